Background: an optimization exercise with open tools, aiming at small area, a short achievable clock period and few clock cycles per item. Do not read the settings as production practice.
RTL that was checked went through simulation tests only; none was proved equivalent to the original.
Order is by start time. A run may have started before the one above it ended, and the first run may already hold edits.
The series may have gaps, and a smaller design here may also do less where the tests do not look.
No functional check of the RTL was part of runs 2 to 12, 17, 18, 30, 31 and 38 to 40.
Power and IR drop assume default switching activity.

File: flow/run.sh
#!/bin/bash
# synth_recipe.tcl (not shown) runs the flow's synth.tcl, then flattens the netlist and writes it again
# the make line also repeats each setting of config.mk as NAME=value (left out here)
make -C /OpenROAD-flow-scripts/flow DESIGN_CONFIG=/design/flow/config.mk WORK_HOME=/design/flow/orfs CLKGATE_MAP_FILE= SYNTH_SCRIPT=/design/flow/synth_recipe.tcl finish
File: flow/config.mk
export PLATFORM = sky130hd
export DESIGN_NAME = booth_multiplier
export DESIGN_NICKNAME = booth_multiplier
export VERILOG_FILES = /design/flow/design.v
export SDC_FILE = /design/flow/constraint.sdc
export NUM_CORES = 4
export LEC_CHECK = 0
export CAP_MARGIN = 20
export CORE_MARGIN = 2
export CORE_UTILIZATION = 40
export SLEW_MARGIN = 20
File: flow/constraint.sdc
create_clock -name core_clock -period 6.0 [get_ports {clk}]
set_input_delay 1.2000 -clock core_clock [delete_from_list [all_inputs] [get_ports {clk}]]
set_output_delay 1.2000 -clock core_clock [all_outputs]
set_load 0.01 [all_outputs]
File: flow/design.v
module register_2bits(clk, reset_n, d, q);
	input clk, reset_n;
	input [1:0] d;
	output reg [1:0] q;
	always @(posedge clk or negedge reset_n)
	begin
		if(reset_n == 0)
			q <= 2'b0;
		else
			q <= d;
	end
endmodule
module register_5bits(clk, reset_n, en, d, q);
	input clk, reset_n, en;
	input [4:0] d;
	output reg [4:0] q;
	always @(posedge clk or negedge reset_n)
	begin
		if(reset_n == 0)
			q <= 4'b0;
		else if (en == 1)
			q <= d;
		else
			q <= q;
	end
endmodule
module register_64bits(clk, reset_n, en, d, q);
	input clk, reset_n, en;
	input [63:0] d;
	output reg [63:0] q;
	always @(posedge clk or negedge reset_n)
	begin
		if(reset_n == 0)
			q <= 64'b0;
		else if (en == 1)
			q <= d;
		else
			q <= q;
	end
endmodule
module register_65bits(clk, reset_n, en, d, q);
	input clk, reset_n, en;
	input [64:0] d;
	output reg [64:0] q;
	always @(posedge clk or negedge reset_n)
	begin
		if(reset_n == 0)
			q <= 65'b0;
		else if (en == 1)
			q <= d;
		else
			q <= q;
	end
endmodule
module register_128bits(clk, reset_n, en, d, q);
	input clk, reset_n, en;
	input [127:0] d;
	output reg [127:0] q;
	always @(posedge clk or negedge reset_n)
	begin
		if(reset_n == 0)
			q <= 128'b0;
		else if (en == 1)
			q <= d;
		else
			q <= q;
	end
endmodule
module state_count_output_controler(op_start, count, q, d, nextCount, countEnabler, op_done);
	input op_start;
	input [4:0] count;
	input [1:0] q;
	output [1:0] d;
	output [4:0]nextCount;
	output countEnabler, op_done;
	parameter IDLE = 2'b00;
	parameter CALCULATING = 2'b01;
	parameter DONE = 2'b10;
	wire finish;
	reg [1:0] d;
	assign finish = count[0] & count[1] & count[2] & count[3] & count[4];
	always @(q, op_start, finish)
	casex({q, op_start, finish})
		4'b0000 : d <= IDLE;
		4'b0010 : d <= CALCULATING;
		4'b00x1 : d <= DONE;	 
		4'b01X0 : d <= CALCULATING;
		4'b01X1 : d <= DONE;
		4'b10XX : d <= DONE;
		default : d <= 2'bxx;	 
	endcase
	assign op_done = q[1];
	assign nextCount = count + 1;
	assign countEnabler = ~q[1] & q[0];
endmodule 
module multiplier_multiplicand_controler(op, shiftedMultiplicand,
		multiplierStart, multiplierIn, multiplierEnabler, multiplierOut,
		multiplicandStart, multiplicandIn, multiplicandEnabler, multiplicandOut);
	input [1:0] op;
	output reg [127:0] shiftedMultiplicand;
	input [63:0] multiplierStart;
	input [64:0] multiplierIn;
	output [64:0] multiplierOut;
	output multiplierEnabler;
	input [63:0] multiplicandStart;
	input [63:0] multiplicandIn;
	output [63:0] multiplicandOut;
	output multiplicandEnabler;
	wire [64:0] multiplicandMinus;	 
	parameter IDLE = 2'b00;
	parameter CALCULATING = 2'b01;
	parameter DONE = 2'b10;
	assign multiplicandMinus = -{multiplicandIn[63],multiplicandIn};
	always @(*)
	case (multiplierIn[2:0])
		3'b000 : shiftedMultiplicand <= 128'b0;
		3'b001 : shiftedMultiplicand <= {multiplicandIn[63],multiplicandIn[63],multiplicandIn,62'b0};
		3'b010 : shiftedMultiplicand <= {multiplicandIn[63],multiplicandIn[63],multiplicandIn,62'b0};
		3'b011 : shiftedMultiplicand <= {multiplicandIn[63],multiplicandIn,63'b0};		
		3'b100 : shiftedMultiplicand <= {multiplicandMinus,63'b0};		
		3'b101 : shiftedMultiplicand <= {multiplicandMinus[64],multiplicandMinus,62'b0};		
		3'b110 : shiftedMultiplicand <= {multiplicandMinus[64],multiplicandMinus,62'b0};	
		3'b111 : shiftedMultiplicand <= 128'b0;
	endcase
	assign multiplierOut = op == IDLE ? { multiplierStart, 1'b0 } :
								  op == CALCULATING ? { multiplierIn[64],multiplierIn[64],multiplierIn[64:2] } :	 
								  multiplierIn;
	assign multiplierEnabler = ~op[1];	 
	assign multiplicandOut = op == IDLE ? multiplicandStart : multiplicandIn;
	assign multiplicandEnabler = ~(op[1] | op[0]);	 
endmodule 
module result_controler(op, shiftedNumber, resultIn, resultOut, resultEnabler);
	input [1:0] op;
	input [127:0] shiftedNumber, resultIn;
	output [127:0] resultOut;
	output resultEnabler;
	parameter IDLE = 2'b00;
	parameter CALCULATING = 2'b01;
	parameter DONE = 2'b10;
	assign resultEnabler = ~op[1] & op[0];
	assign resultOut = shiftedNumber + { resultIn[127],resultIn[127],resultIn[127:2] };	 
endmodule 
module booth_multiplier(clk, reset_n, multiplier, multiplicand, op_start, op_clear, result, op_done);
	input clk, reset_n, op_start, op_clear;
	input [63:0] multiplier, multiplicand;
	output op_done;
	output [127:0] result;
	wire compounded_reset_n, en_cntr, en_mltr, en_mltd, en_res;
	wire [1:0] op, nextOp;
	wire [4:0] counter, nextCounter;
	wire [63:0] mltd, nextMltd;
	wire [64:0] mltr, nextMltr;
	wire [127:0] shiftedNumber, nextResult;
	assign compounded_reset_n = ~op_clear & reset_n;
	register_2bits R0_state (.clk(clk), .reset_n(compounded_reset_n), .d(nextOp), .q(op));
	register_5bits R1_count (.clk(clk), .reset_n(compounded_reset_n), .en(en_cntr), .d(nextCounter), .q(counter));
	register_64bits R2_multiplicand (.clk(clk), .reset_n(compounded_reset_n), .en(en_mltd), .d(nextMltd), .q(mltd));
	register_65bits R3_multiplier (.clk(clk), .reset_n(compounded_reset_n), .en(en_mltr), .d(nextMltr), .q(mltr));
	register_128bits R4_result(.clk(clk), .reset_n(compounded_reset_n), .en(en_res), .d(nextResult), .q(result));
	state_count_output_controler U0_state_count_output_controler(.op_start(op_start), .count(counter), .q(op), .d(nextOp), .nextCount(nextCounter), .countEnabler(en_cntr), .op_done(op_done));
	multiplier_multiplicand_controler U1_multiplier_multiplicand_controler (.op(op), .shiftedMultiplicand(shiftedNumber),
		.multiplierStart(multiplier), .multiplierIn(mltr), .multiplierEnabler(en_mltr), .multiplierOut(nextMltr),
		.multiplicandStart(multiplicand), .multiplicandIn(mltd), .multiplicandEnabler(en_mltd), .multiplicandOut(nextMltd));
	result_controler U2_result_controler(.op(op), .shiftedNumber(shiftedNumber), .resultIn(result), .resultOut(nextResult), .resultEnabler(en_res));
endmodule 
==> results of run 1 <==
==> cell families after synthesis <==
family / count (synthesis)
AOI/OAI and AO/OA: 628
xor gates and xnor gates: 115
adders and majority gates: 71
buffers and inverters: 229
DFF: 264
muxes: 134
and+or+nand+nor: 761
==> metrics by stage <==
stage	setup TNS (ps)	utilization (%)
3_3_place_gp	0	46.5
2_1_floorplan	-141550	-
5_1_grt	-3.08	49.2
6_report	0	49.2
4_1_cts	0	49.1
3_5_place_dp	0	46.5
==> cell usage in the layout (no fill, tap or decap), types with 10 or more instances in the layout <==
| master | netlist | final |
|---|---|---|
| o22ai_1 | 16 | 16 |
| clkbuf_16 | 0 | 34 |
| xnor2_1 | 60 | 60 |
| nor2_1 | 138 | 135 |
| xor2_1 | 54 | 54 |
| a22oi_1 | 15 | 15 |
| a31oi_1 | 13 | 13 |
| o21a_1 | 15 | 15 |
| o21ai_0 | 260 | 259 |
| a21o_1 | 44 | 44 |
| inv_1 | 16 | 16 |
| nor3_1 | 35 | 33 |
| a211oi_1 | 10 | 10 |
| clkdlybuf4s50_1 | 0 | 260 |
| o21bai_1 | 14 | 14 |
| mux2_2 | 62 | 62 |
| dfrtp_1 | 264 | 261 |
| a221oi_1 | 15 | 15 |
| nor2b_1 | 12 | 10 |
| nand3_1 | 33 | 33 |
| mux2i_1 | 72 | 72 |
| nand4_1 | 16 | 16 |
| and3_1 | 12 | 12 |
| nand2_1 | 437 | 437 |
| ha_1 | 68 | 68 |
| buf_4 | 62 | 50 |
| o211ai_1 | 12 | 12 |
| a21oi_1 | 145 | 145 |
==> registers in the layout (all words and copies together), names as in the netlist <==
signal,cells
R4_result.q,128
R0_state.q,2
R1_count.q,5
R2_multiplicand.q,64
R3_multiplier.q,65
==> repair_timing <==
action,4_1_cts,5_1_grt
hold buffers,0,0
gates resized for setup,0,10
hold endpoints to repair,0,0
endpoints found under the setup margin,0,15
==> layer usage <==
metal | vias to the layer above | part of all wire, % | track usage [%]
li1 | 7982 | - | -
met1 | 7876 | 41 | 30.4
met2 | 578 | 48 | 41.9
met3 | 107 | 7.3 | 5.76
met4 | 2 | 3.7 | 9.70
met5 | - | 0.022 | 0
==> worst min path at each step <==
stage / from / to / cells after the start
after floorplan: R3_multiplier.q[10]$_DFFE_PN0P_ / R3_multiplier.q[10]$_DFFE_PN0P_ / 2
after global placement: R4_result.q[1]$_DFFE_PN0P_ / R4_result.q[1]$_DFFE_PN0P_ / 2
after detailed placement: R4_result.q[0]$_DFFE_PN0P_ / R4_result.q[0]$_DFFE_PN0P_ / 2
after CTS: R4_result.q[7]$_DFFE_PN0P_ / R4_result.q[5]$_DFFE_PN0P_ / 2
after global routing: R3_multiplier.q[25]$_DFFE_PN0P_ / R3_multiplier.q[25]$_DFFE_PN0P_ / 2
final: R4_result.q[7]$_DFFE_PN0P_ / R4_result.q[5]$_DFFE_PN0P_ / 2
==> worst reg2reg max path: stages (launching register included) <==
cell       delay [ps]
dfrtp_1           500
nor4_4            320
nand2b_2          150
or4_1             680
or3_1             420
or3_1             370
xnor2_1           140
o21ai_0           160
o211ai_1          110
a21oi_1           230
ha_1              360
a21o_1            210
a21o_1            160
a21oi_1           220
nor2_1             60
a2111oi_0         370
o31a_1            310
o21a_1            260
o21ai_0           140
xnor2_1           160
o21ai_0           100
==> area by class of cell <==
cell class / count / area, um2 / share of cell area [%]
sequential: 264 / 6620 / 29.8
clock buffer: 45 / 962 / 4.33
antenna: 1 / 2.50 / 0.0113
timing repair buffer: 313 / 3040 / 13.7
inverter: 19 / 71.3 / 0.321
tap: 600 / 751 / 3.38
multi-input combinational: 1709 / 10600 / 47.6
clock inverter: 15 / 205 / 0.923
==> results_dict.tcl, run 1 <==
set metrics [dict create \
    outcome "timing/DRC/antenna clean" \
    cp_slowest_stage_delay_ps 680 \
    htree_levels 2 \
    cp-start-kind "register" \
    grt_usage_pct 24.8 \
    grt_pass1_vias 16300 \
    fp.dieH_um 218 \
    fmax_mhz 180 \
    path_cells "nor4_4, nand2b_2, or4_1, or3_1, or3_1, xnor2_1, o21ai_0, o211ai_1, a21oi_1, ha_1, a21o_1, a21o_1, a21oi_1, nor2_1, a2111oi_0, o31a_1, o21a_1, o21ai_0, xnor2_1, o21ai_0" \
    clk_latency_ps 560 \
    ys_top_cells_by_count "nand2_1 (437), dfrtp_1 (264), o21ai_0 (260)" \
    cts_tree "done" \
    crit_fanout 9 \
    drt_pass1_iterations 6 \
    drc 0 \
    synth.area.top_cells "dfrtp_1 (36%), nand2_1 (9.0%), o21ai_0 (7.1%), ha_1 (4.7%), a21oi_1 (4.0%)" \
    dp_hpwl_mm 43.1 \
    antenna_found_initial 1 \
    design_area_um2 22200 \
    seq_area_frac_synth_pct 36.2 \
    cts_buffer_depth 3 \
    slew_headroom_pct 27.1 \
    post-route-period-util_pct 92.8 \
    critPathCaptureType "register" \
    wl_per_cell_um 19.7 \
    finalNonFillerCells 2966 \
    crit_required_ps 6400 \
    synth_edf_count 0 \
    netlist_area_um2 18200 \
    r2r_start "R2_multiplicand.q[8]$_DFFE_PN0P_" \
    core-area_um2 45200 \
    critPathCapture "R4_result.q[122]$_DFFE_PN0P_" \
    avgViaCountPerCell 5.58 \
    r2r_end "R4_result.q[122]$_DFFE_PN0P_" \
    holdWs_ps 477 \
    place_ws_ps 201 \
    worst-r2r-cell-count 20 \
    via_count 16500 \
    dpl.cell_count 2905 \
    setup_viol 0 \
    ff2ff_setup_slack_ps 430 \
    cts.reportedPaths.clkPinSlew_ps 60 \
    worst_pin_slew_ps 1090 \
    overflow 0 \
    start_util_pct 40.4 \
    startpoint "R2_multiplicand.q[8]$_DFFE_PN0P_" \
    fin_ws_ps 434 \
    nNetsFinal 2542 \
    finalHoldViolations 0 \
    cp.arrival_ps 5970 \
    numClockSinks 264 \
    syn2layout_area_growth_pct 21.9 \
    gp_congestion 0.923 \
    synth_top_family_by_area "compound AO/OA/AOI/OAI gates" \
    synthXorXnorAreaFrac_pct 5.56 \
    portBuffers 260 \
    layout-drive-gt1-share_pct 9.43 \
    avgSynthCellArea_um2 8.29 \
    synth_compound_area_share_pct 20.7 \
    syn_inst 2202 \
    n_fill_cell 4367 \
    grt_max_degree 141 \
    numCtsBuffers 34 \
    wl_mm 58.4 \
    die-area_um2 47300 \
    detail-route-antenna-nets 0 \
    fin_crit_ps 5570 \
    drv_cap 0 \
    ys_seq_elements 264 \
    hp-class "reg -> reg" \
    synth_mux_area_share_pct 7.78 \
    pin_count 261 \
    synth_cell_types 81 \
    finClkSkew_ps 29.2 \
    rows 78 \
    dpl_cell_area_um2 21000 \
    synth.most_common_cell "nand2_1" \
    yosysTopAreaCell "dfrtp_1" \
    post_cts_buffers 0 \
    synth_warnings 7 \
    async_flop_share_pct 100 \
    synthSimpleGateAreaFrac_pct 18.7 \
    synth_fa_ha_area_share_pct 4.88 \
    drv_slew 0 \
    yosysTopAreaCellShare_pct 36.2 \
    crit_cells 20 \
    crit_family "compound AO/OA/AOI/OAI gates" \
    cp.buffers_inverters 0 \
    die_width_um 218 \
    critPathKind "reg -> reg" \
    drt-initial-drc-count 1339 \
    ys.flop_type "dfrtp_1" \
    clockRootBuffer "clkbuf_16" \
    cp_slowest_cell "or4_1" \
    grt_pass1_wl_mm 92.9 \
    critPathMostFrequentCell "o21ai_0" \
]
Testbench counts, summed over its fixed seeds: cycles 16,800, items 480.
Power of run 1 is not shown: default switching activity piles up to over one toggle a cycle in this logic, so the estimate is an artifact.
==> run 2, diff against run 1 <==
==> flow/design.v (replaced) <==
module booth_multiplier(clk, reset_n, multiplier, multiplicand, op_start, op_clear, result, op_done);
	input clk, reset_n, op_start, op_clear;
	input [63:0] multiplier, multiplicand;
	output op_done;
	output [127:0] result;
	reg busy, fin, done;
	reg [2:0] cnt;
	wire idle = ~(busy | fin | done);
	wire last = (cnt == 3'd7);
	always @(posedge clk or negedge reset_n)
		if (!reset_n) begin
			busy <= 1'b0; fin <= 1'b0; done <= 1'b0;
		end else if (op_clear) begin
			busy <= 1'b0; fin <= 1'b0; done <= 1'b0;
		end else begin
			busy <= idle ? op_start : (busy & ~last);
			fin <= busy & last;
			done <= fin | done;
		end
	always @(posedge clk)
		cnt <= busy ? cnt + 1'b1 : 3'd0;
	reg [63:0] B;       
	reg [63:0] lo;      
	reg [63:0] S;       
	reg [62:0] C;       
	reg [7:0] DS, DC;  
	reg cf;             
	reg [3:0] e_one, e_two, e_neg;  
	wire [8:0] eb = idle ? {multiplier[7:0], 1'b0} : lo[15:7];
	wire [3:0] n_one, n_two, n_neg;
	genvar g;
	generate for (g = 0; g < 4; g = g + 1) begin : enc
		assign n_one[g] = eb[2*g+1] ^ eb[2*g];
		assign n_two[g] = (eb[2*g+2] & ~eb[2*g+1] & ~eb[2*g]) | (~eb[2*g+2] & eb[2*g+1] & eb[2*g]);
		assign n_neg[g] = eb[2*g+2];
	end endgenerate
	always @(posedge clk) begin
		e_one <= n_one; e_two <= n_two; e_neg <= n_neg;
	end
	wire [64:0] bx = {B[63], B};
	wire [65:0] bx2 = {B[63], B, 1'b0};
	wire [64:0] pp0 = {1'b1, 64'b0} ^ ({65{e_neg[0]}} ^ (({65{e_one[0]}} & bx) | ({65{e_two[0]}} & bx2[64:0])));
	wire [64:0] pp1 = {1'b1, 64'b0} ^ ({65{e_neg[1]}} ^ (({65{e_one[1]}} & bx) | ({65{e_two[1]}} & bx2[64:0])));
	wire [64:0] pp2 = {1'b1, 64'b0} ^ ({65{e_neg[2]}} ^ (({65{e_one[2]}} & bx) | ({65{e_two[2]}} & bx2[64:0])));
	wire [64:0] pp3 = {1'b1, 64'b0} ^ ({65{e_neg[3]}} ^ (({65{e_one[3]}} & bx) | ({65{e_two[3]}} & bx2[64:0])));
	wire s1;
	wire k2;
	wire s3;
	wire k4;
	wire s5;
	wire k6;
	wire s7;
	wire k8;
	wire s9;
	wire k10;
	wire s11;
	wire k12;
	wire s13;
	wire k14;
	wire s15;
	wire k16;
	wire s17;
	wire k18;
	wire s19;
	wire k20;
	wire s21;
	wire k22;
	wire s23;
	wire k24;
	wire s25;
	wire k26;
	wire s27;
	wire k28;
	wire s29;
	wire k30;
	wire s31;
	wire k32;
	wire s33;
	wire k34;
	wire s35;
	wire k36;
	wire s37;
	wire k38;
	wire s39;
	wire k40;
	wire s41;
	wire k42;
	wire s43;
	wire k44;
	wire s45;
	wire k46;
	wire s47;
	wire k48;
	wire s49;
	wire k50;
	wire s51;
	wire k52;
	wire s53;
	wire k54;
	wire s55;
	wire k56;
	wire s57;
	wire k58;
	wire s59;
	wire k60;
	wire s61;
	wire k62;
	wire s63;
	wire k64;
	wire s65;
	wire k66;
	wire s67;
	wire k68;
	wire s69;
	wire k70;
	wire s71;
	wire k72;
	wire s73;
	wire k74;
	wire s75;
	wire k76;
	wire s77;
	wire k78;
	wire s79;
	wire k80;
	wire s81;
	wire k82;
	wire s83;
	wire k84;
	wire s85;
	wire k86;
	wire s87;
	wire k88;
	wire s89;
	wire k90;
	wire s91;
	wire k92;
	wire s93;
	wire k94;
	wire s95;
	wire k96;
	wire s97;
	wire k98;
	wire s99;
	wire k100;
	wire s101;
	wire k102;
	wire s103;
	wire k104;
	wire s105;
	wire k106;
	wire s107;
	wire k108;
	wire s109;
	wire k110;
	wire s111;
	wire k112;
	wire s113;
	wire k114;
	wire s115;
	wire k116;
	wire s117;
	wire k118;
	wire s119;
	wire k120;
	wire s121;
	wire k122;
	wire s123;
	wire k124;
	wire s125;
	wire k126;
	wire s127;
	wire k128;
	wire s129;
	wire k130;
	wire s131;
	wire k132;
	wire s133;
	wire k134;
	wire s135;
	wire k136;
	wire s137;
	wire k138;
	wire s139;
	wire k140;
	wire s141;
	wire k142;
	wire s143;
	wire k144;
	wire s145;
	wire k146;
	wire s147;
	wire k148;
	wire s149;
	wire k150;
	wire s151;
	wire k152;
	wire s153;
	wire k154;
	wire s155;
	wire k156;
	wire s157;
	wire k158;
	wire s159;
	wire k160;
	wire s161;
	wire k162;
	wire s163;
	wire k164;
	wire s165;
	wire k166;
	wire s167;
	wire k168;
	wire s169;
	wire k170;
	wire s171;
	wire k172;
	wire s173;
	wire k174;
	wire s175;
	wire k176;
	wire s177;
	wire k178;
	wire s179;
	wire k180;
	wire s181;
	wire k182;
	wire s183;
	wire k184;
	wire s185;
	wire k186;
	wire s187;
	wire k188;
	wire s189;
	wire k190;
	wire s191;
	wire k192;
	wire s193;
	wire k194;
	wire s195;
	wire k196;
	wire s197;
	wire k198;
	wire s199;
	wire k200;
	wire s201;
	wire k202;
	wire s203;
	wire k204;
	wire s205;
	wire k206;
	wire s207;
	wire k208;
	wire s209;
	wire k210;
	wire s211;
	wire k212;
	wire s213;
	wire k214;
	wire s215;
	wire k216;
	wire s217;
	wire k218;
	wire s219;
	wire k220;
	wire s221;
	wire k222;
	wire s223;
	wire k224;
	wire s225;
	wire k226;
	wire s227;
	wire k228;
	wire s229;
	wire k230;
	wire s231;
	wire k232;
	wire s233;
	wire k234;
	wire s235;
	wire k236;
	wire s237;
	wire k238;
	wire s239;
	wire k240;
	wire s241;
	wire k242;
	wire s243;
	wire k244;
	wire s245;
	wire k246;
	wire s247;
	wire k248;
	wire s249;
	wire k250;
	wire s251;
	wire k252;
	wire s253;
	wire k254;
	wire s255;
	wire k256;
	wire s257;
	wire k258;
	wire s259;
	wire k260;
	wire s261;
	wire k262;
	wire s263;
	wire k264;
	wire s265;
	wire k266;
	wire s267;
	wire k268;
	wire s269;
	wire k270;
	wire s271;
	wire k272;
	wire s273;
	wire k274;
	wire s275;
	wire k276;
	wire s277;
	wire k278;
	wire s279;
	wire k280;
	wire s281;
	wire k282;
	wire s283;
	wire k284;
	wire s285;
	wire k286;
	wire s287;
	wire k288;
	wire s289;
	wire k290;
	wire s291;
	wire k292;
	wire s293;
	wire k294;
	wire s295;
	wire k296;
	wire s297;
	wire k298;
	wire s299;
	wire k300;
	wire s301;
	wire k302;
	wire s303;
	wire k304;
	wire s305;
	wire k306;
	wire s307;
	wire k308;
	wire s309;
	wire k310;
	wire s311;
	wire k312;
	wire s313;
	wire k314;
	wire s315;
	wire k316;
	wire s317;
	wire k318;
	wire s319;
	wire k320;
	wire s321;
	wire k322;
	wire s323;
	wire k324;
	wire s325;
	wire k326;
	wire s327;
	wire k328;
	wire s329;
	wire k330;
	wire s331;
	wire k332;
	wire s333;
	wire k334;
	wire s335;
	wire k336;
	wire s337;
	wire k338;
	wire s339;
	wire k340;
	wire s341;
	wire k342;
	wire s343;
	wire k344;
	wire s345;
	wire k346;
	wire s347;
	wire k348;
	wire s349;
	wire k350;
	wire s351;
	wire k352;
	wire s353;
	wire k354;
	wire s355;
	wire k356;
	wire s357;
	wire k358;
	wire s359;
	wire k360;
	wire s361;
	wire k362;
	wire s363;
	wire k364;
	wire s365;
	wire k366;
	wire s367;
	wire k368;
	wire s369;
	wire k370;
	wire s371;
	wire k372;
	wire s373;
	wire k374;
	wire s375;
	wire k376;
	wire s377;
	wire k378;
	wire s379;
	wire k380;
	wire s381;
	wire k382;
	wire s383;
	wire k384;
	wire s385;
	wire k386;
	wire s387;
	wire k388;
	wire s389;
	wire k390;
	wire s391;
	wire k392;
	wire s393;
	wire k394;
	wire s395;
	wire k396;
	wire s397;
	wire k398;
	wire s399;
	wire k400;
	wire s401;
	wire k402;
	wire s403;
	wire k404;
	wire s405;
	wire k406;
	wire s407;
	wire k408;
	wire s409;
	wire k410;
	wire s411;
	wire k412;
	wire s413;
	wire k414;
	wire s415;
	wire k416;
	wire s417;
	wire k418;
	wire s419;
	wire k420;
	wire s421;
	wire k422;
	wire s423;
	wire k424;
	wire s425;
	wire k426;
	wire s427;
	wire k428;
	wire s429;
	wire k430;
	wire s431;
	wire k432;
	wire s433;
	wire k434;
	wire s435;
	wire k436;
	wire s437;
	wire k438;
	wire s439;
	wire k440;
	wire s441;
	wire k442;
	wire s443;
	wire k444;
	wire s445;
	wire k446;
	wire s447;
	wire k448;
	wire s449;
	wire k450;
	wire s451;
	wire k452;
	wire s453;
	wire k454;
	wire s455;
	wire k456;
	wire s457;
	wire k458;
	wire s459;
	wire k460;
	wire s461;
	wire k462;
	wire s463;
	wire k464;
	wire s465;
	wire k466;
	wire s467;
	wire k468;
	wire s469;
	wire k470;
	wire s471;
	wire k472;
	wire s473;
	wire k474;
	wire s475;
	wire k476;
	wire s477;
	wire k478;
	wire s479;
	wire k480;
	wire s481;
	wire k482;
	wire s483;
	wire k484;
	wire s485;
	wire k486;
	wire s487;
	wire k488;
	wire s489;
	wire k490;
	wire s491;
	wire k492;
	wire s493;
	wire k494;
	wire s495;
	wire k496;
	wire s497;
	wire k498;
	wire s499;
	wire k500;
	wire s501;
	wire k502;
	wire s503;
	wire k504;
	wire s505;
	wire k506;
	wire s507;
	wire k508;
	wire s509;
	wire k510;
	wire s511;
	wire k512;
	assign s1 = S[0] ^ C[0] ^ e_neg[0];
	assign k2 = (S[0] & C[0]) | (S[0] & e_neg[0]) | (C[0] & e_neg[0]);
	assign s3 = S[1] ^ C[1] ^ k2;
	assign k4 = (S[1] & C[1]) | (S[1] & k2) | (C[1] & k2);
	assign s5 = S[2] ^ C[2] ^ e_neg[1];
	assign k6 = (S[2] & C[2]) | (S[2] & e_neg[1]) | (C[2] & e_neg[1]);
	assign s7 = s5 ^ pp0[2] ^ pp1[0];
	assign k8 = (s5 & pp0[2]) | (s5 & pp1[0]) | (pp0[2] & pp1[0]);
	assign s9 = S[3] ^ C[3] ^ k6;
	assign k10 = (S[3] & C[3]) | (S[3] & k6) | (C[3] & k6);
	assign s11 = pp0[3] ^ pp1[1] ^ s9;
	assign k12 = (pp0[3] & pp1[1]) | (pp0[3] & s9) | (pp1[1] & s9);
	assign s13 = S[4] ^ C[4] ^ e_neg[2];
	assign k14 = (S[4] & C[4]) | (S[4] & e_neg[2]) | (C[4] & e_neg[2]);
	assign s15 = s13 ^ pp0[4] ^ pp1[2];
	assign k16 = (s13 & pp0[4]) | (s13 & pp1[2]) | (pp0[4] & pp1[2]);
	assign s17 = pp2[0] ^ k10 ^ s15;
	assign k18 = (pp2[0] & k10) | (pp2[0] & s15) | (k10 & s15);
	assign s19 = S[5] ^ C[5] ^ k14;
	assign k20 = (S[5] & C[5]) | (S[5] & k14) | (C[5] & k14);
	assign s21 = pp0[5] ^ pp1[3] ^ pp2[1];
	assign k22 = (pp0[5] & pp1[3]) | (pp0[5] & pp2[1]) | (pp1[3] & pp2[1]);
	assign s23 = s19 ^ k16 ^ s21;
	assign k24 = (s19 & k16) | (s19 & s21) | (k16 & s21);
	assign s25 = S[6] ^ C[6] ^ e_neg[3];
	assign k26 = (S[6] & C[6]) | (S[6] & e_neg[3]) | (C[6] & e_neg[3]);
	assign s27 = s25 ^ pp0[6] ^ pp1[4];
	assign k28 = (s25 & pp0[6]) | (s25 & pp1[4]) | (pp0[6] & pp1[4]);
	assign s29 = pp2[2] ^ pp3[0] ^ k20;
	assign k30 = (pp2[2] & pp3[0]) | (pp2[2] & k20) | (pp3[0] & k20);
	assign s31 = k22 ^ s27 ^ s29;
	assign k32 = (k22 & s27) | (k22 & s29) | (s27 & s29);
	assign s33 = S[7] ^ C[7] ^ k26;
	assign k34 = (S[7] & C[7]) | (S[7] & k26) | (C[7] & k26);
	assign s35 = pp0[7] ^ pp1[5] ^ pp2[3];
	assign k36 = (pp0[7] & pp1[5]) | (pp0[7] & pp2[3]) | (pp1[5] & pp2[3]);
	assign s37 = pp3[1] ^ s33 ^ k28;
	assign k38 = (pp3[1] & s33) | (pp3[1] & k28) | (s33 & k28);
	assign s39 = s35 ^ k30 ^ s37;
	assign k40 = (s35 & k30) | (s35 & s37) | (k30 & s37);
	assign s41 = S[8] ^ C[8] ^ pp0[8];
	assign k42 = (S[8] & C[8]) | (S[8] & pp0[8]) | (C[8] & pp0[8]);
	assign s43 = pp1[6] ^ pp2[4] ^ pp3[2];
	assign k44 = (pp1[6] & pp2[4]) | (pp1[6] & pp3[2]) | (pp2[4] & pp3[2]);
	assign s45 = k34 ^ k36 ^ s41;
	assign k46 = (k34 & k36) | (k34 & s41) | (k36 & s41);
	assign s47 = s43 ^ k38 ^ s45;
	assign k48 = (s43 & k38) | (s43 & s45) | (k38 & s45);
	assign s49 = S[9] ^ C[9] ^ pp0[9];
	assign k50 = (S[9] & C[9]) | (S[9] & pp0[9]) | (C[9] & pp0[9]);
	assign s51 = pp1[7] ^ pp2[5] ^ pp3[3];
	assign k52 = (pp1[7] & pp2[5]) | (pp1[7] & pp3[3]) | (pp2[5] & pp3[3]);
	assign s53 = k42 ^ k44 ^ s49;
	assign k54 = (k42 & k44) | (k42 & s49) | (k44 & s49);
	assign s55 = s51 ^ k46 ^ s53;
	assign k56 = (s51 & k46) | (s51 & s53) | (k46 & s53);
	assign s57 = S[10] ^ C[10] ^ pp0[10];
	assign k58 = (S[10] & C[10]) | (S[10] & pp0[10]) | (C[10] & pp0[10]);
	assign s59 = pp1[8] ^ pp2[6] ^ pp3[4];
	assign k60 = (pp1[8] & pp2[6]) | (pp1[8] & pp3[4]) | (pp2[6] & pp3[4]);
	assign s61 = k50 ^ k52 ^ s57;
	assign k62 = (k50 & k52) | (k50 & s57) | (k52 & s57);
	assign s63 = s59 ^ k54 ^ s61;
	assign k64 = (s59 & k54) | (s59 & s61) | (k54 & s61);
	assign s65 = S[11] ^ C[11] ^ pp0[11];
	assign k66 = (S[11] & C[11]) | (S[11] & pp0[11]) | (C[11] & pp0[11]);
	assign s67 = pp1[9] ^ pp2[7] ^ pp3[5];
	assign k68 = (pp1[9] & pp2[7]) | (pp1[9] & pp3[5]) | (pp2[7] & pp3[5]);
	assign s69 = k58 ^ k60 ^ s65;
	assign k70 = (k58 & k60) | (k58 & s65) | (k60 & s65);
	assign s71 = s67 ^ k62 ^ s69;
	assign k72 = (s67 & k62) | (s67 & s69) | (k62 & s69);
	assign s73 = S[12] ^ C[12] ^ pp0[12];
	assign k74 = (S[12] & C[12]) | (S[12] & pp0[12]) | (C[12] & pp0[12]);
	assign s75 = pp1[10] ^ pp2[8] ^ pp3[6];
	assign k76 = (pp1[10] & pp2[8]) | (pp1[10] & pp3[6]) | (pp2[8] & pp3[6]);
	assign s77 = k66 ^ k68 ^ s73;
	assign k78 = (k66 & k68) | (k66 & s73) | (k68 & s73);
	assign s79 = s75 ^ k70 ^ s77;
	assign k80 = (s75 & k70) | (s75 & s77) | (k70 & s77);
	assign s81 = S[13] ^ C[13] ^ pp0[13];
	assign k82 = (S[13] & C[13]) | (S[13] & pp0[13]) | (C[13] & pp0[13]);
	assign s83 = pp1[11] ^ pp2[9] ^ pp3[7];
	assign k84 = (pp1[11] & pp2[9]) | (pp1[11] & pp3[7]) | (pp2[9] & pp3[7]);
	assign s85 = k74 ^ k76 ^ s81;
	assign k86 = (k74 & k76) | (k74 & s81) | (k76 & s81);
	assign s87 = s83 ^ k78 ^ s85;
	assign k88 = (s83 & k78) | (s83 & s85) | (k78 & s85);
	assign s89 = S[14] ^ C[14] ^ pp0[14];
	assign k90 = (S[14] & C[14]) | (S[14] & pp0[14]) | (C[14] & pp0[14]);
	assign s91 = pp1[12] ^ pp2[10] ^ pp3[8];
	assign k92 = (pp1[12] & pp2[10]) | (pp1[12] & pp3[8]) | (pp2[10] & pp3[8]);
	assign s93 = k82 ^ k84 ^ s89;
	assign k94 = (k82 & k84) | (k82 & s89) | (k84 & s89);
	assign s95 = s91 ^ k86 ^ s93;
	assign k96 = (s91 & k86) | (s91 & s93) | (k86 & s93);
	assign s97 = S[15] ^ C[15] ^ pp0[15];
	assign k98 = (S[15] & C[15]) | (S[15] & pp0[15]) | (C[15] & pp0[15]);
	assign s99 = pp1[13] ^ pp2[11] ^ pp3[9];
	assign k100 = (pp1[13] & pp2[11]) | (pp1[13] & pp3[9]) | (pp2[11] & pp3[9]);
	assign s101 = k90 ^ k92 ^ s97;
	assign k102 = (k90 & k92) | (k90 & s97) | (k92 & s97);
	assign s103 = s99 ^ k94 ^ s101;
	assign k104 = (s99 & k94) | (s99 & s101) | (k94 & s101);
	assign s105 = S[16] ^ C[16] ^ pp0[16];
	assign k106 = (S[16] & C[16]) | (S[16] & pp0[16]) | (C[16] & pp0[16]);
	assign s107 = pp1[14] ^ pp2[12] ^ pp3[10];
	assign k108 = (pp1[14] & pp2[12]) | (pp1[14] & pp3[10]) | (pp2[12] & pp3[10]);
	assign s109 = k98 ^ k100 ^ s105;
	assign k110 = (k98 & k100) | (k98 & s105) | (k100 & s105);
	assign s111 = s107 ^ k102 ^ s109;
	assign k112 = (s107 & k102) | (s107 & s109) | (k102 & s109);
	assign s113 = S[17] ^ C[17] ^ pp0[17];
	assign k114 = (S[17] & C[17]) | (S[17] & pp0[17]) | (C[17] & pp0[17]);
	assign s115 = pp1[15] ^ pp2[13] ^ pp3[11];
	assign k116 = (pp1[15] & pp2[13]) | (pp1[15] & pp3[11]) | (pp2[13] & pp3[11]);
	assign s117 = k106 ^ k108 ^ s113;
	assign k118 = (k106 & k108) | (k106 & s113) | (k108 & s113);
	assign s119 = s115 ^ k110 ^ s117;
	assign k120 = (s115 & k110) | (s115 & s117) | (k110 & s117);
	assign s121 = S[18] ^ C[18] ^ pp0[18];
	assign k122 = (S[18] & C[18]) | (S[18] & pp0[18]) | (C[18] & pp0[18]);
	assign s123 = pp1[16] ^ pp2[14] ^ pp3[12];
	assign k124 = (pp1[16] & pp2[14]) | (pp1[16] & pp3[12]) | (pp2[14] & pp3[12]);
	assign s125 = k114 ^ k116 ^ s121;
	assign k126 = (k114 & k116) | (k114 & s121) | (k116 & s121);
	assign s127 = s123 ^ k118 ^ s125;
	assign k128 = (s123 & k118) | (s123 & s125) | (k118 & s125);
	assign s129 = S[19] ^ C[19] ^ pp0[19];
	assign k130 = (S[19] & C[19]) | (S[19] & pp0[19]) | (C[19] & pp0[19]);
	assign s131 = pp1[17] ^ pp2[15] ^ pp3[13];
	assign k132 = (pp1[17] & pp2[15]) | (pp1[17] & pp3[13]) | (pp2[15] & pp3[13]);
	assign s133 = k122 ^ k124 ^ s129;
	assign k134 = (k122 & k124) | (k122 & s129) | (k124 & s129);
	assign s135 = s131 ^ k126 ^ s133;
	assign k136 = (s131 & k126) | (s131 & s133) | (k126 & s133);
	assign s137 = S[20] ^ C[20] ^ pp0[20];
	assign k138 = (S[20] & C[20]) | (S[20] & pp0[20]) | (C[20] & pp0[20]);
	assign s139 = pp1[18] ^ pp2[16] ^ pp3[14];
	assign k140 = (pp1[18] & pp2[16]) | (pp1[18] & pp3[14]) | (pp2[16] & pp3[14]);
	assign s141 = k130 ^ k132 ^ s137;
	assign k142 = (k130 & k132) | (k130 & s137) | (k132 & s137);
	assign s143 = s139 ^ k134 ^ s141;
	assign k144 = (s139 & k134) | (s139 & s141) | (k134 & s141);
	assign s145 = S[21] ^ C[21] ^ pp0[21];
	assign k146 = (S[21] & C[21]) | (S[21] & pp0[21]) | (C[21] & pp0[21]);
	assign s147 = pp1[19] ^ pp2[17] ^ pp3[15];
	assign k148 = (pp1[19] & pp2[17]) | (pp1[19] & pp3[15]) | (pp2[17] & pp3[15]);
	assign s149 = k138 ^ k140 ^ s145;
	assign k150 = (k138 & k140) | (k138 & s145) | (k140 & s145);
	assign s151 = s147 ^ k142 ^ s149;
	assign k152 = (s147 & k142) | (s147 & s149) | (k142 & s149);
	assign s153 = S[22] ^ C[22] ^ pp0[22];
	assign k154 = (S[22] & C[22]) | (S[22] & pp0[22]) | (C[22] & pp0[22]);
	assign s155 = pp1[20] ^ pp2[18] ^ pp3[16];
	assign k156 = (pp1[20] & pp2[18]) | (pp1[20] & pp3[16]) | (pp2[18] & pp3[16]);
	assign s157 = k146 ^ k148 ^ s153;
	assign k158 = (k146 & k148) | (k146 & s153) | (k148 & s153);
	assign s159 = s155 ^ k150 ^ s157;
	assign k160 = (s155 & k150) | (s155 & s157) | (k150 & s157);
	assign s161 = S[23] ^ C[23] ^ pp0[23];
	assign k162 = (S[23] & C[23]) | (S[23] & pp0[23]) | (C[23] & pp0[23]);
	assign s163 = pp1[21] ^ pp2[19] ^ pp3[17];
	assign k164 = (pp1[21] & pp2[19]) | (pp1[21] & pp3[17]) | (pp2[19] & pp3[17]);
	assign s165 = k154 ^ k156 ^ s161;
	assign k166 = (k154 & k156) | (k154 & s161) | (k156 & s161);
	assign s167 = s163 ^ k158 ^ s165;
	assign k168 = (s163 & k158) | (s163 & s165) | (k158 & s165);
	assign s169 = S[24] ^ C[24] ^ pp0[24];
	assign k170 = (S[24] & C[24]) | (S[24] & pp0[24]) | (C[24] & pp0[24]);
	assign s171 = pp1[22] ^ pp2[20] ^ pp3[18];
	assign k172 = (pp1[22] & pp2[20]) | (pp1[22] & pp3[18]) | (pp2[20] & pp3[18]);
	assign s173 = k162 ^ k164 ^ s169;
	assign k174 = (k162 & k164) | (k162 & s169) | (k164 & s169);
	assign s175 = s171 ^ k166 ^ s173;
	assign k176 = (s171 & k166) | (s171 & s173) | (k166 & s173);
	assign s177 = S[25] ^ C[25] ^ pp0[25];
	assign k178 = (S[25] & C[25]) | (S[25] & pp0[25]) | (C[25] & pp0[25]);
	assign s179 = pp1[23] ^ pp2[21] ^ pp3[19];
	assign k180 = (pp1[23] & pp2[21]) | (pp1[23] & pp3[19]) | (pp2[21] & pp3[19]);
	assign s181 = k170 ^ k172 ^ s177;
	assign k182 = (k170 & k172) | (k170 & s177) | (k172 & s177);
	assign s183 = s179 ^ k174 ^ s181;
	assign k184 = (s179 & k174) | (s179 & s181) | (k174 & s181);
	assign s185 = S[26] ^ C[26] ^ pp0[26];
	assign k186 = (S[26] & C[26]) | (S[26] & pp0[26]) | (C[26] & pp0[26]);
	assign s187 = pp1[24] ^ pp2[22] ^ pp3[20];
	assign k188 = (pp1[24] & pp2[22]) | (pp1[24] & pp3[20]) | (pp2[22] & pp3[20]);
	assign s189 = k178 ^ k180 ^ s185;
	assign k190 = (k178 & k180) | (k178 & s185) | (k180 & s185);
	assign s191 = s187 ^ k182 ^ s189;
	assign k192 = (s187 & k182) | (s187 & s189) | (k182 & s189);
	assign s193 = S[27] ^ C[27] ^ pp0[27];
	assign k194 = (S[27] & C[27]) | (S[27] & pp0[27]) | (C[27] & pp0[27]);
	assign s195 = pp1[25] ^ pp2[23] ^ pp3[21];
	assign k196 = (pp1[25] & pp2[23]) | (pp1[25] & pp3[21]) | (pp2[23] & pp3[21]);
	assign s197 = k186 ^ k188 ^ s193;
	assign k198 = (k186 & k188) | (k186 & s193) | (k188 & s193);
	assign s199 = s195 ^ k190 ^ s197;
	assign k200 = (s195 & k190) | (s195 & s197) | (k190 & s197);
	assign s201 = S[28] ^ C[28] ^ pp0[28];
	assign k202 = (S[28] & C[28]) | (S[28] & pp0[28]) | (C[28] & pp0[28]);
	assign s203 = pp1[26] ^ pp2[24] ^ pp3[22];
	assign k204 = (pp1[26] & pp2[24]) | (pp1[26] & pp3[22]) | (pp2[24] & pp3[22]);
	assign s205 = k194 ^ k196 ^ s201;
	assign k206 = (k194 & k196) | (k194 & s201) | (k196 & s201);
	assign s207 = s203 ^ k198 ^ s205;
	assign k208 = (s203 & k198) | (s203 & s205) | (k198 & s205);
	assign s209 = S[29] ^ C[29] ^ pp0[29];
	assign k210 = (S[29] & C[29]) | (S[29] & pp0[29]) | (C[29] & pp0[29]);
	assign s211 = pp1[27] ^ pp2[25] ^ pp3[23];
	assign k212 = (pp1[27] & pp2[25]) | (pp1[27] & pp3[23]) | (pp2[25] & pp3[23]);
	assign s213 = k202 ^ k204 ^ s209;
	assign k214 = (k202 & k204) | (k202 & s209) | (k204 & s209);
	assign s215 = s211 ^ k206 ^ s213;
	assign k216 = (s211 & k206) | (s211 & s213) | (k206 & s213);
	assign s217 = S[30] ^ C[30] ^ pp0[30];
	assign k218 = (S[30] & C[30]) | (S[30] & pp0[30]) | (C[30] & pp0[30]);
	assign s219 = pp1[28] ^ pp2[26] ^ pp3[24];
	assign k220 = (pp1[28] & pp2[26]) | (pp1[28] & pp3[24]) | (pp2[26] & pp3[24]);
	assign s221 = k210 ^ k212 ^ s217;
	assign k222 = (k210 & k212) | (k210 & s217) | (k212 & s217);
	assign s223 = s219 ^ k214 ^ s221;
	assign k224 = (s219 & k214) | (s219 & s221) | (k214 & s221);
	assign s225 = S[31] ^ C[31] ^ pp0[31];
	assign k226 = (S[31] & C[31]) | (S[31] & pp0[31]) | (C[31] & pp0[31]);
	assign s227 = pp1[29] ^ pp2[27] ^ pp3[25];
	assign k228 = (pp1[29] & pp2[27]) | (pp1[29] & pp3[25]) | (pp2[27] & pp3[25]);
	assign s229 = k218 ^ k220 ^ s225;
	assign k230 = (k218 & k220) | (k218 & s225) | (k220 & s225);
	assign s231 = s227 ^ k222 ^ s229;
	assign k232 = (s227 & k222) | (s227 & s229) | (k222 & s229);
	assign s233 = S[32] ^ C[32] ^ pp0[32];
	assign k234 = (S[32] & C[32]) | (S[32] & pp0[32]) | (C[32] & pp0[32]);
	assign s235 = pp1[30] ^ pp2[28] ^ pp3[26];
	assign k236 = (pp1[30] & pp2[28]) | (pp1[30] & pp3[26]) | (pp2[28] & pp3[26]);
	assign s237 = k226 ^ k228 ^ s233;
	assign k238 = (k226 & k228) | (k226 & s233) | (k228 & s233);
	assign s239 = s235 ^ k230 ^ s237;
	assign k240 = (s235 & k230) | (s235 & s237) | (k230 & s237);
	assign s241 = S[33] ^ C[33] ^ pp0[33];
	assign k242 = (S[33] & C[33]) | (S[33] & pp0[33]) | (C[33] & pp0[33]);
	assign s243 = pp1[31] ^ pp2[29] ^ pp3[27];
	assign k244 = (pp1[31] & pp2[29]) | (pp1[31] & pp3[27]) | (pp2[29] & pp3[27]);
	assign s245 = k234 ^ k236 ^ s241;
	assign k246 = (k234 & k236) | (k234 & s241) | (k236 & s241);
	assign s247 = s243 ^ k238 ^ s245;
	assign k248 = (s243 & k238) | (s243 & s245) | (k238 & s245);
	assign s249 = S[34] ^ C[34] ^ pp0[34];
	assign k250 = (S[34] & C[34]) | (S[34] & pp0[34]) | (C[34] & pp0[34]);
	assign s251 = pp1[32] ^ pp2[30] ^ pp3[28];
	assign k252 = (pp1[32] & pp2[30]) | (pp1[32] & pp3[28]) | (pp2[30] & pp3[28]);
	assign s253 = k242 ^ k244 ^ s249;
	assign k254 = (k242 & k244) | (k242 & s249) | (k244 & s249);
	assign s255 = s251 ^ k246 ^ s253;
	assign k256 = (s251 & k246) | (s251 & s253) | (k246 & s253);
	assign s257 = S[35] ^ C[35] ^ pp0[35];
	assign k258 = (S[35] & C[35]) | (S[35] & pp0[35]) | (C[35] & pp0[35]);
	assign s259 = pp1[33] ^ pp2[31] ^ pp3[29];
	assign k260 = (pp1[33] & pp2[31]) | (pp1[33] & pp3[29]) | (pp2[31] & pp3[29]);
	assign s261 = k250 ^ k252 ^ s257;
	assign k262 = (k250 & k252) | (k250 & s257) | (k252 & s257);
	assign s263 = s259 ^ k254 ^ s261;
	assign k264 = (s259 & k254) | (s259 & s261) | (k254 & s261);
	assign s265 = S[36] ^ C[36] ^ pp0[36];
	assign k266 = (S[36] & C[36]) | (S[36] & pp0[36]) | (C[36] & pp0[36]);
	assign s267 = pp1[34] ^ pp2[32] ^ pp3[30];
	assign k268 = (pp1[34] & pp2[32]) | (pp1[34] & pp3[30]) | (pp2[32] & pp3[30]);
	assign s269 = k258 ^ k260 ^ s265;
	assign k270 = (k258 & k260) | (k258 & s265) | (k260 & s265);
	assign s271 = s267 ^ k262 ^ s269;
	assign k272 = (s267 & k262) | (s267 & s269) | (k262 & s269);
	assign s273 = S[37] ^ C[37] ^ pp0[37];
	assign k274 = (S[37] & C[37]) | (S[37] & pp0[37]) | (C[37] & pp0[37]);
	assign s275 = pp1[35] ^ pp2[33] ^ pp3[31];
	assign k276 = (pp1[35] & pp2[33]) | (pp1[35] & pp3[31]) | (pp2[33] & pp3[31]);
	assign s277 = k266 ^ k268 ^ s273;
	assign k278 = (k266 & k268) | (k266 & s273) | (k268 & s273);
	assign s279 = s275 ^ k270 ^ s277;
	assign k280 = (s275 & k270) | (s275 & s277) | (k270 & s277);
	assign s281 = S[38] ^ C[38] ^ pp0[38];
	assign k282 = (S[38] & C[38]) | (S[38] & pp0[38]) | (C[38] & pp0[38]);
	assign s283 = pp1[36] ^ pp2[34] ^ pp3[32];
	assign k284 = (pp1[36] & pp2[34]) | (pp1[36] & pp3[32]) | (pp2[34] & pp3[32]);
	assign s285 = k274 ^ k276 ^ s281;
	assign k286 = (k274 & k276) | (k274 & s281) | (k276 & s281);
	assign s287 = s283 ^ k278 ^ s285;
	assign k288 = (s283 & k278) | (s283 & s285) | (k278 & s285);
	assign s289 = S[39] ^ C[39] ^ pp0[39];
	assign k290 = (S[39] & C[39]) | (S[39] & pp0[39]) | (C[39] & pp0[39]);
	assign s291 = pp1[37] ^ pp2[35] ^ pp3[33];
	assign k292 = (pp1[37] & pp2[35]) | (pp1[37] & pp3[33]) | (pp2[35] & pp3[33]);
	assign s293 = k282 ^ k284 ^ s289;
	assign k294 = (k282 & k284) | (k282 & s289) | (k284 & s289);
	assign s295 = s291 ^ k286 ^ s293;
	assign k296 = (s291 & k286) | (s291 & s293) | (k286 & s293);
	assign s297 = S[40] ^ C[40] ^ pp0[40];
	assign k298 = (S[40] & C[40]) | (S[40] & pp0[40]) | (C[40] & pp0[40]);
	assign s299 = pp1[38] ^ pp2[36] ^ pp3[34];
	assign k300 = (pp1[38] & pp2[36]) | (pp1[38] & pp3[34]) | (pp2[36] & pp3[34]);
	assign s301 = k290 ^ k292 ^ s297;
	assign k302 = (k290 & k292) | (k290 & s297) | (k292 & s297);
	assign s303 = s299 ^ k294 ^ s301;
	assign k304 = (s299 & k294) | (s299 & s301) | (k294 & s301);
	assign s305 = S[41] ^ C[41] ^ pp0[41];
	assign k306 = (S[41] & C[41]) | (S[41] & pp0[41]) | (C[41] & pp0[41]);
	assign s307 = pp1[39] ^ pp2[37] ^ pp3[35];
	assign k308 = (pp1[39] & pp2[37]) | (pp1[39] & pp3[35]) | (pp2[37] & pp3[35]);
	assign s309 = k298 ^ k300 ^ s305;
	assign k310 = (k298 & k300) | (k298 & s305) | (k300 & s305);
	assign s311 = s307 ^ k302 ^ s309;
	assign k312 = (s307 & k302) | (s307 & s309) | (k302 & s309);
	assign s313 = S[42] ^ C[42] ^ pp0[42];
	assign k314 = (S[42] & C[42]) | (S[42] & pp0[42]) | (C[42] & pp0[42]);
	assign s315 = pp1[40] ^ pp2[38] ^ pp3[36];
	assign k316 = (pp1[40] & pp2[38]) | (pp1[40] & pp3[36]) | (pp2[38] & pp3[36]);
	assign s317 = k306 ^ k308 ^ s313;
	assign k318 = (k306 & k308) | (k306 & s313) | (k308 & s313);
	assign s319 = s315 ^ k310 ^ s317;
	assign k320 = (s315 & k310) | (s315 & s317) | (k310 & s317);
	assign s321 = S[43] ^ C[43] ^ pp0[43];
	assign k322 = (S[43] & C[43]) | (S[43] & pp0[43]) | (C[43] & pp0[43]);
	assign s323 = pp1[41] ^ pp2[39] ^ pp3[37];
	assign k324 = (pp1[41] & pp2[39]) | (pp1[41] & pp3[37]) | (pp2[39] & pp3[37]);
	assign s325 = k314 ^ k316 ^ s321;
	assign k326 = (k314 & k316) | (k314 & s321) | (k316 & s321);
	assign s327 = s323 ^ k318 ^ s325;
	assign k328 = (s323 & k318) | (s323 & s325) | (k318 & s325);
	assign s329 = S[44] ^ C[44] ^ pp0[44];
	assign k330 = (S[44] & C[44]) | (S[44] & pp0[44]) | (C[44] & pp0[44]);
	assign s331 = pp1[42] ^ pp2[40] ^ pp3[38];
	assign k332 = (pp1[42] & pp2[40]) | (pp1[42] & pp3[38]) | (pp2[40] & pp3[38]);
	assign s333 = k322 ^ k324 ^ s329;
	assign k334 = (k322 & k324) | (k322 & s329) | (k324 & s329);
	assign s335 = s331 ^ k326 ^ s333;
	assign k336 = (s331 & k326) | (s331 & s333) | (k326 & s333);
	assign s337 = S[45] ^ C[45] ^ pp0[45];
	assign k338 = (S[45] & C[45]) | (S[45] & pp0[45]) | (C[45] & pp0[45]);
	assign s339 = pp1[43] ^ pp2[41] ^ pp3[39];
	assign k340 = (pp1[43] & pp2[41]) | (pp1[43] & pp3[39]) | (pp2[41] & pp3[39]);
	assign s341 = k330 ^ k332 ^ s337;
	assign k342 = (k330 & k332) | (k330 & s337) | (k332 & s337);
	assign s343 = s339 ^ k334 ^ s341;
	assign k344 = (s339 & k334) | (s339 & s341) | (k334 & s341);
	assign s345 = S[46] ^ C[46] ^ pp0[46];
	assign k346 = (S[46] & C[46]) | (S[46] & pp0[46]) | (C[46] & pp0[46]);
	assign s347 = pp1[44] ^ pp2[42] ^ pp3[40];
	assign k348 = (pp1[44] & pp2[42]) | (pp1[44] & pp3[40]) | (pp2[42] & pp3[40]);
	assign s349 = k338 ^ k340 ^ s345;
	assign k350 = (k338 & k340) | (k338 & s345) | (k340 & s345);
	assign s351 = s347 ^ k342 ^ s349;
	assign k352 = (s347 & k342) | (s347 & s349) | (k342 & s349);
	assign s353 = S[47] ^ C[47] ^ pp0[47];
	assign k354 = (S[47] & C[47]) | (S[47] & pp0[47]) | (C[47] & pp0[47]);
	assign s355 = pp1[45] ^ pp2[43] ^ pp3[41];
	assign k356 = (pp1[45] & pp2[43]) | (pp1[45] & pp3[41]) | (pp2[43] & pp3[41]);
	assign s357 = k346 ^ k348 ^ s353;
	assign k358 = (k346 & k348) | (k346 & s353) | (k348 & s353);
	assign s359 = s355 ^ k350 ^ s357;
	assign k360 = (s355 & k350) | (s355 & s357) | (k350 & s357);
	assign s361 = S[48] ^ C[48] ^ pp0[48];
	assign k362 = (S[48] & C[48]) | (S[48] & pp0[48]) | (C[48] & pp0[48]);
	assign s363 = pp1[46] ^ pp2[44] ^ pp3[42];
	assign k364 = (pp1[46] & pp2[44]) | (pp1[46] & pp3[42]) | (pp2[44] & pp3[42]);
	assign s365 = k354 ^ k356 ^ s361;
	assign k366 = (k354 & k356) | (k354 & s361) | (k356 & s361);
	assign s367 = s363 ^ k358 ^ s365;
	assign k368 = (s363 & k358) | (s363 & s365) | (k358 & s365);
	assign s369 = S[49] ^ C[49] ^ pp0[49];
	assign k370 = (S[49] & C[49]) | (S[49] & pp0[49]) | (C[49] & pp0[49]);
	assign s371 = pp1[47] ^ pp2[45] ^ pp3[43];
	assign k372 = (pp1[47] & pp2[45]) | (pp1[47] & pp3[43]) | (pp2[45] & pp3[43]);
	assign s373 = k362 ^ k364 ^ s369;
	assign k374 = (k362 & k364) | (k362 & s369) | (k364 & s369);
	assign s375 = s371 ^ k366 ^ s373;
	assign k376 = (s371 & k366) | (s371 & s373) | (k366 & s373);
	assign s377 = S[50] ^ C[50] ^ pp0[50];
	assign k378 = (S[50] & C[50]) | (S[50] & pp0[50]) | (C[50] & pp0[50]);
	assign s379 = pp1[48] ^ pp2[46] ^ pp3[44];
	assign k380 = (pp1[48] & pp2[46]) | (pp1[48] & pp3[44]) | (pp2[46] & pp3[44]);
	assign s381 = k370 ^ k372 ^ s377;
	assign k382 = (k370 & k372) | (k370 & s377) | (k372 & s377);
	assign s383 = s379 ^ k374 ^ s381;
	assign k384 = (s379 & k374) | (s379 & s381) | (k374 & s381);
	assign s385 = S[51] ^ C[51] ^ pp0[51];
	assign k386 = (S[51] & C[51]) | (S[51] & pp0[51]) | (C[51] & pp0[51]);
	assign s387 = pp1[49] ^ pp2[47] ^ pp3[45];
	assign k388 = (pp1[49] & pp2[47]) | (pp1[49] & pp3[45]) | (pp2[47] & pp3[45]);
	assign s389 = k378 ^ k380 ^ s385;
	assign k390 = (k378 & k380) | (k378 & s385) | (k380 & s385);
	assign s391 = s387 ^ k382 ^ s389;
	assign k392 = (s387 & k382) | (s387 & s389) | (k382 & s389);
	assign s393 = S[52] ^ C[52] ^ pp0[52];
	assign k394 = (S[52] & C[52]) | (S[52] & pp0[52]) | (C[52] & pp0[52]);
	assign s395 = pp1[50] ^ pp2[48] ^ pp3[46];
	assign k396 = (pp1[50] & pp2[48]) | (pp1[50] & pp3[46]) | (pp2[48] & pp3[46]);
	assign s397 = k386 ^ k388 ^ s393;
	assign k398 = (k386 & k388) | (k386 & s393) | (k388 & s393);
	assign s399 = s395 ^ k390 ^ s397;
	assign k400 = (s395 & k390) | (s395 & s397) | (k390 & s397);
	assign s401 = S[53] ^ C[53] ^ pp0[53];
	assign k402 = (S[53] & C[53]) | (S[53] & pp0[53]) | (C[53] & pp0[53]);
	assign s403 = pp1[51] ^ pp2[49] ^ pp3[47];
	assign k404 = (pp1[51] & pp2[49]) | (pp1[51] & pp3[47]) | (pp2[49] & pp3[47]);
	assign s405 = k394 ^ k396 ^ s401;
	assign k406 = (k394 & k396) | (k394 & s401) | (k396 & s401);
	assign s407 = s403 ^ k398 ^ s405;
	assign k408 = (s403 & k398) | (s403 & s405) | (k398 & s405);
	assign s409 = S[54] ^ C[54] ^ pp0[54];
	assign k410 = (S[54] & C[54]) | (S[54] & pp0[54]) | (C[54] & pp0[54]);
	assign s411 = pp1[52] ^ pp2[50] ^ pp3[48];
	assign k412 = (pp1[52] & pp2[50]) | (pp1[52] & pp3[48]) | (pp2[50] & pp3[48]);
	assign s413 = k402 ^ k404 ^ s409;
	assign k414 = (k402 & k404) | (k402 & s409) | (k404 & s409);
	assign s415 = s411 ^ k406 ^ s413;
	assign k416 = (s411 & k406) | (s411 & s413) | (k406 & s413);
	assign s417 = S[55] ^ C[55] ^ pp0[55];
	assign k418 = (S[55] & C[55]) | (S[55] & pp0[55]) | (C[55] & pp0[55]);
	assign s419 = pp1[53] ^ pp2[51] ^ pp3[49];
	assign k420 = (pp1[53] & pp2[51]) | (pp1[53] & pp3[49]) | (pp2[51] & pp3[49]);
	assign s421 = k410 ^ k412 ^ s417;
	assign k422 = (k410 & k412) | (k410 & s417) | (k412 & s417);
	assign s423 = s419 ^ k414 ^ s421;
	assign k424 = (s419 & k414) | (s419 & s421) | (k414 & s421);
	assign s425 = S[56] ^ C[56] ^ pp0[56];
	assign k426 = (S[56] & C[56]) | (S[56] & pp0[56]) | (C[56] & pp0[56]);
	assign s427 = pp1[54] ^ pp2[52] ^ pp3[50];
	assign k428 = (pp1[54] & pp2[52]) | (pp1[54] & pp3[50]) | (pp2[52] & pp3[50]);
	assign s429 = k418 ^ k420 ^ s425;
	assign k430 = (k418 & k420) | (k418 & s425) | (k420 & s425);
	assign s431 = s427 ^ k422 ^ s429;
	assign k432 = (s427 & k422) | (s427 & s429) | (k422 & s429);
	assign s433 = S[57] ^ C[57] ^ pp0[57];
	assign k434 = (S[57] & C[57]) | (S[57] & pp0[57]) | (C[57] & pp0[57]);
	assign s435 = pp1[55] ^ pp2[53] ^ pp3[51];
	assign k436 = (pp1[55] & pp2[53]) | (pp1[55] & pp3[51]) | (pp2[53] & pp3[51]);
	assign s437 = k426 ^ k428 ^ s433;
	assign k438 = (k426 & k428) | (k426 & s433) | (k428 & s433);
	assign s439 = s435 ^ k430 ^ s437;
	assign k440 = (s435 & k430) | (s435 & s437) | (k430 & s437);
	assign s441 = S[58] ^ C[58] ^ pp0[58];
	assign k442 = (S[58] & C[58]) | (S[58] & pp0[58]) | (C[58] & pp0[58]);
	assign s443 = pp1[56] ^ pp2[54] ^ pp3[52];
	assign k444 = (pp1[56] & pp2[54]) | (pp1[56] & pp3[52]) | (pp2[54] & pp3[52]);
	assign s445 = k434 ^ k436 ^ s441;
	assign k446 = (k434 & k436) | (k434 & s441) | (k436 & s441);
	assign s447 = s443 ^ k438 ^ s445;
	assign k448 = (s443 & k438) | (s443 & s445) | (k438 & s445);
	assign s449 = S[59] ^ C[59] ^ pp0[59];
	assign k450 = (S[59] & C[59]) | (S[59] & pp0[59]) | (C[59] & pp0[59]);
	assign s451 = pp1[57] ^ pp2[55] ^ pp3[53];
	assign k452 = (pp1[57] & pp2[55]) | (pp1[57] & pp3[53]) | (pp2[55] & pp3[53]);
	assign s453 = k442 ^ k444 ^ s449;
	assign k454 = (k442 & k444) | (k442 & s449) | (k444 & s449);
	assign s455 = s451 ^ k446 ^ s453;
	assign k456 = (s451 & k446) | (s451 & s453) | (k446 & s453);
	assign s457 = S[60] ^ C[60] ^ pp0[60];
	assign k458 = (S[60] & C[60]) | (S[60] & pp0[60]) | (C[60] & pp0[60]);
	assign s459 = pp1[58] ^ pp2[56] ^ pp3[54];
	assign k460 = (pp1[58] & pp2[56]) | (pp1[58] & pp3[54]) | (pp2[56] & pp3[54]);
	assign s461 = k450 ^ k452 ^ s457;
	assign k462 = (k450 & k452) | (k450 & s457) | (k452 & s457);
	assign s463 = s459 ^ k454 ^ s461;
	assign k464 = (s459 & k454) | (s459 & s461) | (k454 & s461);
	assign s465 = S[61] ^ C[61] ^ pp0[61];
	assign k466 = (S[61] & C[61]) | (S[61] & pp0[61]) | (C[61] & pp0[61]);
	assign s467 = pp1[59] ^ pp2[57] ^ pp3[55];
	assign k468 = (pp1[59] & pp2[57]) | (pp1[59] & pp3[55]) | (pp2[57] & pp3[55]);
	assign s469 = k458 ^ k460 ^ s465;
	assign k470 = (k458 & k460) | (k458 & s465) | (k460 & s465);
	assign s471 = s467 ^ k462 ^ s469;
	assign k472 = (s467 & k462) | (s467 & s469) | (k462 & s469);
	assign s473 = S[62] ^ C[62] ^ pp0[62];
	assign k474 = (S[62] & C[62]) | (S[62] & pp0[62]) | (C[62] & pp0[62]);
	assign s475 = pp1[60] ^ pp2[58] ^ pp3[56];
	assign k476 = (pp1[60] & pp2[58]) | (pp1[60] & pp3[56]) | (pp2[58] & pp3[56]);
	assign s477 = k466 ^ k468 ^ s473;
	assign k478 = (k466 & k468) | (k466 & s473) | (k468 & s473);
	assign s479 = s475 ^ k470 ^ s477;
	assign k480 = (s475 & k470) | (s475 & s477) | (k470 & s477);
	assign s481 = ~(S[63] ^ pp0[63]);
	assign k482 = S[63] | pp0[63];
	assign s483 = pp1[61] ^ pp2[59] ^ pp3[57];
	assign k484 = (pp1[61] & pp2[59]) | (pp1[61] & pp3[57]) | (pp2[59] & pp3[57]);
	assign s485 = k474 ^ k476 ^ s481;
	assign k486 = (k474 & k476) | (k474 & s481) | (k476 & s481);
	assign s487 = s483 ^ k478 ^ s485;
	assign k488 = (s483 & k478) | (s483 & s485) | (k478 & s485);
	assign s489 = pp0[64] ^ pp1[62] ^ pp2[60];
	assign k490 = (pp0[64] & pp1[62]) | (pp0[64] & pp2[60]) | (pp1[62] & pp2[60]);
	assign s491 = pp3[58] ^ k482 ^ k484;
	assign k492 = (pp3[58] & k482) | (pp3[58] & k484) | (k482 & k484);
	assign s493 = s489 ^ k486 ^ s491;
	assign k494 = (s489 & k486) | (s489 & s491) | (k486 & s491);
	assign s495 = ~(pp1[63] ^ pp2[61]);
	assign k496 = pp1[63] | pp2[61];
	assign s497 = pp3[59] ^ k490 ^ s495;
	assign k498 = (pp3[59] & k490) | (pp3[59] & s495) | (k490 & s495);
	assign s499 = k492 ^ s497 ^ k494;
	assign k500 = (k492 & s497) | (k492 & k494) | (s497 & k494);
	assign s501 = pp1[64] ^ pp2[62] ^ pp3[60];
	assign k502 = (pp1[64] & pp2[62]) | (pp1[64] & pp3[60]) | (pp2[62] & pp3[60]);
	assign s503 = k496 ^ s501 ^ k498;
	assign k504 = (k496 & s501) | (k496 & k498) | (s501 & k498);
	assign s505 = ~(pp2[63] ^ pp3[61]);
	assign k506 = pp2[63] | pp3[61];
	assign s507 = k502 ^ s505 ^ k504;
	assign k508 = (k502 & s505) | (k502 & k504) | (s505 & k504);
	assign s509 = pp2[64] ^ pp3[62] ^ k506;
	assign k510 = (pp2[64] & pp3[62]) | (pp2[64] & k506) | (pp3[62] & k506);
	assign s511 = ~(pp3[63] ^ k510);
	assign k512 = pp3[63] | k510;
	wire [71:0] sp = {1'b0, pp3[64], s511, s509, s507, s503, s499, k488, k480, k472, k464, k456, k448, k440, k432, k424, k416, k408, k400, k392, k384, k376, k368, k360, k352, k344, k336, k328, k320, k312, k304, k296, k288, k280, k272, k264, k256, k248, k240, k232, k224, k216, k208, k200, k192, k184, k176, k168, k160, k152, k144, k136, k128, k120, k112, k104, k96, k88, k80, k72, k64, k56, k48, k40, k32, k24, k18, k12, k8, k4, pp0[1], s1};
	wire [71:0] cp = {1'b0, k512, 1'b0, k508, 1'b0, k500, 1'b0, s493, s487, s479, s471, s463, s455, s447, s439, s431, s423, s415, s407, s399, s391, s383, s375, s367, s359, s351, s343, s335, s327, s319, s311, s303, s295, s287, s279, s271, s263, s255, s247, s239, s231, s223, s215, s207, s199, s191, s183, s175, s167, s159, s151, s143, s135, s127, s119, s111, s103, s95, s87, s79, s71, s63, s55, s47, s39, s31, s23, s17, s11, s7, s3, pp0[0]};
	wire [63:0] s_next = {sp[71] | cp[71], sp[70:8]};
	wire [62:0] c_next = cp[70:8];
	wire [8:0] low = DS + DC + cf;
	wire [63:0] hi = S + {1'b0, C} + low[8];
	wire first = busy & (cnt == 3'd0);
	always @(posedge clk) begin
		DS <= sp[7:0];
		DC <= cp[7:0];
		cf <= low[8] & ~first;
		B <= idle ? multiplicand : B;
		lo <= (busy | fin) ? {low[7:0], lo[63:8]} : (done ? lo : multiplier);
		S <= busy ? s_next : (fin ? {~hi[63], hi[62:0]} : (done ? S : {1'b1, 63'b0}));
		C <= busy ? c_next : 63'b0;
	end
	assign result = {S, lo};
	assign op_done = done;
endmodule
==> results_dict.tcl, run 2 <==
set metrics [dict create \
    min_path_cells 1 \
    gp_congestion 0.920 \
    slew_headroom_pct 33.9 \
    fin_crit_ps 5290 \
    hold_buffers 0 \
    final_common_cell "xnor2_1" \
    numCtsBuffers 38 \
    critPathMostFrequentCell "fa_1" \
    core-area_um2 58700 \
    critPathKind "reg -> reg" \
    avgSynthCellArea_um2 11.2 \
    ys_top_cells_by_count "xnor2_1 (284), fa_1 (253), a22oi_1 (252)" \
    yosysTopAreaCellShare_pct 24.3 \
    setup-tns-final_ps 0 \
    grt_pass1_vias 18300 \
    regArea_um2 7700 \
    multi_input_area_um2 14900 \
    synthXorXnorAreaFrac_pct 12.2 \
    power.density_nw_per_um2 481 \
    syn2layout_area_growth_pct 18.2 \
    avgViaCountPerCell 5.69 \
    drc 0 \
    crit_required_ps 6280 \
    antenna_found_initial 5 \
    via_count 17300 \
    wl_mm 71.6 \
    synth.most_common_cell "xnor2_1" \
    start_util_pct 40.2 \
    synth_mux_area_share_pct 3.03 \
    design_area_um2 27900 \
    reg.largest.list "B (64), S (64), lo (64)" \
    post_cts_buffers 0 \
    worst-r2r-cell-count 24 \
    cts.reportedPaths.clkPinSlew_ps 60 \
    clockRootBuffer "clkbuf_16" \
    dpl.cell_count 2972 \
    drt-initial-drc-count 1307 \
    ys.flop_type "edfxtp_1" \
    cp_slowest_stage_delay_ps 420 \
    cp.buffers_inverters 3 \
    finalNonFillerCells 3045 \
    drv_slew 0 \
    grt_pass1_wl_mm 111 \
    fin_util_pct 47.5 \
    fmax_mhz 189 \
    portBuffers 260 \
    vdd.ir_drop.worst_uv 237 \
    post-route-period-util_pct 88.2 \
    rsz0062_at_grt "no" \
    layout-drive-gt1-share_pct 7.32 \
    yosysTopAreaCell "edfxtp_1" \
    startpoint "DS[0]$_DFF_P_" \
    nNetsFinal 2700 \
    synth.area.top_cells "edfxtp_1 (24%), fa_1 (21%), xnor2_1 (11%), a22oi_1 (8.0%), dfxtp_1 (7.9%)" \
    finClkSkew_ps 38.8 \
    clk_latency_ps 590 \
    dp_hpwl_mm 54.1 \
    outcome "timing/DRC/antenna clean" \
    cts_buffer_depth 3 \
    die-area_um2 60900 \
    detail-route-antenna-nets 0 \
    rows 89 \
    ctsResizeCount 0 \
    synth_cell_types 74 \
    worst_pin_slew_ps 991 \
    crit_fanout 4 \
    worstHoldStart "cnt[0]$_SDFF_PN0_" \
    hp-class "reg -> reg" \
    die_width_um 247 \
    drv_cap 0 \
    path_cells "inv_1, fa_1, inv_1, fa_1, nand2_1, nand2_1, a21oi_1, o21bai_1, a21oi_1, o21bai_1, a21oi_1, fa_1, inv_1, fa_1, a211o_1, a211o_1, a41oi_2, a211oi_1, o31a_1, o21ai_2, o21ai_2, a311oi_2, xor2_1, o21ai_1" \
    netlist_area_um2 23600 \
    cts_tree "done" \
    syn_inst 2112 \
    leakage_nw 10.5 \
    synth_warnings 1 \
    n_fill_cell 5340 \
    fp.dieH_um 247 \
    crit_cells 24 \
    layout_common_cells "xnor2_1 (284), clkdlybuf4s50_1 (260), fa_1 (253)" \
    wl_per_cell_um 23.5 \
    synth_edf_count 191 \
    finalHoldViolations 0 \
    async_flop_share_pct 1.05 \
    cp_slowest_cell "fa_1" \
    grt_usage_pct 23.7 \
    synth_top_family_by_area "adder cells" \
    crit_family "compound AO/OA/AOI/OAI gates" \
    pin_count 261 \
    ys_seq_elements 287 \
    setup_viol 0 \
    critPathCaptureType "register" \
    cp.arrival_ps 5570 \
    grt_max_degree 86 \
    seq_area_frac_synth_pct 32.5 \
    dpl_cell_area_um2 26500 \
    overflow 0 \
    cp-start-kind "register" \
    drt_pass1_iterations 5 \
    numClockSinks 287 \
    holdWs_ps 443 \
    synth_fa_ha_area_share_pct 25.5 \
    htree_levels 2 \
    synth_compound_area_share_pct 16.0 \
    synthSimpleGateAreaFrac_pct 6.24 \
    r2r_start "DS[0]$_DFF_P_" \
    ff2ff_setup_slack_ps 710 \
]
run 2: changes by cell type after synthesis, sizes merged, moves of 69 or more:
cell,delta
dfxtp,+93
edfxtp,+191
o21ai,-159
dfrtp,-261
nand2,-317
a21oi,-69
nor2,-89
a22oi,+237
fa,+252
xnor2,+223
run 2: metrics by stage:
stage	total power, W	setup slack (ps)
6_report	0.0134	706
5_1_grt	0.0147	310
4_1_cts	0.0136	707
3_5_place_dp	0.0111	773
3_3_place_gp	0.0110	792
2_1_floorplan	0.00843	1310
run 2: power by group:
| group | switching (W) | internal (W) | total [W] | leakage (nW) |
|---|---|---|---|---|
| logic | 0.00391 | 0.00364 | 0.00756 | 6.95 |
| registers | 0.000773 | 0.00268 | 0.00345 | 2.90 |
| clock network | 0.000970 | 0.00144 | 0.00241 | 0.646 |
run 2: final timing paths:
check,end
setup / recovery,S[50]$_DFFE_PP_
hold / removal,cnt[0]$_SDFF_PN0_
setup reg to reg,S[50]$_DFFE_PP_
hold reg to reg,cnt[0]$_SDFF_PN0_
max in group asynchronous,fin$_DFF_PN0_
min in group asynchronous,busy$_DFF_PN0_
run 2: cell type report:
type	instances	area share (%)
well taps	773	3.47
repair buffers	279	9.86
clock buffers	57	4.00
inverters	65	0.875
clock inverters	13	0.750
flip-flops and latches	287	27.6
multi-input cells	1568	53.4
diodes	3	0.0269
run 2: metal layers:
| metal | global-route usage, % | wire (um) |
|---|---|---|
| met5 | 0 | 13 |
| met4 | 7.76 | 2180 |
| met3 | 4.37 | 4600 |
| met2 | 38.4 | 33900 |
| met1 | 32.1 | 30900 |
run 2: kinds of logic (layout without fill, tap and decap cells):
kind of cell             count (synthesis)  in the layout
XOR/XNOR                               328            328
adder cells (fa/ha/maj)                329            329
buffers and inverters                  257            414
AO/OA/AOI/OAI                          544            544
other                                    0              3
AND/OR/NAND/NOR                        303            303
flip-flops                             287            287
multiplexers                            64             64
==> run 3, diff against run 2 <==
--- a/flow/design.v
+++ b/flow/design.v
@@ -1071,8 +1071,10 @@
 	wire [71:0] cp = {1'b0, k512, 1'b0, k508, 1'b0, k500, 1'b0, s493, s487, s479, s471, s463, s455, s447, s439, s431, s423, s415, s407, s399, s391, s383, s375, s367, s359, s351, s343, s335, s327, s319, s311, s303, s295, s287, s279, s271, s263, s255, s247, s239, s231, s223, s215, s207, s199, s191, s183, s175, s167, s159, s151, s143, s135, s127, s119, s111, s103, s95, s87, s79, s71, s63, s55, s47, s39, s31, s23, s17, s11, s7, s3, pp0[0]};
 	wire [63:0] s_next = {sp[71] | cp[71], sp[70:8]};
 	wire [62:0] c_next = cp[70:8];
-	wire [8:0] low = DS + DC + cf;
-	wire [63:0] hi = S + {1'b0, C} + low[8];
+	wire [9:0] low0 = {1'b0, DS, cf} + {1'b0, DC, cf};
+	wire [8:0] low = low0[9:1];
+	wire [72:0] sum = {S, DS, cf} + {1'b0, C, DC, cf};
+	wire [63:0] hi = sum[72:9];
 	wire first = busy & (cnt == 3'd0);
 	always @(posedge clk) begin
 		DS <= sp[7:0];
--- a/flow/config.mk
+++ b/flow/config.mk
@@ -5,7 +5,9 @@
 export SDC_FILE = /design/flow/constraint.sdc
 export NUM_CORES = 4
 export LEC_CHECK = 0
+export ABC_CLOCK_PERIOD_IN_PS = 2700
 export CAP_MARGIN = 20
 export CORE_MARGIN = 2
 export CORE_UTILIZATION = 40
+export SETUP_SLACK_MARGIN = 3.3
 export SLEW_MARGIN = 20
==> results_dict.tcl, run 3 <==
set metrics [dict create \
    outcome "timing/DRC/antenna clean" \
    critPathKind "reg -> reg" \
    path_cells "ha_4, o21ai_0, o211ai_1, nand2_1, a211o_1, and2_4, o31a_1, o41ai_4, a211oi_2, a31oi_1, o21ai_1" \
    antenna_found_initial 5 \
    numCtsBuffers 38 \
    synth.area.top_cells "edfxtp_1 (23%), fa_1 (20%), a22oi_1 (7.7%), dfxtp_1 (7.6%), xnor2_1 (6.3%)" \
    cts_buffer_depth 3 \
    crit_fanout 4 \
    wl_mm 90.6 \
    cp-start-kind "register" \
    setup_viol 0 \
    fmax_mhz 298 \
    syn_inst 2349 \
    slew_headroom_pct 39.3 \
    cp.arrival_ps 3670 \
    rows 90 \
    numClockSinks 287 \
    leakage_nw 13.7 \
    rsz0062_at_grt "yes" \
    layout_common_cells "edfxtp_1 (191), a22oi_1 (171), inv_1 (162)" \
    drt_pass1_iterations 6 \
    cp_slowest_cell "edfxtp_1" \
    critPathCaptureType "register" \
    avgSynthCellArea_um2 10.5 \
    drv_cap 0 \
    finClkSkew_ps 16.2 \
    avgViaCountPerCell 5.85 \
    layout-drive-gt1-share_pct 32.0 \
    htree_levels 2 \
    grt_usage_pct 28.0 \
    finalNonFillerCells 3525 \
    clockRootBuffer "clkbuf_16" \
    final_common_cell "edfxtp_1" \
    holdWs_ps 436 \
    start_util_pct 40.6 \
    async_flop_share_pct 1.05 \
    cts_tree "done" \
    via_count 20600 \
    ys_top_cells_by_count "a22oi_1 (252), fa_1 (250), edfxtp_1 (191)" \
    pin_count 261 \
    diodes 0 \
    worst_pin_slew_ps 904 \
    place_ws_ps 1820 \
    vdd.ir_drop.worst_uv 248 \
    die-area_um2 63400 \
    die_width_um 252 \
    grt_pass1_wl_mm 135 \
    fp.dieH_um 252 \
    post-route-period-util_pct 56.0 \
    ys.flop_type "edfxtp_1" \
    syn2layout_area_growth_pct 38.3 \
    seq_area_frac_synth_pct 31.2 \
    synth.most_common_cell "a22oi_1" \
    finalHoldViolations 0 \
    overflow 0 \
    hold_buffers 0 \
    yosysTopAreaCell "edfxtp_1" \
    core-area_um2 60600 \
    grt_max_degree 81 \
    fin_crit_ps 3360 \
    drv_slew 0 \
    cp_slowest_stage_delay_ps 440 \
    yosysTopAreaCellShare_pct 23.3 \
    fin_ws_ps 2640 \
    detail-route-antenna-nets 0 \
    fin_util_pct 56.1 \
    setup-tns-final_ps 0 \
    synth_edf_count 191 \
    drt-initial-drc-count 2096 \
    dp_hpwl_mm 57.1 \
    clk_latency_ps 570 \
    gp_congestion 1.01 \
    reg.largest.list "B (64), S (64), lo (64)" \
    drc 0 \
    ys_seq_elements 287 \
    dpl.cell_count 3202 \
    cp.buffers_inverters 0 \
    netlist_area_um2 24600 \
    crit_family "compound AO/OA/AOI/OAI gates" \
    power.density_nw_per_um2 466 \
    crit_required_ps 6310 \
    cts.reportedPaths.clkPinSlew_ps 70 \
    portBuffers 260 \
    nNetsFinal 3173 \
    grt_pass1_vias 21600 \
    synth_cell_types 77 \
    synth_warnings 1 \
    wl_per_cell_um 25.7 \
    hp-class "reg -> reg" \
]
-- run 3: changes by cell type after synthesis, moves of 23 or more --
cell,previous run,this run
clkbuf_1,83,108
inv_1,63,170
nand2_1,121,147
o21ai_0,76,99
xnor2_1,284,178
xor2_1,44,152
-- run 3: stage by stage --
step	total power [W]	cell area, um2
6_report	0.0159	34000
5_1_grt	0.0170	34000
4_1_cts	0.0154	33200
3_5_place_dp	0.0115	27800
3_3_place_gp	0.0113	27800
2_1_floorplan	0.00876	25200
-- run 3: logic make-up (layout without fill, tap and decap cells) --
group,after synthesis,after routing,synth area share [%]
buf+inv,379,772,6.15
compound gates,581,581,16.1
xor+xnor,330,330,11.8
mux,64,64,2.90
simple gates,380,381,7.58
flops,287,287,31.2
fa+ha+maj,328,328,24.3
-- run 3: repair_timing --
action                                  4_1_cts  5_1_grt
pin swaps                                   253      182
setup buffers                               206       33
resized for setup                           607      152
endpoints found under the setup margin      376      196
cloned                                       13        1
-- run 3: power by group --
part | leakage (nW) | switching (W) | internal, W
Combinational | 10.1 | 0.00535 | 0.00486
Sequential | 2.90 | 0.000571 | 0.00268
Clock | 0.641 | 0.000972 | 0.00142
-- run 3: path summary, 6_finish.rpt --
check,start,to,slack [ps],depth (start not counted)
worst min register to register,cnt[0]$_SDFF_PN0_,cnt[0]$_SDFF_PN0_,440,1
worst min-delay path,cnt[0]$_SDFF_PN0_,cnt[0]$_SDFF_PN0_,440,1
max in group asynchronous,reset_n,busy$_DFF_PN0_,5020,1
worst max-delay path,S[1]$_DFFE_PP_,S[49]$_DFFE_PP_,2640,11
min in group asynchronous,reset_n,busy$_DFF_PN0_,810,1
worst max register to register,S[1]$_DFFE_PP_,S[49]$_DFFE_PP_,2640,11
-- run 3: metal layers --
| layer | up-vias | wire length, um | GRT usage (%) |
|---|---|---|---|
| li1 | 8896 | - | - |
| met1 | 10400 | 36200 | 36.7 |
| met2 | 1061 | 43400 | 46.4 |
| met3 | 236 | 7030 | 4.67 |
| met4 | 2 | 3980 | 11.0 |
| met5 | - | 11 | 0 |
-- run 3: cell type report --
class                   instances  area (um2)
multi-input cells            1684       17800
inverters                     173         663
well taps                     782         978
flip-flops and latches        287        7730
clock buffers                  54        1140
fillers                      5042       26600
clock inverters                16         165
repair buffers                528        5500
repair inverters                1        16.3
-- run 3: worst register-to-register path, delay by kind of cell, from the launching register on --
family	cells	cell delay [ps]
AO/OA/AOI/OAI	8	2000
adder cells (fa/ha/maj)	1	330
flip-flops	1	440
AND/OR/NAND/NOR	2	330
==> run 4, diff against run 3 <==
--- a/flow/config.mk
+++ b/flow/config.mk
@@ -5,9 +5,7 @@
 export SDC_FILE = /design/flow/constraint.sdc
 export NUM_CORES = 4
 export LEC_CHECK = 0
-export ABC_CLOCK_PERIOD_IN_PS = 2700
 export CAP_MARGIN = 20
 export CORE_MARGIN = 2
 export CORE_UTILIZATION = 40
-export SETUP_SLACK_MARGIN = 3.3
 export SLEW_MARGIN = 20
==> results_dict.tcl, run 4 <==
set metrics [dict create \
    post_cts_buffers 0 \
    ctsResizeCount 0 \
    fmax_mhz 240 \
    cp_slowest_cell "clkinv_2" \
    crit_required_ps 6270 \
    wl_mm 79.3 \
    ys_top_cells_by_count "a22oi_1 (252), fa_1 (250), edfxtp_1 (191)" \
    cp.buffers_inverters 3 \
    synth_warnings 1 \
    synth.area.top_cells "edfxtp_1 (23%), fa_1 (20%), a22oi_1 (7.7%), dfxtp_1 (7.6%), xnor2_1 (6.3%)" \
    worst-r2r-cell-count 10 \
    design_area_um2 28800 \
    yosysTopAreaCell "edfxtp_1" \
    numClockSinks 287 \
    critPathKind "reg -> reg" \
    hp-class "reg -> reg" \
    seq_area_frac_synth_pct 31.2 \
    vdd.ir_drop.worst_uv 232 \
    regArea_um2 7700 \
    worst_pin_slew_ps 1040 \
    drv_slew 0 \
    critPathCaptureType "register" \
    cts_buffer_depth 3 \
    crit_family "buffers and inverters" \
    yosysTopAreaCellShare_pct 23.3 \
    ys.flop_type "edfxtp_1" \
    syn_inst 2349 \
    finClkSkew_ps 28.4 \
    power.density_nw_per_um2 476 \
    gp_congestion 0.935 \
    setup_viol 0 \
    routed-wl-met3_mm 6.25 \
    pin_count 261 \
    finalHoldViolations 0 \
    final_common_cell "clkdlybuf4s50_1" \
    post-route-period-util_pct 69.5 \
    core-area_um2 60600 \
    avgSynthCellArea_um2 10.5 \
    cts.reportedPaths.clkPinSlew_ps 60 \
    crit_cells 10 \
    nNetsFinal 2923 \
    finalNonFillerCells 3277 \
    dpl_cell_area_um2 27500 \
    syn2layout_area_growth_pct 17.1 \
    fin_crit_ps 4170 \
    crit_fanout 35 \
    die_width_um 252 \
    overflow 0 \
    drv_cap 0 \
    outcome "timing/DRC/antenna clean" \
    start_util_pct 40.6 \
    cp.arrival_ps 4430 \
    drt_pass1_iterations 6 \
    via_count 18900 \
    numCtsBuffers 38 \
    async_flop_share_pct 1.05 \
    wl_met2_mm 37.4 \
    hold_buffers 0 \
    cp-start-kind "register" \
    setup-tns-final_ps 0 \
    rows 90 \
    grt_usage_pct 24.8 \
    slew_headroom_pct 30.4 \
    dp_hpwl_mm 58.9 \
    synth_cell_types 77 \
    grt_pass1_wl_mm 120 \
    leakage_nw 11.3 \
    path_cells "clkinv_2, buf_4, xnor2_1, fa_1, fa_1, inv_1, fa_1, fa_1, nand2_1, o21ai_0" \
    min_path_cells 1 \
    dr.max_layer_used "met4" \
    detail-route-antenna-nets 0 \
    drt-initial-drc-count 1769 \
    ys_seq_elements 287 \
    antenna_found_initial 3 \
    grt_max_degree 72 \
    layout-drive-gt1-share_pct 6.94 \
    die-area_um2 63400 \
    netlist_area_um2 24600 \
    multi_input_area_um2 15400 \
    grt_pass1_vias 19300 \
    drc 0 \
    synth.most_common_cell "a22oi_1" \
    clk_latency_ps 560 \
    avgViaCountPerCell 5.77 \
    dpl.cell_count 3205 \
    critPathMostFrequentCell "fa_1" \
    clockRootBuffer "clkbuf_16" \
    rsz0062_at_grt "no" \
    layout_common_cells "clkdlybuf4s50_1 (260), a22oi_1 (252), fa_1 (250)" \
    n_fill_cell 5615 \
    cts_tree "done" \
    reg.largest.list "B (64), S (64), lo (64)" \
    wl_per_cell_um 24.2 \
    cp_slowest_stage_delay_ps 770 \
    fp.dieH_um 252 \
    htree_levels 2 \
    portBuffers 260 \
    wl_met1_mm 33.2 \
    synth_edf_count 191 \
]
==> run 4: cell types whose count changed in the layout (fill, tap and decap cells not counted), sizes merged, moves of 3 or more <==
cell	previous run	this run
dlygate4sd2	105	0
inv	175	172
buf	271	20
clkbuf	56	51
dlymetal6s2s	5	0
clkdlybuf4s50	143	260
==> run 4: cell type report <==
type	count	area share, %
multi-input cells	1683	53.6
flip-flops and latches	287	26.7
repair buffers	280	9.56
clock buffers	51	3.69
well taps	782	3.40
inverters	173	2.26
clock inverters	19	0.748
diodes	2	0.0174
==> run 4: where the power goes <==
part,internal (W),leakage [nW],switching (W)
clock,0.00142,0.623,0.000942
sequential,0.00268,2.90,0.000738
combinational,0.00359,7.79,0.00433
total,0.00769,11.3,0.00601
==> run 4: metal layers <==
metal	track usage, %	vias up
li1	-	8355
met1	33.4	9542
met2	40.3	868
met3	4.90	158
met4	8.18	0
met5	0	-
==> run 4: worst reg2reg max path, cell delays in order (launching register included) <==
cell,delay [ps]
dfxtp_1,510
clkinv_2,770
buf_4,610
xnor2_1,260
fa_1,440
fa_1,420
inv_1,110
fa_1,210
fa_1,400
nand2_1,70
o21ai_0,80
==> run 4: cells by family after synthesis <==
kind of cell / count (synthesis) / synth area share [%]
AND/OR/NAND/NOR: 380 / 7.58
multiplexers: 64 / 2.90
AO/OA/AOI/OAI: 581 / 16.1
XOR/XNOR: 330 / 11.8
buffers and inverters: 379 / 6.15
flip-flops: 287 / 31.2
adder cells (fa/ha/maj): 328 / 24.3
==> run 4: final timing paths <==
path / start / end / slack (ps)
max: e_neg[1]$_DFF_P_ / S[59]$_DFFE_PP_ / 1830
min: cnt[0]$_SDFF_PN0_ / cnt[0]$_SDFF_PN0_ / 440
max reg2reg: e_neg[1]$_DFF_P_ / S[59]$_DFFE_PP_ / 1830
min reg2reg: cnt[0]$_SDFF_PN0_ / cnt[0]$_SDFF_PN0_ / 440
max in group asynchronous: reset_n / busy$_DFF_PN0_ / 4990
min in group asynchronous: reset_n / fin$_DFF_PN0_ / 840
==> run 4: per-stage QoR <==
| stage | hold WS, ps | worst slack [ps] | util (%) | total power, W |
|---|---|---|---|---|
| 2_1_floorplan | 402 | 1640 | - | 0.00858 |
| 3_3_place_gp | 411 | 1850 | 45.4 | 0.0112 |
| 3_5_place_dp | 436 | 1840 | 45.4 | 0.0113 |
| 4_1_cts | 452 | 1830 | 47.5 | 0.0138 |
| 5_1_grt | 493 | 1700 | 47.5 | 0.0149 |
| 6_report | 440 | 1830 | 47.5 | 0.0137 |
--- run 5: outline of the changes from run 4 ---
flow/design.v: 1090 -> 1616 lines; modules unchanged: 0
  booth_multiplier: edited, 1090 -> 1616 lines, shown in part
==> module booth_multiplier as of run 5, first 49 of 1616 lines <==
module booth_multiplier(clk, reset_n, multiplier, multiplicand, op_start, op_clear, result, op_done);
	input clk, reset_n, op_start, op_clear;
	input [63:0] multiplier, multiplicand;
	output op_done;
	output [127:0] result;
	reg busy, fin, done;
	reg [2:0] cnt;
	wire idle = ~(busy | fin | done);
	wire last = (cnt == 3'd7);
	always @(posedge clk or negedge reset_n)
		if (!reset_n) begin
			busy <= 1'b0; fin <= 1'b0; done <= 1'b0;
		end else if (op_clear) begin
			busy <= 1'b0; fin <= 1'b0; done <= 1'b0;
		end else begin
			busy <= idle ? op_start : (busy & ~last);
			fin <= busy & last;
			done <= fin | done;
		end
	always @(posedge clk)
		cnt <= busy ? cnt + 1'b1 : 3'd0;
	reg [63:0] B;       
	reg [63:0] lo;      
	reg [63:0] S;       
	reg [62:0] C;       
	reg [7:0] DS, DC;  
	reg cf;             
	wire [8:0] eb = idle ? {multiplier[7:0], 1'b0} : lo[15:7];
	wire [3:0] n_one, n_two, n_neg;
	genvar g;
	generate for (g = 0; g < 4; g = g + 1) begin : enc
		assign n_one[g] = eb[2*g+1] ^ eb[2*g];
		assign n_two[g] = (eb[2*g+2] & ~eb[2*g+1] & ~eb[2*g]) | (~eb[2*g+2] & eb[2*g+1] & eb[2*g]);
		assign n_neg[g] = eb[2*g+2];
	end endgenerate
	reg [3:0] e_one, e_two, e_neg;
	always @(posedge clk) begin
		e_one <= n_one; e_two <= n_two; e_neg <= n_neg;
	end
	wire [3:0] negb = e_neg;
	wire [64:0] bx = {B[63], B};
	wire [65:0] bx2 = {B[63], B, 1'b0};
	wire [64:0] pp0;
	assign pp0 = {1'b1, 64'b0} ^ ({65{e_neg[0]}} ^ (({65{e_one[0]}} & bx) | ({65{e_two[0]}} & bx2[64:0])));
	wire [64:0] pp1;
	assign pp1 = {1'b1, 64'b0} ^ ({65{e_neg[1]}} ^ (({65{e_one[1]}} & bx) | ({65{e_two[1]}} & bx2[64:0])));
	wire [64:0] pp2;
	assign pp2 = {1'b1, 64'b0} ^ ({65{e_neg[2]}} ^ (({65{e_one[2]}} & bx) | ({65{e_two[2]}} & bx2[64:0])));
	wire [64:0] pp3;
--- a/flow/config.mk
+++ b/flow/config.mk
@@ -5,7 +5,9 @@
 export SDC_FILE = /design/flow/constraint.sdc
 export NUM_CORES = 4
 export LEC_CHECK = 0
+export ABC_CLOCK_PERIOD_IN_PS = 2700
 export CAP_MARGIN = 20
 export CORE_MARGIN = 2
 export CORE_UTILIZATION = 40
+export SETUP_SLACK_MARGIN = 3.3
 export SLEW_MARGIN = 20
==> results_dict.tcl, run 5 <==
set metrics [dict create \
    r2r_end "S[12]$_DFFE_PP_" \
    cts.reportedPaths.clkPinSlew_ps 60 \
    synth_warnings 1 \
    p_int_w 0.00872 \
    outcome "timing/DRC/antenna clean" \
    avgViaCountPerCell 5.72 \
    met3_usage_pct 5.65 \
    leakage_nw 13.0 \
    nNetsFinal 3016 \
    pin_count 261 \
    setup-tns-final_ps 0 \
    critPathCapture "S[12]$_DFFE_PP_" \
    p_seq_share_pct 21.3 \
    grt_usage_pct 28.2 \
    drv_slew 0 \
    drt_pass1_iterations 5 \
    grt_pass1_vias 20000 \
    start_util_pct 40.3 \
    met2_usage_pct 46.6 \
    hp-class "reg -> reg" \
    overflow 0 \
    syn2layout_area_growth_pct 40.4 \
    worst-r2r-cell-count 16 \
    via_count 19100 \
    vdd.ir_drop.worst_uv 252 \
    slew_headroom_pct 36.2 \
    switching_share_pct 42.0 \
    syn_inst 2139 \
    die_width_um 244 \
    gp_congestion 0.896 \
    rsz0062_at_grt "yes" \
    fmax_mhz 299 \
    detail-route-antenna-nets 0 \
    synth.area.top_cells "edfxtp_1 (25%), fa_1 (22%), xnor2_1 (10%), dfxtp_1 (8.2%), a22oi_1 (8.2%)" \
    wl_mm 85.2 \
    crit_required_ps 6300 \
    grt_max_degree 80 \
    drv_cap 0 \
    async_flop_share_pct 1.04 \
    seq_area_frac_synth_pct 33.4 \
    place_ws_ps 1990 \
    crit_fanout 2 \
    drt-initial-drc-count 1858 \
    finClkSkew_ps 52.0 \
    yosysTopAreaCell "edfxtp_1" \
    synth_cell_types 68 \
    fp.dieH_um 244 \
    critPathCaptureType "register" \
    finalHoldViolations 0 \
    netlist_area_um2 23100 \
    portBuffers 260 \
    fin_crit_ps 3340 \
    grt_pass1_wl_mm 127 \
    numClockSinks 289 \
    cp-start-kind "register" \
    wl_per_cell_um 25.5 \
    layout-drive-gt1-share_pct 29.6 \
    dp_hpwl_mm 51.8 \
    final_common_cell "nand2_1" \
    post-route-period-util_pct 55.7 \
    reg.largest.list "B (64), S (64), lo (64)" \
    ys.flop_type "edfxtp_1" \
    diodes 0 \
    combPwrFrac_pct 62.9 \
    antenna_found_initial 1 \
    numCtsBuffers 38 \
    grt.busiest_layer "met2" \
    p_clk_share_pct 15.8 \
    n_fill_cell 4683 \
    synth.most_common_cell "nand2_1" \
    fin_ws_ps 2660 \
    setup_viol 0 \
    clk_latency_ps 600 \
    layout_common_cells "nand2_1 (271), xnor2_1 (221), edfxtp_1 (191)" \
    die-area_um2 59700 \
    cp.arrival_ps 3640 \
    drc 0 \
    core-area_um2 57400 \
    min_path_cells 1 \
    cts_tree "done" \
    ys_seq_elements 289 \
    power.density_nw_per_um2 463 \
    worst_pin_slew_ps 956 \
    ys_top_cells_by_count "nand2_1 (278), xnor2_1 (272), fa_1 (256)" \
    critPathKind "reg -> reg" \
    clockRootBuffer "clkbuf_16" \
    use_met1_pct 36.3 \
    ff2ff_setup_slack_ps 2660 \
    rows 88 \
    cts_buffer_depth 3 \
    htree_levels 2 \
    avgSynthCellArea_um2 10.8 \
    switchingPower_w 0.00630 \
    synth_edf_count 191 \
    startpoint "cf$_DFF_P_" \
    r2r_start "cf$_DFF_P_" \
    hold_buffers 0 \
    yosysTopAreaCellShare_pct 24.8 \
]
-- run 5: critical path, cell delays in order, from the launching register on --
cell      delay (ps)
dfxtp_2          320
inv_2             40
fa_2             400
nor2b_2          130
o211ai_1         110
and3_1           190
or3b_4           410
buf_6            130
buf_6            110
a211oi_4         320
buf_4            170
o21a_1           160
buf_4            130
buf_6             90
nor2_2            30
xnor2_1          130
a22o_1           190
-- run 5: routing by layer --
layer	share of wire [%]	routed length (um)	up-vias
li1	-	-	8254
met1	39	33400	9642
met2	48	40800	978
met3	8.2	7020	251
met4	4.7	3970	2
met5	0.015	13	-
-- run 5: worst min-delay path by stage --
stage | from | endpoint | slack [ps]
CTS | cnt[0]$_SDFF_PN0_ | cnt[0]$_SDFF_PN0_ | 450
finish | cnt[0]$_SDFF_PN0_ | cnt[0]$_SDFF_PN0_ | 440
global route | cnt[0]$_SDFF_PN0_ | cnt[0]$_SDFF_PN0_ | 460
global placement | cnt[0]$_SDFF_PN0_ | cnt[0]$_SDFF_PN0_ | 410
floorplan | cnt[0]$_SDFF_PN0_ | cnt[0]$_SDFF_PN0_ | 400
detailed placement | cnt[0]$_SDFF_PN0_ | cnt[0]$_SDFF_PN0_ | 430
-- run 5: cells by family (layout without fill, tap and decap cells) --
kind of cell	Yosys count	count (layout)	share of synthesized area, %
muxes	9	9	0.401
AOI/OAI and AO/OA	469	469	14.6
buffers and inverters	279	718	4.84
and+or+nand+nor	466	467	9.25
DFF	289	289	33.4
adders and majority gates	335	335	26.5
xor gates and xnor gates	292	292	11.1
-- run 5: power groups by stage --
stage	sequential [W]	combinational [W]	clock, W
2_1_floorplan	0.00313	0.00537	0
3_3_place_gp	0.00349	0.00760	0
3_5_place_dp	0.00350	0.00766	0
4_1_cts	0.00319	0.00898	0.00242
5_1_grt	0.00325	0.0104	0.00250
6_report	0.00319	0.00946	0.00237
-- run 5: what timing repair did --
item	CTS	global route
endpoints found under the hold margin	0	0
cloned	17	2
buffers inserted	216	42
setup endpoints to repair	454	200
resized for setup	428	170
pin swaps	256	154
-- run 5: final cells by class --
type / instances / area [um2] / share of cell area [%]
multi-input cells: 1572 / 16200 / 49.9
flip-flops and latches: 289 / 7770 / 23.9
repair buffers: 553 / 5850 / 18.0
clock buffers: 47 / 1000 / 3.10
well taps: 765 / 957 / 2.95
inverters: 95 / 364 / 1.12
clock inverters: 23 / 299 / 0.922
-- run 5: through the flow --
step                power [W]  util [%]  hold WS (ps)  instances  cell area (um2)
floorplan             0.00850         -           402       2139            23800
finish                 0.0150      56.6           442       3344            32400
global route           0.0162      56.6           458       3344            32400
global placement       0.0111      46.3           411       2997            26600
CTS                    0.0146      54.7           450       3300            31400
detailed placement     0.0112      46.3           433       2997            26600
==> run 6, diff against run 5 <==
--- a/flow/design.v
+++ b/flow/design.v
@@ -34,20 +34,26 @@
 		assign n_neg[g] = eb[2*g+2];
 	end endgenerate
 	reg [3:0] e_one, e_two, e_neg;
+	reg [3:0] f_one, f_two, f_neg;  
 	always @(posedge clk) begin
 		e_one <= n_one; e_two <= n_two; e_neg <= n_neg;
+		f_one <= ~n_one; f_two <= ~n_two; f_neg <= ~n_neg;
 	end
 	wire [3:0] negb = e_neg;
 	wire [64:0] bx = {B[63], B};
 	wire [65:0] bx2 = {B[63], B, 1'b0};
 	wire [64:0] pp0;
-	assign pp0 = {1'b1, 64'b0} ^ ({65{e_neg[0]}} ^ (({65{e_one[0]}} & bx) | ({65{e_two[0]}} & bx2[64:0])));
+	assign pp0[32:0] = {33{e_neg[0]}} ^ (({33{e_one[0]}} & bx[32:0]) | ({33{e_two[0]}} & bx2[32:0]));
+	assign pp0[64:33] = {1'b1, 31'b0} ^ ({32{f_neg[0]}} ^ (({32{f_one[0]}} | ~bx[64:33]) & ({32{f_two[0]}} | ~bx2[64:33])));
 	wire [64:0] pp1;
-	assign pp1 = {1'b1, 64'b0} ^ ({65{e_neg[1]}} ^ (({65{e_one[1]}} & bx) | ({65{e_two[1]}} & bx2[64:0])));
+	assign pp1[32:0] = {33{e_neg[1]}} ^ (({33{e_one[1]}} & bx[32:0]) | ({33{e_two[1]}} & bx2[32:0]));
+	assign pp1[64:33] = {1'b1, 31'b0} ^ ({32{f_neg[1]}} ^ (({32{f_one[1]}} | ~bx[64:33]) & ({32{f_two[1]}} | ~bx2[64:33])));
 	wire [64:0] pp2;
-	assign pp2 = {1'b1, 64'b0} ^ ({65{e_neg[2]}} ^ (({65{e_one[2]}} & bx) | ({65{e_two[2]}} & bx2[64:0])));
+	assign pp2[32:0] = {33{e_neg[2]}} ^ (({33{e_one[2]}} & bx[32:0]) | ({33{e_two[2]}} & bx2[32:0]));
+	assign pp2[64:33] = {1'b1, 31'b0} ^ ({32{f_neg[2]}} ^ (({32{f_one[2]}} | ~bx[64:33]) & ({32{f_two[2]}} | ~bx2[64:33])));
 	wire [64:0] pp3;
-	assign pp3 = {1'b1, 64'b0} ^ ({65{e_neg[3]}} ^ (({65{e_one[3]}} & bx) | ({65{e_two[3]}} & bx2[64:0])));
+	assign pp3[32:0] = {33{e_neg[3]}} ^ (({33{e_one[3]}} & bx[32:0]) | ({33{e_two[3]}} & bx2[32:0]));
+	assign pp3[64:33] = {1'b1, 31'b0} ^ ({32{f_neg[3]}} ^ (({32{f_one[3]}} | ~bx[64:33]) & ({32{f_two[3]}} | ~bx2[64:33])));
 	wire fs1 = S[0] ^ C[0] ^ negb[0];
 	wire fc1 = (S[0] & C[0]) | (S[0] & negb[0]) | (C[0] & negb[0]);
 	wire fs2 = S[1] ^ C[1] ^ fc1;
==> results_dict.tcl, run 6 <==
set metrics [dict create \
    outcome "timing/DRC/antenna clean" \
    wl_met1_mm 31.0 \
    post-route-period-util_pct 55.1 \
    holdPathEnd "cnt[0]$_SDFF_PN0_" \
    avgViaCountPerCell 5.62 \
    async_flop_share_pct 0.997 \
    switching_share_pct 41.2 \
    vdd.ir_drop.worst_uv 299 \
    crit_required_ps 6320 \
    finClkSkew_ps 35.8 \
    layout_common_cells "xnor2_1 (212), edfxtp_1 (191), buf_4 (190)" \
    critPathCaptureType "register" \
    pin_count 261 \
    clockRootBuffer "clkbuf_16" \
    drv_slew 0 \
    gp_congestion 0.896 \
    ff2ff_setup_slack_ps 2700 \
    nNetsFinal 2891 \
    synth.most_common_cell "xnor2_1" \
    numClockSinks 301 \
    cts_buffer_depth 3 \
    p_clk_share_pct 15.8 \
    avgSynthCellArea_um2 11.5 \
    htree_levels 2 \
    critPathKind "reg -> reg" \
    switchingPower_w 0.00624 \
    routed-wl-met3_mm 5.52 \
    clk_latency_ps 590 \
    ys_seq_elements 301 \
    dp_hpwl_mm 49.7 \
    min_path_cells 1 \
    reg.largest.list "B (64), S (64), lo (64)" \
    r2r_start "DS[0]$_DFF_P_" \
    final_common_cell "xnor2_1" \
    leakage_nw 12.8 \
    worst_pin_slew_ps 760 \
    finalHoldViolations 0 \
    path_cells "inv_2, fa_2, nand2b_4, a21oi_4, o211ai_4, a2111oi_4, nor4_4, buf_6, o31a_4, buf_12, buf_6, o21ai_4, a21oi_2, xor2_1, o21ai_1" \
    via_count 18000 \
    dr.max_layer_used "met4" \
    grt_usage_pct 25.6 \
    synth.area.top_cells "edfxtp_1 (25%), fa_1 (22%), xnor2_1 (10%), dfxtp_1 (9.3%), ha_1 (4.3%)" \
    r2r_end "S[45]$_DFFE_PP_" \
    slew_headroom_pct 49.3 \
    combPwrFrac_pct 62.6 \
    cts_tree "done" \
    wl_mm 78.2 \
    critPathMostFrequentCell "buf_6" \
    power.density_nw_per_um2 468 \
    n_fill_cell 4637 \
    netlist_area_um2 22900 \
    drc 0 \
    synth_cell_types 69 \
    drv_cap 0 \
    synth_warnings 1 \
    cp_slowest_cell "a2111oi_4" \
    p_int_w 0.00891 \
    grt_max_degree 73 \
    portBuffers 260 \
    setup_viol 0 \
    crit_fanout 4 \
    cp_slowest_stage_delay_ps 530 \
    drt_pass1_iterations 6 \
    ys.flop_type "edfxtp_1" \
    syn_inst 1988 \
    rsz0062_at_grt "yes" \
    p_seq_share_pct 21.6 \
    start_util_pct 40.5 \
    hold_buffers 0 \
    die_width_um 244 \
    antenna_found_initial 3 \
    fmax_mhz 303 \
    synth_edf_count 191 \
    cts.reportedPaths.clkPinSlew_ps 60 \
    cp-start-kind "register" \
    fin_crit_ps 3300 \
    seq_area_frac_synth_pct 34.7 \
    hp-class "reg -> reg" \
    drt-initial-drc-count 1717 \
    grt_pass1_wl_mm 116 \
    cp.arrival_ps 3630 \
    setup-tns-final_ps 0 \
    rows 87 \
    fp.dieH_um 244 \
    worst-r2r-cell-count 15 \
    wl_per_cell_um 24.4 \
    grt_pass1_vias 18800 \
    detail-route-antenna-nets 0 \
    ys_top_cells_by_count "xnor2_1 (274), fa_1 (256), edfxtp_1 (191)" \
    wl_met2_mm 38.5 \
    cp.buffers_inverters 4 \
    worstHoldStart "cnt[0]$_SDFF_PN0_" \
    syn2layout_area_growth_pct 41.0 \
    numCtsBuffers 38 \
    yosysTopAreaCell "edfxtp_1" \
    overflow 0 \
    core-area_um2 56600 \
    die-area_um2 59300 \
    power_w 0.0152 \
    crit_family "compound AO/OA/AOI/OAI gates" \
    layout-drive-gt1-share_pct 34.6 \
    yosysTopAreaCellShare_pct 25.0 \
]
[run 6: changes by cell type after synthesis, moves of 8 or more]
cell	change
a22oi_1	-124
buf_1	-15
clkbuf_2	-28
dfxtp_1	+12
inv_1	+18
mux2_2	+56
nand2_1	-170
nor2_1	-11
o21ai_0	+10
o21ai_1	+8
o22ai_1	+120
o31ai_1	-13
xor2_1	+24
[run 6: area by class of cell]
class                           instances  area (um2)  area share [%]
Inverter                              113         464            1.43
Timing Repair Buffer                  542        5320            16.4
Sequential cell                       301        8020            24.8
Clock buffer                           53        1090            3.37
Clock inverter                         17         191           0.591
Antenna cell                            1        2.50         0.00773
Multi-Input combinational cell       1428       16300            50.5
Tap cell                              756         946            2.92
[run 6: through the flow]
stage	utilization [%]	std cells	hold WS [ps]	setup WS (ps)	instance area [um2]
detailed placement	46.9	2884	438	2410	26500
finish	57.2	3211	445	2700	32400
CTS	54.1	3126	451	2730	30600
floorplan	-	1988	420	2870	23500
global route	57.2	3211	475	2590	32400
global placement	46.9	2884	436	2440	26500
[run 6: kinds of logic (layout without fill, tap and decap cells)]
group,count (synthesis),after routing,share of synthesized area (%)
AO/OA/AOI/OAI,450,450,13.4
adder cells (fa/ha/maj),335,335,26.6
XOR/XNOR,318,318,12.1
flip-flops,301,301,34.7
buffers and inverters,260,725,4.41
AND/OR/NAND/NOR,258,259,5.56
multiplexers,66,66,3.19
other,0,1,0
[run 6: how the worst max path moves through the flow]
stage | start | to | slack, ps | cells after the start
final | DS[0]$_DFF_P_ | S[45]$_DFFE_PP_ | 2700 | 15
after global routing | S[20]$_DFFE_PP_ | S[53]$_DFFE_PP_ | 2590 | 15
after CTS | S[48]$_DFFE_PP_ | S[62]$_DFFE_PP_ | 2730 | 11
after detailed placement | S[34]$_DFFE_PP_ | S[62]$_DFFE_PP_ | 2410 | 11
after global placement | S[34]$_DFFE_PP_ | S[62]$_DFFE_PP_ | 2440 | 11
after floorplan | S[50]$_DFFE_PP_ | S[62]$_DFFE_PP_ | 2870 | 11
[run 6: timing repair]
action	in CTS	in global routing
pin swaps	257	213
setup endpoints to repair	435	192
gates resized for setup	452	224
setup buffers	162	83
gates cloned	10	1
[run 6: power by group through the flow]
stage	sequential, W	clock, W	combinational [W]
after CTS	0.00326	0.00244	0.00889
final	0.00327	0.00240	0.00948
after global placement	0.00343	0	0.00775
after global routing	0.00332	0.00252	0.0104
after floorplan	0.00325	0	0.00531
after detailed placement	0.00344	0	0.00790
[run 6: metal layers]
metal	up-vias	GRT usage, %
li1	7852	-
met1	9138	32.9
met2	864	43.2
met3	194	4.44
met4	0	9.94
met5	-	0
==> run 7, diff against run 6 <==
--- a/flow/config.mk
+++ b/flow/config.mk
@@ -5,9 +5,9 @@
 export SDC_FILE = /design/flow/constraint.sdc
 export NUM_CORES = 4
 export LEC_CHECK = 0
-export ABC_CLOCK_PERIOD_IN_PS = 2700
+export ABC_CLOCK_PERIOD_IN_PS = 2000
 export CAP_MARGIN = 20
 export CORE_MARGIN = 2
 export CORE_UTILIZATION = 40
-export SETUP_SLACK_MARGIN = 3.3
+export SETUP_SLACK_MARGIN = 3.5
 export SLEW_MARGIN = 20
==> results_dict.tcl, run 7 <==
set metrics [dict create \
    vdd.ir_drop.worst_uv 261 \
    rows 87 \
    hp-class "reg -> reg" \
    grt_max_degree 94 \
    gp_congestion 0.895 \
    p_clk_share_pct 15.4 \
    nNetsFinal 2989 \
    ys.flop_type "edfxtp_1" \
    slew_headroom_pct 47.0 \
    core-area_um2 56600 \
    worst_pin_slew_ps 795 \
    start_util_pct 40.5 \
    final_common_cell "xnor2_1" \
    grt_pass1_vias 19300 \
    cts.reportedPaths.clkPinSlew_ps 60 \
    syn_inst 1988 \
    switchingPower_w 0.00632 \
    antenna_found_initial 2 \
    die_width_um 244 \
    portBuffers 260 \
    post-route-period-util_pct 54.5 \
    leakage_nw 13.3 \
    async_flop_share_pct 0.997 \
    fp.dieH_um 244 \
    synth.most_common_cell "xnor2_1" \
    synth.area.top_cells "edfxtp_1 (25%), fa_1 (22%), xnor2_1 (10%), dfxtp_1 (9.3%), ha_1 (4.3%)" \
    rsz0062_at_grt "yes" \
    crit_fanout 4 \
    drt-initial-drc-count 1458 \
    critPathCaptureType "register" \
    ys_seq_elements 301 \
    setup_viol 0 \
    holdWs_ps 460 \
    ys_top_cells_by_count "xnor2_1 (274), fa_1 (256), edfxtp_1 (191)" \
    synth_edf_count 191 \
    numCtsBuffers 38 \
    finalHoldViolations 0 \
    avgSynthCellArea_um2 11.5 \
    layout-drive-gt1-share_pct 40.6 \
    htree_levels 2 \
    netlist_area_um2 22900 \
    outcome "timing/DRC/antenna clean" \
    clockRootBuffer "clkbuf_16" \
    reg.largest.list "B (64), S (64), lo (64)" \
    numClockSinks 301 \
    finClkSkew_ps 23.6 \
    power.density_nw_per_um2 464 \
    synth_warnings 1 \
    cp-start-kind "register" \
    fmax_mhz 306 \
    pin_count 261 \
    drc 0 \
    cts_buffer_depth 3 \
    dp_hpwl_mm 49.4 \
    ff2ff_setup_slack_ps 2730 \
    finalNonFillerCells 3309 \
    setup-tns-final_ps 0 \
    dpl.cell_count 2878 \
    synth_cell_types 69 \
    drv_cap 0 \
    overflow 0 \
    fin_util_pct 59.8 \
    seq_area_frac_synth_pct 34.7 \
    yosysTopAreaCell "edfxtp_1" \
    p_seq_share_pct 20.8 \
    detail-route-antenna-nets 0 \
    grt_usage_pct 26.6 \
    grt_pass1_wl_mm 120 \
    hold_buffers 0 \
    die-area_um2 59300 \
    wl_per_cell_um 24.8 \
    layout_common_cells "xnor2_1 (211), buf_4 (202), edfxtp_1 (191)" \
    wl_mm 82.0 \
    combPwrFrac_pct 63.8 \
    critPathKind "reg -> reg" \
    yosysTopAreaCellShare_pct 25.0 \
    cp.arrival_ps 3590 \
    crit_required_ps 6320 \
    syn2layout_area_growth_pct 47.4 \
    drv_slew 0 \
    fin_crit_ps 3270 \
    drt_pass1_iterations 6 \
    p_int_w 0.00938 \
    clk_latency_ps 570 \
    via_count 18600 \
    avgViaCountPerCell 5.61 \
    switching_share_pct 40.3 \
    cts_tree "done" \
]
## run 7: cell counts after synthesis
No cell type changed its count.
## run 7: cell type report
| type | count | area [um2] |
|---|---|---|
| clock inverter | 11 | 154 |
| tap | 756 | 946 |
| sequential | 301 | 8040 |
| timing repair buffer | 639 | 6700 |
| clock buffer | 59 | 1160 |
| fill | 4471 | 22800 |
| antenna | 1 | 2.50 |
| multi-input combinational | 1429 | 16400 |
| inverter | 113 | 462 |
## run 7: final timing paths
path                            cells past startpoint                end              start
max in group asynchronous                           1     busy$_DFF_PN0_            reset_n
min in group asynchronous                           1      fin$_DFF_PN0_            reset_n
worst max-delay path                               11    S[62]$_DFFE_PP_    S[45]$_DFFE_PP_
worst min-delay path                                1  cnt[0]$_SDFF_PN0_  cnt[0]$_SDFF_PN0_
worst min register to register                      1  cnt[0]$_SDFF_PN0_  cnt[0]$_SDFF_PN0_
worst max register to register                     11    S[62]$_DFFE_PP_    S[45]$_DFFE_PP_
## run 7: cells by family after synthesis
kind of cell	Yosys count	share of synthesized area [%]
buf+inv	260	4.41
xor+xnor	318	12.1
flops	301	34.7
fa+ha+maj	335	26.6
simple gates	258	5.56
mux	66	3.19
compound gates	450	13.4
## run 7: through the flow
stage	power (W)	setup slack [ps]	area, um2
after global routing	0.0168	2630	33800
after global placement	0.0112	2340	26800
after floorplan	0.00868	2870	24000
after detailed placement	0.0113	2340	26800
after CTS	0.0151	2750	32400
final	0.0157	2730	33800
## run 7: routing by layer
metal	share of wire, %	track usage (%)
met1	39	33.5
met2	49	45.1
met3	7.8	5.08
met4	4.8	10.3
met5	0.016	0
## run 7: critical path, stage by stage (launching register included)
cell and delay, ps:
edfxtp_1 400, ha_1 360, and3_1 220, and2_1 200, a221oi_4 340, o32ai_2 130
a311oi_2 220, o21ai_2 130, a41o_4 330, a211oi_4 280, nor4_1 70, a311o_1 320
## run 7: what timing repair did
| item | in CTS | in global routing |
|---|---|---|
| cloned | 10 | 4 |
| gates resized for setup | 777 | 191 |
| setup endpoints to repair | 400 | 288 |
| endpoints found under the hold margin | 0 | 0 |
| buffers inserted | 271 | 75 |
| pin swaps | 233 | 161 |
## run 7: power by group through the flow
stage               registers [W]  logic [W]  clock network [W]
finish                    0.00326     0.0100            0.00242
global route              0.00331     0.0110            0.00255
CTS                       0.00324    0.00941            0.00246
detailed placement        0.00351    0.00783                  0
global placement          0.00350    0.00772                  0
floorplan                 0.00324    0.00544                  0
==> run 8, diff against run 7 <==
--- a/flow/config.mk
+++ b/flow/config.mk
@@ -5,9 +5,9 @@
 export SDC_FILE = /design/flow/constraint.sdc
 export NUM_CORES = 4
 export LEC_CHECK = 0
-export ABC_CLOCK_PERIOD_IN_PS = 2000
+export ABC_CLOCK_PERIOD_IN_PS = 1500
 export CAP_MARGIN = 20
 export CORE_MARGIN = 2
 export CORE_UTILIZATION = 40
-export SETUP_SLACK_MARGIN = 3.5
+export SETUP_SLACK_MARGIN = 3.3
 export SLEW_MARGIN = 20
==> results_dict.tcl, run 8 <==
set metrics [dict create \
    finClkSkew_ps 35.8 \
    fin_crit_ps 3300 \
    cts_buffer_depth 3 \
    dp_hpwl_mm 49.7 \
    worst_pin_slew_ps 760 \
    critPathCaptureType "register" \
    detail-route-antenna-nets 0 \
    synth_fa_ha_area_share_pct 26.6 \
    drv_slew 0 \
    start_util_pct 40.5 \
    drt-initial-drc-count 1717 \
    ys_top_cells_by_count "xnor2_1 (274), fa_1 (256), edfxtp_1 (191)" \
    worstHoldStart "cnt[0]$_SDFF_PN0_" \
    avgSynthCellArea_um2 11.5 \
    yosysTopAreaCell "edfxtp_1" \
    synth_cell_types 69 \
    layout-drive-gt1-share_pct 34.6 \
    numClockSinks 301 \
    cts.reportedPaths.clkPinSlew_ps 60 \
    htree_levels 2 \
    synth_top_family_by_area "adder cells" \
    setup_viol 0 \
    r2r_start "DS[0]$_DFF_P_" \
    crit_family "compound AO/OA/AOI/OAI gates" \
    cp-start-kind "register" \
    synth_edf_count 191 \
    hold_buffers 0 \
    fmax_mhz 303 \
    pin_count 261 \
    synthSimpleGateAreaFrac_pct 5.56 \
    drt_pass1_iterations 6 \
    ys_seq_elements 301 \
    outcome "timing/DRC/antenna clean" \
    nNetsFinal 2891 \
    crit_required_ps 6320 \
    antenna_found_initial 3 \
    cp.buffers_inverters 4 \
    syn_inst 1988 \
    ys.flop_type "edfxtp_1" \
    critPathMostFrequentCell "buf_6" \
    drv_cap 0 \
    cp_slowest_cell "a2111oi_4" \
    fp.dieH_um 244 \
    hp-class "reg -> reg" \
    setup-tns-final_ps 0 \
    startpoint "DS[0]$_DFF_P_" \
    switching_share_pct 41.2 \
    synth_warnings 1 \
    slew_headroom_pct 49.3 \
    cp_slowest_stage_delay_ps 530 \
    clockRootBuffer "clkbuf_16" \
    synthXorXnorAreaFrac_pct 12.1 \
    reg.largest.list "B (64), S (64), lo (64)" \
    clk_latency_ps 590 \
    grt_max_degree 73 \
    numCtsBuffers 38 \
    p_clk_share_pct 15.8 \
    yosysTopAreaCellShare_pct 25.0 \
    grt_pass1_wl_mm 116 \
    die_width_um 244 \
    grt_usage_pct 25.6 \
    synth_compound_area_share_pct 13.4 \
    critPathKind "reg -> reg" \
    netlist_area_um2 22900 \
    p_int_w 0.00891 \
    avgViaCountPerCell 5.62 \
    drc 0 \
    path_cells "inv_2, fa_2, nand2b_4, a21oi_4, o211ai_4, a2111oi_4, nor4_4, buf_6, o31a_4, buf_12, buf_6, o21ai_4, a21oi_2, xor2_1, o21ai_1" \
    rows 87 \
    syn2layout_area_growth_pct 41.0 \
    layout_common_cells "xnor2_1 (212), edfxtp_1 (191), buf_4 (190)" \
    crit_fanout 4 \
    finalHoldViolations 0 \
    synth_mux_area_share_pct 3.19 \
    grt_pass1_vias 18800 \
    die-area_um2 59300 \
    portBuffers 260 \
    combPwrFrac_pct 62.6 \
    p_seq_share_pct 21.6 \
    seq_area_frac_synth_pct 34.7 \
    power.density_nw_per_um2 468 \
    n_fill_cell 4637 \
    power_w 0.0152 \
    synth.area.top_cells "edfxtp_1 (25%), fa_1 (22%), xnor2_1 (10%), dfxtp_1 (9.3%), ha_1 (4.3%)" \
    core-area_um2 56600 \
    synth.most_common_cell "xnor2_1" \
    rsz0062_at_grt "yes" \
    switchingPower_w 0.00624 \
    overflow 0 \
    wl_mm 78.2 \
    final_common_cell "xnor2_1" \
    wl_per_cell_um 24.4 \
    gp_congestion 0.896 \
    cts_tree "done" \
    leakage_nw 12.8 \
    post-route-period-util_pct 55.1 \
    cp.arrival_ps 3630 \
    fin_util_pct 57.2 \
    vdd.ir_drop.worst_uv 299 \
    via_count 18000 \
    async_flop_share_pct 0.997 \
]
## run 8: cell counts after synthesis
No cell type changed its count.
## run 8: power by group through the flow
stage | logic (W) | registers [W] | clock network, W
floorplan | 0.00531 | 0.00325 | 0
global placement | 0.00775 | 0.00343 | 0
detailed placement | 0.00790 | 0.00344 | 0
CTS | 0.00889 | 0.00326 | 0.00244
global route | 0.0104 | 0.00332 | 0.00252
finish | 0.00948 | 0.00327 | 0.00240
## run 8: timing repair
action / 4_1_cts / 5_1_grt
hold endpoints to repair: 0 / 0
buffers inserted: 162 / 83
gates resized for setup: 452 / 224
endpoints found under the setup margin: 435 / 192
gates cloned: 10 / 1
pin swaps: 257 / 213
## run 8: final timing paths
kind / end / slack (ps) / depth (start not counted)
setup / recovery: S[45]$_DFFE_PP_ / 2700 / 15
hold / removal: cnt[0]$_SDFF_PN0_ / 450 / 1
setup reg to reg: S[45]$_DFFE_PP_ / 2700 / 15
hold reg to reg: cnt[0]$_SDFF_PN0_ / 450 / 1
max in group asynchronous: busy$_DFF_PN0_ / 5010 / 1
min in group asynchronous: done$_DFF_PN0_ / 820 / 1
## run 8: worst register-to-register path: cells and delay by family (launching register included)
family | cells | cell delay, ps
xor gates and xnor gates | 1 | 190
DFF | 1 | 320
adders and majority gates | 1 | 390
and+or+nand+nor | 2 | 230
buffers and inverters | 4 | 450
AOI/OAI and AO/OA | 7 | 1490
## run 8: cell families (layout without fill, tap and decap cells)
logic type / count (synthesis) / count (layout)
AOI/OAI and AO/OA: 450 / 450
xor gates and xnor gates: 318 / 318
adders and majority gates: 335 / 335
buffers and inverters: 260 / 725
DFF: 301 / 301
muxes: 66 / 66
other: 0 / 1
and+or+nand+nor: 258 / 259
## run 8: layout make-up
| type | count | area [um2] | area share (%) |
|---|---|---|---|
| Timing Repair Buffer | 542 | 5320 | 16.4 |
| Antenna cell | 1 | 2.50 | 0.00773 |
| Clock inverter | 17 | 191 | 0.591 |
| Sequential cell | 301 | 8020 | 24.8 |
| Tap cell | 756 | 946 | 2.92 |
| Inverter | 113 | 464 | 1.43 |
| Clock buffer | 53 | 1090 | 3.37 |
| Multi-Input combinational cell | 1428 | 16300 | 50.5 |
## run 8: metrics by stage
step / cell area (um2) / hold slack [ps] / std cells / setup slack [ps]
after floorplan: 23500 / 420 / 1988 / 2870
after global routing: 32400 / 475 / 3211 / 2590
after CTS: 30600 / 451 / 3126 / 2730
after detailed placement: 26500 / 438 / 2884 / 2410
after global placement: 26500 / 436 / 2884 / 2440
final: 32400 / 445 / 3211 / 2700
## run 8: per-layer routing
metal / vias up / track usage [%] / wire [um]
li1: 7852 / - / -
met1: 9138 / 32.9 / 31000
met2: 864 / 43.2 / 38500
met3: 194 / 4.44 / 5520
met4: 0 / 9.94 / 3260
met5: - / 0 / 0
==> run 9, diff against run 8 <==
--- a/flow/design.v
+++ b/flow/design.v
@@ -33,27 +33,44 @@
 		assign n_two[g] = (eb[2*g+2] & ~eb[2*g+1] & ~eb[2*g]) | (~eb[2*g+2] & eb[2*g+1] & eb[2*g]);
 		assign n_neg[g] = eb[2*g+2];
 	end endgenerate
-	reg [3:0] e_one, e_two, e_neg;
-	reg [3:0] f_one, f_two, f_neg;  
+	reg [3:0] e_one, e_two, e_neg;     
+	wire [3:0] n_nz = n_one | n_two;
+	reg [3:0] f_one, f_two, f_neg;     
+	reg [3:0] g_nz, g_two, g_neg;      
+	reg [3:0] h_nz, h_two, h_neg;      
 	always @(posedge clk) begin
 		e_one <= n_one; e_two <= n_two; e_neg <= n_neg;
 		f_one <= ~n_one; f_two <= ~n_two; f_neg <= ~n_neg;
+		g_nz <= n_nz; g_two <= n_two; g_neg <= n_neg;
+		h_nz <= ~n_nz; h_two <= ~n_two; h_neg <= ~n_neg;
 	end
 	wire [3:0] negb = e_neg;
 	wire [64:0] bx = {B[63], B};
-	wire [65:0] bx2 = {B[63], B, 1'b0};
-	wire [64:0] pp0;
-	assign pp0[32:0] = {33{e_neg[0]}} ^ (({33{e_one[0]}} & bx[32:0]) | ({33{e_two[0]}} & bx2[32:0]));
-	assign pp0[64:33] = {1'b1, 31'b0} ^ ({32{f_neg[0]}} ^ (({32{f_one[0]}} | ~bx[64:33]) & ({32{f_two[0]}} | ~bx2[64:33])));
-	wire [64:0] pp1;
-	assign pp1[32:0] = {33{e_neg[1]}} ^ (({33{e_one[1]}} & bx[32:0]) | ({33{e_two[1]}} & bx2[32:0]));
-	assign pp1[64:33] = {1'b1, 31'b0} ^ ({32{f_neg[1]}} ^ (({32{f_one[1]}} | ~bx[64:33]) & ({32{f_two[1]}} | ~bx2[64:33])));
-	wire [64:0] pp2;
-	assign pp2[32:0] = {33{e_neg[2]}} ^ (({33{e_one[2]}} & bx[32:0]) | ({33{e_two[2]}} & bx2[32:0]));
-	assign pp2[64:33] = {1'b1, 31'b0} ^ ({32{f_neg[2]}} ^ (({32{f_one[2]}} | ~bx[64:33]) & ({32{f_two[2]}} | ~bx2[64:33])));
-	wire [64:0] pp3;
-	assign pp3[32:0] = {33{e_neg[3]}} ^ (({33{e_one[3]}} & bx[32:0]) | ({33{e_two[3]}} & bx2[32:0]));
-	assign pp3[64:33] = {1'b1, 31'b0} ^ ({32{f_neg[3]}} ^ (({32{f_one[3]}} | ~bx[64:33]) & ({32{f_two[3]}} | ~bx2[64:33])));
+	wire [64:0] bx2 = {B, 1'b0};
+	wire [64:0] pp0, px0;
+	assign px0[15:0] = {16{e_neg[0]}} ^ (({16{e_one[0]}} & bx[15:0]) | ({16{e_two[0]}} & bx2[15:0]));
+	assign px0[31:16] = {16{f_neg[0]}} ^ (({16{f_one[0]}} | ~bx[31:16]) & ({16{f_two[0]}} | ~bx2[31:16]));
+	assign px0[48:32] = {17{g_neg[0]}} ^ ({17{g_nz[0]}} & (g_two[0] ? bx2[48:32] : bx[48:32]));
+	assign px0[64:49] = ~{16{h_neg[0]}} ^ (~{16{h_nz[0]}} & (h_two[0] ? bx[64:49] : bx2[64:49]));
+	assign pp0 = {~px0[64], px0[63:0]};
+	wire [64:0] pp1, px1;
+	assign px1[15:0] = {16{e_neg[1]}} ^ (({16{e_one[1]}} & bx[15:0]) | ({16{e_two[1]}} & bx2[15:0]));
+	assign px1[31:16] = {16{f_neg[1]}} ^ (({16{f_one[1]}} | ~bx[31:16]) & ({16{f_two[1]}} | ~bx2[31:16]));
+	assign px1[48:32] = {17{g_neg[1]}} ^ ({17{g_nz[1]}} & (g_two[1] ? bx2[48:32] : bx[48:32]));
+	assign px1[64:49] = ~{16{h_neg[1]}} ^ (~{16{h_nz[1]}} & (h_two[1] ? bx[64:49] : bx2[64:49]));
+	assign pp1 = {~px1[64], px1[63:0]};
+	wire [64:0] pp2, px2;
+	assign px2[15:0] = {16{e_neg[2]}} ^ (({16{e_one[2]}} & bx[15:0]) | ({16{e_two[2]}} & bx2[15:0]));
+	assign px2[31:16] = {16{f_neg[2]}} ^ (({16{f_one[2]}} | ~bx[31:16]) & ({16{f_two[2]}} | ~bx2[31:16]));
+	assign px2[48:32] = {17{g_neg[2]}} ^ ({17{g_nz[2]}} & (g_two[2] ? bx2[48:32] : bx[48:32]));
+	assign px2[64:49] = ~{16{h_neg[2]}} ^ (~{16{h_nz[2]}} & (h_two[2] ? bx[64:49] : bx2[64:49]));
+	assign pp2 = {~px2[64], px2[63:0]};
+	wire [64:0] pp3, px3;
+	assign px3[15:0] = {16{e_neg[3]}} ^ (({16{e_one[3]}} & bx[15:0]) | ({16{e_two[3]}} & bx2[15:0]));
+	assign px3[31:16] = {16{f_neg[3]}} ^ (({16{f_one[3]}} | ~bx[31:16]) & ({16{f_two[3]}} | ~bx2[31:16]));
+	assign px3[48:32] = {17{g_neg[3]}} ^ ({17{g_nz[3]}} & (g_two[3] ? bx2[48:32] : bx[48:32]));
+	assign px3[64:49] = ~{16{h_neg[3]}} ^ (~{16{h_nz[3]}} & (h_two[3] ? bx[64:49] : bx2[64:49]));
+	assign pp3 = {~px3[64], px3[63:0]};
 	wire fs1 = S[0] ^ C[0] ^ negb[0];
 	wire fc1 = (S[0] & C[0]) | (S[0] & negb[0]) | (C[0] & negb[0]);
 	wire fs2 = S[1] ^ C[1] ^ fc1;
@@ -568,7 +585,7 @@
 	wire fc256 = pp3[63] | fc255;
 	wire [71:0] sp = {1'b0, pp3[64], fs256, fc254, fs254, fc250, fs250, fc244, fc240, fc236, fc232, fc228, fc224, fc220, fc216, fc212, fc208, fc204, fc200, fc196, fc192, fc188, fc184, fc180, fc176, fc172, fc168, fc164, fc160, fc156, fc152, fc148, fc144, fc140, fc136, fc132, fc128, fc124, fc120, fc116, fc112, fc108, fc104, fc100, fc96, fc92, fc88, fc84, fc80, fc76, fc72, fc68, fc64, fc60, fc56, fc52, fc48, fc44, fc40, fc36, fc32, fc28, fc24, fc20, fc16, fc12, fc9, fc6, fs5, fc2, pp0[1], pp0[0]};
 	wire [71:0] cp = {1'b0, fc256, 1'b0, fs255, fc252, fs252, fc247, fs247, fs244, fs240, fs236, fs232, fs228, fs224, fs220, fs216, fs212, fs208, fs204, fs200, fs196, fs192, fs188, fs184, fs180, fs176, fs172, fs168, fs164, fs160, fs156, fs152, fs148, fs144, fs140, fs136, fs132, fs128, fs124, fs120, fs116, fs112, fs108, fs104, fs100, fs96, fs92, fs88, fs84, fs80, fs76, fs72, fs68, fs64, fs60, fs56, fs52, fs48, fs44, fs40, fs36, fs32, fs28, fs24, fs20, fs16, fs12, fs9, fs6, fs4, fs2, fs1};
-	wire [63:0] s_next = {sp[71] | cp[71], sp[70:8]};
+	wire [63:0] s_next = {(sp[71] | cp[71]) ^ last, sp[70:8]};
 	wire [62:0] c_next = cp[70:8];
 	wire [71:0] aa = {S, DS};
 	wire [71:0] ab = {1'b0, C, DC};
@@ -1609,12 +1626,12 @@
 	wire [63:0] hi = asum[71:8];
 	wire first = busy & (cnt == 3'd0);
 	always @(posedge clk) begin
-		DS <= sp[7:0];
-		DC <= cp[7:0];
-		cf <= acarry & ~first;
+		DS <= busy ? sp[7:0] : 8'b0;
+		DC <= busy ? cp[7:0] : 8'b0;
+		cf <= busy & ~first & acarry;
 		B <= idle ? multiplicand : B;
 		lo <= (busy | fin) ? {asum[7:0], lo[63:8]} : (done ? lo : multiplier);
-		S <= busy ? s_next : (fin ? {~hi[63], hi[62:0]} : (done ? S : {1'b1, 63'b0}));
+		S <= busy ? s_next : (idle ? {1'b1, 63'b0} : hi);
 		C <= busy ? c_next : 63'b0;
 	end
 	assign result = {S, lo};
--- a/flow/config.mk
+++ b/flow/config.mk
@@ -5,7 +5,6 @@
 export SDC_FILE = /design/flow/constraint.sdc
 export NUM_CORES = 4
 export LEC_CHECK = 0
-export ABC_CLOCK_PERIOD_IN_PS = 1500
 export CAP_MARGIN = 20
 export CORE_MARGIN = 2
 export CORE_UTILIZATION = 40
==> results_dict.tcl, run 9 <==
set metrics [dict create \
    vdd.ir_drop.worst_uv 276 \
    setup-tns-final_ps 0 \
    drt-initial-drc-count 1196 \
    syn_inst 2441 \
    drt_pass1_iterations 7 \
    layout-drive-gt1-share_pct 26.9 \
    nNetsFinal 3212 \
    path_cells "mux2_4, nand2_4, xnor2_2, fa_1, fa_1, inv_2, fa_2, a32o_1, or3_1" \
    ys_top_cells_by_count "nand2_1 (321), inv_1 (258), fa_1 (256)" \
    worst-r2r-cell-count 9 \
    hold_buffers 0 \
    p_int_w 0.00850 \
    r2r_start "e_two[0]$_DFF_P_" \
    grt_usage_pct 24.3 \
    critPathCaptureType "register" \
    cp_slowest_cell "fa_1" \
    power.density_nw_per_um2 451 \
    cp-start-kind "register" \
    die_width_um 251 \
    worst_pin_slew_ps 921 \
    layout_common_cells "nand2_1 (293), xnor2_1 (214), inv_1 (208)" \
    clk_latency_ps 590 \
    gp_congestion 0.886 \
    synth_cell_types 71 \
    drv_slew 0 \
    async_flop_share_pct 0.971 \
    finalHoldViolations 0 \
    start_util_pct 40.4 \
    setup_viol 0 \
    fin_ws_ps 2960 \
    ys.flop_type "dfxtp_1" \
    drc 0 \
    dp_hpwl_mm 53.4 \
    ys_seq_elements 309 \
    yosysTopAreaCellShare_pct 21.1 \
    die-area_um2 62800 \
    cp_slowest_stage_delay_ps 510 \
    synth_warnings 1 \
    detail-route-antenna-nets 0 \
    clockRootBuffer "clkbuf_16" \
    hp-class "reg -> reg" \
    final_common_cell "nand2_1" \
    netlist_area_um2 24300 \
    switchingPower_w 0.00617 \
    slew_headroom_pct 38.6 \
    cts.reportedPaths.clkPinSlew_ps 60 \
    pin_count 261 \
    synth.most_common_cell "nand2_1" \
    antenna_found_initial 2 \
    numClockSinks 309 \
    drv_cap 0 \
    synth.area.top_cells "fa_1 (21%), edfxtp_1 (16%), dfxtp_1 (15%), xnor2_1 (8.9%), nand2_1 (5.0%)" \
    multi_input_area_um2 17200 \
    avgViaCountPerCell 5.30 \
    critPathMostFrequentCell "fa_1" \
    cts_tree "done" \
    core-area_um2 60200 \
    combPwrFrac_pct 59.4 \
    wl_per_cell_um 21.8 \
    regArea_um2 7630 \
    rsz0062_at_grt "yes" \
    grt_max_degree 69 \
    crit_required_ps 6450 \
    seq_area_frac_synth_pct 30.7 \
    place_ws_ps 2270 \
    ff2ff_setup_slack_ps 2960 \
    p_clk_share_pct 17.4 \
    holdPathEnd "cnt[0]$_SDFF_PN0_" \
    avgSynthCellArea_um2 9.97 \
    wl_mm 77.6 \
    syn2layout_area_growth_pct 33.8 \
    via_count 18900 \
    portBuffers 260 \
    switching_share_pct 42.0 \
    grt_pass1_wl_mm 117 \
    grt_pass1_vias 19400 \
    crit_fanout 8 \
    p_seq_share_pct 23.2 \
    n_fill_cell 5237 \
    yosysTopAreaCell "fa_1" \
    reg.largest.list "B (64), S (64), lo (64)" \
    critPathKind "reg -> reg" \
    rows 90 \
    r2r_end "S[26]$_DFF_P_" \
    fmax_mhz 329 \
    outcome "timing/DRC/antenna clean" \
    power_w 0.0147 \
    post-route-period-util_pct 50.6 \
    overflow 0 \
    worstHoldStart "cnt[0]$_SDFF_PN0_" \
    finClkSkew_ps 23.5 \
    leakage_nw 13.8 \
    fin_crit_ps 3040 \
    fp.dieH_um 251 \
    numCtsBuffers 39 \
    min_path_cells 1 \
    cp.arrival_ps 3490 \
    cts_buffer_depth 3 \
    synth_edf_count 128 \
    htree_levels 2 \
]
## run 9: timing repair
action                                  4_1_cts  5_1_grt
resized for setup                           484      193
endpoints found under the setup margin      360      183
setup buffers                                97       38
pin swaps                                   217      173
cloned                                        7        1
## run 9: layout make-up
type,count,area share (%)
Multi-Input combinational cell,1717,52.9
Sequential cell,309,23.5
Timing Repair Buffer,419,13.2
Clock buffer,57,3.47
Inverter,259,3.16
Tap cell,782,3.01
Clock inverter,15,0.749
Antenna cell,1,0.00769
## run 9: per-stage QoR
step / area (um2) / cells / utilization [%] / hold slack, ps
3_3_place_gp: 27800 / 3343 / 46.1 / 414
4_1_cts: 31400 / 3519 / 52.1 / 443
2_1_floorplan: 24900 / 2441 / - / 402
3_5_place_dp: 27800 / 3343 / 46.1 / 428
5_1_grt: 32600 / 3558 / 54.0 / 471
6_report: 32600 / 3559 / 54.0 / 440
## run 9: power by group through the flow
stage | Combinational, W | Sequential, W | Clock (W)
floorplan | 0.00545 | 0.00310 | 0
global placement | 0.00750 | 0.00346 | 0
detailed placement | 0.00760 | 0.00346 | 0
CTS | 0.00829 | 0.00339 | 0.00260
global route | 0.00985 | 0.00346 | 0.00268
finish | 0.00872 | 0.00340 | 0.00255
## run 9: worst max path at each step
stage                                 from             to  slack (ps)  cells after the start
after floorplan           e_two[0]$_DFF_P_  S[26]$_DFF_P_        3010                     10
after global routing            cf$_DFF_P_  S[62]$_DFF_P_        2880                     11
after global placement    e_neg[0]$_DFF_P_  S[26]$_DFF_P_        2300                      8
after detailed placement  e_neg[0]$_DFF_P_  S[26]$_DFF_P_        2270                      8
after CTS                       cf$_DFF_P_  S[62]$_DFF_P_        2950                     11
final                     e_two[0]$_DFF_P_  S[26]$_DFF_P_        2960                      9
## run 9: cells by family after synthesis
| logic type | Yosys count | share of synthesized area [%] |
|---|---|---|
| fa+ha+maj | 335 | 25.1 |
| flops | 309 | 30.7 |
| xor+xnor | 297 | 10.7 |
| compound gates | 345 | 9.77 |
| buf+inv | 416 | 6.47 |
| simple gates | 602 | 11.2 |
| mux | 137 | 5.98 |
## run 9: metal layers
layer,part of all wire (%),vias up,GRT usage (%)
li1,-,8644,-
met1,42,9432,31.5
met2,49,645,41.6
met3,5.7,148,3.78
met4,3.2,2,7.48
met5,0.013,-,0
## run 9: worst max-delay path: cells and delay by family, from the launching register on
family / cells / cell delay (ps)
buffers and inverters: 1 / 40
adders and majority gates: 3 / 1340
AOI/OAI and AO/OA: 1 / 200
xor gates and xnor gates: 1 / 130
muxes: 1 / 340
and+or+nand+nor: 2 / 380
DFF: 1 / 460
==> run 10, diff against run 9 <==
--- a/flow/config.mk
+++ b/flow/config.mk
@@ -7,6 +7,7 @@
 export LEC_CHECK = 0
 export CAP_MARGIN = 20
 export CORE_MARGIN = 2
-export CORE_UTILIZATION = 40
+export CORE_UTILIZATION = 65
+export PLACE_DENSITY = 0.85
 export SETUP_SLACK_MARGIN = 3.3
 export SLEW_MARGIN = 20
==> results_dict.tcl, run 10 <==
set metrics [dict create \
    pin_count 261 \
    fin_util_pct 87.6 \
    synth.most_common_cell "nand2_1" \
    synth_top_family_by_area "adder cells" \
    grt_max_degree 81 \
    synthXorXnorAreaFrac_pct 10.7 \
    clockRootBuffer "clkbuf_16" \
    cts_tree "done" \
    rows 70 \
    gp_congestion 0.948 \
    start_util_pct 66.2 \
    wl_mm 94.1 \
    finClkSkew_ps 30.1 \
    yosysTopAreaCell "fa_1" \
    clk_latency_ps 590 \
    fin_ws_ps 2770 \
    antenna_found_initial 5 \
    critPathCapture "S[26]$_DFF_P_" \
    reg.largest.list "B (64), S (64), lo (64)" \
    final_common_cell "nand2_1" \
    setup_viol 0 \
    cp-start-kind "register" \
    syn2layout_area_growth_pct 32.4 \
    leakage_nw 13.9 \
    synth_mux_area_share_pct 5.98 \
    die_width_um 198 \
    via_count 21900 \
    portBuffers 260 \
    startpoint "DS[1]$_SDFF_PN0_" \
    post-route-period-util_pct 53.8 \
    drt-initial-drc-count 3021 \
    numCtsBuffers 36 \
    r2r_start "DS[1]$_SDFF_PN0_" \
    synth_edf_count 128 \
    dp_hpwl_mm 51.6 \
    avgSynthCellArea_um2 9.97 \
    slew_headroom_pct 17.0 \
    synth.area.top_cells "fa_1 (21%), edfxtp_1 (16%), dfxtp_1 (15%), xnor2_1 (8.9%), nand2_1 (5.0%)" \
    critPathKind "reg -> reg" \
    fp.dieH_um 198 \
    crit_fanout 4 \
    worst-r2r-cell-count 11 \
    yosysTopAreaCellShare_pct 21.1 \
    critPathCaptureType "register" \
    ys_top_cells_by_count "nand2_1 (321), inv_1 (258), fa_1 (256)" \
    power.density_nw_per_um2 484 \
    place_ws_ps 2320 \
    grt_pass1_wl_mm 130 \
    htree_levels 2 \
    synth_cell_types 71 \
    cts.reportedPaths.clkPinSlew_ps 80 \
    netlist_area_um2 24300 \
    seq_area_frac_synth_pct 30.7 \
    drv_slew 0 \
    drc 0 \
    ff2ff_setup_slack_ps 2770 \
    cp.arrival_ps 3740 \
    overflow 0 \
    drv_cap 0 \
    layout-drive-gt1-share_pct 27.8 \
    die-area_um2 39000 \
    crit_required_ps 6520 \
    fin_crit_ps 3230 \
    core-area_um2 36800 \
    synth_fa_ha_area_share_pct 25.1 \
    outcome "timing/DRC/antenna clean" \
    drt_pass1_iterations 8 \
    hp-class "reg -> reg" \
    synth_compound_area_share_pct 9.77 \
    synthSimpleGateAreaFrac_pct 11.2 \
    vdd.ir_drop.worst_uv 356 \
    worst_pin_slew_ps 1240 \
    layout_common_cells "nand2_1 (296), xnor2_1 (213), inv_1 (203)" \
    ys_seq_elements 309 \
    grt_pass1_vias 22200 \
    nNetsFinal 3217 \
    avgViaCountPerCell 6.74 \
    detail-route-antenna-nets 0 \
    ys.flop_type "dfxtp_1" \
    hold_buffers 0 \
    n_fill_cell 1525 \
    setup-tns-final_ps 0 \
    r2r_end "S[26]$_DFF_P_" \
    async_flop_share_pct 0.971 \
    finalHoldViolations 0 \
    fmax_mhz 310 \
    wl_per_cell_um 29.0 \
    syn_inst 2441 \
    cts_buffer_depth 3 \
    grt_usage_pct 44.5 \
    rsz0062_at_grt "yes" \
    numClockSinks 309 \
    synth_warnings 1 \
]
run 10: kinds of logic after synthesis:
family	after synthesis
DFF	309
xor gates and xnor gates	297
and+or+nand+nor	602
muxes	137
buffers and inverters	416
adders and majority gates	335
AOI/OAI and AO/OA	345
run 10: metrics by stage:
stage / hold slack, ps / total power [W] / area (um2) / std cells
final: 464 / 0.0156 / 32200 / 3249
after global routing: 508 / 0.0164 / 32200 / 3247
after CTS: 457 / 0.0143 / 31000 / 3198
after detailed placement: 438 / 0.0112 / 27400 / 3031
after global placement: 413 / 0.0109 / 27400 / 3030
after floorplan: 402 / 0.00856 / 24900 / 2441
run 10: power by group:
part / total [W] / internal (W) / leakage [nW] / switching (W)
logic: 0.00984 / 0.00456 / 10.5 / 0.00528
registers: 0.00341 / 0.00272 / 2.88 / 0.000695
clock network: 0.00235 / 0.00132 / 0.594 / 0.00104
total: 0.0156 / 0.00859 / 13.9 / 0.00702
run 10: layer usage:
metal / vias to the layer above / track usage, % / wire [um]
li1: 8660 / - / -
met4: 4 / 27.3 / 8500
met5: - / 0 / 33
met1: 10500 / 53.3 / 30600
met3: 708 / 11.8 / 12600
met2: 2066 / 72.0 / 42400
run 10: timing repair:
item | 4_1_cts | 5_1_grt
cloned | 11 | 1
gates resized for setup | 513 | 200
buffers inserted | 90 | 47
endpoints found under the setup margin | 247 | 156
pin swaps | 201 | 152
run 10: cell type report:
cell class	count	area (um2)	share of cell area (%)
diodes	3	7.51	0.0233
clock buffers	48	1030	3.19
clock inverters	18	185	0.575
inverters	259	990	3.07
multi-input cells	1717	17200	53.5
flip-flops and latches	309	7640	23.7
well taps	468	586	1.82
repair buffers	427	4550	14.1
run 10: worst min-delay path by stage:
stage	startpoint	endpoint	slack [ps]	cells past startpoint
global route	cnt[2]$_SDFF_PN0_	cf$_DFF_P_	510	2
floorplan	cnt[0]$_SDFF_PN0_	cnt[0]$_SDFF_PN0_	400	1
CTS	cnt[2]$_SDFF_PN0_	cf$_DFF_P_	460	2
global placement	cnt[0]$_SDFF_PN0_	cnt[0]$_SDFF_PN0_	410	1
finish	cnt[2]$_SDFF_PN0_	cf$_DFF_P_	460	2
detailed placement	cnt[0]$_SDFF_PN0_	cnt[0]$_SDFF_PN0_	440	1
run 10: worst max-delay path, cell delays in order (launching register included):
cell and delay (ps):
dfxtp_1 360, ha_1 230, nor2_1 390, a211oi_4 140, o21a_1 250, o21a_4 280, buf_6 140, o21ai_4 230
o21ai_2 110, a31o_2 310, a2111oi_0 520, or3_1 180
==> run 11: too many edits to list; what changed since run 10 <==
flow/design.v: 1639 -> 1642 lines; modules unchanged: 0
  booth_multiplier: edited, 1639 -> 1642 lines, shown in part
==> module booth_multiplier, changes in run 11, first 36 of 642 lines <==
@@ -71,488 +71,492 @@
 	assign px3[48:32] = {17{g_neg[3]}} ^ ({17{g_nz[3]}} & (g_two[3] ? bx2[48:32] : bx[48:32]));
 	assign px3[64:49] = ~{16{h_neg[3]}} ^ (~{16{h_nz[3]}} & (h_two[3] ? bx[64:49] : bx2[64:49]));
 	assign pp3 = {~px3[64], px3[63:0]};
-	wire fs1 = S[0] ^ C[0] ^ negb[0];
-	wire fc1 = (S[0] & C[0]) | (S[0] & negb[0]) | (C[0] & negb[0]);
-	wire fs2 = S[1] ^ C[1] ^ fc1;
-	wire fc2 = (S[1] & C[1]) | (S[1] & fc1) | (C[1] & fc1);
-	wire fs3 = S[2] ^ C[2] ^ negb[1];
-	wire fc3 = (S[2] & C[2]) | (S[2] & negb[1]) | (C[2] & negb[1]);
+	reg first;
+	always @(posedge clk) first <= idle & op_start;
+	wire [63:0] Sx = first ? {1'b1, 63'b0} : S;
+	wire [62:0] Cx = first ? 63'b0 : C;
+	wire fs1 = Sx[0] ^ Cx[0] ^ negb[0];
+	wire fc1 = (Sx[0] & Cx[0]) | (Sx[0] & negb[0]) | (Cx[0] & negb[0]);
+	wire fs2 = Sx[1] ^ Cx[1] ^ fc1;
+	wire fc2 = (Sx[1] & Cx[1]) | (Sx[1] & fc1) | (Cx[1] & fc1);
+	wire fs3 = Sx[2] ^ Cx[2] ^ negb[1];
+	wire fc3 = (Sx[2] & Cx[2]) | (Sx[2] & negb[1]) | (Cx[2] & negb[1]);
 	wire fs4 = pp0[2] ^ pp1[0] ^ fs3;
 	wire fc4 = (pp0[2] & pp1[0]) | (pp0[2] & fs3) | (pp1[0] & fs3);
-	wire fs5 = S[3] ^ C[3] ^ fc3;
-	wire fc5 = (S[3] & C[3]) | (S[3] & fc3) | (C[3] & fc3);
+	wire fs5 = Sx[3] ^ Cx[3] ^ fc3;
+	wire fc5 = (Sx[3] & Cx[3]) | (Sx[3] & fc3) | (Cx[3] & fc3);
 	wire fs6 = pp0[3] ^ pp1[1] ^ fc4;
 	wire fc6 = (pp0[3] & pp1[1]) | (pp0[3] & fc4) | (pp1[1] & fc4);
-	wire fs7 = S[4] ^ C[4] ^ negb[2];
-	wire fc7 = (S[4] & C[4]) | (S[4] & negb[2]) | (C[4] & negb[2]);
+	wire fs7 = Sx[4] ^ Cx[4] ^ negb[2];
+	wire fc7 = (Sx[4] & Cx[4]) | (Sx[4] & negb[2]) | (Cx[4] & negb[2]);
 	wire fs8 = pp0[4] ^ pp1[2] ^ pp2[0];
 	wire fc8 = (pp0[4] & pp1[2]) | (pp0[4] & pp2[0]) | (pp1[2] & pp2[0]);
 	wire fs9 = fs7 ^ fc5 ^ fs8;
 	wire fc9 = (fs7 & fc5) | (fs7 & fs8) | (fc5 & fs8);
--- a/flow/config.mk
+++ b/flow/config.mk
@@ -7,7 +7,6 @@
 export LEC_CHECK = 0
 export CAP_MARGIN = 20
 export CORE_MARGIN = 2
-export CORE_UTILIZATION = 65
-export PLACE_DENSITY = 0.85
+export CORE_UTILIZATION = 40
 export SETUP_SLACK_MARGIN = 3.3
 export SLEW_MARGIN = 20
==> results_dict.tcl, run 11 <==
set metrics [dict create \
    syn_inst 2397 \
    start_util_pct 40.3 \
    synth_top_family_by_area "adder cells" \
    post-route-period-util_pct 56.8 \
    htree_levels 2 \
    ys_seq_elements 310 \
    drv_cap 0 \
    die-area_um2 64000 \
    seq_area_frac_synth_pct 32.9 \
    grt_pass1_vias 20000 \
    grt_usage_pct 24.8 \
    ff2ff_setup_slack_ps 2590 \
    nNetsFinal 3277 \
    grt_max_degree 76 \
    numClockSinks 310 \
    wl_per_cell_um 22.3 \
    synth_mux_area_share_pct 6.05 \
    final_common_cell "nand2_1" \
    place_ws_ps 1950 \
    synth.area.top_cells "edfxtp_1 (23%), fa_1 (21%), dfxtp_1 (9.3%), xnor2_1 (5.8%), xor2_1 (5.2%)" \
    netlist_area_um2 24800 \
    fin_crit_ps 3410 \
    detail-route-antenna-nets 0 \
    regArea_um2 8240 \
    yosysTopAreaCellShare_pct 23.3 \
    rows 91 \
    cp-start-kind "register" \
    reg.largest.list "B (64), S (64), lo (64)" \
    min_path_cells 1 \
    holdPathEnd "cnt[0]$_SDFF_PN0_" \
    portBuffers 260 \
    numCtsBuffers 40 \
    layout-drive-gt1-share_pct 28.0 \
    synth.most_common_cell "nand2_1" \
    avgSynthCellArea_um2 10.3 \
    design_area_um2 33900 \
    async_flop_share_pct 0.968 \
    slew_headroom_pct 30.9 \
    power_w 0.0198 \
    wl_mm 81.2 \
    layout_common_cells "nand2_1 (311), edfxtp_1 (192), fa_1 (165)" \
    syn2layout_area_growth_pct 36.8 \
    gp_congestion 0.907 \
    synth_fa_ha_area_share_pct 24.6 \
    crit_fanout 3 \
    worstHoldStart "cnt[0]$_SDFF_PN0_" \
    vdd.ir_drop.worst_uv 318 \
    fin_ws_ps 2590 \
    cts.reportedPaths.clkPinSlew_ps 60 \
    clk_latency_ps 590 \
    overflow 0 \
    dpl_cell_area_um2 28200 \
    grt_pass1_wl_mm 121 \
    antenna_found_initial 5 \
    cp.arrival_ps 3730 \
    critPathKind "reg -> reg" \
    synth_cell_types 67 \
    synth_edf_count 192 \
    worst_pin_slew_ps 1040 \
    pin_count 261 \
    ys_top_cells_by_count "nand2_1 (335), fa_1 (256), edfxtp_1 (192)" \
    drc 0 \
    avgViaCountPerCell 5.36 \
    n_fill_cell 5223 \
    crit_required_ps 6320 \
    drt-initial-drc-count 1395 \
    finClkSkew_ps 24.8 \
    dp_hpwl_mm 53.7 \
    r2r_start "S[0]$_DFFE_PN_" \
    die_width_um 253 \
    power.density_nw_per_um2 584 \
    r2r_end "S[55]$_DFFE_PN_" \
    synthXorXnorAreaFrac_pct 11.0 \
    critPathCaptureType "register" \
    setup-tns-final_ps 0 \
    hp-class "reg -> reg" \
    leakage_nw 14.6 \
    worst-r2r-cell-count 11 \
    core-area_um2 61500 \
    yosysTopAreaCell "edfxtp_1" \
    drt_pass1_iterations 5 \
    rsz0062_at_grt "yes" \
    fmax_mhz 293 \
    finalHoldViolations 0 \
    cts_tree "done" \
    fp.dieH_um 253 \
    via_count 19500 \
    drv_slew 0 \
    outcome "timing/DRC/antenna clean" \
    synthSimpleGateAreaFrac_pct 11.7 \
    multi_input_area_um2 17100 \
    setup_viol 0 \
    ys.flop_type "edfxtp_1" \
    synth_warnings 1 \
    clockRootBuffer "clkbuf_16" \
    cts_buffer_depth 3 \
    synth_compound_area_share_pct 8.46 \
]
==> run 11: layer usage <==
layer / vias to the layer above / track usage, % / part of all wire (%)
li1: 8748 / - / -
met1: 9888 / 32.7 / 42
met2: 669 / 42.1 / 49
met3: 163 / 3.92 / 5.7
met4: 4 / 7.20 / 3.1
met5: - / 0 / 0.026
==> run 11: kinds of logic after synthesis <==
group | count (synthesis)
xor gates and xnor gates | 310
adders and majority gates | 334
buffers and inverters | 352
muxes | 141
DFF | 310
and+or+nand+nor | 635
AOI/OAI and AO/OA | 315
==> run 11: worst max-delay path by stage <==
stage / startpoint / to / slack [ps] / depth (start not counted)
final: S[0]$_DFFE_PN_ / S[55]$_DFFE_PN_ / 2590 / 11
after detailed placement: busy$_DFF_PN0_ / h_nz[1]$_DFF_P_ / 1950 / 11
after CTS: S[13]$_DFFE_PN_ / S[55]$_DFFE_PN_ / 2620 / 11
after floorplan: f_two[0]$_DFF_P_ / S[54]$_DFFE_PN_ / 2890 / 10
after global placement: busy$_DFF_PN0_ / h_nz[1]$_DFF_P_ / 2000 / 11
after global routing: S[0]$_DFFE_PN_ / S[21]$_DFFE_PN_ / 2490 / 16
==> run 11: cell type report <==
type	instances	share of cell area, %
antenna	1	0.00738
timing repair buffer	531	16.0
clock inverter	21	0.764
sequential	310	24.3
inverter	193	2.21
clock buffer	53	3.29
tap	790	2.92
multi-input combinational	1735	50.6
==> run 11: stage by stage <==
stage	util [%]	hold WS (ps)	instances
after floorplan	-	398	2397
after global placement	45.9	412	3308
after detailed placement	45.9	419	3308
after CTS	52.6	428	3564
after global routing	55.1	464	3634
final	55.1	427	3634
==> run 11: report_power, final <==
part           switching [W]  leakage (nW)  internal, W
clock network        0.00103         0.681      0.00153
registers           0.000764          2.96      0.00335
logic                0.00671          10.9      0.00641
==> run 11: worst max-delay path, stage by stage (launching register included) <==
cell,delay (ps)
edfxtp_1,430
ha_4,300
nand4_1,210
a211oi_4,320
o21ai_4,110
a21oi_4,270
o21ai_4,170
a2111oi_4,480
nor2_4,40
nand2_2,100
fa_2,420
mux2_2,260
==> run 11: timing repair <==
item / in CTS / in global routing
pin swaps: 173 / 190
setup endpoints to repair: 425 / 145
hold buffers: 0 / 0
buffers inserted: 172 / 66
cloned: 10 / 3
gates resized for setup: 464 / 240
==> run 12, diff against run 11 <==
--- a/flow/config.mk
+++ b/flow/config.mk
@@ -8,5 +8,5 @@
 export CAP_MARGIN = 20
 export CORE_MARGIN = 2
 export CORE_UTILIZATION = 40
-export SETUP_SLACK_MARGIN = 3.3
+export SETUP_SLACK_MARGIN = 3.0
 export SLEW_MARGIN = 20
==> results_dict.tcl, run 12 <==
set metrics [dict create \
    outcome "timing/DRC/antenna clean" \
    critPathCapture "S[55]$_DFFE_PN_" \
    worst-r2r-cell-count 11 \
    via_count 18600 \
    die_width_um 253 \
    pin_count 261 \
    post-route-period-util_pct 56.3 \
    overflow 0 \
    r2r_start "S[17]$_DFFE_PN_" \
    combPwrFrac_pct 64.9 \
    crit_family "compound AO/OA/AOI/OAI gates" \
    synth_warnings 1 \
    startpoint "S[17]$_DFFE_PN_" \
    synth_edf_count 192 \
    hold_buffers 0 \
    r2r_end "S[55]$_DFFE_PN_" \
    cp_slowest_cell "or3_4" \
    synth.most_common_cell "nand2_1" \
    reg.largest.list "B (64), S (64), lo (64)" \
    synth_cell_types 67 \
    crit_cells 11 \
    ys_top_cells_by_count "nand2_1 (335), fa_1 (256), edfxtp_1 (192)" \
    worst_pin_slew_ps 1150 \
    ys_seq_elements 310 \
    fp.dieH_um 253 \
    grt_max_degree 90 \
    p_int_w 0.0113 \
    netlist_area_um2 24800 \
    wl_mm 77.9 \
    cp-start-kind "register" \
    htree_levels 2 \
    synth.area.top_cells "edfxtp_1 (23%), fa_1 (21%), dfxtp_1 (9.3%), xnor2_1 (5.8%), xor2_1 (5.2%)" \
    drv_cap 0 \
    p_seq_share_pct 21.3 \
    layout-drive-gt1-share_pct 18.5 \
    syn2layout_area_growth_pct 29.1 \
    fin_crit_ps 3380 \
    detail-route-antenna-nets 0 \
    clk_latency_ps 600 \
    setup-tns-final_ps 0 \
    yosysTopAreaCell "edfxtp_1" \
    finClkSkew_ps 47.6 \
    critPathKind "reg -> reg" \
    numClockSinks 310 \
    crit_fanout 4 \
    cp.buffers_inverters 0 \
    wl_per_cell_um 22.2 \
    final_common_cell "nand2_1" \
    cp_slowest_stage_delay_ps 460 \
    ys.flop_type "edfxtp_1" \
    yosysTopAreaCellShare_pct 23.3 \
    grt_pass1_vias 19500 \
    rows 91 \
    drc 0 \
    critPathCaptureType "register" \
    avgSynthCellArea_um2 10.3 \
    switching_share_pct 43.0 \
    antenna_found_initial 2 \
    portBuffers 260 \
    finalHoldViolations 0 \
    cts_tree "done" \
    start_util_pct 40.3 \
    ff2ff_setup_slack_ps 2620 \
    nNetsFinal 3146 \
    hp-class "reg -> reg" \
    rsz0062_at_grt "yes" \
    numCtsBuffers 40 \
    fin_ws_ps 2620 \
    grt_pass1_wl_mm 118 \
    setup_viol 0 \
    holdWs_ps 437 \
    place_ws_ps 2150 \
    die-area_um2 64000 \
    fmax_mhz 296 \
    syn_inst 2397 \
    async_flop_share_pct 0.968 \
    path_cells "ha_4, nand2_1, o21ai_2, o21ba_1, o21a_1, or3_4, a2111oi_4, nor2_2, nand2_2, fa_2, mux2_2" \
    core-area_um2 61500 \
    seq_area_frac_synth_pct 32.9 \
    drt-initial-drc-count 1376 \
    crit_required_ps 6330 \
    cp.arrival_ps 3710 \
    cts_buffer_depth 3 \
    layout_common_cells "nand2_1 (321), clkdlybuf4s50_1 (260), fa_1 (220)" \
    power.density_nw_per_um2 617 \
    dp_hpwl_mm 55.7 \
    switchingPower_w 0.00848 \
    grt_usage_pct 24.2 \
    drt_pass1_iterations 5 \
    leakage_nw 13.4 \
    clockRootBuffer "clkbuf_16" \
    drv_slew 0 \
    gp_congestion 0.912 \
    cts.reportedPaths.clkPinSlew_ps 60 \
    slew_headroom_pct 23.2 \
    p_clk_share_pct 13.8 \
    vdd.ir_drop.worst_uv 358 \
    avgViaCountPerCell 5.31 \
]
==> run 12: kinds of logic (layout without fill, tap and decap cells) <==
family / Yosys count / in the layout / share of synthesized area (%)
AO/OA/AOI/OAI: 315 / 315 / 8.46
XOR/XNOR: 310 / 310 / 11.0
adder cells (fa/ha/maj): 334 / 334 / 24.6
buffers and inverters: 352 / 667 / 5.41
flip-flops: 310 / 310 / 32.9
multiplexers: 141 / 141 / 6.05
other: 0 / 1 / 0
AND/OR/NAND/NOR: 635 / 635 / 11.7
==> run 12: layout make-up <==
cell class	count	area, um2
clock buffers	48	1130
diodes	1	2.50
flip-flops and latches	310	8220
multi-input cells	1735	16500
well taps	790	988
clock inverters	26	373
fillers	5360	29500
repair buffers	400	4040
inverters	193	734
==> run 12: stage by stage <==
step / util, % / area (um2) / instances / power (W)
after floorplan: - / 24900 / 2397 / 0.0114
after global placement: 45.6 / 28000 / 3311 / 0.0148
after detailed placement: 45.6 / 28000 / 3311 / 0.0150
after CTS: 50.5 / 31100 / 3467 / 0.0190
after global routing: 52.0 / 32000 / 3503 / 0.0214
final: 52.0 / 32000 / 3503 / 0.0197
==> run 12: worst min-delay path by stage <==
stage	start	endpoint	slack (ps)	cells past startpoint
after floorplan	cnt[0]$_SDFF_PN0_	cnt[0]$_SDFF_PN0_	400	1
final	cnt[0]$_SDFF_PN0_	cnt[0]$_SDFF_PN0_	440	1
after global routing	cnt[0]$_SDFF_PN0_	cnt[0]$_SDFF_PN0_	470	1
after CTS	cnt[0]$_SDFF_PN0_	cnt[0]$_SDFF_PN0_	440	1
after global placement	cnt[0]$_SDFF_PN0_	cnt[0]$_SDFF_PN0_	410	1
after detailed placement	cnt[0]$_SDFF_PN0_	cnt[0]$_SDFF_PN0_	430	1
==> run 12: per-layer routing <==
metal	global-route usage, %	part of all wire (%)	wire length [um]
met5	0	0	0
met4	6.02	2.5	1970
met3	3.30	5.4	4170
met2	42.7	51	39700
met1	31.2	41	32000
==> run 12: power by group through the flow <==
stage	registers, W	logic, W	clock network (W)
2_1_floorplan	0.00384	0.00755	0
3_3_place_gp	0.00426	0.0106	0
3_5_place_dp	0.00426	0.0107	0
4_1_cts	0.00418	0.0120	0.00277
5_1_grt	0.00428	0.0143	0.00285
6_report	0.00420	0.0128	0.00272
==> run 12: timing repair <==
action / in CTS / in global routing
buffers inserted: 81 / 34
pin swaps: 117 / 115
gates cloned: 1 / 1
gates resized for setup: 205 / 136
endpoints found under the setup margin: 134 / 66
==> run 13: too many edits to list; what changed since run 12 <==
flow/design.v: 1642 -> 1627 lines; modules unchanged: 0
  booth_multiplier: edited, 1642 -> 1627 lines, shown in part
==> module booth_multiplier, changes in run 13, first 29 of 685 lines <==
@@ -36,527 +36,511 @@
 	reg [3:0] e_one, e_two, e_neg;     
 	wire [3:0] n_nz = n_one | n_two;
 	reg [3:0] f_one, f_two, f_neg;     
-	reg [3:0] g_nz, g_two, g_neg;      
-	reg [3:0] h_nz, h_two, h_neg;      
 	always @(posedge clk) begin
 		e_one <= n_one; e_two <= n_two; e_neg <= n_neg;
 		f_one <= ~n_one; f_two <= ~n_two; f_neg <= ~n_neg;
-		g_nz <= n_nz; g_two <= n_two; g_neg <= n_neg;
-		h_nz <= ~n_nz; h_two <= ~n_two; h_neg <= ~n_neg;
 	end
 	wire [3:0] negb = e_neg;
 	wire [64:0] bx = {B[63], B};
 	wire [64:0] bx2 = {B, 1'b0};
 	wire [64:0] pp0, px0;
-	assign px0[15:0] = {16{e_neg[0]}} ^ (({16{e_one[0]}} & bx[15:0]) | ({16{e_two[0]}} & bx2[15:0]));
-	assign px0[31:16] = {16{f_neg[0]}} ^ (({16{f_one[0]}} | ~bx[31:16]) & ({16{f_two[0]}} | ~bx2[31:16]));
-	assign px0[48:32] = {17{g_neg[0]}} ^ ({17{g_nz[0]}} & (g_two[0] ? bx2[48:32] : bx[48:32]));
-	assign px0[64:49] = ~{16{h_neg[0]}} ^ (~{16{h_nz[0]}} & (h_two[0] ? bx[64:49] : bx2[64:49]));
+	assign px0[31:0] = {32{e_neg[0]}} ^ (({32{e_one[0]}} & bx[31:0]) | ({32{e_two[0]}} & bx2[31:0]));
+	assign px0[64:32] = {33{f_neg[0]}} ^ (({33{f_one[0]}} | ~bx[64:32]) & ({33{f_two[0]}} | ~bx2[64:32]));
 	assign pp0 = {~px0[64], px0[63:0]};
 	wire [64:0] pp1, px1;
-	assign px1[15:0] = {16{e_neg[1]}} ^ (({16{e_one[1]}} & bx[15:0]) | ({16{e_two[1]}} & bx2[15:0]));
-	assign px1[31:16] = {16{f_neg[1]}} ^ (({16{f_one[1]}} | ~bx[31:16]) & ({16{f_two[1]}} | ~bx2[31:16]));
-	assign px1[48:32] = {17{g_neg[1]}} ^ ({17{g_nz[1]}} & (g_two[1] ? bx2[48:32] : bx[48:32]));
-	assign px1[64:49] = ~{16{h_neg[1]}} ^ (~{16{h_nz[1]}} & (h_two[1] ? bx[64:49] : bx2[64:49]));
+	assign px1[31:0] = {32{e_neg[1]}} ^ (({32{e_one[1]}} & bx[31:0]) | ({32{e_two[1]}} & bx2[31:0]));
--- a/flow/config.mk
+++ b/flow/config.mk
@@ -8,5 +8,5 @@
 export CAP_MARGIN = 20
 export CORE_MARGIN = 2
 export CORE_UTILIZATION = 40
-export SETUP_SLACK_MARGIN = 3.0
+export SETUP_SLACK_MARGIN = 3.3
 export SLEW_MARGIN = 20
==> results_dict.tcl, run 13 <==
set metrics [dict create \
    rsz0062_at_grt "yes" \
    setup-tns-final_ps 0 \
    reg.largest.list "B (64), S (64), lo (64)" \
    diodes 0 \
    die-area_um2 59500 \
    n_fill_cell 4788 \
    hp-class "reg -> reg" \
    power_w 0.0141 \
    finClkSkew_ps 17.3 \
    wl_per_cell_um 22.8 \
    grt_usage_pct 25.8 \
    critPathKind "reg -> reg" \
    multi_input_area_um2 16300 \
    grt_max_degree 70 \
    seq_area_frac_synth_pct 31.8 \
    cp-start-kind "register" \
    design_area_um2 32100 \
    r2r_start "S[36]$_DFF_P_" \
    worst_pin_slew_ps 843 \
    clockRootBuffer "clkbuf_16" \
    final_common_cell "nand2_1" \
    dp_hpwl_mm 50.5 \
    start_util_pct 40.6 \
    synth_cell_types 81 \
    drt-initial-drc-count 1303 \
    fp.dieH_um 244 \
    place_ws_ps 2300 \
    numClockSinks 301 \
    synth.most_common_cell "xnor2_1" \
    core-area_um2 56700 \
    slew_headroom_pct 43.8 \
    nNetsFinal 3111 \
    die_width_um 244 \
    async_flop_share_pct 0.997 \
    worst-r2r-cell-count 12 \
    regArea_um2 7460 \
    finalHoldViolations 0 \
    drt_pass1_iterations 6 \
    outcome "timing/DRC/antenna clean" \
    fin_ws_ps 2930 \
    cts_tree "done" \
    avgViaCountPerCell 5.55 \
    drc 0 \
    syn2layout_area_growth_pct 39.2 \
    critPathCapture "S[63]$_DFF_P_" \
    synth_warnings 1 \
    overflow 0 \
    setup_viol 0 \
    ff2ff_setup_slack_ps 2930 \
    power.density_nw_per_um2 438 \
    wl_mm 78.2 \
    post-route-period-util_pct 51.2 \
    cp.arrival_ps 3480 \
    detail-route-antenna-nets 0 \
    worstHoldStart "cnt[0]$_SDFF_PN0_" \
    crit_required_ps 6410 \
    grt_pass1_vias 19500 \
    holdWs_ps 439 \
    drv_cap 0 \
    critPathCaptureType "register" \
    clk_latency_ps 580 \
    dpl_cell_area_um2 26400 \
    netlist_area_um2 23000 \
    layout_common_cells "nand2_1 (247), xnor2_1 (207), fa_1 (156)" \
    ys.flop_type "dfxtp_1" \
    grt_pass1_wl_mm 118 \
    cts.reportedPaths.clkPinSlew_ps 60 \
    ys_top_cells_by_count "xnor2_1 (266), nand2_1 (261), fa_1 (256)" \
    ys_seq_elements 301 \
    yosysTopAreaCell "fa_1" \
    fmax_mhz 325 \
    avgSynthCellArea_um2 10.2 \
    pin_count 261 \
    gp_congestion 0.929 \
    drv_slew 0 \
    numCtsBuffers 37 \
    syn_inst 2257 \
    leakage_nw 13.2 \
    synth_edf_count 128 \
    portBuffers 260 \
    layout-drive-gt1-share_pct 29.7 \
    htree_levels 2 \
    antenna_found_initial 1 \
    yosysTopAreaCellShare_pct 22.2 \
    rows 87 \
    vdd.ir_drop.worst_uv 306 \
    startpoint "S[36]$_DFF_P_" \
    via_count 19000 \
    cts_buffer_depth 3 \
    r2r_end "S[63]$_DFF_P_" \
    crit_fanout 5 \
    fin_crit_ps 3070 \
    synth.area.top_cells "fa_1 (22%), edfxtp_1 (17%), dfxtp_1 (15%), xnor2_1 (10%), ha_1 (4.3%)" \
]
==> run 13: changes by cell type after synthesis, sizes merged, moves of 11 or more <==
cell    previous run  this run
mux2              70         2
a22oi             62       128
mux2i             71         9
inv              191       210
nor2             103        51
nor2b            123         2
a211oi             3        14
dfxtp            115       170
xor2             146        35
edfxtp           192       128
o22ai             65       130
and2               4        76
nand2            335       261
xnor2            164       266
==> run 13: logic make-up after synthesis <==
family | count (synthesis) | share of synthesized area, %
mux | 11 | 0.489
fa+ha+maj | 335 | 26.5
flops | 301 | 31.8
simple gates | 470 | 9.51
xor+xnor | 301 | 11.4
compound gates | 469 | 14.1
buf+inv | 370 | 6.14
==> run 13: report_power, final <==
part           switching [W]  internal (W)
Clock               0.000959       0.00136
Sequential          0.000466       0.00262
Combinational        0.00444       0.00422
Total                0.00586       0.00819
==> run 13: how the worst min path moves through the flow <==
stage                        end  slack (ps)  depth (start not counted)
2_1_floorplan  cnt[0]$_SDFF_PN0_         400                          1
3_3_place_gp   cnt[0]$_SDFF_PN0_         410                          1
3_5_place_dp   cnt[0]$_SDFF_PN0_         430                          1
4_1_cts        cnt[0]$_SDFF_PN0_         440                          1
5_1_grt        cnt[0]$_SDFF_PN0_         470                          1
6_report       cnt[0]$_SDFF_PN0_         440                          1
==> run 13: cell type report <==
class / instances / area share, %
Inverter: 211 / 2.63
Clock buffer: 51 / 3.25
Timing Repair Buffer: 507 / 16.4
Clock inverter: 17 / 0.585
Multi-Input combinational cell: 1586 / 50.9
Tap cell: 756 / 2.95
Sequential cell: 301 / 23.3
==> run 13: layer usage <==
layer	wire length, um	up-vias	GRT usage [%]
met4	3130	0	9.49
met5	0	-	0
li1	-	8420	-
met1	31600	9600	33.7
met3	5150	177	3.96
met2	38200	820	43.2
==> run 13: worst max-delay path, stage by stage (launching register included) <==
cell and delay [ps]:
dfxtp_2 340, ha_4 290, nand4_1 150, or4_4 640, nand3b_4 190, a21oi_4 230, nor3_4 70, buf_12 160
buf_12 130, o311ai_4 270, a41oi_2 180, xnor2_1 160, a22oi_1 80
==> run 13: timing repair <==
item | 4_1_cts | 5_1_grt
gates resized for setup | 503 | 242
cloned | 12 | 0
buffers inserted | 134 | 80
pin swaps | 261 | 198
setup endpoints to repair | 399 | 138
hold buffers | 0 | 0
==> run 13: stage by stage <==
stage / util, % / cells
2_1_floorplan: - / 2257
3_3_place_gp: 46.6 / 3134
3_5_place_dp: 46.6 / 3135
4_1_cts: 53.8 / 3349
5_1_grt: 56.6 / 3429
6_report: 56.6 / 3429
Testbench counts for the RTL of run 13, summed over its fixed seeds: cycles 5,760, items 480.
==> run 14, diff against run 13 <==
==> flow/flow/run.sh (new file) <==
#!/bin/bash
# Standard layout, except that the port buffers are plain buffers (buf_2)
# instead of the delay buffers buffer_ports picks by default.
bash standard.sh "BUFFER_PORTS_ARGS=-buffer_cell sky130_fd_sc_hd__buf_2" finish > standard.log 2>&1
==> flow/standard.sh (new file) <==
#!/bin/bash
# synth_recipe.tcl (not shown) runs the flow's synth.tcl, then flattens the netlist and writes it again
# the make line also repeats each setting of config.mk as NAME=value (left out here)
make -C /OpenROAD-flow-scripts/flow DESIGN_CONFIG=/design/flow/config.mk WORK_HOME=/design/flow/orfs CLKGATE_MAP_FILE= SYNTH_SCRIPT=/design/flow/synth_recipe.tcl "${@:-finish}"
removed: flow/run.sh
==> results_dict.tcl, run 14 <==
set metrics [dict create \
    cp.buffers_inverters 2 \
    setup_viol 0 \
    gp_congestion 0.949 \
    switching_share_pct 42.0 \
    syn_inst 2257 \
    detail-route-antenna-nets 0 \
    ys_top_cells_by_count "xnor2_1 (266), nand2_1 (261), fa_1 (256)" \
    critPathCapture "S[63]$_DFF_P_" \
    design_area_um2 31200 \
    layout-drive-gt1-share_pct 38.9 \
    cp_slowest_stage_delay_ps 640 \
    wl_mm 78.3 \
    leakage_nw 13.0 \
    rows 87 \
    avgViaCountPerCell 5.54 \
    fin_crit_ps 3120 \
    crit_family "simple AND/OR/NAND/NOR gates" \
    path_cells "ha_4, nand4_1, or4_4, nand3b_4, a21oi_4, nor3_4, buf_12, buf_8, o311ai_4, a41oi_2, xnor2_1, a22oi_1" \
    yosysTopAreaCell "fa_1" \
    outcome "timing/DRC/antenna clean" \
    r2r_start "S[29]$_DFF_P_" \
    cp-start-kind "register" \
    dpl_cell_area_um2 25100 \
    grt_pass1_vias 19600 \
    r2r_end "S[63]$_DFF_P_" \
    avgSynthCellArea_um2 10.2 \
    fp.dieH_um 244 \
    ys.flop_type "dfxtp_1" \
    synth.most_common_cell "xnor2_1" \
    combPwrFrac_pct 60.5 \
    drv_slew 0 \
    numClockSinks 301 \
    pin_count 261 \
    crit_cells 12 \
    switchingPower_w 0.00600 \
    vdd.ir_drop.worst_uv 272 \
    hp-class "in -> async" \
    async_flop_share_pct 0.997 \
    antenna_found_initial 0 \
    p_clk_share_pct 17.8 \
    finClkSkew_ps 23.1 \
    yosysTopAreaCellShare_pct 22.2 \
    fmax_mhz 321 \
    netlist_area_um2 23000 \
    layout_common_cells "buf_2 (260), nand2_1 (254), xnor2_1 (215)" \
    overflow 0 \
    cp.arrival_ps 3550 \
    drv_cap 0 \
    nNetsFinal 3118 \
    synth.area.top_cells "fa_1 (22%), edfxtp_1 (17%), dfxtp_1 (15%), xnor2_1 (10%), ha_1 (4.3%)" \
    startpoint "S[29]$_DFF_P_" \
    grt_usage_pct 25.4 \
    rsz0062_at_grt "yes" \
    power.density_nw_per_um2 458 \
    cts_tree "done" \
    ys_seq_elements 301 \
    final_common_cell "buf_2" \
    dp_hpwl_mm 49.8 \
    worst_pin_slew_ps 847 \
    grt_max_degree 80 \
    synth_cell_types 81 \
    htree_levels 2 \
    grt_pass1_wl_mm 117 \
    die-area_um2 59500 \
    syn2layout_area_growth_pct 35.3 \
    start_util_pct 40.6 \
    reg.largest.list "B (64), S (64), lo (64)" \
    ff2ff_setup_slack_ps 2880 \
    p_seq_share_pct 21.7 \
    finalHoldViolations 0 \
    critPathKind "reg -> reg" \
    portBuffers 260 \
    p_int_w 0.00828 \
    via_count 19000 \
    crit_fanout 5 \
    drt-initial-drc-count 1698 \
    cts.reportedPaths.clkPinSlew_ps 60 \
    clockRootBuffer "clkbuf_16" \
    critPathCaptureType "register" \
    crit_required_ps 6440 \
    die_width_um 244 \
    cts_buffer_depth 3 \
    drc 0 \
    synth_warnings 1 \
    post-route-period-util_pct 51.9 \
    seq_area_frac_synth_pct 31.8 \
    hold_buffers 0 \
    core-area_um2 56700 \
    wl_per_cell_um 22.8 \
    slew_headroom_pct 43.5 \
    setup-tns-final_ps 0 \
    cp_slowest_cell "or4_4" \
    worst-r2r-cell-count 12 \
    synth_edf_count 128 \
    numCtsBuffers 39 \
    drt_pass1_iterations 7 \
    diodes 0 \
    clk_latency_ps 600 \
]
-- run 14: worst register-to-register path, cell delays in order, from the launching register on --
cell      delay (ps)
dfxtp_4          360
ha_4             270
nand4_1          160
or4_4            640
nand3b_4         190
a21oi_4          250
nor3_4            90
buf_12           160
buf_8            140
o311ai_4         290
a41oi_2          170
xnor2_1          180
a22oi_1           70
-- run 14: power groups by stage --
stage          logic [W]  clock network, W  registers [W]
2_1_floorplan    0.00499                 0        0.00298
3_3_place_gp     0.00697                 0        0.00318
3_5_place_dp     0.00707                 0        0.00320
4_1_cts          0.00790           0.00258        0.00311
5_1_grt          0.00958           0.00266        0.00315
6_report         0.00864           0.00254        0.00310
-- run 14: cell families (layout without fill, tap and decap cells) --
| family | count (synthesis) | in the layout | synth area share, % |
|---|---|---|---|
| multiplexers | 11 | 11 | 0.489 |
| AO/OA/AOI/OAI | 469 | 469 | 14.1 |
| buffers and inverters | 370 | 793 | 6.14 |
| XOR/XNOR | 301 | 301 | 11.4 |
| adder cells (fa/ha/maj) | 335 | 335 | 26.5 |
| AND/OR/NAND/NOR | 470 | 472 | 9.51 |
| flip-flops | 301 | 301 | 31.8 |
-- run 14: metrics by stage --
stage | hold slack [ps] | util [%] | total power [W] | cells | setup WS, ps
6_report | 390 | 55.0 | 0.0143 | 3438 | 2880
5_1_grt | 379 | 55.0 | 0.0154 | 3438 | 2830
3_5_place_dp | 434 | 44.3 | 0.0103 | 3134 | 2280
2_1_floorplan | 402 | - | 0.00797 | 2257 | 3080
3_3_place_gp | 415 | 44.3 | 0.0102 | 3134 | 2350
4_1_cts | 361 | 51.9 | 0.0136 | 3353 | 2940
-- run 14: per-layer routing --
layer | track usage, % | vias up | routed length (um)
met5 | 0 | - | 0
met4 | 9.27 | 0 | 3020
met3 | 4.40 | 198 | 5810
met1 | 33.1 | 9483 | 31200
met2 | 42.4 | 924 | 38200
li1 | - | 8433 | -
-- run 14: worst min path at each step --
stage	slack [ps]	startpoint	cells past startpoint	to
3_3_place_gp	410	cnt[0]$_SDFF_PN0_	1	cnt[0]$_SDFF_PN0_
3_5_place_dp	430	cnt[0]$_SDFF_PN0_	1	cnt[0]$_SDFF_PN0_
6_report	390	reset_n	1	done$_DFF_PN0_
4_1_cts	360	reset_n	1	done$_DFF_PN0_
2_1_floorplan	400	cnt[0]$_SDFF_PN0_	1	cnt[0]$_SDFF_PN0_
5_1_grt	380	reset_n	1	done$_DFF_PN0_
-- run 14: cell type report --
class	instances	area, um2
clock buffers	52	1140
clock inverters	20	258
fillers	4771	25500
inverters	211	838
multi-input cells	1588	16400
flip-flops and latches	301	7460
well taps	756	946
repair buffers	510	4160
-- run 14: repair_timing --
| item | 4_1_cts | 5_1_grt |
|---|---|---|
| hold endpoints to repair | 0 | 0 |
| cloned | 11 | 2 |
| setup buffers | 136 | 83 |
| resized for setup | 363 | 227 |
| endpoints found under the setup margin | 220 | 133 |
| pin swaps | 253 | 197 |
==> run 15, diff against run 14 <==
==> flow/flow/run.sh (replaced) <==
#!/bin/bash
# Standard layout with two changes: the port buffers are plain buffers (buf_2)
# instead of delay buffers, and synthesis leaves adders to abc (no full-adder
# cells). Registers are untouched by either change.
bash standard.sh ADDER_MAP_FILE= "BUFFER_PORTS_ARGS=-buffer_cell sky130_fd_sc_hd__buf_2" finish > standard.log 2>&1
==> results_dict.tcl, run 15 <==
set metrics [dict create \
    outcome "timing/DRC/antenna clean" \
    synthSimpleGateAreaFrac_pct 6.22 \
    startpoint "cf$_DFF_P_" \
    numCtsBuffers 38 \
    clockRootBuffer "clkbuf_16" \
    finClkSkew_ps 32.2 \
    seq_area_frac_synth_pct 31.1 \
    path_cells "maj3_2, maj3_2, maj3_2, a21bo_4, maj3_2, maj3_2, maj3_2, maj3_2, maj3_2, maj3_2, a21o_1, a211oi_2, o21ai_1" \
    drv_cap 0 \
    async_flop_share_pct 0.997 \
    ys.flop_type "dfxtp_1" \
    finalNonFillerCells 3589 \
    pin_count 261 \
    grt_pass1_vias 19300 \
    numClockSinks 301 \
    drt_pass1_iterations 6 \
    drc 0 \
    critPathMostFrequentCell "maj3_2" \
    nNetsFinal 2923 \
    vdd.ir_drop.worst_uv 338 \
    synth_edf_count 128 \
    power_w 0.0158 \
    hp-class "in -> async" \
    cp_slowest_stage_delay_ps 330 \
    synth_compound_area_share_pct 13.1 \
    netlist_area_um2 23600 \
    ys_top_cells_by_count "xnor2_1 (518), xor2_1 (317), maj3_1 (258)" \
    synth_cell_types 60 \
    power.density_nw_per_um2 560 \
    portBuffers 260 \
    ys_seq_elements 301 \
    grt_usage_pct 23.4 \
    worst_pin_slew_ps 891 \
    rsz0062_at_grt "yes" \
    critPathCaptureType "register" \
    fin_util_pct 48.5 \
    final_common_cell "xnor2_1" \
    worst-r2r-cell-count 13 \
    grt_pass1_wl_mm 111 \
    yosysTopAreaCellShare_pct 19.2 \
    clk_latency_ps 580 \
    cp-start-kind "register" \
    synth.area.top_cells "xnor2_1 (19%), edfxtp_1 (16%), dfxtp_1 (14%), xor2_1 (12%), maj3_1 (11%)" \
    setup-tns-final_ps 0 \
    synth.most_common_cell "xnor2_1" \
    cts_tree "done" \
    reg.largest.list "B (64), S (64), lo (64)" \
    gp_congestion 0.952 \
    synth_fa_ha_area_share_pct 11.4 \
    crit_required_ps 6420 \
    crit_family "adder cells" \
    synthXorXnorAreaFrac_pct 31.0 \
    finalHoldViolations 0 \
    cp_slowest_cell "dfxtp_2" \
    avgViaCountPerCell 5.48 \
    htree_levels 2 \
    fin_crit_ps 3990 \
    yosysTopAreaCell "xnor2_1" \
    synth_warnings 1 \
    dpl.cell_count 3446 \
    cts.reportedPaths.clkPinSlew_ps 60 \
    cts_buffer_depth 3 \
    layout-drive-gt1-share_pct 22.7 \
    cp.buffers_inverters 0 \
    start_util_pct 40.6 \
    synth_mux_area_share_pct 3.16 \
    core-area_um2 58000 \
    crit_fanout 2 \
    setup_viol 0 \
    cp.arrival_ps 4410 \
    post-route-period-util_pct 66.5 \
    dp_hpwl_mm 51.7 \
    wl_mm 73.2 \
    detail-route-antenna-nets 0 \
    slew_headroom_pct 40.4 \
    grt_max_degree 72 \
    syn_inst 2551 \
    wl_per_cell_um 20.4 \
    fmax_mhz 251 \
    overflow 0 \
    r2r_end "S[6]$_DFF_P_" \
    layout_common_cells "xnor2_1 (490), xor2_1 (303), buf_2 (260)" \
    fp.dieH_um 247 \
    syn2layout_area_growth_pct 19.4 \
    die_width_um 247 \
    antenna_found_initial 4 \
    ff2ff_setup_slack_ps 2010 \
    die-area_um2 60900 \
    leakage_nw 10.7 \
    critPathKind "reg -> reg" \
    drv_slew 0 \
    r2r_start "cf$_DFF_P_" \
    via_count 19700 \
    rows 88 \
    synth_top_family_by_area "XOR/XNOR gates" \
    drt-initial-drc-count 1418 \
    avgSynthCellArea_um2 9.24 \
]
-- run 15: changes by cell type in the layout (fill, tap and decap cells not counted), sizes merged, moves of 13 or more --
| cell | change |
|---|---|
| fa | -256 |
| nand2 | -125 |
| o22ai | +13 |
| mux2 | +57 |
| maj3 | +267 |
| o21ai | +53 |
| xnor2 | +252 |
| ha | -79 |
| buf | -154 |
| inv | -103 |
| and2 | -69 |
| xor2 | +282 |
| a21o | -13 |
| nor2 | +90 |
-- run 15: layout make-up --
cell class	instances	area (um2)
inverters	99	374
clock buffers	50	1040
diodes	3	7.51
well taps	765	957
flip-flops and latches	301	7400
fillers	5374	29900
repair buffers	354	2100
clock inverters	20	294
multi-input cells	1997	16000
-- run 15: kinds of logic after synthesis --
| kind of cell | after synthesis |
|---|---|
| DFF | 301 |
| xor gates and xnor gates | 835 |
| and+or+nand+nor | 346 |
| muxes | 67 |
| adders and majority gates | 267 |
| buffers and inverters | 253 |
| AOI/OAI and AO/OA | 482 |
-- run 15: metrics by stage --
step | setup WS [ps] | hold slack (ps) | instance area, um2
after floorplan | 2020 | 448 | 23700
after global placement | 1660 | 463 | 25500
after detailed placement | 1700 | 476 | 25500
after CTS | 1980 | 398 | 27700
after global routing | 1890 | 405 | 28200
final | 2010 | 429 | 28200
-- run 15: power breakdown --
group	internal (W)	leakage [nW]	switching [W]
registers	0.00262	2.79	0.000708
logic	0.00465	7.31	0.00531
clock network	0.00150	0.645	0.000991
-- run 15: what timing repair did --
item	in CTS	in global routing
setup endpoints to repair	114	74
resized for setup	136	61
endpoints found under the hold margin	0	0
pin swaps	70	70
cloned	0	0
buffers inserted	49	21
hold buffers	0	0
-- run 15: metal layers --
metal | wire length [um] | share of wire [%] | GRT usage [%]
met1 | 31000 | 42 | 29.7
met5 | 0 | 0 | 0
met2 | 36200 | 49 | 41.0
met4 | 2520 | 3.4 | 8.42
met3 | 3520 | 4.8 | 2.38
-- run 15: worst max path at each step --
stage                          to  slack, ps  depth (start not counted)
floorplan            S[6]$_DFF_P_       2020                         13
global placement    S[45]$_DFF_P_       1660                         13
detailed placement  S[45]$_DFF_P_       1700                         13
CTS                  S[6]$_DFF_P_       1980                         13
global route         S[6]$_DFF_P_       1890                         13
finish               S[6]$_DFF_P_       2010                         13
==> run 16, diff against run 15 <==
==> flow/flow/run.sh (replaced) <==
#!/bin/bash
# Standard layout with two changes: the port buffers are plain buffers (buf_2)
# instead of delay buffers, and the resizer may swap a cell for one of
# another footprint.
bash standard.sh MATCH_CELL_FOOTPRINT=0 "BUFFER_PORTS_ARGS=-buffer_cell sky130_fd_sc_hd__buf_2" finish > standard.log 2>&1
==> results_dict.tcl, run 16 <==
set metrics [dict create \
    outcome "timing/DRC/antenna clean" \
    power.density_nw_per_um2 453 \
    die-area_um2 59500 \
    setup-tns-final_ps 0 \
    grt_pass1_vias 19200 \
    finClkSkew_ps 43.5 \
    design_area_um2 31400 \
    synth_edf_count 128 \
    worst_pin_slew_ps 897 \
    clk_latency_ps 590 \
    leakage_nw 13.1 \
    cts.reportedPaths.clkPinSlew_ps 60 \
    drt-initial-drc-count 1289 \
    power_w 0.0142 \
    synth.area.top_cells "fa_1 (22%), edfxtp_1 (17%), dfxtp_1 (15%), xnor2_1 (10%), ha_1 (4.3%)" \
    crit_required_ps 6400 \
    wl_per_cell_um 22.2 \
    r2r_end "S[63]$_DFF_P_" \
    synth_warnings 1 \
    async_flop_share_pct 0.997 \
    syn_inst 2257 \
    drt_pass1_iterations 5 \
    seq_area_frac_synth_pct 31.8 \
    portBuffers 260 \
    dp_hpwl_mm 49.8 \
    netlist_area_um2 23000 \
    cp.arrival_ps 3480 \
    cts_tree "done" \
    synth_cell_types 81 \
    layout-drive-gt1-share_pct 40.2 \
    gp_congestion 0.934 \
    core-area_um2 56700 \
    via_count 19000 \
    worst-r2r-cell-count 11 \
    ys.flop_type "dfxtp_1" \
    yosysTopAreaCell "fa_1" \
    fmax_mhz 325 \
    yosysTopAreaCellShare_pct 22.2 \
    hp-class "in -> async" \
    post-route-period-util_pct 51.3 \
    fp.dieH_um 244 \
    fin_crit_ps 3080 \
    ys_seq_elements 301 \
    grt_max_degree 82 \
    dpl_cell_area_um2 25100 \
    htree_levels 2 \
    start_util_pct 40.6 \
    hold_buffers 0 \
    wl_mm 77.1 \
    avgSynthCellArea_um2 10.2 \
    detail-route-antenna-nets 0 \
    slew_headroom_pct 40.2 \
    drv_slew 0 \
    grt_usage_pct 24.7 \
    numCtsBuffers 38 \
    nNetsFinal 3150 \
    r2r_start "C[28]$_SDFF_PN0_" \
    cts_buffer_depth 3 \
    vdd.ir_drop.worst_uv 287 \
    critPathKind "reg -> reg" \
    final_common_cell "buf_2" \
    pin_count 261 \
    crit_fanout 5 \
    ff2ff_setup_slack_ps 2920 \
    clockRootBuffer "clkbuf_16" \
    ys_top_cells_by_count "xnor2_1 (266), nand2_1 (261), fa_1 (256)" \
    layout_common_cells "buf_2 (260), nand2_1 (258), xnor2_1 (214)" \
    reg.largest.list "B (64), S (64), lo (64)" \
    holdWs_ps 417 \
    setup_viol 0 \
    avgViaCountPerCell 5.47 \
    syn2layout_area_growth_pct 36.3 \
    numClockSinks 301 \
    drv_cap 0 \
    finalHoldViolations 0 \
    antenna_found_initial 1 \
    rows 87 \
    critPathCaptureType "register" \
    rsz0062_at_grt "yes" \
    cp-start-kind "register" \
    die_width_um 244 \
    synth.most_common_cell "xnor2_1" \
    overflow 0 \
    grt_pass1_wl_mm 114 \
    drc 0 \
]
==> run 16: changes by cell type after synthesis, moves of 79 or more <==
| cell | delta |
|---|---|
| nor2_1 | -92 |
| ha_1 | +79 |
| maj3_1 | -258 |
| fa_1 | +256 |
| xnor2_1 | -252 |
| xor2_1 | -282 |
| nand2_1 | +125 |
| inv_1 | +112 |
==> run 16: repair_timing <==
item                                    CTS  global route
pin swaps                               245           229
gates cloned                              6             5
buffers inserted                        151           102
gates resized for setup                 353           281
endpoints found under the setup margin  151           124
==> run 16: cells by family after synthesis <==
| logic type | after synthesis | synth area share [%] |
|---|---|---|
| AOI/OAI and AO/OA | 469 | 14.1 |
| xor gates and xnor gates | 301 | 11.4 |
| adders and majority gates | 335 | 26.5 |
| buffers and inverters | 370 | 6.14 |
| DFF | 301 | 31.8 |
| muxes | 11 | 0.489 |
| and+or+nand+nor | 470 | 9.51 |
==> run 16: worst max-delay path by stage <==
| stage | cells after the start | to | slack, ps | start |
|---|---|---|---|---|
| after global placement | 7 | S[18]$_DFF_P_ | 2340 | e_neg[0]$_DFF_P_ |
| after CTS | 10 | S[55]$_DFF_P_ | 2900 | DS[4]$_SDFF_PN0_ |
| after floorplan | 9 | S[50]$_DFF_P_ | 3080 | f_two[1]$_DFF_P_ |
| after global routing | 11 | S[55]$_DFF_P_ | 2840 | S[37]$_DFF_P_ |
| final | 11 | S[63]$_DFF_P_ | 2920 | C[28]$_SDFF_PN0_ |
| after detailed placement | 7 | S[50]$_DFF_P_ | 2270 | f_two[3]$_DFF_P_ |
==> run 16: cell type report <==
class                   count  area, um2
fillers                  4733      25300
multi-input cells        1586      16500
flip-flops and latches    301       7460
repair buffers            545       4300
clock buffers              55       1150
well taps                 756        946
inverters                 211        843
clock inverters            14        223
diodes                      1       2.50
==> run 16: layer usage <==
metal  wire length, um  global-route usage, %  vias up
li1                  -                      -     8493
met3              4410                   3.98      174
met5                 0                      0        -
met2             37900                   41.1      701
met1             31800                   32.5     9619
met4              2930                   8.66        0
==> run 16: worst max-delay path, cell delays in order (launching register included) <==
cell and delay (ps):
dfxtp_2 340, ha_4 280, nand4_1 140, or4_4 630
nand3b_4 190, a21oi_4 260, nor3_4 150, buf_6 170
o311ai_4 280, a41oi_2 170, xnor2_1 170, a22oi_1 90
==> run 16: metrics by stage <==
| step | std cells | util [%] | setup slack, ps |
|---|---|---|---|
| after detailed placement | 3135 | 44.3 | 2270 |
| after floorplan | 2257 | - | 3080 |
| after CTS | 3361 | 51.8 | 2900 |
| final | 3469 | 55.4 | 2920 |
| after global placement | 3134 | 44.2 | 2340 |
| after global routing | 3469 | 55.4 | 2840 |
==> run 16: report_power, final <==
| part | switching [W] | internal [W] | total, W |
|---|---|---|---|
| combinational | 0.00444 | 0.00413 | 0.00857 |
| clock | 0.000987 | 0.00156 | 0.00254 |
| sequential | 0.000492 | 0.00262 | 0.00311 |
==> run 17, diff against run 16 <==
--- a/flow/design.v
+++ b/flow/design.v
@@ -575,6 +575,30 @@
 	wire [71:0] cp = {1'b0, fc256, 1'b0, fs255, fc252, fs252, fc247, fs247, fs244, fs240, fs236, fs232, fs228, fs224, fs220, fs216, fs212, fs208, fs204, fs200, fs196, fs192, fs188, fs184, fs180, fs176, fs172, fs168, fs164, fs160, fs156, fs152, fs148, fs144, fs140, fs136, fs132, fs128, fs124, fs120, fs116, fs112, fs108, fs104, fs100, fs96, fs92, fs88, fs84, fs80, fs76, fs72, fs68, fs64, fs60, fs56, fs52, fs48, fs44, fs40, fs36, fs32, fs28, fs24, fs20, fs16, fs12, fs9, fs6, fs4, fs2, fs1};
 	wire [63:0] s_next = {(sp[71] | cp[71]) ^ last, sp[70:8]};
 	wire [62:0] c_next = cp[70:8];
+	wire [71:0] asum;
+	wire acarry;
+	booth_final_adder u_add(.S(S), .C(C), .DS(DS), .DC(DC), .cf(cf), .asum(asum), .acarry(acarry));
+	wire [63:0] hi = asum[71:8];
+	wire first = busy & (cnt == 3'd0);
+	always @(posedge clk) begin
+		DS <= busy ? sp[7:0] : 8'b0;
+		DC <= busy ? cp[7:0] : 8'b0;
+		cf <= busy & ~first & acarry;
+		B <= idle ? multiplicand : B;
+		lo <= (busy | fin) ? {asum[7:0], lo[63:8]} : (done ? lo : multiplier);
+		S <= busy ? s_next : (idle ? {1'b1, 63'b0} : hi);
+		C <= busy ? c_next : 63'b0;
+	end
+	assign result = {S, lo};
+	assign op_done = done;
+endmodule
+module booth_final_adder(S, C, DS, DC, cf, asum, acarry);
+	input [63:0] S;
+	input [62:0] C;
+	input [7:0] DS, DC;
+	input cf;
+	output [71:0] asum;
+	output acarry;
 	wire [71:0] aa = {S, DS};
 	wire [71:0] ab = {1'b0, C, DC};
 	wire [71:0] ap = aa ^ ab;
@@ -1609,19 +1633,6 @@
 	assign ap7[71] = ap6[71] & ap6[63];
 	assign ag7[72] = ag6[72] | (ap6[72] & ag6[63]);
 	assign ap7[72] = ap6[72] & ap6[63];
-	wire [71:0] asum = ap ^ ag7[71:0];
-	wire acarry = ag7[8];   
-	wire [63:0] hi = asum[71:8];
-	wire first = busy & (cnt == 3'd0);
-	always @(posedge clk) begin
-		DS <= busy ? sp[7:0] : 8'b0;
-		DC <= busy ? cp[7:0] : 8'b0;
-		cf <= busy & ~first & acarry;
-		B <= idle ? multiplicand : B;
-		lo <= (busy | fin) ? {asum[7:0], lo[63:8]} : (done ? lo : multiplier);
-		S <= busy ? s_next : (idle ? {1'b1, 63'b0} : hi);
-		C <= busy ? c_next : 63'b0;
-	end
-	assign result = {S, lo};
-	assign op_done = done;
+	assign asum = ap ^ ag7[71:0];
+	assign acarry = ag7[8];   
 endmodule
==> flow/run.sh (new file) <==
#!/bin/bash
# synth_recipe.tcl (not shown) runs the flow's synth.tcl, then flattens the netlist and writes it again
# the make line also repeats each setting of config.mk as NAME=value (left out here)
make -C /OpenROAD-flow-scripts/flow DESIGN_CONFIG=/design/flow/config.mk WORK_HOME=/design/flow/orfs CLKGATE_MAP_FILE= SYNTH_SCRIPT=/design/flow/synth_recipe.tcl finish
--- a/flow/config.mk
+++ b/flow/config.mk
@@ -10,3 +10,4 @@
 export CORE_UTILIZATION = 40
 export SETUP_SLACK_MARGIN = 3.3
 export SLEW_MARGIN = 20
+export SYNTH_HIERARCHICAL = 1
removed: flow/flow/run.sh
removed: flow/standard.sh
==> results_dict.tcl, run 17 <==
set metrics [dict create \
    outcome "timing/DRC/antenna clean" \
    hold_buffers 0 \
    drc 0 \
    final_common_cell "xnor2_1" \
    cts_tree "done" \
    worst_pin_slew_ps 978 \
    numClockSinks 301 \
    yosysTopAreaCell "fa_1" \
    layout-drive-gt1-share_pct 36.1 \
    reg.largest.list "B (64), S (64), lo (64)" \
    start_util_pct 40.3 \
    ys_top_cells_by_count "xnor2_1 (282), fa_1 (256), dfxtp_1 (170)" \
    post-route-period-util_pct 51.6 \
    dpl_cell_area_um2 26000 \
    die_width_um 242 \
    cts.reportedPaths.clkPinSlew_ps 50 \
    r2r_start "S[20]$_DFF_P_" \
    drt-initial-drc-count 1264 \
    clk_latency_ps 590 \
    layout_common_cells "xnor2_1 (229), buf_4 (160), fa_1 (155)" \
    numCtsBuffers 39 \
    die-area_um2 58500 \
    finClkSkew_ps 25.9 \
    critPathCapture "S[50]$_DFF_P_" \
    setup-tns-final_ps 0 \
    setup_viol 0 \
    wl_mm 74.9 \
    core-area_um2 56200 \
    grt.busiest_layer "met2" \
    worst-r2r-cell-count 14 \
    synth.most_common_cell "xnor2_1" \
    dp_hpwl_mm 48.1 \
    grt_pass1_vias 18400 \
    ys.flop_type "dfxtp_1" \
    wl_per_cell_um 23.7 \
    drv_cap 0 \
    seq_area_frac_synth_pct 32.4 \
    drv_slew 0 \
    overflow 0 \
    startpoint "S[20]$_DFF_P_" \
    slew_headroom_pct 34.8 \
    nNetsFinal 2845 \
    portBuffers 260 \
    synth.area.top_cells "fa_1 (23%), edfxtp_1 (17%), dfxtp_1 (15%), xnor2_1 (11%), ha_1 (4.4%)" \
    leakage_nw 12.7 \
    ys_seq_elements 301 \
    avgSynthCellArea_um2 11.5 \
    met3_usage_pct 5.05 \
    critPathCaptureType "register" \
    detail-route-antenna-nets 0 \
    crit_required_ps 6470 \
    ff2ff_setup_slack_ps 2910 \
    netlist_area_um2 22600 \
    power_w 0.0148 \
    cp.arrival_ps 3560 \
    design_area_um2 31900 \
    drt_pass1_iterations 5 \
    met2_usage_pct 41.6 \
    finalHoldViolations 0 \
    htree_levels 2 \
    fp.dieH_um 242 \
    r2r_end "S[50]$_DFF_P_" \
    cp-start-kind "register" \
    yosysTopAreaCellShare_pct 22.6 \
    gp_congestion 0.870 \
    syn2layout_area_growth_pct 40.9 \
    grt_pass1_wl_mm 111 \
    async_flop_share_pct 0.997 \
    fmax_mhz 323 \
    power.density_nw_per_um2 466 \
    avgViaCountPerCell 5.54 \
    antenna_found_initial 2 \
    synth_cell_types 69 \
    pin_count 261 \
    fin_crit_ps 3090 \
    clockRootBuffer "clkbuf_16" \
    synth_edf_count 128 \
    fin_util_pct 56.8 \
    holdWs_ps 466 \
    hp-class "reg -> reg" \
    synth_warnings 7 \
    critPathKind "reg -> reg" \
    vdd.ir_drop.worst_uv 255 \
    syn_inst 1972 \
    via_count 17500 \
    grt_usage_pct 24.7 \
    cts_buffer_depth 3 \
    rows 87 \
    use_met1_pct 31.1 \
    crit_fanout 4 \
    grt_max_degree 90 \
    rsz0062_at_grt "yes" \
]
run 17: changes by cell type after synthesis, moves of 36 or more:
cell,delta
a22o_1,+60
buf_2,+36
clkbuf_1,-44
inv_1,-110
mux2_2,+65
nand2_1,-214
run 17: final cells by class:
class,count,area (um2)
flip-flops and latches,301,7520
inverters,103,435
fillers,4646,24300
clock inverters,25,279
clock buffers,47,1040
multi-input cells,1418,16400
diodes,1,2.50
repair buffers,514,5240
well taps,756,946
run 17: worst min-delay path by stage:
stage,end,slack (ps),startpoint,cells after the start
6_report,cnt[0]$_SDFF_PN0_,470,cnt[0]$_SDFF_PN0_,1
5_1_grt,cnt[0]$_SDFF_PN0_,480,cnt[0]$_SDFF_PN0_,1
4_1_cts,cnt[0]$_SDFF_PN0_,470,cnt[0]$_SDFF_PN0_,1
3_5_place_dp,cnt[0]$_SDFF_PN0_,460,cnt[0]$_SDFF_PN0_,1
3_3_place_gp,cnt[0]$_SDFF_PN0_,440,cnt[0]$_SDFF_PN0_,1
2_1_floorplan,cnt[0]$_SDFF_PN0_,420,cnt[0]$_SDFF_PN0_,1
run 17: where the power goes:
group	switching [W]	internal (W)	total [W]
sequential	0.000628	0.00270	0.00333
combinational	0.00453	0.00458	0.00911
clock	0.00102	0.00139	0.00241
total	0.00618	0.00867	0.0148
run 17: per-layer routing:
metal,vias up,part of all wire [%]
li1,7740,-
met1,8881,40
met2,726,49
met3,175,6.8
met4,2,3.6
met5,-,0.017
run 17: kinds of logic after synthesis:
group | share of synthesized area [%]
adder cells (fa/ha/maj) | 27.1
buffers and inverters | 4.69
AO/OA/AOI/OAI | 14.4
XOR/XNOR | 12.6
multiplexers | 3.55
flip-flops | 32.4
other | 0.0166
AND/OR/NAND/NOR | 5.34
run 17: critical path, stage by stage (launching register included):
cell and delay, ps:
dfxtp_4 350, ha_4 240, a21o_1 170, a21o_1 180, a221o_1 330, a31o_1 220
a21oi_4 270, inv_4 80, buf_6 130, nand3_4 70, nor4_4 50, o21a_1 230
o41ai_4 320, xnor2_1 130, a22o_1 190
run 17: stage by stage:
stage | cells | setup WS [ps]
after floorplan | 1972 | 3210
after global placement | 2858 | 2380
after detailed placement | 2858 | 2550
after CTS | 3068 | 2900
after global routing | 3165 | 2820
final | 3165 | 2910
run 17: per-module statistics from Yosys, one instance, submodules excluded:
module,copies in the design,cell area (um2),flops+latches,cells
booth_final_adder,1,2970,0,388
booth_multiplier,1,19700,301,1584
run 17: repair_timing:
action	CTS	global route
gates cloned	7	3
pin swaps	217	188
gates resized for setup	496	214
setup endpoints to repair	314	162
buffers inserted	131	93
==> run 18, diff against run 17 <==
==> flow/flow/run.sh (new file) <==
#!/bin/bash
# Standard layout, except that the port buffers are plain buffers (buf_2)
# instead of the delay buffers buffer_ports picks by default.
bash standard.sh "BUFFER_PORTS_ARGS=-buffer_cell sky130_fd_sc_hd__buf_2" finish > standard.log 2>&1
==> flow/standard.sh (new file) <==
#!/bin/bash
# synth_recipe.tcl (not shown) runs the flow's synth.tcl, then flattens the netlist and writes it again
# the make line also repeats each setting of config.mk as NAME=value (left out here)
make -C /OpenROAD-flow-scripts/flow DESIGN_CONFIG=/design/flow/config.mk WORK_HOME=/design/flow/orfs CLKGATE_MAP_FILE= SYNTH_SCRIPT=/design/flow/synth_recipe.tcl "${@:-finish}"
removed: flow/run.sh
==> results_dict.tcl, run 18 <==
set metrics [dict create \
    avgViaCountPerCell 5.56 \
    antenna_found_initial 2 \
    cts_tree "done" \
    n_fill_cell 4764 \
    drv_cap 0 \
    path_cells "ha_4, and4_2, a221o_1, a31o_1, a21oi_4, inv_4, a41oi_4, nor2b_2, or3_4, a31oi_1, xnor2_1, a22o_1" \
    finalNonFillerCells 3121 \
    nNetsFinal 2803 \
    ys_top_cells_by_count "xnor2_1 (282), fa_1 (256), dfxtp_1 (170)" \
    pin_count 261 \
    r2r_end "S[38]$_DFF_P_" \
    fin_crit_ps 3120 \
    leakage_nw 12.3 \
    cts.reportedPaths.clkPinSlew_ps 60 \
    hp-class "in -> async" \
    grt_pass1_wl_mm 109 \
    diodes 0 \
    avgSynthCellArea_um2 11.5 \
    layout_common_cells "buf_2 (260), xnor2_1 (233), fa_1 (173)" \
    final_common_cell "buf_2" \
    cp_slowest_cell "dfxtp_2" \
    grt_pass1_vias 18300 \
    dpl.cell_count 2858 \
    ys.flop_type "dfxtp_1" \
    grt_max_degree 90 \
    vdd.ir_drop.worst_uv 275 \
    dpl_cell_area_um2 24700 \
    cp.arrival_ps 3580 \
    clockRootBuffer "clkbuf_16" \
    via_count 17300 \
    synth_warnings 7 \
    async_flop_share_pct 0.997 \
    yosysTopAreaCellShare_pct 22.6 \
    drt-initial-drc-count 1304 \
    critPathKind "reg -> reg" \
    core-area_um2 56200 \
    drt_pass1_iterations 6 \
    hold_buffers 0 \
    seq_area_frac_synth_pct 32.4 \
    cp.buffers_inverters 1 \
    crit_required_ps 6460 \
    gp_congestion 0.899 \
    finalHoldViolations 0 \
    worst-r2r-cell-count 12 \
    outcome "timing/DRC/antenna clean" \
    setup_viol 0 \
    slew_headroom_pct 36.3 \
    clk_latency_ps 580 \
    layout-drive-gt1-share_pct 43.3 \
    netlist_area_um2 22600 \
    place_ws_ps 2580 \
    synth.most_common_cell "xnor2_1" \
    start_util_pct 40.3 \
    wl_per_cell_um 23.0 \
    synth_edf_count 128 \
    numCtsBuffers 38 \
    crit_family "compound AO/OA/AOI/OAI gates" \
    die-area_um2 58500 \
    cp-start-kind "register" \
    design_area_um2 30200 \
    detail-route-antenna-nets 0 \
    synth_cell_types 69 \
    setup-tns-final_ps 0 \
    ys_seq_elements 301 \
    overflow 0 \
    fmax_mhz 320 \
    die_width_um 242 \
    post-route-period-util_pct 52.1 \
    yosysTopAreaCell "fa_1" \
    reg.largest.list "B (64), S (64), lo (64)" \
    fin_ws_ps 2880 \
    numClockSinks 301 \
    dp_hpwl_mm 47.3 \
    r2r_start "C[21]$_SDFF_PN0_" \
    finClkSkew_ps 21.8 \
    ff2ff_setup_slack_ps 2880 \
    fp.dieH_um 242 \
    wl_mm 71.7 \
    syn_inst 1972 \
    drc 0 \
    rsz0062_at_grt "yes" \
    htree_levels 2 \
    grt_usage_pct 24.0 \
    rows 87 \
    cp_slowest_stage_delay_ps 390 \
    drv_slew 0 \
    synth.area.top_cells "fa_1 (23%), edfxtp_1 (17%), dfxtp_1 (15%), xnor2_1 (11%), ha_1 (4.4%)" \
    power_w 0.0145 \
    syn2layout_area_growth_pct 33.3 \
    crit_fanout 5 \
    power.density_nw_per_um2 482 \
    critPathCaptureType "register" \
    portBuffers 260 \
    cts_buffer_depth 3 \
    worst_pin_slew_ps 955 \
]
## run 18: worst max path at each step
| stage | slack, ps | from | endpoint | cells past startpoint |
|---|---|---|---|---|
| 6_report | 2880 | C[21]$_SDFF_PN0_ | S[38]$_DFF_P_ | 12 |
| 5_1_grt | 2780 | C[2]$_SDFF_PN0_ | S[63]$_DFF_P_ | 15 |
| 4_1_cts | 2880 | S[20]$_DFF_P_ | S[63]$_DFF_P_ | 14 |
| 3_5_place_dp | 2580 | e_neg[0]$_DFF_P_ | S[11]$_DFF_P_ | 6 |
| 3_3_place_gp | 2460 | e_one[3]$_DFF_P_ | S[22]$_DFF_P_ | 6 |
| 2_1_floorplan | 3210 | S[20]$_DFF_P_ | S[38]$_DFF_P_ | 13 |
## run 18: power breakdown
part / internal (W) / switching, W
clock network: 0.00142 / 0.000961
logic: 0.00437 / 0.00445
registers: 0.00268 / 0.000635
## run 18: kinds of logic (layout without fill, tap and decap cells)
logic type	after synthesis	in the layout	synth area share (%)
xor gates and xnor gates	326	326	12.6
buffers and inverters	253	646	4.69
other	1	1	0.0166
muxes	72	72	3.55
and+or+nand+nor	224	224	5.34
AOI/OAI and AO/OA	459	459	14.4
DFF	301	301	32.4
adders and majority gates	336	336	27.1
## run 18: Yosys stat by module, one instance, submodules excluded
module,copies in the design,cell area [um2],cells,flops+latches
booth_final_adder,1,2970,388,0
booth_multiplier,1,19700,1584,301
## run 18: through the flow
step	utilization, %	hold slack, ps
2_1_floorplan	-	420
3_3_place_gp	44.0	438
3_5_place_dp	44.0	442
4_1_cts	51.4	378
5_1_grt	53.7	392
6_report	53.7	405
## run 18: layer usage
metal | vias up | routed length (um) | global-route usage [%]
met4 | 0 | 2820 | 8.57
met2 | 725 | 35500 | 40.9
met3 | 191 | 4660 | 3.73
li1 | 7667 | - | -
met1 | 8758 | 28700 | 30.8
met5 | - | 0 | 0
## run 18: what timing repair did
| action | CTS | global route |
|---|---|---|
| pin swaps | 198 | 187 |
| cloned | 7 | 2 |
| buffers inserted | 139 | 45 |
| endpoints found under the setup margin | 134 | 123 |
| gates resized for setup | 309 | 207 |
## run 18: cell type report
class | count | area, um2 | area share (%)
multi-input cells | 1418 | 16200 | 53.8
flip-flops and latches | 301 | 7470 | 24.8
repair buffers | 473 | 3780 | 12.5
clock buffers | 48 | 1010 | 3.34
well taps | 756 | 946 | 3.14
inverters | 103 | 439 | 1.46
clock inverters | 22 | 278 | 0.921
==> run 19: too many edits to list; what changed since run 18 <==
flow/design.v: 1638 -> 1359 lines; modules unchanged: 1
  booth_final_adder: edited, 1044 -> 700 lines, shown in part
  booth_pfx1p: new, 6 lines
  booth_pfx1g: new, 5 lines
  booth_pfx2p: new, 6 lines
  booth_pfx2g: new, 5 lines
  booth_pfx3p: new, 6 lines, not shown
  booth_pfx3g: new, 5 lines
  booth_pfx4p: new, 6 lines, not shown
  booth_pfx4g: new, 5 lines
  booth_pfx5p: new, 6 lines, not shown
  booth_pfx5g: new, 5 lines
  booth_pfx6g: new, 5 lines
  booth_pfx7g: new, 5 lines
==> module booth_final_adder as of run 19, first 56 of 700 lines <==
module booth_final_adder(S, C, DS, DC, cf, asum, acarry);
	input [63:0] S;
	input [62:0] C;
	input [7:0] DS, DC;
	input cf;
	output [71:0] asum;
	output acarry;
	wire [71:0] aa = {S, DS};
	wire [71:0] ab = {1'b0, C, DC};
	wire [71:0] ap = aa ^ ab;
	wire [72:0] g0 = {aa & ab, cf};
	wire [72:0] p0 = {ap, 1'b0};
	wire [72:0] g1, p1;
	assign g1[0] = g0[0];
	assign p1[0] = p0[0];
	assign g1[2] = g0[2];
	assign p1[2] = p0[2];
	assign g1[4] = g0[4];
	assign p1[4] = p0[4];
	assign g1[6] = g0[6];
	assign p1[6] = p0[6];
	assign g1[8] = g0[8];
	assign p1[8] = p0[8];
	assign g1[10] = g0[10];
	assign p1[10] = p0[10];
	assign g1[12] = g0[12];
	assign p1[12] = p0[12];
	assign g1[14] = g0[14];
	assign p1[14] = p0[14];
	assign g1[16] = g0[16];
	assign p1[16] = p0[16];
	assign g1[18] = g0[18];
	assign p1[18] = p0[18];
	assign g1[20] = g0[20];
	assign p1[20] = p0[20];
	assign g1[22] = g0[22];
	assign p1[22] = p0[22];
	assign g1[24] = g0[24];
	assign p1[24] = p0[24];
	assign g1[26] = g0[26];
	assign p1[26] = p0[26];
	assign g1[28] = g0[28];
	assign p1[28] = p0[28];
	assign g1[30] = g0[30];
	assign p1[30] = p0[30];
	assign g1[32] = g0[32];
	assign p1[32] = p0[32];
	assign g1[34] = g0[34];
	assign p1[34] = p0[34];
	assign g1[36] = g0[36];
	assign p1[36] = p0[36];
	assign g1[38] = g0[38];
	assign p1[38] = p0[38];
	assign g1[40] = g0[40];
	assign p1[40] = p0[40];
	assign g1[42] = g0[42];
==> module booth_pfx1p as of run 19 <==
module booth_pfx1p(gh, ph, gl, pl, g, p);
	input [34:0] gh, ph, gl, pl;
	output [34:0] g, p;
	assign g = gh | (ph & gl);
	assign p = ph & pl;
endmodule
==> module booth_pfx1g as of run 19 <==
module booth_pfx1g(gh, ph, gl, g);
	input [0:0] gh, ph, gl;
	output [0:0] g;
	assign g = gh | (ph & gl);
endmodule
==> module booth_pfx2p as of run 19 <==
module booth_pfx2p(gh, ph, gl, pl, g, p);
	input [33:0] gh, ph, gl, pl;
	output [33:0] g, p;
	assign g = gh | (ph & gl);
	assign p = ph & pl;
endmodule
==> module booth_pfx2g as of run 19 <==
module booth_pfx2g(gh, ph, gl, g);
	input [1:0] gh, ph, gl;
	output [1:0] g;
	assign g = gh | (ph & gl);
endmodule
==> module booth_pfx3g as of run 19 <==
module booth_pfx3g(gh, ph, gl, g);
	input [3:0] gh, ph, gl;
	output [3:0] g;
	assign g = gh | (ph & gl);
endmodule
==> module booth_pfx4g as of run 19 <==
module booth_pfx4g(gh, ph, gl, g);
	input [7:0] gh, ph, gl;
	output [7:0] g;
	assign g = gh | (ph & gl);
endmodule
==> module booth_pfx5g as of run 19 <==
module booth_pfx5g(gh, ph, gl, g);
	input [15:0] gh, ph, gl;
	output [15:0] g;
	assign g = gh | (ph & gl);
endmodule
==> module booth_pfx6g as of run 19 <==
module booth_pfx6g(gh, ph, gl, g);
	input [31:0] gh, ph, gl;
	output [31:0] g;
	assign g = gh | (ph & gl);
endmodule
==> module booth_pfx7g as of run 19 <==
module booth_pfx7g(gh, ph, gl, g);
	input [8:0] gh, ph, gl;
	output [8:0] g;
	assign g = gh | (ph & gl);
endmodule
removed: flow/flow/run.sh
removed: flow/standard.sh
==> flow/run.sh (new file) <==
#!/bin/bash
# synth_recipe.tcl (not shown) runs the flow's synth.tcl, then flattens the netlist and writes it again
# the make line also repeats each setting of config.mk as NAME=value (left out here)
make -C /OpenROAD-flow-scripts/flow DESIGN_CONFIG=/design/flow/config.mk WORK_HOME=/design/flow/orfs CLKGATE_MAP_FILE= SYNTH_SCRIPT=/design/flow/synth_recipe.tcl finish
==> results_dict.tcl, run 19 <==
set metrics [dict create \
    pin_count 261 \
    cp_slowest_cell "fa_2" \
    path_cells "buf_12, buf_16, buf_6, o22ai_4, xnor2_2, fa_2, fa_2, fa_2, and2_1" \
    r2r_start "f_two[0]$_DFF_P_" \
    layout-drive-gt1-share_pct 31.8 \
    rsz0062_at_grt "yes" \
    cp_slowest_stage_delay_ps 550 \
    critPathCaptureType "register" \
    via_count 18000 \
    power_w 0.0144 \
    grt_pass1_wl_mm 115 \
    fmax_mhz 352 \
    overflow 0 \
    syn_inst 2080 \
    grt_usage_pct 25.0 \
    grt_max_degree 110 \
    finalHoldViolations 0 \
    avgSynthCellArea_um2 11.4 \
    fin_crit_ps 2840 \
    netlist_area_um2 23700 \
    cts.reportedPaths.clkPinSlew_ps 60 \
    synth_warnings 7 \
    numCtsBuffers 39 \
    finClkSkew_ps 29.6 \
    grt_pass1_vias 18900 \
    drt-initial-drc-count 1403 \
    r2r_end "C[43]$_SDFF_PN0_" \
    setup_viol 0 \
    worst-r2r-cell-count 9 \
    cp.buffers_inverters 3 \
    rows 89 \
    drv_slew 0 \
    die-area_um2 61200 \
    power.density_nw_per_um2 446 \
    wl_per_cell_um 23.9 \
    reg.largest.list "B (64), S (64), lo (64)" \
    worst_pin_slew_ps 1070 \
    crit_fanout 8 \
    cts_buffer_depth 3 \
    detail-route-antenna-nets 0 \
    worstHoldStart "cnt[2]$_SDFF_PN0_" \
    die_width_um 247 \
    crit_family "adder cells" \
    critPathKind "reg -> reg" \
    drv_cap 0 \
    holdWs_ps 453 \
    fp.dieH_um 247 \
    clockRootBuffer "clkbuf_16" \
    cts_tree "done" \
    final_common_cell "a21o_1" \
    leakage_nw 14.6 \
    drt_pass1_iterations 6 \
    crit_required_ps 6460 \
    drc 0 \
    antenna_found_initial 4 \
    setup-tns-final_ps 0 \
    vdd.ir_drop.worst_uv 302 \
    dp_hpwl_mm 50.0 \
    start_util_pct 40.3 \
    portBuffers 260 \
    nNetsFinal 2880 \
    hold_buffers 0 \
    gp_congestion 0.867 \
    avgViaCountPerCell 5.57 \
    core-area_um2 58800 \
    htree_levels 2 \
    post-route-period-util_pct 47.3 \
    outcome "timing/DRC/antenna clean" \
    cp-start-kind "register" \
    hp-class "reg -> reg" \
    cp.arrival_ps 3290 \
    critPathMostFrequentCell "fa_2" \
    layout_common_cells "a21o_1 (201), and2_1 (196), xnor2_1 (189)" \
    clk_latency_ps 580 \
    ff2ff_setup_slack_ps 3160 \
    min_path_cells 2 \
    holdPathEnd "cf$_DFF_P_" \
    numClockSinks 301 \
    wl_mm 77.2 \
    slew_headroom_pct 28.8 \
    syn2layout_area_growth_pct 36.3 \
]
-- run 19: how the worst max path moves through the flow --
| stage | cells past startpoint | to | start |
|---|---|---|---|
| after floorplan | 7 | S[12]$_DFF_P_ | e_neg[0]$_DFF_P_ |
| after global placement | 6 | S[28]$_DFF_P_ | e_one[3]$_DFF_P_ |
| after detailed placement | 6 | S[28]$_DFF_P_ | e_one[2]$_DFF_P_ |
| after CTS | 8 | S[28]$_DFF_P_ | f_two[0]$_DFF_P_ |
| after global routing | 7 | C[1]$_SDFF_PN0_ | B[8]$_DFFE_PP_ |
| final | 9 | C[43]$_SDFF_PN0_ | f_two[0]$_DFF_P_ |
-- run 19: what timing repair did --
item                                    in CTS  in global routing
cloned                                      12                  1
pin swaps                                  226                175
endpoints found under the setup margin     299                170
setup buffers                              121                 36
gates resized for setup                    556                164
-- run 19: final cells by class --
cell class	count	area [um2]
clock buffer	56	1100
sequential	301	7510
fill	4868	26500
tap	773	967
clock inverter	15	156
multi-input combinational	1555	17400
inverter	76	335
timing repair buffer	445	4800
antenna	4	10.0
-- run 19: routing by layer --
layer	routed length, um	part of all wire [%]	vias to the layer above	global-route usage [%]
li1	-	-	7982	-
met1	31400	41	9108	31.5
met2	38600	50	728	43.5
met3	4630	6.0	155	3.66
met4	2600	3.4	0	8.75
met5	0	0	-	0
-- run 19: worst reg2reg max path, stage by stage, from the launching register on --
cell and delay, ps:
dfxtp_4 390, buf_12 140, buf_16 150, buf_6 120, o22ai_4 160, xnor2_2 150
fa_2 470, fa_2 550, fa_2 430, and2_1 170
-- run 19: per-stage QoR --
step	instances	area, um2	util, %	setup WS, ps
2_1_floorplan	2080	23700	-	3300
3_3_place_gp	2980	26700	45.5	2500
3_5_place_dp	2980	26700	45.5	2530
4_1_cts	3184	31100	52.9	3140
5_1_grt	3225	32300	54.9	3100
6_report	3225	32300	54.9	3160
-- run 19: power by group --
group          total [W]  switching [W]  leakage, nW  internal [W]
clock network    0.00234       0.000965        0.604       0.00137
registers        0.00336       0.000664         2.81       0.00269
logic            0.00871        0.00426         11.1       0.00445
total             0.0144        0.00589         14.6       0.00852
Testbench counts for the RTL of run 19, summed over its fixed seeds: cycles 5,760, items 480.
==> run 20, diff against run 19 <==
==> flow/flow/run.sh (new file) <==
#!/bin/bash
# Standard layout with two changes: the port buffers are plain buffers (buf_2)
# instead of delay buffers, and synthesis leaves adders to abc (no full-adder
# cells). Registers are untouched by either change.
bash standard.sh ADDER_MAP_FILE= "BUFFER_PORTS_ARGS=-buffer_cell sky130_fd_sc_hd__buf_2" finish > standard.log 2>&1
==> flow/standard.sh (new file) <==
#!/bin/bash
# synth_recipe.tcl (not shown) runs the flow's synth.tcl, then flattens the netlist and writes it again
# the make line also repeats each setting of config.mk as NAME=value (left out here)
make -C /OpenROAD-flow-scripts/flow DESIGN_CONFIG=/design/flow/config.mk WORK_HOME=/design/flow/orfs CLKGATE_MAP_FILE= SYNTH_SCRIPT=/design/flow/synth_recipe.tcl "${@:-finish}"
removed: flow/run.sh
==> results_dict.tcl, run 20 <==
set metrics [dict create \
    numCtsBuffers 41 \
    overflow 0 \
    finClkSkew_ps 30.0 \
    die_width_um 272 \
    critPathKind "reg -> reg" \
    synth_warnings 7 \
    cp_slowest_cell "dfxtp_4" \
    grt_usage_pct 22.1 \
    setup_viol 0 \
    final_common_cell "xnor2_1" \
    cp.arrival_ps 3130 \
    worst_pin_slew_ps 1050 \
    grt_max_degree 72 \
    syn2layout_area_growth_pct 13.9 \
    vdd.ir_drop.worst_uv 257 \
    grt_pass1_vias 21700 \
    start_util_pct 40.3 \
    drt_pass1_iterations 5 \
    gp_congestion 0.891 \
    finalNonFillerCells 3929 \
    wl_per_cell_um 21.4 \
    portBuffers 260 \
    cp-start-kind "register" \
    critPathCaptureType "register" \
    hold_buffers 0 \
    detail-route-antenna-nets 0 \
    crit_required_ps 6470 \
    critPathMostFrequentCell "a21o_4" \
    avgSynthCellArea_um2 10.5 \
    drv_slew 0 \
    wl_mm 84.1 \
    post-route-period-util_pct 44.3 \
    cp_slowest_stage_delay_ps 360 \
    layout-drive-gt1-share_pct 28.5 \
    met2_usage_pct 38.1 \
    dpl.cell_count 3815 \
    rsz0062_at_grt "yes" \
    antenna_found_initial 3 \
    layout_common_cells "xnor2_1 (437), buf_2 (260), a21o_1 (205)" \
    fp.dieH_um 272 \
    nNetsFinal 3077 \
    crit_fanout 6 \
    cts_tree "done" \
    clockRootBuffer "clkbuf_16" \
    drv_cap 0 \
    rows 98 \
    finalHoldViolations 0 \
    use_met1_pct 29.2 \
    drt-initial-drc-count 1689 \
    power.density_nw_per_um2 534 \
    fin_crit_ps 2660 \
    pin_count 261 \
    slew_headroom_pct 29.9 \
    fmax_mhz 376 \
    clk_latency_ps 600 \
    htree_levels 2 \
    hp-class "in -> async" \
    core-area_um2 71200 \
    syn_inst 2741 \
    met3_usage_pct 3.13 \
    grt_pass1_wl_mm 130 \
    avgViaCountPerCell 5.51 \
    netlist_area_um2 28700 \
    die-area_um2 73900 \
    holdWs_ps 396 \
    drc 0 \
    setup-tns-final_ps 0 \
    reg.largest.list "B (64), S (64), lo (64)" \
    leakage_nw 14.9 \
    cts_buffer_depth 3 \
    dp_hpwl_mm 58.5 \
    via_count 21700 \
    cts.reportedPaths.clkPinSlew_ps 60 \
    grt.busiest_layer "met2" \
    numClockSinks 301 \
    path_cells "and2_2, a21o_1, a21o_1, a21o_4, a21o_4, a21o_4, a21o_4, a21o_1, xor2_1, o31a_1" \
    outcome "timing/DRC/antenna clean" \
]
[run 20: worst paths after layout]
kind | startpoint | to | slack, ps | depth (start not counted)
max | S[7]$_DFF_P_ | S[63]$_DFF_P_ | 3340 | 10
min | reset_n | busy$_DFF_PN0_ | 400 | 1
max reg2reg | S[7]$_DFF_P_ | S[63]$_DFF_P_ | 3340 | 10
min reg2reg | cnt[0]$_SDFF_PN0_ | cnt[0]$_SDFF_PN0_ | 480 | 1
max in group asynchronous | reset_n | busy$_DFF_PN0_ | 5490 | 1
min in group core_clock | cnt[0]$_SDFF_PN0_ | cnt[0]$_SDFF_PN0_ | 480 | 1
[run 20: timing repair]
item | in CTS | in global routing
pin swaps | 13 | 12
setup buffers | 15 | 20
gates resized for setup | 91 | 83
setup endpoints to repair | 126 | 77
cloned | 2 | 0
[run 20: final cells by class]
| cell class | instances | area, um2 |
|---|---|---|
| inverters | 51 | 196 |
| clock inverters | 19 | 253 |
| clock buffers | 57 | 1150 |
| repair buffers | 319 | 1840 |
| multi-input cells | 2231 | 20600 |
| diodes | 1 | 2.50 |
| flip-flops and latches | 301 | 7500 |
| fillers | 6633 | 38600 |
| well taps | 950 | 1190 |
[run 20: critical path, delay by kind of cell (launching register included)]
kind | cells | cell delay (ps)
xor gates and xnor gates | 1 | 150
AOI/OAI and AO/OA | 8 | 1780
DFF | 1 | 360
and+or+nand+nor | 1 | 220
[run 20: power breakdown]
part,internal [W],switching [W],total (W)
sequential,0.00265,0.000879,0.00353
combinational,0.00645,0.00491,0.0114
clock,0.00153,0.00104,0.00257
[run 20: routing by layer]
| layer | up-vias | part of all wire, % |
|---|---|---|
| li1 | 10100 | - |
| met1 | 10800 | 44 |
| met2 | 590 | 49 |
| met3 | 93 | 5.3 |
| met4 | 0 | 1.9 |
| met5 | - | 0 |
[run 20: through the flow]
stage	util (%)	cell area (um2)	power [W]	setup slack, ps
4_1_cts	45.3	32300	0.0174	3280
2_1_floorplan	-	28700	0.0126	3300
6_report	45.9	32700	0.0175	3340
5_1_grt	45.9	32700	0.0185	3280
3_3_place_gp	42.8	30500	0.0145	2510
3_5_place_dp	42.8	30500	0.0147	2390
==> run 21, diff against run 20 <==
--- a/flow/config.mk
+++ b/flow/config.mk
@@ -8,6 +8,6 @@
 export CAP_MARGIN = 20
 export CORE_MARGIN = 2
 export CORE_UTILIZATION = 40
-export SETUP_SLACK_MARGIN = 3.3
+export SETUP_SLACK_MARGIN = 3.55
 export SLEW_MARGIN = 20
 export SYNTH_HIERARCHICAL = 1
==> results_dict.tcl, run 21 <==
set metrics [dict create \
    finClkSkew_ps 41.9 \
    clockRootBuffer "clkbuf_16" \
    place_ws_ps 2640 \
    crit_fanout 7 \
    die_width_um 272 \
    critPathKind "reg -> reg" \
    hp-class "in -> async" \
    grt_pass1_vias 22100 \
    grt_pass1_wl_mm 133 \
    gp_congestion 0.860 \
    fmax_mhz 360 \
    critPathCaptureType "register" \
    layout_common_cells "xnor2_1 (422), buf_2 (256), a21o_1 (205)" \
    pin_count 261 \
    startpoint "S[0]$_DFF_P_" \
    outcome "timing/DRC/antenna clean" \
    core-area_um2 71200 \
    synth_warnings 7 \
    avgSynthCellArea_um2 10.5 \
    setup-tns-final_ps 0 \
    nNetsFinal 3146 \
    met3_usage_pct 3.01 \
    wl_mm 88.0 \
    portBuffers 260 \
    drv_cap 0 \
    clk_latency_ps 610 \
    setup_viol 0 \
    via_count 22200 \
    wl_per_cell_um 22.0 \
    r2r_start "S[0]$_DFF_P_" \
    fin_crit_ps 2780 \
    drt-initial-drc-count 1519 \
    diodes 0 \
    leakage_nw 15.5 \
    grt_usage_pct 22.8 \
    drt_pass1_iterations 5 \
    die-area_um2 73900 \
    drv_slew 0 \
    power.density_nw_per_um2 524 \
    vdd.ir_drop.worst_uv 247 \
    worst_pin_slew_ps 987 \
    fp.dieH_um 272 \
    grt_max_degree 65 \
    r2r_end "S[56]$_DFF_P_" \
    layout-drive-gt1-share_pct 32.8 \
    cts_tree "done" \
    met2_usage_pct 39.0 \
    worst-r2r-cell-count 10 \
    overflow 0 \
    numCtsBuffers 40 \
    ff2ff_setup_slack_ps 3220 \
    detail-route-antenna-nets 0 \
    slew_headroom_pct 34.2 \
    dp_hpwl_mm 58.8 \
    rsz0062_at_grt "yes" \
    drc 0 \
    final_common_cell "xnor2_1" \
    use_met1_pct 30.3 \
    netlist_area_um2 28700 \
    cts.reportedPaths.clkPinSlew_ps 60 \
    syn_inst 2741 \
    cts_buffer_depth 3 \
    antenna_found_initial 2 \
    htree_levels 2 \
    critPathCapture "S[56]$_DFF_P_" \
    grt.busiest_layer "met2" \
    rows 98 \
    cp-start-kind "register" \
    fin_ws_ps 3220 \
    start_util_pct 40.3 \
    cp.arrival_ps 3230 \
    reg.largest.list "B (64), S (64), lo (64)" \
    finalHoldViolations 0 \
    numClockSinks 301 \
    crit_required_ps 6460 \
    syn2layout_area_growth_pct 18.1 \
    avgViaCountPerCell 5.56 \
    post-route-period-util_pct 46.3 \
]
## run 21: repair_timing
action	in CTS	in global routing
endpoints found under the setup margin	344	127
pin swaps	18	31
cloned	2	1
setup buffers	59	48
gates resized for setup	191	118
hold buffers	0	0
## run 21: worst min path at each step
stage	slack [ps]	startpoint	end	cells past startpoint
2_1_floorplan	430	cnt[0]$_SDFF_PN0_	cnt[0]$_SDFF_PN0_	1
3_3_place_gp	450	cnt[0]$_SDFF_PN0_	cnt[0]$_SDFF_PN0_	1
3_5_place_dp	460	cnt[0]$_SDFF_PN0_	cnt[0]$_SDFF_PN0_	1
4_1_cts	340	reset_n	done$_DFF_PN0_	1
5_1_grt	350	reset_n	done$_DFF_PN0_	1
6_report	380	reset_n	done$_DFF_PN0_	1
## run 21: area by class of cell
cell class                 instances  area (um2)
sequential                       301        7590
inverter                          51         210
multi-input combinational       2231       20700
tap                              950        1190
clock inverter                    12         179
fill                            6548       37400
timing repair buffer             389        2710
clock buffer                      62        1280
## run 21: critical path: stages (launching register included)
cell and delay, ps:
dfxtp_4 370, xor2_2 180, a21o_1 220, a21o_1 230, a21o_1 170, a21o_4 230, a21o_4 290, a21o_4 270
a21o_1 200, xor3_1 210, a22o_1 230
## run 21: report_power, final
group,total (W),switching (W),internal (W),leakage (nW)
Sequential,0.00355,0.000871,0.00268,2.83
Clock,0.00261,0.00104,0.00157,0.716
Combinational,0.0116,0.00496,0.00663,12.0
Total,0.0178,0.00687,0.0109,15.5
## run 21: routing by layer
metal  up-vias  part of all wire, %
met2       706                   49
met5         -                    0
met4         0                  2.4
met3       113                  5.4
li1      10300                    -
met1     11100                   44
## run 21: through the flow
step           total power (W)  std cells  util (%)  instance area, um2  hold WS (ps)
2_1_floorplan           0.0126       2743         -               28800           433
3_3_place_gp            0.0144       3812      42.8               30500           445
3_5_place_dp            0.0146       3812      42.8               30500           455
4_1_cts                 0.0175       3947      46.3               33000           343
5_1_grt                 0.0188       3996      47.6               33900           351
6_report                0.0178       3996      47.6               33900           378
==> run 22, diff against run 21 <==
--- a/flow/config.mk
+++ b/flow/config.mk
@@ -8,6 +8,6 @@
 export CAP_MARGIN = 20
 export CORE_MARGIN = 2
 export CORE_UTILIZATION = 40
-export SETUP_SLACK_MARGIN = 3.55
+export SETUP_SLACK_MARGIN = 3.1
 export SLEW_MARGIN = 20
 export SYNTH_HIERARCHICAL = 1
==> results_dict.tcl, run 22 <==
set metrics [dict create \
    place_ws_ps 2520 \
    die-area_um2 73900 \
    grt_usage_pct 21.9 \
    critPathKind "reg -> reg" \
    detail-route-antenna-nets 0 \
    finalNonFillerCells 3913 \
    core-area_um2 71200 \
    clk_latency_ps 600 \
    clockRootBuffer "clkbuf_16" \
    vdd.ir_drop.worst_uv 235 \
    dp_hpwl_mm 59.1 \
    pin_count 261 \
    fin_crit_ps 2870 \
    fin_ws_ps 3130 \
    gp_congestion 0.854 \
    cts_tree "done" \
    start_util_pct 40.3 \
    slew_headroom_pct 33.5 \
    setup_viol 0 \
    dpl.cell_count 3815 \
    netlist_area_um2 28700 \
    diodes 0 \
    design_area_um2 32300 \
    n_fill_cell 6705 \
    setup-tns-final_ps 0 \
    drc 0 \
    numClockSinks 301 \
    antenna_found_initial 2 \
    worst-r2r-cell-count 11 \
    layout-drive-gt1-share_pct 26.3 \
    cp.arrival_ps 3350 \
    grt_pass1_vias 21700 \
    numCtsBuffers 40 \
    drt-initial-drc-count 1496 \
    layout_common_cells "xnor2_1 (438), buf_2 (260), a21o_1 (207)" \
    grt_max_degree 65 \
    hp-class "in -> async" \
    power.density_nw_per_um2 531 \
    fp.dieH_um 272 \
    cts_buffer_depth 3 \
    rsz0062_at_grt "yes" \
    portBuffers 260 \
    post-route-period-util_pct 47.8 \
    finClkSkew_ps 45.8 \
    rows 98 \
    critPathCaptureType "register" \
    fmax_mhz 349 \
    nNetsFinal 3064 \
    syn_inst 2741 \
    drt_pass1_iterations 8 \
    avgViaCountPerCell 5.50 \
    grt_pass1_wl_mm 128 \
    dpl_cell_area_um2 30500 \
    finalHoldViolations 0 \
    crit_fanout 17 \
    crit_required_ps 6480 \
    wl_per_cell_um 21.3 \
    final_common_cell "xnor2_1" \
    die_width_um 272 \
    synth_warnings 7 \
    worst_pin_slew_ps 997 \
    outcome "timing/DRC/antenna clean" \
    htree_levels 2 \
    holdWs_ps 388 \
    reg.largest.list "B (64), S (64), lo (64)" \
    cts.reportedPaths.clkPinSlew_ps 60 \
    drv_cap 0 \
    overflow 0 \
    drv_slew 0 \
    avgSynthCellArea_um2 10.5 \
    syn2layout_area_growth_pct 12.6 \
    hold_buffers 0 \
    leakage_nw 14.8 \
    cp-start-kind "register" \
    wl_mm 83.4 \
    via_count 21500 \
]
run 22: per-layer routing:
| metal | track usage [%] | wire, um |
|---|---|---|
| met1 | 28.8 | 36400 |
| met2 | 37.1 | 39800 |
| met3 | 3.68 | 5140 |
| met4 | 6.00 | 2100 |
| met5 | 0 | 0 |
run 22: stage by stage:
| step | util, % | total power [W] |
|---|---|---|
| 3_3_place_gp | 42.8 | 0.0144 |
| 4_1_cts | 44.8 | 0.0172 |
| 6_report | 45.4 | 0.0172 |
| 3_5_place_dp | 42.8 | 0.0146 |
| 2_1_floorplan | - | 0.0126 |
| 5_1_grt | 45.4 | 0.0182 |
run 22: worst paths after layout:
kind	start	end	slack, ps
worst min register to register	cnt[0]$_SDFF_PN0_	cnt[0]$_SDFF_PN0_	460
worst max register to register	S[23]$_DFF_P_	S[56]$_DFF_P_	3130
worst max-delay path	S[23]$_DFF_P_	S[56]$_DFF_P_	3130
min in group core_clock	cnt[0]$_SDFF_PN0_	cnt[0]$_SDFF_PN0_	460
max in group asynchronous	reset_n	busy$_DFF_PN0_	5490
worst min-delay path	reset_n	fin$_DFF_PN0_	390
run 22: layout make-up:
type | instances | area [um2] | share of cell area (%)
Clock buffer | 59 | 1160 | 3.58
Clock inverter | 14 | 179 | 0.554
Inverter | 51 | 193 | 0.596
Multi-Input combinational cell | 2231 | 20400 | 63.1
Sequential cell | 301 | 7440 | 23.0
Tap cell | 950 | 1190 | 3.68
Timing Repair Buffer | 307 | 1750 | 5.43
run 22: worst max-delay path, stage by stage, from the launching register on:
cell and delay, ps:
dfxtp_2 360, and2_2 220, a21o_1 200, a21o_1 200, a21o_4 270, a21o_1 190
buf_4 210, a21o_1 280, a21o_4 240, a21o_1 160, xor3_1 220, a22o_1 220
run 22: power by group:
part           leakage, nW  switching [W]  internal [W]  total [W]
clock                0.651        0.00102       0.00144    0.00246
sequential            2.80       0.000952       0.00263    0.00358
combinational         11.4        0.00471       0.00640     0.0111
run 22: timing repair:
action,CTS,global route
gates resized for setup,33,69
endpoints found under the setup margin,79,62
buffers inserted,5,17
pin swaps,3,9
cloned,1,2
==> run 23, diff against run 22 <==
--- a/flow/config.mk
+++ b/flow/config.mk
@@ -8,6 +8,7 @@
 export CAP_MARGIN = 20
 export CORE_MARGIN = 2
 export CORE_UTILIZATION = 40
-export SETUP_SLACK_MARGIN = 3.1
+export SETUP_SLACK_MARGIN = 3.3
 export SLEW_MARGIN = 20
 export SYNTH_HIERARCHICAL = 1
+export TNS_END_PERCENT = 20
==> results_dict.tcl, run 23 <==
set metrics [dict create \
    outcome "timing/DRC/antenna clean" \
    path_cells "xor2_1, and2_1, a21o_4, a21o_4, a21o_1, buf_12, a21o_4, buf_12, a21o_4, a21o_1, xor2_1, o31a_1" \
    layout_common_cells "xnor2_1 (435), buf_2 (260), a21o_1 (207)" \
    critPathKind "reg -> reg" \
    detail-route-antenna-nets 0 \
    fmax_mhz 359 \
    dpl.cell_count 3818 \
    finalNonFillerCells 3916 \
    pin_count 261 \
    crit_required_ps 6480 \
    numClockSinks 301 \
    netlist_area_um2 28700 \
    die-area_um2 73900 \
    finalHoldViolations 0 \
    final_common_cell "xnor2_1" \
    drc 0 \
    antenna_found_initial 1 \
    via_count 21400 \
    clockRootBuffer "clkbuf_16" \
    setup_viol 0 \
    post-route-period-util_pct 46.4 \
    leakage_nw 14.9 \
    grt_usage_pct 21.6 \
    syn2layout_area_growth_pct 13.1 \
    critPathCaptureType "register" \
    cp_slowest_cell "dfxtp_2" \
    avgViaCountPerCell 5.47 \
    drv_cap 0 \
    slew_headroom_pct 42.4 \
    n_fill_cell 6779 \
    drv_slew 0 \
    grt_pass1_wl_mm 126 \
    setup-tns-final_ps 0 \
    fin_crit_ps 2780 \
    holdWs_ps 393 \
    hold_buffers 0 \
    gp_congestion 0.864 \
    cp.buffers_inverters 2 \
    drt-initial-drc-count 1527 \
    drt_pass1_iterations 5 \
    cp.arrival_ps 3260 \
    numCtsBuffers 40 \
    start_util_pct 40.3 \
    fp.dieH_um 272 \
    wl_per_cell_um 21.0 \
    dp_hpwl_mm 58.7 \
    vdd.ir_drop.worst_uv 244 \
    reg.largest.list "B (64), S (64), lo (64)" \
    crit_fanout 5 \
    rows 98 \
    crit_family "compound AO/OA/AOI/OAI gates" \
    htree_levels 2 \
    wl_mm 82.3 \
    power_w 0.0173 \
    layout-drive-gt1-share_pct 27.4 \
    die_width_um 272 \
    fin_util_pct 45.6 \
    critPathMostFrequentCell "a21o_4" \
    grt_max_degree 65 \
    portBuffers 260 \
    power.density_nw_per_um2 534 \
    avgSynthCellArea_um2 10.5 \
    grt_pass1_vias 21600 \
    diodes 0 \
    rsz0062_at_grt "yes" \
    cts_tree "done" \
    finClkSkew_ps 49.5 \
    clk_latency_ps 590 \
    cp-start-kind "register" \
    cts.reportedPaths.clkPinSlew_ps 60 \
    cts_buffer_depth 3 \
    worst_pin_slew_ps 864 \
    syn_inst 2741 \
    synth_warnings 7 \
    overflow 0 \
    core-area_um2 71200 \
    cp_slowest_stage_delay_ps 330 \
    hp-class "in -> async" \
    nNetsFinal 3068 \
]
-- run 23: cell types whose count changed in the layout (fill, tap and decap cells not counted), moves of 4 or more --
cell and change:
o21ai_0 -4, dfxtp_2 +19, dfxtp_4 +4, dfxtp_1 -23, o21ai_1 +4, and2_4 +6
clkbuf_8 -5, buf_8 +4
-- run 23: path summary, 6_finish.rpt --
| path | start | end | slack, ps | depth (start not counted) |
|---|---|---|---|---|
| setup / recovery | DC[1]$_SDFF_PN0_ | S[63]$_DFF_P_ | 3220 | 12 |
| hold / removal | reset_n | busy$_DFF_PN0_ | 390 | 1 |
| setup reg to reg | DC[1]$_SDFF_PN0_ | S[63]$_DFF_P_ | 3220 | 12 |
| hold reg to reg | cnt[0]$_SDFF_PN0_ | cnt[0]$_SDFF_PN0_ | 480 | 1 |
| max in group asynchronous | reset_n | busy$_DFF_PN0_ | 5480 | 1 |
| min in group core_clock | cnt[0]$_SDFF_PN0_ | cnt[0]$_SDFF_PN0_ | 480 | 1 |
-- run 23: layout make-up --
class	instances	area (um2)	area share [%]
clock buffers	52	1080	3.32
clock inverters	20	233	0.717
inverters	51	195	0.601
multi-input cells	2231	20500	63.0
flip-flops and latches	301	7480	23.1
well taps	950	1190	3.66
repair buffers	311	1820	5.61
-- run 23: power breakdown --
group,switching [W],internal [W],leakage (nW)
Combinational,0.00497,0.00644,11.4
Clock,0.00102,0.00141,0.638
Sequential,0.000837,0.00265,2.81
Total,0.00683,0.0105,14.9
-- run 23: what timing repair did --
item | in CTS | in global routing
pin swaps | 17 | 22
resized for setup | 73 | 95
cloned | 2 | 1
setup endpoints to repair | 131 | 98
setup buffers | 11 | 12
-- run 23: per-layer routing --
metal,global-route usage [%],up-vias,share of wire [%]
met4,6.55,0,2.8
met5,0,-,0
met1,28.7,10600,44
li1,-,10100,-
met2,36.3,605,48
met3,3.39,104,5.7
-- run 23: per-stage QoR --
| step | worst slack (ps) | cell area, um2 |
|---|---|---|
| after floorplan | 2940 | 28700 |
| after global placement | 2640 | 30500 |
| after detailed placement | 2490 | 30500 |
| after CTS | 3190 | 32100 |
| after global routing | 3160 | 32500 |
| final | 3220 | 32500 |
==> run 24, diff against run 23 <==
--- a/flow/config.mk
+++ b/flow/config.mk
@@ -8,7 +8,7 @@
 export CAP_MARGIN = 20
 export CORE_MARGIN = 2
 export CORE_UTILIZATION = 40
+export PLACE_DENSITY = 0.7
 export SETUP_SLACK_MARGIN = 3.3
 export SLEW_MARGIN = 20
 export SYNTH_HIERARCHICAL = 1
-export TNS_END_PERCENT = 20
==> results_dict.tcl, run 24 <==
set metrics [dict create \
    avgViaCountPerCell 5.49 \
    critPathKind "reg -> reg" \
    avgSynthCellArea_um2 10.5 \
    drc 0 \
    wl_mm 81.5 \
    cp_slowest_cell "dfxtp_2" \
    crit_family "compound AO/OA/AOI/OAI gates" \
    startpoint "DS[7]$_SDFF_PN0_" \
    clk_latency_ps 600 \
    hold_buffers 0 \
    cp.arrival_ps 3140 \
    grt_pass1_wl_mm 123 \
    reg.largest.list "B (64), S (64), lo (64)" \
    setup_viol 0 \
    critPathMostFrequentCell "a21o_1" \
    overflow 0 \
    outcome "timing/DRC/antenna clean" \
    regArea_um2 7490 \
    cp-start-kind "register" \
    syn_inst 2741 \
    rows 98 \
    setup-tns-final_ps 0 \
    syn2layout_area_growth_pct 13.7 \
    core-area_um2 71200 \
    start_util_pct 40.3 \
    dpl_cell_area_um2 30500 \
    grt_usage_pct 21.2 \
    antenna_found_initial 2 \
    n_fill_cell 6643 \
    cp_slowest_stage_delay_ps 340 \
    finalNonFillerCells 3936 \
    netlist_area_um2 28700 \
    critPathCaptureType "register" \
    r2r_start "DS[7]$_SDFF_PN0_" \
    grt_pass1_vias 21100 \
    power_w 0.0172 \
    crit_required_ps 6450 \
    power.density_nw_per_um2 526 \
    synth_warnings 7 \
    finalHoldViolations 0 \
    cts_tree "done" \
    numClockSinks 301 \
    nNetsFinal 3085 \
    post-route-period-util_pct 44.7 \
    fmax_mhz 373 \
    cts.reportedPaths.clkPinSlew_ps 60 \
    die_width_um 272 \
    drt-initial-drc-count 1504 \
    htree_levels 2 \
    numCtsBuffers 40 \
    leakage_nw 14.9 \
    hp-class "in -> async" \
    gp_congestion 0.830 \
    rsz0062_at_grt "yes" \
    dpl.cell_count 3821 \
    cp.buffers_inverters 2 \
    layout-drive-gt1-share_pct 28.4 \
    layout_common_cells "xnor2_1 (437), buf_2 (260), a21o_1 (204)" \
    portBuffers 260 \
    slew_headroom_pct 38.2 \
    design_area_um2 32600 \
    multi_input_area_um2 20500 \
    detail-route-antenna-nets 0 \
    fin_crit_ps 2680 \
    pin_count 261 \
    crit_fanout 3 \
    wl_per_cell_um 20.7 \
    fp.dieH_um 272 \
    path_cells "and2_2, a21o_1, a21o_1, a21o_1, a21o_4, a21o_4, buf_4, buf_4, a21o_1, xor3_1, a22o_1" \
    worst_pin_slew_ps 927 \
    drv_cap 0 \
    via_count 21600 \
    drt_pass1_iterations 5 \
    vdd.ir_drop.worst_uv 266 \
    drv_slew 0 \
    dp_hpwl_mm 56.5 \
    die-area_um2 73900 \
    clockRootBuffer "clkbuf_16" \
    cts_buffer_depth 3 \
    final_common_cell "xnor2_1" \
    finClkSkew_ps 33.0 \
    grt_max_degree 77 \
]
==> run 24: repair_timing <==
action | CTS | global route
setup endpoints to repair | 211 | 107
resized for setup | 91 | 89
cloned | 1 | 1
buffers inserted | 28 | 10
pin swaps | 15 | 12
==> run 24: path summary, 6_finish.rpt <==
kind	endpoint	slack, ps	depth (start not counted)
max	S[47]$_DFF_P_	3320	11
min	busy$_DFF_PN0_	410	1
max reg2reg	S[47]$_DFF_P_	3320	11
min reg2reg	cnt[0]$_SDFF_PN0_	470	1
max in group asynchronous	busy$_DFF_PN0_	5470	1
min in group core_clock	cnt[0]$_SDFF_PN0_	470	1
==> run 24: metal layers <==
layer	track usage [%]	vias up	wire length [um]
met5	0	-	13
met4	5.99	2	2180
met1	28.2	10600	35300
met2	35.7	743	38600
li1	-	10200	-
met3	3.37	117	5320
==> run 24: worst register-to-register path: stages (launching register included) <==
cell	delay, ps
dfxtp_2	340
and2_2	210
a21o_1	210
a21o_1	200
a21o_1	200
a21o_4	230
a21o_4	270
buf_4	160
buf_4	130
a21o_1	150
xor3_1	210
a22o_1	230
==> run 24: area by class of cell <==
cell class              instances  area share [%]
well taps                     950            3.64
clock inverters                18           0.495
inverters                      51           0.602
multi-input cells            2231            63.0
clock buffers                  56            3.41
repair buffers                328            5.93
diodes                          1         0.00767
flip-flops and latches        301            23.0
==> run 24: stage by stage <==
stage / hold slack, ps / worst slack (ps) / utilization, %
6_report: 407 / 3320 / 45.8
4_1_cts: 371 / 3280 / 45.3
3_5_place_dp: 460 / 2460 / 42.9
2_1_floorplan: 433 / 3300 / -
3_3_place_gp: 452 / 2510 / 42.9
5_1_grt: 386 / 3220 / 45.8
==> run 24: where the power goes <==
group / switching, W / leakage, nW / internal [W]
Clock: 0.00102 / 0.617 / 0.00136
Combinational: 0.00487 / 11.5 / 0.00646
Sequential: 0.000807 / 2.81 / 0.00265
Total: 0.00670 / 14.9 / 0.0105
==> run 25, diff against run 24 <==
--- a/flow/design.v
+++ b/flow/design.v
@@ -35,29 +35,23 @@
 	end endgenerate
 	reg [3:0] e_one, e_two, e_neg;     
 	wire [3:0] n_nz = n_one | n_two;
-	reg [3:0] f_one, f_two, f_neg;     
 	always @(posedge clk) begin
 		e_one <= n_one; e_two <= n_two; e_neg <= n_neg;
-		f_one <= ~n_one; f_two <= ~n_two; f_neg <= ~n_neg;
 	end
 	wire [3:0] negb = e_neg;
 	wire [64:0] bx = {B[63], B};
 	wire [64:0] bx2 = {B, 1'b0};
 	wire [64:0] pp0, px0;
-	assign px0[31:0] = {32{e_neg[0]}} ^ (({32{e_one[0]}} & bx[31:0]) | ({32{e_two[0]}} & bx2[31:0]));
-	assign px0[64:32] = {33{f_neg[0]}} ^ (({33{f_one[0]}} | ~bx[64:32]) & ({33{f_two[0]}} | ~bx2[64:32]));
+	assign px0[64:0] = {65{e_neg[0]}} ^ (({65{e_one[0]}} & bx[64:0]) | ({65{e_two[0]}} & bx2[64:0]));
 	assign pp0 = {~px0[64], px0[63:0]};
 	wire [64:0] pp1, px1;
-	assign px1[31:0] = {32{e_neg[1]}} ^ (({32{e_one[1]}} & bx[31:0]) | ({32{e_two[1]}} & bx2[31:0]));
-	assign px1[64:32] = {33{f_neg[1]}} ^ (({33{f_one[1]}} | ~bx[64:32]) & ({33{f_two[1]}} | ~bx2[64:32]));
+	assign px1[64:0] = {65{e_neg[1]}} ^ (({65{e_one[1]}} & bx[64:0]) | ({65{e_two[1]}} & bx2[64:0]));
 	assign pp1 = {~px1[64], px1[63:0]};
 	wire [64:0] pp2, px2;
-	assign px2[31:0] = {32{e_neg[2]}} ^ (({32{e_one[2]}} & bx[31:0]) | ({32{e_two[2]}} & bx2[31:0]));
-	assign px2[64:32] = {33{f_neg[2]}} ^ (({33{f_one[2]}} | ~bx[64:32]) & ({33{f_two[2]}} | ~bx2[64:32]));
+	assign px2[64:0] = {65{e_neg[2]}} ^ (({65{e_one[2]}} & bx[64:0]) | ({65{e_two[2]}} & bx2[64:0]));
 	assign pp2 = {~px2[64], px2[63:0]};
 	wire [64:0] pp3, px3;
-	assign px3[31:0] = {32{e_neg[3]}} ^ (({32{e_one[3]}} & bx[31:0]) | ({32{e_two[3]}} & bx2[31:0]));
-	assign px3[64:32] = {33{f_neg[3]}} ^ (({33{f_one[3]}} | ~bx[64:32]) & ({33{f_two[3]}} | ~bx2[64:32]));
+	assign px3[64:0] = {65{e_neg[3]}} ^ (({65{e_one[3]}} & bx[64:0]) | ({65{e_two[3]}} & bx2[64:0]));
 	assign pp3 = {~px3[64], px3[63:0]};
 	wire fs1 = S[0] ^ C[0] ^ negb[0];
 	wire fc1 = (S[0] & C[0]) | (S[0] & negb[0]) | (C[0] & negb[0]);
--- a/flow/config.mk
+++ b/flow/config.mk
@@ -8,7 +8,6 @@
 export CAP_MARGIN = 20
 export CORE_MARGIN = 2
 export CORE_UTILIZATION = 40
-export PLACE_DENSITY = 0.7
 export SETUP_SLACK_MARGIN = 3.3
 export SLEW_MARGIN = 20
 export SYNTH_HIERARCHICAL = 1
==> results_dict.tcl, run 25 <==
set metrics [dict create \
    grt_usage_pct 21.9 \
    layout_common_cells "xnor2_1 (624), buf_2 (260), a22oi_1 (248)" \
    avgSynthCellArea_um2 10.6 \
    drt_pass1_iterations 5 \
    vdd.ir_drop.worst_uv 240 \
    power_w 0.0169 \
    finClkSkew_ps 27.1 \
    worst-r2r-cell-count 11 \
    synth_warnings 7 \
    post-route-period-util_pct 45.3 \
    syn2layout_area_growth_pct 15.2 \
    rsz0062_at_grt "yes" \
    hp-class "in -> async" \
    grt_pass1_wl_mm 121 \
    via_count 20200 \
    outcome "timing/DRC/antenna clean" \
    avgViaCountPerCell 5.50 \
    cts_tree "done" \
    leakage_nw 13.9 \
    ff2ff_setup_slack_ps 3280 \
    fin_crit_ps 2720 \
    pin_count 261 \
    fp.dieH_um 264 \
    use_met1_pct 26.7 \
    syn_inst 2549 \
    clk_latency_ps 570 \
    met3_usage_pct 4.17 \
    final_common_cell "xnor2_1" \
    layout-drive-gt1-share_pct 29.0 \
    wl_mm 79.7 \
    wl_per_cell_um 21.7 \
    dpl_cell_area_um2 28700 \
    hold_buffers 0 \
    cp.arrival_ps 3180 \
    drc 0 \
    netlist_area_um2 27100 \
    die-area_um2 69800 \
    power.density_nw_per_um2 543 \
    crit_required_ps 6460 \
    detail-route-antenna-nets 0 \
    finalHoldViolations 0 \
    overflow 0 \
    drt-initial-drc-count 1224 \
    crit_fanout 5 \
    design_area_um2 31200 \
    critPathCaptureType "register" \
    rows 95 \
    numCtsBuffers 37 \
    gp_congestion 0.815 \
    cts.reportedPaths.clkPinSlew_ps 60 \
    holdWs_ps 415 \
    htree_levels 2 \
    grt.busiest_layer "met2" \
    grt_max_degree 80 \
    cts_buffer_depth 3 \
    die_width_um 264 \
    critPathKind "reg -> reg" \
    dp_hpwl_mm 54.1 \
    setup-tns-final_ps 0 \
    n_fill_cell 6251 \
    numClockSinks 289 \
    slew_headroom_pct 40.9 \
    nNetsFinal 2903 \
    start_util_pct 40.3 \
    worst_pin_slew_ps 886 \
    met2_usage_pct 38.5 \
    core-area_um2 67200 \
    reg.largest.list "B (64), S (64), lo (64)" \
    setup_viol 0 \
    drv_slew 0 \
    clockRootBuffer "clkbuf_16" \
    fmax_mhz 368 \
    drv_cap 0 \
    grt_pass1_vias 20800 \
    cp-start-kind "register" \
    antenna_found_initial 9 \
    portBuffers 260 \
]
-- run 25: cell type report --
| type | instances | area (um2) | share of cell area [%] |
|---|---|---|---|
| Antenna cell | 3 | 7.51 | 0.0241 |
| Clock buffer | 46 | 1020 | 3.27 |
| Clock inverter | 22 | 223 | 0.714 |
| Inverter | 2 | 7.51 | 0.0241 |
| Multi-Input combinational cell | 2081 | 19200 | 61.7 |
| Sequential cell | 289 | 7270 | 23.3 |
| Tap cell | 873 | 1090 | 3.50 |
| Timing Repair Buffer | 360 | 2340 | 7.51 |
-- run 25: path summary, 6_finish.rpt --
path / from / endpoint
max: S[0]$_DFF_P_ / S[59]$_DFF_P_
min: reset_n / fin$_DFF_PN0_
max reg2reg: S[0]$_DFF_P_ / S[59]$_DFF_P_
min reg2reg: cnt[0]$_SDFF_PN0_ / cnt[0]$_SDFF_PN0_
max in group asynchronous: reset_n / busy$_DFF_PN0_
min in group core_clock: cnt[0]$_SDFF_PN0_ / cnt[0]$_SDFF_PN0_
-- run 25: critical path, cell delays in order, from the launching register on --
cell and delay, ps:
dfxtp_4 350, and2_2 190, a21o_1 180, a21o_1 240
a21o_1 190, a21o_4 230, a21o_4 280, a21o_4 250
buf_6 130, a21o_1 150, xor3_1 190, a22o_1 210
-- run 25: routing by layer --
layer,wire (um),up-vias
li1,-,9473
met1,33200,9995
met2,39000,612
met3,4860,143
met4,2530,10
met5,61,-
-- run 25: timing repair --
item / in CTS / in global routing
setup endpoints to repair: 186 / 136
pin swaps: 16 / 17
gates cloned: 1 / 3
resized for setup: 112 / 85
buffers inserted: 42 / 39
-- run 25: report_power, final --
group          internal, W  switching [W]
combinational      0.00654        0.00468
clock              0.00132       0.000980
sequential         0.00258       0.000843
total               0.0104        0.00650
-- run 25: stage by stage --
step	util (%)	instances	setup slack [ps]
CTS	45.6	3631	3250
floorplan	-	2551	3300
finish	46.5	3676	3280
global placement	42.7	3520	2720
global route	46.5	3674	3210
detailed placement	42.7	3520	2570
Testbench counts for the RTL of run 25, summed over its fixed seeds: cycles 5,760, items 480.
==> run 26, diff against run 25 <==
--- a/flow/design.v
+++ b/flow/design.v
@@ -35,23 +35,29 @@
 	end endgenerate
 	reg [3:0] e_one, e_two, e_neg;     
 	wire [3:0] n_nz = n_one | n_two;
+	reg [3:0] f_one, f_two, f_neg;     
 	always @(posedge clk) begin
 		e_one <= n_one; e_two <= n_two; e_neg <= n_neg;
+		f_one <= ~n_one; f_two <= ~n_two; f_neg <= ~n_neg;
 	end
 	wire [3:0] negb = e_neg;
 	wire [64:0] bx = {B[63], B};
 	wire [64:0] bx2 = {B, 1'b0};
 	wire [64:0] pp0, px0;
-	assign px0[64:0] = {65{e_neg[0]}} ^ (({65{e_one[0]}} & bx[64:0]) | ({65{e_two[0]}} & bx2[64:0]));
+	assign px0[31:0] = {32{e_neg[0]}} ^ (({32{e_one[0]}} & bx[31:0]) | ({32{e_two[0]}} & bx2[31:0]));
+	assign px0[64:32] = {33{f_neg[0]}} ^ (({33{f_one[0]}} | ~bx[64:32]) & ({33{f_two[0]}} | ~bx2[64:32]));
 	assign pp0 = {~px0[64], px0[63:0]};
 	wire [64:0] pp1, px1;
-	assign px1[64:0] = {65{e_neg[1]}} ^ (({65{e_one[1]}} & bx[64:0]) | ({65{e_two[1]}} & bx2[64:0]));
+	assign px1[31:0] = {32{e_neg[1]}} ^ (({32{e_one[1]}} & bx[31:0]) | ({32{e_two[1]}} & bx2[31:0]));
+	assign px1[64:32] = {33{f_neg[1]}} ^ (({33{f_one[1]}} | ~bx[64:32]) & ({33{f_two[1]}} | ~bx2[64:32]));
 	assign pp1 = {~px1[64], px1[63:0]};
 	wire [64:0] pp2, px2;
-	assign px2[64:0] = {65{e_neg[2]}} ^ (({65{e_one[2]}} & bx[64:0]) | ({65{e_two[2]}} & bx2[64:0]));
+	assign px2[31:0] = {32{e_neg[2]}} ^ (({32{e_one[2]}} & bx[31:0]) | ({32{e_two[2]}} & bx2[31:0]));
+	assign px2[64:32] = {33{f_neg[2]}} ^ (({33{f_one[2]}} | ~bx[64:32]) & ({33{f_two[2]}} | ~bx2[64:32]));
 	assign pp2 = {~px2[64], px2[63:0]};
 	wire [64:0] pp3, px3;
-	assign px3[64:0] = {65{e_neg[3]}} ^ (({65{e_one[3]}} & bx[64:0]) | ({65{e_two[3]}} & bx2[64:0]));
+	assign px3[31:0] = {32{e_neg[3]}} ^ (({32{e_one[3]}} & bx[31:0]) | ({32{e_two[3]}} & bx2[31:0]));
+	assign px3[64:32] = {33{f_neg[3]}} ^ (({33{f_one[3]}} | ~bx[64:32]) & ({33{f_two[3]}} | ~bx2[64:32]));
 	assign pp3 = {~px3[64], px3[63:0]};
 	wire fs1 = S[0] ^ C[0] ^ negb[0];
 	wire fc1 = (S[0] & C[0]) | (S[0] & negb[0]) | (C[0] & negb[0]);
--- a/flow/config.mk
+++ b/flow/config.mk
@@ -8,6 +8,8 @@
 export CAP_MARGIN = 20
 export CORE_MARGIN = 2
 export CORE_UTILIZATION = 40
+export CTS_CLUSTER_DIAMETER = 100
+export CTS_CLUSTER_SIZE = 20
 export SETUP_SLACK_MARGIN = 3.3
 export SLEW_MARGIN = 20
 export SYNTH_HIERARCHICAL = 1
==> results_dict.tcl, run 26 <==
set metrics [dict create \
    outcome "timing/DRC/antenna clean" \
    wl_per_cell_um 21.5 \
    cp-start-kind "register" \
    grt_pass1_vias 21600 \
    wl_mm 83.8 \
    htree_levels 1 \
    cts.reportedPaths.clkPinSlew_ps 90 \
    netlist_area_um2 28700 \
    finalHoldViolations 0 \
    die_width_um 272 \
    crit_fanout 5 \
    avgSynthCellArea_um2 10.5 \
    drv_slew 0 \
    portBuffers 260 \
    avgViaCountPerCell 5.53 \
    overflow 0 \
    die-area_um2 73900 \
    power_w 0.0166 \
    dp_hpwl_mm 58.5 \
    drt_pass1_iterations 7 \
    syn_inst 2741 \
    rsz0062_at_grt "yes" \
    antenna_found_initial 3 \
    grt_pass1_wl_mm 130 \
    hp-class "in -> async" \
    critPathCapture "S[56]$_DFF_P_" \
    rows 98 \
    startpoint "C[8]$_SDFF_PN0_" \
    slew_headroom_pct 29.6 \
    setup-tns-final_ps 0 \
    clockRootBuffer "clkbuf_16" \
    r2r_start "C[8]$_SDFF_PN0_" \
    numCtsBuffers 24 \
    leakage_nw 14.7 \
    power.density_nw_per_um2 517 \
    syn2layout_area_growth_pct 12.1 \
    worst-r2r-cell-count 10 \
    synth_warnings 7 \
    layout-drive-gt1-share_pct 28.4 \
    fp.dieH_um 272 \
    grt_usage_pct 22.1 \
    drv_cap 0 \
    via_count 21600 \
    ff2ff_setup_slack_ps 3310 \
    core-area_um2 71200 \
    drc 0 \
    clk_latency_ps 610 \
    critPathCaptureType "register" \
    dpl.cell_count 3815 \
    fin_util_pct 45.2 \
    crit_required_ps 6470 \
    detail-route-antenna-nets 0 \
    nNetsFinal 3062 \
    finalNonFillerCells 3898 \
    grt_max_degree 72 \
    reg.largest.list "B (64), S (64), lo (64)" \
    fmax_mhz 372 \
    final_common_cell "xnor2_1" \
    cts_buffer_depth 3 \
    finClkSkew_ps 48.7 \
    pin_count 261 \
    cp.arrival_ps 3160 \
    gp_congestion 0.891 \
    cts_tree "done" \
    layout_common_cells "xnor2_1 (437), buf_2 (260), a21o_1 (204)" \
    vdd.ir_drop.worst_uv 263 \
    start_util_pct 40.3 \
    r2r_end "S[56]$_DFF_P_" \
    numClockSinks 301 \
    setup_viol 0 \
    worst_pin_slew_ps 1060 \
    post-route-period-util_pct 44.8 \
    fin_crit_ps 2690 \
    drt-initial-drc-count 1558 \
    critPathKind "reg -> reg" \
    diodes 0 \
]
[run 26: area by class of cell]
class,count,area (um2)
clock buffers,31,647
clock inverters,13,155
fillers,6689,39100
inverters,51,196
multi-input cells,2232,20600
flip-flops and latches,301,7510
well taps,950,1190
repair buffers,320,1880
[run 26: through the flow]
step           setup slack, ps  area [um2]  hold WS (ps)
4_1_cts                   3300       31700           332
2_1_floorplan             3300       28700           433
3_5_place_dp              2390       30500           469
3_3_place_gp              2510       30500           445
6_report                  3310       32200           362
5_1_grt                   3270       32200           335
[run 26: worst min-delay path by stage]
stage,from,endpoint,slack [ps],cells past startpoint
after detailed placement,cnt[0]$_SDFF_PN0_,cnt[0]$_SDFF_PN0_,470,1
after global routing,reset_n,busy$_DFF_PN0_,340,1
final,reset_n,busy$_DFF_PN0_,360,1
after CTS,reset_n,busy$_DFF_PN0_,330,1
after global placement,cnt[0]$_SDFF_PN0_,cnt[0]$_SDFF_PN0_,440,1
after floorplan,cnt[0]$_SDFF_PN0_,cnt[0]$_SDFF_PN0_,430,1
[run 26: timing repair]
action                                  CTS  global route
gates resized for setup                 100            84
hold buffers                              0             0
pin swaps                                14            12
gates cloned                              3             1
buffers inserted                         19            16
endpoints found under the setup margin  127            75
[run 26: worst max-delay path, cell delays in order (launching register included)]
cell and delay, ps:
dfxtp_4 370, xor2_2 180, a21o_1 220, a21o_1 230, a21o_4 260, a21o_4 210, a21o_4 240, a21o_4 260
a21o_1 170, xor3_1 180, a22o_1 210
[run 26: metal layers]
| metal | share of wire (%) | up-vias | GRT usage (%) |
|---|---|---|---|
| met5 | 0.016 | - | 0 |
| met4 | 2.0 | 2 | 4.14 |
| met3 | 5.7 | 99 | 3.38 |
| met2 | 49 | 624 | 38.4 |
| met1 | 44 | 10800 | 29.1 |
| li1 | - | 10100 | - |
[run 26: power by group]
part	total, W	leakage, nW	switching [W]	internal, W
clock	0.00173	0.392	0.000905	0.000820
combinational	0.0114	11.5	0.00493	0.00646
sequential	0.00354	2.81	0.000880	0.00266
total	0.0166	14.7	0.00671	0.00993
Testbench counts for the RTL of run 26, summed over its fixed seeds: cycles 5,760, items 480.
==> run 27, diff against run 26 <==
--- a/flow/design.v
+++ b/flow/design.v
@@ -35,29 +35,23 @@
 	end endgenerate
 	reg [3:0] e_one, e_two, e_neg;     
 	wire [3:0] n_nz = n_one | n_two;
-	reg [3:0] f_one, f_two, f_neg;     
 	always @(posedge clk) begin
 		e_one <= n_one; e_two <= n_two; e_neg <= n_neg;
-		f_one <= ~n_one; f_two <= ~n_two; f_neg <= ~n_neg;
 	end
 	wire [3:0] negb = e_neg;
 	wire [64:0] bx = {B[63], B};
 	wire [64:0] bx2 = {B, 1'b0};
 	wire [64:0] pp0, px0;
-	assign px0[31:0] = {32{e_neg[0]}} ^ (({32{e_one[0]}} & bx[31:0]) | ({32{e_two[0]}} & bx2[31:0]));
-	assign px0[64:32] = {33{f_neg[0]}} ^ (({33{f_one[0]}} | ~bx[64:32]) & ({33{f_two[0]}} | ~bx2[64:32]));
+	assign px0[64:0] = {65{e_neg[0]}} ^ (({65{e_one[0]}} & bx[64:0]) | ({65{e_two[0]}} & bx2[64:0]));
 	assign pp0 = {~px0[64], px0[63:0]};
 	wire [64:0] pp1, px1;
-	assign px1[31:0] = {32{e_neg[1]}} ^ (({32{e_one[1]}} & bx[31:0]) | ({32{e_two[1]}} & bx2[31:0]));
-	assign px1[64:32] = {33{f_neg[1]}} ^ (({33{f_one[1]}} | ~bx[64:32]) & ({33{f_two[1]}} | ~bx2[64:32]));
+	assign px1[64:0] = {65{e_neg[1]}} ^ (({65{e_one[1]}} & bx[64:0]) | ({65{e_two[1]}} & bx2[64:0]));
 	assign pp1 = {~px1[64], px1[63:0]};
 	wire [64:0] pp2, px2;
-	assign px2[31:0] = {32{e_neg[2]}} ^ (({32{e_one[2]}} & bx[31:0]) | ({32{e_two[2]}} & bx2[31:0]));
-	assign px2[64:32] = {33{f_neg[2]}} ^ (({33{f_one[2]}} | ~bx[64:32]) & ({33{f_two[2]}} | ~bx2[64:32]));
+	assign px2[64:0] = {65{e_neg[2]}} ^ (({65{e_one[2]}} & bx[64:0]) | ({65{e_two[2]}} & bx2[64:0]));
 	assign pp2 = {~px2[64], px2[63:0]};
 	wire [64:0] pp3, px3;
-	assign px3[31:0] = {32{e_neg[3]}} ^ (({32{e_one[3]}} & bx[31:0]) | ({32{e_two[3]}} & bx2[31:0]));
-	assign px3[64:32] = {33{f_neg[3]}} ^ (({33{f_one[3]}} | ~bx[64:32]) & ({33{f_two[3]}} | ~bx2[64:32]));
+	assign px3[64:0] = {65{e_neg[3]}} ^ (({65{e_one[3]}} & bx[64:0]) | ({65{e_two[3]}} & bx2[64:0]));
 	assign pp3 = {~px3[64], px3[63:0]};
 	wire fs1 = S[0] ^ C[0] ^ negb[0];
 	wire fc1 = (S[0] & C[0]) | (S[0] & negb[0]) | (C[0] & negb[0]);
--- a/flow/config.mk
+++ b/flow/config.mk
@@ -8,8 +8,6 @@
 export CAP_MARGIN = 20
 export CORE_MARGIN = 2
 export CORE_UTILIZATION = 40
-export CTS_CLUSTER_DIAMETER = 100
-export CTS_CLUSTER_SIZE = 20
-export SETUP_SLACK_MARGIN = 3.3
+export SETUP_SLACK_MARGIN = 3.4
 export SLEW_MARGIN = 20
 export SYNTH_HIERARCHICAL = 1
==> results_dict.tcl, run 27 <==
set metrics [dict create \
    vdd.ir_drop.worst_uv 259 \
    synth_warnings 7 \
    slew_headroom_pct 38.6 \
    hp-class "in -> async" \
    critPathKind "reg -> reg" \
    rows 95 \
    post-route-period-util_pct 44.1 \
    clockRootBuffer "clkbuf_16" \
    hold_buffers 0 \
    drt_pass1_iterations 5 \
    fin_crit_ps 2640 \
    critPathCaptureType "register" \
    grt_usage_pct 22.0 \
    grt_max_degree 73 \
    start_util_pct 40.3 \
    htree_levels 2 \
    outcome "timing/DRC/antenna clean" \
    grt_pass1_wl_mm 121 \
    avgSynthCellArea_um2 10.6 \
    portBuffers 260 \
    drv_slew 0 \
    fmax_mhz 378 \
    layout_common_cells "xnor2_1 (623), buf_2 (260), a22oi_1 (248)" \
    cts_buffer_depth 3 \
    drv_cap 0 \
    layout-drive-gt1-share_pct 29.3 \
    dp_hpwl_mm 53.2 \
    clk_latency_ps 580 \
    overflow 0 \
    numCtsBuffers 37 \
    wl_mm 83.7 \
    gp_congestion 0.845 \
    wl_per_cell_um 22.7 \
    setup-tns-final_ps 0 \
    fp.dieH_um 264 \
    finalHoldViolations 0 \
    antenna_found_initial 8 \
    detail-route-antenna-nets 0 \
    power.density_nw_per_um2 542 \
    worst_pin_slew_ps 921 \
    numClockSinks 289 \
    power_w 0.0172 \
    setup_viol 0 \
    nNetsFinal 2917 \
    final_common_cell "xnor2_1" \
    pin_count 261 \
    syn2layout_area_growth_pct 16.9 \
    die-area_um2 69800 \
    rsz0062_at_grt "yes" \
    die_width_um 264 \
    crit_required_ps 6460 \
    drt-initial-drc-count 1428 \
    cp.arrival_ps 3110 \
    avgViaCountPerCell 5.58 \
    syn_inst 2549 \
    cts_tree "done" \
    core-area_um2 67200 \
    finClkSkew_ps 22.6 \
    grt_pass1_vias 20700 \
    netlist_area_um2 27100 \
    drc 0 \
    cp-start-kind "register" \
    cts.reportedPaths.clkPinSlew_ps 60 \
    via_count 20600 \
    leakage_nw 14.0 \
    reg.largest.list "B (64), S (64), lo (64)" \
    crit_fanout 6 \
]
run 27: layout make-up:
cell class	instances	area (um2)
timing repair buffer	374	2700
sequential	289	7320
inverter	2	7.51
fill	6167	35500
clock inverter	22	256
multi-input combinational	2081	19300
clock buffer	46	1010
antenna	3	7.51
tap	873	1090
run 27: metal layers:
metal / share of wire, % / GRT usage, %
met1: 42 / 27.5
met2: 48 / 38.0
met3: 6.8 / 4.06
met4: 3.4 / 7.72
met5: 0.067 / 0
run 27: report_power, final:
part           switching (W)  internal [W]
sequential          0.000818       0.00258
clock               0.000991       0.00138
combinational        0.00478       0.00662
run 27: final timing paths:
check	start	to	slack (ps)	depth (start not counted)
max	C[8]$_SDFF_PN0_	S[63]$_DFF_P_	3360	10
min	reset_n	busy$_DFF_PN0_	410	1
max reg2reg	C[8]$_SDFF_PN0_	S[63]$_DFF_P_	3360	10
min reg2reg	cnt[0]$_SDFF_PN0_	cnt[0]$_SDFF_PN0_	490	1
max in group asynchronous	reset_n	busy$_DFF_PN0_	5470	1
min in group core_clock	cnt[0]$_SDFF_PN0_	cnt[0]$_SDFF_PN0_	490	1
run 27: stage by stage:
stage | hold slack, ps | instances | utilization (%) | setup WS [ps] | cell area [um2]
CTS | 378 | 3637 | 45.9 | 3310 | 30800
detailed placement | 477 | 3520 | 42.8 | 2840 | 28700
global route | 382 | 3689 | 47.1 | 3300 | 31700
finish | 408 | 3690 | 47.2 | 3360 | 31700
global placement | 466 | 3520 | 42.8 | 2870 | 28700
floorplan | 454 | 2551 | - | 3370 | 27100
run 27: critical path, stage by stage (launching register included):
cell	delay (ps)
dfxtp_4	370
xor2_1	170
a21o_1	210
a21o_1	220
a21o_4	240
a21o_4	210
a21o_4	270
a21o_4	260
a21o_1	170
xor2_1	170
o31a_1	240
run 27: timing repair:
item	CTS	global route
endpoints found under the hold margin	0	0
setup endpoints to repair	200	143
pin swaps	24	27
setup buffers	46	37
gates cloned	3	13
resized for setup	125	88
Testbench counts for the RTL of run 27, summed over its fixed seeds: cycles 5,760, items 480.
==> run 28, diff against run 27 <==
--- a/flow/config.mk
+++ b/flow/config.mk
@@ -8,6 +8,8 @@
 export CAP_MARGIN = 20
 export CORE_MARGIN = 2
 export CORE_UTILIZATION = 40
-export SETUP_SLACK_MARGIN = 3.4
+export CTS_CLUSTER_DIAMETER = 100
+export CTS_CLUSTER_SIZE = 20
+export SETUP_SLACK_MARGIN = 3.3
 export SLEW_MARGIN = 20
 export SYNTH_HIERARCHICAL = 1
==> results_dict.tcl, run 28 <==
set metrics [dict create \
    hold_buffers 0 \
    synth_warnings 7 \
    gp_congestion 0.815 \
    start_util_pct 40.3 \
    pin_count 261 \
    grt_pass1_wl_mm 120 \
    power.density_nw_per_um2 530 \
    crit_fanout 5 \
    die_width_um 264 \
    clockRootBuffer "clkbuf_16" \
    layout-drive-gt1-share_pct 27.9 \
    dpl.cell_count 3520 \
    wl_per_cell_um 21.6 \
    design_area_um2 30600 \
    htree_levels 1 \
    layout_common_cells "xnor2_1 (624), buf_2 (260), a22oi_1 (248)" \
    rsz0062_at_grt "yes" \
    slew_headroom_pct 41.0 \
    core-area_um2 67200 \
    detail-route-antenna-nets 0 \
    fin_crit_ps 2650 \
    cts_buffer_depth 3 \
    fp.dieH_um 264 \
    netlist_area_um2 27100 \
    rows 95 \
    cts.reportedPaths.clkPinSlew_ps 100 \
    cts_tree "done" \
    avgViaCountPerCell 5.50 \
    numClockSinks 289 \
    hp-class "in -> async" \
    finClkSkew_ps 27.7 \
    drt-initial-drc-count 1297 \
    portBuffers 260 \
    n_fill_cell 6290 \
    reg.largest.list "B (64), S (64), lo (64)" \
    power_w 0.0162 \
    via_count 20000 \
    setup_viol 0 \
    leakage_nw 13.5 \
    final_common_cell "xnor2_1" \
    syn_inst 2549 \
    drc 0 \
    overflow 0 \
    cp.arrival_ps 3120 \
    drt_pass1_iterations 7 \
    dp_hpwl_mm 54.1 \
    regArea_um2 7280 \
    outcome "timing/DRC/antenna clean" \
    syn2layout_area_growth_pct 12.9 \
    vdd.ir_drop.worst_uv 199 \
    finalNonFillerCells 3637 \
    post-route-period-util_pct 44.2 \
    grt_max_degree 75 \
    finalHoldViolations 0 \
    dpl_cell_area_um2 28700 \
    cp-start-kind "register" \
    fmax_mhz 377 \
    avgSynthCellArea_um2 10.6 \
    critPathKind "reg -> reg" \
    clk_latency_ps 580 \
    place_ws_ps 2570 \
    critPathCaptureType "register" \
    grt_pass1_vias 20600 \
    numCtsBuffers 23 \
    drv_slew 0 \
    antenna_found_initial 7 \
    die-area_um2 69800 \
    crit_required_ps 6470 \
    setup-tns-final_ps 0 \
    grt_usage_pct 21.6 \
    worst_pin_slew_ps 885 \
    drv_cap 0 \
    wl_mm 78.7 \
    multi_input_area_um2 19200 \
    nNetsFinal 2876 \
    fin_ws_ps 3350 \
]
-- run 28: worst paths after layout --
path | startpoint | end | slack [ps] | cells after the start
setup / recovery | DS[0]$_SDFF_PN0_ | S[63]$_DFF_P_ | 3350 | 10
min in group core_clock | cnt[0]$_SDFF_PN0_ | cnt[0]$_SDFF_PN0_ | 510 | 1
hold / removal | reset_n | fin$_DFF_PN0_ | 400 | 1
setup reg to reg | DS[0]$_SDFF_PN0_ | S[63]$_DFF_P_ | 3350 | 10
hold reg to reg | cnt[0]$_SDFF_PN0_ | cnt[0]$_SDFF_PN0_ | 510 | 1
max in group asynchronous | reset_n | busy$_DFF_PN0_ | 5470 | 1
-- run 28: critical path: stages (launching register included) --
cell	delay [ps]
dfxtp_4	370
xor2_1	140
a21o_1	180
a21o_1	200
a21o_4	240
a21o_4	240
a21o_4	280
a21o_4	270
a21o_1	190
xor2_1	160
o31a_1	240
-- run 28: through the flow --
| stage | util [%] | hold WS, ps |
|---|---|---|
| finish | 45.6 | 399 |
| global placement | 42.7 | 466 |
| global route | 45.6 | 382 |
| CTS | 44.8 | 373 |
| detailed placement | 42.7 | 482 |
| floorplan | - | 454 |
-- run 28: layer usage --
layer / up-vias / track usage [%] / wire, um
li1: 9411 / - / -
met3: 127 / 3.66 / 4620
met1: 9832 / 26.8 / 33200
met5: - / 0 / 55
met2: 620 / 38.0 / 38400
met4: 8 / 7.23 / 2520
-- run 28: power breakdown --
group          total [W]  leakage [nW]  switching [W]  internal [W]
clock network    0.00161         0.356       0.000851      0.000763
registers        0.00342          2.72       0.000848       0.00258
logic             0.0112          10.5        0.00465       0.00652
total             0.0162          13.5        0.00635       0.00986
-- run 28: layout make-up --
type	instances	share of cell area, %
antenna	4	0.0327
timing repair buffer	346	7.27
clock buffer	31	2.04
multi-input combinational	2082	62.9
tap	873	3.57
sequential	289	23.8
inverter	2	0.0245
clock inverter	10	0.360
-- run 28: what timing repair did --
action | in CTS | in global routing
pin swaps | 8 | 21
gates cloned | 2 | 3
hold endpoints to repair | 0 | 0
setup buffers | 35 | 32
endpoints found under the setup margin | 191 | 71
gates resized for setup | 107 | 87
==> run 29, diff against run 28 <==
--- a/flow/config.mk
+++ b/flow/config.mk
@@ -9,7 +9,7 @@
 export CORE_MARGIN = 2
 export CORE_UTILIZATION = 40
 export CTS_CLUSTER_DIAMETER = 100
-export CTS_CLUSTER_SIZE = 20
-export SETUP_SLACK_MARGIN = 3.3
+export CTS_CLUSTER_SIZE = 24
+export SETUP_SLACK_MARGIN = 3.4
 export SLEW_MARGIN = 20
 export SYNTH_HIERARCHICAL = 1
==> results_dict.tcl, run 29 <==
set metrics [dict create \
    rows 95 \
    setup-tns-final_ps 0 \
    detail-route-antenna-nets 0 \
    place_ws_ps 2840 \
    cp-start-kind "register" \
    cp_slowest_cell "dfxtp_2" \
    overflow 0 \
    regArea_um2 7300 \
    core-area_um2 67200 \
    grt_pass1_vias 20400 \
    worst_pin_slew_ps 926 \
    slew_headroom_pct 38.2 \
    p_int_w 0.00988 \
    cts_buffer_depth 3 \
    hp-class "in -> async" \
    ff2ff_setup_slack_ps 3330 \
    multi_input_area_um2 19300 \
    dp_hpwl_mm 53.2 \
    cp.arrival_ps 3140 \
    via_count 20300 \
    post-route-period-util_pct 44.4 \
    rsz0062_at_grt "yes" \
    antenna_found_initial 8 \
    cp_slowest_stage_delay_ps 350 \
    numCtsBuffers 21 \
    layout_common_cells "xnor2_1 (619), buf_2 (261), a22oi_1 (244)" \
    portBuffers 260 \
    netlist_area_um2 27100 \
    final_common_cell "xnor2_1" \
    clk_latency_ps 580 \
    layout-drive-gt1-share_pct 28.6 \
    worst-r2r-cell-count 10 \
    critPathKind "reg -> reg" \
    synth_warnings 7 \
    fin_ws_ps 3330 \
    avgViaCountPerCell 5.58 \
    gp_congestion 0.845 \
    drc 0 \
    outcome "timing/DRC/antenna clean" \
    cts.reportedPaths.clkPinSlew_ps 100 \
    power.density_nw_per_um2 528 \
    vdd.ir_drop.worst_uv 230 \
    finalHoldViolations 0 \
    n_fill_cell 6231 \
    clockRootBuffer "clkbuf_16" \
    leakage_nw 13.7 \
    die-area_um2 69800 \
    drv_slew 0 \
    htree_levels 1 \
    setup_viol 0 \
    crit_fanout 7 \
    critPathMostFrequentCell "a21o_1" \
    switchingPower_w 0.00650 \
    nNetsFinal 2886 \
    p_seq_share_pct 20.8 \
    crit_required_ps 6480 \
    avgSynthCellArea_um2 10.6 \
    numClockSinks 289 \
    reg.largest.list "B (64), S (64), lo (64)" \
    fp.dieH_um 264 \
    start_util_pct 40.3 \
    finClkSkew_ps 40.8 \
    critPathCaptureType "register" \
    drv_cap 0 \
    pin_count 261 \
    syn2layout_area_growth_pct 14.5 \
    grt_usage_pct 21.7 \
    die_width_um 264 \
    syn_inst 2549 \
    fmax_mhz 375 \
    fin_crit_ps 2670 \
    switching_share_pct 39.7 \
    wl_mm 83.5 \
    grt_pass1_wl_mm 120 \
    p_clk_share_pct 9.7 \
    combPwrFrac_pct 69.5 \
    path_cells "and2_2, a21o_1, a21o_1, a21o_1, a21o_4, a21o_4, a21o_4, a21o_1, xor2_1, o31a_1" \
    drt-initial-drc-count 1537 \
    drt_pass1_iterations 5 \
    wl_per_cell_um 22.9 \
    grt_max_degree 73 \
    cts_tree "done" \
]
## run 29: per-layer routing
layer  part of all wire, %  routed length [um]  vias up  track usage, %
met4                   2.0                1670        8            4.61
met1                    42               35200    10100            27.6
met2                    50               41500      681            38.6
met5                 0.061                  51        -               0
li1                      -                   -     9423               -
met3                   6.0                5010      100            3.23
## run 29: power groups by stage
stage	sequential, W	clock (W)	combinational [W]
global route	0.00347	0.00170	0.0122
floorplan	0.00310	0	0.00926
finish	0.00340	0.00159	0.0114
global placement	0.00342	0	0.0107
CTS	0.00336	0.00163	0.0112
detailed placement	0.00343	0	0.0108
## run 29: final timing paths
check,startpoint,to
max,DS[7]$_SDFF_PN0_,S[63]$_DFF_P_
min,reset_n,done$_DFF_PN0_
max reg2reg,DS[7]$_SDFF_PN0_,S[63]$_DFF_P_
min reg2reg,cnt[0]$_SDFF_PN0_,cnt[0]$_SDFF_PN0_
max in group asynchronous,reset_n,busy$_DFF_PN0_
min in group core_clock,cnt[0]$_SDFF_PN0_,cnt[0]$_SDFF_PN0_
## run 29: cell type report
cell class,instances,share of cell area [%]
clock inverter,14,0.524
inverter,2,0.0242
tap,873,3.52
sequential,289,23.5
antenna,2,0.0161
clock buffer,24,1.77
timing repair buffer,360,8.47
multi-input combinational,2080,62.2
## run 29: metrics by stage
stage	area, um2	std cells	utilization (%)	hold slack [ps]	power (W)
3_5_place_dp	28700	3520	42.8	477	0.0143
4_1_cts	30300	3607	45.1	368	0.0162
2_1_floorplan	27100	2551	-	454	0.0124
6_report	31000	3644	46.2	397	0.0164
5_1_grt	31000	3643	46.2	383	0.0174
3_3_place_gp	28700	3520	42.8	466	0.0141
## run 29: worst max-delay path: cells and delay by family (launching register included)
kind,cells,cell delay (ps)
AOI/OAI and AO/OA,8,1830
xor gates and xnor gates,1,170
DFF,1,350
and+or+nand+nor,1,200
## run 29: repair_timing
item | in CTS | in global routing
hold endpoints to repair | 0 | 0
pin swaps | 23 | 27
gates cloned | 2 | 15
resized for setup | 130 | 71
endpoints found under the setup margin | 200 | 141
buffers inserted | 47 | 20
hold buffers | 0 | 0
--- run 30: outline of the changes from run 29 ---
flow/design.v: 1353 -> 890 lines; modules unchanged: 1
  booth_final_adder: edited, 700 -> 228 lines, shown in part
  booth_ks1: new, 11 lines
  booth_ks2: new, 11 lines
  booth_ks3: new, 11 lines
  booth_ks4: new, 11 lines
  booth_ks5: new, 11 lines, not shown
  booth_ks6: new, 11 lines, not shown
  booth_ks7: new, 8 lines
  removed: booth_pfx1p, booth_pfx1g, booth_pfx2p, booth_pfx2g, booth_pfx3p, booth_pfx3g, booth_pfx4p, booth_pfx4g, booth_pfx5p, booth_pfx5g, booth_pfx6g, booth_pfx7g
==> module booth_final_adder as of run 30, first 13 of 228 lines <==
module booth_final_adder(S, C, DS, DC, cf, asum, acarry);
	input [63:0] S;
	input [62:0] C;
	input [7:0] DS, DC;
	input cf;
	output [71:0] asum;
	output acarry;
	wire [71:0] aa = {S, DS};
	wire [71:0] ab = {1'b0, C, DC};
	wire [71:0] ap = aa ^ ab;
	wire [72:0] g0 = {aa & ab, cf};
	wire [72:0] p0 = {ap, 1'b0};
	wire [72:0] g1, p1;
==> module booth_ks1 as of run 30 <==
module booth_ks1(gh, ph, gl, pl, gf, go, po, gfo);
	input [71:0] gh, ph, gl;
	input [70:0] pl;
	input [0:0] gf;
	output [71:0] go;
	output [70:0] po;
	output [0:0] gfo;
	assign gfo = ~gf;
	assign go = ~(gh | (ph & gl));
	assign po = ~(ph[71:1] & pl);
endmodule
==> module booth_ks2 as of run 30 <==
module booth_ks2(gh, ph, gl, pl, gf, go, po, gfo);
	input [70:0] gh, ph, gl;
	input [68:0] pl;
	input [1:0] gf;
	output [70:0] go;
	output [68:0] po;
	output [1:0] gfo;
	assign gfo = ~gf;
	assign go = ~(gh & (ph | gl));
	assign po = ~(ph[70:2] | pl);
endmodule
==> module booth_ks3 as of run 30 <==
module booth_ks3(gh, ph, gl, pl, gf, go, po, gfo);
	input [68:0] gh, ph, gl;
	input [64:0] pl;
	input [3:0] gf;
	output [68:0] go;
	output [64:0] po;
	output [3:0] gfo;
	assign gfo = ~gf;
	assign go = ~(gh | (ph & gl));
	assign po = ~(ph[68:4] & pl);
endmodule
==> module booth_ks4 as of run 30 <==
module booth_ks4(gh, ph, gl, pl, gf, go, po, gfo);
	input [64:0] gh, ph, gl;
	input [56:0] pl;
	input [7:0] gf;
	output [64:0] go;
	output [56:0] po;
	output [7:0] gfo;
	assign gfo = ~gf;
	assign go = ~(gh & (ph | gl));
	assign po = ~(ph[64:8] | pl);
endmodule
==> module booth_ks7 as of run 30 <==
module booth_ks7(gh, ph, gl, gf, go, gfo);
	input [8:0] gh, ph, gl;
	input [63:0] gf;
	output [8:0] go;
	output [63:0] gfo;
	assign gfo = ~gf;
	assign go = ~(gh | (ph & gl));
endmodule
--- a/flow/config.mk
+++ b/flow/config.mk
@@ -9,7 +9,7 @@
 export CORE_MARGIN = 2
 export CORE_UTILIZATION = 40
 export CTS_CLUSTER_DIAMETER = 100
-export CTS_CLUSTER_SIZE = 24
-export SETUP_SLACK_MARGIN = 3.4
+export CTS_CLUSTER_SIZE = 20
+export SETUP_SLACK_MARGIN = 3.3
 export SLEW_MARGIN = 20
 export SYNTH_HIERARCHICAL = 1
==> results_dict.tcl, run 30 <==
set metrics [dict create \
    outcome "timing/DRC/antenna clean" \
    grt_pass1_vias 22500 \
    gp_congestion 0.998 \
    cp.arrival_ps 3140 \
    drv_cap 0 \
    antenna_found_initial 0 \
    clk_latency_ps 590 \
    rsz0062_at_grt "yes" \
    fp.dieH_um 269 \
    crit_required_ps 6490 \
    r2r_end "S[30]$_DFF_P_" \
    htree_levels 1 \
    netlist_area_um2 28100 \
    post-route-period-util_pct 44.3 \
    wl_mm 97.4 \
    ff2ff_setup_slack_ps 3340 \
    vdd.ir_drop.worst_uv 235 \
    critPathCapture "S[30]$_DFF_P_" \
    avgSynthCellArea_um2 9.34 \
    die_width_um 269 \
    start_util_pct 40.2 \
    reg.largest.list "B (64), S (64), lo (64)" \
    cp.buffers_inverters 2 \
    hold_buffers 0 \
    cts_tree "done" \
    design_area_um2 31700 \
    grt_pass1_wl_mm 143 \
    n_fill_cell 6940 \
    drc 0 \
    syn_inst 3007 \
    path_cells "buf_4, buf_16, a22oi_1, xnor2_1, maj3_2, maj3_1, maj3_1, a22o_1" \
    layout_common_cells "xnor2_1 (618), buf_2 (260), a22oi_1 (248)" \
    crit_cells 8 \
    finalHoldViolations 0 \
    cp_slowest_cell "dfxtp_4" \
    diodes 0 \
    die-area_um2 72300 \
    grt_usage_pct 26.3 \
    portBuffers 260 \
    critPathMostFrequentCell "maj3_1" \
    clockRootBuffer "clkbuf_16" \
    cp-start-kind "register" \
    setup_viol 0 \
    fin_crit_ps 2660 \
    critPathKind "reg -> reg" \
    hp-class "in -> async" \
    fmax_mhz 376 \
    cts_buffer_depth 3 \
    regArea_um2 7220 \
    finClkSkew_ps 23.1 \
    nNetsFinal 3300 \
    crit_family "adder cells" \
    multi_input_area_um2 19800 \
    grt_max_degree 69 \
    dpl.cell_count 4045 \
    numCtsBuffers 23 \
    startpoint "e_two[1]$_DFF_P_" \
    drt-initial-drc-count 1817 \
    avgViaCountPerCell 5.54 \
    wl_per_cell_um 23.6 \
    power.density_nw_per_um2 529 \
    via_count 22900 \
    leakage_nw 11.8 \
    final_common_cell "xnor2_1" \
    cts.reportedPaths.clkPinSlew_ps 90 \
    layout-drive-gt1-share_pct 24.0 \
    drt_pass1_iterations 5 \
    critPathCaptureType "register" \
    worst_pin_slew_ps 1120 \
    slew_headroom_pct 25.1 \
    finalNonFillerCells 4125 \
    dp_hpwl_mm 69.0 \
    crit_fanout 18 \
    synth_warnings 7 \
    detail-route-antenna-nets 0 \
    numClockSinks 289 \
    cp_slowest_stage_delay_ps 570 \
    dpl_cell_area_um2 29800 \
    overflow 0 \
    r2r_start "e_two[1]$_DFF_P_" \
    syn2layout_area_growth_pct 12.8 \
    core-area_um2 69800 \
    setup-tns-final_ps 0 \
    rows 97 \
    worst-r2r-cell-count 8 \
    pin_count 261 \
    drv_slew 0 \
]
## run 30: cell count changes in the layout (fill, tap and decap cells not counted), sizes merged, moves of 9 or more
cell    delta
a21o     -214
a21oi    +203
and2     -141
buf       -30
clkbuf     -9
inv      +123
nand2    +174
nor2     +132
o21ai    +174
xnor3     +71
xor3      -71
## run 30: worst register-to-register path, stage by stage (launching register included)
cell and delay [ps]:
dfxtp_4 570, buf_4 200, buf_16 170, a22oi_1 130
xnor2_1 180, maj3_2 350, maj3_1 390, maj3_1 400
a22o_1 190
## run 30: timing repair
action                     CTS  global route
resized for setup           64           110
cloned                       0             0
setup buffers               24            14
setup endpoints to repair  194            96
## run 30: worst min path at each step
stage,start,endpoint,slack (ps),depth (start not counted)
4_1_cts,reset_n,busy$_DFF_PN0_,380,1
3_5_place_dp,cnt[0]$_SDFF_PN0_,cnt[0]$_SDFF_PN0_,490,1
3_3_place_gp,cnt[0]$_SDFF_PN0_,cnt[0]$_SDFF_PN0_,480,1
2_1_floorplan,cnt[0]$_SDFF_PN0_,cnt[0]$_SDFF_PN0_,450,1
5_1_grt,reset_n,busy$_DFF_PN0_,370,1
6_report,reset_n,busy$_DFF_PN0_,390,1
## run 30: metrics by stage
stage	setup slack (ps)	total power (W)	hold WS [ps]	utilization, %
6_report	3340	0.0168	391	45.4
5_1_grt	3260	0.0178	369	45.4
4_1_cts	3300	0.0167	377	44.8
3_5_place_dp	2640	0.0146	491	42.7
3_3_place_gp	2640	0.0145	479	42.7
2_1_floorplan	3500	0.0125	454	-
## run 30: layer usage
metal  share of wire, %  track usage, %  vias to the layer above
met4                3.0            7.46                        0
met2                 47            44.6                      808
li1                   -               -                    10800
met5                  0               0                        -
met3                7.0            4.12                      150
met1                 43            34.6                    11100
## run 30: area by class of cell
| type | count | share of cell area [%] |
|---|---|---|
| Multi-Input combinational cell | 2408 | 62.6 |
| Sequential cell | 289 | 22.8 |
| Inverter | 130 | 1.54 |
| Tap cell | 940 | 3.71 |
| Timing Repair Buffer | 316 | 6.72 |
| Clock buffer | 29 | 2.02 |
| Clock inverter | 13 | 0.596 |
## run 30: report_power, final
group	internal (W)	switching (W)	leakage (nW)
combinational	0.00650	0.00501	8.71
sequential	0.00255	0.000924	2.70
clock	0.000883	0.000892	0.396
total	0.00994	0.00683	11.8
==> run 31, diff against run 30 <==
--- a/flow/config.mk
+++ b/flow/config.mk
@@ -10,6 +10,6 @@
 export CORE_UTILIZATION = 40
 export CTS_CLUSTER_DIAMETER = 100
 export CTS_CLUSTER_SIZE = 20
-export SETUP_SLACK_MARGIN = 3.3
+export SETUP_SLACK_MARGIN = 3.5
 export SLEW_MARGIN = 20
 export SYNTH_HIERARCHICAL = 1
==> results_dict.tcl, run 31 <==
set metrics [dict create \
    post-route-period-util_pct 42.5 \
    cp-start-kind "register" \
    clk_latency_ps 600 \
    outcome "timing/DRC/antenna clean" \
    wl_per_cell_um 24.1 \
    syn2layout_area_growth_pct 20.7 \
    fp.dieH_um 269 \
    drv_cap 0 \
    gp_congestion 0.988 \
    drt_pass1_iterations 6 \
    diodes 0 \
    r2r_end "S[25]$_DFF_P_" \
    cts_tree "done" \
    via_count 23400 \
    cp.arrival_ps 3020 \
    nNetsFinal 3345 \
    path_cells "buf_16, a22oi_1, xnor2_1, maj3_2, maj3_1, maj3_1, a22o_1" \
    power.density_nw_per_um2 513 \
    critPathMostFrequentCell "maj3_1" \
    final_common_cell "xnor2_1" \
    die-area_um2 72300 \
    grt_pass1_wl_mm 144 \
    holdWs_ps 387 \
    detail-route-antenna-nets 0 \
    finClkSkew_ps 30.8 \
    crit_fanout 36 \
    start_util_pct 40.2 \
    layout-drive-gt1-share_pct 36.4 \
    finalHoldViolations 0 \
    antenna_found_initial 0 \
    fin_ws_ps 3450 \
    crit_required_ps 6470 \
    design_area_um2 33900 \
    drc 0 \
    fin_crit_ps 2550 \
    cts.reportedPaths.clkPinSlew_ps 90 \
    place_ws_ps 2680 \
    fmax_mhz 392 \
    avgViaCountPerCell 5.62 \
    vdd.ir_drop.worst_uv 331 \
    slew_headroom_pct 39.2 \
    grt_usage_pct 26.3 \
    cp_slowest_stage_delay_ps 440 \
    overflow 0 \
    setup-tns-final_ps 0 \
    core-area_um2 69800 \
    portBuffers 260 \
    drv_slew 0 \
    critPathKind "reg -> reg" \
    htree_levels 1 \
    wl_mm 100 \
    setup_viol 0 \
    cp_slowest_cell "dfxtp_4" \
    avgSynthCellArea_um2 9.34 \
    clockRootBuffer "clkbuf_16" \
    cts_buffer_depth 3 \
    layout_common_cells "xnor2_1 (571), buf_2 (260), nand2_1 (199)" \
    reg.largest.list "B (64), S (64), lo (64)" \
    rows 97 \
    dp_hpwl_mm 69.1 \
    rsz0062_at_grt "yes" \
    die_width_um 269 \
    netlist_area_um2 28100 \
    worst_pin_slew_ps 912 \
    syn_inst 3007 \
    ff2ff_setup_slack_ps 3450 \
    numClockSinks 289 \
    pin_count 261 \
    leakage_nw 12.6 \
    synth_warnings 7 \
    grt_pass1_vias 22700 \
    critPathCapture "S[25]$_DFF_P_" \
    startpoint "e_two[1]$_DFF_P_" \
    numCtsBuffers 22 \
    worst-r2r-cell-count 7 \
    hp-class "in -> async" \
    drt-initial-drc-count 1898 \
    grt_max_degree 78 \
    critPathCaptureType "register" \
    dpl_cell_area_um2 29800 \
    power_w 0.0174 \
    r2r_start "e_two[1]$_DFF_P_" \
]
run 31: cell type report:
cell class / instances / area (um2)
Fill cell: 6666 / 35900
Multi-Input combinational cell: 2408 / 21400
Sequential cell: 289 / 7300
Timing Repair Buffer: 362 / 2750
Tap cell: 940 / 1180
Clock buffer: 28 / 594
Inverter: 130 / 488
Clock inverter: 12 / 174
run 31: repair_timing:
action / 4_1_cts / 5_1_grt
setup buffers: 57 / 21
gates resized for setup: 222 / 364
hold buffers: 0 / 0
gates cloned: 3 / 4
pin swaps: 5 / 68
setup endpoints to repair: 267 / 119
run 31: where the power goes:
part / total, W / internal (W) / switching [W] / leakage (nW)
Sequential: 0.00353 / 0.00258 / 0.000949 / 2.72
Clock: 0.00171 / 0.000824 / 0.000891 / 0.374
Combinational: 0.0122 / 0.00683 / 0.00532 / 9.49
Total: 0.0174 / 0.0102 / 0.00716 / 12.6
run 31: layer usage:
metal,up-vias,part of all wire [%],GRT usage (%)
li1,10800,-,-
met1,11600,43,35.0
met2,810,49,45.7
met3,131,5.9,3.22
met4,0,2.7,5.60
met5,-,0,0
run 31: metrics by stage:
| stage | utilization [%] | std cells |
|---|---|---|
| floorplan | - | 3009 |
| global placement | 42.6 | 4044 |
| detailed placement | 42.6 | 4044 |
| CTS | 45.8 | 4144 |
| global route | 48.6 | 4169 |
| finish | 48.6 | 4169 |
run 31: critical path: cells and delay by family (launching register included):
kind                       cells  cell delay (ps)
DFF                            1              440
AOI/OAI and AO/OA              2              320
xor gates and xnor gates       1              190
buffers and inverters          1              230
adders and majority gates      3             1170
run 31: worst min path at each step:
stage          depth (start not counted)         startpoint  slack [ps]                 to
6_report                               1            reset_n         390      fin$_DFF_PN0_
2_1_floorplan                          1  cnt[0]$_SDFF_PN0_         450  cnt[0]$_SDFF_PN0_
3_3_place_gp                           1  cnt[0]$_SDFF_PN0_         480  cnt[0]$_SDFF_PN0_
4_1_cts                                1            reset_n         360      fin$_DFF_PN0_
3_5_place_dp                           1  cnt[0]$_SDFF_PN0_         470  cnt[0]$_SDFF_PN0_
5_1_grt                                1            reset_n         370      fin$_DFF_PN0_
==> run 32, diff against run 31 <==
==> flow/design.v: back to that of run 25 <==
--- a/flow/config.mk
+++ b/flow/config.mk
@@ -8,8 +8,8 @@
 export CAP_MARGIN = 20
 export CORE_MARGIN = 2
 export CORE_UTILIZATION = 40
-export CTS_CLUSTER_DIAMETER = 100
-export CTS_CLUSTER_SIZE = 20
-export SETUP_SLACK_MARGIN = 3.5
+export CTS_CLUSTER_DIAMETER = 80
+export CTS_CLUSTER_SIZE = 16
+export SETUP_SLACK_MARGIN = 3.3
 export SLEW_MARGIN = 20
 export SYNTH_HIERARCHICAL = 1
==> results_dict.tcl, run 32 <==
set metrics [dict create \
    p_seq_share_pct 20.6 \
    htree_levels 1 \
    gp_congestion 0.815 \
    netlist_area_um2 27100 \
    setup_viol 0 \
    via_count 20100 \
    drc 0 \
    numCtsBuffers 30 \
    cp.buffers_inverters 1 \
    portBuffers 260 \
    finalHoldViolations 0 \
    post-route-period-util_pct 45.4 \
    wl_mm 79.5 \
    path_cells "and2_2, a21o_1, a21o_1, a21o_1, a21o_4, a21o_4, a21o_4, buf_6, a21o_1, xor3_1, a22o_1" \
    leakage_nw 13.8 \
    die_width_um 264 \
    core-area_um2 67200 \
    final_common_cell "xnor2_1" \
    clockRootBuffer "clkbuf_16" \
    fin_ws_ps 3280 \
    numClockSinks 289 \
    fin_util_pct 46.3 \
    avgSynthCellArea_um2 10.6 \
    grt_pass1_wl_mm 120 \
    combPwrFrac_pct 67.8 \
    detail-route-antenna-nets 0 \
    die-area_um2 69800 \
    switching_share_pct 39.0 \
    setup-tns-final_ps 0 \
    outcome "timing/DRC/antenna clean" \
    drv_cap 0 \
    antenna_found_initial 6 \
    nNetsFinal 2907 \
    drv_slew 0 \
    critPathKind "reg -> reg" \
    cts.reportedPaths.clkPinSlew_ps 70 \
    grt_max_degree 75 \
    hold_buffers 0 \
    avgViaCountPerCell 5.48 \
    layout_common_cells "xnor2_1 (624), buf_2 (260), a22oi_1 (248)" \
    wl_per_cell_um 21.6 \
    crit_fanout 4 \
    grt_pass1_vias 20700 \
    cp-start-kind "register" \
    regArea_um2 7300 \
    multi_input_area_um2 19200 \
    drt-initial-drc-count 1315 \
    p_clk_share_pct 11.6 \
    worst_pin_slew_ps 878 \
    pin_count 261 \
    cts_buffer_depth 3 \
    startpoint "S[0]$_DFF_P_" \
    synth_warnings 7 \
    holdWs_ps 358 \
    overflow 0 \
    fp.dieH_um 264 \
    start_util_pct 40.3 \
    vdd.ir_drop.worst_uv 253 \
    hp-class "in -> async" \
    ff2ff_setup_slack_ps 3280 \
    switchingPower_w 0.00647 \
    power.density_nw_per_um2 533 \
    clk_latency_ps 630 \
    cp.arrival_ps 3230 \
    r2r_start "S[0]$_DFF_P_" \
    critPathMostFrequentCell "a21o_1" \
    p_int_w 0.0101 \
    crit_family "compound AO/OA/AOI/OAI gates" \
    layout-drive-gt1-share_pct 28.9 \
    cp_slowest_cell "dfxtp_4" \
    syn2layout_area_growth_pct 14.8 \
    power_w 0.0166 \
    fin_crit_ps 2720 \
    drt_pass1_iterations 5 \
    rows 95 \
    n_fill_cell 6268 \
    cts_tree "done" \
    reg.largest.list "B (64), S (64), lo (64)" \
    finClkSkew_ps 31.1 \
    place_ws_ps 2570 \
    syn_inst 2549 \
    cp_slowest_stage_delay_ps 350 \
    fmax_mhz 367 \
    rsz0062_at_grt "yes" \
    crit_required_ps 6510 \
    grt_usage_pct 21.8 \
    slew_headroom_pct 41.5 \
    critPathCaptureType "register" \
    dp_hpwl_mm 54.1 \
]
## run 32: layout make-up
class | count | share of cell area (%)
Antenna cell | 3 | 0.0241
Clock buffer | 35 | 2.47
Clock inverter | 21 | 0.692
Inverter | 2 | 0.0241
Multi-Input combinational cell | 2081 | 61.8
Sequential cell | 289 | 23.5
Tap cell | 873 | 3.51
Timing Repair Buffer | 371 | 7.97
## run 32: repair_timing
| item | 4_1_cts | 5_1_grt |
|---|---|---|
| hold endpoints to repair | 0 | 0 |
| pin swaps | 16 | 23 |
| cloned | 1 | 4 |
| setup buffers | 37 | 54 |
| endpoints found under the setup margin | 201 | 75 |
| gates resized for setup | 111 | 97 |
## run 32: final timing paths
| path | end | depth (start not counted) |
|---|---|---|
| worst min-delay path | busy$_DFF_PN0_ | 1 |
| worst min register to register | cnt[0]$_SDFF_PN0_ | 1 |
| worst max register to register | S[59]$_DFF_P_ | 11 |
| min in group core_clock | cnt[0]$_SDFF_PN0_ | 1 |
| max in group asynchronous | busy$_DFF_PN0_ | 1 |
| worst max-delay path | S[59]$_DFF_P_ | 11 |
## run 32: power by group through the flow
| stage | Clock, W | Sequential, W | Combinational (W) |
|---|---|---|---|
| 3_5_place_dp | 0 | 0.00346 | 0.0108 |
| 3_3_place_gp | 0 | 0.00345 | 0.0107 |
| 6_report | 0.00192 | 0.00341 | 0.0113 |
| 2_1_floorplan | 0 | 0.00310 | 0.00926 |
| 5_1_grt | 0.00205 | 0.00349 | 0.0121 |
| 4_1_cts | 0.00199 | 0.00341 | 0.0111 |
## run 32: metrics by stage
step | area, um2 | cells
6_report | 31100 | 3675
5_1_grt | 31100 | 3673
4_1_cts | 30300 | 3614
3_5_place_dp | 28700 | 3520
3_3_place_gp | 28700 | 3520
2_1_floorplan | 27100 | 2551
## run 32: layer usage
layer  vias up  GRT usage (%)  share of wire, %
met5         -              0             0.044
met4         6           5.85               2.7
met3       108           3.76               6.3
met2       655           38.8                49
met1      9886           27.0                42
li1       9474              -                 -
Testbench counts for the RTL of run 32, summed over its fixed seeds: cycles 5,760, items 480.
==> run 33, diff against run 32 <==
--- a/flow/config.mk
+++ b/flow/config.mk
@@ -7,9 +7,9 @@
 export LEC_CHECK = 0
 export CAP_MARGIN = 20
 export CORE_MARGIN = 2
-export CORE_UTILIZATION = 40
-export CTS_CLUSTER_DIAMETER = 80
-export CTS_CLUSTER_SIZE = 16
+export CORE_UTILIZATION = 60
+export CTS_CLUSTER_DIAMETER = 100
+export CTS_CLUSTER_SIZE = 20
 export SETUP_SLACK_MARGIN = 3.3
 export SLEW_MARGIN = 20
 export SYNTH_HIERARCHICAL = 1
==> results_dict.tcl, run 33 <==
set metrics [dict create \
    fin_crit_ps 2730 \
    grt_max_degree 84 \
    pin_count 261 \
    setup_viol 0 \
    drv_slew 0 \
    place_ws_ps 2500 \
    hp-class "in -> async" \
    critPathCaptureType "register" \
    gp_congestion 0.835 \
    cp.arrival_ps 3210 \
    drc 0 \
    worst_pin_slew_ps 945 \
    grt_pass1_vias 20700 \
    netlist_area_um2 27100 \
    htree_levels 1 \
    vdd.ir_drop.worst_uv 284 \
    via_count 20300 \
    dp_hpwl_mm 51.1 \
    slew_headroom_pct 37.0 \
    setup-tns-final_ps 0 \
    portBuffers 260 \
    design_area_um2 30000 \
    power.density_nw_per_um2 530 \
    power_w 0.0159 \
    die_width_um 217 \
    fin_ws_ps 3270 \
    leakage_nw 13.4 \
    grt_usage_pct 31.6 \
    cp_slowest_stage_delay_ps 360 \
    detail-route-antenna-nets 0 \
    layout-drive-gt1-share_pct 27.0 \
    critPathMostFrequentCell "a21o_4" \
    numClockSinks 289 \
    layout_common_cells "xnor2_1 (624), buf_2 (260), a22oi_1 (248)" \
    cp.buffers_inverters 1 \
    overflow 0 \
    dpl_cell_area_um2 28400 \
    rsz0062_at_grt "yes" \
    final_common_cell "xnor2_1" \
    crit_fanout 4 \
    ff2ff_setup_slack_ps 3270 \
    clockRootBuffer "clkbuf_16" \
    numCtsBuffers 18 \
    drv_cap 0 \
    drt_pass1_iterations 5 \
    post-route-period-util_pct 45.5 \
    crit_family "compound AO/OA/AOI/OAI gates" \
    finalHoldViolations 0 \
    path_cells "and2_2, a21o_1, a21o_4, a21o_4, a21o_4, a21o_4, buf_6, a21o_4, a21o_1, xor3_1, a22o_1" \
    grt_pass1_wl_mm 117 \
    wl_mm 76.2 \
    start_util_pct 61.0 \
    crit_required_ps 6470 \
    critPathKind "reg -> reg" \
    cts_tree "done" \
    cts_buffer_depth 3 \
    die-area_um2 46900 \
    cp_slowest_cell "dfxtp_4" \
    synth_warnings 7 \
    fin_util_pct 67.5 \
    wl_per_cell_um 22.9 \
    reg.largest.list "B (64), S (64), lo (64)" \
    cp-start-kind "register" \
    fmax_mhz 366 \
    syn2layout_area_growth_pct 10.7 \
    cts.reportedPaths.clkPinSlew_ps 100 \
    drt-initial-drc-count 1524 \
    nNetsFinal 2858 \
    antenna_found_initial 2 \
    rows 77 \
    avgSynthCellArea_um2 10.6 \
    syn_inst 2549 \
    outcome "timing/DRC/antenna clean" \
    finClkSkew_ps 38.3 \
    core-area_um2 44400 \
    avgViaCountPerCell 6.11 \
    clk_latency_ps 580 \
    fp.dieH_um 217 \
]
[run 33: cell count changes in the layout (fill, tap and decap cells not counted), sizes merged]
cell      previous run  this run
buf                369       334
clkinv              10         3
clkbuf              37        30
clkinvlp             2         0
inv                 11         2
and2               237       236
diode                3         1
[run 33: layout make-up]
| cell class | count | area, um2 |
|---|---|---|
| Inverter | 2 | 7.51 |
| Fill cell | 3474 | 14400 |
| Clock buffer | 29 | 492 |
| Multi-Input combinational cell | 2080 | 19300 |
| Antenna cell | 1 | 2.50 |
| Tap cell | 592 | 741 |
| Clock inverter | 3 | 43.8 |
| Sequential cell | 289 | 7270 |
| Timing Repair Buffer | 335 | 2190 |
[run 33: where the power goes]
part / switching (W) / internal [W]
Sequential: 0.000832 / 0.00257
Clock: 0.000747 / 0.000579
Combinational: 0.00467 / 0.00651
Total: 0.00625 / 0.00965
[run 33: per-layer routing]
metal  up-vias  routed length (um)  global-route usage (%)
met4         4                2210                    8.40
met1     10200               31600                    39.7
met5         -                  22                       0
met2       656               38100                    56.6
met3       114                4340                    4.59
li1       9363                   -                       -
[run 33: path summary, 6_finish.rpt]
kind                                    from           endpoint  depth (start not counted)
max in group asynchronous            reset_n     busy$_DFF_PN0_                          1
min in group core_clock    cnt[0]$_SDFF_PN0_  cnt[0]$_SDFF_PN0_                          1
setup / recovery                S[8]$_DFF_P_      S[62]$_DFF_P_                         11
hold / removal                       reset_n     busy$_DFF_PN0_                          1
hold reg to reg            cnt[0]$_SDFF_PN0_  cnt[0]$_SDFF_PN0_                          1
setup reg to reg                S[8]$_DFF_P_      S[62]$_DFF_P_                         11
[run 33: timing repair]
action / CTS / global route
pin swaps: 16 / 12
cloned: 2 / 1
endpoints found under the setup margin: 131 / 157
hold buffers: 0 / 0
gates resized for setup: 105 / 78
setup buffers: 36 / 20
[run 33: worst register-to-register path, cell delays in order (launching register included)]
cell,delay [ps]
dfxtp_4,360
and2_2,190
a21o_1,220
a21o_4,250
a21o_4,220
a21o_4,210
a21o_4,260
buf_6,160
a21o_4,210
a21o_1,180
xor3_1,180
a22o_1,200
[run 33: through the flow]
| stage | hold WS, ps | cells |
|---|---|---|
| floorplan | 454 | 2551 |
| global placement | 469 | 3239 |
| detailed placement | 495 | 3239 |
| CTS | 397 | 3309 |
| global route | 400 | 3330 |
| finish | 414 | 3331 |
==> run 34, diff against run 33 <==
--- a/flow/config.mk
+++ b/flow/config.mk
@@ -7,9 +7,9 @@
 export LEC_CHECK = 0
 export CAP_MARGIN = 20
 export CORE_MARGIN = 2
-export CORE_UTILIZATION = 60
+export CORE_UTILIZATION = 50
 export CTS_CLUSTER_DIAMETER = 100
 export CTS_CLUSTER_SIZE = 20
-export SETUP_SLACK_MARGIN = 3.3
+export SETUP_SLACK_MARGIN = 3.4
 export SLEW_MARGIN = 20
 export SYNTH_HIERARCHICAL = 1
==> results_dict.tcl, run 34 <==
set metrics [dict create \
    drv_slew 0 \
    grt_usage_pct 27.3 \
    grt_pass1_vias 19900 \
    syn_inst 2549 \
    hp-class "in -> async" \
    fmax_mhz 366 \
    overflow 0 \
    final_common_cell "xnor2_1" \
    via_count 20000 \
    clockRootBuffer "clkbuf_16" \
    dpl.cell_count 3343 \
    avgViaCountPerCell 5.75 \
    cts.reportedPaths.clkPinSlew_ps 100 \
    layout-drive-gt1-share_pct 28.8 \
    finalHoldViolations 0 \
    finClkSkew_ps 21.1 \
    drt_pass1_iterations 6 \
    pin_count 261 \
    cp-start-kind "register" \
    gp_congestion 0.819 \
    rows 85 \
    dpl_cell_area_um2 28500 \
    drt-initial-drc-count 1306 \
    layout_common_cells "xnor2_1 (623), buf_2 (261), a22oi_1 (248)" \
    holdWs_ps 423 \
    dp_hpwl_mm 51.6 \
    regArea_um2 7280 \
    leakage_nw 13.7 \
    numClockSinks 289 \
    synth_warnings 7 \
    place_ws_ps 2710 \
    crit_fanout 7 \
    cts_buffer_depth 3 \
    clk_latency_ps 570 \
    portBuffers 260 \
    setup_viol 0 \
    grt_max_degree 91 \
    r2r_start "S[1]$_DFF_P_" \
    critPathCaptureType "register" \
    wl_mm 78.1 \
    fin_ws_ps 3260 \
    worst_pin_slew_ps 864 \
    fin_crit_ps 2740 \
    cp.arrival_ps 3180 \
    nNetsFinal 2896 \
    syn2layout_area_growth_pct 13.3 \
    drc 0 \
    drv_cap 0 \
    grt_pass1_wl_mm 118 \
    design_area_um2 30700 \
    antenna_found_initial 6 \
    critPathKind "reg -> reg" \
    cts_tree "done" \
    ff2ff_setup_slack_ps 3260 \
    crit_required_ps 6440 \
    netlist_area_um2 27100 \
    startpoint "S[1]$_DFF_P_" \
    die_width_um 237 \
    avgSynthCellArea_um2 10.6 \
    critPathCapture "S[63]$_DFF_P_" \
    outcome "timing/DRC/antenna clean" \
    multi_input_area_um2 19300 \
    wl_per_cell_um 22.5 \
    numCtsBuffers 21 \
    post-route-period-util_pct 45.6 \
    power.density_nw_per_um2 528 \
    rsz0062_at_grt "yes" \
    detail-route-antenna-nets 0 \
    n_fill_cell 4736 \
    r2r_end "S[63]$_DFF_P_" \
    start_util_pct 50.4 \
    setup-tns-final_ps 0 \
    htree_levels 1 \
    die-area_um2 56100 \
    core-area_um2 53700 \
    vdd.ir_drop.worst_uv 328 \
    worst-r2r-cell-count 10 \
    fp.dieH_um 237 \
    finalNonFillerCells 3479 \
    reg.largest.list "B (64), S (64), lo (64)" \
    slew_headroom_pct 42.4 \
]
run 34: cell type report:
| type | instances | share of cell area, % |
|---|---|---|
| repair buffers | 369 | 8.13 |
| clock inverters | 10 | 0.351 |
| multi-input cells | 2081 | 63.0 |
| flip-flops and latches | 289 | 23.7 |
| diodes | 4 | 0.0326 |
| well taps | 696 | 2.84 |
| clock buffers | 28 | 1.94 |
| inverters | 2 | 0.0245 |
run 34: report_power, final:
part	total (W)	internal, W	switching, W	leakage [nW]
combinational	0.0113	0.00657	0.00469	10.6
sequential	0.00341	0.00257	0.000836	2.71
clock	0.00155	0.000748	0.000801	0.343
run 34: repair_timing:
item | in CTS | in global routing
gates cloned | 3 | 0
endpoints found under the setup margin | 187 | 101
resized for setup | 126 | 65
pin swaps | 16 | 9
hold buffers | 0 | 0
setup buffers | 53 | 38
run 34: worst min path at each step:
stage,start,to,cells after the start
final,reset_n,fin$_DFF_PN0_,1
after global routing,reset_n,fin$_DFF_PN0_,1
after CTS,reset_n,fin$_DFF_PN0_,1
after detailed placement,cnt[0]$_SDFF_PN0_,cnt[0]$_SDFF_PN0_,1
after global placement,cnt[0]$_SDFF_PN0_,cnt[0]$_SDFF_PN0_,1
after floorplan,cnt[0]$_SDFF_PN0_,cnt[0]$_SDFF_PN0_,1
run 34: stage by stage:
stage,util (%),total power (W)
final,57.1,0.0162
after global routing,57.1,0.0173
after CTS,56.1,0.0162
after detailed placement,53.1,0.0143
after global placement,53.1,0.0142
after floorplan,-,0.0124
run 34: critical path, stage by stage, from the launching register on:
cell     delay, ps
dfxtp_4        400
and2_2         210
a21o_1         180
a21o_1         190
a21o_1         190
a21o_4         230
a21o_4         320
a21o_4         290
a21o_1         170
xor2_1         160
o31a_1         250
run 34: routing by layer:
| layer | up-vias | wire [um] | part of all wire (%) | global-route usage, % |
|---|---|---|---|---|
| met4 | 0 | 2890 | 3.7 | 9.86 |
| met1 | 9849 | 32400 | 41 | 34.6 |
| met2 | 600 | 38400 | 49 | 47.3 |
| met3 | 122 | 4400 | 5.6 | 3.96 |
| li1 | 9438 | - | - | - |
| met5 | - | 0 | 0 | 0 |
==> run 35, diff against run 34 <==
--- a/flow/config.mk
+++ b/flow/config.mk
@@ -7,9 +7,9 @@
 export LEC_CHECK = 0
 export CAP_MARGIN = 20
 export CORE_MARGIN = 2
-export CORE_UTILIZATION = 50
+export CORE_UTILIZATION = 45
 export CTS_CLUSTER_DIAMETER = 100
 export CTS_CLUSTER_SIZE = 20
-export SETUP_SLACK_MARGIN = 3.4
+export SETUP_SLACK_MARGIN = 3.3
 export SLEW_MARGIN = 20
 export SYNTH_HIERARCHICAL = 1
==> results_dict.tcl, run 35 <==
set metrics [dict create \
    outcome "timing/DRC/antenna clean" \
    cts_buffer_depth 3 \
    slew_headroom_pct 37.8 \
    worst_pin_slew_ps 933 \
    die_width_um 249 \
    finalHoldViolations 0 \
    dpl.cell_count 3421 \
    rows 89 \
    setup-tns-final_ps 0 \
    wl_per_cell_um 22.1 \
    finClkSkew_ps 29.2 \
    hp-class "in -> async" \
    reg.largest.list "B (64), S (64), lo (64)" \
    numClockSinks 289 \
    cts.reportedPaths.clkPinSlew_ps 90 \
    syn_inst 2549 \
    pin_count 261 \
    vdd.ir_drop.worst_uv 280 \
    finalNonFillerCells 3537 \
    critPathMostFrequentCell "a21o_4" \
    fmax_mhz 367 \
    cp.buffers_inverters 1 \
    antenna_found_initial 7 \
    via_count 19800 \
    drv_cap 0 \
    final_common_cell "xnor2_1" \
    grt_pass1_vias 20400 \
    die-area_um2 62200 \
    cts_tree "done" \
    gp_congestion 0.843 \
    fin_util_pct 51.6 \
    layout_common_cells "xnor2_1 (622), buf_2 (260), a22oi_1 (248)" \
    n_fill_cell 5316 \
    wl_mm 78.1 \
    leakage_nw 13.6 \
    numCtsBuffers 22 \
    grt_max_degree 83 \
    crit_family "compound AO/OA/AOI/OAI gates" \
    cp_slowest_stage_delay_ps 390 \
    netlist_area_um2 27100 \
    htree_levels 1 \
    avgViaCountPerCell 5.61 \
    critPathKind "reg -> reg" \
    start_util_pct 45.7 \
    cp.arrival_ps 3220 \
    power.density_nw_per_um2 531 \
    fin_crit_ps 2720 \
    path_cells "and2_2, a21o_1, a21o_1, a21o_4, a21o_4, a21o_4, a21o_4, buf_4, a21o_1, xor3_1, a22o_1" \
    nNetsFinal 2878 \
    drv_slew 0 \
    synth_warnings 7 \
    critPathCaptureType "register" \
    layout-drive-gt1-share_pct 28.2 \
    cp-start-kind "register" \
    grt_usage_pct 24.3 \
    dp_hpwl_mm 52.7 \
    overflow 0 \
    fp.dieH_um 249 \
    power_w 0.0162 \
    crit_required_ps 6490 \
    drc 0 \
    dpl_cell_area_um2 28600 \
    post-route-period-util_pct 45.4 \
    syn2layout_area_growth_pct 12.8 \
    detail-route-antenna-nets 0 \
    setup_viol 0 \
    cp_slowest_cell "dfxtp_4" \
    grt_pass1_wl_mm 120 \
    clockRootBuffer "clkbuf_16" \
    drt-initial-drc-count 1057 \
    crit_fanout 6 \
    portBuffers 260 \
    core-area_um2 59200 \
    drt_pass1_iterations 5 \
    design_area_um2 30600 \
    avgSynthCellArea_um2 10.6 \
    rsz0062_at_grt "yes" \
    clk_latency_ps 600 \
]
run 35: cell count changes in the layout (fill, tap and decap cells not counted), moves of 3 or more:
| cell | change |
|---|---|
| xor2_1 | +4 |
| xor2_2 | -4 |
| dfxtp_1 | -4 |
| dfxtp_4 | +4 |
| and2_1 | +3 |
| buf_8 | +3 |
| buf_16 | -3 |
| and2_4 | -4 |
| buf_4 | -11 |
| buf_6 | -7 |
run 35: cell type report:
type	count	area, um2	share of cell area [%]
diodes	2	5.00	0.0164
clock buffers	27	569	1.86
clock inverters	13	170	0.557
inverters	2	7.51	0.0246
multi-input cells	2083	19300	63.1
flip-flops and latches	289	7300	23.9
well taps	773	967	3.16
repair buffers	348	2250	7.37
run 35: metal layers:
metal / up-vias / global-route usage (%) / part of all wire [%]
met2: 515 / 43.4 / 49
li1: 9412 / - / -
met5: - / 0 / 0.072
met1: 9785 / 30.7 / 42
met4: 10 / 6.25 / 3.1
met3: 127 / 3.49 / 5.0
run 35: final timing paths:
path                                        start                end  slack (ps)  cells after the start
worst min-delay path                      reset_n     busy$_DFF_PN0_         380                      1
min in group core_clock         cnt[0]$_SDFF_PN0_  cnt[0]$_SDFF_PN0_         500                      1
worst max register to register       S[9]$_DFF_P_      S[62]$_DFF_P_        3280                     11
max in group asynchronous                 reset_n     busy$_DFF_PN0_        5500                      1
worst max-delay path                 S[9]$_DFF_P_      S[62]$_DFF_P_        3280                     11
worst min register to register  cnt[0]$_SDFF_PN0_  cnt[0]$_SDFF_PN0_         500                      1
run 35: stage by stage:
| stage | setup slack, ps | hold WS, ps |
|---|---|---|
| floorplan | 3300 | 454 |
| global placement | 2750 | 469 |
| detailed placement | 2660 | 476 |
| CTS | 3260 | 338 |
| global route | 3220 | 349 |
| finish | 3280 | 377 |
run 35: power breakdown:
part	leakage [nW]	switching, W	internal [W]
combinational	10.5	0.00466	0.00652
sequential	2.72	0.000875	0.00258
clock	0.356	0.000845	0.000758
run 35: repair_timing:
action	4_1_cts	5_1_grt
gates cloned	3	2
hold buffers	0	0
pin swaps	16	18
setup buffers	35	34
endpoints found under the setup margin	128	87
resized for setup	101	92
==> run 36, diff against run 35 <==
==> flow/flow/run.sh (replaced) <==
#!/bin/bash
# Standard layout with two changes: the port buffers are plain buffers (buf_1)
# instead of delay buffers, and synthesis leaves adders to abc (no full-adder
# cells). Registers are untouched by either change.
bash standard.sh ADDER_MAP_FILE= "BUFFER_PORTS_ARGS=-buffer_cell sky130_fd_sc_hd__buf_1" finish > standard.log 2>&1
--- a/flow/config.mk
+++ b/flow/config.mk
@@ -7,7 +7,7 @@
 export LEC_CHECK = 0
 export CAP_MARGIN = 20
 export CORE_MARGIN = 2
-export CORE_UTILIZATION = 45
+export CORE_UTILIZATION = 50
 export CTS_CLUSTER_DIAMETER = 100
 export CTS_CLUSTER_SIZE = 20
 export SETUP_SLACK_MARGIN = 3.3
==> results_dict.tcl, run 36 <==
set metrics [dict create \
    fp.dieH_um 237 \
    wl_per_cell_um 22.7 \
    avgSynthCellArea_um2 10.6 \
    drt-initial-drc-count 1328 \
    netlist_area_um2 27100 \
    wl_met2_mm 39.1 \
    pin_count 261 \
    dp_hpwl_mm 51.3 \
    power.density_nw_per_um2 537 \
    rsz0062_at_grt "yes" \
    grt_max_degree 69 \
    post-route-period-util_pct 44.5 \
    worst_pin_slew_ps 940 \
    leakage_nw 12.8 \
    wl_met1_mm 33.4 \
    finClkSkew_ps 27.6 \
    die_width_um 237 \
    wl_mm 78.6 \
    r2r_end "S[63]$_DFF_P_" \
    avgViaCountPerCell 5.82 \
    ff2ff_setup_slack_ps 3330 \
    finalHoldViolations 0 \
    crit_required_ps 6460 \
    fmax_mhz 374 \
    hold_buffers 0 \
    critPathCaptureType "register" \
    vdd.ir_drop.worst_uv 293 \
    outcome "timing/DRC/antenna clean" \
    numClockSinks 289 \
    diodes 0 \
    dr.max_layer_used "met4" \
    detail-route-antenna-nets 0 \
    clockRootBuffer "clkbuf_16" \
    grt_pass1_wl_mm 118 \
    critPathKind "reg -> reg" \
    fin_ws_ps 3330 \
    clk_latency_ps 570 \
    rows 85 \
    grt_pass1_vias 20300 \
    via_count 20100 \
    slew_headroom_pct 37.3 \
    cts.reportedPaths.clkPinSlew_ps 90 \
    fin_crit_ps 2670 \
    cts_buffer_depth 3 \
    reg.largest.list "B (64), S (64), lo (64)" \
    grt_usage_pct 26.8 \
    design_area_um2 30200 \
    r2r_start "C[8]$_SDFF_PN0_" \
    synth_warnings 7 \
    hp-class "in -> async" \
    die-area_um2 56100 \
    crit_fanout 5 \
    antenna_found_initial 0 \
    overflow 0 \
    cp.arrival_ps 3130 \
    htree_levels 1 \
    drv_cap 0 \
    start_util_pct 50.4 \
    final_common_cell "xnor2_1" \
    routed-wl-met3_mm 3.46 \
    syn2layout_area_growth_pct 11.4 \
    setup-tns-final_ps 0 \
    layout_common_cells "xnor2_1 (624), buf_1 (260), a22oi_1 (247)" \
    numCtsBuffers 20 \
    setup_viol 0 \
    power_w 0.0162 \
    layout-drive-gt1-share_pct 18.2 \
    nNetsFinal 2881 \
    place_ws_ps 2640 \
    worst-r2r-cell-count 11 \
    cp-start-kind "register" \
    drt_pass1_iterations 7 \
    core-area_um2 53700 \
    portBuffers 260 \
    drc 0 \
    syn_inst 2549 \
    drv_slew 0 \
    gp_congestion 0.811 \
    dpl_cell_area_um2 28200 \
    n_fill_cell 4694 \
    cts_tree "done" \
]
==> run 36: repair_timing <==
action,CTS,global route
buffers inserted,28,44
endpoints found under the setup margin,192,65
gates resized for setup,93,88
cloned,3,5
pin swaps,15,13
==> run 36: how the worst max path moves through the flow <==
stage	start	end
after floorplan	S[23]$_DFF_P_	S[63]$_DFF_P_
after global placement	DS[1]$_SDFF_PN0_	S[56]$_DFF_P_
after detailed placement	DS[1]$_SDFF_PN0_	S[61]$_DFF_P_
after CTS	e_neg[2]$_DFF_P_	S[49]$_DFF_P_
after global routing	S[28]$_DFF_P_	S[63]$_DFF_P_
final	C[8]$_SDFF_PN0_	S[63]$_DFF_P_
==> run 36: layout make-up <==
type                            count  area, um2  share of cell area (%)
Clock buffer                       27        548                    1.82
Clock inverter                      9        101                   0.336
Inverter                            2       7.51                  0.0249
Multi-Input combinational cell   2081      19300                    63.8
Sequential cell                   289       7260                    24.1
Tap cell                          696        871                    2.89
Timing Repair Buffer              355       2130                    7.07
==> run 36: metrics by stage <==
| stage | utilization [%] | instances | hold WS [ps] |
|---|---|---|---|
| 2_1_floorplan | - | 2551 | 454 |
| 3_3_place_gp | 52.4 | 3343 | 470 |
| 3_5_place_dp | 52.4 | 3343 | 518 |
| 4_1_cts | 54.9 | 3410 | 404 |
| 5_1_grt | 56.2 | 3459 | 419 |
| 6_report | 56.2 | 3459 | 432 |
==> run 36: worst max-delay path, stage by stage (launching register included) <==
cell	delay (ps)
dfxtp_4	380
xor2_1	170
a21o_1	220
a21o_1	220
a21o_4	220
a21o_4	200
a21o_4	190
buf_12	140
a21o_4	240
a21o_1	190
xor2_1	150
o31a_1	240
==> run 36: routing by layer <==
| layer | up-vias | global-route usage (%) |
|---|---|---|
| met2 | 516 | 47.5 |
| li1 | 9408 | - |
| met4 | 0 | 8.04 |
| met3 | 131 | 3.18 |
| met5 | - | 0 |
| met1 | 10100 | 34.2 |
==> run 36: power breakdown <==
group | total, W | switching [W] | internal, W
clock | 0.00149 | 0.000779 | 0.000707
combinational | 0.0114 | 0.00484 | 0.00651
sequential | 0.00338 | 0.000812 | 0.00257
total | 0.0162 | 0.00643 | 0.00978
==> run 37, diff against run 36 <==
==> flow/flow/run.sh (replaced) <==
#!/bin/bash
# Standard layout with two changes: the port buffers are plain buffers (buf_2)
# instead of delay buffers, and synthesis leaves adders to abc (no full-adder
# cells). Registers are untouched by either change.
bash standard.sh ADDER_MAP_FILE= "BUFFER_PORTS_ARGS=-buffer_cell sky130_fd_sc_hd__buf_2" finish > standard.log 2>&1
==> results_dict.tcl, run 37 <==
set metrics [dict create \
    dp_hpwl_mm 51.4 \
    overflow 0 \
    drt_pass1_iterations 6 \
    via_count 20000 \
    nNetsFinal 2867 \
    p_int_w 0.00974 \
    numCtsBuffers 20 \
    p_seq_share_pct 20.9 \
    layout-drive-gt1-share_pct 27.3 \
    vdd.ir_drop.worst_uv 218 \
    finClkSkew_ps 41.9 \
    syn2layout_area_growth_pct 11.7 \
    met2_usage_pct 46.7 \
    fin_util_pct 56.3 \
    post-route-period-util_pct 44.1 \
    critPathCaptureType "register" \
    clockRootBuffer "clkbuf_16" \
    finalHoldViolations 0 \
    cts_tree "done" \
    fp.dieH_um 237 \
    grt_pass1_vias 19900 \
    dpl_cell_area_um2 28500 \
    outcome "timing/DRC/antenna clean" \
    n_fill_cell 4667 \
    met3_usage_pct 2.73 \
    reg.largest.list "B (64), S (64), lo (64)" \
    leakage_nw 13.5 \
    rsz0062_at_grt "yes" \
    avgSynthCellArea_um2 10.6 \
    r2r_start "DS[1]$_SDFF_PN0_" \
    cts_buffer_depth 3 \
    grt_usage_pct 26.3 \
    drv_cap 0 \
    switching_share_pct 39.4 \
    grt.busiest_layer "met2" \
    crit_required_ps 6440 \
    hp-class "in -> async" \
    drv_slew 0 \
    grt_pass1_wl_mm 117 \
    avgViaCountPerCell 5.79 \
    grt_max_degree 70 \
    critPathKind "reg -> reg" \
    critPathCapture "S[51]$_DFF_P_" \
    layout_common_cells "xnor2_1 (624), buf_2 (260), a22oi_1 (248)" \
    fmax_mhz 378 \
    portBuffers 260 \
    wl_per_cell_um 22.4 \
    clk_latency_ps 580 \
    combPwrFrac_pct 70.2 \
    switchingPower_w 0.00633 \
    setup_viol 0 \
    netlist_area_um2 27100 \
    cp-start-kind "register" \
    numClockSinks 289 \
    use_met1_pct 33.9 \
    worst-r2r-cell-count 10 \
    start_util_pct 50.4 \
    power.density_nw_per_um2 531 \
    worst_pin_slew_ps 1080 \
    design_area_um2 30300 \
    synth_warnings 7 \
    core-area_um2 53700 \
    wl_mm 77.0 \
    cts.reportedPaths.clkPinSlew_ps 100 \
    final_common_cell "xnor2_1" \
    ff2ff_setup_slack_ps 3350 \
    gp_congestion 0.820 \
    crit_fanout 5 \
    die-area_um2 56100 \
    startpoint "DS[1]$_SDFF_PN0_" \
    p_clk_share_pct 8.9 \
    cp.arrival_ps 3090 \
    pin_count 261 \
    detail-route-antenna-nets 0 \
    htree_levels 1 \
    syn_inst 2549 \
    drc 0 \
    antenna_found_initial 1 \
    r2r_end "S[51]$_DFF_P_" \
    rows 85 \
    setup-tns-final_ps 0 \
    fin_crit_ps 2650 \
    die_width_um 237 \
    slew_headroom_pct 28.1 \
    drt-initial-drc-count 1392 \
]
## run 37: timing repair
item	in CTS	in global routing
gates cloned	2	4
hold buffers	0	0
resized for setup	81	90
endpoints found under the setup margin	189	73
pin swaps	7	18
buffers inserted	26	34
## run 37: worst min-delay path by stage
stage	from	endpoint	slack, ps
detailed placement	cnt[0]$_SDFF_PN0_	cnt[0]$_SDFF_PN0_	490
CTS	reset_n	fin$_DFF_PN0_	370
global route	reset_n	fin$_DFF_PN0_	390
finish	reset_n	fin$_DFF_PN0_	400
global placement	cnt[0]$_SDFF_PN0_	cnt[0]$_SDFF_PN0_	470
floorplan	cnt[0]$_SDFF_PN0_	cnt[0]$_SDFF_PN0_	450
## run 37: worst max-delay path: stages (launching register included)
cell and delay [ps]:
dfxtp_2 350, and2_2 190, a21o_1 170, a21o_1 190, a21o_4 240, a21o_4 240, a21o_4 270, buf_4 170
a21o_1 170, xor3_2 270, a22o_1 220
## run 37: layout make-up
class	instances	area (um2)	share of cell area, %
diodes	2	5.00	0.0165
multi-input cells	2081	19200	63.5
repair buffers	341	2310	7.62
clock buffers	26	533	1.76
inverters	2	7.51	0.0248
clock inverters	10	78.8	0.260
flip-flops and latches	289	7250	24.0
well taps	696	871	2.88
## run 37: metal layers
| layer | routed length (um) | part of all wire [%] |
|---|---|---|
| met4 | 2170 | 2.8 |
| met3 | 3290 | 4.3 |
| met2 | 38500 | 50 |
| met1 | 33100 | 43 |
| met5 | 0 | 0 |
## run 37: power groups by stage
stage / Clock, W / Sequential [W] / Combinational (W)
after floorplan: 0 / 0.00310 / 0.00926
after global placement: 0 / 0.00342 / 0.0108
after detailed placement: 0 / 0.00343 / 0.0109
after CTS: 0.00147 / 0.00336 / 0.0111
after global routing: 0.00154 / 0.00344 / 0.0121
final: 0.00143 / 0.00337 / 0.0113
## run 37: through the flow
step	worst slack (ps)	hold WS (ps)	instances	total power, W
4_1_cts	3290	370	3407	0.0160
3_3_place_gp	2700	467	3343	0.0142
5_1_grt	3280	385	3446	0.0171
2_1_floorplan	3300	454	2551	0.0124
6_report	3350	402	3447	0.0161
3_5_place_dp	2660	487	3343	0.0143
## Run 38: large edit since run 37, in outline
flow/design.v: 1353 -> 1353 lines; modules unchanged: 13
  booth_multiplier: edited, 588 -> 588 lines, shown in part
==> module booth_multiplier, changes in run 38, first 36 of 773 lines <==
@@ -59,514 +59,514 @@
 	wire fc2 = (S[1] & C[1]) | (S[1] & fc1) | (C[1] & fc1);
 	wire fs3 = S[2] ^ C[2] ^ negb[1];
 	wire fc3 = (S[2] & C[2]) | (S[2] & negb[1]) | (C[2] & negb[1]);
-	wire fs4 = pp0[2] ^ pp1[0] ^ fs3;
-	wire fc4 = (pp0[2] & pp1[0]) | (pp0[2] & fs3) | (pp1[0] & fs3);
+	wire fs4 = fs3 ^ pp0[2] ^ pp1[0];
+	wire fc4 = (fs3 & pp0[2]) | (fs3 & pp1[0]) | (pp0[2] & pp1[0]);
 	wire fs5 = S[3] ^ C[3] ^ fc3;
 	wire fc5 = (S[3] & C[3]) | (S[3] & fc3) | (C[3] & fc3);
-	wire fs6 = pp0[3] ^ pp1[1] ^ fc4;
-	wire fc6 = (pp0[3] & pp1[1]) | (pp0[3] & fc4) | (pp1[1] & fc4);
+	wire fs6 = pp0[3] ^ pp1[1] ^ fs5;
+	wire fc6 = (pp0[3] & pp1[1]) | (pp0[3] & fs5) | (pp1[1] & fs5);
 	wire fs7 = S[4] ^ C[4] ^ negb[2];
 	wire fc7 = (S[4] & C[4]) | (S[4] & negb[2]) | (C[4] & negb[2]);
-	wire fs8 = pp0[4] ^ pp1[2] ^ pp2[0];
-	wire fc8 = (pp0[4] & pp1[2]) | (pp0[4] & pp2[0]) | (pp1[2] & pp2[0]);
-	wire fs9 = fs7 ^ fc5 ^ fs8;
-	wire fc9 = (fs7 & fc5) | (fs7 & fs8) | (fc5 & fs8);
+	wire fs8 = fs7 ^ pp0[4] ^ pp1[2];
+	wire fc8 = (fs7 & pp0[4]) | (fs7 & pp1[2]) | (pp0[4] & pp1[2]);
+	wire fs9 = pp2[0] ^ fc5 ^ fs8;
+	wire fc9 = (pp2[0] & fc5) | (pp2[0] & fs8) | (fc5 & fs8);
 	wire fs10 = S[5] ^ C[5] ^ fc7;
 	wire fc10 = (S[5] & C[5]) | (S[5] & fc7) | (C[5] & fc7);
 	wire fs11 = pp0[5] ^ pp1[3] ^ pp2[1];
 	wire fc11 = (pp0[5] & pp1[3]) | (pp0[5] & pp2[1]) | (pp1[3] & pp2[1]);
-	wire fs12 = fc8 ^ fs10 ^ fs11;
-	wire fc12 = (fc8 & fs10) | (fc8 & fs11) | (fs10 & fs11);
+	wire fs12 = fs10 ^ fs11 ^ fc8;
+	wire fc12 = (fs10 & fs11) | (fs10 & fc8) | (fs11 & fc8);
 	wire fs13 = S[6] ^ C[6] ^ negb[3];
 	wire fc13 = (S[6] & C[6]) | (S[6] & negb[3]) | (C[6] & negb[3]);
-	wire fs14 = pp0[6] ^ pp1[4] ^ pp2[2];
-	wire fc14 = (pp0[6] & pp1[4]) | (pp0[6] & pp2[2]) | (pp1[4] & pp2[2]);
==> results_dict.tcl, run 38 <==
set metrics [dict create \
    grt_pass1_vias 20800 \
    rows 86 \
    fin_crit_ps 2670 \
    dp_hpwl_mm 53.6 \
    die-area_um2 57900 \
    critPathKind "reg -> reg" \
    drv_cap 0 \
    grt_usage_pct 26.9 \
    overflow 0 \
    slew_headroom_pct 32.3 \
    vdd.ir_drop.worst_uv 335 \
    clk_latency_ps 580 \
    fp.dieH_um 241 \
    p_int_w 0.00964 \
    wl_per_cell_um 21.9 \
    setup-tns-final_ps 0 \
    r2r_start "S[39]$_DFF_P_" \
    finalHoldViolations 0 \
    cp-start-kind "register" \
    core-area_um2 55200 \
    via_count 21000 \
    drt-initial-drc-count 1374 \
    avgViaCountPerCell 5.73 \
    syn2layout_area_growth_pct 13.4 \
    post-route-period-util_pct 44.4 \
    rsz0062_at_grt "yes" \
    drc 0 \
    reg.largest.list "B (64), S (64), lo (64)" \
    pin_count 261 \
    layout_common_cells "xnor2_1 (483), buf_2 (260), a21o_1 (202)" \
    cts.reportedPaths.clkPinSlew_ps 80 \
    place_ws_ps 2590 \
    finClkSkew_ps 31.5 \
    portBuffers 260 \
    hp-class "in -> async" \
    power.density_nw_per_um2 536 \
    detail-route-antenna-nets 0 \
    outcome "timing/DRC/antenna clean" \
    cp.arrival_ps 3140 \
    crit_required_ps 6470 \
    numCtsBuffers 22 \
    fin_ws_ps 3330 \
    start_util_pct 50.7 \
    grt_max_degree 79 \
    n_fill_cell 4740 \
    switchingPower_w 0.00736 \
    antenna_found_initial 0 \
    nNetsFinal 3032 \
    setup_viol 0 \
    htree_levels 1 \
    clockRootBuffer "clkbuf_16" \
    worst_pin_slew_ps 1010 \
    crit_fanout 9 \
    drt_pass1_iterations 5 \
    fmax_mhz 375 \
    grt.busiest_layer "met2" \
    cts_buffer_depth 3 \
    combPwrFrac_pct 70.7 \
    met3_usage_pct 4.56 \
    synth_warnings 7 \
    cts_tree "done" \
    syn_inst 2689 \
    critPathCaptureType "register" \
    use_met1_pct 35.6 \
    leakage_nw 14.4 \
    netlist_area_um2 28000 \
    startpoint "S[39]$_DFF_P_" \
    numClockSinks 289 \
    regArea_um2 7300 \
    gp_congestion 0.826 \
    met2_usage_pct 45.6 \
    avgSynthCellArea_um2 10.4 \
    diodes 0 \
    p_clk_share_pct 9.3 \
    die_width_um 241 \
    fin_util_pct 57.5 \
    grt_pass1_wl_mm 121 \
    layout-drive-gt1-share_pct 30.1 \
    multi_input_area_um2 20300 \
    switching_share_pct 43.3 \
    final_common_cell "xnor2_1" \
    drv_slew 0 \
    p_seq_share_pct 20.0 \
    wl_mm 80.1 \
]
[run 38: cell count changes in the layout (fill, tap and decap cells not counted), moves of 49 or more]
cell      before  now
xnor2_1      624  483
nand2_1       29  130
xnor2_2        1   87
a21boi_0       4   60
maj3_2       103   52
a21oi_1        6   56
a22oi_1      248  199
a22oi_2        4   53
maj3_1       129   80
[run 38: power by group through the flow]
stage / combinational (W) / clock, W / sequential [W]
floorplan: 0.00975 / 0 / 0.00305
global placement: 0.0112 / 0 / 0.00350
finish: 0.0120 / 0.00159 / 0.00340
CTS: 0.0118 / 0.00162 / 0.00339
detailed placement: 0.0114 / 0 / 0.00350
global route: 0.0130 / 0.00169 / 0.00347
[run 38: worst paths after layout]
path,to,slack (ps),cells after the start
max in group asynchronous,busy$_DFF_PN0_,5480,1
max reg2reg,S[60]$_DFF_P_,3330,10
min in group core_clock,cnt[0]$_SDFF_PN0_,500,1
max,S[60]$_DFF_P_,3330,10
min reg2reg,cnt[0]$_SDFF_PN0_,500,1
min,busy$_DFF_PN0_,400,1
[run 38: layer usage]
metal	wire length (um)	up-vias
met3	4900	112
met1	34700	10400
li1	-	9911
met5	0	-
met4	2160	0
met2	38300	607
[run 38: repair_timing]
item	4_1_cts	5_1_grt
gates cloned	2	1
gates resized for setup	108	106
hold buffers	0	0
pin swaps	11	22
buffers inserted	34	53
setup endpoints to repair	139	131
[run 38: metrics by stage]
| step | hold WS (ps) | cell area [um2] | instances | power [W] |
|---|---|---|---|---|
| 2_1_floorplan | 454 | 28000 | 2691 | 0.0128 |
| 3_3_place_gp | 471 | 29500 | 3534 | 0.0147 |
| 4_1_cts | 375 | 31000 | 3610 | 0.0168 |
| 3_5_place_dp | 488 | 29500 | 3534 | 0.0149 |
| 5_1_grt | 377 | 31700 | 3664 | 0.0182 |
| 6_report | 402 | 31700 | 3664 | 0.0170 |
[run 38: area by class of cell]
| cell class | count | share of cell area [%] |
|---|---|---|
| multi-input combinational | 2217 | 63.8 |
| timing repair buffer | 365 | 7.93 |
| inverter | 5 | 0.0591 |
| clock buffer | 29 | 1.88 |
| tap | 748 | 2.95 |
| sequential | 289 | 23.0 |
| clock inverter | 11 | 0.406 |
[run 38: critical path, stage by stage (launching register included)]
cell and delay [ps]:
dfxtp_2 380, and2_2 220, a21o_1 210, a21o_1 260, a21o_4 280, a21o_1 200, a21o_4 220, a21o_4 210
a21o_1 170, xor3_1 190, a32o_1 210
--- run 39: outline of the changes from run 38 ---
flow/design.v: 1353 -> 1353 lines; modules unchanged: 13
  booth_multiplier: edited, 588 -> 588 lines, shown in part
==> module booth_multiplier, changes in run 39, first 36 of 745 lines <==
@@ -75,498 +75,498 @@
 	wire fc10 = (S[5] & C[5]) | (S[5] & fc7) | (C[5] & fc7);
 	wire fs11 = pp0[5] ^ pp1[3] ^ pp2[1];
 	wire fc11 = (pp0[5] & pp1[3]) | (pp0[5] & pp2[1]) | (pp1[3] & pp2[1]);
-	wire fs12 = fs10 ^ fs11 ^ fc8;
-	wire fc12 = (fs10 & fs11) | (fs10 & fc8) | (fs11 & fc8);
+	wire fs12 = fs10 ^ fc8 ^ fs11;
+	wire fc12 = (fs10 & fc8) | (fs10 & fs11) | (fc8 & fs11);
 	wire fs13 = S[6] ^ C[6] ^ negb[3];
 	wire fc13 = (S[6] & C[6]) | (S[6] & negb[3]) | (C[6] & negb[3]);
 	wire fs14 = fs13 ^ pp0[6] ^ pp1[4];
 	wire fc14 = (fs13 & pp0[6]) | (fs13 & pp1[4]) | (pp0[6] & pp1[4]);
 	wire fs15 = pp2[2] ^ pp3[0] ^ fc10;
 	wire fc15 = (pp2[2] & pp3[0]) | (pp2[2] & fc10) | (pp3[0] & fc10);
-	wire fs16 = fs14 ^ fc11 ^ fs15;
-	wire fc16 = (fs14 & fc11) | (fs14 & fs15) | (fc11 & fs15);
+	wire fs16 = fc11 ^ fs14 ^ fs15;
+	wire fc16 = (fc11 & fs14) | (fc11 & fs15) | (fs14 & fs15);
 	wire fs17 = S[7] ^ C[7] ^ fc13;
 	wire fc17 = (S[7] & C[7]) | (S[7] & fc13) | (C[7] & fc13);
 	wire fs18 = pp0[7] ^ pp1[5] ^ pp2[3];
 	wire fc18 = (pp0[7] & pp1[5]) | (pp0[7] & pp2[3]) | (pp1[5] & pp2[3]);
-	wire fs19 = pp3[1] ^ fs17 ^ fs18;
-	wire fc19 = (pp3[1] & fs17) | (pp3[1] & fs18) | (fs17 & fs18);
-	wire fs20 = fc14 ^ fc15 ^ fs19;
-	wire fc20 = (fc14 & fc15) | (fc14 & fs19) | (fc15 & fs19);
+	wire fs19 = pp3[1] ^ fs17 ^ fc14;
+	wire fc19 = (pp3[1] & fs17) | (pp3[1] & fc14) | (fs17 & fc14);
+	wire fs20 = fs18 ^ fc15 ^ fs19;
+	wire fc20 = (fs18 & fc15) | (fs18 & fs19) | (fc15 & fs19);
 	wire fs21 = S[8] ^ C[8] ^ pp0[8];
 	wire fc21 = (S[8] & C[8]) | (S[8] & pp0[8]) | (C[8] & pp0[8]);
 	wire fs22 = pp1[6] ^ pp2[4] ^ pp3[2];
 	wire fc22 = (pp1[6] & pp2[4]) | (pp1[6] & pp3[2]) | (pp2[4] & pp3[2]);
-	wire fs23 = fc17 ^ fs21 ^ fs22;
-	wire fc23 = (fc17 & fs21) | (fc17 & fs22) | (fs21 & fs22);
==> results_dict.tcl, run 39 <==
set metrics [dict create \
    hp-class "in -> async" \
    start_util_pct 50.6 \
    netlist_area_um2 27300 \
    die_width_um 238 \
    rsz0062_at_grt "yes" \
    drt_pass1_iterations 6 \
    grt_pass1_vias 21300 \
    grt_max_degree 65 \
    final_common_cell "xnor2_1" \
    drv_cap 0 \
    wl_per_cell_um 24.0 \
    numCtsBuffers 21 \
    gp_congestion 0.855 \
    finClkSkew_ps 30.1 \
    avgSynthCellArea_um2 10.3 \
    finalNonFillerCells 3570 \
    setup_viol 0 \
    htree_levels 1 \
    reg.largest.list "B (64), S (64), lo (64)" \
    outcome "timing/DRC/antenna clean" \
    die-area_um2 56500 \
    routed-wl-met3_mm 4.83 \
    core-area_um2 53900 \
    detail-route-antenna-nets 0 \
    numClockSinks 289 \
    overflow 0 \
    ff2ff_setup_slack_ps 3270 \
    layout-drive-gt1-share_pct 27.8 \
    cp_slowest_stage_delay_ps 390 \
    syn_inst 2652 \
    crit_fanout 6 \
    syn2layout_area_growth_pct 13.3 \
    critPathKind "reg -> reg" \
    critPathCaptureType "register" \
    slew_headroom_pct 42.6 \
    power.density_nw_per_um2 475 \
    avgViaCountPerCell 5.96 \
    drv_slew 0 \
    critPathMostFrequentCell "a21o_1" \
    hold_buffers 0 \
    drc 0 \
    clockRootBuffer "clkbuf_16" \
    leakage_nw 13.5 \
    drt-initial-drc-count 1496 \
    setup-tns-final_ps 0 \
    worst_pin_slew_ps 860 \
    grt_pass1_wl_mm 128 \
    worst-r2r-cell-count 11 \
    pin_count 261 \
    dr.max_layer_used "met4" \
    grt_usage_pct 29.1 \
    cts_tree "done" \
    fmax_mhz 366 \
    via_count 21300 \
    portBuffers 260 \
    r2r_end "S[63]$_DFF_P_" \
    cts.reportedPaths.clkPinSlew_ps 80 \
    clk_latency_ps 580 \
    cp_slowest_cell "dfxtp_4" \
    wl_met2_mm 41.1 \
    wl_met1_mm 36.5 \
    r2r_start "S[15]$_DFF_P_" \
    cts_buffer_depth 3 \
    vdd.ir_drop.worst_uv 249 \
    wl_mm 85.5 \
    nNetsFinal 2989 \
    finalHoldViolations 0 \
    dpl.cell_count 3443 \
    synth_warnings 7 \
    cp.arrival_ps 3200 \
    layout_common_cells "xnor2_1 (533), buf_2 (260), a21o_1 (201)" \
    path_cells "and2_2, a21o_1, a21o_1, a21o_1, a21o_4, a21o_4, buf_12, a21o_4, a21o_1, xor2_1, o31a_1" \
    antenna_found_initial 3 \
    fin_crit_ps 2730 \
    rows 85 \
    crit_required_ps 6470 \
    fp.dieH_um 238 \
    post-route-period-util_pct 45.6 \
    dp_hpwl_mm 55.4 \
    cp-start-kind "register" \
]
==> run 39: timing repair <==
action | in CTS | in global routing
cloned | 2 | 3
buffers inserted | 39 | 43
pin swaps | 12 | 22
endpoints found under the setup margin | 185 | 105
resized for setup | 94 | 118
==> run 39: area by class of cell <==
type | count | area (um2)
multi-input cells | 2177 | 19500
clock buffers | 30 | 601
repair buffers | 364 | 2570
fillers | 4690 | 23000
flip-flops and latches | 289 | 7290
clock inverters | 8 | 111
diodes | 2 | 5.00
well taps | 696 | 871
inverters | 4 | 17.5
==> run 39: worst max path at each step <==
stage	startpoint	to	slack (ps)	cells after the start
2_1_floorplan	S[23]$_DFF_P_	S[63]$_DFF_P_	3300	10
3_3_place_gp	DS[0]$_SDFF_PN0_	S[60]$_DFF_P_	2640	10
3_5_place_dp	DS[0]$_SDFF_PN0_	S[60]$_DFF_P_	2530	10
4_1_cts	DS[0]$_SDFF_PN0_	S[63]$_DFF_P_	3240	11
5_1_grt	C[24]$_SDFF_PN0_	S[50]$_DFF_P_	3210	11
6_report	S[15]$_DFF_P_	S[63]$_DFF_P_	3270	11
==> run 39: through the flow <==
step / hold WS (ps) / area (um2) / setup slack, ps / util [%] / total power (W)
global route: 386 / 30900 / 3210 / 57.4 / 0.0157
floorplan: 433 / 27300 / 3300 / - / 0.0108
CTS: 388 / 30300 / 3240 / 56.1 / 0.0145
global placement: 446 / 28600 / 2640 / 53.1 / 0.0124
finish: 407 / 30900 / 3270 / 57.4 / 0.0147
detailed placement: 460 / 28600 / 2530 / 53.1 / 0.0125
==> run 39: report_power, final <==
part	internal (W)	switching, W
combinational	0.00496	0.00490
sequential	0.00251	0.000715
clock	0.000768	0.000836
==> run 39: layer usage <==
| metal | GRT usage [%] | vias up |
|---|---|---|
| met3 | 4.10 | 146 |
| met5 | 0 | - |
| li1 | - | 9879 |
| met4 | 10.0 | 0 |
| met2 | 49.6 | 666 |
| met1 | 37.8 | 10600 |
==> run 39: worst max-delay path, delay by kind of cell, from the launching register on <==
family | cells | cell delay, ps
compound gates | 8 | 1760
xor+xnor | 1 | 150
buf+inv | 1 | 140
flops | 1 | 390
simple gates | 1 | 210
==> run 40, diff against run 39 <==
--- a/flow/design.v
+++ b/flow/design.v
@@ -59,38 +59,38 @@
 	wire fc2 = (S[1] & C[1]) | (S[1] & fc1) | (C[1] & fc1);
 	wire fs3 = S[2] ^ C[2] ^ negb[1];
 	wire fc3 = (S[2] & C[2]) | (S[2] & negb[1]) | (C[2] & negb[1]);
-	wire fs4 = fs3 ^ pp0[2] ^ pp1[0];
-	wire fc4 = (fs3 & pp0[2]) | (fs3 & pp1[0]) | (pp0[2] & pp1[0]);
+	wire fs4 = pp0[2] ^ pp1[0] ^ fs3;
+	wire fc4 = (pp0[2] & pp1[0]) | (pp0[2] & fs3) | (pp1[0] & fs3);
 	wire fs5 = S[3] ^ C[3] ^ fc3;
 	wire fc5 = (S[3] & C[3]) | (S[3] & fc3) | (C[3] & fc3);
-	wire fs6 = pp0[3] ^ pp1[1] ^ fs5;
-	wire fc6 = (pp0[3] & pp1[1]) | (pp0[3] & fs5) | (pp1[1] & fs5);
+	wire fs6 = pp0[3] ^ pp1[1] ^ fc4;
+	wire fc6 = (pp0[3] & pp1[1]) | (pp0[3] & fc4) | (pp1[1] & fc4);
 	wire fs7 = S[4] ^ C[4] ^ negb[2];
 	wire fc7 = (S[4] & C[4]) | (S[4] & negb[2]) | (C[4] & negb[2]);
-	wire fs8 = fs7 ^ pp0[4] ^ pp1[2];
-	wire fc8 = (fs7 & pp0[4]) | (fs7 & pp1[2]) | (pp0[4] & pp1[2]);
-	wire fs9 = pp2[0] ^ fc5 ^ fs8;
-	wire fc9 = (pp2[0] & fc5) | (pp2[0] & fs8) | (fc5 & fs8);
+	wire fs8 = pp0[4] ^ pp1[2] ^ pp2[0];
+	wire fc8 = (pp0[4] & pp1[2]) | (pp0[4] & pp2[0]) | (pp1[2] & pp2[0]);
+	wire fs9 = fs7 ^ fc5 ^ fs8;
+	wire fc9 = (fs7 & fc5) | (fs7 & fs8) | (fc5 & fs8);
 	wire fs10 = S[5] ^ C[5] ^ fc7;
 	wire fc10 = (S[5] & C[5]) | (S[5] & fc7) | (C[5] & fc7);
 	wire fs11 = pp0[5] ^ pp1[3] ^ pp2[1];
 	wire fc11 = (pp0[5] & pp1[3]) | (pp0[5] & pp2[1]) | (pp1[3] & pp2[1]);
-	wire fs12 = fs10 ^ fc8 ^ fs11;
-	wire fc12 = (fs10 & fc8) | (fs10 & fs11) | (fc8 & fs11);
+	wire fs12 = fc8 ^ fs10 ^ fs11;
+	wire fc12 = (fc8 & fs10) | (fc8 & fs11) | (fs10 & fs11);
 	wire fs13 = S[6] ^ C[6] ^ negb[3];
 	wire fc13 = (S[6] & C[6]) | (S[6] & negb[3]) | (C[6] & negb[3]);
-	wire fs14 = fs13 ^ pp0[6] ^ pp1[4];
-	wire fc14 = (fs13 & pp0[6]) | (fs13 & pp1[4]) | (pp0[6] & pp1[4]);
-	wire fs15 = pp2[2] ^ pp3[0] ^ fc10;
-	wire fc15 = (pp2[2] & pp3[0]) | (pp2[2] & fc10) | (pp3[0] & fc10);
+	wire fs14 = pp0[6] ^ pp1[4] ^ pp2[2];
+	wire fc14 = (pp0[6] & pp1[4]) | (pp0[6] & pp2[2]) | (pp1[4] & pp2[2]);
+	wire fs15 = pp3[0] ^ fs13 ^ fc10;
+	wire fc15 = (pp3[0] & fs13) | (pp3[0] & fc10) | (fs13 & fc10);
 	wire fs16 = fc11 ^ fs14 ^ fs15;
 	wire fc16 = (fc11 & fs14) | (fc11 & fs15) | (fs14 & fs15);
 	wire fs17 = S[7] ^ C[7] ^ fc13;
 	wire fc17 = (S[7] & C[7]) | (S[7] & fc13) | (C[7] & fc13);
 	wire fs18 = pp0[7] ^ pp1[5] ^ pp2[3];
 	wire fc18 = (pp0[7] & pp1[5]) | (pp0[7] & pp2[3]) | (pp1[5] & pp2[3]);
-	wire fs19 = pp3[1] ^ fs17 ^ fc14;
-	wire fc19 = (pp3[1] & fs17) | (pp3[1] & fc14) | (fs17 & fc14);
+	wire fs19 = pp3[1] ^ fc14 ^ fs17;
+	wire fc19 = (pp3[1] & fc14) | (pp3[1] & fs17) | (fc14 & fs17);
 	wire fs20 = fs18 ^ fc15 ^ fs19;
 	wire fc20 = (fs18 & fc15) | (fs18 & fs19) | (fc15 & fs19);
 	wire fs21 = S[8] ^ C[8] ^ pp0[8];
@@ -551,22 +551,22 @@
 	wire fc248 = pp1[63] | pp2[61];
 	wire fs249 = pp3[59] ^ fc245 ^ fs248;
 	wire fc249 = (pp3[59] & fc245) | (pp3[59] & fs248) | (fc245 & fs248);
-	wire fs250 = fc246 ^ fs249;
-	wire fc250 = fc246 & fs249;
+	wire fs250 = fc246 ^ fs249 ^ fc247;
+	wire fc250 = (fc246 & fs249) | (fc246 & fc247) | (fs249 & fc247);
 	wire fs251 = pp1[64] ^ pp2[62] ^ pp3[60];
 	wire fc251 = (pp1[64] & pp2[62]) | (pp1[64] & pp3[60]) | (pp2[62] & pp3[60]);
 	wire fs252 = fc248 ^ fs251 ^ fc249;
 	wire fc252 = (fc248 & fs251) | (fc248 & fc249) | (fs251 & fc249);
 	wire fs253 = ~(pp2[63] ^ pp3[61]);
 	wire fc253 = pp2[63] | pp3[61];
-	wire fs254 = fc251 ^ fs253;
-	wire fc254 = fc251 & fs253;
+	wire fs254 = fc251 ^ fs253 ^ fc252;
+	wire fc254 = (fc251 & fs253) | (fc251 & fc252) | (fs253 & fc252);
 	wire fs255 = pp2[64] ^ pp3[62] ^ fc253;
 	wire fc255 = (pp2[64] & pp3[62]) | (pp2[64] & fc253) | (pp3[62] & fc253);
 	wire fs256 = ~(pp3[63] ^ fc255);
 	wire fc256 = pp3[63] | fc255;
-	wire [71:0] sp = {1'b0, pp3[64], fs256, fc254, fs254, fc250, fs250, fs247, fc240, fc236, fc232, fc228, fc224, fc220, fc216, fc212, fc208, fc204, fc200, fc196, fc192, fc188, fc184, fc180, fc176, fc172, fc168, fc164, fc160, fc156, fc152, fc148, fc144, fc140, fc136, fc132, fc128, fc124, fc120, fc116, fc112, fc108, fc104, fc100, fc96, fc92, fc88, fc84, fc80, fc76, fc72, fc68, fc64, fc60, fc56, fc52, fc48, fc44, fc40, fc36, fc32, fc28, fc24, fc20, fc16, fc12, fc9, fc6, fc4, fc2, pp0[1], fs1};
-	wire [71:0] cp = {1'b0, fc256, 1'b0, fs255, fc252, fs252, fc247, fc244, fs244, fs240, fs236, fs232, fs228, fs224, fs220, fs216, fs212, fs208, fs204, fs200, fs196, fs192, fs188, fs184, fs180, fs176, fs172, fs168, fs164, fs160, fs156, fs152, fs148, fs144, fs140, fs136, fs132, fs128, fs124, fs120, fs116, fs112, fs108, fs104, fs100, fs96, fs92, fs88, fs84, fs80, fs76, fs72, fs68, fs64, fs60, fs56, fs52, fs48, fs44, fs40, fs36, fs32, fs28, fs24, fs20, fs16, fs12, fs9, fs6, fs4, fs2, pp0[0]};
+	wire [71:0] sp = {1'b0, pp3[64], fs256, fs255, fs254, fs252, fs250, fc244, fc240, fc236, fc232, fc228, fc224, fc220, fc216, fc212, fc208, fc204, fc200, fc196, fc192, fc188, fc184, fc180, fc176, fc172, fc168, fc164, fc160, fc156, fc152, fc148, fc144, fc140, fc136, fc132, fc128, fc124, fc120, fc116, fc112, fc108, fc104, fc100, fc96, fc92, fc88, fc84, fc80, fc76, fc72, fc68, fc64, fc60, fc56, fc52, fc48, fc44, fc40, fc36, fc32, fc28, fc24, fc20, fc16, fc12, fc9, fc6, fs5, fc2, pp0[1], pp0[0]};
+	wire [71:0] cp = {1'b0, fc256, 1'b0, fc254, 1'b0, fc250, 1'b0, fs247, fs244, fs240, fs236, fs232, fs228, fs224, fs220, fs216, fs212, fs208, fs204, fs200, fs196, fs192, fs188, fs184, fs180, fs176, fs172, fs168, fs164, fs160, fs156, fs152, fs148, fs144, fs140, fs136, fs132, fs128, fs124, fs120, fs116, fs112, fs108, fs104, fs100, fs96, fs92, fs88, fs84, fs80, fs76, fs72, fs68, fs64, fs60, fs56, fs52, fs48, fs44, fs40, fs36, fs32, fs28, fs24, fs20, fs16, fs12, fs9, fs6, fs4, fs2, fs1};
 	wire [63:0] s_next = {(sp[71] | cp[71]) ^ last, sp[70:8]};
 	wire [62:0] c_next = cp[70:8];
 	wire [71:0] asum;
==> results_dict.tcl, run 40 <==
set metrics [dict create \
    outcome "timing/DRC/antenna clean" \
    cp-start-kind "register" \
    holdWs_ps 420 \
    leakage_nw 13.0 \
    syn_inst 2584 \
    grt_pass1_vias 20000 \
    detail-route-antenna-nets 0 \
    vdd.ir_drop.worst_uv 287 \
    hold_buffers 0 \
    pin_count 261 \
    fin_crit_ps 2710 \
    layout-drive-gt1-share_pct 30.0 \
    reg.largest.list "B (64), S (64), lo (64)" \
    slew_headroom_pct 34.7 \
    clockRootBuffer "clkbuf_16" \
    avgSynthCellArea_um2 10.5 \
    htree_levels 1 \
    setup_viol 0 \
    grt.busiest_layer "met2" \
    drv_slew 0 \
    use_met1_pct 37.9 \
    power_w 0.0159 \
    antenna_found_initial 1 \
    drv_cap 0 \
    met2_usage_pct 45.4 \
    core-area_um2 53600 \
    numCtsBuffers 20 \
    cts.reportedPaths.clkPinSlew_ps 90 \
    finClkSkew_ps 25.2 \
    cp.arrival_ps 3170 \
    finalHoldViolations 0 \
    dp_hpwl_mm 52.1 \
    wl_mm 77.9 \
    startpoint "S[0]$_DFF_P_" \
    rows 85 \
    wl_per_cell_um 22.3 \
    nNetsFinal 2907 \
    grt_usage_pct 27.2 \
    dpl_cell_area_um2 28400 \
    final_common_cell "xnor2_1" \
    clk_latency_ps 570 \
    netlist_area_um2 27000 \
    critPathCapture "S[63]$_DFF_P_" \
    critPathKind "reg -> reg" \
    r2r_start "S[0]$_DFF_P_" \
    setup-tns-final_ps 0 \
    synth_warnings 7 \
    cts_buffer_depth 3 \
    start_util_pct 50.4 \
    gp_congestion 0.834 \
    met3_usage_pct 3.30 \
    power.density_nw_per_um2 524 \
    worst-r2r-cell-count 10 \
    die_width_um 237 \
    via_count 20000 \
    r2r_end "S[63]$_DFF_P_" \
    portBuffers 260 \
    critPathCaptureType "register" \
    drt-initial-drc-count 1341 \
    drc 0 \
    crit_fanout 6 \
    drt_pass1_iterations 6 \
    grt_max_degree 89 \
    syn2layout_area_growth_pct 12.1 \
    fp.dieH_um 237 \
    overflow 0 \
    die-area_um2 55900 \
    numClockSinks 287 \
    grt_pass1_wl_mm 119 \
    ff2ff_setup_slack_ps 3290 \
    fin_ws_ps 3290 \
    design_area_um2 30300 \
    worst_pin_slew_ps 980 \
    fmax_mhz 369 \
    layout_common_cells "xnor2_1 (727), buf_2 (260), a22oi_1 (221)" \
    post-route-period-util_pct 45.2 \
    rsz0062_at_grt "yes" \
    hp-class "in -> async" \
    cts_tree "done" \
    crit_required_ps 6460 \
    place_ws_ps 2550 \
    avgViaCountPerCell 5.72 \
]
run 40: timing repair:
item,in CTS,in global routing
endpoints found under the hold margin,0,0
cloned,2,0
buffers inserted,42,20
pin swaps,16,14
setup endpoints to repair,131,51
resized for setup,103,73
run 40: cell type report:
class | count | area (um2)
fillers | 4700 | 23300
multi-input cells | 2122 | 19300
flip-flops and latches | 287 | 7220
repair buffers | 341 | 2280
well taps | 696 | 871
clock buffers | 26 | 523
clock inverters | 10 | 109
inverters | 3 | 11.3
diodes | 2 | 5.00
run 40: how the worst min path moves through the flow:
stage | slack [ps] | start | depth (start not counted) | end
finish | 420 | reset_n | 1 | busy$_DFF_PN0_
global route | 400 | reset_n | 1 | busy$_DFF_PN0_
CTS | 400 | reset_n | 1 | busy$_DFF_PN0_
detailed placement | 480 | cnt[0]$_SDFF_PN0_ | 1 | cnt[0]$_SDFF_PN0_
global placement | 470 | cnt[0]$_SDFF_PN0_ | 1 | cnt[0]$_SDFF_PN0_
floorplan | 450 | cnt[0]$_SDFF_PN0_ | 1 | cnt[0]$_SDFF_PN0_
run 40: worst max-delay path: stages (launching register included):
cell     delay (ps)
dfxtp_2         370
and2_2          200
a21o_1          180
a21o_1          260
a21o_1          210
a21o_4          220
a21o_4          290
a21o_4          260
a21o_1          190
xor2_1          150
o31a_1          240
run 40: metrics by stage:
step | util [%] | cells
after floorplan | - | 2592
after global placement | 53.1 | 3385
after detailed placement | 53.1 | 3385
after CTS | 55.8 | 3465
after global routing | 56.5 | 3486
final | 56.5 | 3487
run 40: per-layer routing:
layer	wire, um	share of wire [%]
met5	0	0
met2	36700	47
met4	1790	2.3
met1	35400	45
met3	3980	5.1
run 40: report_power, final:
group	total (W)	switching, W	internal [W]
Combinational	0.0110	0.00518	0.00586
Clock	0.00147	0.000791	0.000682
Sequential	0.00336	0.000817	0.00255
Total	0.0159	0.00679	0.00908
==> run 41, diff against run 40 <==
==> flow/design.v: back to that of run 25 <==
--- a/flow/config.mk
+++ b/flow/config.mk
@@ -5,6 +5,7 @@
 export SDC_FILE = /design/flow/constraint.sdc
 export NUM_CORES = 4
 export LEC_CHECK = 0
+export ABC_AREA = 1
 export CAP_MARGIN = 20
 export CORE_MARGIN = 2
 export CORE_UTILIZATION = 50
==> results_dict.tcl, run 41 <==
set metrics [dict create \
    grt_pass1_vias 33200 \
    fp.dieH_um 262 \
    critPathCapture "S[41]$_DFF_P_" \
    r2r_start "busy$_DFF_PN0_" \
    grt_max_degree 73 \
    portBuffers 260 \
    layout_common_cells "nand2_1 (3635), inv_1 (929), nand3_1 (844)" \
    multi_input_area_um2 21800 \
    n_fill_cell 7001 \
    syn2layout_area_growth_pct 9.03 \
    hp-class "in -> async" \
    pin_count 261 \
    cp-start-kind "register" \
    critPathCaptureType "register" \
    grt_pass1_wl_mm 167 \
    power_w 0.0154 \
    overflow 0 \
    drv_slew 0 \
    via_count 38200 \
    nNetsFinal 6774 \
    drt_pass1_iterations 6 \
    die_width_um 262 \
    path_cells "buf_6, nor2_4, buf_4, nand2_1, nand2_1" \
    leakage_nw 22.8 \
    rsz0062_at_grt "yes" \
    wl_per_cell_um 14.1 \
    final_common_cell "nand2_1" \
    rows 94 \
    crit_fanout 42 \
    netlist_area_um2 33200 \
    cp_slowest_cell "dfrtp_4" \
    fin_util_pct 55.1 \
    power.density_nw_per_um2 427 \
    fin_crit_ps 2510 \
    drc 0 \
    post-route-period-util_pct 41.9 \
    detail-route-antenna-nets 0 \
    dpl_cell_area_um2 34900 \
    cts_buffer_depth 3 \
    finalNonFillerCells 7527 \
    dpl.cell_count 7460 \
    outcome "timing/DRC/antenna clean" \
    worst-r2r-cell-count 5 \
    critPathMostFrequentCell "nand2_1" \
    ff2ff_setup_slack_ps 3490 \
    setup-tns-final_ps 0 \
    drt-initial-drc-count 2976 \
    synth_warnings 7 \
    slew_headroom_pct 39.8 \
    syn_inst 6502 \
    worst_pin_slew_ps 902 \
    finalHoldViolations 0 \
    reg.largest.list "B (64), S (64), lo (64)" \
    core-area_um2 65700 \
    cp.arrival_ps 3030 \
    numCtsBuffers 23 \
    vdd.ir_drop.worst_uv 233 \
    cts_tree "done" \
    avgSynthCellArea_um2 5.11 \
    numClockSinks 289 \
    finClkSkew_ps 37.0 \
    htree_levels 1 \
    antenna_found_initial 4 \
    start_util_pct 50.5 \
    clockRootBuffer "clkbuf_16" \
    avgViaCountPerCell 5.08 \
    design_area_um2 36200 \
    hold_buffers 0 \
    regArea_um2 7160 \
    cp_slowest_stage_delay_ps 710 \
    grt_usage_pct 30.0 \
    layout-drive-gt1-share_pct 8.17 \
    clk_latency_ps 610 \
    r2r_end "S[41]$_DFF_P_" \
    startpoint "busy$_DFF_PN0_" \
    gp_congestion 0.874 \
    setup_viol 0 \
    dp_hpwl_mm 77.4 \
    crit_required_ps 6520 \
    wl_mm 106 \
    drv_cap 0 \
    fmax_mhz 398 \
    cts.reportedPaths.clkPinSlew_ps 90 \
    critPathKind "reg -> reg" \
    die-area_um2 68500 \
]
[run 41: report_power, final]
group / total [W] / switching, W / leakage, nW / internal [W]
sequential: 0.00337 / 0.000784 / 2.69 / 0.00259
combinational: 0.0104 / 0.00681 / 19.7 / 0.00355
clock: 0.00172 / 0.000883 / 0.382 / 0.000833
[run 41: critical path: cells and delay by family (launching register included)]
kind / cells / cell delay (ps)
buffers and inverters: 2 / 890
AND/OR/NAND/NOR: 3 / 770
flip-flops: 1 / 710
[run 41: final cells by class]
cell class | count | area share, %
clock buffers | 28 | 1.64
well taps | 864 | 2.98
flip-flops and latches | 289 | 19.8
clock inverters | 14 | 0.535
inverters | 944 | 9.87
multi-input cells | 5078 | 60.2
repair buffers | 306 | 4.99
diodes | 4 | 0.0276
[run 41: worst min path at each step]
| stage | endpoint | slack [ps] | startpoint | cells past startpoint |
|---|---|---|---|---|
| CTS | busy$_DFF_PN0_ | 340 | reset_n | 1 |
| detailed placement | cnt[0]$_SDFF_PN0_ | 430 | cnt[0]$_SDFF_PN0_ | 1 |
| global placement | cnt[0]$_SDFF_PN0_ | 430 | cnt[0]$_SDFF_PN0_ | 1 |
| floorplan | cnt[0]$_SDFF_PN0_ | 410 | cnt[0]$_SDFF_PN0_ | 1 |
| global route | busy$_DFF_PN0_ | 350 | reset_n | 1 |
| finish | busy$_DFF_PN0_ | 370 | reset_n | 1 |
[run 41: routing by layer]
layer | vias to the layer above | routed length, um | GRT usage, %
li1 | 20300 | - | -
met1 | 16700 | 46700 | 40.2
met2 | 1073 | 48600 | 51.5
met3 | 134 | 7920 | 3.41
met4 | 0 | 2820 | 7.34
met5 | - | 0 | 0
[run 41: per-stage QoR]
step           hold slack (ps)  worst slack, ps
5_1_grt                    347             3260
3_5_place_dp               435             2820
3_3_place_gp               426             2860
4_1_cts                    337             3300
6_report                   366             3490
2_1_floorplan              414             3290
[run 41: repair_timing]
action | in CTS | in global routing
endpoints found under the setup margin | 129 | 173
setup buffers | 2 | 15
pin swaps | 2 | 6
gates cloned | 2 | 2
resized for setup | 26 | 92
Testbench counts for the RTL of run 41, summed over its fixed seeds: cycles 5,760, items 480.
==> run 42, diff against run 41 <==
--- a/flow/config.mk
+++ b/flow/config.mk
@@ -11,6 +11,6 @@
 export CORE_UTILIZATION = 50
 export CTS_CLUSTER_DIAMETER = 100
 export CTS_CLUSTER_SIZE = 20
-export SETUP_SLACK_MARGIN = 3.3
+export SETUP_SLACK_MARGIN = 3.45
 export SLEW_MARGIN = 20
 export SYNTH_HIERARCHICAL = 1
==> results_dict.tcl, run 42 <==
set metrics [dict create \
    critPathCapture "S[17]$_DFF_P_" \
    wl_per_cell_um 14.3 \
    overflow 0 \
    syn_inst 6502 \
    clk_latency_ps 630 \
    cts_buffer_depth 3 \
    post-route-period-util_pct 42.1 \
    leakage_nw 22.9 \
    drt_pass1_iterations 7 \
    clockRootBuffer "clkbuf_16" \
    fmax_mhz 395 \
    switching_share_pct 54.6 \
    nNetsFinal 6783 \
    switchingPower_w 0.00858 \
    crit_fanout 48 \
    wl_mm 108 \
    drc 0 \
    via_count 38500 \
    final_common_cell "nand2_1" \
    vdd.ir_drop.worst_uv 286 \
    combPwrFrac_pct 66.3 \
    finClkSkew_ps 39.7 \
    gp_congestion 0.895 \
    netlist_area_um2 33200 \
    worst_pin_slew_ps 1030 \
    avgSynthCellArea_um2 5.11 \
    critPathKind "reg -> reg" \
    hp-class "in -> async" \
    syn2layout_area_growth_pct 9.98 \
    n_fill_cell 7041 \
    htree_levels 1 \
    outcome "timing/DRC/antenna clean" \
    die-area_um2 68500 \
    layout-drive-gt1-share_pct 9.27 \
    p_clk_share_pct 11.9 \
    cts.reportedPaths.clkPinSlew_ps 90 \
    drv_slew 0 \
    die_width_um 262 \
    grt_max_degree 85 \
    drv_cap 0 \
    synth_warnings 7 \
    p_int_w 0.00714 \
    avgViaCountPerCell 5.11 \
    numCtsBuffers 25 \
    rsz0062_at_grt "yes" \
    ff2ff_setup_slack_ps 3470 \
    power.density_nw_per_um2 430 \
    cp_slowest_stage_delay_ps 790 \
    dp_hpwl_mm 78.5 \
    r2r_end "S[17]$_DFF_P_" \
    regArea_um2 7220 \
    reg.largest.list "B (64), S (64), lo (64)" \
    multi_input_area_um2 21800 \
    layout_common_cells "nand2_1 (3622), inv_1 (919), nand3_1 (844)" \
    portBuffers 260 \
    rows 94 \
    grt_usage_pct 30.1 \
    crit_cells 4 \
    worst-r2r-cell-count 4 \
    cp_slowest_cell "nor2_4" \
    fp.dieH_um 262 \
    crit_required_ps 6550 \
    setup_viol 0 \
    startpoint "busy$_DFF_PN0_" \
    finalHoldViolations 0 \
    p_seq_share_pct 21.8 \
    setup-tns-final_ps 0 \
    slew_headroom_pct 31.3 \
    critPathCaptureType "register" \
    fin_crit_ps 2530 \
    core-area_um2 65700 \
    antenna_found_initial 5 \
    drt-initial-drc-count 3230 \
    pin_count 261 \
    crit_family "simple AND/OR/NAND/NOR gates" \
    cp-start-kind "register" \
    numClockSinks 289 \
    r2r_start "busy$_DFF_PN0_" \
    cp.buffers_inverters 1 \
    grt_pass1_wl_mm 167 \
    holdWs_ps 352 \
    start_util_pct 50.5 \
    cts_tree "done" \
    detail-route-antenna-nets 0 \
    path_cells "nor2_4, buf_4, nand2_1, nand2_1" \
    cp.arrival_ps 3080 \
    grt_pass1_vias 32700 \
    critPathMostFrequentCell "nand2_1" \
]
## run 42: worst register-to-register path, stage by stage, from the launching register on
cell and delay [ps]:
dfrtp_4 750, nor2_4 800, buf_4 530, nand2_1 270
nand2_1 110
## run 42: power groups by stage
stage	Combinational [W]	Clock (W)	Sequential (W)
floorplan	0.00810	0	0.00311
global placement	0.0100	0	0.00339
detailed placement	0.0102	0	0.00340
CTS	0.0103	0.00191	0.00337
global route	0.0121	0.00196	0.00351
finish	0.0104	0.00187	0.00342
## run 42: layout make-up
cell class	count	area share [%]
multi-input cells	5078	59.8
inverters	944	9.77
clock buffers	33	1.93
well taps	864	2.96
repair buffers	312	5.23
flip-flops and latches	289	19.8
repair inverters	1	0.0206
clock inverters	12	0.493
diodes	4	0.0274
## run 42: what timing repair did
| action | 4_1_cts | 5_1_grt |
|---|---|---|
| gates resized for setup | 57 | 146 |
| setup buffers | 5 | 17 |
| cloned | 3 | 2 |
| pin swaps | 4 | 8 |
| endpoints found under the setup margin | 172 | 127 |
| hold buffers | 0 | 0 |
## run 42: metrics by stage
step	worst slack, ps	std cells	total power [W]	util, %	area (um2)
2_1_floorplan	3350	6504	0.0112	-	33300
3_3_place_gp	2800	7461	0.0134	53.1	34900
3_5_place_dp	2750	7461	0.0136	53.1	34900
4_1_cts	3450	7514	0.0155	54.8	36000
5_1_grt	3350	7537	0.0175	55.6	36500
6_report	3470	7537	0.0157	55.6	36500
## run 42: worst min path at each step
stage | cells after the start | endpoint | from
final | 1 | done$_DFF_PN0_ | reset_n
after CTS | 1 | busy$_DFF_PN0_ | reset_n
after detailed placement | 1 | cnt[0]$_SDFF_PN0_ | cnt[0]$_SDFF_PN0_
after floorplan | 1 | cnt[0]$_SDFF_PN0_ | cnt[0]$_SDFF_PN0_
after global routing | 1 | done$_DFF_PN0_ | reset_n
after global placement | 1 | cnt[0]$_SDFF_PN0_ | cnt[0]$_SDFF_PN0_
## run 42: layer usage
| layer | global-route usage (%) | routed length [um] | part of all wire, % | up-vias |
|---|---|---|---|---|
| met2 | 49.5 | 47900 | 45 | 1084 |
| met5 | 0 | 8 | 0.0074 | - |
| met3 | 3.55 | 7690 | 7.1 | 118 |
| met4 | 6.41 | 2130 | 2.0 | 2 |
| li1 | - | - | - | 20300 |
| met1 | 42.4 | 49900 | 46 | 17000 |
==> run 43, diff against run 42 <==
--- a/flow/config.mk
+++ b/flow/config.mk
@@ -5,12 +5,12 @@
 export SDC_FILE = /design/flow/constraint.sdc
 export NUM_CORES = 4
 export LEC_CHECK = 0
-export ABC_AREA = 1
 export CAP_MARGIN = 20
 export CORE_MARGIN = 2
 export CORE_UTILIZATION = 50
+export CTS_BUF_LIST = sky130_fd_sc_hd__clkbuf_4 sky130_fd_sc_hd__clkbuf_8 sky130_fd_sc_hd__clkbuf_16
 export CTS_CLUSTER_DIAMETER = 100
 export CTS_CLUSTER_SIZE = 20
-export SETUP_SLACK_MARGIN = 3.45
+export SETUP_SLACK_MARGIN = 3.3
 export SLEW_MARGIN = 20
 export SYNTH_HIERARCHICAL = 1
==> results_dict.tcl, run 43 <==
set metrics [dict create \
    outcome "timing/DRC/antenna clean" \
    via_count 20000 \
    die-area_um2 56100 \
    reg.largest.list "B (64), S (64), lo (64)" \
    cp_slowest_stage_delay_ps 350 \
    drc 0 \
    clockRootBuffer "clkbuf_16" \
    synth_warnings 7 \
    finalHoldViolations 0 \
    dpl.cell_count 3343 \
    finalNonFillerCells 3447 \
    wl_per_cell_um 22.4 \
    r2r_end "S[51]$_DFF_P_" \
    drv_cap 0 \
    fmax_mhz 378 \
    layout_common_cells "xnor2_1 (624), buf_2 (260), a22oi_1 (248)" \
    drt-initial-drc-count 1436 \
    dr.max_layer_used "met4" \
    grt_pass1_wl_mm 117 \
    crit_family "compound AO/OA/AOI/OAI gates" \
    setup_viol 0 \
    critPathCapture "S[51]$_DFF_P_" \
    routed-wl-met3_mm 3.51 \
    clk_latency_ps 580 \
    crit_cells 10 \
    die_width_um 237 \
    wl_met2_mm 38.6 \
    cp-start-kind "register" \
    pin_count 261 \
    r2r_start "DS[7]$_SDFF_PN0_" \
    final_common_cell "xnor2_1" \
    n_fill_cell 4666 \
    post-route-period-util_pct 44.1 \
    cp_slowest_cell "dfxtp_2" \
    antenna_found_initial 1 \
    fin_crit_ps 2640 \
    critPathKind "reg -> reg" \
    avgSynthCellArea_um2 10.6 \
    critPathCaptureType "register" \
    finClkSkew_ps 36.7 \
    netlist_area_um2 27100 \
    dp_hpwl_mm 51.4 \
    hp-class "in -> async" \
    cts_tree "done" \
    regArea_um2 7250 \
    cts_buffer_depth 3 \
    path_cells "and2_2, a21o_1, a21o_1, a21o_1, a21o_4, a21o_4, buf_4, a21o_1, xor3_2, a22o_1" \
    cp.buffers_inverters 1 \
    multi_input_area_um2 19200 \
    syn2layout_area_growth_pct 11.8 \
    drt_pass1_iterations 6 \
    fp.dieH_um 237 \
    layout-drive-gt1-share_pct 27.5 \
    vdd.ir_drop.worst_uv 216 \
    rsz0062_at_grt "yes" \
    wl_met1_mm 32.9 \
    critPathMostFrequentCell "a21o_1" \
    core-area_um2 53700 \
    syn_inst 2549 \
    rows 85 \
    grt_usage_pct 26.3 \
    avgViaCountPerCell 5.79 \
    overflow 0 \
    worst_pin_slew_ps 1080 \
    htree_levels 1 \
    nNetsFinal 2867 \
    crit_required_ps 6450 \
    cp.arrival_ps 3090 \
    numCtsBuffers 20 \
    drv_slew 0 \
    ff2ff_setup_slack_ps 3360 \
    portBuffers 260 \
    fin_util_pct 56.4 \
    gp_congestion 0.820 \
    start_util_pct 50.4 \
    grt_max_degree 70 \
    crit_fanout 5 \
    power.density_nw_per_um2 532 \
    hold_buffers 0 \
    detail-route-antenna-nets 0 \
    leakage_nw 13.5 \
    wl_mm 77.0 \
    setup-tns-final_ps 0 \
    worst-r2r-cell-count 10 \
    startpoint "DS[7]$_SDFF_PN0_" \
    slew_headroom_pct 28.1 \
    grt_pass1_vias 19900 \
    cts.reportedPaths.clkPinSlew_ps 90 \
    numClockSinks 289 \
]
run 43: worst register-to-register path: cells and delay by family (launching register included):
kind                      cells  cell delay [ps]
DFF                           1              350
buffers and inverters         1              180
and+or+nand+nor               1              200
AOI/OAI and AO/OA             7             1540
xor gates and xnor gates      1              270
run 43: timing repair:
item,CTS,global route
endpoints found under the hold margin,0,0
setup buffers,26,34
cloned,2,4
pin swaps,7,18
endpoints found under the setup margin,189,73
resized for setup,81,90
run 43: layout make-up:
cell class	count	area share, %
Multi-Input combinational cell	2081	63.4
Sequential cell	289	24.0
Timing Repair Buffer	341	7.62
Tap cell	696	2.88
Clock buffer	26	1.82
Clock inverter	10	0.260
Inverter	2	0.0248
Antenna cell	2	0.0165
run 43: power breakdown:
group | switching (W) | internal, W
sequential | 0.000799 | 0.00256
combinational | 0.00475 | 0.00653
clock | 0.000788 | 0.000668
run 43: metal layers:
metal | vias to the layer above | GRT usage (%)
met5 | - | 0
met3 | 109 | 2.73
li1 | 9385 | -
met4 | 0 | 7.56
met2 | 508 | 46.7
met1 | 9962 | 33.9
run 43: worst min-delay path by stage:
stage	start	end	slack [ps]	depth (start not counted)
floorplan	cnt[0]$_SDFF_PN0_	cnt[0]$_SDFF_PN0_	450	1
global placement	cnt[0]$_SDFF_PN0_	cnt[0]$_SDFF_PN0_	470	1
detailed placement	cnt[0]$_SDFF_PN0_	cnt[0]$_SDFF_PN0_	490	1
CTS	reset_n	fin$_DFF_PN0_	370	1
global route	reset_n	fin$_DFF_PN0_	390	1
finish	reset_n	done$_DFF_PN0_	400	1
run 43: metrics by stage:
stage          hold slack (ps)  cell area [um2]  total power (W)  worst slack, ps
2_1_floorplan              454            27100           0.0124             3300
3_3_place_gp               467            28500           0.0142             2700
3_5_place_dp               487            28500           0.0143             2660
4_1_cts                    372            29700           0.0160             3290
5_1_grt                    385            30300           0.0171             3280
6_report                   401            30300           0.0161             3360

static timing again, ports no longer ideal:
No port has a modelled driver above. Below, the same layouts with a new extraction and two added sets of constraints. Step 1 sets driving cells, clkbuf_16 on the clock port and buf_2 on the other inputs (assumed; they add their load-dependent delay and slew). Step 2 moves the port delays by t, midway between the first and last clock arrival at a register: inputs arrive t later, outputs are due t later. That takes back most of the time a late clock gives input paths. Three values: ideal ports, drivers, drivers and shift; two values: the first two.
run | t (ns) | setup WS [ns] | worst hold slack (ns) | worst data-port slew with drivers (ns)
run 1 | 0.607 | 0.434 / 0.434 / 0.434 | 0.477 / 0.477 / 0.477 | 0.08
run 2 | 0.627 | 0.706 / 0.706 / 0.706 | 0.443 / 0.443 / 0.443 | 0.08
run 3 | 0.622 | 2.639 / 2.639 / 2.639 | 0.436 / 0.436 / 0.436 | 0.09
run 4 | 0.611 | 1.832 / 1.832 / 1.832 | 0.440 / 0.440 / 0.440 | 0.10
run 5 | 0.633 | 2.660 / 2.660 / 2.660 | 0.442 / 0.442 / 0.442 | 0.14
run 6 | 0.633 | 2.696 / 2.696 / 2.696 | 0.445 / 0.445 / 0.445 | 0.08
run 7 | 0.622 | 2.730 / 2.730 / 2.730 | 0.460 / 0.460 / 0.460 | 0.11
run 8 | 0.633 | 2.696 / 2.696 / 2.696 | 0.445 / 0.445 / 0.445 | 0.08
run 9 | 0.637 | 2.965 / 2.965 / 2.965 | 0.440 / 0.440 / 0.440 | 0.10
run 10 | 0.635 | 2.771 / 2.771 / 2.771 | 0.464 / 0.464 / 0.464 | 0.10
run 11 | 0.633 | 2.592 / 2.592 / 2.592 | 0.427 / 0.427 / 0.427 | 0.08
run 12 | 0.639 | 2.622 / 2.622 / 2.622 | 0.437 / 0.437 / 0.437 | 0.09
run 13 | 0.627 | 2.926 / 2.926 / 2.926 | 0.439 / 0.439 / 0.439 | 0.07
run 14 | 0.647 | 2.884 / 2.884 / 2.884 | 0.390 / 0.411 / 0.439 | 0.09
run 15 | 0.626 | 2.012 / 2.012 / 2.012 | 0.429 / 0.440 / 0.492 | 0.07
run 16 | 0.627 | 2.920 / 2.920 / 2.920 | 0.417 / 0.409 / 0.437 | 0.07
run 17 | 0.639 | 2.906 / 2.906 / 2.906 | 0.466 / 0.466 / 0.466 | 0.10
run 18 | 0.626 | 2.877 / 2.877 / 2.877 | 0.405 / 0.394 / 0.447 | 0.09
run 19 | 0.623 | 3.162 / 3.162 / 3.162 | 0.453 / 0.453 / 0.453 | 0.10
run 20 | 0.646 | 3.341 / 3.327 / 3.328 | 0.396 / 0.382 / 0.478 | 0.07
run 21 | 0.654 | 3.225 / 3.225 / 3.225 | 0.378 / 0.372 / 0.468 | 0.06
run 22 | 0.641 | 3.132 / 3.132 / 3.132 | 0.388 / 0.374 / 0.464 | 0.05
run 23 | 0.636 | 3.217 / 3.217 / 3.217 | 0.393 / 0.378 / 0.479 | 0.05
run 24 | 0.649 | 3.316 / 3.316 / 3.316 | 0.407 / 0.402 / 0.470 | 0.07
run 25 | 0.619 | 3.285 / 3.285 / 3.285 | 0.415 / 0.403 / 0.499 | 0.07
run 26 | 0.651 | 3.315 / 3.310 / 3.315 | 0.362 / 0.353 / 0.485 | 0.07
run 27 | 0.622 | 3.355 / 3.355 / 3.355 | 0.408 / 0.403 / 0.490 | 0.11
run 28 | 0.623 | 3.348 / 3.348 / 3.348 | 0.399 / 0.389 / 0.510 | 0.09
run 29 | 0.623 | 3.335 / 3.335 / 3.335 | 0.397 / 0.385 / 0.499 | 0.11
run 30 | 0.643 | 3.341 / 3.341 / 3.341 | 0.391 / 0.358 / 0.514 | 0.06
run 31 | 0.648 | 3.451 / 3.451 / 3.451 | 0.387 / 0.361 / 0.499 | 0.05
run 32 | 0.671 | 3.278 / 3.278 / 3.278 | 0.358 / 0.347 / 0.505 | 0.07
run 33 | 0.621 | 3.268 / 3.268 / 3.268 | 0.414 / 0.396 / 0.552 | 0.07
run 34 | 0.617 | 3.265 / 3.265 / 3.265 | 0.423 / 0.419 / 0.506 | 0.10
run 35 | 0.647 | 3.278 / 3.278 / 3.278 | 0.377 / 0.350 / 0.498 | 0.08
run 36 | 0.609 | 3.328 / 3.328 / 3.328 | 0.432 / 0.418 / 0.535 | 0.09
run 37 | 0.616 | 3.355 / 3.355 / 3.355 | 0.402 / 0.387 / 0.497 | 0.10
run 38 | 0.632 | 3.334 / 3.334 / 3.334 | 0.402 / 0.392 / 0.503 | 0.06
run 39 | 0.629 | 3.266 / 3.266 / 3.266 | 0.407 / 0.375 / 0.482 | 0.07
run 40 | 0.620 | 3.289 / 3.289 / 3.289 | 0.420 / 0.408 / 0.500 | 0.08
run 41 | 0.663 | 3.487 / 3.447 / 3.487 | 0.366 / 0.343 / 0.442 | 0.12
run 42 | 0.676 | 3.471 / 3.448 / 3.471 | 0.352 / 0.340 / 0.466 | 0.08
run 43 | 0.619 | 3.355 / 3.355 / 3.355 | 0.401 / 0.387 / 0.498 | 0.11
After both steps setup and hold are still met in every run listed. For run 20, which loses most, drivers alone change the setup slack by -0.014 ns; drivers and shift together by -0.013 ns.
